Background: an optimization exercise with open tools, aiming at small area and a short achievable clock period. Do not read the settings as production practice.
RTL that was checked went through simulation tests only; none was proved equivalent to the original.
The runs stand in the order in which they began. Some may have run side by side, so a run need not build on the results above it, and the first need not be the original design.
The series may have gaps, and a smaller design here may also do less where the tests do not look.
No functional check of the RTL was part of runs 1 to 4, 6 to 9, 12, 15 to 23, 28, 32 and 43.
In runs 36 and 38 to 45 the design's own scripts or RTL, not TritonCTS, make the clock network.
The clock port is modelled as an ideal driver, which makes a skipped or thinned clock tree look cheaper than it is; a real chip needs a root buffer or a tree.

### design/flow/run.sh
#!/bin/bash
# synth_recipe.tcl (not shown) runs the flow's synth.tcl, then flattens the netlist and writes it again
# the make line also repeats each setting of config.mk as NAME=value (left out here)
make -C /OpenROAD-flow-scripts/flow DESIGN_CONFIG=/design/flow/config.mk WORK_HOME=/design/flow/orfs CLKGATE_MAP_FILE= SYNTH_SCRIPT=/design/flow/synth_recipe.tcl finish
### design/flow/config.mk
export PLATFORM = sky130hd
export DESIGN_NAME = int8_mac_tree
export DESIGN_NICKNAME = int8_mac_tree
export VERILOG_FILES = /design/flow/design.v
export SDC_FILE = /design/flow/constraint.sdc
export NUM_CORES = 4
export LEC_CHECK = 0
export CAP_MARGIN = 20
export CORE_MARGIN = 2
export CORE_UTILIZATION = 40
export SLEW_MARGIN = 20
### design/flow/constraint.sdc
create_clock -name core_clock -period 12.0 [get_ports {clk}]
set_input_delay 2.4000 -clock core_clock [delete_from_list [all_inputs] [get_ports {clk}]]
set_output_delay 2.4000 -clock core_clock [all_outputs]
set_load 0.01 [all_outputs]
### design/flow/design.v
module multiplier_8bit (
    input signed [7:0] A,
    input signed [7:0] B,
    output signed [15:0] P
);
    assign P = A * B;
endmodule
module adder_16bit (
    input signed [15:0] A,
    input signed [15:0] B,
    output signed [16:0] S
);
    assign S = A + B;
endmodule
module adder_17bit (
    input signed [16:0] A,
    input signed [16:0] B,
    output signed [17:0] S
);
    assign S = A + B;
endmodule
module adder_18bit (
    input signed [17:0] A,
    input signed [17:0] B,
    output signed [18:0] S
);
    assign S = A + B;
endmodule
module int8_mac_tree (
    input clk,  
    input reset,  
    input signed [7:0] in0,
    input signed [7:0] in1,
    input signed [7:0] in2,
    input signed [7:0] in3,
    input signed [7:0] in4,
    input signed [7:0] in5,
    input signed [7:0] in6,
    input signed [7:0] in7,
    input signed [7:0] in8,
    input signed [7:0] in9,
    input signed [7:0] in10,
    input signed [7:0] in11,
    input signed [7:0] in12,
    input signed [7:0] in13,
    input signed [7:0] in14,
    input signed [7:0] in15,
    output reg signed [31:0] out,
    output signed [15:0] prod0, prod1, prod2, prod3, prod4, prod5, prod6, prod7,
    output signed [17:0] sum_level2_0, sum_level2_1
);  
    wire signed [16:0] sum_level1_out [0:3];
    wire signed [18:0] out_temp;
    reg signed [7:0] in0_reg, in1_reg, in2_reg, in3_reg, in4_reg, in5_reg, in6_reg, in7_reg, 
                     in8_reg, in9_reg, in10_reg, in11_reg, in12_reg, in13_reg, in14_reg, in15_reg;
    always @(posedge clk or posedge reset) begin
        if (reset) begin
            in0_reg <= 8'h0; in1_reg <= 8'h0; in2_reg <= 8'h0; in3_reg <= 8'h0;
            in4_reg <= 8'h0; in5_reg <= 8'h0; in6_reg <= 8'h0; in7_reg <= 8'h0;
            in8_reg <= 8'h0; in9_reg <= 8'h0; in10_reg <= 8'h0; in11_reg <= 8'h0;
            in12_reg <= 8'h0; in13_reg <= 8'h0; in14_reg <= 8'h0; in15_reg <= 8'h0;
        end else begin
            in0_reg <= in0; in1_reg <= in1; in2_reg <= in2; in3_reg <= in3;
            in4_reg <= in4; in5_reg <= in5; in6_reg <= in6; in7_reg <= in7;
            in8_reg <= in8; in9_reg <= in9; in10_reg <= in10; in11_reg <= in11;
            in12_reg <= in12; in13_reg <= in13; in14_reg <= in14; in15_reg <= in15;
        end
    end
    multiplier_8bit mul0 (.A(in0_reg), .B(in1_reg), .P(prod0));
    multiplier_8bit mul1 (.A(in2_reg), .B(in3_reg), .P(prod1));
    multiplier_8bit mul2 (.A(in4_reg), .B(in5_reg), .P(prod2));
    multiplier_8bit mul3 (.A(in6_reg), .B(in7_reg), .P(prod3));
    multiplier_8bit mul4 (.A(in8_reg), .B(in9_reg), .P(prod4));
    multiplier_8bit mul5 (.A(in10_reg), .B(in11_reg), .P(prod5));
    multiplier_8bit mul6 (.A(in12_reg), .B(in13_reg), .P(prod6));
    multiplier_8bit mul7 (.A(in14_reg), .B(in15_reg), .P(prod7));
    adder_16bit add_l1_0 (.A(prod0), .B(prod1), .S(sum_level1_out[0]));
    adder_16bit add_l1_1 (.A(prod2), .B(prod3), .S(sum_level1_out[1]));
    adder_16bit add_l1_2 (.A(prod4), .B(prod5), .S(sum_level1_out[2]));
    adder_16bit add_l1_3 (.A(prod6), .B(prod7), .S(sum_level1_out[3]));
    adder_17bit add_l2_0 (.A(sum_level1_out[0]), .B(sum_level1_out[1]), .S(sum_level2_0));
    adder_17bit add_l2_1 (.A(sum_level1_out[2]), .B(sum_level1_out[3]), .S(sum_level2_1));
    adder_18bit add_final (.A(sum_level2_0), .B(sum_level2_1), .S(out_temp));
    always @(posedge clk or posedge reset) begin
        if (reset)
            out <= 32'h0;
        else
            out <= out_temp;
    end
endmodule
==> results of run 1 <==
-- cell type report --
type | count | area [µm²] | share of cell area
Clock buffer | 19 | 433 | 0.0134
Clock inverter | 13 | 160 | 0.00495
Inverter | 764 | 2870 | 0.0889
Multi-Input combinational cell | 1926 | 20800 | 0.644
Sequential cell | 147 | 3680 | 0.114
Tap cell | 882 | 1100 | 0.0341
Timing Repair Buffer | 327 | 3270 | 0.101
-- logic make-up after synthesis --
kind of cell | synth area share
AND/OR/NAND/NOR | 0.131
buffers and inverters | 0.108
adder cells (fa/ha/maj) | 0.499
XOR/XNOR | 0.0606
multiplexers | 0.000729
flip-flops | 0.134
AO/OA/AOI/OAI | 0.0662
-- synthesized netlist by cell type (14+ instances only) --
| library cell | n | area share |
|---|---|---|
| dfrtp_1 | 147 | 0.13 |
| xnor2_1 | 139 | 0.044 |
| nor2_1 | 72 | 0.0098 |
| nor3_1 | 16 | 0.0029 |
| fa_1 | 507 | 0.37 |
| a21oi_1 | 75 | 0.014 |
| nand2_1 | 174 | 0.024 |
| and2_1 | 323 | 0.074 |
| ha_1 | 284 | 0.13 |
| xor2_1 | 51 | 0.016 |
| a21o_1 | 47 | 0.013 |
| o21ai_0 | 39 | 0.0071 |
| nand2b_1 | 44 | 0.010 |
| o21bai_1 | 14 | 0.0038 |
| inv_1 | 764 | 0.10 |
-- worst paths after layout --
kind / startpoint / endpoint / slack [ns] / cells after the start
min: in4_reg[0] / out[0] / 1.14 / 3
max in group asynchronous: reset / in1_reg[2] / 8.58 / 3
min reg2reg: in4_reg[0] / out[0] / 1.14 / 3
max reg2reg: in15_reg[2] / out[18] / 3.23 / 31
min in group asynchronous: reset / in15_reg[6] / 2.30 / 2
max: in15_reg[2] / sum_level2_1[15] / 1.23 / 27
-- per-layer routing --
layer / up-vias / GRT usage
li1: 9215 / -
met1: 9743 / 0.293
met2: 388 / 0.338
met3: 79 / 0.0386
met4: 0 / 0.0755
met5: - / 0
-- through the flow --
stage,setup WS [ns],utilization
after global routing,0.821,0.474
final,1.23,0.474
after detailed placement,1.75,0.465
after global placement,1.72,0.465
after floorplan,3.03,-
after CTS,1.16,0.474
-- worst reg2reg max path, delay by kind of cell (launching register included) --
family / cells / cell delay (ns)
buffers and inverters: 6 / 0.43
flip-flops: 1 / 0.50
adder cells (fa/ha/maj): 9 / 3.92
AO/OA/AOI/OAI: 9 / 2.25
AND/OR/NAND/NOR: 5 / 0.85
XOR/XNOR: 2 / 0.62
==> flow_summary.json, run 1 <==
{
  "n_antenna_cell": 0,
  "cts.path.max_buffers": 2,
  "routed.top_layer": "met4",
  "finalInstanceArea_mm2": 0.0323,
  "arrival_ns": 8.37,
  "wl_per_cell_um": 17.4,
  "rsz0062_at_grt": "false",
  "num-fill-cells": 6503,
  "hold_violations": 0,
  "dp_hpwl_mm": 63.0,
  "place.gp.congestion": 0.864,
  "firstDrtPassIters": 4,
  "fmax_mhz": 92.9,
  "std_cell_rows": 96,
  "cts_resized": 0,
  "holdWs_ns": 1.14,
  "largest-register": "out",
  "mostFrequentLayoutCells": "763 x inv_1, 507 x fa_1, 325 x clkdlybuf4s50_1",
  "overflow": 0,
  "avgViaCountPerCell": 4.76,
  "grt_pass1_vias": 20686,
  "hold_class": "flop to flop",
  "synth_area_mm2": 0.0275,
  "ant_nets": 0,
  "crit_buf_inv": 6,
  "largest_register_ffs": 19,
  "drc": 0,
  "clk_pin_slew_ns": 0.08,
  "final_common_cell": "inv_1",
  "critPathLaunchType": "flop",
  "final_max_slew_viol_count": 0,
  "synth_seq_cells": 147,
  "worstPathMaxFanout": 8,
  "antenna_found_initial": 0,
  "crit_type": "flop to output pin",
  "fin_worst_skew_ns": 0.0196,
  "clkSinkCount": 147,
  "postSynthCellCount": 2851,
  "placed_area_mm2": 0.0317,
  "worstMarginPinSlew_ns": 0.941,
  "cts_htree_levels": 4,
  "nets": 4104,
  "ys_warn_count": 1,
  "die_w_um": 266,
  "critPathSlowestCell": "clkdlybuf4s50_1",
  "seq_area_frac_synth": 0.134,
  "clk_latency_ns": 0.51,
  "synth_ff_type": "dfrtp_1",
  "cts_buffers": 17,
  "grt_usage": 0.213,
  "area_delta_synth_final_pct": 17.7,
  "grt_max_degree": 58,
  "ctsHoldBuffers": 0,
  "synth.distinct_cells": 57,
  "avgSynthCellArea_um2": 9.63,
  "drive_gt1_frac": 0.0200,
  "drt-total-wl_mm": 70.9,
  "dieHeight_um": 266,
  "fin_cells": 4078,
  "die_area_mm2": 0.0708,
  "cpMostUsedCell": "fa_1",
  "grt_pass1_wl_mm": 114,
  "async_reset_ff_frac": 1.00,
  "worstPathRequired_ns": 9.60,
  "met3WireLength_mm": 3.53,
  "finalCritPeriodShare": 0.897,
  "cp-end-kind": "output pin",
  "max-cap-violations": 0,
  "tns_ns": 0,
  "synth_edf_count": 0,
  "slew_headroom": 0.368,
  "syn_nets": 3772,
  "setup_viol": 0,
  "cts_root_buf": "clkbuf_16",
  "io_buffers": 325,
  "cts_tree": "done",
  "placedCellCount": 4046,
  "drt-met1-wl_mm": 32.7,
  "cpPeakStageDelay_ns": 0.71,
  "coreArea_mm2": 0.0682,
  "io_pins": 326,
  "post_cts_buffers": 0,
  "outcome": "no timing/DRC/antenna violations",
  "finalCriticalPeriod_ns": 10.77,
  "cpLargestDelayFamily": "adder cells",
  "wl_met2_mm": 32.5,
  "vias": 19425,
  "drt-initial-drc-count": 839,
  "start_util": 0.403
}
Power of run 1 is not shown: default switching activity piles up to over one toggle a cycle in this logic, so the estimate is an artifact.
==> inputs of run 2 (changes only) <==
==> design/flow/design.v (replaced) <==
module multiplier_8bit (
    input signed [7:0] A,
    input signed [7:0] B,
    output signed [15:0] P
);
    assign P = A * B;
endmodule
module adder_16bit (
    input signed [15:0] A,
    input signed [15:0] B,
    output signed [16:0] S
);
    assign S = A + B;
endmodule
module adder_17bit (
    input signed [16:0] A,
    input signed [16:0] B,
    output signed [17:0] S
);
    assign S = A + B;
endmodule
module adder_18bit (
    input signed [17:0] A,
    input signed [17:0] B,
    output signed [18:0] S
);
    assign S = A + B;
endmodule
module int8_mac_tree (
    input clk,  
    input reset,  
    input signed [7:0] in0,
    input signed [7:0] in1,
    input signed [7:0] in2,
    input signed [7:0] in3,
    input signed [7:0] in4,
    input signed [7:0] in5,
    input signed [7:0] in6,
    input signed [7:0] in7,
    input signed [7:0] in8,
    input signed [7:0] in9,
    input signed [7:0] in10,
    input signed [7:0] in11,
    input signed [7:0] in12,
    input signed [7:0] in13,
    input signed [7:0] in14,
    input signed [7:0] in15,
    output signed [31:0] out,
    output reg signed [15:0] prod0, prod1, prod2, prod3, prod4, prod5, prod6, prod7,
    output signed [17:0] sum_level2_0, sum_level2_1
);
    wire signed [15:0] p0, p1, p2, p3, p4, p5, p6, p7;
    multiplier_8bit mul0 (.A(in0),  .B(in1),  .P(p0));
    multiplier_8bit mul1 (.A(in2),  .B(in3),  .P(p1));
    multiplier_8bit mul2 (.A(in4),  .B(in5),  .P(p2));
    multiplier_8bit mul3 (.A(in6),  .B(in7),  .P(p3));
    multiplier_8bit mul4 (.A(in8),  .B(in9),  .P(p4));
    multiplier_8bit mul5 (.A(in10), .B(in11), .P(p5));
    multiplier_8bit mul6 (.A(in12), .B(in13), .P(p6));
    multiplier_8bit mul7 (.A(in14), .B(in15), .P(p7));
    always @(posedge clk or posedge reset) begin
        if (reset) begin
            prod0 <= 16'h0; prod1 <= 16'h0; prod2 <= 16'h0; prod3 <= 16'h0;
            prod4 <= 16'h0; prod5 <= 16'h0; prod6 <= 16'h0; prod7 <= 16'h0;
        end else begin
            prod0 <= p0; prod1 <= p1; prod2 <= p2; prod3 <= p3;
            prod4 <= p4; prod5 <= p5; prod6 <= p6; prod7 <= p7;
        end
    end
    assign sum_level2_0 = prod0 + prod1 + prod2 + prod3;
    assign sum_level2_1 = prod4 + prod5 + prod6 + prod7;
    reg signed [18:0] out_r;
    always @(posedge clk or posedge reset) begin
        if (reset)
            out_r <= 19'h0;
        else
            out_r <= sum_level2_0 + sum_level2_1;
    end
    assign out = out_r;
endmodule
==> run 2 against run 1 <==
Still clean on timing, DRC and antenna; flip-flop and latch count did not move; sequential share of layout area about the same; register-to-register slack gained 3.5 ns; first-iteration DRC count grew 22%; worst hold slack got worse by 0.34 ns; core utilization up 0.43 points; fmax grew 42%; die area fell by 0.20%; critical path type unchanged; critical endpoint is now sum_level2_0[17].
==> flow_summary.json, run 2 <==
{
  "cpPeakStageDelay_ns": 0.71,
  "grt_pass1_vias": 22010,
  "finalCriticalPeriod_ns": 7.57,
  "synth_top_family_by_area": "adder cells",
  "die_area_mm2": 0.0706,
  "register_area_mm2": 0.00368,
  "synth_ff_type": "dfrtp_1",
  "critPathLaunchType": "flop",
  "synth_top_area_frac": 0.370,
  "cts.path.max_buffers": 2,
  "arrival_ns": 5.17,
  "largest-register": "out_r",
  "cp.depth": 13,
  "ctsHoldBuffers": 0,
  "worstMarginPinSlew_ns": 0.973,
  "cpMostUsedCell": "fa_1",
  "io_pins": 326,
  "largest_register_ffs": 19,
  "synth_edf_count": 0,
  "synth-xor-area-share": 0.0508,
  "yosys.area_share.simple": 0.147,
  "use_met3": 0.0429,
  "synthAdderAreaFrac": 0.500,
  "mostFrequentLayoutCells": "746 x inv_1, 507 x fa_1, 325 x clkdlybuf4s50_1",
  "final_max_slew_viol_count": 0,
  "setup_viol": 0,
  "vias": 19845,
  "hold_violations": 0,
  "finalCritPeriodShare": 0.631,
  "cts_root_buf": "clkbuf_16",
  "seq_area_frac_synth": 0.134,
  "fin_worst_skew_ns": 0.0134,
  "synth_area_mm2": 0.0274,
  "worstPathMaxFanout": 4,
  "cp-end-kind": "output pin",
  "grt_use_met1": 0.285,
  "clk_latency_ns": 0.47,
  "std_cell_rows": 95,
  "avgSynthCellArea_um2": 9.58,
  "place.gp.congestion": 0.936,
  "crit_buf_inv": 1,
  "postSynthCellCount": 2861,
  "firstDrtPassIters": 5,
  "yosysMostFrequentCell": "inv_1",
  "overflow": 0,
  "drt-total-wl_mm": 73.2,
  "cpLargestDelayFamily": "adder cells",
  "start_util": 0.406,
  "final_common_cell": "inv_1",
  "num-fill-cells": 6374,
  "grt-busiest-layer": "met2",
  "multi_input_area_mm2": 0.0208,
  "synthTopCellsByCount": "747 x inv_1, 507 x fa_1, 307 x and2_1, 284 x ha_1, 197 x nand2_1",
  "drt-initial-drc-count": 1025,
  "grt_pass1_wl_mm": 120,
  "post_cts_buffers": 0,
  "synth.largest_area_cell": "fa_1",
  "grt_max_degree": 77,
  "slew_headroom": 0.352,
  "hold_class": "flop to flop",
  "max-cap-violations": 0,
  "async_reset_ff_frac": 1.00,
  "cts_resized": 0,
  "outcome": "no timing/DRC/antenna violations",
  "drive_gt1_frac": 0.0181,
  "nets": 4114,
  "synthMuxAreaShare": 0.00110,
  "cts_tree": "done",
  "dp_hpwl_mm": 65.0,
  "fmax_mhz": 132,
  "path_cells": "fa_1 > fa_1 > ha_1 > fa_1 > a21oi_2 > o211ai_2 > a221oi_1 > o21bai_1 > a211oi_1 > o21bai_1 > a21oi_1 > xnor2_1 > clkdlybuf4s50_1",
  "tns_ns": 0,
  "grt_usage": 0.219,
  "die_w_um": 266,
  "syn_nets": 3782,
  "synth_seq_cells": 147,
  "synth.distinct_cells": 66,
  "clkSinkCount": 147,
  "use_met2": 0.370,
  "yosys-top-cells-area": "fa_1 37%, dfrtp_1 13%, ha_1 13%",
  "worstRegToRegCells": 21,
  "critPathSlowestCell": "clkdlybuf4s50_1",
  "area_delta_synth_final_pct": 17.8,
  "coreArea_mm2": 0.0675,
  "wl_per_cell_um": 17.9,
  "n_antenna_cell": 0,
  "cts_buffers": 17,
  "synth_compound_area_frac": 0.0611,
  "rsz0062_at_grt": "false",
  "cts_htree_levels": 4,
  "antenna_found_initial": 0,
  "ant_nets": 0,
  "holdPathStages": 2,
  "crit_type": "flop to output pin",
  "dieHeight_um": 266,
  "avgViaCountPerCell": 4.87,
  "drc": 0,
  "io_buffers": 325,
  "clk_pin_slew_ns": 0.07,
  "worstPathRequired_ns": 9.60,
  "ys_warn_count": 1
}
## run 2: cell types whose count changed after synthesis, sizes merged, moves of 16 or more
| cell | previous run | this run |
|---|---|---|
| nand2 | 174 | 197 |
| a21oi | 82 | 66 |
| xor2 | 51 | 20 |
| a21boi | 1 | 21 |
| a21o | 47 | 16 |
| nor2b | 7 | 23 |
| inv | 764 | 747 |
| o21ai | 48 | 67 |
| nand2b | 44 | 62 |
## run 2: routing by layer
layer | wire length [µm] | vias up
met5 | 0 | -
met4 | 2050 | 0
met3 | 4200 | 93
met2 | 35300 | 439
met1 | 31600 | 10045
li1 | - | 9268
## run 2: final cells by class
class / count / area share
Clock buffer: 19 / 0.0140
Inverter: 747 / 0.0870
Timing Repair Buffer: 327 / 0.101
Tap cell: 873 / 0.0338
Clock inverter: 12 / 0.00484
Multi-Input combinational cell: 1953 / 0.645
Sequential cell: 147 / 0.114
## run 2: kinds of logic (layout without fill, tap and decap cells)
group / after synthesis / count (layout)
simple gates: 752 / 752
xor+xnor: 152 / 152
buf+inv: 761 / 1105
flops: 147 / 147
mux: 3 / 3
compound gates: 255 / 255
fa+ha+maj: 791 / 791
## run 2: final timing paths
| kind | slack (ns) | end | startpoint |
|---|---|---|---|
| min reg2reg | 0.81 | out_r[0] | prod7[0] |
| max | 4.43 | sum_level2_0[17] | prod1[1] |
| min in group asynchronous | 2.40 | prod6[0] | reset |
| min | 0.81 | out_r[0] | prod7[0] |
| max in group asynchronous | 8.10 | prod1[14] | reset |
| max reg2reg | 6.75 | out_r[17] | prod5[0] |
## run 2: metrics by stage
| stage | cells | hold slack [ns] | worst slack (ns) | util | cell area, µm² |
|---|---|---|---|---|---|
| after global routing | 4078 | 0.837 | 4.19 | 0.478 | 32300 |
| after global placement | 4047 | 0.767 | 4.84 | 0.469 | 31700 |
| after detailed placement | 4047 | 0.764 | 4.80 | 0.469 | 31700 |
| after CTS | 4078 | 0.803 | 4.36 | 0.478 | 32300 |
| final | 4078 | 0.809 | 4.43 | 0.478 | 32300 |
| after floorplan | 2861 | 0.743 | 5.65 | - | 27400 |
## run 2: worst min-delay path, cell delays in order (launching register included)
cell	delay, ns
dfrtp_1	0.38
ha_1	0.23
ha_1	0.16
Power of run 2 is left out for the same reason.
==> inputs of run 3 (changes only) <==
--- a/design/flow/design.v
+++ b/design/flow/design.v
@@ -5,3 +5,305 @@
 );
-    assign P = A * B;
+    wire pp1;
+    assign pp1 = A[0] & B[0];
+    wire pp2;
+    assign pp2 = A[0] & B[1];
+    wire pp3;
+    assign pp3 = A[0] & B[2];
+    wire pp4;
+    assign pp4 = A[0] & B[3];
+    wire pp5;
+    assign pp5 = A[0] & B[4];
+    wire pp6;
+    assign pp6 = A[0] & B[5];
+    wire pp7;
+    assign pp7 = A[0] & B[6];
+    wire pp8;
+    assign pp8 = ~(A[0] & B[7]);
+    wire pp9;
+    assign pp9 = A[1] & B[0];
+    wire pp10;
+    assign pp10 = A[1] & B[1];
+    wire pp11;
+    assign pp11 = A[1] & B[2];
+    wire pp12;
+    assign pp12 = A[1] & B[3];
+    wire pp13;
+    assign pp13 = A[1] & B[4];
+    wire pp14;
+    assign pp14 = A[1] & B[5];
+    wire pp15;
+    assign pp15 = A[1] & B[6];
+    wire pp16;
+    assign pp16 = ~(A[1] & B[7]);
+    wire pp17;
+    assign pp17 = A[2] & B[0];
+    wire pp18;
+    assign pp18 = A[2] & B[1];
+    wire pp19;
+    assign pp19 = A[2] & B[2];
+    wire pp20;
+    assign pp20 = A[2] & B[3];
+    wire pp21;
+    assign pp21 = A[2] & B[4];
+    wire pp22;
+    assign pp22 = A[2] & B[5];
+    wire pp23;
+    assign pp23 = A[2] & B[6];
+    wire pp24;
+    assign pp24 = ~(A[2] & B[7]);
+    wire pp25;
+    assign pp25 = A[3] & B[0];
+    wire pp26;
+    assign pp26 = A[3] & B[1];
+    wire pp27;
+    assign pp27 = A[3] & B[2];
+    wire pp28;
+    assign pp28 = A[3] & B[3];
+    wire pp29;
+    assign pp29 = A[3] & B[4];
+    wire pp30;
+    assign pp30 = A[3] & B[5];
+    wire pp31;
+    assign pp31 = A[3] & B[6];
+    wire pp32;
+    assign pp32 = ~(A[3] & B[7]);
+    wire pp33;
+    assign pp33 = A[4] & B[0];
+    wire pp34;
+    assign pp34 = A[4] & B[1];
+    wire pp35;
+    assign pp35 = A[4] & B[2];
+    wire pp36;
+    assign pp36 = A[4] & B[3];
+    wire pp37;
+    assign pp37 = A[4] & B[4];
+    wire pp38;
+    assign pp38 = A[4] & B[5];
+    wire pp39;
+    assign pp39 = A[4] & B[6];
+    wire pp40;
+    assign pp40 = ~(A[4] & B[7]);
+    wire pp41;
+    assign pp41 = A[5] & B[0];
+    wire pp42;
+    assign pp42 = A[5] & B[1];
+    wire pp43;
+    assign pp43 = A[5] & B[2];
+    wire pp44;
+    assign pp44 = A[5] & B[3];
+    wire pp45;
+    assign pp45 = A[5] & B[4];
+    wire pp46;
+    assign pp46 = A[5] & B[5];
+    wire pp47;
+    assign pp47 = A[5] & B[6];
+    wire pp48;
+    assign pp48 = ~(A[5] & B[7]);
+    wire pp49;
+    assign pp49 = A[6] & B[0];
+    wire pp50;
+    assign pp50 = A[6] & B[1];
+    wire pp51;
+    assign pp51 = A[6] & B[2];
+    wire pp52;
+    assign pp52 = A[6] & B[3];
+    wire pp53;
+    assign pp53 = A[6] & B[4];
+    wire pp54;
+    assign pp54 = A[6] & B[5];
+    wire pp55;
+    assign pp55 = A[6] & B[6];
+    wire pp56;
+    assign pp56 = ~(A[6] & B[7]);
+    wire pp57;
+    assign pp57 = ~(A[7] & B[0]);
+    wire pp58;
+    assign pp58 = ~(A[7] & B[1]);
+    wire pp59;
+    assign pp59 = ~(A[7] & B[2]);
+    wire pp60;
+    assign pp60 = ~(A[7] & B[3]);
+    wire pp61;
+    assign pp61 = ~(A[7] & B[4]);
+    wire pp62;
+    assign pp62 = ~(A[7] & B[5]);
+    wire pp63;
+    assign pp63 = ~(A[7] & B[6]);
+    wire pp64;
+    assign pp64 = A[7] & B[7];
+    wire s65;
+    wire c66;
+    assign s65 = pp7 ^ pp14;
+    assign c66 = pp7 & pp14;
+    wire s67;
+    wire c68;
+    assign s67 = pp8 ^ pp15 ^ pp22;
+    assign c68 = (pp8 & pp15) | (pp8 & pp22) | (pp15 & pp22);
+    wire s69;
+    wire c70;
+    assign s69 = pp29 ^ pp36;
+    assign c70 = pp29 & pp36;
+    wire s71;
+    wire c72;
+    assign s71 = pp16 ^ pp23 ^ pp30;
+    assign c72 = (pp16 & pp23) | (pp16 & pp30) | (pp23 & pp30);
+    wire s73;
+    wire c74;
+    assign s73 = pp37 ^ pp44 ^ pp51;
+    assign c74 = (pp37 & pp44) | (pp37 & pp51) | (pp44 & pp51);
+    wire s75;
+    wire c76;
+    assign s75 = pp24 ^ pp31 ^ pp38;
+    assign c76 = (pp24 & pp31) | (pp24 & pp38) | (pp31 & pp38);
+    wire s77;
+    wire c78;
+    assign s77 = pp5 ^ pp12;
+    assign c78 = pp5 & pp12;
+    wire s79;
+    wire c80;
+    assign s79 = pp6 ^ pp13 ^ pp20;
+    assign c80 = (pp6 & pp13) | (pp6 & pp20) | (pp13 & pp20);
+    wire s81;
+    wire c82;
+    assign s81 = pp27 ^ pp34;
+    assign c82 = pp27 & pp34;
+    wire s83;
+    wire c84;
+    assign s83 = pp21 ^ pp28 ^ pp35;
+    assign c84 = (pp21 & pp28) | (pp21 & pp35) | (pp28 & pp35);
+    wire s85;
+    wire c86;
+    assign s85 = pp42 ^ pp49 ^ s65;
+    assign c86 = (pp42 & pp49) | (pp42 & s65) | (pp49 & s65);
+    wire s87;
+    wire c88;
+    assign s87 = pp43 ^ pp50 ^ pp57;
+    assign c88 = (pp43 & pp50) | (pp43 & pp57) | (pp50 & pp57);
+    wire s89;
+    wire c90;
+    assign s89 = c66 ^ s67 ^ s69;
+    assign c90 = (c66 & s67) | (c66 & s69) | (s67 & s69);
+    wire s91;
+    wire c92;
+    assign s91 = pp58 ^ 1'b1 ^ c68;
+    assign c92 = (pp58 & 1'b1) | (pp58 & c68) | (1'b1 & c68);
+    wire s93;
+    wire c94;
+    assign s93 = c70 ^ s71 ^ s73;
+    assign c94 = (c70 & s71) | (c70 & s73) | (s71 & s73);
+    wire s95;
+    wire c96;
+    assign s95 = pp45 ^ pp52 ^ pp59;
+    assign c96 = (pp45 & pp52) | (pp45 & pp59) | (pp52 & pp59);
+    wire s97;
+    wire c98;
+    assign s97 = c72 ^ c74 ^ s75;
+    assign c98 = (c72 & c74) | (c72 & s75) | (c74 & s75);
+    wire s99;
+    wire c100;
+    assign s99 = pp32 ^ pp39 ^ pp46;
+    assign c100 = (pp32 & pp39) | (pp32 & pp46) | (pp39 & pp46);
+    wire s101;
+    wire c102;
+    assign s101 = pp53 ^ pp60 ^ c76;
+    assign c102 = (pp53 & pp60) | (pp53 & c76) | (pp60 & c76);
+    wire s103;
+    wire c104;
+    assign s103 = pp40 ^ pp47 ^ pp54;
+    assign c104 = (pp40 & pp47) | (pp40 & pp54) | (pp47 & pp54);
+    wire s105;
+    wire c106;
+    assign s105 = pp4 ^ pp11;
+    assign c106 = pp4 & pp11;
+    wire s107;
+    wire c108;
+    assign s107 = pp19 ^ pp26 ^ pp33;
+    assign c108 = (pp19 & pp26) | (pp19 & pp33) | (pp26 & pp33);
+    wire s109;
+    wire c110;
+    assign s109 = pp41 ^ c78 ^ s79;
+    assign c110 = (pp41 & c78) | (pp41 & s79) | (c78 & s79);
+    wire s111;
+    wire c112;
+    assign s111 = c80 ^ c82 ^ s83;
+    assign c112 = (c80 & c82) | (c80 & s83) | (c82 & s83);
+    wire s113;
+    wire c114;
+    assign s113 = c84 ^ c86 ^ s87;
+    assign c114 = (c84 & c86) | (c84 & s87) | (c86 & s87);
+    wire s115;
+    wire c116;
+    assign s115 = c88 ^ c90 ^ s91;
+    assign c116 = (c88 & c90) | (c88 & s91) | (c90 & s91);
+    wire s117;
+    wire c118;
+    assign s117 = c92 ^ c94 ^ s95;
+    assign c118 = (c92 & c94) | (c92 & s95) | (c94 & s95);
+    wire s119;
+    wire c120;
+    assign s119 = c96 ^ c98 ^ s99;
+    assign c120 = (c96 & c98) | (c96 & s99) | (c98 & s99);
+    wire s121;
+    wire c122;
+    assign s121 = pp61 ^ c100 ^ c102;
+    assign c122 = (pp61 & c100) | (pp61 & c102) | (c100 & c102);
+    wire s123;
+    wire c124;
+    assign s123 = pp48 ^ pp55 ^ pp62;
+    assign c124 = (pp48 & pp55) | (pp48 & pp62) | (pp55 & pp62);
+    wire s125;
+    wire c126;
+    assign s125 = pp3 ^ pp10;
+    assign c126 = pp3 & pp10;
+    wire s127;
+    wire c128;
+    assign s127 = pp18 ^ pp25 ^ s105;
+    assign c128 = (pp18 & pp25) | (pp18 & s105) | (pp25 & s105);
+    wire s129;
+    wire c130;
+    assign s129 = s77 ^ c106 ^ s107;
+    assign c130 = (s77 & c106) | (s77 & s107) | (c106 & s107);
+    wire s131;
+    wire c132;
+    assign s131 = s81 ^ c108 ^ s109;
+    assign c132 = (s81 & c108) | (s81 & s109) | (c108 & s109);
+    wire s133;
+    wire c134;
+    assign s133 = s85 ^ c110 ^ s111;
+    assign c134 = (s85 & c110) | (s85 & s111) | (c110 & s111);
+    wire s135;
+    wire c136;
+    assign s135 = s89 ^ c112 ^ s113;
+    assign c136 = (s89 & c112) | (s89 & s113) | (c112 & s113);
+    wire s137;
+    wire c138;
+    assign s137 = s93 ^ c114 ^ s115;
+    assign c138 = (s93 & c114) | (s93 & s115) | (c114 & s115);
+    wire s139;
+    wire c140;
+    assign s139 = s97 ^ c116 ^ s117;
+    assign c140 = (s97 & c116) | (s97 & s117) | (c116 & s117);
+    wire s141;
+    wire c142;
+    assign s141 = s101 ^ c118 ^ s119;
+    assign c142 = (s101 & c118) | (s101 & s119) | (c118 & s119);
+    wire s143;
+    wire c144;
+    assign s143 = s103 ^ c120 ^ s121;
+    assign c144 = (s103 & c120) | (s103 & s121) | (c120 & s121);
+    wire s145;
+    wire c146;
+    assign s145 = c104 ^ c122 ^ s123;
+    assign c146 = (c104 & c122) | (c104 & s123) | (c122 & s123);
+    wire s147;
+    wire c148;
+    assign s147 = pp56 ^ pp63 ^ c124;
+    assign c148 = (pp56 & pp63) | (pp56 & c124) | (pp63 & c124);
+    wire [14:0] va149;
+    wire [14:0] vb150;
+    wire [14:0] vs151;
+    assign va149 = {1'b1, pp64, c146, c144, c142, c140, c138, c136, c134, c132, c130, c128, c126, pp17, pp2};
+    assign vb150 = {1'b0, c148, s147, s145, s143, s141, s139, s137, s135, s133, s131, s129, s127, s125, pp9};
+    assign vs151 = va149 + vb150;
+    assign P = {vs151[14], vs151[13], vs151[12], vs151[11], vs151[10], vs151[9], vs151[8], vs151[7], vs151[6], vs151[5], vs151[4], vs151[3], vs151[2], vs151[1], vs151[0], pp1};
 endmodule
@@ -10,5 +312,141 @@
     input signed [15:0] B,
-    output signed [16:0] S
+    input signed [15:0] C,
+    input signed [15:0] D,
+    output signed [17:0] S
 );
-    assign S = A + B;
+    wire s1;
+    wire c2;
+    assign s1 = A[0] ^ B[0];
+    assign c2 = A[0] & B[0];
+    wire s3;
+    wire c4;
+    assign s3 = A[1] ^ B[1] ^ C[1];
+    assign c4 = (A[1] & B[1]) | (A[1] & C[1]) | (B[1] & C[1]);
+    wire s5;
+    wire c6;
+    assign s5 = A[2] ^ B[2] ^ C[2];
+    assign c6 = (A[2] & B[2]) | (A[2] & C[2]) | (B[2] & C[2]);
+    wire s7;
+    wire c8;
+    assign s7 = A[3] ^ B[3] ^ C[3];
+    assign c8 = (A[3] & B[3]) | (A[3] & C[3]) | (B[3] & C[3]);
+    wire s9;
+    wire c10;
+    assign s9 = A[4] ^ B[4] ^ C[4];
+    assign c10 = (A[4] & B[4]) | (A[4] & C[4]) | (B[4] & C[4]);
+    wire s11;
+    wire c12;
+    assign s11 = A[5] ^ B[5] ^ C[5];
+    assign c12 = (A[5] & B[5]) | (A[5] & C[5]) | (B[5] & C[5]);
+    wire s13;
+    wire c14;
+    assign s13 = A[6] ^ B[6] ^ C[6];
+    assign c14 = (A[6] & B[6]) | (A[6] & C[6]) | (B[6] & C[6]);
+    wire s15;
+    wire c16;
+    assign s15 = A[7] ^ B[7] ^ C[7];
+    assign c16 = (A[7] & B[7]) | (A[7] & C[7]) | (B[7] & C[7]);
+    wire s17;
+    wire c18;
+    assign s17 = A[8] ^ B[8] ^ C[8];
+    assign c18 = (A[8] & B[8]) | (A[8] & C[8]) | (B[8] & C[8]);
+    wire s19;
+    wire c20;
+    assign s19 = A[9] ^ B[9] ^ C[9];
+    assign c20 = (A[9] & B[9]) | (A[9] & C[9]) | (B[9] & C[9]);
+    wire s21;
+    wire c22;
+    assign s21 = A[10] ^ B[10] ^ C[10];
+    assign c22 = (A[10] & B[10]) | (A[10] & C[10]) | (B[10] & C[10]);
+    wire s23;
+    wire c24;
+    assign s23 = A[11] ^ B[11] ^ C[11];
+    assign c24 = (A[11] & B[11]) | (A[11] & C[11]) | (B[11] & C[11]);
+    wire s25;
+    wire c26;
+    assign s25 = A[12] ^ B[12] ^ C[12];
+    assign c26 = (A[12] & B[12]) | (A[12] & C[12]) | (B[12] & C[12]);
+    wire s27;
+    wire c28;
+    assign s27 = A[13] ^ B[13] ^ C[13];
+    assign c28 = (A[13] & B[13]) | (A[13] & C[13]) | (B[13] & C[13]);
+    wire s29;
+    wire c30;
+    assign s29 = A[14] ^ B[14] ^ C[14];
+    assign c30 = (A[14] & B[14]) | (A[14] & C[14]) | (B[14] & C[14]);
+    wire s31;
+    wire c32;
+    assign s31 = ~A[15] ^ ~B[15] ^ ~C[15];
+    assign c32 = (~A[15] & ~B[15]) | (~A[15] & ~C[15]) | (~B[15] & ~C[15]);
+    wire s33;
+    wire c34;
+    assign s33 = C[0] ^ D[0];
+    assign c34 = C[0] & D[0];
+    wire s35;
+    wire c36;
+    assign s35 = D[1] ^ c2 ^ s3;
+    assign c36 = (D[1] & c2) | (D[1] & s3) | (c2 & s3);
+    wire s37;
+    wire c38;
+    assign s37 = D[2] ^ c4 ^ s5;
+    assign c38 = (D[2] & c4) | (D[2] & s5) | (c4 & s5);
+    wire s39;
+    wire c40;
+    assign s39 = D[3] ^ c6 ^ s7;
+    assign c40 = (D[3] & c6) | (D[3] & s7) | (c6 & s7);
+    wire s41;
+    wire c42;
+    assign s41 = D[4] ^ c8 ^ s9;
+    assign c42 = (D[4] & c8) | (D[4] & s9) | (c8 & s9);
+    wire s43;
+    wire c44;
+    assign s43 = D[5] ^ c10 ^ s11;
+    assign c44 = (D[5] & c10) | (D[5] & s11) | (c10 & s11);
+    wire s45;
+    wire c46;
+    assign s45 = D[6] ^ c12 ^ s13;
+    assign c46 = (D[6] & c12) | (D[6] & s13) | (c12 & s13);
+    wire s47;
+    wire c48;
+    assign s47 = D[7] ^ c14 ^ s15;
+    assign c48 = (D[7] & c14) | (D[7] & s15) | (c14 & s15);
+    wire s49;
+    wire c50;
+    assign s49 = D[8] ^ c16 ^ s17;
+    assign c50 = (D[8] & c16) | (D[8] & s17) | (c16 & s17);
+    wire s51;
+    wire c52;
+    assign s51 = D[9] ^ c18 ^ s19;
+    assign c52 = (D[9] & c18) | (D[9] & s19) | (c18 & s19);
+    wire s53;
+    wire c54;
+    assign s53 = D[10] ^ c20 ^ s21;
+    assign c54 = (D[10] & c20) | (D[10] & s21) | (c20 & s21);
+    wire s55;
+    wire c56;
+    assign s55 = D[11] ^ c22 ^ s23;
+    assign c56 = (D[11] & c22) | (D[11] & s23) | (c22 & s23);
+    wire s57;
+    wire c58;
+    assign s57 = D[12] ^ c24 ^ s25;
+    assign c58 = (D[12] & c24) | (D[12] & s25) | (c24 & s25);
+    wire s59;
+    wire c60;
+    assign s59 = D[13] ^ c26 ^ s27;
+    assign c60 = (D[13] & c26) | (D[13] & s27) | (c26 & s27);
+    wire s61;
+    wire c62;
+    assign s61 = D[14] ^ c28 ^ s29;
+    assign c62 = (D[14] & c28) | (D[14] & s29) | (c28 & s29);
+    wire s63;
+    wire c64;
+    assign s63 = ~D[15] ^ c30 ^ s31;
+    assign c64 = (~D[15] & c30) | (~D[15] & s31) | (c30 & s31);
+    wire [17:0] va65;
+    wire [17:0] vb66;
+    wire [17:0] vs67;
+    assign va65 = {1'b1, c32, c62, c60, c58, c56, c54, c52, c50, c48, c46, c44, c42, c40, c38, c36, c34, s1};
+    assign vb66 = {1'b0, c64, s63, s61, s59, s57, s55, s53, s51, s49, s47, s45, s43, s41, s39, s37, s35, s33};
+    assign vs67 = va65 + vb66;
+    assign S = {vs67[17], vs67[16], vs67[15], vs67[14], vs67[13], vs67[12], vs67[11], vs67[10], vs67[9], vs67[8], vs67[7], vs67[6], vs67[5], vs67[4], vs67[3], vs67[2], vs67[1], vs67[0]};
 endmodule
@@ -69,5 +507,7 @@
     end
-    assign sum_level2_0 = prod0 + prod1 + prod2 + prod3;
-    assign sum_level2_1 = prod4 + prod5 + prod6 + prod7;
+    adder_16bit sum0 (.A(prod0), .B(prod1), .C(prod2), .D(prod3), .S(sum_level2_0));
+    adder_16bit sum1 (.A(prod4), .B(prod5), .C(prod6), .D(prod7), .S(sum_level2_1));
     reg signed [18:0] out_r;
+    wire signed [18:0] out_sum;
+    adder_18bit add_final (.A(sum_level2_0), .B(sum_level2_1), .S(out_sum));
     always @(posedge clk or posedge reset) begin
@@ -76,3 +516,3 @@
         else
-            out_r <= sum_level2_0 + sum_level2_1;
+            out_r <= out_sum;
     end
==> run 3 against run 2 <==
Area after synthesis down 17%; via count down 12%; sequential share of layout area up 2.0 points; design area down 15%; core utilization up 1.0 points; worst hold slack better by 0.11 ns; first-iteration DRC count down 18%; die area down 17%; wire length down 15%; register-to-register slack worse by 0.19 ns.
==> flow_summary.json, run 3 <==
{
  "outcome": "no timing/DRC/antenna violations",
  "antenna_found_initial": 3,
  "cts_resized": 0,
  "io_pins": 326,
  "n_antenna_cell": 0,
  "use_met2": 0.344,
  "avgSynthCellArea_um2": 9.21,
  "io_buffers": 325,
  "fin_worst_skew_ns": 0.0148,
  "setup_viol": 0,
  "overflow": 0,
  "cts_tree": "done",
  "cts_htree_levels": 4,
  "placedCellCount": 3542,
  "finalCritPeriodShare": 0.621,
  "clkSinkCount": 147,
  "synth_top_area_frac": 0.308,
  "synth_area_mm2": 0.0228,
  "rsz0062_at_grt": "false",
  "synth_seq_cells": 147,
  "worstPathMaxFanout": 5,
  "synth.largest_area_cell": "fa_1",
  "vias": 17446,
  "async_reset_ff_frac": 1.00,
  "synth_edf_count": 0,
  "hold_violations": 0,
  "tns_ns": 0,
  "area_delta_synth_final_pct": 20.8,
  "die_w_um": 243,
  "fmax_mhz": 134,
  "cts_buffers": 17,
  "slew_headroom": 0.354,
  "largest_register_ffs": 19,
  "ant_nets": 0,
  "ctsHoldBuffers": 0,
  "critPathLaunchType": "flop",
  "clk_pin_slew_ns": 0.07,
  "std_cell_rows": 87,
  "grt_max_degree": 84,
  "crit_type": "flop to output pin",
  "grt-busiest-layer": "met2",
  "grt_pass1_vias": 18341,
  "start_util": 0.404,
  "final_max_slew_viol_count": 0,
  "drt-total-wl_mm": 62.2,
  "num-fill-cells": 5440,
  "clk_latency_ns": 0.48,
  "grt_pass1_wl_mm": 100,
  "dp_hpwl_mm": 53.8,
  "finalCriticalPeriod_ns": 7.45,
  "cp-end-kind": "output pin",
  "yosys-top-cells-area": "fa_1 31%, dfrtp_1 16%, ha_1 12%",
  "synth_ff_type": "dfrtp_1",
  "avgViaCountPerCell": 4.88,
  "drt-initial-drc-count": 842,
  "arrival_ns": 5.05,
  "ys_warn_count": 1,
  "dieHeight_um": 243,
  "final_common_cell": "inv_1",
  "die_area_mm2": 0.0589,
  "use_met3": 0.0439,
  "synth.distinct_cells": 64,
  "syn_nets": 3180,
  "place.gp.congestion": 0.894,
  "synthTopCellsByCount": "607 x inv_1, 351 x fa_1, 337 x and2_1, 224 x ha_1, 206 x nand2_1",
  "grt_usage": 0.219,
  "coreArea_mm2": 0.0564,
  "wl_per_cell_um": 17.4,
  "largest-register": "out_r",
  "holdWs_ns": 0.914,
  "worstPathRequired_ns": 9.60,
  "worstMarginPinSlew_ns": 0.970,
  "fin_cells": 3574,
  "seq_area_frac_synth": 0.161,
  "hold_class": "flop to flop",
  "finish.utilization": 0.488,
  "post_cts_buffers": 0,
  "drive_gt1_frac": 0.0238,
  "postSynthCellCount": 2475,
  "max-cap-violations": 0,
  "firstDrtPassIters": 8,
  "mostFrequentLayoutCells": "606 x inv_1, 351 x fa_1, 337 x and2_1",
  "drc": 0,
  "cts.path.max_buffers": 2,
  "grt_use_met1": 0.304,
  "nets": 3510,
  "yosysMostFrequentCell": "inv_1",
  "cts_root_buf": "clkbuf_16"
}
-- run 3: cell count changes after synthesis, sizes merged, moves of 29 or more --
cell    previous run  this run
o21ai             67        25
nand2b            62         3
and2             308       337
ha               284       224
inv              747       607
a21o              16        46
fa               507       351
-- run 3: final timing paths --
check / slack, ns / from / depth (start not counted) / endpoint
worst max-delay path: 4.55 / prod4[1] / 15 / sum_level2_1[16]
worst min-delay path: 0.91 / prod3[0] / 3 / out_r[0]
worst max register to register: 6.56 / prod0[1] / 18 / out_r[18]
worst min register to register: 0.91 / prod3[0] / 3 / out_r[0]
max in group asynchronous: 8.02 / reset / 3 / prod7[0]
min in group asynchronous: 2.47 / reset / 2 / prod5[14]
-- run 3: stage by stage --
stage / cell area [µm²] / setup slack (ns)
after floorplan: 22800 / 5.65
after global placement: 26900 / 5.00
after detailed placement: 26900 / 4.99
after CTS: 27500 / 4.46
after global routing: 27500 / 4.26
final: 27500 / 4.55
-- run 3: logic make-up (layout without fill, tap and decap cells) --
kind of cell | after synthesis | after routing | synth area share
simple gates | 707 | 707 | 0.163
buf+inv | 622 | 965 | 0.105
fa+ha+maj | 575 | 575 | 0.431
compound gates | 291 | 291 | 0.0884
flops | 147 | 147 | 0.161
xor+xnor | 130 | 130 | 0.0499
mux | 3 | 3 | 0.00137
-- run 3: final cells by class --
class	count	area, µm²	area share
clock buffer	21	480	0.0174
clock inverter	11	150	0.00545
inverter	607	2280	0.0829
multi-input combinational	1706	16700	0.608
sequential	147	3680	0.134
tap	756	946	0.0344
timing repair buffer	326	3260	0.118
-- run 3: routing by layer --
metal | vias up | wire length [µm]
li1 | 8217 | -
met1 | 8692 | 28600
met2 | 451 | 28200
met3 | 86 | 3450
met4 | 0 | 1980
met5 | - | 0
-- run 3: worst max-delay path, stage by stage (launching register included) --
cell and delay (ns):
dfrtp_1 0.34, inv_1 0.06, fa_1 0.55, inv_1 0.07, fa_1 0.51, fa_1 0.42, a21oi_1 0.23, o2111ai_1 0.28
a31o_2 0.30, a21o_1 0.17, a21o_1 0.17, a21o_1 0.20, a21o_1 0.18, a21oi_1 0.18, xnor2_1 0.28, clkdlybuf4s50_1 0.64
Power of run 3 is left out for the same reason.
==> inputs of run 4 (changes only) <==
--- a/design/flow/design.v
+++ b/design/flow/design.v
@@ -301,9 +301,203 @@
     assign c148 = (pp56 & pp63) | (pp56 & c124) | (pp63 & c124);
-    wire [14:0] va149;
-    wire [14:0] vb150;
-    wire [14:0] vs151;
-    assign va149 = {1'b1, pp64, c146, c144, c142, c140, c138, c136, c134, c132, c130, c128, c126, pp17, pp2};
-    assign vb150 = {1'b0, c148, s147, s145, s143, s141, s139, s137, s135, s133, s131, s129, s127, s125, pp9};
-    assign vs151 = va149 + vb150;
-    assign P = {vs151[14], vs151[13], vs151[12], vs151[11], vs151[10], vs151[9], vs151[8], vs151[7], vs151[6], vs151[5], vs151[4], vs151[3], vs151[2], vs151[1], vs151[0], pp1};
+    wire g149;
+    wire p150;
+    assign g149 = pp2 & pp9;
+    assign p150 = pp2 ^ pp9;
+    wire g151;
+    wire p152;
+    assign g151 = pp17 & s125;
+    assign p152 = pp17 ^ s125;
+    wire g153;
+    wire p154;
+    assign g153 = c126 & s127;
+    assign p154 = c126 ^ s127;
+    wire g155;
+    wire p156;
+    assign g155 = c128 & s129;
+    assign p156 = c128 ^ s129;
+    wire g157;
+    wire p158;
+    assign g157 = c130 & s131;
+    assign p158 = c130 ^ s131;
+    wire g159;
+    wire p160;
+    assign g159 = c132 & s133;
+    assign p160 = c132 ^ s133;
+    wire g161;
+    wire p162;
+    assign g161 = c134 & s135;
+    assign p162 = c134 ^ s135;
+    wire g163;
+    wire p164;
+    assign g163 = c136 & s137;
+    assign p164 = c136 ^ s137;
+    wire g165;
+    wire p166;
+    assign g165 = c138 & s139;
+    assign p166 = c138 ^ s139;
+    wire g167;
+    wire p168;
+    assign g167 = c140 & s141;
+    assign p168 = c140 ^ s141;
+    wire g169;
+    wire p170;
+    assign g169 = c142 & s143;
+    assign p170 = c142 ^ s143;
+    wire g171;
+    wire p172;
+    assign g171 = c144 & s145;
+    assign p172 = c144 ^ s145;
+    wire g173;
+    wire p174;
+    assign g173 = c146 & s147;
+    assign p174 = c146 ^ s147;
+    wire g175;
+    wire p176;
+    assign g175 = pp64 & c148;
+    assign p176 = pp64 ^ c148;
+    wire g177;
+    wire p178;
+    assign g177 = 1'b1 & 1'b0;
+    assign p178 = 1'b1 ^ 1'b0;
+    wire G179;
+    assign G179 = g151 | (p152 & g149);
+    wire P180;
+    assign P180 = p152 & p150;
+    wire G181;
+    assign G181 = g155 | (p156 & g153);
+    wire P182;
+    assign P182 = p156 & p154;
+    wire G183;
+    assign G183 = g159 | (p160 & g157);
+    wire P184;
+    assign P184 = p160 & p158;
+    wire G185;
+    assign G185 = g163 | (p164 & g161);
+    wire P186;
+    assign P186 = p164 & p162;
+    wire G187;
+    assign G187 = g167 | (p168 & g165);
+    wire P188;
+    assign P188 = p168 & p166;
+    wire G189;
+    assign G189 = g171 | (p172 & g169);
+    wire P190;
+    assign P190 = p172 & p170;
+    wire G191;
+    assign G191 = g175 | (p176 & g173);
+    wire P192;
+    assign P192 = p176 & p174;
+    wire G193;
+    assign G193 = g153 | (p154 & G179);
+    wire P194;
+    assign P194 = p154 & P180;
+    wire G195;
+    assign G195 = G181 | (P182 & G179);
+    wire P196;
+    assign P196 = P182 & P180;
+    wire G197;
+    assign G197 = g161 | (p162 & G183);
+    wire P198;
+    assign P198 = p162 & P184;
+    wire G199;
+    assign G199 = G185 | (P186 & G183);
+    wire P200;
+    assign P200 = P186 & P184;
+    wire G201;
+    assign G201 = g169 | (p170 & G187);
+    wire P202;
+    assign P202 = p170 & P188;
+    wire G203;
+    assign G203 = G189 | (P190 & G187);
+    wire P204;
+    assign P204 = P190 & P188;
+    wire G205;
+    assign G205 = g177 | (p178 & G191);
+    wire P206;
+    assign P206 = p178 & P192;
+    wire G207;
+    assign G207 = g157 | (p158 & G195);
+    wire P208;
+    assign P208 = p158 & P196;
+    wire G209;
+    assign G209 = G183 | (P184 & G195);
+    wire P210;
+    assign P210 = P184 & P196;
+    wire G211;
+    assign G211 = G197 | (P198 & G195);
+    wire P212;
+    assign P212 = P198 & P196;
+    wire G213;
+    assign G213 = G199 | (P200 & G195);
+    wire P214;
+    assign P214 = P200 & P196;
+    wire G215;
+    assign G215 = g173 | (p174 & G203);
+    wire P216;
+    assign P216 = p174 & P204;
+    wire G217;
+    assign G217 = G191 | (P192 & G203);
+    wire P218;
+    assign P218 = P192 & P204;
+    wire G219;
+    assign G219 = G205 | (P206 & G203);
+    wire P220;
+    assign P220 = P206 & P204;
+    wire G221;
+    assign G221 = g165 | (p166 & G213);
+    wire P222;
+    assign P222 = p166 & P214;
+    wire G223;
+    assign G223 = G187 | (P188 & G213);
+    wire P224;
+    assign P224 = P188 & P214;
+    wire G225;
+    assign G225 = G201 | (P202 & G213);
+    wire P226;
+    assign P226 = P202 & P214;
+    wire G227;
+    assign G227 = G203 | (P204 & G213);
+    wire P228;
+    assign P228 = P204 & P214;
+    wire G229;
+    assign G229 = G215 | (P216 & G213);
+    wire P230;
+    assign P230 = P216 & P214;
+    wire G231;
+    assign G231 = G217 | (P218 & G213);
+    wire P232;
+    assign P232 = P218 & P214;
+    wire G233;
+    assign G233 = G219 | (P220 & G213);
+    wire P234;
+    assign P234 = P220 & P214;
+    wire sum235;
+    assign sum235 = p152 ^ g149;
+    wire sum236;
+    assign sum236 = p154 ^ G179;
+    wire sum237;
+    assign sum237 = p156 ^ G193;
+    wire sum238;
+    assign sum238 = p158 ^ G195;
+    wire sum239;
+    assign sum239 = p160 ^ G207;
+    wire sum240;
+    assign sum240 = p162 ^ G209;
+    wire sum241;
+    assign sum241 = p164 ^ G211;
+    wire sum242;
+    assign sum242 = p166 ^ G213;
+    wire sum243;
+    assign sum243 = p168 ^ G221;
+    wire sum244;
+    assign sum244 = p170 ^ G223;
+    wire sum245;
+    assign sum245 = p172 ^ G225;
+    wire sum246;
+    assign sum246 = p174 ^ G227;
+    wire sum247;
+    assign sum247 = p176 ^ G229;
+    wire sum248;
+    assign sum248 = p178 ^ G231;
+    assign P = {sum248, sum247, sum246, sum245, sum244, sum243, sum242, sum241, sum240, sum239, sum238, sum237, sum236, sum235, p150, pp1};
 endmodule
==> design/flow/flow/run.sh (new file) <==
#!/bin/bash
# Standard layout, with the port buffers made from a plain buffer cell
# instead of the delay buffer buffer_ports picks on its own.
set -euo pipefail
export BUFFER_PORTS_ARGS="-buffer_cell sky130_fd_sc_hd__buf_2"
bash standard.sh > standard.log 2>&1
==> design/flow/standard.sh (new file) <==
#!/bin/bash
# synth_recipe.tcl (not shown) runs the flow's synth.tcl, then flattens the netlist and writes it again
# the make line also repeats each setting of config.mk as NAME=value (left out here)
make -C /OpenROAD-flow-scripts/flow DESIGN_CONFIG=/design/flow/config.mk WORK_HOME=/design/flow/orfs CLKGATE_MAP_FILE= SYNTH_SCRIPT=/design/flow/synth_recipe.tcl "${@:-finish}"
removed: design/flow/run.sh
==> run 4 against run 3 <==
Fmax up 7.1%; worst hold slack better by 0.024 ns; highest routed layer unchanged; sequential share of layout area up 1.6 points; die area is 5.1% lower; final cell count fell by 8.6%; register-to-register slack improved by 0.09 ns; wire length shrank 4.5%; non-clock buffer count unchanged; design area down 11%; core utilization fell by 2.9 points; still clean; clock skew barely moved.
==> flow_summary.json, run 4 <==
{
  "n_antenna_cell": 0,
  "synth_area_mm2": 0.0216,
  "nets": 3278,
  "ys_warn_count": 1,
  "placedCellCount": 3234,
  "yosys-top-cells-area": "fa_1 35%, dfrtp_1 17%, ha_1 13%",
  "worstPathMaxFanout": 5,
  "critPathLaunchType": "flop",
  "synthTopCellsByCount": "467 x inv_1, 375 x fa_1, 314 x and2_1, 238 x nand2_1, 216 x ha_1",
  "finalCriticalPeriod_ns": 6.96,
  "cts_htree_levels": 4,
  "clkSinkCount": 147,
  "clk_latency_ns": 0.49,
  "post_cts_buffers": 0,
  "ctsHoldBuffers": 0,
  "synth.largest_area_cell": "fa_1",
  "setup_viol": 0,
  "synth_top_area_frac": 0.347,
  "cts_buffers": 17,
  "overflow": 0,
  "worstRegToRegCells": 20,
  "cts_root_buf": "clkbuf_16",
  "largest_register_ffs": 19,
  "finish.utilization": 0.460,
  "finalCritPeriodShare": 0.580,
  "syn_nets": 2946,
  "io_pins": 326,
  "place.gp.congestion": 0.903,
  "r2r_slack_ns": 6.65,
  "seq_area_frac_synth": 0.170,
  "firstDrtPassIters": 4,
  "wl_per_cell_um": 18.2,
  "outcome": "no timing/DRC/antenna violations",
  "area_delta_synth_final_pct": 14.0,
  "fin_cells": 3266,
  "worstPathRequired_ns": 9.60,
  "final_max_slew_viol_count": 0,
  "clk_pin_slew_ns": 0.07,
  "arrival_ns": 4.56,
  "synth_seq_cells": 147,
  "holdPathEnd": "out_r[0]",
  "setup_ws_ns": 5.04,
  "slew_headroom": 0.375,
  "mostFrequentLayoutCells": "466 x inv_1, 375 x fa_1, 325 x buf_2",
  "crit_type": "flop to output pin",
  "reg2reg_to": "out_r[17]",
  "std_cell_rows": 85,
  "drt-initial-drc-count": 643,
  "async_reset_ff_frac": 1.00,
  "grt_pass1_vias": 17347,
  "worstMarginPinSlew_ns": 0.937,
  "hold_class": "flop to flop",
  "synth.distinct_cells": 44,
  "drt-total-wl_mm": 59.4,
  "drc": 0,
  "cp-end-kind": "output pin",
  "cts_tree": "done",
  "coreArea_mm2": 0.0536,
  "ant_nets": 0,
  "dp_hpwl_mm": 52.1,
  "grt_max_degree": 78,
  "postSynthCellCount": 2225,
  "largest-register": "out_r",
  "worstHoldStart": "prod6[0]",
  "grt_usage": 0.225,
  "start_util": 0.403,
  "cts_resized": 0,
  "hold_violations": 0,
  "rsz0062_at_grt": "false",
  "avgSynthCellArea_um2": 9.71,
  "vias": 15891,
  "antenna_found_initial": 2,
  "tns_ns": 0,
  "io_buffers": 325,
  "die_area_mm2": 0.0559,
  "yosysMostFrequentCell": "inv_1",
  "max-cap-violations": 0,
  "cts.path.max_buffers": 2,
  "holdPathStages": 3,
  "final_common_cell": "inv_1",
  "fmax_mhz": 144,
  "dieHeight_um": 236,
  "pre_cts_ws_ns": 5.52,
  "fin_worst_skew_ns": 0.0145,
  "avgViaCountPerCell": 4.87,
  "die_w_um": 236,
  "rr_startpoint": "prod5[4]",
  "drive_gt1_frac": 0.149,
  "synth_edf_count": 0,
  "synth_ff_type": "dfrtp_1",
  "grt_pass1_wl_mm": 95.6
}
[run 4: worst max-delay path: stages (launching register included)]
cell	delay [ns]
dfrtp_1	0.35
inv_1	0.06
fa_1	0.49
fa_1	0.51
inv_1	0.04
ha_1	0.35
a21oi_2	0.20
a21oi_2	0.10
o2111a_2	0.31
or3_1	0.37
a21oi_1	0.22
o21bai_1	0.08
a21o_1	0.20
a21o_1	0.17
a21oi_1	0.40
buf_2	0.22
[run 4: worst max-delay path by stage]
stage | startpoint | end
finish | prod4[2] | sum_level2_1[17]
global route | prod5[5] | sum_level2_1[17]
CTS | prod4[2] | sum_level2_1[17]
detailed placement | prod4[2] | sum_level2_1[17]
global placement | prod4[2] | sum_level2_1[17]
floorplan | reset | out_r[0]
[run 4: routing by layer]
layer / routed length [µm] / global-route usage
met2: 29200 / 0.382
met1: 24200 / 0.274
met5: 0 / 0
met3: 4050 / 0.0589
met4: 1970 / 0.0819
[run 4: cell type report]
| class | count | area [µm²] |
|---|---|---|
| Fill cell | 5247 | 29000 |
| Sequential cell | 147 | 3680 |
| Inverter | 467 | 1760 |
| Clock inverter | 15 | 183 |
| Multi-Input combinational cell | 1598 | 16100 |
| Tap cell | 696 | 871 |
| Timing Repair Buffer | 326 | 1630 |
| Clock buffer | 17 | 425 |
[run 4: cells by family (layout without fill, tap and decap cells)]
| family | Yosys count | in the layout | share of synthesized area |
|---|---|---|---|
| buffers and inverters | 480 | 825 | 0.0856 |
| AND/OR/NAND/NOR | 688 | 688 | 0.164 |
| AO/OA/AOI/OAI | 207 | 207 | 0.0619 |
| adder cells (fa/ha/maj) | 591 | 591 | 0.472 |
| flip-flops | 147 | 147 | 0.170 |
| XOR/XNOR | 112 | 112 | 0.0461 |
[run 4: through the flow]
stage / hold WS [ns] / cell area (µm²)
finish: 0.938 / 24600
global route: 0.971 / 24600
CTS: 0.964 / 24600
detailed placement: 0.951 / 24000
floorplan: 0.839 / 21600
global placement: 0.959 / 24000
Power of run 4 is left out for the same reason.
==> run 5: too many edits to list; what changed since run 4 <==
design/flow/design.v: 714 -> 652 lines; modules unchanged: 2
  multiplier_8bit: edited, 503 -> 461 lines, shown in part
  adder_16bit: edited, 143 -> 111 lines, not shown
  fa_cell: new, 10 lines
  ha_cell: new, 9 lines
  removed: adder_17bit
==> module multiplier_8bit, changes in run 5, first 47 of 655 lines <==
@@ -135,369 +135,327 @@
     wire c66;
-    assign s65 = pp7 ^ pp14;
-    assign c66 = pp7 & pp14;
-    wire s67;
-    wire c68;
-    assign s67 = pp8 ^ pp15 ^ pp22;
-    assign c68 = (pp8 & pp15) | (pp8 & pp22) | (pp15 & pp22);
-    wire s69;
-    wire c70;
-    assign s69 = pp29 ^ pp36;
-    assign c70 = pp29 & pp36;
+    ha_cell u67 (.a(pp7), .b(pp14), .s(s65), .co(c66));
+    wire s68;
+    wire c69;
+    fa_cell u70 (.a(pp8), .b(pp15), .c(pp22), .s(s68), .co(c69));
     wire s71;
     wire c72;
-    assign s71 = pp16 ^ pp23 ^ pp30;
-    assign c72 = (pp16 & pp23) | (pp16 & pp30) | (pp23 & pp30);
-    wire s73;
-    wire c74;
-    assign s73 = pp37 ^ pp44 ^ pp51;
-    assign c74 = (pp37 & pp44) | (pp37 & pp51) | (pp44 & pp51);
-    wire s75;
-    wire c76;
-    assign s75 = pp24 ^ pp31 ^ pp38;
-    assign c76 = (pp24 & pp31) | (pp24 & pp38) | (pp31 & pp38);
+    ha_cell u73 (.a(pp29), .b(pp36), .s(s71), .co(c72));
+    wire s74;
+    wire c75;
+    fa_cell u76 (.a(pp16), .b(pp23), .c(pp30), .s(s74), .co(c75));
     wire s77;
     wire c78;
-    assign s77 = pp5 ^ pp12;
-    assign c78 = pp5 & pp12;
-    wire s79;
-    wire c80;
-    assign s79 = pp6 ^ pp13 ^ pp20;
-    assign c80 = (pp6 & pp13) | (pp6 & pp20) | (pp13 & pp20);
-    wire s81;
-    wire c82;
-    assign s81 = pp27 ^ pp34;
-    assign c82 = pp27 & pp34;
+    fa_cell u79 (.a(pp37), .b(pp44), .c(pp51), .s(s77), .co(c78));
+    wire s80;
+    wire c81;
==> module fa_cell as of run 5 <==
module fa_cell (
    input a,
    input b,
    input c,
    output s,
    output co
);
    assign s = a ^ b ^ c;
    assign co = (a & b) | (a & c) | (b & c);
endmodule
==> module ha_cell as of run 5 <==
module ha_cell (
    input a,
    input b,
    output s,
    output co
);
    assign s = a ^ b;
    assign co = a & b;
endmodule
--- a/design/flow/config.mk
+++ b/design/flow/config.mk
@@ -11 +11,3 @@
 export SLEW_MARGIN = 20
+export SYNTH_HIERARCHICAL = 1
+export SYNTH_MINIMUM_KEEP_SIZE = 0
==> run 5 against run 4 <==
First-iteration DRC count rose by 17%; critical path depth fell by 5; clock skew fell by 0.0066 ns; clock-buffer cell count rose by 3.
==> flow_summary.json, run 5 <==
{
  "io_buffers": 325,
  "syn_nets": 2795,
  "finalCritPeriodShare": 0.533,
  "rsz0062_at_grt": "false",
  "avgSynthCellArea_um2": 10.8,
  "start_util": 0.405,
  "synth.distinct_cells": 56,
  "cts_htree_levels": 4,
  "synth_seq_cells": 147,
  "ys_warn_count": 7,
  "drt-initial-drc-count": 752,
  "slew_headroom": 0.402,
  "die_w_um": 240,
  "seq_area_frac_synth": 0.165,
  "crit_buf_inv": 2,
  "cts.path.max_buffers": 2,
  "final_max_slew_viol_count": 0,
  "cpPeakStageDelay_ns": 0.53,
  "synth_edf_count": 0,
  "drc": 0,
  "yosysMostFrequentCell": "and2_1",
  "async_reset_ff_frac": 1.00,
  "coreArea_mm2": 0.0552,
  "synth_top_area_frac": 0.343,
  "hold_violations": 0,
  "hold_class": "flop to flop",
  "outcome": "no timing/DRC/antenna violations",
  "grt_pass1_vias": 16640,
  "drive_gt1_frac": 0.193,
  "grt_pass1_wl_mm": 96.0,
  "dieHeight_um": 240,
  "synth.largest_area_cell": "fa_1",
  "grt_max_degree": 85,
  "arrival_ns": 3.99,
  "largest-register": "out_r",
  "ant_nets": 0,
  "drt-total-wl_mm": 61.0,
  "final_common_cell": "and2_1",
  "critPathLaunchType": "flop",
  "cpMostUsedCell": "fa_1",
  "path_cells": "fa_1 > fa_1 > inv_1 > fa_1 > nand2b_1 > a21o_1 > a21oi_2 > a31oi_1 > xnor2_1 > buf_2",
  "tns_ns": 0,
  "overflow": 0,
  "fin_worst_skew_ns": 0.00786,
  "largest_register_ffs": 19,
  "cts_resized": 0,
  "synth_ff_type": "dfrtp_1",
  "critPathSlowestCell": "fa_1",
  "synthTopCellsByCount": "402 x and2_1, 383 x fa_1, 208 x ha_1, 156 x nand2_1, 147 x dfrtp_1",
  "firstDrtPassIters": 5,
  "die_area_mm2": 0.0578,
  "cp-end-kind": "output pin",
  "cts_tree": "done",
  "yosys-top-cells-area": "fa_1 34%, dfrtp_1 16%, ha_1 12%",
  "clk_pin_slew_ns": 0.06,
  "synth_area_mm2": 0.0223,
  "worstPathMaxFanout": 4,
  "crit_type": "flop to output pin",
  "std_cell_rows": 86,
  "mostFrequentLayoutCells": "402 x and2_1, 383 x fa_1, 325 x buf_2",
  "dp_hpwl_mm": 52.4,
  "wl_per_cell_um": 20.2,
  "cpLargestDelayFamily": "adder cells",
  "nets": 2985,
  "worstPathRequired_ns": 9.60,
  "place.gp.congestion": 0.882,
  "finish.utilization": 0.442,
  "clk_latency_ns": 0.49,
  "vias": 15408,
  "antenna_found_initial": 4,
  "area_delta_synth_final_pct": 9.33,
  "n_antenna_cell": 0,
  "post_cts_buffers": 0,
  "postSynthCellCount": 2074,
  "io_pins": 326,
  "finalCriticalPeriod_ns": 6.39,
  "ctsHoldBuffers": 0,
  "grt_usage": 0.222,
  "worstMarginPinSlew_ns": 0.898,
  "clkSinkCount": 147,
  "avgViaCountPerCell": 5.10,
  "cts_root_buf": "clkbuf_16",
  "max-cap-violations": 0,
  "fmax_mhz": 156,
  "cts_buffers": 17,
  "setup_viol": 0,
  "num-fill-cells": 5285
}
-- run 5: Yosys stat by module (local to each module, per instance) --
module / area, µm² / flip-flops and latches / times used
int8_mac_tree: 3780 / 147 / 1
ha_cell: 12.5 / 0 / 52
adder_16bit: 945 / 0 / 2
adder_18bit: 873 / 0 / 1
fa_cell: 20.0 / 0 / 348
multiplier_8bit: 1020 / 0 / 8
-- run 5: worst paths after layout --
check	start	endpoint	slack [ns]	depth (start not counted)
hold / removal	prod7[0]	out_r[0]	0.87	3
hold reg to reg	prod7[0]	out_r[0]	0.87	3
min in group asynchronous	reset	prod2[14]	2.06	2
setup reg to reg	prod4[1]	out_r[18]	7.14	14
max in group asynchronous	reset	prod0[10]	8.46	3
setup / recovery	prod2[1]	sum_level2_0[16]	5.61	10
-- run 5: logic make-up (layout without fill, tap and decap cells) --
family,count (synthesis),after routing,synth area share
other,8,8,0.00134
buffers and inverters,251,452,0.0667
AOI/OAI and AO/OA,293,293,0.0952
adders and majority gates,591,591,0.460
xor gates and xnor gates,98,98,0.0384
DFF,147,147,0.165
and+or+nand+nor,686,686,0.174
-- run 5: cell type report --
class	instances	area, µm²	area share
multi-input combinational	1676	17200	0.703
sequential	147	3680	0.151
timing repair buffer	326	1630	0.0669
tap	748	936	0.0383
clock buffer	20	457	0.0187
inverter	96	365	0.0150
clock inverter	10	181	0.00743
-- run 5: worst reg2reg max path, delay by kind of cell (launching register included) --
family                   cells  cell delay, ns
adder cells (fa/ha/maj)      4            1.78
flip-flops                   1            0.48
XOR/XNOR                     1            0.51
AND/OR/NAND/NOR              2            0.23
AO/OA/AOI/OAI                7            1.77
-- run 5: stage by stage --
stage / std cells / hold slack (ns) / setup WS (ns) / instance area, µm²
after floorplan: 2074 / 0.839 / 5.65 / 22300
after global placement: 2993 / 0.852 / 5.87 / 23800
after detailed placement: 2993 / 0.848 / 5.84 / 23800
after CTS: 3023 / 0.884 / 5.54 / 24400
after global routing: 3023 / 0.919 / 5.43 / 24400
final: 3023 / 0.874 / 5.61 / 24400
-- run 5: per-layer routing --
metal | global-route usage | vias to the layer above | wire length [µm]
li1 | - | 7082 | -
met1 | 0.312 | 7880 | 28000
met2 | 0.339 | 379 | 27700
met3 | 0.0619 | 67 | 4020
met4 | 0.0527 | 0 | 1310
met5 | 0 | - | 0
Power of run 5 is left out for the same reason.
## Run 6: large edit since run 5, in outline
design/flow/design.v: 652 -> 888 lines; modules unchanged: 4
  multiplier_8bit: edited, 461 -> 457 lines, shown in part
  adder_16bit: edited, 111 -> 351 lines, not shown
==> module multiplier_8bit as of run 6, first 78 of 457 lines <==
module multiplier_8bit (
    input signed [7:0] A,
    input signed [7:0] B,
    output signed [15:0] P
);
    wire pp1;
    assign pp1 = A[0] & B[0];
    wire pp2;
    assign pp2 = A[0] & B[1];
    wire pp3;
    assign pp3 = A[0] & B[2];
    wire pp4;
    assign pp4 = A[0] & B[3];
    wire pp5;
    assign pp5 = A[0] & B[4];
    wire pp6;
    assign pp6 = A[0] & B[5];
    wire pp7;
    assign pp7 = A[0] & B[6];
    wire pp8;
    assign pp8 = ~(A[0] & B[7]);
    wire pp9;
    assign pp9 = A[1] & B[0];
    wire pp10;
    assign pp10 = A[1] & B[1];
    wire pp11;
    assign pp11 = A[1] & B[2];
    wire pp12;
    assign pp12 = A[1] & B[3];
    wire pp13;
    assign pp13 = A[1] & B[4];
    wire pp14;
    assign pp14 = A[1] & B[5];
    wire pp15;
    assign pp15 = A[1] & B[6];
    wire pp16;
    assign pp16 = ~(A[1] & B[7]);
    wire pp17;
    assign pp17 = A[2] & B[0];
    wire pp18;
    assign pp18 = A[2] & B[1];
    wire pp19;
    assign pp19 = A[2] & B[2];
    wire pp20;
    assign pp20 = A[2] & B[3];
    wire pp21;
    assign pp21 = A[2] & B[4];
    wire pp22;
    assign pp22 = A[2] & B[5];
    wire pp23;
    assign pp23 = A[2] & B[6];
    wire pp24;
    assign pp24 = ~(A[2] & B[7]);
    wire pp25;
    assign pp25 = A[3] & B[0];
    wire pp26;
    assign pp26 = A[3] & B[1];
    wire pp27;
    assign pp27 = A[3] & B[2];
    wire pp28;
    assign pp28 = A[3] & B[3];
    wire pp29;
    assign pp29 = A[3] & B[4];
    wire pp30;
    assign pp30 = A[3] & B[5];
    wire pp31;
    assign pp31 = A[3] & B[6];
    wire pp32;
    assign pp32 = ~(A[3] & B[7]);
    wire pp33;
    assign pp33 = A[4] & B[0];
    wire pp34;
    assign pp34 = A[4] & B[1];
    wire pp35;
    assign pp35 = A[4] & B[2];
    wire pp36;
    assign pp36 = A[4] & B[3];
    wire pp37;
--- a/design/flow/config.mk
+++ b/design/flow/config.mk
@@ -9,3 +9,3 @@
 export CORE_MARGIN = 2
-export CORE_UTILIZATION = 40
+export CORE_UTILIZATION = 65
 export SLEW_MARGIN = 20
==> run 6 against run 5 <==
Die area is 37% lower; via count is 1.7% higher; non-clock buffer count stayed put; critical path type unchanged.
==> flow_summary.json, run 6 <==
{
  "synth.largest_area_cell": "fa_1",
  "std_cell_rows": 68,
  "syn_nets": 2883,
  "fin_worst_skew_ns": 0.0152,
  "largest-register": "out_r",
  "nets": 3043,
  "synth_ff_type": "dfrtp_1",
  "drt-total-wl_mm": 55.5,
  "io_buffers": 325,
  "firstDrtPassIters": 7,
  "cts_htree_levels": 4,
  "synth_seq_cells": 147,
  "ys_warn_count": 7,
  "avgSynthCellArea_um2": 10.9,
  "grt-busiest-layer": "met2",
  "cpPeakStageDelay_ns": 0.56,
  "mostFrequentLayoutCells": "402 x and2_1, 399 x fa_1, 325 x buf_2",
  "dp_hpwl_mm": 48.0,
  "antenna_found_initial": 1,
  "seq_area_frac_synth": 0.161,
  "n_antenna_cell": 0,
  "final_common_cell": "and2_1",
  "overflow": 0,
  "grt_use_met1": 0.470,
  "grt_pass1_wl_mm": 89.2,
  "setup_viol": 0,
  "drive_gt1_frac": 0.171,
  "hold_violations": 0,
  "fmax_mhz": 149,
  "die_w_um": 191,
  "synth_area_mm2": 0.0228,
  "place.gp.congestion": 0.988,
  "synth_edf_count": 0,
  "async_reset_ff_frac": 1.00,
  "yosysMostFrequentCell": "and2_1",
  "clkSinkCount": 147,
  "cts_tree": "done",
  "cts.path.max_buffers": 2,
  "worstPathRequired_ns": 9.60,
  "crit_type": "flop to output pin",
  "grt_pass1_vias": 16435,
  "post_cts_buffers": 0,
  "finalCritPeriodShare": 0.559,
  "start_util": 0.660,
  "cts_resized": 0,
  "wl_per_cell_um": 20.4,
  "dieHeight_um": 191,
  "avgViaCountPerCell": 5.76,
  "cts_buffers": 17,
  "coreArea_mm2": 0.0345,
  "drc": 0,
  "postSynthCellCount": 2094,
  "slew_headroom": 0.400,
  "synth.distinct_cells": 43,
  "critPathSlowestCell": "fa_1",
  "synthTopCellsByCount": "402 x and2_1, 399 x fa_1, 260 x ha_1, 177 x buf_4, 158 x nand2_1",
  "yosys-top-cells-area": "fa_1 35%, dfrtp_1 16%, ha_1 14%",
  "r2r_slack_ns": 7.26,
  "holdWs_ns": 0.786,
  "drt-initial-drc-count": 996,
  "ctsHoldBuffers": 0,
  "largest_register_ffs": 19,
  "vias": 15671,
  "use_met2": 0.480,
  "final_max_slew_viol_count": 0,
  "ant_nets": 0,
  "synth_top_area_frac": 0.350,
  "worstPathMaxFanout": 4,
  "finalCriticalPeriod_ns": 6.70,
  "clk_pin_slew_ns": 0.07,
  "use_met3": 0.0587,
  "max-cap-violations": 0,
  "grt_usage": 0.322,
  "arrival_ns": 4.30,
  "worstMarginPinSlew_ns": 0.900,
  "cts_root_buf": "clkbuf_16",
  "clk_latency_ns": 0.44,
  "tns_ns": 0,
  "cp-end-kind": "output pin",
  "hold_class": "flop to flop",
  "io_pins": 326,
  "die_area_mm2": 0.0366,
  "cpMostUsedCell": "fa_1",
  "num-fill-cells": 2718,
  "path_cells": "fa_1 > fa_1 > fa_1 > nand3_1 > a21oi_1 > or2_4 > a311o_1 > a221oi_2 > o21bai_1 > fa_1 > buf_2",
  "area_delta_synth_final_pct": 6.07,
  "grt_max_degree": 79,
  "outcome": "no timing/DRC/antenna violations",
  "rsz0062_at_grt": "false",
  "critPathLaunchType": "flop"
}
-- run 6: changes by cell type in the layout (fill, tap and decap cells not counted), moves of 14 or more --
cell      delta
a21o_1      -30
nand2b_1    +16
ha_1        +52
xor2_1      -18
nand3_1     +22
fa_1        +16
o21ai_2     -14
-- run 6: final cells by class --
| type | count | area (µm²) | share of cell area |
|---|---|---|---|
| Inverter | 96 | 365 | 0.0151 |
| Clock buffer | 21 | 440 | 0.0182 |
| Sequential cell | 147 | 3680 | 0.152 |
| Tap cell | 455 | 569 | 0.0235 |
| Timing Repair Buffer | 326 | 1630 | 0.0675 |
| Multi-Input combinational cell | 1666 | 17400 | 0.719 |
| Clock inverter | 11 | 105 | 0.00434 |
-- run 6: worst paths after layout --
kind	cells past startpoint	from	end
hold reg to reg	3	prod3[0]	out_r[0]
hold / removal	3	prod3[0]	out_r[0]
setup / recovery	11	prod0[1]	sum_level2_0[16]
max in group asynchronous	3	reset	out_r[14]
min in group asynchronous	2	reset	prod4[14]
setup reg to reg	15	prod4[5]	out_r[18]
-- run 6: logic make-up after synthesis --
family / synth area share
DFF: 0.161
adders and majority gates: 0.493
AOI/OAI and AO/OA: 0.0656
buffers and inverters: 0.0758
xor gates and xnor gates: 0.0315
and+or+nand+nor: 0.173
-- run 6: metal layers --
layer,vias up,routed length (µm),share of wire
li1,7038,-,-
met1,7930,24200,0.44
met2,574,24800,0.45
met3,127,3950,0.071
met4,2,2510,0.045
met5,-,13,0.00023
-- run 6: metrics by stage --
| stage | worst slack [ns] | cell area [µm²] | cells | util |
|---|---|---|---|---|
| after global placement | 5.64 | 23600 | 2690 | 0.685 |
| final | 5.30 | 24200 | 2722 | 0.700 |
| after floorplan | 5.65 | 22800 | 2094 | - |
| after CTS | 5.27 | 24200 | 2722 | 0.700 |
| after detailed placement | 5.51 | 23600 | 2690 | 0.685 |
| after global routing | 5.10 | 24200 | 2722 | 0.700 |
-- run 6: Yosys stat by module, one instance, submodules excluded --
module | cell area, µm² | times used | cells | flip-flops and latches
adder_18bit | 873 | 1 | 113 | 0
adder_16bit | 758 | 2 | 94 | 0
fa_cell | 20.0 | 340 | 1 | 0
multiplier_8bit | 1060 | 8 | 148 | 0
ha_cell | 12.5 | 108 | 1 | 0
int8_mac_tree | 3780 | 1 | 161 | 147
-- run 6: critical path, delay by kind of cell (launching register included) --
kind | cells | cell delay, ns
AOI/OAI and AO/OA | 4 | 0.93
adders and majority gates | 4 | 1.94
buffers and inverters | 1 | 0.18
DFF | 1 | 0.42
and+or+nand+nor | 2 | 0.39
Power of run 6 is left out for the same reason.
==> inputs of run 7 (changes only) <==
--- a/design/flow/config.mk
+++ b/design/flow/config.mk
@@ -9,3 +9,3 @@
 export CORE_MARGIN = 2
-export CORE_UTILIZATION = 65
+export CORE_UTILIZATION = 40
 export SLEW_MARGIN = 20
==> run 7 against run 6 <==
Design area rose by 2.1%; via count shrank 2.2%; final cell count is 11% higher; worst hold slack improved by 0.041 ns.
==> flow_summary.json, run 7 <==
{
  "std_cell_rows": 87,
  "avgViaCountPerCell": 5.07,
  "synth_ff_type": "dfrtp_1",
  "grt_pass1_wl_mm": 96.8,
  "cts_tree": "done",
  "clkSinkCount": 147,
  "async_reset_ff_frac": 1.00,
  "final_common_cell": "and2_1",
  "finalInstanceArea_mm2": 0.0247,
  "path_cells": "fa_1 > fa_1 > fa_1 > nand3_1 > a21oi_1 > or2_4 > a311o_1 > a221oi_2 > o21bai_1 > fa_1 > buf_2",
  "dp_hpwl_mm": 52.9,
  "cpLargestDelayFamily": "adder cells",
  "synth.largest_area_cell": "fa_1",
  "setup_viol": 0,
  "largest-register": "out_r",
  "critPathSlowestCell": "fa_1",
  "placed_area_mm2": 0.0240,
  "finalCriticalPeriod_ns": 6.87,
  "grt_max_degree": 79,
  "crit_type": "flop to output pin",
  "synth_area_mm2": 0.0228,
  "yosys-top-cells-area": "fa_1 35%, dfrtp_1 16%, ha_1 14%",
  "worstMarginPinSlew_ns": 0.815,
  "avgSynthCellArea_um2": 10.9,
  "area_delta_synth_final_pct": 8.35,
  "grt_usage": 0.216,
  "cts_buffers": 17,
  "mostFrequentLayoutCells": "402 x and2_1, 399 x fa_1, 325 x buf_2",
  "wl_per_cell_um": 20.2,
  "dieHeight_um": 243,
  "ys_warn_count": 7,
  "setup_ws_ns": 5.13,
  "postSynthCellCount": 2094,
  "place.gp.congestion": 0.906,
  "rsz0062_at_grt": "false",
  "coreArea_mm2": 0.0564,
  "synth_seq_cells": 147,
  "cpMostUsedCell": "fa_1",
  "holdWs_ns": 0.827,
  "overflow": 0,
  "hold_violations": 0,
  "start_util": 0.404,
  "max-cap-violations": 0,
  "drive_gt1_frac": 0.172,
  "die_w_um": 243,
  "n_antenna_cell": 0,
  "synth.distinct_cells": 43,
  "clk_latency_ns": 0.49,
  "synth_top_area_frac": 0.350,
  "fmax_mhz": 146,
  "firstDrtPassIters": 5,
  "fin_worst_skew_ns": 0.0142,
  "final_max_slew_viol_count": 0,
  "synthTopCellsByCount": "402 x and2_1, 399 x fa_1, 260 x ha_1, 177 x buf_4, 158 x nand2_1",
  "drc": 0,
  "syn_nets": 2883,
  "worstPathRequired_ns": 9.60,
  "slew_headroom": 0.456,
  "worstPathMaxFanout": 4,
  "io_buffers": 325,
  "cts.path.max_buffers": 2,
  "antenna_found_initial": 2,
  "crit_buf_inv": 1,
  "pre_cts_ws_ns": 5.50,
  "finalCritPeriodShare": 0.572,
  "outcome": "no timing/DRC/antenna violations",
  "tns_ns": 0,
  "ctsHoldBuffers": 0,
  "die_area_mm2": 0.0589,
  "vias": 15333,
  "drt-total-wl_mm": 61.0,
  "cts_resized": 0,
  "nets": 3044,
  "largest_register_ffs": 19,
  "post_cts_buffers": 0,
  "seq_area_frac_synth": 0.161,
  "synth_edf_count": 0,
  "drt-initial-drc-count": 707,
  "clk_pin_slew_ns": 0.06,
  "cpPeakStageDelay_ns": 0.57,
  "hold_class": "flop to flop",
  "ant_nets": 0,
  "cts_root_buf": "clkbuf_16",
  "critPathLaunchType": "flop",
  "io_pins": 326,
  "arrival_ns": 4.47,
  "yosysMostFrequentCell": "and2_1",
  "cts_htree_levels": 4,
  "cp-end-kind": "output pin",
  "grt_pass1_vias": 16838
}
## run 7: cell counts after synthesis
No cell type changed its count.
## run 7: through the flow
step                cells  utilization
finish               3024        0.438
global route         3024        0.438
CTS                  3023        0.438
detailed placement   2991        0.426
global placement     2991        0.426
floorplan            2094            -
## run 7: layer usage
metal | routed length, µm | track usage | vias to the layer above
met5 | 13 | 0 | -
li1 | - | - | 7035
met1 | 27800 | 0.298 | 7840
met2 | 27800 | 0.332 | 374
met4 | 1530 | 0.0623 | 2
met3 | 3900 | 0.0608 | 82
## run 7: logic make-up after synthesis
logic type	Yosys count	share of synthesized area
xor gates and xnor gates	82	0.0315
DFF	147	0.161
adders and majority gates	659	0.493
AOI/OAI and AO/OA	215	0.0656
and+or+nand+nor	710	0.173
buffers and inverters	281	0.0758
## run 7: layout make-up
class,count,area (µm²)
Clock buffer,20,457
Clock inverter,12,204
Fill cell,5462,31700
Inverter,96,365
Multi-Input combinational cell,1666,17400
Sequential cell,147,3680
Tap cell,756,946
Timing Repair Buffer,327,1660
## run 7: worst reg2reg max path: cells and delay by family, from the launching register on
| family | cells | cell delay (ns) |
|---|---|---|
| compound gates | 5 | 1.53 |
| fa+ha+maj | 5 | 2.45 |
| xor+xnor | 1 | 0.28 |
| simple gates | 4 | 0.59 |
| flops | 1 | 0.42 |
## run 7: per-module statistics from Yosys, one instance, submodules excluded
module	copies in the design	flip-flops and latches	cells inside	area, µm²
adder_16bit	2	0	94	758
adder_18bit	1	0	113	873
fa_cell	340	0	1	20.0
ha_cell	108	0	1	12.5
int8_mac_tree	1	147	161	3780
multiplier_8bit	8	0	148	1060
## run 7: final timing paths
kind                               endpoint  slack, ns     start  depth (start not counted)
setup / recovery           sum_level2_0[16]       5.13  prod0[1]                         11
hold / removal                     out_r[0]       0.83  prod3[0]                          3
setup reg to reg                  out_r[17]       6.61  prod0[1]                         15
hold reg to reg                    out_r[0]       0.83  prod3[0]                          3
max in group asynchronous          out_r[2]       8.76     reset                          4
min in group asynchronous         out_r[16]       2.04     reset                          2
Power of run 7 is left out for the same reason.
==> run 8: too many edits to list; what changed since run 7 <==
design/flow/design.v: 888 -> 857 lines; modules unchanged: 4
  multiplier_8bit: edited, 457 -> 443 lines, shown in part
  adder_16bit: edited, 351 -> 334 lines, not shown
==> module multiplier_8bit as of run 8, first 78 of 443 lines <==
module multiplier_8bit (
    input signed [7:0] A,
    input signed [7:0] B,
    output signed [15:0] P
);
    wire pp1;
    assign pp1 = A[0] & B[0];
    wire pp2;
    assign pp2 = A[0] & B[1];
    wire pp3;
    assign pp3 = A[0] & B[2];
    wire pp4;
    assign pp4 = A[0] & B[3];
    wire pp5;
    assign pp5 = A[0] & B[4];
    wire pp6;
    assign pp6 = A[0] & B[5];
    wire pp7;
    assign pp7 = A[0] & B[6];
    wire pp8;
    assign pp8 = ~(A[0] & B[7]);
    wire pp9;
    assign pp9 = A[1] & B[0];
    wire pp10;
    assign pp10 = A[1] & B[1];
    wire pp11;
    assign pp11 = A[1] & B[2];
    wire pp12;
    assign pp12 = A[1] & B[3];
    wire pp13;
    assign pp13 = A[1] & B[4];
    wire pp14;
    assign pp14 = A[1] & B[5];
    wire pp15;
    assign pp15 = A[1] & B[6];
    wire pp16;
    assign pp16 = ~(A[1] & B[7]);
    wire pp17;
    assign pp17 = A[2] & B[0];
    wire pp18;
    assign pp18 = A[2] & B[1];
    wire pp19;
    assign pp19 = A[2] & B[2];
    wire pp20;
    assign pp20 = A[2] & B[3];
    wire pp21;
    assign pp21 = A[2] & B[4];
    wire pp22;
    assign pp22 = A[2] & B[5];
    wire pp23;
    assign pp23 = A[2] & B[6];
    wire pp24;
    assign pp24 = ~(A[2] & B[7]);
    wire pp25;
    assign pp25 = A[3] & B[0];
    wire pp26;
    assign pp26 = A[3] & B[1];
    wire pp27;
    assign pp27 = A[3] & B[2];
    wire pp28;
    assign pp28 = A[3] & B[3];
    wire pp29;
    assign pp29 = A[3] & B[4];
    wire pp30;
    assign pp30 = A[3] & B[5];
    wire pp31;
    assign pp31 = A[3] & B[6];
    wire pp32;
    assign pp32 = ~(A[3] & B[7]);
    wire pp33;
    assign pp33 = A[4] & B[0];
    wire pp34;
    assign pp34 = A[4] & B[1];
    wire pp35;
    assign pp35 = A[4] & B[2];
    wire pp36;
    assign pp36 = A[4] & B[3];
    wire pp37;
--- a/design/flow/config.mk
+++ b/design/flow/config.mk
@@ -9,3 +9,3 @@
 export CORE_MARGIN = 2
-export CORE_UTILIZATION = 40
+export CORE_UTILIZATION = 65
 export SLEW_MARGIN = 20
==> run 8 against run 7 <==
Final cell count fell by 9.6%; fmax rose by 3.4%; worst setup slack improved by 0.23 ns; area after synthesis fell by 0.94%; die area fell by 38%; largest cell class unchanged.
==> flow_summary.json, run 8 <==
{
  "path_cells": "fa_1 > fa_1 > ha_1 > ha_1 > o211ai_1 > nand2_1 > a31o_2 > a21o_1 > a21o_2 > ha_1 > nor2_1 > xnor2_1 > buf_2",
  "cp.depth": 13,
  "n_antenna_cell": 0,
  "final_max_slew_viol_count": 0,
  "holdPathStages": 3,
  "io_buffers": 325,
  "syn_nets": 2909,
  "pre_cts_ws_ns": 5.53,
  "arrival_ns": 4.24,
  "die_area_mm2": 0.0363,
  "ys_warn_count": 7,
  "avgViaCountPerCell": 5.83,
  "cts_htree_levels": 4,
  "area_delta_synth_final_pct": 6.39,
  "coreArea_mm2": 0.0344,
  "place.gp.congestion": 0.942,
  "antenna_found_initial": 0,
  "die_w_um": 190,
  "worstRegToRegCells": 19,
  "tns_ns": 0,
  "worstPathMaxFanout": 2,
  "post_cts_buffers": 0,
  "grt_usage": 0.325,
  "postSynthCellCount": 2100,
  "setup_ws_ns": 5.36,
  "synth_ff_type": "dfrtp_1",
  "cts_buffers": 17,
  "worstPathRequired_ns": 9.60,
  "overflow": 0,
  "synth_area_mm2": 0.0226,
  "finalInstanceArea_mm2": 0.0240,
  "dp_hpwl_mm": 48.0,
  "seq_area_frac_synth": 0.163,
  "wl_per_cell_um": 20.4,
  "yosysMostFrequentCell": "and2_1",
  "cts_tree": "done",
  "use_met3": 0.0534,
  "synth.distinct_cells": 46,
  "cpMostUsedCell": "ha_1",
  "clkSinkCount": 147,
  "grt_max_degree": 79,
  "start_util": 0.657,
  "grt-busiest-layer": "met2",
  "clk_pin_slew_ns": 0.06,
  "num-fill-cells": 2687,
  "cts.path.max_buffers": 2,
  "firstDrtPassIters": 5,
  "max-cap-violations": 0,
  "nets": 3077,
  "ctsHoldBuffers": 0,
  "slew_headroom": 0.338,
  "rsz0062_at_grt": "false",
  "synth_top_area_frac": 0.302,
  "drt-initial-drc-count": 901,
  "avgSynthCellArea_um2": 10.8,
  "cp-end-kind": "output pin",
  "cts_resized": 0,
  "clk_latency_ns": 0.43,
  "outcome": "no timing/DRC/antenna violations",
  "grt_pass1_wl_mm": 90.0,
  "fmax_mhz": 151,
  "grt_pass1_vias": 16797,
  "critPathSlowestCell": "fa_1",
  "synth_edf_count": 0,
  "largest_register_ffs": 19,
  "drc": 0,
  "setup_viol": 0,
  "synth.largest_area_cell": "fa_1",
  "finalCritPeriodShare": 0.553,
  "synth_seq_cells": 147,
  "drt-total-wl_mm": 55.9,
  "cpLargestDelayFamily": "adder cells",
  "ant_nets": 0,
  "synthTopCellsByCount": "400 x and2_1, 341 x fa_1, 338 x ha_1, 177 x buf_4, 162 x nand2_1",
  "io_pins": 326,
  "grt_use_met1": 0.467,
  "largest-register": "out_r",
  "crit_buf_inv": 1,
  "dieHeight_um": 190,
  "critPathLaunchType": "flop",
  "crit_type": "flop to output pin",
  "async_reset_ff_frac": 1.00,
  "hold_violations": 0,
  "vias": 15937,
  "mostFrequentLayoutCells": "400 x and2_1, 341 x fa_1, 338 x ha_1",
  "finalCriticalPeriod_ns": 6.64,
  "cts_root_buf": "clkbuf_16",
  "yosys-top-cells-area": "fa_1 30%, ha_1 19%, dfrtp_1 16%",
  "placed_area_mm2": 0.0235,
  "final_common_cell": "and2_1",
  "use_met2": 0.503,
  "fin_worst_skew_ns": 0.0186,
  "cpPeakStageDelay_ns": 0.59,
  "std_cell_rows": 68,
  "drive_gt1_frac": 0.187,
  "finish.utilization": 0.699,
  "hold_class": "flop to flop",
  "worstMarginPinSlew_ns": 0.993
}
run 8: cell types whose count changed after synthesis, sizes merged, moves of 22 or more:
cell    previous run  this run
ha               260       338
fa               399       341
inv               96        48
nor2              44        86
nand2b            30         4
xnor2             46        72
a21oi             81        57
xor2              36        14
run 8: cell families (layout without fill, tap and decap cells):
kind of cell	Yosys count	count (layout)	share of synthesized area
and+or+nand+nor	756	756	0.183
adders and majority gates	679	679	0.489
xor gates and xnor gates	86	86	0.0333
DFF	147	147	0.163
AOI/OAI and AO/OA	199	199	0.0609
buffers and inverters	225	405	0.0668
muxes	8	8	0.00399
run 8: Yosys stat by module, one instance, submodules excluded:
module,flip-flops and latches,cells,times used,cell area [µm²]
adder_18bit,0,113,1,873
int8_mac_tree,147,161,1,3780
multiplier_8bit,0,133,8,850
fa_cell,0,1,340,20.0
adder_16bit,0,84,2,578
ha_cell,0,1,254,12.5
run 8: final cells by class:
| cell class | instances | area, µm² | share of cell area |
|---|---|---|---|
| multi-input cells | 1728 | 17400 | 0.724 |
| flip-flops and latches | 147 | 3680 | 0.153 |
| repair buffers | 326 | 1630 | 0.0680 |
| well taps | 455 | 569 | 0.0237 |
| clock buffers | 19 | 443 | 0.0184 |
| inverters | 48 | 185 | 0.00770 |
| clock inverters | 12 | 121 | 0.00505 |
run 8: worst reg2reg max path, cell delays in order (launching register included):
cell      delay, ns
dfrtp_1        0.48
fa_1           0.59
fa_1           0.42
ha_1           0.29
ha_1           0.20
o211ai_1       0.29
nand2_1        0.12
a31o_2         0.28
a21o_1         0.21
a21o_2         0.21
ha_1           0.18
nor2_1         0.12
xnor2_1        0.20
ha_1           0.36
a21oi_1        0.26
o21bai_1       0.09
a21oi_1        0.13
o21ai_1        0.13
a221oi_2       0.29
xnor2_1        0.15
run 8: metrics by stage:
stage,hold WS (ns),std cells
6_report,0.770,2735
5_1_grt,0.836,2735
4_1_cts,0.773,2735
3_5_place_dp,0.766,2704
3_3_place_gp,0.756,2704
2_1_floorplan,0.865,2100
run 8: routing by layer:
metal,vias to the layer above,wire length [µm]
met3,113,4350
met1,7993,24500
met5,-,0
met2,626,24800
met4,0,2190
li1,7205,-
run 8: final timing paths:
kind	slack (ns)	to	from
min reg2reg	0.77	out_r[0]	prod5[0]
max in group asynchronous	8.45	prod5[14]	reset
max reg2reg	6.92	out_r[16]	prod4[1]
max	5.36	sum_level2_1[9]	prod4[1]
min	0.77	out_r[0]	prod5[0]
min in group asynchronous	2.07	prod2[15]	reset
Power of run 8 is left out for the same reason.
==> inputs of run 9 (changes only) <==
--- a/design/flow/design.v
+++ b/design/flow/design.v
@@ -354,90 +354,114 @@
     wire G268;
-    assign G268 = G256 | (P257 & G254);
+    assign G268 = c217 | (s216 & G254);
     wire P269;
-    assign P269 = P257 & P255;
+    assign P269 = s216 & P255;
     wire G270;
-    assign G270 = G260 | (P261 & G258);
+    assign G270 = G256 | (P257 & G254);
     wire P271;
-    assign P271 = P261 & P259;
+    assign P271 = P257 & P255;
     wire G272;
-    assign G272 = G264 | (P265 & G262);
+    assign G272 = c229 | (s228 & G258);
     wire P273;
-    assign P273 = P265 & P263;
+    assign P273 = s228 & P259;
     wire G274;
-    assign G274 = G270 | (P271 & G268);
+    assign G274 = G260 | (P261 & G258);
     wire P275;
-    assign P275 = P271 & P269;
+    assign P275 = P261 & P259;
     wire G276;
-    assign G276 = G272 | (P273 & G274);
+    assign G276 = c241 | (s240 & G262);
     wire P277;
-    assign P277 = P273 & P275;
+    assign P277 = s240 & P263;
     wire G278;
-    assign G278 = G258 | (P259 & G268);
+    assign G278 = G264 | (P265 & G262);
     wire P279;
-    assign P279 = P259 & P269;
+    assign P279 = P265 & P263;
     wire G280;
-    assign G280 = G262 | (P263 & G274);
+    assign G280 = g252 | (p253 & G266);
     wire P281;
-    assign P281 = P263 & P275;
+    assign P281 = p253 & P267;
     wire G282;
-    assign G282 = G266 | (P267 & G276);
+    assign G282 = c223 | (s222 & G270);
     wire P283;
-    assign P283 = P267 & P277;
+    assign P283 = s222 & P271;
     wire G284;
-    assign G284 = c217 | (s216 & G254);
+    assign G284 = G258 | (P259 & G270);
     wire P285;
-    assign P285 = s216 & P255;
+    assign P285 = P259 & P271;
     wire G286;
-    assign G286 = c223 | (s222 & G268);
+    assign G286 = G272 | (P273 & G270);
     wire P287;
-    assign P287 = s222 & P269;
+    assign P287 = P273 & P271;
     wire G288;
-    assign G288 = c229 | (s228 & G278);
+    assign G288 = G274 | (P275 & G270);
     wire P289;
-    assign P289 = s228 & P279;
+    assign P289 = P275 & P271;
     wire G290;
-    assign G290 = c235 | (s234 & G274);
+    assign G290 = c247 | (s246 & G278);
     wire P291;
-    assign P291 = s234 & P275;
+    assign P291 = s246 & P279;
     wire G292;
-    assign G292 = c241 | (s240 & G280);
+    assign G292 = G266 | (P267 & G278);
     wire P293;
-    assign P293 = s240 & P281;
+    assign P293 = P267 & P279;
     wire G294;
-    assign G294 = c247 | (s246 & G276);
+    assign G294 = G280 | (P281 & G278);
     wire P295;
-    assign P295 = s246 & P277;
+    assign P295 = P281 & P279;
     wire G296;
-    assign G296 = g252 | (p253 & G282);
+    assign G296 = c235 | (s234 & G288);
     wire P297;
-    assign P297 = p253 & P283;
-    wire sum298;
-    assign sum298 = s213 ^ c211;
-    wire sum299;
-    assign sum299 = s216 ^ G254;
-    wire sum300;
-    assign sum300 = s219 ^ G284;
-    wire sum301;
-    assign sum301 = s222 ^ G268;
-    wire sum302;
-    assign sum302 = s225 ^ G286;
-    wire sum303;
-    assign sum303 = s228 ^ G278;
-    wire sum304;
-    assign sum304 = s231 ^ G288;
-    wire sum305;
-    assign sum305 = s234 ^ G274;
-    wire sum306;
-    assign sum306 = s237 ^ G290;
-    wire sum307;
-    assign sum307 = s240 ^ G280;
-    wire sum308;
-    assign sum308 = s243 ^ G292;
-    wire sum309;
-    assign sum309 = s246 ^ G276;
+    assign P297 = s234 & P289;
+    wire G298;
+    assign G298 = G262 | (P263 & G288);
+    wire P299;
+    assign P299 = P263 & P289;
+    wire G300;
+    assign G300 = G276 | (P277 & G288);
+    wire P301;
+    assign P301 = P277 & P289;
+    wire G302;
+    assign G302 = G278 | (P279 & G288);
+    wire P303;
+    assign P303 = P279 & P289;
+    wire G304;
+    assign G304 = G290 | (P291 & G288);
+    wire P305;
+    assign P305 = P291 & P289;
+    wire G306;
+    assign G306 = G292 | (P293 & G288);
+    wire P307;
+    assign P307 = P293 & P289;
+    wire G308;
+    assign G308 = G294 | (P295 & G288);
+    wire P309;
+    assign P309 = P295 & P289;
     wire sum310;
-    assign sum310 = s249 ^ G294;
+    assign sum310 = s213 ^ c211;
     wire sum311;
-    assign sum311 = p253 ^ G282;
-    assign P = {sum311, sum310, sum309, sum308, sum307, sum306, sum305, sum304, sum303, sum302, sum301, sum300, sum299, sum298, s210, pp1};
+    assign sum311 = s216 ^ G254;
+    wire sum312;
+    assign sum312 = s219 ^ G268;
+    wire sum313;
+    assign sum313 = s222 ^ G270;
+    wire sum314;
+    assign sum314 = s225 ^ G282;
+    wire sum315;
+    assign sum315 = s228 ^ G284;
+    wire sum316;
+    assign sum316 = s231 ^ G286;
+    wire sum317;
+    assign sum317 = s234 ^ G288;
+    wire sum318;
+    assign sum318 = s237 ^ G296;
+    wire sum319;
+    assign sum319 = s240 ^ G298;
+    wire sum320;
+    assign sum320 = s243 ^ G300;
+    wire sum321;
+    assign sum321 = s246 ^ G302;
+    wire sum322;
+    assign sum322 = s249 ^ G304;
+    wire sum323;
+    assign sum323 = p253 ^ G306;
+    assign P = {sum323, sum322, sum321, sum320, sum319, sum318, sum317, sum316, sum315, sum314, sum313, sum312, sum311, sum310, s210, pp1};
 endmodule
==> run 9 against run 8 <==
Still clean on timing, DRC and antenna; via count rose by 2.4%; core utilization rose by 0.52 points; global-route usage rose by 0.21 points; first-iteration DRC count rose by 2.1%; sequential share of layout area fell by 0.26 points; final cell count rose by 2.4%; fmax rose by 1.1%.
==> flow_summary.json, run 9 <==
{
  "syn_nets": 2949,
  "antenna_found_initial": 1,
  "setup_viol": 0,
  "grt_pass1_wl_mm": 91.8,
  "r2r_slack_ns": 6.95,
  "io_pins": 326,
  "worstPathMaxFanout": 2,
  "grt_max_degree": 80,
  "critPathLaunchType": "flop",
  "drc": 0,
  "start_util": 0.662,
  "worstPathRequired_ns": 9.60,
  "avgSynthCellArea_um2": 10.6,
  "postSynthCellCount": 2164,
  "cts_htree_levels": 4,
  "yosys-top-cells-area": "fa_1 30%, ha_1 17%, dfrtp_1 16%",
  "ctsHoldBuffers": 0,
  "finalCriticalPeriod_ns": 6.57,
  "area_delta_synth_final_pct": 6.45,
  "tns_ns": 0,
  "die_area_mm2": 0.0369,
  "placed_area_mm2": 0.0239,
  "rsz0062_at_grt": "false",
  "coreArea_mm2": 0.0347,
  "drt-initial-drc-count": 920,
  "ant_nets": 0,
  "num-fill-cells": 2728,
  "yosysMostFrequentCell": "and2_1",
  "place.gp.congestion": 0.970,
  "drt-total-wl_mm": 57.1,
  "mostFrequentLayoutCells": "408 x and2_1, 341 x fa_1, 325 x buf_2",
  "clk_pin_slew_ns": 0.06,
  "post_cts_buffers": 0,
  "grt_usage": 0.327,
  "fmax_mhz": 152,
  "ys_warn_count": 7,
  "final_max_slew_viol_count": 0,
  "avgViaCountPerCell": 5.83,
  "hold_violations": 0,
  "fin_worst_skew_ns": 0.0101,
  "std_cell_rows": 68,
  "hold_class": "flop to flop",
  "wl_per_cell_um": 20.4,
  "synth_top_area_frac": 0.297,
  "rr_startpoint": "prod4[1]",
  "synthTopCellsByCount": "408 x and2_1, 341 x fa_1, 314 x ha_1, 177 x buf_4, 162 x nand2_1",
  "critPathSlowestCell": "fa_1",
  "async_reset_ff_frac": 1.00,
  "cts_resized": 0,
  "seq_area_frac_synth": 0.160,
  "firstDrtPassIters": 6,
  "holdWs_ns": 0.821,
  "synth_edf_count": 0,
  "grt_pass1_vias": 17135,
  "drive_gt1_frac": 0.186,
  "worstRegToRegCells": 19,
  "register_area_mm2": 0.00368,
  "arrival_ns": 4.17,
  "crit_type": "flop to output pin",
  "dieHeight_um": 192,
  "worstMarginPinSlew_ns": 0.861,
  "synth_seq_cells": 147,
  "overflow": 0,
  "cpPeakStageDelay_ns": 0.55,
  "path_cells": "fa_1 > fa_1 > ha_1 > ha_1 > o211ai_1 > nand2_1 > a31o_2 > a21o_1 > a21o_2 > ha_1 > nor2_1 > xnor2_1 > buf_2",
  "cp-end-kind": "output pin",
  "clk_latency_ns": 0.42,
  "synth.largest_area_cell": "fa_1",
  "largest-register": "out_r",
  "finalCritPeriodShare": 0.547,
  "final_common_cell": "and2_1",
  "synth_ff_type": "dfrtp_1",
  "slew_headroom": 0.426,
  "outcome": "no timing/DRC/antenna violations",
  "cts_root_buf": "clkbuf_16",
  "io_buffers": 325,
  "largest_register_ffs": 19,
  "synth.distinct_cells": 46,
  "max-cap-violations": 0,
  "cts_buffers": 17,
  "clkSinkCount": 147,
  "multi_input_area_mm2": 0.0177,
  "die_w_um": 192,
  "dp_hpwl_mm": 49.4,
  "synth_area_mm2": 0.0230,
  "reg2reg_to": "out_r[16]",
  "cpMostUsedCell": "ha_1",
  "cp-endpoint": "sum_level2_1[9]",
  "timing.critical_path.from": "prod4[1]",
  "finalInstanceArea_mm2": 0.0245,
  "cts.path.max_buffers": 2,
  "cts_tree": "done",
  "vias": 16324,
  "nets": 3117
}
[run 9: cell count changes after synthesis, sizes merged, moves of 16 or more]
| cell | delta |
|---|---|
| o2111ai | +16 |
| xor2 | +16 |
| nor2b | +16 |
| a21oi | +16 |
| inv | +16 |
| ha | -24 |
[run 9: cells by family (layout without fill, tap and decap cells)]
logic type	Yosys count	count (layout)	share of synthesized area
adders and majority gates	655	655	0.468
buffers and inverters	241	421	0.0683
xor gates and xnor gates	102	102	0.0389
DFF	147	147	0.160
AOI/OAI and AO/OA	255	255	0.0848
and+or+nand+nor	764	764	0.180
other	0	1	0
[run 9: how the worst min path moves through the flow]
stage	startpoint	to	slack (ns)	depth (start not counted)
finish	prod3[0]	out_r[0]	0.82	3
CTS	prod3[0]	out_r[0]	0.82	3
global route	prod3[0]	out_r[0]	0.86	3
global placement	prod3[0]	out_r[0]	0.80	3
floorplan	prod7[0]	out_r[0]	0.87	4
detailed placement	prod3[0]	out_r[0]	0.80	3
[run 9: final cells by class]
type / count / area share
repair buffers: 326 / 0.0668
clock inverters: 13 / 0.00655
inverters: 64 / 0.0100
well taps: 455 / 0.0233
diodes: 1 / 0.000102
flip-flops and latches: 147 / 0.150
multi-input cells: 1776 / 0.725
clock buffers: 18 / 0.0180
[run 9: critical path, delay by kind of cell (launching register included)]
kind / cells / cell delay, ns
buffers and inverters: 1 / 0.23
and+or+nand+nor: 2 / 0.25
adders and majority gates: 5 / 1.61
xor gates and xnor gates: 1 / 0.28
DFF: 1 / 0.40
AOI/OAI and AO/OA: 4 / 0.97
[run 9: metal layers]
metal | vias up | GRT usage | wire length (µm)
li1 | 7412 | - | -
met1 | 8233 | 0.460 | 24400
met2 | 575 | 0.514 | 26100
met3 | 104 | 0.0590 | 4370
met4 | 0 | 0.110 | 2120
met5 | - | 0 | 0
[run 9: Yosys stat by module, one instance, submodules excluded]
module	cell area, µm²	cells inside	flops+latches	times used
adder_16bit	578	84	0	2
int8_mac_tree	3780	161	147	1
fa_cell	20.0	1	0	340
adder_18bit	873	113	0	1
ha_cell	12.5	1	0	254
multiplier_8bit	897	141	0	8
[run 9: stage by stage]
stage | setup slack [ns] | util | std cells
finish | 5.43 | 0.704 | 2800
global route | 5.24 | 0.704 | 2799
floorplan | 5.65 | - | 2164
detailed placement | 5.89 | 0.687 | 2768
global placement | 5.95 | 0.687 | 2768
CTS | 5.43 | 0.704 | 2799
Power of run 9 is left out for the same reason.
==> inputs of run 10 (changes only) <==
==> design/flow/design.v: back to that of run 5 <==
==> design/flow/flow/run.sh (replaced) <==
#!/bin/bash
# Standard layout, with the port buffers made from a plain buffer cell
# instead of the delay buffer buffer_ports picks on its own, and timing
# repair aiming at a setup slack of 6.5 ns.
set -euo pipefail
export BUFFER_PORTS_ARGS="-buffer_cell sky130_fd_sc_hd__buf_2"
bash standard.sh SETUP_SLACK_MARGIN=6.5 finish > standard.log 2>&1
==> run 10 against run 9 <==
Clock-buffer cell count rose by 1; synthesized cell count fell by 4.2%; first-iteration DRC count rose by 18%; flip-flop and latch count did not move; design area rose by 11%; critical endpoint is now sum_level2_0[16].
==> flow_summary.json, run 10 <==
{
  "worstPathMaxFanout": 4,
  "overflow": 0,
  "yosys-top-cells-area": "fa_1 34%, dfrtp_1 16%, ha_1 12%",
  "worstMarginPinSlew_ns": 0.840,
  "wl_per_cell_um": 21.9,
  "largest-register": "out_r",
  "ctsHoldBuffers": 0,
  "arrival_ns": 3.46,
  "placedCellCount": 2694,
  "final_max_slew_viol_count": 0,
  "synth_seq_cells": 147,
  "antenna_found_initial": 1,
  "setup_ws_ns": 6.14,
  "area_delta_synth_final_pct": 21.8,
  "synthTopCellsByCount": "402 x and2_1, 383 x fa_1, 208 x ha_1, 156 x nand2_1, 147 x dfrtp_1",
  "finalCriticalPeriod_ns": 5.86,
  "pre_cts_ws_ns": 5.91,
  "ys_warn_count": 7,
  "largest_register_ffs": 19,
  "place.gp.congestion": 0.942,
  "syn_nets": 2795,
  "vias": 16617,
  "crit_type": "flop to output pin",
  "clkSinkCount": 147,
  "rsz0062_at_grt": "true",
  "dp_hpwl_mm": 48.6,
  "firstDrtPassIters": 7,
  "mostFrequentLayoutCells": "331 x and2_1, 315 x fa_1, 213 x buf_2",
  "clk_latency_ns": 0.44,
  "nets": 3084,
  "grt_pass1_vias": 17219,
  "std_cell_rows": 67,
  "cts_htree_levels": 4,
  "drive_gt1_frac": 0.353,
  "cts_root_buf": "clkbuf_16",
  "cts_tree": "done",
  "cts.path.max_buffers": 2,
  "synth.largest_area_cell": "fa_1",
  "dieHeight_um": 189,
  "grt_max_degree": 85,
  "fmax_mhz": 171,
  "cts_buffers": 17,
  "n_antenna_cell": 0,
  "holdWs_ns": 0.825,
  "tns_ns": 0,
  "postSynthCellCount": 2074,
  "avgSynthCellArea_um2": 10.8,
  "drt-initial-drc-count": 1086,
  "yosysMostFrequentCell": "and2_1",
  "finalCritPeriodShare": 0.489,
  "worstPathRequired_ns": 9.60,
  "slew_headroom": 0.440,
  "max-cap-violations": 0,
  "io_pins": 326,
  "critPathLaunchType": "flop",
  "start_util": 0.663,
  "synth_area_mm2": 0.0223,
  "clk_pin_slew_ns": 0.07,
  "grt_usage": 0.340,
  "outcome": "no timing/DRC/antenna violations",
  "drc": 0,
  "hold_violations": 0,
  "avgViaCountPerCell": 5.88,
  "cp-end-kind": "output pin",
  "fin_cells": 2824,
  "synth_ff_type": "dfrtp_1",
  "hold_class": "flop to flop",
  "grt_pass1_wl_mm": 93.7,
  "synth_edf_count": 0,
  "seq_area_frac_synth": 0.165,
  "io_buffers": 325,
  "synth_top_area_frac": 0.343,
  "die_area_mm2": 0.0359,
  "synth.distinct_cells": 56,
  "drt-total-wl_mm": 61.8,
  "fin_worst_skew_ns": 0.0129,
  "async_reset_ff_frac": 1.00,
  "coreArea_mm2": 0.0337,
  "die_w_um": 189,
  "ant_nets": 0,
  "setup_viol": 0,
  "final_common_cell": "and2_1"
}
==> run 10: worst paths after layout <==
path / depth (start not counted) / end / slack, ns / start
hold reg to reg: 3 / out_r[0] / 0.83 / prod3[0]
min in group asynchronous: 3 / out_r[17] / 2.24 / reset
setup reg to reg: 16 / out_r[17] / 7.42 / prod2[1]
setup / recovery: 10 / sum_level2_0[16] / 6.14 / prod2[1]
max in group asynchronous: 4 / prod2[4] / 8.51 / reset
hold / removal: 3 / out_r[0] / 0.83 / prod3[0]
==> run 10: modules after synthesis, one instance, submodules excluded <==
module / area [µm²] / cells inside / flip-flops and latches / copies in the design
int8_mac_tree: 3780 / 161 / 147 / 1
adder_18bit: 873 / 113 / 0 / 1
ha_cell: 12.5 / 1 / 0 / 52
multiplier_8bit: 1020 / 144 / 0 / 8
adder_16bit: 945 / 124 / 0 / 2
fa_cell: 20.0 / 1 / 0 / 348
==> run 10: repair_timing <==
item	CTS	global route
buffers inserted	58	40
gates resized for setup	141	371
pin swaps	114	113
endpoints found under the hold margin	0	0
setup endpoints to repair	69	81
==> run 10: kinds of logic after synthesis <==
kind of cell | Yosys count | synth area share
and+or+nand+nor | 686 | 0.174
adders and majority gates | 591 | 0.460
AOI/OAI and AO/OA | 293 | 0.0952
buffers and inverters | 251 | 0.0667
DFF | 147 | 0.165
xor gates and xnor gates | 98 | 0.0384
other | 8 | 0.00134
==> run 10: worst max-delay path, stage by stage, from the launching register on <==
cell and delay [ns]:
dfrtp_1 0.43, fa_1 0.50, fa_1 0.56, inv_2 0.05, fa_2 0.35, nand2b_4 0.17
a21o_1 0.20, a21oi_4 0.26, a31oi_4 0.14, xnor2_2 0.19, buf_4 0.18
==> run 10: routing by layer <==
layer	global-route usage	vias up	wire length [µm]
li1	-	7268	-
met1	0.475	8545	25400
met2	0.535	656	29600
met3	0.0656	146	4350
met4	0.124	2	2430
met5	0	-	13
==> run 10: area by class of cell <==
class                      count  area, µm²
clock buffer                  19        453
clock inverter                13        205
fill                        2056       6500
inverter                      96        364
multi-input combinational   1676      18900
sequential                   147       3700
tap                          448        561
timing repair buffer         425       3030
==> run 10: stage by stage <==
stage,util,area [µm²]
2_1_floorplan,-,23000
3_5_place_dp,0.712,24000
4_1_cts,0.764,25800
6_report,0.807,27200
3_3_place_gp,0.712,24000
5_1_grt,0.807,27200
Power of run 10 is left out for the same reason.
==> inputs of run 11 (changes only) <==
==> design/flow/flow/run.sh (replaced) <==
#!/bin/bash
# Standard layout, with the port buffers made from a plain buffer cell
# instead of the delay buffer buffer_ports picks on its own, and timing
# repair aiming at a setup slack of 6.0 ns.
set -euo pipefail
export BUFFER_PORTS_ARGS="-buffer_cell sky130_fd_sc_hd__buf_2"
bash standard.sh SETUP_SLACK_MARGIN=6.0 finish > standard.log 2>&1
==> run 11 against run 10 <==
Worst hold slack worse by 0.0077 ns; non-clock buffer count is 84 lower; fmax down 1.3%; flip-flop and latch count unchanged; sequential share of layout area up 1.6 points; die area stayed put; worst setup slack lost 0.079 ns; clock-buffer cell count up 1; still clean on timing, DRC and antenna; via count is 4.5% lower; area after synthesis did not move; clock skew up 0.0056 ns.
==> flow_summary.json, run 11 <==
{
  "outcome": "no timing/DRC/antenna violations",
  "yosysMostFrequentCell": "and2_1",
  "final_max_slew_viol_count": 0,
  "setup_ws_ns": 6.06,
  "io_buffers": 325,
  "crit_buf_inv": 1,
  "ys_warn_count": 7,
  "largest_register_ffs": 19,
  "path_cells": "fa_1 > fa_1 > ha_1 > a211oi_2 > o21ai_2 > a31o_2 > xor2_1 > buf_2",
  "finalInstanceArea_mm2": 0.0243,
  "nets": 3000,
  "cp-end-kind": "output pin",
  "fin_worst_skew_ns": 0.0185,
  "synth_seq_cells": 147,
  "ctsHoldBuffers": 0,
  "pre_cts_ws_ns": 5.85,
  "ant_nets": 0,
  "tns_ns": 0,
  "place.gp.congestion": 0.971,
  "avgSynthCellArea_um2": 10.8,
  "synth_area_mm2": 0.0223,
  "vias": 15865,
  "synthTopCellsByCount": "402 x and2_1, 383 x fa_1, 208 x ha_1, 156 x nand2_1, 147 x dfrtp_1",
  "io_pins": 326,
  "seq_area_frac_synth": 0.165,
  "clk_pin_slew_ns": 0.07,
  "drive_gt1_frac": 0.211,
  "cts_root_buf": "clkbuf_16",
  "coreArea_mm2": 0.0337,
  "antenna_found_initial": 1,
  "yosys-top-cells-area": "fa_1 34%, dfrtp_1 16%, ha_1 12%",
  "finalCriticalPeriod_ns": 5.94,
  "worstPathMaxFanout": 5,
  "drc": 0,
  "placed_area_mm2": 0.0234,
  "cts_tree": "done",
  "synth_edf_count": 0,
  "cts_buffers": 17,
  "cpLargestDelayFamily": "adder cells",
  "finalCritPeriodShare": 0.495,
  "syn_nets": 2795,
  "arrival_ns": 3.54,
  "avgViaCountPerCell": 5.79,
  "n_antenna_cell": 0,
  "async_reset_ff_frac": 1.00,
  "max-cap-violations": 0,
  "synth.distinct_cells": 56,
  "rsz0062_at_grt": "true",
  "crit_type": "flop to output pin",
  "slew_headroom": 0.513,
  "synth_top_area_frac": 0.343,
  "postSynthCellCount": 2074,
  "largest-register": "out_r",
  "drt-initial-drc-count": 984,
  "grt_pass1_wl_mm": 90.2,
  "grt_usage": 0.328,
  "overflow": 0,
  "critPathSlowestCell": "fa_1",
  "dp_hpwl_mm": 48.0,
  "cts.path.max_buffers": 2,
  "hold_class": "flop to flop",
  "cts_htree_levels": 4,
  "die_w_um": 189,
  "hold_violations": 0,
  "setup_viol": 0,
  "worstPathRequired_ns": 9.60,
  "area_delta_synth_final_pct": 8.82,
  "grt_max_degree": 61,
  "cpPeakStageDelay_ns": 0.59,
  "fmax_mhz": 168,
  "synth_ff_type": "dfrtp_1",
  "start_util": 0.663,
  "std_cell_rows": 67,
  "final_common_cell": "and2_1",
  "worstMarginPinSlew_ns": 0.731,
  "grt_pass1_vias": 16707,
  "critPathLaunchType": "flop",
  "die_area_mm2": 0.0359,
  "mostFrequentLayoutCells": "402 x and2_1, 381 x fa_1, 321 x buf_2",
  "dieHeight_um": 189,
  "clkSinkCount": 147,
  "wl_per_cell_um": 20.6,
  "drt-total-wl_mm": 56.5,
  "firstDrtPassIters": 5,
  "synth.largest_area_cell": "fa_1",
  "clk_latency_ns": 0.44,
  "cpMostUsedCell": "fa_1"
}
## run 11: cell counts after synthesis
Identical to the previous run, type by type.
## run 11: area by class of cell
cell class | instances | area (µm²)
Clock buffer | 20 | 457
Clock inverter | 12 | 144
Fill cell | 2547 | 9390
Inverter | 96 | 364
Multi-Input combinational cell | 1676 | 17300
Sequential cell | 147 | 3690
Tap cell | 448 | 561
Timing Repair Buffer | 341 | 1770
## run 11: logic make-up (layout without fill, tap and decap cells)
kind of cell / count (synthesis) / in the layout / share of synthesized area
simple gates: 686 / 686 / 0.174
fa+ha+maj: 591 / 591 / 0.460
compound gates: 293 / 293 / 0.0952
buf+inv: 251 / 469 / 0.0667
flops: 147 / 147 / 0.165
xor+xnor: 98 / 98 / 0.0384
other cells: 8 / 8 / 0.00134
## run 11: worst paths after layout
check | from | endpoint | slack, ns | cells after the start
worst max-delay path | prod0[1] | sum_level2_0[7] | 6.06 | 8
worst min-delay path | prod5[0] | out_r[0] | 0.82 | 3
worst max register to register | prod0[1] | out_r[18] | 7.39 | 14
worst min register to register | prod5[0] | out_r[0] | 0.82 | 3
max in group asynchronous | reset | prod0[1] | 9.01 | 3
min in group asynchronous | reset | prod1[6] | 1.92 | 2
## run 11: metal layers
| metal | routed length, µm | global-route usage | up-vias |
|---|---|---|---|
| met1 | 23900 | 0.469 | 8012 |
| met5 | 0 | 0 | - |
| met4 | 2440 | 0.133 | 0 |
| li1 | - | - | 7112 |
| met3 | 4320 | 0.0513 | 122 |
| met2 | 25800 | 0.508 | 619 |
## run 11: repair_timing
action,4_1_cts,5_1_grt
pin swaps,2,18
endpoints found under the hold margin,0,0
setup endpoints to repair,10,17
resized for setup,8,31
setup buffers,3,10
## run 11: through the flow
step,hold WS [ns],utilization,instances
6_report,0.817,0.721,2740
3_3_place_gp,0.797,0.695,2694
3_5_place_dp,0.788,0.695,2694
4_1_cts,0.809,0.714,2729
5_1_grt,0.855,0.721,2740
2_1_floorplan,0.839,-,2074
## run 11: modules after synthesis, one instance, submodules excluded
module           cells inside  cell area (µm²)
int8_mac_tree             161             3780
multiplier_8bit           144             1020
adder_16bit               124              945
adder_18bit               113              873
fa_cell                     1             20.0
ha_cell                     1             12.5
## run 11: worst min-delay path: stages, from the launching register on
cell     delay [ns]
dfrtp_1        0.35
ha_1           0.13
ha_1           0.18
ha_1           0.13
Power of run 11 is left out for the same reason.
==> run 12: too many edits to list; what changed since run 11 <==
design/flow/design.v: 652 -> 1083 lines; modules unchanged: 3
  multiplier_8bit: edited, 461 -> 447 lines, shown in part
  adder_16bit: edited, 111 -> 334 lines, not shown
  hac_cell: new, 9 lines
  adder_18bit: edited, 7 -> 220 lines, not shown
==> module multiplier_8bit as of run 12, first 78 of 447 lines <==
module multiplier_8bit (
    input signed [7:0] A,
    input signed [7:0] B,
    output signed [15:0] P
);
    wire pp1;
    assign pp1 = A[0] & B[0];
    wire pp2;
    assign pp2 = A[0] & B[1];
    wire pp3;
    assign pp3 = A[0] & B[2];
    wire pp4;
    assign pp4 = A[0] & B[3];
    wire pp5;
    assign pp5 = A[0] & B[4];
    wire pp6;
    assign pp6 = A[0] & B[5];
    wire pp7;
    assign pp7 = A[0] & B[6];
    wire pp8;
    assign pp8 = ~(A[0] & B[7]);
    wire pp9;
    assign pp9 = A[1] & B[0];
    wire pp10;
    assign pp10 = A[1] & B[1];
    wire pp11;
    assign pp11 = A[1] & B[2];
    wire pp12;
    assign pp12 = A[1] & B[3];
    wire pp13;
    assign pp13 = A[1] & B[4];
    wire pp14;
    assign pp14 = A[1] & B[5];
    wire pp15;
    assign pp15 = A[1] & B[6];
    wire pp16;
    assign pp16 = ~(A[1] & B[7]);
    wire pp17;
    assign pp17 = A[2] & B[0];
    wire pp18;
    assign pp18 = A[2] & B[1];
    wire pp19;
    assign pp19 = A[2] & B[2];
    wire pp20;
    assign pp20 = A[2] & B[3];
    wire pp21;
    assign pp21 = A[2] & B[4];
    wire pp22;
    assign pp22 = A[2] & B[5];
    wire pp23;
    assign pp23 = A[2] & B[6];
    wire pp24;
    assign pp24 = ~(A[2] & B[7]);
    wire pp25;
    assign pp25 = A[3] & B[0];
    wire pp26;
    assign pp26 = A[3] & B[1];
    wire pp27;
    assign pp27 = A[3] & B[2];
    wire pp28;
    assign pp28 = A[3] & B[3];
    wire pp29;
    assign pp29 = A[3] & B[4];
    wire pp30;
    assign pp30 = A[3] & B[5];
    wire pp31;
    assign pp31 = A[3] & B[6];
    wire pp32;
    assign pp32 = ~(A[3] & B[7]);
    wire pp33;
    assign pp33 = A[4] & B[0];
    wire pp34;
    assign pp34 = A[4] & B[1];
    wire pp35;
    assign pp35 = A[4] & B[2];
    wire pp36;
    assign pp36 = A[4] & B[3];
    wire pp37;
==> module hac_cell as of run 12 <==
module hac_cell (
    input a,
    input b,
    output s,
    output co
);
    assign s = ~(a ^ b);
    assign co = a | b;
endmodule
==> run 12 against run 11 <==
Still clean on timing, DRC and antenna; first-iteration DRC count down 32%; clock-buffer cell count down 3; synthesized cell count down 3.4%.
==> flow_summary.json, run 12 <==
{
  "timing.critical_path.from": "prod4[1]",
  "fin_worst_skew_ns": 0.0100,
  "coreArea_mm2": 0.0327,
  "slew_headroom": 0.381,
  "clk_latency_ns": 0.44,
  "outcome": "no timing/DRC/antenna violations",
  "hold_violations": 0,
  "worstPathMaxFanout": 2,
  "wl_per_cell_um": 20.2,
  "vias": 14986,
  "cts_root_buf": "clkbuf_16",
  "placed_area_mm2": 0.0224,
  "synth-xor-area-share": 0.0352,
  "cp.depth": 13,
  "tns_ns": 0,
  "avgViaCountPerCell": 5.67,
  "synthMuxAreaShare": 0,
  "synth_edf_count": 0,
  "synth_compound_area_frac": 0.0617,
  "max-cap-violations": 0,
  "yosysMostFrequentCell": "and2_1",
  "final_common_cell": "and2_1",
  "rr_startpoint": "prod0[1]",
  "path_cells": "fa_1 > fa_1 > ha_1 > ha_2 > o211ai_1 > nand2_1 > a31o_2 > a21o_1 > a21o_2 > ha_4 > nor2_4 > xnor2_2 > buf_2",
  "worstRegToRegCells": 25,
  "crit_buf_inv": 1,
  "wl_met2_mm": 24.9,
  "async_reset_ff_frac": 1.00,
  "largest-register": "out_r",
  "r2r_slack_ns": 6.74,
  "drt-initial-drc-count": 674,
  "critPathSlowestCell": "fa_1",
  "drive_gt1_frac": 0.235,
  "grt_max_degree": 79,
  "grt_pass1_vias": 15845,
  "synth.distinct_cells": 39,
  "yosys-top-cells-area": "fa_1 32%, dfrtp_1 17%, ha_1 15%",
  "postSynthCellCount": 2003,
  "ys_warn_count": 7,
  "io_buffers": 325,
  "largest_register_ffs": 19,
  "finalCriticalPeriod_ns": 6.36,
  "synthTopCellsByCount": "400 x and2_1, 348 x fa_1, 268 x ha_1, 196 x buf_4, 160 x nand2_1",
  "met3WireLength_mm": 3.88,
  "worstHoldStart": "prod4[0]",
  "holdPathStages": 3,
  "final_max_slew_viol_count": 0,
  "worstPathRequired_ns": 9.60,
  "critPathLaunchType": "flop",
  "start_util": 0.663,
  "cts_htree_levels": 4,
  "seq_area_frac_synth": 0.170,
  "place.gp.congestion": 0.963,
  "synth_top_family_by_area": "adder cells",
  "dp_hpwl_mm": 45.2,
  "setup_ws_ns": 5.64,
  "pre_cts_ws_ns": 5.87,
  "grt_pass1_wl_mm": 86.3,
  "io_pins": 326,
  "overflow": 0,
  "cp-endpoint": "sum_level2_1[9]",
  "drt-total-wl_mm": 53.4,
  "ant_nets": 0,
  "antenna_found_initial": 3,
  "die_w_um": 187,
  "cpLargestDelayFamily": "adder cells",
  "cpPeakStageDelay_ns": 0.56,
  "avgSynthCellArea_um2": 10.8,
  "yosys.area_share.simple": 0.183,
  "cts_tree": "done",
  "synth_ff_type": "dfrtp_1",
  "routed.top_layer": "met4",
  "synth.largest_area_cell": "fa_1",
  "std_cell_rows": 66,
  "reg2reg_to": "out_r[17]",
  "rsz0062_at_grt": "true",
  "cts_buffers": 17,
  "firstDrtPassIters": 5,
  "ctsHoldBuffers": 0,
  "fmax_mhz": 157,
  "synth_seq_cells": 147,
  "arrival_ns": 3.96,
  "crit_type": "flop to output pin",
  "dieHeight_um": 187,
  "hold_class": "flop to flop",
  "cts.path.max_buffers": 2,
  "die_area_mm2": 0.0348,
  "synth_top_area_frac": 0.322,
  "grt_usage": 0.322,
  "worstMarginPinSlew_ns": 0.929,
  "area_delta_synth_final_pct": 8.75,
  "drt-met1-wl_mm": 23.1,
  "n_antenna_cell": 0,
  "finalCritPeriodShare": 0.530,
  "drc": 0,
  "mostFrequentLayoutCells": "400 x and2_1, 348 x fa_1, 313 x buf_2",
  "clk_pin_slew_ns": 0.07,
  "finalInstanceArea_mm2": 0.0236,
  "cpMostUsedCell": "fa_1",
  "finish.utilization": 0.721,
  "nets": 2935,
  "setup_viol": 0,
  "clkSinkCount": 147,
  "synthAdderAreaFrac": 0.476,
  "synth_area_mm2": 0.0217,
  "syn_nets": 2749,
  "cp-end-kind": "output pin"
}
-- run 12: changes by cell type in the layout (fill, tap and decap cells not counted), moves of 39 or more --
| cell | delta |
|---|---|
| nor2_1 | +47 |
| xor2_1 | -39 |
| ha_1 | +59 |
| inv_1 | -66 |
| a21oi_1 | -45 |
-- run 12: area by class of cell --
class                           count  area, µm²
Multi-Input combinational cell   1632      16700
Inverter                           28        109
Clock inverter                     15        123
Clock buffer                       17        425
Fill cell                        2519       9140
Tap cell                          442        553
Sequential cell                   147       3680
Timing Repair Buffer              363       1970
-- run 12: worst min-delay path by stage --
stage | slack (ns) | endpoint
after floorplan | 0.95 | out_r[0]
after global placement | 0.81 | out_r[0]
after detailed placement | 0.83 | out_r[0]
after CTS | 0.84 | out_r[0]
after global routing | 0.88 | out_r[0]
final | 0.83 | out_r[0]
-- run 12: per-module statistics from Yosys (local to each module, per instance) --
module,times used,cells inside,cell area (µm²)
adder_16bit,2,84,578
adder_18bit,1,85,594
fa_cell,348,1,20.0
ha_cell,217,1,12.5
int8_mac_tree,1,161,3780
multiplier_8bit,8,128,807
-- run 12: tightest hold or removal path, delay by kind of cell, from the launching register on --
| family | cells | cell delay, ns |
|---|---|---|
| adders and majority gates | 3 | 0.44 |
| DFF | 1 | 0.36 |
-- run 12: layer usage --
| layer | global-route usage | vias up |
|---|---|---|
| met3 | 0.0743 | 77 |
| met2 | 0.499 | 488 |
| met1 | 0.455 | 7686 |
| li1 | - | 6735 |
| met4 | 0.0980 | 0 |
| met5 | 0 | - |
-- run 12: what timing repair did --
action | CTS | global route
setup endpoints to repair | 20 | 24
setup buffers | 21 | 15
resized for setup | 51 | 26
pin swaps | 41 | 25
-- run 12: logic make-up after synthesis --
group                      count (synthesis)
xor gates and xnor gates                  87
AOI/OAI and AO/OA                        180
and+or+nand+nor                          741
adders and majority gates                616
DFF                                      147
other                                      8
buffers and inverters                    224
-- run 12: through the flow --
step	hold WS (ns)	std cells
floorplan	0.953	2003
global placement	0.814	2576
detailed placement	0.826	2576
CTS	0.839	2629
global route	0.879	2644
finish	0.832	2644
Power of run 12 is left out for the same reason.
==> inputs of run 13 (changes only) <==
==> design/flow/design.v: back to that of run 5 <==
--- a/design/flow/config.mk
+++ b/design/flow/config.mk
@@ -9,3 +9,3 @@
 export CORE_MARGIN = 2
-export CORE_UTILIZATION = 65
+export CORE_UTILIZATION = 75
 export SLEW_MARGIN = 20
==> run 13 against run 12 <==
Register-to-register slack better by 0.60 ns; clock skew up 0.0026 ns; area after synthesis up 3.1%; via count up 11%; critical path depth down 2; flip-flop and latch count unchanged; first-iteration DRC count up 91%; worst setup slack better by 0.37 ns; core utilization up 10 points; global-route usage up 6.2 points; critical path type unchanged; largest cell class unchanged.
==> flow_summary.json, run 13 <==
{
  "clk_latency_ns": 0.44,
  "cts_buffers": 17,
  "critPathLaunchType": "flop",
  "nets": 3004,
  "arrival_ns": 3.59,
  "drt-initial-drc-count": 1290,
  "critPathSlowestCell": "fa_1",
  "rsz0062_at_grt": "true",
  "coreArea_mm2": 0.0295,
  "hold_violations": 0,
  "tns_ns": 0,
  "final_common_cell": "and2_1",
  "avgSynthCellArea_um2": 10.8,
  "antenna_found_initial": 2,
  "io_pins": 326,
  "die_area_mm2": 0.0312,
  "cp-end-kind": "output pin",
  "firstDrtPassIters": 5,
  "die_w_um": 177,
  "r2r_slack_ns": 7.34,
  "grt_usage": 0.384,
  "grt_max_degree": 88,
  "multi_input_area_mm2": 0.0174,
  "outcome": "no timing/DRC/antenna violations",
  "worstPathRequired_ns": 9.60,
  "syn_nets": 2795,
  "n_antenna_cell": 0,
  "grt_pass1_vias": 17283,
  "worstMarginPinSlew_ns": 0.803,
  "finalCritPeriodShare": 0.499,
  "largest_register_ffs": 19,
  "synth_edf_count": 0,
  "yosys-top-cells-area": "fa_1 34%, dfrtp_1 16%, ha_1 12%",
  "drt-total-wl_mm": 58.0,
  "overflow": 0,
  "postSynthCellCount": 2074,
  "synth.distinct_cells": 56,
  "yosysMostFrequentCell": "and2_1",
  "path_cells": "fa_1 > fa_1 > inv_1 > fa_2 > nand2b_4 > a21o_1 > a21oi_4 > buf_4 > a31oi_4 > xnor2_2 > buf_2",
  "wl_per_cell_um": 21.6,
  "io_buffers": 325,
  "num-fill-cells": 1730,
  "cts_htree_levels": 4,
  "mostFrequentLayoutCells": "402 x and2_1, 380 x fa_1, 320 x buf_2",
  "dp_hpwl_mm": 47.6,
  "synth_ff_type": "dfrtp_1",
  "synth_area_mm2": 0.0223,
  "cts_root_buf": "clkbuf_16",
  "cts.path.max_buffers": 2,
  "place.gp.congestion": 0.982,
  "dieHeight_um": 177,
  "hold_class": "flop to flop",
  "crit_type": "flop to output pin",
  "drive_gt1_frac": 0.214,
  "seq_area_frac_synth": 0.165,
  "finish.utilization": 0.824,
  "synthTopCellsByCount": "402 x and2_1, 383 x fa_1, 208 x ha_1, 156 x nand2_1, 147 x dfrtp_1",
  "largest-register": "out_r",
  "drc": 0,
  "finalCriticalPeriod_ns": 5.99,
  "register_area_mm2": 0.00368,
  "cpPeakStageDelay_ns": 0.56,
  "max-cap-violations": 0,
  "placedCellCount": 2636,
  "cpMostUsedCell": "fa_1",
  "setup_viol": 0,
  "fin_cells": 2686,
  "synth_seq_cells": 147,
  "slew_headroom": 0.465,
  "ys_warn_count": 7,
  "start_util": 0.758,
  "clkSinkCount": 147,
  "async_reset_ff_frac": 1.00,
  "vias": 16586,
  "final_max_slew_viol_count": 0,
  "cts_tree": "done",
  "area_delta_synth_final_pct": 8.81,
  "worstPathMaxFanout": 3,
  "clk_pin_slew_ns": 0.07,
  "ant_nets": 0,
  "grt_pass1_wl_mm": 91.4,
  "synth.largest_area_cell": "fa_1",
  "avgViaCountPerCell": 6.17,
  "fmax_mhz": 167,
  "std_cell_rows": 63,
  "fin_worst_skew_ns": 0.0127,
  "synth_top_area_frac": 0.343
}
-- run 13: changes by cell type after synthesis, moves of 13 or more --
cell,change
a21oi_2,-24
inv_1,+66
nor2_1,-54
a31oi_1,+17
buf_4,-55
nand4_1,+13
a21o_1,+33
a21oi_1,+47
xor2_1,+37
xnor2_1,-26
ha_1,-60
nor3_1,-19
fa_1,+35
-- run 13: what timing repair did --
item | in CTS | in global routing
buffers inserted | 4 | 14
endpoints found under the setup margin | 11 | 19
pin swaps | 6 | 19
hold buffers | 0 | 0
gates resized for setup | 11 | 34
-- run 13: cells by family (layout without fill, tap and decap cells) --
logic type	after synthesis	count (layout)	synth area share
other cells	8	8	0.00134
xor+xnor	98	98	0.0384
buf+inv	251	473	0.0667
fa+ha+maj	591	591	0.460
compound gates	293	293	0.0952
flops	147	147	0.165
simple gates	686	686	0.174
-- run 13: final timing paths --
path / from / endpoint / cells after the start
worst max-delay path: prod2[1] / sum_level2_0[16] / 11
worst min-delay path: prod5[0] / out_r[0] / 3
worst max register to register: prod2[1] / out_r[17] / 17
worst min register to register: prod5[0] / out_r[0] / 3
max in group asynchronous: reset / prod4[2] / 4
min in group asynchronous: reset / prod1[15] / 3
-- run 13: per-module statistics from Yosys, one instance, submodules excluded --
module           copies in the design  cells inside  flip-flops and latches  cell area, µm²
ha_cell                            52             1                       0            12.5
int8_mac_tree                       1           161                     147            3780
multiplier_8bit                     8           144                       0            1020
adder_18bit                         1           113                       0             873
adder_16bit                         2           124                       0             945
fa_cell                           348             1                       0            20.0
-- run 13: per-layer routing --
layer	GRT usage	part of all wire	vias up	routed length, µm
met4	0.157	0.048	2	2770
met3	0.0848	0.087	199	5040
met5	0	0.00022	-	13
met1	0.524	0.39	8476	22500
met2	0.604	0.48	793	27700
li1	-	-	7116	-
-- run 13: layout make-up --
cell class | instances | area share
Clock buffer | 21 | 0.0189
Clock inverter | 11 | 0.00618
Inverter | 96 | 0.0150
Multi-Input combinational cell | 1676 | 0.714
Sequential cell | 147 | 0.152
Tap cell | 390 | 0.0201
Timing Repair Buffer | 345 | 0.0739
-- run 13: stage by stage --
step                setup WS [ns]  cell area [µm²]  hold WS [ns]
global placement             5.93            23300         0.807
finish                       6.01            24300         0.864
detailed placement           5.83            23300         0.852
global route                 5.89            24300         0.904
floorplan                    6.04            22400         0.839
CTS                          5.95            24000         0.862
-- run 13: critical path: cells and delay by family, from the launching register on --
kind | cells | cell delay [ns]
adders and majority gates | 3 | 1.42
AOI/OAI and AO/OA | 3 | 0.48
DFF | 1 | 0.47
buffers and inverters | 3 | 0.40
xor gates and xnor gates | 1 | 0.21
and+or+nand+nor | 1 | 0.17
Power of run 13 is left out for the same reason.
==> inputs of run 14 (changes only) <==
--- a/design/flow/flow/run.sh
+++ b/design/flow/flow/run.sh
@@ -5,3 +5,3 @@
 set -euo pipefail
-export BUFFER_PORTS_ARGS="-buffer_cell sky130_fd_sc_hd__buf_2"
+export BUFFER_PORTS_ARGS="-buffer_cell sky130_fd_sc_hd__buf_1"
 bash standard.sh SETUP_SLACK_MARGIN=6.0 finish > standard.log 2>&1
--- a/design/flow/config.mk
+++ b/design/flow/config.mk
@@ -9,3 +9,3 @@
 export CORE_MARGIN = 2
-export CORE_UTILIZATION = 75
+export CORE_UTILIZATION = 65
 export SLEW_MARGIN = 20
==> run 14 against run 13 <==
Fmax increased by 0.91%; first-iteration DRC count fell by 35%; critical endpoint is now sum_level2_0[13]; wire length down 4.7%; sequential share of layout area is 0.31 points higher; via count is 4.4% lower; worst hold slack worse by 0.012 ns; critical path depth fell by 2; non-clock buffer count decreased by 10; design area down 2.0%; flip-flop and latch count unchanged; clock skew increased by 0.0021 ns; register-to-register slack better by 0.09 ns.
==> flow_summary.json, run 14 <==
{
  "cpMostUsedCell": "fa_1",
  "critPathSlowestCell": "fa_1",
  "yosys.area_share.simple": 0.174,
  "synth_area_mm2": 0.0223,
  "grt_max_degree": 148,
  "path_cells": "fa_1 > fa_1 > ha_1 > and2_1 > nor2b_4 > a21oi_1 > o211ai_2 > xnor2_1 > buf_1",
  "use_met3": 0.0447,
  "cts_buffers": 17,
  "worstPathRequired_ns": 9.60,
  "finalCriticalPeriod_ns": 5.94,
  "cts_htree_levels": 4,
  "antenna_found_initial": 1,
  "hold_violations": 0,
  "finalCritPeriodShare": 0.495,
  "cpPeakStageDelay_ns": 0.54,
  "synthAdderAreaFrac": 0.460,
  "overflow": 0,
  "mostFrequentLayoutCells": "402 x and2_1, 381 x fa_1, 303 x buf_1",
  "synth_seq_cells": 147,
  "wl_per_cell_um": 20.2,
  "setup_viol": 0,
  "drc": 0,
  "worstMarginPinSlew_ns": 0.831,
  "dp_hpwl_mm": 47.2,
  "io_buffers": 325,
  "clk_latency_ns": 0.44,
  "synthTopCellsByCount": "402 x and2_1, 383 x fa_1, 208 x ha_1, 156 x nand2_1, 147 x dfrtp_1",
  "synth-xor-area-share": 0.0384,
  "outcome": "no timing/DRC/antenna violations",
  "nets": 2994,
  "cts_tree": "done",
  "area_delta_synth_final_pct": 6.67,
  "clk_pin_slew_ns": 0.07,
  "synth_top_family_by_area": "adder cells",
  "ys_warn_count": 7,
  "clkSinkCount": 147,
  "synth.largest_area_cell": "fa_1",
  "ctsHoldBuffers": 0,
  "drt-initial-drc-count": 837,
  "cts.path.max_buffers": 2,
  "coreArea_mm2": 0.0337,
  "num-fill-cells": 2610,
  "place.gp.congestion": 0.970,
  "yosys-top-cells-area": "fa_1 34%, dfrtp_1 16%, ha_1 12%",
  "vias": 15849,
  "use_met2": 0.488,
  "syn_nets": 2795,
  "arrival_ns": 3.54,
  "cpLargestDelayFamily": "adder cells",
  "fin_worst_skew_ns": 0.0148,
  "grt-busiest-layer": "met2",
  "std_cell_rows": 67,
  "async_reset_ff_frac": 1.00,
  "largest_register_ffs": 19,
  "postSynthCellCount": 2074,
  "drive_gt1_frac": 0.0761,
  "synth_ff_type": "dfrtp_1",
  "dieHeight_um": 189,
  "synth_compound_area_frac": 0.0952,
  "crit_buf_inv": 1,
  "final_common_cell": "and2_1",
  "yosysMostFrequentCell": "and2_1",
  "synth_top_area_frac": 0.343,
  "grt_pass1_vias": 16654,
  "hold_class": "flop to flop",
  "grt_pass1_wl_mm": 89.4,
  "synth.distinct_cells": 56,
  "tns_ns": 0,
  "synthMuxAreaShare": 0,
  "rsz0062_at_grt": "true",
  "avgViaCountPerCell": 5.79,
  "drt-total-wl_mm": 55.3,
  "avgSynthCellArea_um2": 10.8,
  "fmax_mhz": 168,
  "die_w_um": 189,
  "io_pins": 326,
  "grt_use_met1": 0.472,
  "final_max_slew_viol_count": 0,
  "cp-end-kind": "output pin",
  "ant_nets": 0,
  "crit_type": "flop to output pin",
  "seq_area_frac_synth": 0.165,
  "slew_headroom": 0.446,
  "grt_usage": 0.324,
  "start_util": 0.663,
  "worstPathMaxFanout": 7,
  "largest-register": "out_r",
  "cts_root_buf": "clkbuf_16",
  "firstDrtPassIters": 5,
  "synth_edf_count": 0,
  "max-cap-violations": 0,
  "critPathLaunchType": "flop",
  "die_area_mm2": 0.0359
}
==> run 14: cell counts after synthesis <==
Identical to the previous run, type by type.
==> run 14: per-module statistics from Yosys, one instance, submodules excluded <==
| module | flops+latches | cells |
|---|---|---|
| fa_cell | 0 | 1 |
| ha_cell | 0 | 1 |
| adder_18bit | 0 | 113 |
| int8_mac_tree | 147 | 161 |
| multiplier_8bit | 0 | 144 |
| adder_16bit | 0 | 124 |
==> run 14: timing repair <==
| item | in CTS | in global routing |
|---|---|---|
| endpoints found under the hold margin | 0 | 0 |
| setup endpoints to repair | 11 | 28 |
| setup buffers | 4 | 5 |
| pin swaps | 4 | 9 |
| gates resized for setup | 17 | 46 |
==> run 14: logic make-up after synthesis <==
group | count (synthesis)
buffers and inverters | 251
other | 8
and+or+nand+nor | 686
AOI/OAI and AO/OA | 293
adders and majority gates | 591
DFF | 147
xor gates and xnor gates | 98
==> run 14: worst min-delay path, delay by kind of cell, from the launching register on <==
kind                     cells  cell delay [ns]
adder cells (fa/ha/maj)      3             0.47
flip-flops                   1             0.35
==> run 14: path summary, 6_finish.rpt <==
kind	startpoint	endpoint	slack, ns	depth (start not counted)
max	prod1[8]	sum_level2_0[13]	6.06	9
min	prod5[0]	out_r[0]	0.85	3
max reg2reg	prod1[1]	out_r[17]	7.43	17
min reg2reg	prod5[0]	out_r[0]	0.85	3
max in group asynchronous	reset	prod4[5]	9.19	3
min in group asynchronous	reset	prod1[15]	2.16	3
==> run 14: layout make-up <==
type                       instances  area [µm²]  share of cell area
multi-input combinational       1676       17300               0.727
sequential                       147        3690               0.155
timing repair buffer             335        1350              0.0565
tap                              448         561              0.0235
clock buffer                      20         447              0.0187
inverter                          96         364              0.0153
clock inverter                    12        98.8             0.00415
antenna                            1        2.50            0.000105
==> run 14: layer usage <==
metal  up-vias  wire length, µm
met1      8048            23900
met4         0             2650
met3       139             3540
met5         -                0
met2       557            25200
li1       7105                -
==> run 14: per-stage QoR <==
stage / instances / hold slack (ns) / setup slack (ns) / cell area [µm²] / utilization
final: 2735 / 0.851 / 6.06 / 23800 / 0.707
after global routing: 2734 / 0.904 / 5.98 / 23800 / 0.707
after CTS: 2729 / 0.844 / 5.93 / 23600 / 0.702
after detailed placement: 2693 / 0.815 / 5.71 / 23000 / 0.683
after global placement: 2693 / 0.810 / 5.78 / 23000 / 0.683
after floorplan: 2074 / 0.839 / 6.04 / 22400 / -
Power of run 14 is left out for the same reason.
==> run 15: too many edits to list; what changed since run 14 <==
design/flow/design.v: 652 -> 812 lines; modules unchanged: 4
  multiplier_8bit: edited, 461 -> 399 lines, shown in part
  hac_cell: new, 9 lines
  adder_18bit: edited, 7 -> 220 lines, not shown
==> module multiplier_8bit, changes in run 15, first 44 of 420 lines <==
@@ -144,6 +144,6 @@
     wire c75;
-    fa_cell u76 (.a(pp16), .b(pp23), .c(pp30), .s(s74), .co(c75));
+    fa_cell u76 (.a(1'b1), .b(pp16), .c(pp23), .s(s74), .co(c75));
     wire s77;
     wire c78;
-    fa_cell u79 (.a(pp37), .b(pp44), .c(pp51), .s(s77), .co(c78));
+    fa_cell u79 (.a(pp30), .b(pp37), .c(pp44), .s(s77), .co(c78));
     wire s80;
@@ -171,9 +171,9 @@
     wire c102;
-    fa_cell u103 (.a(c66), .b(s68), .c(s71), .s(s101), .co(c102));
+    fa_cell u103 (.a(c66), .b(s71), .c(s68), .s(s101), .co(c102));
     wire s104;
     wire c105;
-    fa_cell u106 (.a(pp58), .b(1'b1), .c(c69), .s(s104), .co(c105));
+    fa_cell u106 (.a(pp51), .b(pp58), .c(c72), .s(s104), .co(c105));
     wire s107;
     wire c108;
-    fa_cell u109 (.a(c72), .b(s74), .c(s77), .s(s107), .co(c108));
+    fa_cell u109 (.a(c69), .b(s74), .c(s77), .s(s107), .co(c108));
     wire s110;
@@ -201,21 +201,21 @@
     wire c132;
-    fa_cell u133 (.a(pp41), .b(c84), .c(s86), .s(s131), .co(c132));
+    fa_cell u133 (.a(pp41), .b(c84), .c(s89), .s(s131), .co(c132));
     wire s134;
     wire c135;
-    fa_cell u136 (.a(c87), .b(c90), .c(s92), .s(s134), .co(c135));
+    fa_cell u136 (.a(c90), .b(c87), .c(s92), .s(s134), .co(c135));
     wire s137;
     wire c138;
-    fa_cell u139 (.a(c93), .b(c96), .c(s98), .s(s137), .co(c138));
+    fa_cell u139 (.a(c93), .b(s98), .c(c96), .s(s137), .co(c138));
     wire s140;
     wire c141;
-    fa_cell u142 (.a(c99), .b(c102), .c(s104), .s(s140), .co(c141));
+    fa_cell u142 (.a(c99), .b(s104), .c(c102), .s(s140), .co(c141));
     wire s143;
     wire c144;
-    fa_cell u145 (.a(c105), .b(c108), .c(s110), .s(s143), .co(c144));
+    fa_cell u145 (.a(s110), .b(c105), .c(c108), .s(s143), .co(c144));
     wire s146;
     wire c147;
==> module hac_cell as of run 15 <==
module hac_cell (
    input a,
    input b,
    output s,
    output co
);
    assign s = ~(a ^ b);
    assign co = a | b;
endmodule
==> run 15 against run 14 <==
Still clean; worst hold slack got worse by 0.033 ns; via count fell by 4.3%; synthesized cell count fell by 4.3%; register-to-register slack got worse by 0.08 ns; first-iteration DRC count fell by 0.60%; clock skew fell by 0.0039 ns; final cell count fell by 3.1%; area after synthesis fell by 3.8%; critical path type unchanged.
==> flow_summary.json, run 15 <==
{
  "outcome": "no timing/DRC/antenna violations",
  "final_common_cell": "and2_1",
  "seq_area_frac_synth": 0.171,
  "crit_type": "flop to output pin",
  "slew_headroom": 0.424,
  "setup_viol": 0,
  "drt-initial-drc-count": 832,
  "crit_buf_inv": 2,
  "firstDrtPassIters": 5,
  "nets": 2940,
  "die_w_um": 186,
  "wl_per_cell_um": 20.0,
  "cpMostUsedCell": "fa_1",
  "yosysMostFrequentCell": "and2_1",
  "worstPathMaxFanout": 4,
  "dieHeight_um": 186,
  "ys_warn_count": 7,
  "syn_nets": 2731,
  "start_util": 0.660,
  "antenna_found_initial": 1,
  "synth_area_mm2": 0.0215,
  "fmax_mhz": 166,
  "grt_max_degree": 65,
  "grt_pass1_wl_mm": 82.7,
  "synth.largest_area_cell": "fa_1",
  "area_delta_synth_final_pct": 8.20,
  "synth.distinct_cells": 44,
  "finalCritPeriodShare": 0.501,
  "io_pins": 326,
  "rsz0062_at_grt": "true",
  "dp_hpwl_mm": 45.1,
  "async_reset_ff_frac": 1.00,
  "finalCriticalPeriod_ns": 6.01,
  "hold_class": "flop to flop",
  "path_cells": "fa_1 > fa_1 > ha_4 > o211ai_1 > o21ai_2 > buf_4 > nand3_2 > o311ai_4 > xnor2_1 > buf_2",
  "critPathSlowestCell": "fa_1",
  "cts_tree": "done",
  "worstMarginPinSlew_ns": 0.864,
  "synthTopCellsByCount": "400 x and2_1, 374 x fa_1, 242 x ha_1, 184 x nand2_1, 160 x buf_4",
  "final_max_slew_viol_count": 0,
  "drt-total-wl_mm": 52.9,
  "drive_gt1_frac": 0.0807,
  "tns_ns": 0,
  "grt_usage": 0.319,
  "cts_root_buf": "clkbuf_16",
  "cts.path.max_buffers": 2,
  "clk_pin_slew_ns": 0.06,
  "max-cap-violations": 0,
  "coreArea_mm2": 0.0325,
  "worstPathRequired_ns": 9.60,
  "cts_buffers": 17,
  "std_cell_rows": 66,
  "arrival_ns": 3.61,
  "synth_ff_type": "dfrtp_1",
  "vias": 15171,
  "avgSynthCellArea_um2": 10.8,
  "largest_register_ffs": 19,
  "avgViaCountPerCell": 5.73,
  "place.gp.congestion": 0.938,
  "hold_violations": 0,
  "num-fill-cells": 2515,
  "clk_latency_ns": 0.43,
  "synth_seq_cells": 147,
  "fin_worst_skew_ns": 0.0109,
  "postSynthCellCount": 1985,
  "synth_edf_count": 0,
  "cts_htree_levels": 4,
  "cp-end-kind": "output pin",
  "cpPeakStageDelay_ns": 0.57,
  "largest-register": "out_r",
  "grt_pass1_vias": 15550,
  "overflow": 0,
  "mostFrequentLayoutCells": "400 x and2_1, 371 x fa_1, 297 x buf_1",
  "ant_nets": 0,
  "io_buffers": 325,
  "clkSinkCount": 147,
  "synth_top_area_frac": 0.349,
  "yosys-top-cells-area": "fa_1 35%, dfrtp_1 17%, ha_1 14%",
  "drc": 0,
  "die_area_mm2": 0.0345,
  "cpLargestDelayFamily": "adder cells",
  "critPathLaunchType": "flop"
}
run 15: changes by cell type after synthesis, moves of 21 or more:
| cell | before | now |
|---|---|---|
| a21o_1 | 50 | 14 |
| inv_1 | 94 | 46 |
| nand2_1 | 156 | 184 |
| ha_1 | 208 | 242 |
| xor2_1 | 54 | 13 |
| nor3_1 | 0 | 21 |
run 15: what timing repair did:
action,4_1_cts,5_1_grt
setup endpoints to repair,19,25
endpoints found under the hold margin,0,0
pin swaps,17,19
resized for setup,47,61
hold buffers,0,0
buffers inserted,14,13
run 15: per-stage QoR:
step / instance area [µm²] / util / cells / hold WS (ns) / setup WS, ns
finish: 23200 / 0.714 / 2649 / 0.818 / 5.99
global route: 23200 / 0.714 / 2648 / 0.862 / 5.90
global placement: 22100 / 0.678 / 2590 / 0.796 / 5.82
floorplan: 21500 / - / 1985 / 0.927 / 6.24
CTS: 22900 / 0.704 / 2635 / 0.811 / 5.94
detailed placement: 22100 / 0.678 / 2590 / 0.807 / 5.75
run 15: worst paths after layout:
kind / from / cells past startpoint / slack [ns] / to
min in group asynchronous: reset / 2 / 2.05 / prod1[15]
hold reg to reg: prod5[0] / 3 / 0.82 / out_r[0]
setup reg to reg: prod4[4] / 18 / 7.35 / out_r[15]
max in group asynchronous: reset / 3 / 8.62 / prod4[2]
setup / recovery: prod4[4] / 10 / 5.99 / sum_level2_1[13]
hold / removal: prod5[0] / 3 / 0.82 / out_r[0]
run 15: kinds of logic after synthesis:
group | synth area share
buf+inv | 0.0647
fa+ha+maj | 0.490
simple gates | 0.180
xor+xnor | 0.0273
compound gates | 0.0616
mux | 0.00373
other cells | 0.00140
flops | 0.171
run 15: worst min-delay path, delay by kind of cell, from the launching register on:
kind | cells | cell delay (ns)
adder cells (fa/ha/maj) | 3 | 0.43
flip-flops | 1 | 0.36
run 15: layer usage:
metal  wire length [µm]  up-vias  track usage  part of all wire
met5                 13        -            0           0.00025
met4               1790        2        0.103             0.034
met3               4050       97       0.0597             0.077
met2              24300      577        0.489              0.46
met1              22800     7717        0.464              0.43
li1                   -     6778            -                 -
run 15: final cells by class:
| class | count | area (µm²) | area share |
|---|---|---|---|
| Tap cell | 442 | 553 | 0.0238 |
| Antenna cell | 1 | 2.50 | 0.000108 |
| Clock inverter | 11 | 130 | 0.00560 |
| Timing Repair Buffer | 354 | 1480 | 0.0639 |
| Clock buffer | 20 | 447 | 0.0192 |
| Inverter | 46 | 176 | 0.00759 |
| Multi-Input combinational cell | 1628 | 16800 | 0.721 |
| Sequential cell | 147 | 3690 | 0.159 |
run 15: modules after synthesis (local to each module, per instance):
module	flops+latches	cells	area [µm²]
adder_18bit	0	85	597
ha_cell	0	1	12.5
int8_mac_tree	147	161	3780
multiplier_8bit	0	119	737
fa_cell	0	1	20.0
adder_16bit	0	128	885
Power of run 15 is left out for the same reason.
==> inputs of run 16 (changes only) <==
--- a/design/flow/design.v
+++ b/design/flow/design.v
@@ -502,9 +502,232 @@
     fa_cell u96 (.a(~D[15]), .b(c44), .c(s46), .s(s94), .co(c95));
-    wire [17:0] va97;
-    wire [17:0] vb98;
-    wire [17:0] vs99;
-    assign va97 = {1'b1, c47, c92, c89, c86, c83, c80, c77, c74, c71, c68, c65, c62, c59, c56, c53, c50, s1};
-    assign vb98 = {1'b0, c95, s94, s91, s88, s85, s82, s79, s76, s73, s70, s67, s64, s61, s58, s55, s52, s49};
-    assign vs99 = va97 + vb98;
-    assign S = {vs99[17], vs99[16], vs99[15], vs99[14], vs99[13], vs99[12], vs99[11], vs99[10], vs99[9], vs99[8], vs99[7], vs99[6], vs99[5], vs99[4], vs99[3], vs99[2], vs99[1], vs99[0]};
+    wire s97;
+    wire c98;
+    ha_cell u99 (.a(s1), .b(s49), .s(s97), .co(c98));
+    wire s100;
+    wire c101;
+    ha_cell u102 (.a(c50), .b(s52), .s(s100), .co(c101));
+    wire s103;
+    wire c104;
+    ha_cell u105 (.a(c53), .b(s55), .s(s103), .co(c104));
+    wire s106;
+    wire c107;
+    ha_cell u108 (.a(c56), .b(s58), .s(s106), .co(c107));
+    wire s109;
+    wire c110;
+    ha_cell u111 (.a(c59), .b(s61), .s(s109), .co(c110));
+    wire s112;
+    wire c113;
+    ha_cell u114 (.a(c62), .b(s64), .s(s112), .co(c113));
+    wire s115;
+    wire c116;
+    ha_cell u117 (.a(c65), .b(s67), .s(s115), .co(c116));
+    wire s118;
+    wire c119;
+    ha_cell u120 (.a(c68), .b(s70), .s(s118), .co(c119));
+    wire s121;
+    wire c122;
+    ha_cell u123 (.a(c71), .b(s73), .s(s121), .co(c122));
+    wire s124;
+    wire c125;
+    ha_cell u126 (.a(c74), .b(s76), .s(s124), .co(c125));
+    wire s127;
+    wire c128;
+    ha_cell u129 (.a(c77), .b(s79), .s(s127), .co(c128));
+    wire s130;
+    wire c131;
+    ha_cell u132 (.a(c80), .b(s82), .s(s130), .co(c131));
+    wire s133;
+    wire c134;
+    ha_cell u135 (.a(c83), .b(s85), .s(s133), .co(c134));
+    wire s136;
+    wire c137;
+    ha_cell u138 (.a(c86), .b(s88), .s(s136), .co(c137));
+    wire s139;
+    wire c140;
+    ha_cell u141 (.a(c89), .b(s91), .s(s139), .co(c140));
+    wire s142;
+    wire c143;
+    ha_cell u144 (.a(c92), .b(s94), .s(s142), .co(c143));
+    wire s145;
+    wire c146;
+    ha_cell u147 (.a(c47), .b(c95), .s(s145), .co(c146));
+    wire g148;
+    wire p149;
+    assign g148 = 1'b1 & 1'b0;
+    assign p149 = 1'b1 ^ 1'b0;
+    wire G150;
+    assign G150 = c101 | (s100 & c98);
+    wire P151;
+    assign P151 = s100 & s97;
+    wire G152;
+    assign G152 = c107 | (s106 & c104);
+    wire P153;
+    assign P153 = s106 & s103;
+    wire G154;
+    assign G154 = c113 | (s112 & c110);
+    wire P155;
+    assign P155 = s112 & s109;
+    wire G156;
+    assign G156 = c119 | (s118 & c116);
+    wire P157;
+    assign P157 = s118 & s115;
+    wire G158;
+    assign G158 = c125 | (s124 & c122);
+    wire P159;
+    assign P159 = s124 & s121;
+    wire G160;
+    assign G160 = c131 | (s130 & c128);
+    wire P161;
+    assign P161 = s130 & s127;
+    wire G162;
+    assign G162 = c137 | (s136 & c134);
+    wire P163;
+    assign P163 = s136 & s133;
+    wire G164;
+    assign G164 = c143 | (s142 & c140);
+    wire P165;
+    assign P165 = s142 & s139;
+    wire G166;
+    assign G166 = g148 | (p149 & c146);
+    wire P167;
+    assign P167 = p149 & s145;
+    wire G168;
+    assign G168 = c104 | (s103 & G150);
+    wire P169;
+    assign P169 = s103 & P151;
+    wire G170;
+    assign G170 = G152 | (P153 & G150);
+    wire P171;
+    assign P171 = P153 & P151;
+    wire G172;
+    assign G172 = c116 | (s115 & G154);
+    wire P173;
+    assign P173 = s115 & P155;
+    wire G174;
+    assign G174 = G156 | (P157 & G154);
+    wire P175;
+    assign P175 = P157 & P155;
+    wire G176;
+    assign G176 = c128 | (s127 & G158);
+    wire P177;
+    assign P177 = s127 & P159;
+    wire G178;
+    assign G178 = G160 | (P161 & G158);
+    wire P179;
+    assign P179 = P161 & P159;
+    wire G180;
+    assign G180 = c140 | (s139 & G162);
+    wire P181;
+    assign P181 = s139 & P163;
+    wire G182;
+    assign G182 = G164 | (P165 & G162);
+    wire P183;
+    assign P183 = P165 & P163;
+    wire G184;
+    assign G184 = c110 | (s109 & G170);
+    wire P185;
+    assign P185 = s109 & P171;
+    wire G186;
+    assign G186 = G154 | (P155 & G170);
+    wire P187;
+    assign P187 = P155 & P171;
+    wire G188;
+    assign G188 = G172 | (P173 & G170);
+    wire P189;
+    assign P189 = P173 & P171;
+    wire G190;
+    assign G190 = G174 | (P175 & G170);
+    wire P191;
+    assign P191 = P175 & P171;
+    wire G192;
+    assign G192 = c134 | (s133 & G178);
+    wire P193;
+    assign P193 = s133 & P179;
+    wire G194;
+    assign G194 = G162 | (P163 & G178);
+    wire P195;
+    assign P195 = P163 & P179;
+    wire G196;
+    assign G196 = G180 | (P181 & G178);
+    wire P197;
+    assign P197 = P181 & P179;
+    wire G198;
+    assign G198 = G182 | (P183 & G178);
+    wire P199;
+    assign P199 = P183 & P179;
+    wire G200;
+    assign G200 = c122 | (s121 & G190);
+    wire P201;
+    assign P201 = s121 & P191;
+    wire G202;
+    assign G202 = G158 | (P159 & G190);
+    wire P203;
+    assign P203 = P159 & P191;
+    wire G204;
+    assign G204 = G176 | (P177 & G190);
+    wire P205;
+    assign P205 = P177 & P191;
+    wire G206;
+    assign G206 = G178 | (P179 & G190);
+    wire P207;
+    assign P207 = P179 & P191;
+    wire G208;
+    assign G208 = G192 | (P193 & G190);
+    wire P209;
+    assign P209 = P193 & P191;
+    wire G210;
+    assign G210 = G194 | (P195 & G190);
+    wire P211;
+    assign P211 = P195 & P191;
+    wire G212;
+    assign G212 = G196 | (P197 & G190);
+    wire P213;
+    assign P213 = P197 & P191;
+    wire G214;
+    assign G214 = G198 | (P199 & G190);
+    wire P215;
+    assign P215 = P199 & P191;
+    wire G216;
+    assign G216 = c146 | (s145 & G214);
+    wire P217;
+    assign P217 = s145 & P215;
+    wire G218;
+    assign G218 = G166 | (P167 & G214);
+    wire P219;
+    assign P219 = P167 & P215;
+    wire sum220;
+    assign sum220 = s100 ^ c98;
+    wire sum221;
+    assign sum221 = s103 ^ G150;
+    wire sum222;
+    assign sum222 = s106 ^ G168;
+    wire sum223;
+    assign sum223 = s109 ^ G170;
+    wire sum224;
+    assign sum224 = s112 ^ G184;
+    wire sum225;
+    assign sum225 = s115 ^ G186;
+    wire sum226;
+    assign sum226 = s118 ^ G188;
+    wire sum227;
+    assign sum227 = s121 ^ G190;
+    wire sum228;
+    assign sum228 = s124 ^ G200;
+    wire sum229;
+    assign sum229 = s127 ^ G202;
+    wire sum230;
+    assign sum230 = s130 ^ G204;
+    wire sum231;
+    assign sum231 = s133 ^ G206;
+    wire sum232;
+    assign sum232 = s136 ^ G208;
+    wire sum233;
+    assign sum233 = s139 ^ G210;
+    wire sum234;
+    assign sum234 = s142 ^ G212;
+    wire sum235;
+    assign sum235 = s145 ^ G214;
+    wire sum236;
+    assign sum236 = p149 ^ G216;
+    assign S = {sum236, sum235, sum234, sum233, sum232, sum231, sum230, sum229, sum228, sum227, sum226, sum225, sum224, sum223, sum222, sum221, sum220, s97};
 endmodule
==> run 16 against run 15 <==
Register-to-register slack got worse by 0.63 ns; worst hold slack got worse by 0.011 ns; flip-flop and latch count did not move; highest routed layer is now met4.
==> flow_summary.json, run 16 <==
{
  "place.gp.congestion": 0.968,
  "nets": 2881,
  "cpMostUsedCell": "fa_1",
  "fin_worst_skew_ns": 0.0116,
  "largest_register_ffs": 19,
  "clk_latency_ns": 0.43,
  "cts_tree": "done",
  "path_cells": "fa_1 > fa_1 > ha_1 > ha_2 > o211ai_1 > nand2_1 > a31o_2 > a21o_1 > a21o_2 > ha_4 > nor2_4 > xnor2_4 > buf_6",
  "ys_warn_count": 7,
  "synth_edf_count": 0,
  "reg2reg_to": "out_r[15]",
  "tns_ns": 0,
  "async_reset_ff_frac": 1.00,
  "dp_hpwl_mm": 43.6,
  "slew_headroom": 0.378,
  "crit_type": "flop to output pin",
  "worstPathMaxFanout": 2,
  "final_max_slew_viol_count": 0,
  "synth.largest_area_cell": "fa_1",
  "dieHeight_um": 185,
  "drive_gt1_frac": 0.0832,
  "die_w_um": 185,
  "cpLargestDelayFamily": "adder cells",
  "rr_startpoint": "prod1[1]",
  "clkSinkCount": 147,
  "cpPeakStageDelay_ns": 0.54,
  "finalInstanceArea_mm2": 0.0230,
  "io_buffers": 325,
  "worstHoldStart": "prod3[0]",
  "hold_violations": 0,
  "num-fill-cells": 2507,
  "setup_viol": 0,
  "cts.path.max_buffers": 2,
  "seq_area_frac_synth": 0.173,
  "overflow": 0,
  "start_util": 0.658,
  "drc": 0,
  "vias": 14467,
  "final_common_cell": "and2_1",
  "cts_root_buf": "clkbuf_16",
  "area_delta_synth_final_pct": 8.27,
  "hold_class": "flop to flop",
  "synth_area_mm2": 0.0213,
  "holdPathStages": 3,
  "critPathSlowestCell": "fa_1",
  "mostFrequentLayoutCells": "400 x and2_1, 372 x fa_1, 297 x buf_1",
  "worstPathRequired_ns": 9.60,
  "synth_ff_type": "dfrtp_1",
  "critPathLaunchType": "flop",
  "postSynthCellCount": 1931,
  "firstDrtPassIters": 5,
  "io_pins": 326,
  "worstRegToRegCells": 23,
  "cts_htree_levels": 4,
  "finalCriticalPeriod_ns": 6.38,
  "rsz0062_at_grt": "true",
  "synth.distinct_cells": 38,
  "syn_nets": 2685,
  "ctsHoldBuffers": 0,
  "die_area_mm2": 0.0342,
  "cp-end-kind": "output pin",
  "holdPathEnd": "out_r[0]",
  "clk_pin_slew_ns": 0.06,
  "register_area_mm2": 0.00368,
  "r2r_slack_ns": 6.72,
  "yosysMostFrequentCell": "and2_1",
  "multi_input_area_mm2": 0.0163,
  "synth_seq_cells": 147,
  "cts_buffers": 17,
  "std_cell_rows": 66,
  "fmax_mhz": 157,
  "grt_pass1_vias": 15085,
  "max-cap-violations": 0,
  "antenna_found_initial": 0,
  "cp.depth": 13,
  "avgSynthCellArea_um2": 11.0,
  "grt_usage": 0.313,
  "yosys-top-cells-area": "fa_1 35%, dfrtp_1 17%, ha_1 15%",
  "n_antenna_cell": 0,
  "grt_max_degree": 76,
  "outcome": "no timing/DRC/antenna violations",
  "crit_buf_inv": 1,
  "coreArea_mm2": 0.0324,
  "avgViaCountPerCell": 5.60,
  "ant_nets": 0,
  "synthTopCellsByCount": "400 x and2_1, 372 x fa_1, 252 x ha_1, 196 x buf_4, 168 x nand2_1",
  "wl_per_cell_um": 20.0,
  "holdWs_ns": 0.808,
  "grt_pass1_wl_mm": 80.1,
  "synth_top_area_frac": 0.350,
  "arrival_ns": 3.98,
  "finalCritPeriodShare": 0.532,
  "drt-total-wl_mm": 51.5,
  "placed_area_mm2": 0.0216,
  "largest-register": "out_r",
  "drt-initial-drc-count": 781,
  "worstMarginPinSlew_ns": 0.933
}
==> run 16: cell types whose count changed after synthesis, moves of 4 or more <==
cell	delta
a21o_1	+4
a21oi_1	-29
buf_4	+36
clkbuf_1	-4
ha_1	+10
inv_1	-10
nand2_1	-16
nand2b_1	-6
nor2_1	+4
o211ai_1	-8
o21a_1	-6
o21ai_0	-10
xor2_1	-4
==> run 16: worst max path at each step <==
stage | startpoint | slack [ns] | end
CTS | prod5[1] | 5.62 | sum_level2_1[9]
global placement | in2[0] | 5.86 | prod1[14]
detailed placement | in8[0] | 5.76 | prod4[14]
finish | prod1[1] | 5.62 | sum_level2_0[9]
global route | prod2[1] | 5.48 | sum_level2_0[9]
floorplan | in0[0] | 6.27 | prod0[14]
==> run 16: worst min-delay path, cell delays in order, from the launching register on <==
cell	delay, ns
dfrtp_1	0.36
ha_1	0.13
ha_1	0.15
ha_1	0.14
==> run 16: kinds of logic after synthesis <==
logic type / synth area share
compound gates: 0.0467
xor+xnor: 0.0259
fa+ha+maj: 0.498
buf+inv: 0.0755
flops: 0.173
mux: 0.00376
other cells: 0.00141
simple gates: 0.176
==> run 16: cell type report <==
cell class,instances,area share
Clock buffer,20,0.0202
Timing Repair Buffer,373,0.0754
Inverter,36,0.00603
Tap cell,442,0.0240
Clock inverter,12,0.00619
Multi-Input combinational cell,1552,0.709
Sequential cell,147,0.160
==> run 16: Yosys stat by module, one instance, submodules excluded <==
| module | times used | cell area, µm² |
|---|---|---|
| fa_cell | 372 | 20.0 |
| adder_18bit | 1 | 593 |
| ha_cell | 193 | 12.5 |
| int8_mac_tree | 1 | 3780 |
| multiplier_8bit | 8 | 737 |
| adder_16bit | 2 | 578 |
==> run 16: what timing repair did <==
| item | in CTS | in global routing |
|---|---|---|
| endpoints found under the setup margin | 22 | 28 |
| pin swaps | 35 | 27 |
| setup buffers | 32 | 14 |
| gates resized for setup | 61 | 62 |
| hold endpoints to repair | 0 | 0 |
==> run 16: per-stage QoR <==
| stage | cells | utilization | setup WS, ns |
|---|---|---|---|
| final | 2582 | 0.712 | 5.62 |
| after global routing | 2582 | 0.712 | 5.48 |
| after CTS | 2568 | 0.700 | 5.62 |
| after detailed placement | 2504 | 0.667 | 5.76 |
| after global placement | 2504 | 0.667 | 5.86 |
| after floorplan | 1931 | - | 6.27 |
==> run 16: metal layers <==
layer	GRT usage	vias to the layer above	share of wire
li1	-	6496	-
met1	0.441	7408	0.42
met2	0.495	485	0.47
met3	0.0751	78	0.076
met4	0.0765	0	0.025
met5	0	-	0
Power of run 16 is left out for the same reason.
==> inputs of run 17 (changes only) <==
==> design/flow/design.v: back to that of run 15 <==
==> design/flow/flow/run.sh (replaced) <==
#!/bin/bash
# Standard layout, with the port buffers made from a plain buffer cell
# instead of the delay buffer buffer_ports picks on its own, and timing
# repair aiming at a setup slack of 6.2 ns.
set -euo pipefail
export BUFFER_PORTS_ARGS="-buffer_cell sky130_fd_sc_hd__buf_1"
bash standard.sh SETUP_SLACK_MARGIN=6.2 finish > standard.log 2>&1
==> run 17 against run 16 <==
Critical path type unchanged; largest cell class unchanged; non-clock buffer count is 14 higher; critical path depth is 4 lower; core utilization is 2.1 points higher; fmax is 6.6% higher; still clean on timing, DRC and antenna.
==> flow_summary.json, run 17 <==
{
  "yosys-top-cells-area": "fa_1 35%, dfrtp_1 17%, ha_1 14%",
  "synthTopCellsByCount": "400 x and2_1, 374 x fa_1, 242 x ha_1, 184 x nand2_1, 160 x buf_4",
  "drc": 0,
  "crit_type": "flop to output pin",
  "setup_viol": 0,
  "synth_top_area_frac": 0.349,
  "die_w_um": 186,
  "cts_root_buf": "clkbuf_16",
  "clk_pin_slew_ns": 0.06,
  "synth_edf_count": 0,
  "worstMarginPinSlew_ns": 0.876,
  "arrival_ns": 3.58,
  "worstPathRequired_ns": 9.60,
  "synth.distinct_cells": 44,
  "drt-met1-wl_mm": 22.9,
  "rsz0062_at_grt": "true",
  "worstPathMaxFanout": 3,
  "drive_gt1_frac": 0.148,
  "critPathLaunchType": "flop",
  "firstDrtPassIters": 5,
  "dp_hpwl_mm": 45.1,
  "postSynthCellCount": 1985,
  "register_area_mm2": 0.00369,
  "cp-end-kind": "output pin",
  "wl_met2_mm": 25.0,
  "grt_pass1_wl_mm": 83.4,
  "hold_class": "flop to flop",
  "met3WireLength_mm": 4.10,
  "pre_cts_ws_ns": 5.75,
  "finalInstanceArea_mm2": 0.0239,
  "io_buffers": 325,
  "vias": 15313,
  "clkSinkCount": 147,
  "final_max_slew_viol_count": 0,
  "largest-register": "out_r",
  "multi_input_area_mm2": 0.0170,
  "die_area_mm2": 0.0345,
  "hold_violations": 0,
  "final_common_cell": "and2_1",
  "path_cells": "fa_1 > fa_1 > ha_4 > a211oi_2 > o21ai_2 > o21a_1 > or3_4 > o311a_4 > buf_2",
  "ys_warn_count": 7,
  "place.gp.congestion": 0.938,
  "setup_ws_ns": 6.02,
  "cpMostUsedCell": "fa_1",
  "dieHeight_um": 186,
  "max-cap-violations": 0,
  "crit_buf_inv": 1,
  "n_antenna_cell": 0,
  "drt-total-wl_mm": 53.8,
  "area_delta_synth_final_pct": 11.0,
  "cts_tree": "done",
  "cpLargestDelayFamily": "adder cells",
  "synth_ff_type": "dfrtp_1",
  "routed.top_layer": "met5",
  "fin_worst_skew_ns": 0.0105,
  "placed_area_mm2": 0.0221,
  "ctsHoldBuffers": 0,
  "nets": 2973,
  "avgViaCountPerCell": 5.71,
  "wl_per_cell_um": 20.1,
  "outcome": "no timing/DRC/antenna violations",
  "grt_usage": 0.322,
  "cts.path.max_buffers": 2,
  "fmax_mhz": 167,
  "seq_area_frac_synth": 0.171,
  "ant_nets": 0,
  "overflow": 0,
  "finish.utilization": 0.733,
  "grt_max_degree": 65,
  "finalCriticalPeriod_ns": 5.98,
  "cpPeakStageDelay_ns": 0.56,
  "avgSynthCellArea_um2": 10.8,
  "synth_area_mm2": 0.0215,
  "largest_register_ffs": 19,
  "synth.largest_area_cell": "fa_1",
  "grt_pass1_vias": 15707,
  "mostFrequentLayoutCells": "399 x and2_1, 361 x fa_1, 227 x buf_1",
  "start_util": 0.660,
  "cts_htree_levels": 4,
  "cts_buffers": 17,
  "critPathSlowestCell": "fa_1",
  "antenna_found_initial": 1,
  "syn_nets": 2731,
  "num-fill-cells": 2446,
  "slew_headroom": 0.416,
  "drt-initial-drc-count": 887,
  "clk_latency_ns": 0.44,
  "coreArea_mm2": 0.0325,
  "tns_ns": 0,
  "async_reset_ff_frac": 1.00,
  "yosysMostFrequentCell": "and2_1",
  "finalCritPeriodShare": 0.499,
  "std_cell_rows": 66,
  "synth_seq_cells": 147,
  "io_pins": 326
}
==> run 17: cell types whose count changed in the layout (fill, tap and decap cells not counted), sizes merged, moves of 8 or more <==
cell and delta:
clkbuf +56, buf -42, a21oi +32, nand2 +16, o21ai +12, ha -10, o211ai +8
==> run 17: worst paths after layout <==
kind | startpoint | end | slack [ns] | depth (start not counted)
worst max-delay path | prod6[1] | sum_level2_1[15] | 6.02 | 9
worst min-delay path | prod5[0] | out_r[0] | 0.82 | 3
worst max register to register | prod0[1] | out_r[15] | 7.23 | 22
worst min register to register | prod5[0] | out_r[0] | 0.82 | 3
max in group asynchronous | reset | prod4[5] | 8.62 | 3
min in group asynchronous | reset | prod1[13] | 2.05 | 2
==> run 17: modules after synthesis (local to each module, per instance) <==
| module | cell area [µm²] | cells | flops+latches |
|---|---|---|---|
| multiplier_8bit | 737 | 119 | 0 |
| ha_cell | 12.5 | 1 | 0 |
| adder_16bit | 885 | 128 | 0 |
| int8_mac_tree | 3780 | 161 | 147 |
| adder_18bit | 597 | 85 | 0 |
| fa_cell | 20.0 | 1 | 0 |
==> run 17: stage by stage <==
step | hold slack, ns | instances
global placement | 0.796 | 2590
global route | 0.862 | 2681
finish | 0.822 | 2681
floorplan | 0.927 | 1985
detailed placement | 0.807 | 2590
CTS | 0.811 | 2648
==> run 17: logic make-up (layout without fill, tap and decap cells) <==
group / count (synthesis) / count (layout) / share of synthesized area
flops: 147 / 147 / 0.171
mux: 8 / 8 / 0.00373
other cells: 8 / 8 / 0.00140
compound gates: 212 / 212 / 0.0616
buf+inv: 210 / 464 / 0.0647
xor+xnor: 67 / 67 / 0.0273
simple gates: 717 / 717 / 0.180
fa+ha+maj: 616 / 616 / 0.490
==> run 17: worst min-delay path: stages, from the launching register on <==
cell,delay (ns)
dfrtp_1,0.35
ha_1,0.13
ha_1,0.18
ha_1,0.13
==> run 17: per-layer routing <==
metal  vias to the layer above  GRT usage
met5                         -          0
met4                         2     0.0989
met3                        96     0.0608
met2                       596      0.499
met1                      7776      0.464
li1                       6843          -
==> run 17: timing repair <==
action	4_1_cts	5_1_grt
buffers inserted	27	33
gates resized for setup	102	163
pin swaps	33	59
endpoints found under the setup margin	25	40
==> run 17: layout make-up <==
cell class                      count  share of cell area
Clock inverter                     11             0.00546
Timing Repair Buffer              387              0.0779
Tap cell                          442              0.0232
Multi-Input combinational cell   1628               0.712
Sequential cell                   147               0.155
Clock buffer                       20              0.0187
Inverter                           46             0.00740
Power of run 17 is left out for the same reason.
==> inputs of run 18 (changes only) <==
==> design/flow/flow/run.sh (replaced) <==
#!/bin/bash
# Standard layout, with the port buffers made from a plain buffer cell
# instead of the delay buffer buffer_ports picks on its own, and timing
# repair aiming at a setup slack of 6.0 ns.
set -euo pipefail
export BUFFER_PORTS_ARGS="-buffer_cell sky130_fd_sc_hd__buf_1"
bash standard.sh SETUP_SLACK_MARGIN=6.0 finish > standard.log 2>&1
--- a/design/flow/config.mk
+++ b/design/flow/config.mk
@@ -10,2 +10,3 @@
 export CORE_UTILIZATION = 65
+export CTS_BUF_LIST = sky130_fd_sc_hd__clkbuf_8
 export SLEW_MARGIN = 20
==> run 18 against run 17 <==
Die area unchanged; wire length fell by 1.3%; critical path depth unchanged; design area decreased by 2.7%; final cell count down 0.86%; via count shrank 0.69%; non-clock buffer count is 23 lower.
==> flow_summary.json, run 18 <==
{
  "clkSinkCount": 147,
  "arrival_ns": 3.65,
  "coreArea_mm2": 0.0325,
  "met3WireLength_mm": 4.04,
  "dieHeight_um": 186,
  "ys_warn_count": 7,
  "setup_viol": 0,
  "hold_class": "flop to flop",
  "cts_root_buf": "clkbuf_8",
  "largest-register": "out_r",
  "cpLargestDelayFamily": "adder cells",
  "largest_register_ffs": 19,
  "cpPeakStageDelay_ns": 0.60,
  "clk_pin_slew_ns": 0.09,
  "drive_gt1_frac": 0.0866,
  "syn_nets": 2731,
  "drt-total-wl_mm": 53.1,
  "fmax_mhz": 165,
  "antenna_found_initial": 0,
  "yosysMostFrequentCell": "and2_1",
  "place.gp.congestion": 0.938,
  "async_reset_ff_frac": 1.00,
  "synth_top_area_frac": 0.349,
  "fin_worst_skew_ns": 0.0129,
  "cts_htree_levels": 4,
  "finalCriticalPeriod_ns": 6.05,
  "outcome": "no timing/DRC/antenna violations",
  "final_max_slew_viol_count": 0,
  "cts_buffers": 17,
  "synth.largest_area_cell": "fa_1",
  "rsz0062_at_grt": "true",
  "overflow": 0,
  "grt_pass1_wl_mm": 83.0,
  "synthTopCellsByCount": "400 x and2_1, 374 x fa_1, 242 x ha_1, 184 x nand2_1, 160 x buf_4",
  "synth_area_mm2": 0.0215,
  "grt_usage": 0.321,
  "nets": 2950,
  "synth_edf_count": 0,
  "wl_per_cell_um": 20.0,
  "firstDrtPassIters": 5,
  "die_w_um": 186,
  "seq_area_frac_synth": 0.171,
  "wl_met2_mm": 24.5,
  "vias": 15207,
  "crit_type": "flop to output pin",
  "die_area_mm2": 0.0345,
  "critPathLaunchType": "flop",
  "tns_ns": 0,
  "dp_hpwl_mm": 45.1,
  "avgViaCountPerCell": 5.72,
  "pre_cts_ws_ns": 5.75,
  "hold_violations": 0,
  "yosys-top-cells-area": "fa_1 35%, dfrtp_1 17%, ha_1 14%",
  "cts.path.max_buffers": 2,
  "io_buffers": 325,
  "finalCritPeriodShare": 0.504,
  "grt_max_degree": 65,
  "drt-initial-drc-count": 829,
  "worstPathRequired_ns": 9.60,
  "crit_buf_inv": 1,
  "grt_pass1_vias": 15630,
  "synth_ff_type": "dfrtp_1",
  "std_cell_rows": 66,
  "drc": 0,
  "final_common_cell": "and2_1",
  "num-fill-cells": 2544,
  "avgSynthCellArea_um2": 10.8,
  "critPathSlowestCell": "fa_2",
  "n_antenna_cell": 0,
  "synth.distinct_cells": 44,
  "mostFrequentLayoutCells": "400 x and2_1, 371 x fa_1, 304 x buf_1",
  "area_delta_synth_final_pct": 8.02,
  "worstPathMaxFanout": 3,
  "io_pins": 326,
  "slew_headroom": 0.425,
  "finish.utilization": 0.713,
  "cp-end-kind": "output pin",
  "cts_tree": "done",
  "start_util": 0.660,
  "worstMarginPinSlew_ns": 0.863,
  "ant_nets": 0,
  "max-cap-violations": 0,
  "path_cells": "fa_1 > fa_2 > ha_4 > a211oi_4 > o21ai_2 > o21a_1 > or3_4 > o311a_4 > buf_6",
  "postSynthCellCount": 1985,
  "setup_ws_ns": 5.95,
  "drt-met1-wl_mm": 22.8,
  "synth_seq_cells": 147,
  "routed.top_layer": "met4",
  "clk_latency_ns": 0.46
}
run 18: logic make-up after synthesis:
group | share of synthesized area
XOR/XNOR | 0.0273
flip-flops | 0.171
adder cells (fa/ha/maj) | 0.490
AO/OA/AOI/OAI | 0.0616
multiplexers | 0.00373
AND/OR/NAND/NOR | 0.180
buffers and inverters | 0.0647
other | 0.00140
run 18: final cells by class:
type / instances / area (µm²) / share of cell area
Multi-Input combinational cell: 1628 / 16800 / 0.725
Sequential cell: 147 / 3700 / 0.159
Timing Repair Buffer: 364 / 1570 / 0.0678
Tap cell: 442 / 553 / 0.0238
Clock buffer: 18 / 248 / 0.0107
Inverter: 46 / 176 / 0.00760
Clock inverter: 13 / 138 / 0.00593
run 18: Yosys stat by module (local to each module, per instance):
module           cell area, µm²  flops+latches  times used
int8_mac_tree              3780            147           1
adder_16bit                 885              0           2
multiplier_8bit             737              0           8
adder_18bit                 597              0           1
fa_cell                    20.0              0         372
ha_cell                    12.5              0         159
run 18: stage by stage:
stage	cell area, µm²	std cells	hold WS, ns
floorplan	21500	1985	0.927
global placement	22100	2590	0.796
detailed placement	22100	2590	0.807
CTS	22800	2640	0.824
global route	23200	2658	0.881
finish	23200	2658	0.825
run 18: timing repair:
action / CTS / global route
hold buffers: 0 / 0
endpoints found under the hold margin: 0 / 0
setup buffers: 19 / 18
endpoints found under the setup margin: 20 / 25
pin swaps: 21 / 24
gates resized for setup: 63 / 63
run 18: final timing paths:
| kind | startpoint | to | slack (ns) | cells after the start |
|---|---|---|---|---|
| min in group asynchronous | reset | prod1[8] | 2.02 | 2 |
| worst min-delay path | prod5[0] | out_r[0] | 0.82 | 3 |
| worst max-delay path | prod0[1] | sum_level2_0[15] | 5.95 | 9 |
| worst max register to register | prod0[1] | out_r[15] | 7.17 | 22 |
| worst min register to register | prod5[0] | out_r[0] | 0.82 | 3 |
| max in group asynchronous | reset | prod5[8] | 8.66 | 3 |
run 18: routing by layer:
| metal | GRT usage | vias to the layer above |
|---|---|---|
| met5 | 0 | - |
| met4 | 0.0986 | 0 |
| met3 | 0.0628 | 90 |
| met2 | 0.495 | 580 |
| met1 | 0.464 | 7745 |
| li1 | - | 6792 |
run 18: tightest hold or removal path, cell delays in order (launching register included):
cell,delay [ns]
dfrtp_1,0.36
ha_1,0.13
ha_1,0.17
ha_1,0.13
Power of run 18 is left out for the same reason.
==> run 19: too many edits to list; what changed since run 18 <==
design/flow/design.v: 812 -> 1043 lines; modules unchanged: 4
  multiplier_8bit: edited, 399 -> 399 lines, not shown
  adder_16bit: edited, 111 -> 334 lines, shown in part
  ao_cell: new, 8 lines
  adder_18bit: edited, 220 -> 220 lines, not shown
==> module adder_16bit, changes in run 19, first 44 of 240 lines <==
@@ -103,9 +103,232 @@
     fa_cell u96 (.a(~D[15]), .b(c44), .c(s46), .s(s94), .co(c95));
-    wire [17:0] va97;
-    wire [17:0] vb98;
-    wire [17:0] vs99;
-    assign va97 = {1'b1, c47, c92, c89, c86, c83, c80, c77, c74, c71, c68, c65, c62, c59, c56, c53, c50, s1};
-    assign vb98 = {1'b0, c95, s94, s91, s88, s85, s82, s79, s76, s73, s70, s67, s64, s61, s58, s55, s52, s49};
-    assign vs99 = va97 + vb98;
-    assign S = {vs99[17], vs99[16], vs99[15], vs99[14], vs99[13], vs99[12], vs99[11], vs99[10], vs99[9], vs99[8], vs99[7], vs99[6], vs99[5], vs99[4], vs99[3], vs99[2], vs99[1], vs99[0]};
+    wire s97;
+    wire c98;
+    ha_cell u99 (.a(s1), .b(s49), .s(s97), .co(c98));
+    wire s100;
+    wire c101;
+    ha_cell u102 (.a(c50), .b(s52), .s(s100), .co(c101));
+    wire s103;
+    wire c104;
+    ha_cell u105 (.a(c53), .b(s55), .s(s103), .co(c104));
+    wire s106;
+    wire c107;
+    ha_cell u108 (.a(c56), .b(s58), .s(s106), .co(c107));
+    wire s109;
+    wire c110;
+    ha_cell u111 (.a(c59), .b(s61), .s(s109), .co(c110));
+    wire s112;
+    wire c113;
+    ha_cell u114 (.a(c62), .b(s64), .s(s112), .co(c113));
+    wire s115;
+    wire c116;
+    ha_cell u117 (.a(c65), .b(s67), .s(s115), .co(c116));
+    wire s118;
+    wire c119;
+    ha_cell u120 (.a(c68), .b(s70), .s(s118), .co(c119));
+    wire s121;
+    wire c122;
+    ha_cell u123 (.a(c71), .b(s73), .s(s121), .co(c122));
+    wire s124;
+    wire c125;
+    ha_cell u126 (.a(c74), .b(s76), .s(s124), .co(c125));
+    wire s127;
+    wire c128;
+    ha_cell u129 (.a(c77), .b(s79), .s(s127), .co(c128));
+    wire s130;
+    wire c131;
==> module ao_cell as of run 19 <==
module ao_cell (
    input g,
    input p,
    input c,
    output y
);
    assign y = g | (p & c);
endmodule
--- a/design/flow/config.mk
+++ b/design/flow/config.mk
@@ -10,3 +10,2 @@
 export CORE_UTILIZATION = 65
-export CTS_BUF_LIST = sky130_fd_sc_hd__clkbuf_8
 export SLEW_MARGIN = 20
==> run 19 against run 18 <==
Core utilization fell by 1.1 points; critical path depth rose by 1; non-clock buffer count fell by 24; area after synthesis barely moved; fmax rose by 2.0%; final cell count fell by 5.3%; critical endpoint is now sum_level2_0[17]; largest cell class unchanged.
==> flow_summary.json, run 19 <==
{
  "mostFrequentLayoutCells": "465 x and2_1, 372 x fa_1, 314 x buf_1",
  "worstMarginPinSlew_ns": 0.915,
  "die_w_um": 186,
  "grt_pass1_vias": 14551,
  "avgViaCountPerCell": 5.58,
  "slew_headroom": 0.390,
  "nets": 2764,
  "worstPathMaxFanout": 6,
  "drive_gt1_frac": 0.0540,
  "yosys-top-cells-area": "fa_1 35%, dfrtp_1 17%, and2_1 14%",
  "finalCriticalPeriod_ns": 5.93,
  "cp-end-kind": "output pin",
  "critPathLaunchType": "flop",
  "std_cell_rows": 66,
  "cpLargestDelayFamily": "adder cells",
  "cts.path.max_buffers": 2,
  "synthTopCellsByCount": "465 x and2_1, 372 x fa_1, 215 x a21o_1, 201 x ha_1, 196 x buf_4",
  "crit_buf_inv": 2,
  "fin_worst_skew_ns": 0.0131,
  "fmax_mhz": 169,
  "async_reset_ff_frac": 1.00,
  "ys_warn_count": 7,
  "critPathSlowestCell": "fa_1",
  "postSynthCellCount": 1896,
  "firstDrtPassIters": 5,
  "synth_ff_type": "dfrtp_1",
  "hold_class": "flop to flop",
  "ant_nets": 0,
  "antenna_found_initial": 0,
  "cts_htree_levels": 4,
  "synth.largest_area_cell": "fa_1",
  "grt_pass1_wl_mm": 78.9,
  "wl_per_cell_um": 19.8,
  "io_pins": 326,
  "final_common_cell": "and2_1",
  "coreArea_mm2": 0.0325,
  "num-fill-cells": 2463,
  "area_delta_synth_final_pct": 6.22,
  "finalCritPeriodShare": 0.494,
  "synth_seq_cells": 147,
  "start_util": 0.661,
  "clk_pin_slew_ns": 0.07,
  "synth_top_area_frac": 0.346,
  "cts_buffers": 17,
  "hold_violations": 0,
  "cts_root_buf": "clkbuf_16",
  "avgSynthCellArea_um2": 11.3,
  "seq_area_frac_synth": 0.171,
  "drt-initial-drc-count": 696,
  "cpMostUsedCell": "a21o_4",
  "synth_area_mm2": 0.0215,
  "grt_max_degree": 70,
  "overflow": 0,
  "cts_tree": "done",
  "drt-total-wl_mm": 49.9,
  "synth_edf_count": 0,
  "final_max_slew_viol_count": 0,
  "clkSinkCount": 147,
  "drc": 0,
  "worstPathRequired_ns": 9.60,
  "tns_ns": 0,
  "place.gp.congestion": 0.937,
  "dp_hpwl_mm": 42.6,
  "die_area_mm2": 0.0345,
  "setup_viol": 0,
  "crit_type": "flop to output pin",
  "n_antenna_cell": 0,
  "vias": 14051,
  "synth.distinct_cells": 17,
  "syn_nets": 2599,
  "rsz0062_at_grt": "true",
  "yosysMostFrequentCell": "and2_1",
  "arrival_ns": 3.53,
  "cpPeakStageDelay_ns": 0.57,
  "dieHeight_um": 186,
  "io_buffers": 325,
  "largest-register": "out_r",
  "outcome": "no timing/DRC/antenna violations",
  "max-cap-violations": 0,
  "largest_register_ffs": 19,
  "holdWs_ns": 0.838,
  "path_cells": "fa_1 > fa_1 > ha_1 > a21o_1 > a21o_4 > a21o_4 > a21o_4 > a21o_1 > inv_2 > clkbuf_2",
  "clk_latency_ns": 0.44,
  "grt_usage": 0.305
}
-- run 19: worst reg2reg max path: stages, from the launching register on --
cell	delay [ns]
dfrtp_1	0.42
fa_1	0.57
fa_1	0.41
ha_1	0.32
a21o_1	0.21
a21o_4	0.26
a21o_1	0.17
xor2_1	0.40
ha_1	0.35
and2_1	0.18
and2_1	0.15
a21o_1	0.24
a21o_1	0.24
a21o_1	0.18
xor2_1	0.32
-- run 19: cell type report --
| type | instances | area [µm²] | share of cell area |
|---|---|---|---|
| Clock buffer | 17 | 425 | 0.0186 |
| Inverter | 21 | 82.6 | 0.00362 |
| Multi-Input combinational cell | 1534 | 16500 | 0.725 |
| Tap cell | 442 | 553 | 0.0242 |
| Clock inverter | 15 | 185 | 0.00811 |
| Sequential cell | 147 | 3690 | 0.162 |
| Timing Repair Buffer | 340 | 1350 | 0.0590 |
-- run 19: metal layers --
layer  global-route usage  vias to the layer above  wire (µm)
met5                    0                        -          0
met4               0.0917                        0       1400
met3               0.0671                       78       3610
met2                0.470                      464      23000
met1                0.438                     7216      21900
li1                     -                     6293          -
-- run 19: modules after synthesis (local to each module, per instance) --
module	cells inside	cell area, µm²	copies in the design
adder_16bit	57	408	2
adder_18bit	49	382	1
ao_cell	1	7.51	215
fa_cell	1	20.0	372
ha_cell	1	12.5	193
int8_mac_tree	161	3780	1
multiplier_8bit	99	631	8
-- run 19: final timing paths --
path	start	endpoint	slack, ns	cells past startpoint
worst min register to register	prod3[0]	out_r[0]	0.84	3
max in group asynchronous	reset	prod4[3]	8.86	3
worst max register to register	prod0[1]	out_r[18]	7.46	14
worst max-delay path	prod0[1]	sum_level2_0[17]	6.07	10
worst min-delay path	prod3[0]	out_r[0]	0.84	3
min in group asynchronous	reset	out_r[16]	1.90	2
-- run 19: what timing repair did --
| action | in CTS | in global routing |
|---|---|---|
| hold buffers | 0 | 0 |
| buffers inserted | 2 | 11 |
| gates cloned | 0 | 2 |
| pin swaps | 3 | 7 |
| endpoints found under the setup margin | 18 | 18 |
| gates resized for setup | 18 | 39 |
-- run 19: metrics by stage --
step / utilization / cell area, µm² / cells / worst slack, ns
2_1_floorplan: - / 21500 / 1896 / 6.30
3_3_place_gp: 0.671 / 21800 / 2469 / 5.98
3_5_place_dp: 0.671 / 21800 / 2469 / 5.92
4_1_cts: 0.692 / 22500 / 2503 / 6.01
5_1_grt: 0.702 / 22800 / 2516 / 5.98
6_report: 0.702 / 22800 / 2516 / 6.07
-- run 19: logic make-up after synthesis --
kind of cell,share of synthesized area
compound gates,0.0751
buf+inv,0.0721
simple gates,0.167
fa+ha+maj,0.463
xor+xnor,0.0497
flops,0.171
other cells,0.00140
Power of run 19 is left out for the same reason.
==> inputs of run 20 (changes only) <==
--- a/design/flow/design.v
+++ b/design/flow/design.v
@@ -502,232 +502,9 @@
     fa_cell u96 (.a(~D[15]), .b(c44), .c(s46), .s(s94), .co(c95));
-    wire s97;
-    wire c98;
-    ha_cell u99 (.a(s1), .b(s49), .s(s97), .co(c98));
-    wire s100;
-    wire c101;
-    ha_cell u102 (.a(c50), .b(s52), .s(s100), .co(c101));
-    wire s103;
-    wire c104;
-    ha_cell u105 (.a(c53), .b(s55), .s(s103), .co(c104));
-    wire s106;
-    wire c107;
-    ha_cell u108 (.a(c56), .b(s58), .s(s106), .co(c107));
-    wire s109;
-    wire c110;
-    ha_cell u111 (.a(c59), .b(s61), .s(s109), .co(c110));
-    wire s112;
-    wire c113;
-    ha_cell u114 (.a(c62), .b(s64), .s(s112), .co(c113));
-    wire s115;
-    wire c116;
-    ha_cell u117 (.a(c65), .b(s67), .s(s115), .co(c116));
-    wire s118;
-    wire c119;
-    ha_cell u120 (.a(c68), .b(s70), .s(s118), .co(c119));
-    wire s121;
-    wire c122;
-    ha_cell u123 (.a(c71), .b(s73), .s(s121), .co(c122));
-    wire s124;
-    wire c125;
-    ha_cell u126 (.a(c74), .b(s76), .s(s124), .co(c125));
-    wire s127;
-    wire c128;
-    ha_cell u129 (.a(c77), .b(s79), .s(s127), .co(c128));
-    wire s130;
-    wire c131;
-    ha_cell u132 (.a(c80), .b(s82), .s(s130), .co(c131));
-    wire s133;
-    wire c134;
-    ha_cell u135 (.a(c83), .b(s85), .s(s133), .co(c134));
-    wire s136;
-    wire c137;
-    ha_cell u138 (.a(c86), .b(s88), .s(s136), .co(c137));
-    wire s139;
-    wire c140;
-    ha_cell u141 (.a(c89), .b(s91), .s(s139), .co(c140));
-    wire s142;
-    wire c143;
-    ha_cell u144 (.a(c92), .b(s94), .s(s142), .co(c143));
-    wire s145;
-    wire c146;
-    ha_cell u147 (.a(c47), .b(c95), .s(s145), .co(c146));
-    wire g148;
-    wire p149;
-    assign g148 = 1'b1 & 1'b0;
-    assign p149 = 1'b1 ^ 1'b0;
-    wire G150;
-    ao_cell u151 (.g(c101), .p(s100), .c(c98), .y(G150));
-    wire P152;
-    assign P152 = s100 & s97;
-    wire G153;
-    ao_cell u154 (.g(c107), .p(s106), .c(c104), .y(G153));
-    wire P155;
-    assign P155 = s106 & s103;
-    wire G156;
-    ao_cell u157 (.g(c113), .p(s112), .c(c110), .y(G156));
-    wire P158;
-    assign P158 = s112 & s109;
-    wire G159;
-    ao_cell u160 (.g(c119), .p(s118), .c(c116), .y(G159));
-    wire P161;
-    assign P161 = s118 & s115;
-    wire G162;
-    ao_cell u163 (.g(c125), .p(s124), .c(c122), .y(G162));
-    wire P164;
-    assign P164 = s124 & s121;
-    wire G165;
-    ao_cell u166 (.g(c131), .p(s130), .c(c128), .y(G165));
-    wire P167;
-    assign P167 = s130 & s127;
-    wire G168;
-    ao_cell u169 (.g(c137), .p(s136), .c(c134), .y(G168));
-    wire P170;
-    assign P170 = s136 & s133;
-    wire G171;
-    ao_cell u172 (.g(c143), .p(s142), .c(c140), .y(G171));
-    wire P173;
-    assign P173 = s142 & s139;
-    wire G174;
-    ao_cell u175 (.g(g148), .p(p149), .c(c146), .y(G174));
-    wire P176;
-    assign P176 = p149 & s145;
-    wire G177;
-    ao_cell u178 (.g(c104), .p(s103), .c(G150), .y(G177));
-    wire P179;
-    assign P179 = s103 & P152;
-    wire G180;
-    ao_cell u181 (.g(G153), .p(P155), .c(G150), .y(G180));
-    wire P182;
-    assign P182 = P155 & P152;
-    wire G183;
-    ao_cell u184 (.g(c116), .p(s115), .c(G156), .y(G183));
-    wire P185;
-    assign P185 = s115 & P158;
-    wire G186;
-    ao_cell u187 (.g(G159), .p(P161), .c(G156), .y(G186));
-    wire P188;
-    assign P188 = P161 & P158;
-    wire G189;
-    ao_cell u190 (.g(c128), .p(s127), .c(G162), .y(G189));
-    wire P191;
-    assign P191 = s127 & P164;
-    wire G192;
-    ao_cell u193 (.g(G165), .p(P167), .c(G162), .y(G192));
-    wire P194;
-    assign P194 = P167 & P164;
-    wire G195;
-    ao_cell u196 (.g(c140), .p(s139), .c(G168), .y(G195));
-    wire P197;
-    assign P197 = s139 & P170;
-    wire G198;
-    ao_cell u199 (.g(G171), .p(P173), .c(G168), .y(G198));
-    wire P200;
-    assign P200 = P173 & P170;
-    wire G201;
-    ao_cell u202 (.g(c110), .p(s109), .c(G180), .y(G201));
-    wire P203;
-    assign P203 = s109 & P182;
-    wire G204;
-    ao_cell u205 (.g(G156), .p(P158), .c(G180), .y(G204));
-    wire P206;
-    assign P206 = P158 & P182;
-    wire G207;
-    ao_cell u208 (.g(G183), .p(P185), .c(G180), .y(G207));
-    wire P209;
-    assign P209 = P185 & P182;
-    wire G210;
-    ao_cell u211 (.g(G186), .p(P188), .c(G180), .y(G210));
-    wire P212;
-    assign P212 = P188 & P182;
-    wire G213;
-    ao_cell u214 (.g(c134), .p(s133), .c(G192), .y(G213));
-    wire P215;
-    assign P215 = s133 & P194;
-    wire G216;
-    ao_cell u217 (.g(G168), .p(P170), .c(G192), .y(G216));
-    wire P218;
-    assign P218 = P170 & P194;
-    wire G219;
-    ao_cell u220 (.g(G195), .p(P197), .c(G192), .y(G219));
-    wire P221;
-    assign P221 = P197 & P194;
-    wire G222;
-    ao_cell u223 (.g(G198), .p(P200), .c(G192), .y(G222));
-    wire P224;
-    assign P224 = P200 & P194;
-    wire G225;
-    ao_cell u226 (.g(c122), .p(s121), .c(G210), .y(G225));
-    wire P227;
-    assign P227 = s121 & P212;
-    wire G228;
-    ao_cell u229 (.g(G162), .p(P164), .c(G210), .y(G228));
-    wire P230;
-    assign P230 = P164 & P212;
-    wire G231;
-    ao_cell u232 (.g(G189), .p(P191), .c(G210), .y(G231));
-    wire P233;
-    assign P233 = P191 & P212;
-    wire G234;
-    ao_cell u235 (.g(G192), .p(P194), .c(G210), .y(G234));
-    wire P236;
-    assign P236 = P194 & P212;
-    wire G237;
-    ao_cell u238 (.g(G213), .p(P215), .c(G210), .y(G237));
-    wire P239;
-    assign P239 = P215 & P212;
-    wire G240;
-    ao_cell u241 (.g(G216), .p(P218), .c(G210), .y(G240));
-    wire P242;
-    assign P242 = P218 & P212;
-    wire G243;
-    ao_cell u244 (.g(G219), .p(P221), .c(G210), .y(G243));
-    wire P245;
-    assign P245 = P221 & P212;
-    wire G246;
-    ao_cell u247 (.g(G222), .p(P224), .c(G210), .y(G246));
-    wire P248;
-    assign P248 = P224 & P212;
-    wire G249;
-    ao_cell u250 (.g(c146), .p(s145), .c(G246), .y(G249));
-    wire P251;
-    assign P251 = s145 & P248;
-    wire G252;
-    ao_cell u253 (.g(G174), .p(P176), .c(G246), .y(G252));
-    wire P254;
-    assign P254 = P176 & P248;
-    wire sum255;
-    assign sum255 = s100 ^ c98;
-    wire sum256;
-    assign sum256 = s103 ^ G150;
-    wire sum257;
-    assign sum257 = s106 ^ G177;
-    wire sum258;
-    assign sum258 = s109 ^ G180;
-    wire sum259;
-    assign sum259 = s112 ^ G201;
-    wire sum260;
-    assign sum260 = s115 ^ G204;
-    wire sum261;
-    assign sum261 = s118 ^ G207;
-    wire sum262;
-    assign sum262 = s121 ^ G210;
-    wire sum263;
-    assign sum263 = s124 ^ G225;
-    wire sum264;
-    assign sum264 = s127 ^ G228;
-    wire sum265;
-    assign sum265 = s130 ^ G231;
-    wire sum266;
-    assign sum266 = s133 ^ G234;
-    wire sum267;
-    assign sum267 = s136 ^ G237;
-    wire sum268;
-    assign sum268 = s139 ^ G240;
-    wire sum269;
-    assign sum269 = s142 ^ G243;
-    wire sum270;
-    assign sum270 = s145 ^ G246;
-    wire sum271;
-    assign sum271 = p149 ^ G249;
-    assign S = {sum271, sum270, sum269, sum268, sum267, sum266, sum265, sum264, sum263, sum262, sum261, sum260, sum259, sum258, sum257, sum256, sum255, s97};
+    wire [17:0] va97;
+    wire [17:0] vb98;
+    wire [17:0] vs99;
+    assign va97 = {1'b1, c47, c92, c89, c86, c83, c80, c77, c74, c71, c68, c65, c62, c59, c56, c53, c50, s1};
+    assign vb98 = {1'b0, c95, s94, s91, s88, s85, s82, s79, s76, s73, s70, s67, s64, s61, s58, s55, s52, s49};
+    assign vs99 = va97 + vb98;
+    assign S = {vs99[17], vs99[16], vs99[15], vs99[14], vs99[13], vs99[12], vs99[11], vs99[10], vs99[9], vs99[8], vs99[7], vs99[6], vs99[5], vs99[4], vs99[3], vs99[2], vs99[1], vs99[0]};
 endmodule
==> run 20 against run 19 <==
Critical path type unchanged; register-to-register slack lost 0.04 ns; clock skew down 0.0013 ns; clock-buffer cell count stayed put; sequential share of layout area shrank 0.20 points; still clean; highest routed layer is now met5; design area increased by 0.98%; wire length up 1.9%; worst hold slack got worse by 0.041 ns; synthesized cell count is 1.8% higher; core utilization up 0.33 points; via count increased by 3.4%.
==> flow_summary.json, run 20 <==
{
  "r2r_slack_ns": 7.42,
  "tns_ns": 0,
  "placed_area_mm2": 0.0222,
  "avgViaCountPerCell": 5.64,
  "register_area_mm2": 0.00368,
  "fmax_mhz": 169,
  "grt_usage": 0.307,
  "cts_buffers": 17,
  "holdPathStages": 3,
  "finalCritPeriodShare": 0.494,
  "synth_area_mm2": 0.0217,
  "crit_type": "flop to output pin",
  "synth_seq_cells": 147,
  "io_buffers": 325,
  "finish.utilization": 0.705,
  "dieHeight_um": 187,
  "place.gp.congestion": 0.953,
  "clkSinkCount": 147,
  "synth_edf_count": 0,
  "syn_nets": 2635,
  "cts_root_buf": "clkbuf_16",
  "worstPathMaxFanout": 6,
  "cp-end-kind": "output pin",
  "area_delta_synth_final_pct": 6.50,
  "seq_area_frac_synth": 0.170,
  "yosysMostFrequentCell": "and2_1",
  "finalCriticalPeriod_ns": 5.93,
  "synth.largest_area_cell": "fa_1",
  "worstMarginPinSlew_ns": 0.892,
  "std_cell_rows": 66,
  "avgSynthCellArea_um2": 11.2,
  "worstRegToRegCells": 16,
  "start_util": 0.662,
  "multi_input_area_mm2": 0.0168,
  "overflow": 0,
  "largest-register": "out_r",
  "worstHoldStart": "prod3[0]",
  "slew_headroom": 0.405,
  "clk_latency_ns": 0.43,
  "largest_register_ffs": 19,
  "die_area_mm2": 0.0348,
  "drive_gt1_frac": 0.0600,
  "ant_nets": 0,
  "dp_hpwl_mm": 43.7,
  "yosys-top-cells-area": "fa_1 35%, dfrtp_1 17%, and2_1 13%",
  "nets": 2826,
  "firstDrtPassIters": 5,
  "n_antenna_cell": 0,
  "clk_pin_slew_ns": 0.07,
  "drt-total-wl_mm": 50.9,
  "arrival_ns": 3.53,
  "worstPathRequired_ns": 9.60,
  "coreArea_mm2": 0.0327,
  "rsz0062_at_grt": "true",
  "synth.distinct_cells": 45,
  "num-fill-cells": 2476,
  "critPathLaunchType": "flop",
  "ys_warn_count": 7,
  "hold_violations": 0,
  "grt_pass1_vias": 15120,
  "outcome": "no timing/DRC/antenna violations",
  "wl_per_cell_um": 19.7,
  "holdPathEnd": "out_r[0]",
  "postSynthCellCount": 1930,
  "reg2reg_to": "out_r[18]",
  "synth_ff_type": "dfrtp_1",
  "fin_worst_skew_ns": 0.0119,
  "mostFrequentLayoutCells": "451 x and2_1, 372 x fa_1, 310 x buf_1",
  "synthTopCellsByCount": "451 x and2_1, 374 x fa_1, 201 x ha_1, 161 x a21o_1, 160 x buf_4",
  "io_pins": 326,
  "die_w_um": 187,
  "rr_startpoint": "prod4[5]",
  "cts_tree": "done",
  "hold_class": "flop to flop",
  "grt_max_degree": 71,
  "antenna_found_initial": 4,
  "async_reset_ff_frac": 1.00,
  "drc": 0,
  "cts_htree_levels": 4,
  "final_common_cell": "and2_1",
  "setup_viol": 0,
  "synth_top_area_frac": 0.346,
  "vias": 14529,
  "finalInstanceArea_mm2": 0.0231,
  "grt_pass1_wl_mm": 82.4,
  "ctsHoldBuffers": 0,
  "max-cap-violations": 0,
  "final_max_slew_viol_count": 0,
  "cts.path.max_buffers": 2,
  "drt-initial-drc-count": 706
}
-- run 20: how the worst max path moves through the flow --
| stage | startpoint | end | slack, ns | cells after the start |
|---|---|---|---|---|
| 6_report | prod4[5] | sum_level2_1[14] | 6.07 | 9 |
| 5_1_grt | prod5[1] | sum_level2_1[14] | 5.96 | 10 |
| 4_1_cts | prod4[1] | sum_level2_1[10] | 6.00 | 10 |
| 3_5_place_dp | in11[7] | prod5[14] | 5.96 | 12 |
| 3_3_place_gp | in11[7] | prod5[13] | 5.99 | 11 |
| 2_1_floorplan | in0[1] | prod0[14] | 6.30 | 12 |
-- run 20: kinds of logic (layout without fill, tap and decap cells) --
kind of cell | count (synthesis) | after routing | share of synthesized area
adders and majority gates | 575 | 575 | 0.462
AOI/OAI and AO/OA | 241 | 241 | 0.0839
other | 8 | 8 | 0.00139
and+or+nand+nor | 644 | 644 | 0.173
DFF | 147 | 147 | 0.170
buffers and inverters | 199 | 403 | 0.0630
xor gates and xnor gates | 116 | 116 | 0.0469
-- run 20: cell type report --
cell class | instances | area share
clock buffers | 17 | 0.0184
clock inverters | 15 | 0.00646
inverters | 33 | 0.00553
flip-flops and latches | 147 | 0.160
well taps | 442 | 0.0240
repair buffers | 338 | 0.0587
multi-input cells | 1584 | 0.727
-- run 20: what timing repair did --
action                                  CTS  global route
cloned                                    0             0
setup buffers                             3             8
gates resized for setup                  23            34
endpoints found under the setup margin   11            19
pin swaps                                 4            15
-- run 20: layer usage --
| metal | vias up | share of wire | GRT usage |
|---|---|---|---|
| li1 | 6532 | - | - |
| met1 | 7400 | 0.43 | 0.441 |
| met2 | 518 | 0.46 | 0.472 |
| met3 | 73 | 0.080 | 0.0797 |
| met4 | 6 | 0.025 | 0.0775 |
| met5 | - | 0.00071 | 0 |
-- run 20: worst max-delay path: stages, from the launching register on --
cell      delay [ns]
dfrtp_2         0.47
fa_1            0.58
fa_1            0.42
ha_2            0.41
o211ai_1        0.17
a21oi_4         0.18
o211ai_2        0.13
and4b_1         0.24
nor4_4          0.31
buf_4           0.19
-- run 20: through the flow --
step / cells / hold slack [ns] / worst slack (ns)
final: 2576 / 0.797 / 6.07
after global routing: 2576 / 0.862 / 5.96
after CTS: 2568 / 0.806 / 6.00
after detailed placement: 2533 / 0.783 / 5.96
after global placement: 2533 / 0.789 / 5.99
after floorplan: 1930 / 0.927 / 6.30
-- run 20: Yosys stat by module (local to each module, per instance) --
module / area (µm²) / flops+latches
ha_cell: 12.5 / 0
ao_cell: 7.51 / 0
int8_mac_tree: 3780 / 147
adder_18bit: 382 / 0
adder_16bit: 945 / 0
fa_cell: 20.0 / 0
multiplier_8bit: 631 / 0
Power of run 20 is left out for the same reason.
==> inputs of run 21 (changes only) <==
==> design/flow/design.v: back to that of run 19 <==
==> design/flow/flow/run.sh (replaced) <==
#!/bin/bash
# Standard layout, with the port buffers made from a plain buffer cell
# instead of the delay buffer buffer_ports picks on its own, and timing
# repair aiming at a setup slack of 6.2 ns.
set -euo pipefail
export BUFFER_PORTS_ARGS="-buffer_cell sky130_fd_sc_hd__buf_1"
bash standard.sh SETUP_SLACK_MARGIN=6.2 finish > standard.log 2>&1
==> run 21 against run 20 <==
Still clean; fmax down 0.10%; design area up 1.2%; global-route usage up 0.29 points; area after synthesis down 0.71%; worst setup slack worse by 0.0060 ns; core utilization up 1.2 points; register-to-register slack worse by 0.31 ns; die area down 0.69%; worst hold slack better by 0.052 ns; final cell count down 0.93%; flip-flop and latch count unchanged; clock skew up 0.00066 ns; highest routed layer is now met4.
==> flow_summary.json, run 21 <==
{
  "tns_ns": 0,
  "finalCriticalPeriod_ns": 5.93,
  "avgViaCountPerCell": 5.55,
  "slew_headroom": 0.388,
  "synth_ff_type": "dfrtp_1",
  "nets": 2800,
  "finalInstanceArea_mm2": 0.0233,
  "setup_ws_ns": 6.07,
  "dp_hpwl_mm": 42.6,
  "synth.largest_area_cell": "fa_1",
  "coreArea_mm2": 0.0325,
  "syn_nets": 2599,
  "grt_usage": 0.310,
  "ant_nets": 0,
  "holdPathEnd": "out_r[0]",
  "outcome": "no timing/DRC/antenna violations",
  "holdPathStages": 3,
  "max-cap-violations": 0,
  "drive_gt1_frac": 0.0853,
  "area_delta_synth_final_pct": 8.49,
  "yosys-top-cells-area": "fa_1 35%, dfrtp_1 17%, and2_1 14%",
  "final_common_cell": "and2_1",
  "grt_pass1_wl_mm": 80.1,
  "synth_top_area_frac": 0.346,
  "worstHoldStart": "prod3[0]",
  "finalCritPeriodShare": 0.495,
  "grt_max_degree": 70,
  "overflow": 0,
  "cts_root_buf": "clkbuf_16",
  "setup_viol": 0,
  "vias": 14173,
  "synth.distinct_cells": 17,
  "drt-total-wl_mm": 50.5,
  "postSynthCellCount": 1896,
  "cts_htree_levels": 4,
  "yosysMostFrequentCell": "and2_1",
  "start_util": 0.661,
  "cts.path.max_buffers": 2,
  "io_pins": 326,
  "seq_area_frac_synth": 0.171,
  "clk_pin_slew_ns": 0.07,
  "cts_tree": "done",
  "synth_area_mm2": 0.0215,
  "die_w_um": 186,
  "std_cell_rows": 66,
  "wl_per_cell_um": 19.8,
  "synthTopCellsByCount": "465 x and2_1, 372 x fa_1, 215 x a21o_1, 201 x ha_1, 196 x buf_4",
  "dieHeight_um": 186,
  "ys_warn_count": 7,
  "firstDrtPassIters": 5,
  "largest_register_ffs": 19,
  "r2r_slack_ns": 7.11,
  "largest-register": "out_r",
  "antenna_found_initial": 0,
  "crit_type": "flop to output pin",
  "clkSinkCount": 147,
  "rr_startpoint": "prod1[2]",
  "fmax_mhz": 168,
  "async_reset_ff_frac": 1.00,
  "ctsHoldBuffers": 0,
  "avgSynthCellArea_um2": 11.3,
  "worstPathRequired_ns": 9.60,
  "rsz0062_at_grt": "true",
  "drc": 0,
  "mostFrequentLayoutCells": "465 x and2_1, 372 x fa_1, 303 x buf_1",
  "reg2reg_to": "out_r[18]",
  "worstMarginPinSlew_ns": 0.917,
  "grt_pass1_vias": 14773,
  "holdWs_ns": 0.849,
  "place.gp.congestion": 0.937,
  "placed_area_mm2": 0.0218,
  "synth_seq_cells": 147,
  "arrival_ns": 3.53,
  "clk_latency_ns": 0.45,
  "cts_buffers": 17,
  "io_buffers": 325,
  "hold_violations": 0,
  "worstPathMaxFanout": 6,
  "drt-initial-drc-count": 671,
  "critPathLaunchType": "flop",
  "synth_edf_count": 0,
  "pre_cts_ws_ns": 5.92,
  "worstRegToRegCells": 18,
  "final_max_slew_viol_count": 0,
  "hold_class": "flop to flop",
  "fin_worst_skew_ns": 0.0125,
  "die_area_mm2": 0.0345,
  "cp-end-kind": "output pin",
  "n_antenna_cell": 0
}
run 21: cell count changes in the layout (fill, tap and decap cells not counted), moves of 11 or more:
cell / delta
nor2_1: -16
a21oi_1: -24
inv_1: -12
nand2_1: -11
a21o_1: +50
and2_1: +14
xnor2_1: -16
dfrtp_1: -13
xor2_2: +20
dfrtp_2: +13
ha_1: -12
ha_4: +15
buf_4: +39
run 21: logic make-up (layout without fill, tap and decap cells):
logic type	Yosys count	after routing	share of synthesized area
adder cells (fa/ha/maj)	573	573	0.463
XOR/XNOR	122	122	0.0497
AND/OR/NAND/NOR	614	614	0.167
flip-flops	147	147	0.171
buffers and inverters	217	429	0.0721
other	8	8	0.00140
AO/OA/AOI/OAI	215	217	0.0751
run 21: timing repair:
action / in CTS / in global routing
pin swaps: 10 / 20
gates resized for setup: 66 / 45
cloned: 2 / 0
buffers inserted: 23 / 26
setup endpoints to repair: 21 / 25
run 21: per-layer routing:
layer / GRT usage / share of wire
met1: 0.444 / 0.43
met2: 0.479 / 0.47
met5: 0 / 0
met4: 0.0838 / 0.024
met3: 0.0743 / 0.076
run 21: cell type report:
cell class / instances / area [µm²]
Sequential cell: 147 / 3700
Clock inverter: 15 / 185
Fill cell: 2422 / 9210
Clock buffer: 17 / 425
Timing Repair Buffer: 376 / 1690
Multi-Input combinational cell: 1534 / 16700
Tap cell: 442 / 553
Inverter: 21 / 82.6
run 21: how the worst max path moves through the flow:
stage / from / endpoint / cells past startpoint
after global routing: prod4[5] / sum_level2_1[16] / 9
after detailed placement: in8[0] / prod4[14] / 12
after CTS: prod4[1] / sum_level2_1[16] / 9
after floorplan: in0[1] / prod0[14] / 12
final: prod1[2] / sum_level2_0[16] / 9
after global placement: in8[0] / prod4[14] / 12
run 21: critical path, cell delays in order (launching register included):
cell     delay [ns]
dfrtp_2        0.45
fa_1           0.54
fa_1           0.42
ha_1           0.33
and2_1         0.18
a21o_4         0.23
a21o_4         0.25
a21o_1         0.20
xor2_2         0.28
buf_2          0.19
run 21: per-module statistics from Yosys (local to each module, per instance):
module,cells inside,flip-flops and latches,area (µm²)
ha_cell,1,0,12.5
adder_18bit,49,0,382
multiplier_8bit,99,0,631
fa_cell,1,0,20.0
int8_mac_tree,161,147,3780
adder_16bit,57,0,408
ao_cell,1,0,7.51
run 21: stage by stage:
step / cells / utilization
2_1_floorplan: 1896 / -
3_3_place_gp: 2469 / 0.671
3_5_place_dp: 2469 / 0.671
4_1_cts: 2526 / 0.704
5_1_grt: 2552 / 0.717
6_report: 2552 / 0.717
Power of run 21 is left out for the same reason.
==> inputs of run 22 (changes only) <==
==> design/flow/flow/run.sh (replaced) <==
#!/bin/bash
# Standard layout, with the port buffers made from a plain buffer cell
# instead of the delay buffer buffer_ports picks on its own, and timing
# repair aiming at a setup slack of 6.4 ns.
set -euo pipefail
export BUFFER_PORTS_ARGS="-buffer_cell sky130_fd_sc_hd__buf_1"
bash standard.sh SETUP_SLACK_MARGIN=6.4 finish > standard.log 2>&1
==> run 22 against run 21 <==
Still clean; wire length is 3.7% higher; die area stayed put; non-clock buffer count is 25 higher; first-iteration DRC count is 7.3% lower.
==> flow_summary.json, run 22 <==
{
  "critPathSlowestCell": "fa_1",
  "dieHeight_um": 186,
  "cp-end-kind": "output pin",
  "multi_input_area_mm2": 0.0170,
  "avgSynthCellArea_um2": 11.3,
  "synthTopCellsByCount": "465 x and2_1, 372 x fa_1, 215 x a21o_1, 201 x ha_1, 196 x buf_4",
  "mostFrequentLayoutCells": "462 x and2_1, 371 x fa_1, 237 x buf_1",
  "num-fill-cells": 2407,
  "largest-register": "out_r",
  "n_antenna_cell": 0,
  "cts_buffers": 17,
  "outcome": "no timing/DRC/antenna violations",
  "std_cell_rows": 66,
  "grt_pass1_wl_mm": 82.1,
  "cpPeakStageDelay_ns": 0.54,
  "final_common_cell": "and2_1",
  "clkSinkCount": 147,
  "syn_nets": 2599,
  "synth_edf_count": 0,
  "slew_headroom": 0.373,
  "coreArea_mm2": 0.0325,
  "rsz0062_at_grt": "true",
  "cts.path.max_buffers": 2,
  "die_area_mm2": 0.0345,
  "drt-initial-drc-count": 622,
  "place.gp.congestion": 0.964,
  "grt_usage": 0.318,
  "synth_seq_cells": 147,
  "register_area_mm2": 0.00370,
  "finish.utilization": 0.737,
  "antenna_found_initial": 1,
  "ant_nets": 0,
  "yosys-top-cells-area": "fa_1 35%, dfrtp_1 17%, and2_1 14%",
  "final_max_slew_viol_count": 0,
  "ys_warn_count": 7,
  "crit_type": "flop to output pin",
  "worstMarginPinSlew_ns": 0.941,
  "clk_pin_slew_ns": 0.07,
  "io_pins": 326,
  "hold_class": "flop to flop",
  "worstPathMaxFanout": 4,
  "start_util": 0.661,
  "fin_cells": 2577,
  "dp_hpwl_mm": 43.7,
  "area_delta_synth_final_pct": 11.5,
  "finalCritPeriodShare": 0.488,
  "path_cells": "fa_1 > fa_1 > ha_4 > a21o_1 > a21o_1 > buf_6 > a21o_4 > a21o_1 > xor2_2 > buf_2",
  "yosysMostFrequentCell": "and2_1",
  "worstPathRequired_ns": 9.60,
  "synth.distinct_cells": 17,
  "fin_worst_skew_ns": 0.00925,
  "clk_latency_ns": 0.44,
  "max-cap-violations": 0,
  "drt-total-wl_mm": 52.4,
  "fmax_mhz": 171,
  "firstDrtPassIters": 5,
  "grt_pass1_vias": 15371,
  "cpMostUsedCell": "a21o_1",
  "overflow": 0,
  "synth_area_mm2": 0.0215,
  "synth.largest_area_cell": "fa_1",
  "ctsHoldBuffers": 0,
  "seq_area_frac_synth": 0.171,
  "cts_htree_levels": 4,
  "drive_gt1_frac": 0.142,
  "async_reset_ff_frac": 1.00,
  "vias": 14313,
  "arrival_ns": 3.46,
  "cts_root_buf": "clkbuf_16",
  "grt_max_degree": 73,
  "crit_buf_inv": 2,
  "placed_area_mm2": 0.0220,
  "setup_viol": 0,
  "synth_ff_type": "dfrtp_1",
  "die_w_um": 186,
  "cpLargestDelayFamily": "adder cells",
  "hold_violations": 0,
  "finalInstanceArea_mm2": 0.0240,
  "wl_per_cell_um": 20.3,
  "drc": 0,
  "largest_register_ffs": 19,
  "cts_tree": "done",
  "placedCellCount": 2469,
  "tns_ns": 0,
  "io_buffers": 325,
  "postSynthCellCount": 1896,
  "avgViaCountPerCell": 5.55,
  "nets": 2825,
  "synth_top_area_frac": 0.346,
  "finalCriticalPeriod_ns": 5.86,
  "critPathLaunchType": "flop"
}
==> run 22: cell type report <==
class                      instances  area share
multi-input combinational       1534       0.711
sequential                       147       0.155
timing repair buffer             401      0.0844
tap                              442      0.0231
clock buffer                      17      0.0177
clock inverter                    15     0.00569
inverter                          21     0.00345
==> run 22: per-stage QoR <==
step	setup WS (ns)	hold WS, ns
after floorplan	6.35	0.953
after global placement	6.00	0.799
after detailed placement	5.93	0.786
after CTS	6.11	0.807
after global routing	6.08	0.876
final	6.14	0.805
==> run 22: timing repair <==
item | in CTS | in global routing
gates cloned | 2 | 0
setup endpoints to repair | 27 | 39
pin swaps | 21 | 38
gates resized for setup | 114 | 103
setup buffers | 46 | 28
==> run 22: worst min-delay path: cells and delay by family (launching register included) <==
kind	cells	cell delay [ns]
flops	1	0.36
fa+ha+maj	3	0.40
==> run 22: Yosys stat by module, one instance, submodules excluded, excerpt <==
module / times used / cell area [µm²]
adder_18bit: 1 / 382
ao_cell: 215 / 7.51
ha_cell: 193 / 12.5
multiplier_8bit: 8 / 631
adder_16bit: 2 / 408
int8_mac_tree: 1 / 3780
==> run 22: logic make-up after synthesis <==
family | count (synthesis) | synth area share
other | 8 | 0.00140
buffers and inverters | 217 | 0.0721
flip-flops | 147 | 0.171
adder cells (fa/ha/maj) | 573 | 0.463
XOR/XNOR | 122 | 0.0497
AO/OA/AOI/OAI | 215 | 0.0751
AND/OR/NAND/NOR | 614 | 0.167
==> run 22: path summary, 6_finish.rpt <==
| path | end | from | depth (start not counted) | slack, ns |
|---|---|---|---|---|
| setup / recovery | sum_level2_1[14] | prod6[1] | 10 | 6.14 |
| hold / removal | out_r[0] | prod3[0] | 3 | 0.81 |
| setup reg to reg | out_r[18] | prod6[1] | 18 | 7.19 |
| hold reg to reg | out_r[0] | prod3[0] | 3 | 0.81 |
| max in group asynchronous | prod4[3] | reset | 3 | 8.93 |
| min in group asynchronous | out_r[17] | reset | 2 | 1.86 |
==> run 22: per-layer routing <==
metal | global-route usage | vias to the layer above | routed length, µm
met5 | 0 | - | 0
met4 | 0.121 | 0 | 1940
met3 | 0.0704 | 105 | 3740
met2 | 0.497 | 488 | 24700
met1 | 0.437 | 7328 | 22000
li1 | - | 6392 | -
Power of run 22 is left out for the same reason.
==> inputs of run 23 (changes only) <==
--- a/design/flow/design.v
+++ b/design/flow/design.v
@@ -273,3 +273,3 @@
     wire c204;
-    ha_cell u205 (.a(c162), .b(s164), .s(s203), .co(c204));
+    fa_cell u205 (.a(c162), .b(s164), .c(c201), .s(s203), .co(c204));
     wire s206;
@@ -306,27 +306,27 @@
     wire g235;
-    assign g235 = c204 | (s203 & c201);
+    assign g235 = c207 | (s206 & c204);
     wire G236;
-    ao_cell u237 (.g(c207), .p(s206), .c(g235), .y(G236));
+    ao_cell u237 (.g(c210), .p(s209), .c(g235), .y(G236));
     wire P238;
-    assign P238 = s206 & s203;
+    assign P238 = s209 & s206;
     wire G239;
-    ao_cell u240 (.g(c213), .p(s212), .c(c210), .y(G239));
+    ao_cell u240 (.g(c216), .p(s215), .c(c213), .y(G239));
     wire P241;
-    assign P241 = s212 & s209;
+    assign P241 = s215 & s212;
     wire G242;
-    ao_cell u243 (.g(c219), .p(s218), .c(c216), .y(G242));
+    ao_cell u243 (.g(c222), .p(s221), .c(c219), .y(G242));
     wire P244;
-    assign P244 = s218 & s215;
+    assign P244 = s221 & s218;
     wire G245;
-    ao_cell u246 (.g(c225), .p(s224), .c(c222), .y(G245));
+    ao_cell u246 (.g(c228), .p(s227), .c(c225), .y(G245));
     wire P247;
-    assign P247 = s224 & s221;
+    assign P247 = s227 & s224;
     wire G248;
-    ao_cell u249 (.g(c231), .p(s230), .c(c228), .y(G248));
+    ao_cell u249 (.g(g233), .p(p234), .c(c231), .y(G248));
     wire P250;
-    assign P250 = s230 & s227;
+    assign P250 = p234 & s230;
     wire G251;
-    ao_cell u252 (.g(c210), .p(s209), .c(G236), .y(G251));
+    ao_cell u252 (.g(c213), .p(s212), .c(G236), .y(G251));
     wire P253;
-    assign P253 = s209 & P238;
+    assign P253 = s212 & P238;
     wire G254;
@@ -336,5 +336,5 @@
     wire G257;
-    ao_cell u258 (.g(c222), .p(s221), .c(G242), .y(G257));
+    ao_cell u258 (.g(c225), .p(s224), .c(G242), .y(G257));
     wire P259;
-    assign P259 = s221 & P244;
+    assign P259 = s224 & P244;
     wire G260;
@@ -344,56 +344,46 @@
     wire G263;
-    ao_cell u264 (.g(g233), .p(p234), .c(G248), .y(G263));
+    ao_cell u264 (.g(c219), .p(s218), .c(G254), .y(G263));
     wire P265;
-    assign P265 = p234 & P250;
+    assign P265 = s218 & P256;
     wire G266;
-    ao_cell u267 (.g(c216), .p(s215), .c(G254), .y(G266));
+    ao_cell u267 (.g(G242), .p(P244), .c(G254), .y(G266));
     wire P268;
-    assign P268 = s215 & P256;
+    assign P268 = P244 & P256;
     wire G269;
-    ao_cell u270 (.g(G242), .p(P244), .c(G254), .y(G269));
+    ao_cell u270 (.g(G257), .p(P259), .c(G254), .y(G269));
     wire P271;
-    assign P271 = P244 & P256;
+    assign P271 = P259 & P256;
     wire G272;
-    ao_cell u273 (.g(G257), .p(P259), .c(G254), .y(G272));
+    ao_cell u273 (.g(G260), .p(P262), .c(G254), .y(G272));
     wire P274;
-    assign P274 = P259 & P256;
+    assign P274 = P262 & P256;
     wire G275;
-    ao_cell u276 (.g(G260), .p(P262), .c(G254), .y(G275));
+    ao_cell u276 (.g(c231), .p(s230), .c(G272), .y(G275));
     wire P277;
-    assign P277 = P262 & P256;
+    assign P277 = s230 & P274;
     wire G278;
-    ao_cell u279 (.g(c228), .p(s227), .c(G275), .y(G278));
+    ao_cell u279 (.g(G248), .p(P250), .c(G272), .y(G278));
     wire P280;
-    assign P280 = s227 & P277;
-    wire G281;
-    ao_cell u282 (.g(G248), .p(P250), .c(G275), .y(G281));
-    wire P283;
-    assign P283 = P250 & P277;
-    wire G284;
-    ao_cell u285 (.g(G263), .p(P265), .c(G275), .y(G284));
-    wire P286;
-    assign P286 = P265 & P277;
+    assign P280 = P250 & P274;
+    wire sum281;
+    assign sum281 = s206 ^ c204;
+    wire sum282;
+    assign sum282 = s209 ^ g235;
+    wire sum283;
+    assign sum283 = s212 ^ G236;
+    wire sum284;
+    assign sum284 = s215 ^ G251;
+    wire sum285;
+    assign sum285 = s218 ^ G254;
+    wire sum286;
+    assign sum286 = s221 ^ G263;
     wire sum287;
-    assign sum287 = s203 ^ c201;
+    assign sum287 = s224 ^ G266;
     wire sum288;
-    assign sum288 = s206 ^ g235;
+    assign sum288 = s227 ^ G269;
     wire sum289;
-    assign sum289 = s209 ^ G236;
+    assign sum289 = s230 ^ G272;
     wire sum290;
-    assign sum290 = s212 ^ G251;
-    wire sum291;
-    assign sum291 = s215 ^ G254;
-    wire sum292;
-    assign sum292 = s218 ^ G266;
-    wire sum293;
-    assign sum293 = s221 ^ G269;
-    wire sum294;
-    assign sum294 = s224 ^ G272;
-    wire sum295;
-    assign sum295 = s227 ^ G275;
-    wire sum296;
-    assign sum296 = s230 ^ G278;
-    wire sum297;
-    assign sum297 = p234 ^ G281;
-    assign P = {sum297, sum296, sum295, sum294, sum293, sum292, sum291, sum290, sum289, sum288, sum287, s200, s197, s194, s191, pp1};
+    assign sum290 = p234 ^ G275;
+    assign P = {sum290, sum289, sum288, sum287, sum286, sum285, sum284, sum283, sum282, sum281, s203, s200, s197, s194, s191, pp1};
 endmodule
==> design/flow/flow/run.sh (replaced) <==
#!/bin/bash
# Standard layout, with the port buffers made from a plain buffer cell
# instead of the delay buffer buffer_ports picks on its own, and timing
# repair aiming at a setup slack of 6.0 ns.
set -euo pipefail
export BUFFER_PORTS_ARGS="-buffer_cell sky130_fd_sc_hd__buf_1"
bash standard.sh SETUP_SLACK_MARGIN=6.0 finish > standard.log 2>&1
==> run 23 against run 22 <==
Still clean on timing, DRC and antenna; first-iteration DRC count grew 16%; core utilization shrank 3.8 points; wire length shrank 5.4%; critical path depth shrank 1; fmax shrank 1.0%; final cell count shrank 3.5%; global-route usage shrank 1.2 points; non-clock buffer count shrank 58; register-to-register slack gained 0.38 ns; design area shrank 5.4%; synthesized cell count shrank 1.7%; die area shrank 0.82%.
==> flow_summary.json, run 23 <==
{
  "outcome": "no timing/DRC/antenna violations",
  "fin_worst_skew_ns": 0.0141,
  "final_max_slew_viol_count": 0,
  "largest_register_ffs": 19,
  "worstMarginPinSlew_ns": 0.953,
  "coreArea_mm2": 0.0325,
  "tns_ns": 0,
  "syn_nets": 2567,
  "nets": 2734,
  "synth.largest_area_cell": "fa_1",
  "cpPeakStageDelay_ns": 0.55,
  "n_antenna_cell": 0,
  "rsz0062_at_grt": "true",
  "fmax_mhz": 169,
  "ys_warn_count": 7,
  "critPathLaunchType": "flop",
  "io_pins": 326,
  "worstPathMaxFanout": 5,
  "place.gp.congestion": 0.941,
  "clk_pin_slew_ns": 0.07,
  "hold_class": "flop to flop",
  "yosys-top-cells-area": "fa_1 36%, dfrtp_1 17%, and2_1 13%",
  "slew_headroom": 0.365,
  "synth_top_area_frac": 0.357,
  "clk_latency_ns": 0.45,
  "seq_area_frac_synth": 0.173,
  "overflow": 0,
  "io_buffers": 325,
  "dp_hpwl_mm": 42.6,
  "finalCritPeriodShare": 0.493,
  "setup_viol": 0,
  "synth_edf_count": 0,
  "cts.path.max_buffers": 2,
  "yosysMostFrequentCell": "and2_1",
  "synthTopCellsByCount": "457 x and2_1, 380 x fa_1, 199 x a21o_1, 196 x buf_4, 193 x ha_1",
  "postSynthCellCount": 1864,
  "path_cells": "fa_1 > fa_1 > ha_4 > a21o_1 > a21o_4 > a21o_4 > a21o_1 > xor2_2 > buf_2",
  "cts_root_buf": "clkbuf_16",
  "grt_pass1_wl_mm": 78.6,
  "grt_pass1_vias": 14557,
  "drt-initial-drc-count": 722,
  "final_common_cell": "and2_1",
  "grt_max_degree": 79,
  "max-cap-violations": 0,
  "holdWs_ns": 0.787,
  "drc": 0,
  "largest-register": "out_r",
  "async_reset_ff_frac": 1.00,
  "arrival_ns": 3.52,
  "die_area_mm2": 0.0343,
  "wl_per_cell_um": 19.9,
  "hold_violations": 0,
  "mostFrequentLayoutCells": "457 x and2_1, 380 x fa_1, 309 x buf_1",
  "area_delta_synth_final_pct": 6.36,
  "crit_type": "flop to output pin",
  "drt-total-wl_mm": 49.6,
  "avgViaCountPerCell": 5.55,
  "worstPathRequired_ns": 9.60,
  "synth_seq_cells": 147,
  "antenna_found_initial": 1,
  "cts_htree_levels": 4,
  "vias": 13802,
  "avgSynthCellArea_um2": 11.4,
  "synth_ff_type": "dfrtp_1",
  "start_util": 0.657,
  "ant_nets": 0,
  "critPathSlowestCell": "fa_1",
  "cp-end-kind": "output pin",
  "drive_gt1_frac": 0.0528,
  "std_cell_rows": 66,
  "firstDrtPassIters": 5,
  "finalCriticalPeriod_ns": 5.92,
  "synth_area_mm2": 0.0213,
  "grt_usage": 0.305,
  "cts_buffers": 17,
  "cts_tree": "done",
  "clkSinkCount": 147,
  "dieHeight_um": 185,
  "die_w_um": 185,
  "synth.distinct_cells": 17
}
==> run 23: area by class of cell <==
class                   instances  area [µm²]
flip-flops and latches        147        3690
multi-input cells            1501       16300
well taps                     442         553
clock inverters                14         215
repair buffers                343        1400
inverters                      21        82.6
fillers                      2505        9780
clock buffers                  18         429
==> run 23: worst paths after layout <==
path / from / endpoint / slack, ns / cells after the start
max in group asynchronous: reset / prod1[3] / 8.56 / 5
setup reg to reg: prod4[2] / out_r[18] / 7.57 / 15
hold reg to reg: prod7[0] / out_r[0] / 0.79 / 3
hold / removal: prod7[0] / out_r[0] / 0.79 / 3
setup / recovery: prod0[1] / sum_level2_0[16] / 6.08 / 9
min in group asynchronous: reset / prod2[15] / 2.24 / 3
==> run 23: logic make-up after synthesis <==
logic type,after synthesis,synth area share
AOI/OAI and AO/OA,199,0.0701
xor gates and xnor gates,114,0.0468
adders and majority gates,573,0.470
buffers and inverters,217,0.0727
DFF,147,0.173
other,8,0.00141
and+or+nand+nor,606,0.166
==> run 23: per-module statistics from Yosys, one instance, submodules excluded <==
module	times used	cell area [µm²]
int8_mac_tree	1	3780
ha_cell	185	12.5
fa_cell	380	20.0
multiplier_8bit	8	616
adder_16bit	2	408
ao_cell	199	7.51
adder_18bit	1	382
==> run 23: stage by stage <==
step                      setup slack, ns  instances   util  instance area [µm²]
final                                6.08       2486  0.699                22700
after global routing                 5.97       2486  0.699                22700
after CTS                            6.00       2470  0.689                22400
after detailed placement             5.88       2437  0.667                21600
after global placement               5.94       2437  0.667                21600
after floorplan                      6.21       1864      -                21300
==> run 23: what timing repair did <==
action	in CTS	in global routing
cloned	0	1
pin swaps	2	4
resized for setup	25	28
buffers inserted	1	14
setup endpoints to repair	18	18
hold buffers	0	0
==> run 23: metal layers <==
| layer | vias to the layer above | global-route usage | part of all wire |
|---|---|---|---|
| li1 | 6172 | - | - |
| met1 | 7098 | 0.441 | 0.44 |
| met2 | 466 | 0.472 | 0.46 |
| met3 | 66 | 0.0663 | 0.072 |
| met4 | 0 | 0.0838 | 0.028 |
| met5 | - | 0 | 0 |
==> run 23: critical path, delay by kind of cell (launching register included) <==
kind	cells	cell delay [ns]
buf+inv	1	0.19
compound gates	4	0.91
flops	1	0.43
fa+ha+maj	3	1.27
xor+xnor	1	0.27
Power of run 23 is left out for the same reason.
==> inputs of run 24 (changes only) <==
--- a/design/flow/design.v
+++ b/design/flow/design.v
@@ -328,62 +328,58 @@
     wire G251;
-    ao_cell u252 (.g(c213), .p(s212), .c(G236), .y(G251));
+    ao_cell u252 (.g(G239), .p(P241), .c(G236), .y(G251));
     wire P253;
-    assign P253 = s212 & P238;
+    assign P253 = P241 & P238;
     wire G254;
-    ao_cell u255 (.g(G239), .p(P241), .c(G236), .y(G254));
+    ao_cell u255 (.g(G245), .p(P247), .c(G242), .y(G254));
     wire P256;
-    assign P256 = P241 & P238;
+    assign P256 = P247 & P244;
     wire G257;
-    ao_cell u258 (.g(c225), .p(s224), .c(G242), .y(G257));
+    ao_cell u258 (.g(G254), .p(P256), .c(G251), .y(G257));
     wire P259;
-    assign P259 = s224 & P244;
+    assign P259 = P256 & P253;
     wire G260;
-    ao_cell u261 (.g(G245), .p(P247), .c(G242), .y(G260));
+    ao_cell u261 (.g(G242), .p(P244), .c(G251), .y(G260));
     wire P262;
-    assign P262 = P247 & P244;
+    assign P262 = P244 & P253;
     wire G263;
-    ao_cell u264 (.g(c219), .p(s218), .c(G254), .y(G263));
+    ao_cell u264 (.g(G248), .p(P250), .c(G257), .y(G263));
     wire P265;
-    assign P265 = s218 & P256;
+    assign P265 = P250 & P259;
     wire G266;
-    ao_cell u267 (.g(G242), .p(P244), .c(G254), .y(G266));
+    ao_cell u267 (.g(c213), .p(s212), .c(G236), .y(G266));
     wire P268;
-    assign P268 = P244 & P256;
+    assign P268 = s212 & P238;
     wire G269;
-    ao_cell u270 (.g(G257), .p(P259), .c(G254), .y(G269));
+    ao_cell u270 (.g(c219), .p(s218), .c(G251), .y(G269));
     wire P271;
-    assign P271 = P259 & P256;
+    assign P271 = s218 & P253;
     wire G272;
-    ao_cell u273 (.g(G260), .p(P262), .c(G254), .y(G272));
+    ao_cell u273 (.g(c225), .p(s224), .c(G260), .y(G272));
     wire P274;
-    assign P274 = P262 & P256;
+    assign P274 = s224 & P262;
     wire G275;
-    ao_cell u276 (.g(c231), .p(s230), .c(G272), .y(G275));
+    ao_cell u276 (.g(c231), .p(s230), .c(G257), .y(G275));
     wire P277;
-    assign P277 = s230 & P274;
-    wire G278;
-    ao_cell u279 (.g(G248), .p(P250), .c(G272), .y(G278));
-    wire P280;
-    assign P280 = P250 & P274;
+    assign P277 = s230 & P259;
+    wire sum278;
+    assign sum278 = s206 ^ c204;
+    wire sum279;
+    assign sum279 = s209 ^ g235;
+    wire sum280;
+    assign sum280 = s212 ^ G236;
     wire sum281;
-    assign sum281 = s206 ^ c204;
+    assign sum281 = s215 ^ G266;
     wire sum282;
-    assign sum282 = s209 ^ g235;
+    assign sum282 = s218 ^ G251;
     wire sum283;
-    assign sum283 = s212 ^ G236;
+    assign sum283 = s221 ^ G269;
     wire sum284;
-    assign sum284 = s215 ^ G251;
+    assign sum284 = s224 ^ G260;
     wire sum285;
-    assign sum285 = s218 ^ G254;
+    assign sum285 = s227 ^ G272;
     wire sum286;
-    assign sum286 = s221 ^ G263;
+    assign sum286 = s230 ^ G257;
     wire sum287;
-    assign sum287 = s224 ^ G266;
-    wire sum288;
-    assign sum288 = s227 ^ G269;
-    wire sum289;
-    assign sum289 = s230 ^ G272;
-    wire sum290;
-    assign sum290 = p234 ^ G275;
-    assign P = {sum290, sum289, sum288, sum287, sum286, sum285, sum284, sum283, sum282, sum281, s203, s200, s197, s194, s191, pp1};
+    assign sum287 = p234 ^ G275;
+    assign P = {sum287, sum286, sum285, sum284, sum283, sum282, sum281, sum280, sum279, sum278, s203, s200, s197, s194, s191, pp1};
 endmodule
==> run 24 against run 23 <==
Final cell count is 1.1% lower; sequential share of layout area is 0.23 points higher; highest routed layer is now met5; via count is 1.9% lower; first-iteration DRC count is 16% lower; synthesized cell count is 0.86% lower; critical path depth stayed put; still clean on timing, DRC and antenna; worst hold slack better by 0.013 ns; worst setup slack better by 0.017 ns; non-clock buffer count is 11 lower; flip-flop and latch count stayed put; fmax is 0.28% higher; register-to-register slack hardly changed.
==> flow_summary.json, run 24 <==
{
  "outcome": "no timing/DRC/antenna violations",
  "avgSynthCellArea_um2": 11.5,
  "dieHeight_um": 185,
  "drt-total-wl_mm": 49.7,
  "grt_max_degree": 70,
  "worstMarginPinSlew_ns": 0.918,
  "std_cell_rows": 66,
  "synth.largest_area_cell": "fa_1",
  "synth_edf_count": 0,
  "area_delta_synth_final_pct": 5.36,
  "start_util": 0.655,
  "seq_area_frac_synth": 0.173,
  "hold_violations": 0,
  "largest-register": "out_r",
  "crit_type": "flop to output pin",
  "syn_nets": 2551,
  "worstPathRequired_ns": 9.60,
  "cpMostUsedCell": "fa_1",
  "async_reset_ff_frac": 1.00,
  "cts.path.max_buffers": 2,
  "multi_input_area_mm2": 0.0161,
  "synth_seq_cells": 147,
  "ant_nets": 0,
  "setup_viol": 0,
  "critPathSlowestCell": "fa_1",
  "ys_warn_count": 7,
  "worstHoldStart": "prod3[0]",
  "rsz0062_at_grt": "false",
  "register_area_mm2": 0.00369,
  "max-cap-violations": 0,
  "clk_latency_ns": 0.43,
  "clkSinkCount": 147,
  "nets": 2707,
  "synth.distinct_cells": 17,
  "fmax_mhz": 169,
  "crit_buf_inv": 1,
  "largest_register_ffs": 19,
  "die_area_mm2": 0.0341,
  "hold_class": "flop to flop",
  "wl_per_cell_um": 20.2,
  "cts_root_buf": "clkbuf_16",
  "holdWs_ns": 0.800,
  "place.gp.congestion": 0.927,
  "synthTopCellsByCount": "457 x and2_1, 380 x fa_1, 196 x buf_4, 193 x ha_1, 191 x a21o_1",
  "synth_ff_type": "dfrtp_1",
  "timing.critical_path.from": "prod4[4]",
  "avgViaCountPerCell": 5.51,
  "cts_tree": "done",
  "finalCritPeriodShare": 0.492,
  "grt_pass1_vias": 14627,
  "final_max_slew_viol_count": 0,
  "vias": 13543,
  "drt-initial-drc-count": 609,
  "arrival_ns": 3.50,
  "n_antenna_cell": 0,
  "num-fill-cells": 2616,
  "overflow": 0,
  "fin_worst_skew_ns": 0.0117,
  "clk_pin_slew_ns": 0.07,
  "cpPeakStageDelay_ns": 0.57,
  "final_common_cell": "and2_1",
  "io_buffers": 325,
  "synth_top_area_frac": 0.359,
  "coreArea_mm2": 0.0324,
  "dp_hpwl_mm": 42.7,
  "cpLargestDelayFamily": "adder cells",
  "io_pins": 326,
  "cts_htree_levels": 4,
  "drc": 0,
  "cp-end-kind": "output pin",
  "firstDrtPassIters": 5,
  "postSynthCellCount": 1848,
  "ctsHoldBuffers": 0,
  "drive_gt1_frac": 0.0412,
  "grt_pass1_wl_mm": 78.8,
  "grt_usage": 0.309,
  "path_cells": "fa_1 > fa_1 > ha_1 > and3_1 > and2_1 > a21o_4 > a21o_1 > xor2_1 > buf_1",
  "critPathLaunchType": "flop",
  "cts_buffers": 17,
  "synth_area_mm2": 0.0212,
  "finalCriticalPeriod_ns": 5.90,
  "rr_startpoint": "prod0[1]",
  "slew_headroom": 0.388,
  "worstPathMaxFanout": 9,
  "yosysMostFrequentCell": "and2_1",
  "yosys-top-cells-area": "fa_1 36%, dfrtp_1 17%, and2_1 13%",
  "tns_ns": 0,
  "die_w_um": 185,
  "mostFrequentLayoutCells": "457 x and2_1, 380 x fa_1, 312 x buf_1",
  "antenna_found_initial": 2
}
[run 24: cell types whose count changed after synthesis]
| cell | before | now |
|---|---|---|
| and3_1 | 18 | 10 |
| a21o_1 | 199 | 191 |
[run 24: cells by family (layout without fill, tap and decap cells)]
family | Yosys count | count (layout) | share of synthesized area
buffers and inverters | 217 | 385 | 0.0731
other | 8 | 8 | 0.00142
AO/OA/AOI/OAI | 191 | 192 | 0.0676
XOR/XNOR | 114 | 114 | 0.0471
adder cells (fa/ha/maj) | 573 | 573 | 0.473
flip-flops | 147 | 147 | 0.173
AND/OR/NAND/NOR | 598 | 598 | 0.165
[run 24: per-layer routing]
metal / wire, µm / vias up / global-route usage
met5: 12 / - / 0
met4: 1380 / 2 / 0.0857
met3: 3430 / 69 / 0.0668
met2: 23100 / 399 / 0.488
met1: 21700 / 7000 / 0.438
li1: - / 6073 / -
[run 24: worst paths after layout]
check | to | slack [ns] | cells past startpoint
max | sum_level2_1[9] | 6.10 | 9
min | out_r[0] | 0.80 | 3
max reg2reg | out_r[18] | 7.58 | 15
min reg2reg | out_r[0] | 0.80 | 3
max in group asynchronous | prod4[3] | 8.78 | 3
min in group asynchronous | prod2[14] | 1.94 | 2
[run 24: modules after synthesis, one instance, submodules excluded]
module	flip-flops and latches	cells	cell area, µm²
fa_cell	0	1	20.0
adder_16bit	0	57	408
ao_cell	0	1	7.51
ha_cell	0	1	12.5
adder_18bit	0	49	382
int8_mac_tree	147	161	3780
multiplier_8bit	0	96	609
[run 24: cell type report]
type	count	area share
Tap cell	442	0.0247
Clock buffer	21	0.0215
Multi-Input combinational cell	1485	0.721
Sequential cell	147	0.165
Clock inverter	11	0.00622
Timing Repair Buffer	332	0.0579
Inverter	21	0.00370
[run 24: timing repair]
action | 4_1_cts | 5_1_grt
cloned | 0 | 1
pin swaps | 0 | 5
gates resized for setup | 17 | 21
setup buffers | 0 | 5
endpoints found under the setup margin | 18 | 18
[run 24: stage by stage]
step                worst slack, ns  utilization  cell area [µm²]  cells
floorplan                      6.09            -            21200   1848
global placement               5.85        0.665            21500   2421
detailed placement             5.80        0.665            21500   2421
CTS                            5.97        0.686            22200   2453
global route                   5.99        0.690            22300   2459
finish                         6.10        0.690            22300   2459
[run 24: worst min-delay path, stage by stage (launching register included)]
cell,delay [ns]
dfrtp_1,0.36
ha_1,0.13
ha_1,0.14
ha_1,0.13
Power of run 24 is left out for the same reason.
==> inputs of run 25 (changes only) <==
==> design/flow/flow/run.sh (replaced) <==
#!/bin/bash
# Standard layout, with the port buffers made from a plain buffer cell
# instead of the delay buffer buffer_ports picks on its own, and timing
# repair aiming at a setup slack of 6.1 ns.
set -euo pipefail
export BUFFER_PORTS_ARGS="-buffer_cell sky130_fd_sc_hd__buf_1"
bash standard.sh SETUP_SLACK_MARGIN=6.1 finish > standard.log 2>&1
==> run 25 against run 24 <==
Non-clock buffer count is 10 higher; first-iteration DRC count is 7.7% lower; register-to-register slack worse by 0.13 ns; global-route usage is 0.42 points lower; still clean on timing, DRC and antenna; fmax is 0.44% higher; largest cell class unchanged; design area is 1.4% higher; critical path type unchanged; critical path depth stayed put; worst setup slack better by 0.026 ns; core utilization is 0.94 points higher; synthesized cell count stayed put; worst hold slack worse by 0.019 ns; via count is 1.0% higher.
==> flow_summary.json, run 25 <==
{
  "synth_area_mm2": 0.0212,
  "seq_area_frac_synth": 0.173,
  "hold_class": "flop to flop",
  "final_common_cell": "and2_1",
  "largest_register_ffs": 19,
  "critPathLaunchType": "flop",
  "vias": 13678,
  "syn_nets": 2551,
  "ant_nets": 0,
  "yosysMostFrequentCell": "and2_1",
  "slew_headroom": 0.354,
  "finalCriticalPeriod_ns": 5.88,
  "area_delta_synth_final_pct": 6.80,
  "tns_ns": 0,
  "antenna_found_initial": 2,
  "finish.utilization": 0.700,
  "synthMuxAreaShare": 0,
  "rsz0062_at_grt": "true",
  "avgSynthCellArea_um2": 11.5,
  "synth_edf_count": 0,
  "synthTopCellsByCount": "457 x and2_1, 380 x fa_1, 196 x buf_4, 193 x ha_1, 191 x a21o_1",
  "worstMarginPinSlew_ns": 0.969,
  "worstRegToRegCells": 15,
  "overflow": 0,
  "grt_pass1_vias": 14285,
  "hold_violations": 0,
  "grt_usage": 0.305,
  "firstDrtPassIters": 5,
  "yosys-top-cells-area": "fa_1 36%, dfrtp_1 17%, and2_1 13%",
  "synth_seq_cells": 147,
  "max-cap-violations": 0,
  "outcome": "no timing/DRC/antenna violations",
  "mostFrequentLayoutCells": "457 x and2_1, 372 x fa_1, 305 x buf_1",
  "largest-register": "out_r",
  "drt-initial-drc-count": 562,
  "postSynthCellCount": 1848,
  "rr_startpoint": "prod4[1]",
  "finalCritPeriodShare": 0.490,
  "grt_max_degree": 76,
  "synth.largest_area_cell": "fa_1",
  "setup_viol": 0,
  "cts_root_buf": "clkbuf_16",
  "cts_tree": "done",
  "cts_htree_levels": 4,
  "fmax_mhz": 170,
  "drc": 0,
  "cts.path.max_buffers": 2,
  "clk_latency_ns": 0.43,
  "grt_pass1_wl_mm": 77.8,
  "nets": 2718,
  "clkSinkCount": 147,
  "r2r_slack_ns": 7.45,
  "avgViaCountPerCell": 5.54,
  "reg2reg_to": "out_r[18]",
  "synth_top_area_frac": 0.359,
  "drt-total-wl_mm": 49.6,
  "worstPathRequired_ns": 9.60,
  "std_cell_rows": 66,
  "synth.distinct_cells": 17,
  "synth_top_family_by_area": "adder cells",
  "fin_worst_skew_ns": 0.0126,
  "worstPathMaxFanout": 5,
  "drive_gt1_frac": 0.0661,
  "synth-xor-area-share": 0.0471,
  "cp-end-kind": "output pin",
  "yosys.area_share.simple": 0.165,
  "place.gp.congestion": 0.938,
  "wl_per_cell_um": 20.1,
  "ctsHoldBuffers": 0,
  "synthAdderAreaFrac": 0.473,
  "start_util": 0.655,
  "ys_warn_count": 7,
  "n_antenna_cell": 0,
  "synth_ff_type": "dfrtp_1",
  "cp-endpoint": "sum_level2_1[15]",
  "die_area_mm2": 0.0341,
  "dieHeight_um": 185,
  "io_pins": 326,
  "cts_buffers": 17,
  "die_w_um": 185,
  "io_buffers": 325,
  "dp_hpwl_mm": 42.2,
  "synth_compound_area_frac": 0.0676,
  "final_max_slew_viol_count": 0,
  "async_reset_ff_frac": 1.00,
  "crit_type": "flop to output pin",
  "timing.critical_path.from": "prod4[1]",
  "coreArea_mm2": 0.0324,
  "clk_pin_slew_ns": 0.06,
  "arrival_ns": 3.48
}
[run 25: stage by stage]
stage	setup slack (ns)	area, µm²	hold slack, ns	instances
finish	6.12	22700	0.782	2468
global route	6.03	22700	0.841	2468
CTS	6.10	22300	0.786	2458
detailed placement	5.79	21500	0.767	2421
global placement	5.89	21500	0.772	2421
floorplan	6.10	21200	0.953	1848
[run 25: cell families (layout without fill, tap and decap cells)]
| family | after synthesis | after routing |
|---|---|---|
| xor gates and xnor gates | 114 | 114 |
| and+or+nand+nor | 598 | 598 |
| buffers and inverters | 217 | 393 |
| AOI/OAI and AO/OA | 191 | 193 |
| adders and majority gates | 573 | 573 |
| other | 8 | 8 |
| DFF | 147 | 147 |
[run 25: repair_timing]
action,CTS,global route
endpoints found under the hold margin,0,0
pin swaps,5,8
gates cloned,1,1
gates resized for setup,29,47
setup endpoints to repair,19,24
buffers inserted,6,9
[run 25: final cells by class]
type	count	area (µm²)
inverter	21	82.6
clock inverter	11	178
timing repair buffer	342	1380
fill	2484	9720
sequential	147	3700
tap	442	553
multi-input combinational	1486	16300
clock buffer	19	433
[run 25: worst max-delay path, cell delays in order (launching register included)]
cell     delay (ns)
dfrtp_2        0.45
fa_1           0.52
fa_1           0.61
ha_4           0.22
a21o_1         0.19
a21o_1         0.22
a21o_4         0.26
a21o_1         0.19
xor2_2         0.20
buf_2          0.21
[run 25: per-layer routing]
metal / global-route usage / routed length (µm) / share of wire
met1: 0.432 / 21400 / 0.43
met2: 0.475 / 23200 / 0.47
met3: 0.0769 / 3750 / 0.075
met4: 0.0784 / 1230 / 0.025
met5: 0 / 13 / 0.00026
[run 25: how the worst min path moves through the flow]
stage | startpoint | to | cells after the start
final | prod3[0] | out_r[0] | 3
after detailed placement | prod3[0] | out_r[0] | 3
after floorplan | prod7[0] | out_r[0] | 5
after global routing | prod3[0] | out_r[0] | 3
after global placement | prod3[0] | out_r[0] | 3
after CTS | prod3[0] | out_r[0] | 3
[run 25: modules after synthesis, one instance, submodules excluded]
module           copies in the design  cell area (µm²)  flip-flops and latches  cells inside
int8_mac_tree                       1             3780                     147           161
adder_18bit                         1              382                       0            49
adder_16bit                         2              408                       0            57
fa_cell                           380             20.0                       0             1
ha_cell                           185             12.5                       0             1
ao_cell                           191             7.51                       0             1
multiplier_8bit                     8              609                       0            96
Power of run 25 is left out for the same reason.
==> inputs of run 26 (changes only) <==
==> design/flow/flow/run.sh (replaced) <==
#!/bin/bash
# Standard layout, with the port buffers made from a plain buffer cell
# instead of the delay buffer buffer_ports picks on its own, and timing
# repair aiming at a setup slack of 5.9 ns.
set -euo pipefail
export BUFFER_PORTS_ARGS="-buffer_cell sky130_fd_sc_hd__buf_1"
bash standard.sh SETUP_SLACK_MARGIN=5.9 finish > standard.log 2>&1
==> run 26 against run 25 <==
Sequential share of layout area grew 0.25 points; largest cell class unchanged; critical path type unchanged; first-iteration DRC count grew 22%; worst hold slack gained 0.018 ns; clock skew shrank 0.0011 ns; critical path depth is the same; wire length shrank 0.22%; non-clock buffer count shrank 15.
==> flow_summary.json, run 26 <==
{
  "grt_pass1_wl_mm": 78.7,
  "area_delta_synth_final_pct": 4.68,
  "r2r_slack_ns": 7.51,
  "place.gp.congestion": 0.927,
  "postSynthCellCount": 1848,
  "worstPathRequired_ns": 9.60,
  "overflow": 0,
  "critPathLaunchType": "flop",
  "yosys-top-cells-area": "fa_1 36%, dfrtp_1 17%, and2_1 13%",
  "grt_usage": 0.309,
  "synthTopCellsByCount": "457 x and2_1, 380 x fa_1, 196 x buf_4, 193 x ha_1, 191 x a21o_1",
  "io_buffers": 325,
  "clkSinkCount": 147,
  "firstDrtPassIters": 5,
  "grt_max_degree": 70,
  "hold_class": "flop to flop",
  "cpPeakStageDelay_ns": 0.57,
  "critPathSlowestCell": "fa_1",
  "cts_tree": "done",
  "antenna_found_initial": 2,
  "coreArea_mm2": 0.0324,
  "cts_root_buf": "clkbuf_16",
  "drc": 0,
  "synth_area_mm2": 0.0212,
  "die_area_mm2": 0.0341,
  "num-fill-cells": 2635,
  "largest-register": "out_r",
  "mostFrequentLayoutCells": "457 x and2_1, 380 x fa_1, 316 x buf_1",
  "path_cells": "fa_1 > fa_1 > ha_1 > a21o_1 > a21o_4 > a21o_4 > a21o_1 > xor2_1 > buf_1",
  "use_met2": 0.487,
  "die_w_um": 185,
  "worstPathMaxFanout": 9,
  "worstRegToRegCells": 15,
  "clk_pin_slew_ns": 0.07,
  "worstHoldStart": "prod3[0]",
  "grt-busiest-layer": "met2",
  "finalCriticalPeriod_ns": 5.98,
  "max-cap-violations": 0,
  "synth.distinct_cells": 17,
  "nets": 2701,
  "setup_viol": 0,
  "cts_htree_levels": 4,
  "n_antenna_cell": 0,
  "use_met3": 0.0668,
  "grt_pass1_vias": 14601,
  "dp_hpwl_mm": 42.7,
  "wl_per_cell_um": 20.2,
  "cp-end-kind": "output pin",
  "fmax_mhz": 167,
  "crit_type": "flop to output pin",
  "hold_violations": 0,
  "drive_gt1_frac": 0.0293,
  "clk_latency_ns": 0.43,
  "synth_edf_count": 0,
  "tns_ns": 0,
  "holdPathStages": 3,
  "drt-initial-drc-count": 685,
  "yosysMostFrequentCell": "and2_1",
  "holdPathEnd": "out_r[0]",
  "drt-total-wl_mm": 49.5,
  "io_pins": 326,
  "arrival_ns": 3.58,
  "cts.path.max_buffers": 2,
  "final_max_slew_viol_count": 0,
  "seq_area_frac_synth": 0.173,
  "outcome": "no timing/DRC/antenna violations",
  "avgSynthCellArea_um2": 11.5,
  "std_cell_rows": 66,
  "largest_register_ffs": 19,
  "dieHeight_um": 185,
  "grt_use_met1": 0.437,
  "finalCritPeriodShare": 0.498,
  "vias": 13510,
  "ys_warn_count": 7,
  "synth_top_area_frac": 0.359,
  "ant_nets": 0,
  "rr_startpoint": "prod0[1]",
  "fin_worst_skew_ns": 0.0115,
  "synth.largest_area_cell": "fa_1",
  "worstMarginPinSlew_ns": 0.923,
  "rsz0062_at_grt": "false",
  "final_common_cell": "and2_1",
  "async_reset_ff_frac": 1.00,
  "start_util": 0.655,
  "avgViaCountPerCell": 5.51,
  "slew_headroom": 0.385,
  "syn_nets": 2551,
  "synth_ff_type": "dfrtp_1",
  "cts_buffers": 17,
  "synth_seq_cells": 147,
  "reg2reg_to": "out_r[18]"
}
==> run 26: cell counts after synthesis <==
Identical to the previous run, type by type.
==> run 26: timing repair <==
action,in CTS,in global routing
pin swaps,0,1
buffers inserted,0,0
resized for setup,5,13
hold buffers,0,0
endpoints found under the hold margin,0,0
endpoints found under the setup margin,5,18
==> run 26: worst max-delay path by stage <==
stage               slack [ns]  depth (start not counted)          endpoint     start
floorplan                 6.09                         14         prod0[13]    in0[0]
global placement          5.85                         14         prod4[13]    in9[2]
detailed placement        5.80                         14         prod4[13]    in9[2]
CTS                       5.91                          9   sum_level2_0[9]  prod0[1]
global route              5.90                         10  sum_level2_0[17]  prod0[1]
finish                    6.02                          9   sum_level2_1[9]  prod4[1]
==> run 26: routing by layer <==
metal / up-vias / wire, µm
met3: 71 / 3390
li1: 6060 / -
met2: 412 / 23100
met5: - / 12
met4: 2 / 1400
met1: 6965 / 21600
==> run 26: area by class of cell <==
class                   instances  area, µm²  area share
well taps                     442        553      0.0249
clock inverters                11        139     0.00626
clock buffers                  21        480      0.0216
inverters                      21       82.6     0.00372
flip-flops and latches        147       3680       0.166
multi-input cells            1484      16000       0.721
repair buffers                327       1250      0.0562
==> run 26: cell families after synthesis <==
family / after synthesis / synth area share
compound gates: 191 / 0.0676
simple gates: 598 / 0.165
other cells: 8 / 0.00142
fa+ha+maj: 573 / 0.473
buf+inv: 217 / 0.0731
xor+xnor: 114 / 0.0471
flops: 147 / 0.173
==> run 26: metrics by stage <==
stage                     setup WS [ns]  area [µm²]  hold WS, ns  utilization  instances
after floorplan                    6.09       21200        0.953            -       1848
after CTS                          5.91       22200        0.803        0.685       2453
after global routing               5.90       22200        0.854        0.686       2453
after detailed placement           5.80       21500        0.785        0.665       2421
final                              6.02       22200        0.800        0.686       2453
after global placement             5.85       21500        0.767        0.665       2421
==> run 26: worst max-delay path: cells and delay by family (launching register included) <==
kind / cells / cell delay [ns]
AOI/OAI and AO/OA: 4 / 0.90
xor gates and xnor gates: 1 / 0.20
adders and majority gates: 3 / 1.31
buffers and inverters: 1 / 0.28
DFF: 1 / 0.46
==> run 26: Yosys stat by module (local to each module, per instance) <==
module | times used | cell area [µm²] | cells
fa_cell | 380 | 20.0 | 1
ha_cell | 185 | 12.5 | 1
adder_16bit | 2 | 408 | 57
int8_mac_tree | 1 | 3780 | 161
adder_18bit | 1 | 382 | 49
ao_cell | 191 | 7.51 | 1
multiplier_8bit | 8 | 609 | 96
Power of run 26 is left out for the same reason.
==> inputs of run 27 (changes only) <==
==> design/flow/flow/run.sh (replaced) <==
#!/bin/bash
# Standard layout, with the port buffers made from a plain buffer cell
# instead of the delay buffer buffer_ports picks on its own, and timing
# repair aiming at a setup slack of 6.0 ns.
set -euo pipefail
export BUFFER_PORTS_ARGS="-buffer_cell sky130_fd_sc_hd__buf_1"
bash standard.sh SETUP_SLACK_MARGIN=6.0 finish > standard.log 2>&1
--- a/design/flow/config.mk
+++ b/design/flow/config.mk
@@ -9,3 +9,3 @@
 export CORE_MARGIN = 2
-export CORE_UTILIZATION = 65
+export CORE_UTILIZATION = 72
 export SLEW_MARGIN = 20
==> run 27 against run 26 <==
Synthesized cell count stayed put; wire length is 1.0% lower; critical path depth stayed put; final cell count is 2.3% lower; clock-buffer cell count is 4 lower; clock skew is 0.0016 ns higher; critical path type unchanged; area after synthesis stayed put; flip-flop and latch count stayed put; worst setup slack better by 0.071 ns.
==> flow_summary.json, run 27 <==
{
  "worstPathMaxFanout": 9,
  "arrival_ns": 3.51,
  "synth_seq_cells": 147,
  "synthMuxAreaShare": 0,
  "nets": 2702,
  "worstRegToRegCells": 15,
  "drt-total-wl_mm": 49.0,
  "placed_area_mm2": 0.0215,
  "synth_top_area_frac": 0.359,
  "std_cell_rows": 62,
  "synth_top_family_by_area": "adder cells",
  "place.gp.congestion": 0.962,
  "largest-register": "out_r",
  "overflow": 0,
  "worstPathRequired_ns": 9.60,
  "cpPeakStageDelay_ns": 0.57,
  "synth-xor-area-share": 0.0471,
  "final_common_cell": "and2_1",
  "synth.distinct_cells": 17,
  "avgSynthCellArea_um2": 11.5,
  "rr_startpoint": "prod0[1]",
  "drive_gt1_frac": 0.0373,
  "ys_warn_count": 7,
  "finalCritPeriodShare": 0.493,
  "cp-end-kind": "output pin",
  "start_util": 0.735,
  "clk_pin_slew_ns": 0.08,
  "io_pins": 326,
  "yosysMostFrequentCell": "and2_1",
  "clkSinkCount": 147,
  "async_reset_ff_frac": 1.00,
  "setup_viol": 0,
  "vias": 13730,
  "synth_compound_area_frac": 0.0676,
  "setup_ws_ns": 6.09,
  "outcome": "no timing/DRC/antenna violations",
  "synthAdderAreaFrac": 0.473,
  "reg2reg_to": "out_r[18]",
  "grt_usage": 0.337,
  "mostFrequentLayoutCells": "457 x and2_1, 380 x fa_1, 308 x buf_1",
  "max-cap-violations": 0,
  "wl_per_cell_um": 20.5,
  "critPathLaunchType": "flop",
  "cts_buffers": 17,
  "synth_ff_type": "dfrtp_1",
  "finalInstanceArea_mm2": 0.0222,
  "hold_violations": 0,
  "grt_pass1_vias": 14777,
  "dp_hpwl_mm": 41.9,
  "cts_tree": "done",
  "drt-initial-drc-count": 717,
  "synthTopCellsByCount": "457 x and2_1, 380 x fa_1, 196 x buf_4, 193 x ha_1, 191 x a21o_1",
  "cts.path.max_buffers": 2,
  "coreArea_mm2": 0.0289,
  "ctsHoldBuffers": 0,
  "seq_area_frac_synth": 0.173,
  "yosys-top-cells-area": "fa_1 36%, dfrtp_1 17%, and2_1 13%",
  "holdWs_ns": 0.819,
  "crit_type": "flop to output pin",
  "largest_register_ffs": 19,
  "rsz0062_at_grt": "false",
  "area_delta_synth_final_pct": 4.49,
  "fin_worst_skew_ns": 0.0131,
  "syn_nets": 2551,
  "finalCriticalPeriod_ns": 5.91,
  "tns_ns": 0,
  "ant_nets": 0,
  "antenna_found_initial": 0,
  "r2r_slack_ns": 7.59,
  "synth_area_mm2": 0.0212,
  "synth_edf_count": 0,
  "die_area_mm2": 0.0308,
  "slew_headroom": 0.331,
  "io_buffers": 325,
  "holdPathStages": 3,
  "dieHeight_um": 176,
  "die_w_um": 176,
  "avgViaCountPerCell": 5.73,
  "grt_max_degree": 78,
  "fmax_mhz": 169,
  "n_antenna_cell": 0,
  "num-fill-cells": 2035,
  "path_cells": "fa_1 > fa_1 > ha_1 > a21o_1 > a21o_4 > a21o_4 > a21o_1 > xor2_1 > buf_1",
  "cts_root_buf": "clkbuf_16",
  "postSynthCellCount": 1848,
  "hold_class": "flop to flop",
  "grt_pass1_wl_mm": 79.0,
  "worstHoldStart": "prod3[0]",
  "yosys.area_share.simple": 0.165,
  "pre_cts_ws_ns": 5.82,
  "synth.largest_area_cell": "fa_1",
  "firstDrtPassIters": 5,
  "drc": 0,
  "final_max_slew_viol_count": 0,
  "worstMarginPinSlew_ns": 1.00,
  "clk_latency_ns": 0.43,
  "cts_htree_levels": 4,
  "holdPathEnd": "out_r[0]",
  "critPathSlowestCell": "fa_1"
}
run 27: cell counts after synthesis:
No cell type changed its count.
run 27: routing by layer:
metal	wire length, µm	global-route usage
met1	20200	0.473
met5	0	0
met4	1460	0.0975
met3	3790	0.0740
met2	23600	0.538
run 27: layout make-up:
cell class / instances / area [µm²] / share of cell area
Tap cell: 384 / 480 / 0.0217
Timing Repair Buffer: 328 / 1270 / 0.0573
Sequential cell: 147 / 3680 / 0.166
Multi-Input combinational cell: 1484 / 16000 / 0.724
Clock buffer: 17 / 425 / 0.0192
Clock inverter: 15 / 179 / 0.00807
Inverter: 21 / 82.6 / 0.00373
run 27: kinds of logic after synthesis:
logic type	after synthesis
DFF	147
AOI/OAI and AO/OA	191
buffers and inverters	217
and+or+nand+nor	598
adders and majority gates	573
xor gates and xnor gates	114
other	8
run 27: worst max-delay path: cells and delay by family (launching register included):
family,cells,cell delay [ns]
buffers and inverters,1,0.27
xor gates and xnor gates,1,0.19
adders and majority gates,3,1.30
DFF,1,0.43
AOI/OAI and AO/OA,4,0.88
run 27: modules after synthesis (local to each module, per instance):
module | cell area [µm²] | copies in the design
int8_mac_tree | 3780 | 1
adder_16bit | 408 | 2
ha_cell | 12.5 | 185
adder_18bit | 382 | 1
fa_cell | 20.0 | 380
multiplier_8bit | 609 | 8
ao_cell | 7.51 | 191
run 27: how the worst max path moves through the flow:
stage | from | end | slack, ns | depth (start not counted)
floorplan | in0[0] | prod0[13] | 6.09 | 14
global placement | in9[2] | prod4[13] | 5.87 | 14
detailed placement | in2[0] | prod1[13] | 5.82 | 14
CTS | prod0[1] | sum_level2_0[17] | 6.00 | 10
global route | prod0[1] | sum_level2_0[12] | 6.00 | 9
finish | prod0[1] | sum_level2_0[12] | 6.09 | 9
run 27: per-stage QoR:
| stage | utilization | instances |
|---|---|---|
| CTS | 0.765 | 2395 |
| finish | 0.768 | 2396 |
| global route | 0.768 | 2396 |
| global placement | 0.743 | 2363 |
| detailed placement | 0.743 | 2363 |
| floorplan | - | 1848 |
run 27: repair_timing:
action / in CTS / in global routing
endpoints found under the setup margin: 17 / 19
gates resized for setup: 15 / 19
pin swaps: 0 / 1
cloned: 0 / 0
buffers inserted: 0 / 1
Power of run 27 is left out for the same reason.
==> inputs of run 28 (changes only) <==
--- a/design/flow/design.v
+++ b/design/flow/design.v
@@ -580,140 +580,116 @@
     wire G177;
-    ao_cell u178 (.g(c104), .p(s103), .c(G150), .y(G177));
+    ao_cell u178 (.g(G153), .p(P155), .c(G150), .y(G177));
     wire P179;
-    assign P179 = s103 & P152;
+    assign P179 = P155 & P152;
     wire G180;
-    ao_cell u181 (.g(G153), .p(P155), .c(G150), .y(G180));
+    ao_cell u181 (.g(G159), .p(P161), .c(G156), .y(G180));
     wire P182;
-    assign P182 = P155 & P152;
+    assign P182 = P161 & P158;
     wire G183;
-    ao_cell u184 (.g(c116), .p(s115), .c(G156), .y(G183));
+    ao_cell u184 (.g(G165), .p(P167), .c(G162), .y(G183));
     wire P185;
-    assign P185 = s115 & P158;
+    assign P185 = P167 & P164;
     wire G186;
-    ao_cell u187 (.g(G159), .p(P161), .c(G156), .y(G186));
+    ao_cell u187 (.g(G171), .p(P173), .c(G168), .y(G186));
     wire P188;
-    assign P188 = P161 & P158;
+    assign P188 = P173 & P170;
     wire G189;
-    ao_cell u190 (.g(c128), .p(s127), .c(G162), .y(G189));
+    ao_cell u190 (.g(G180), .p(P182), .c(G177), .y(G189));
     wire P191;
-    assign P191 = s127 & P164;
+    assign P191 = P182 & P179;
     wire G192;
-    ao_cell u193 (.g(G165), .p(P167), .c(G162), .y(G192));
+    ao_cell u193 (.g(G186), .p(P188), .c(G183), .y(G192));
     wire P194;
-    assign P194 = P167 & P164;
+    assign P194 = P188 & P185;
     wire G195;
-    ao_cell u196 (.g(c140), .p(s139), .c(G168), .y(G195));
+    ao_cell u196 (.g(G192), .p(P194), .c(G189), .y(G195));
     wire P197;
-    assign P197 = s139 & P170;
+    assign P197 = P194 & P191;
     wire G198;
-    ao_cell u199 (.g(G171), .p(P173), .c(G168), .y(G198));
+    ao_cell u199 (.g(G183), .p(P185), .c(G189), .y(G198));
     wire P200;
-    assign P200 = P173 & P170;
+    assign P200 = P185 & P191;
     wire G201;
-    ao_cell u202 (.g(c110), .p(s109), .c(G180), .y(G201));
+    ao_cell u202 (.g(G156), .p(P158), .c(G177), .y(G201));
     wire P203;
-    assign P203 = s109 & P182;
+    assign P203 = P158 & P179;
     wire G204;
-    ao_cell u205 (.g(G156), .p(P158), .c(G180), .y(G204));
+    ao_cell u205 (.g(G162), .p(P164), .c(G189), .y(G204));
     wire P206;
-    assign P206 = P158 & P182;
+    assign P206 = P164 & P191;
     wire G207;
-    ao_cell u208 (.g(G183), .p(P185), .c(G180), .y(G207));
+    ao_cell u208 (.g(G168), .p(P170), .c(G198), .y(G207));
     wire P209;
-    assign P209 = P185 & P182;
+    assign P209 = P170 & P200;
     wire G210;
-    ao_cell u211 (.g(G186), .p(P188), .c(G180), .y(G210));
+    ao_cell u211 (.g(G174), .p(P176), .c(G195), .y(G210));
     wire P212;
-    assign P212 = P188 & P182;
+    assign P212 = P176 & P197;
     wire G213;
-    ao_cell u214 (.g(c134), .p(s133), .c(G192), .y(G213));
+    ao_cell u214 (.g(c104), .p(s103), .c(G150), .y(G213));
     wire P215;
-    assign P215 = s133 & P194;
+    assign P215 = s103 & P152;
     wire G216;
-    ao_cell u217 (.g(G168), .p(P170), .c(G192), .y(G216));
+    ao_cell u217 (.g(c110), .p(s109), .c(G177), .y(G216));
     wire P218;
-    assign P218 = P170 & P194;
+    assign P218 = s109 & P179;
     wire G219;
-    ao_cell u220 (.g(G195), .p(P197), .c(G192), .y(G219));
+    ao_cell u220 (.g(c116), .p(s115), .c(G201), .y(G219));
     wire P221;
-    assign P221 = P197 & P194;
+    assign P221 = s115 & P203;
     wire G222;
-    ao_cell u223 (.g(G198), .p(P200), .c(G192), .y(G222));
+    ao_cell u223 (.g(c122), .p(s121), .c(G189), .y(G222));
     wire P224;
-    assign P224 = P200 & P194;
+    assign P224 = s121 & P191;
     wire G225;
-    ao_cell u226 (.g(c122), .p(s121), .c(G210), .y(G225));
+    ao_cell u226 (.g(c128), .p(s127), .c(G204), .y(G225));
     wire P227;
-    assign P227 = s121 & P212;
+    assign P227 = s127 & P206;
     wire G228;
-    ao_cell u229 (.g(G162), .p(P164), .c(G210), .y(G228));
+    ao_cell u229 (.g(c134), .p(s133), .c(G198), .y(G228));
     wire P230;
-    assign P230 = P164 & P212;
+    assign P230 = s133 & P200;
     wire G231;
-    ao_cell u232 (.g(G189), .p(P191), .c(G210), .y(G231));
+    ao_cell u232 (.g(c140), .p(s139), .c(G207), .y(G231));
     wire P233;
-    assign P233 = P191 & P212;
+    assign P233 = s139 & P209;
     wire G234;
-    ao_cell u235 (.g(G192), .p(P194), .c(G210), .y(G234));
+    ao_cell u235 (.g(c146), .p(s145), .c(G195), .y(G234));
     wire P236;
-    assign P236 = P194 & P212;
-    wire G237;
-    ao_cell u238 (.g(G213), .p(P215), .c(G210), .y(G237));
-    wire P239;
-    assign P239 = P215 & P212;
-    wire G240;
-    ao_cell u241 (.g(G216), .p(P218), .c(G210), .y(G240));
-    wire P242;
-    assign P242 = P218 & P212;
-    wire G243;
-    ao_cell u244 (.g(G219), .p(P221), .c(G210), .y(G243));
-    wire P245;
-    assign P245 = P221 & P212;
-    wire G246;
-    ao_cell u247 (.g(G222), .p(P224), .c(G210), .y(G246));
-    wire P248;
-    assign P248 = P224 & P212;
-    wire G249;
-    ao_cell u250 (.g(c146), .p(s145), .c(G246), .y(G249));
-    wire P251;
-    assign P251 = s145 & P248;
-    wire G252;
-    ao_cell u253 (.g(G174), .p(P176), .c(G246), .y(G252));
-    wire P254;
-    assign P254 = P176 & P248;
-    wire sum255;
-    assign sum255 = s100 ^ c98;
-    wire sum256;
-    assign sum256 = s103 ^ G150;
-    wire sum257;
-    assign sum257 = s106 ^ G177;
-    wire sum258;
-    assign sum258 = s109 ^ G180;
-    wire sum259;
-    assign sum259 = s112 ^ G201;
-    wire sum260;
-    assign sum260 = s115 ^ G204;
-    wire sum261;
-    assign sum261 = s118 ^ G207;
-    wire sum262;
-    assign sum262 = s121 ^ G210;
-    wire sum263;
-    assign sum263 = s124 ^ G225;
-    wire sum264;
-    assign sum264 = s127 ^ G228;
-    wire sum265;
-    assign sum265 = s130 ^ G231;
-    wire sum266;
-    assign sum266 = s133 ^ G234;
-    wire sum267;
-    assign sum267 = s136 ^ G237;
-    wire sum268;
-    assign sum268 = s139 ^ G240;
-    wire sum269;
-    assign sum269 = s142 ^ G243;
-    wire sum270;
-    assign sum270 = s145 ^ G246;
-    wire sum271;
-    assign sum271 = p149 ^ G249;
-    assign S = {sum271, sum270, sum269, sum268, sum267, sum266, sum265, sum264, sum263, sum262, sum261, sum260, sum259, sum258, sum257, sum256, sum255, s97};
+    assign P236 = s145 & P197;
+    wire sum237;
+    assign sum237 = s100 ^ c98;
+    wire sum238;
+    assign sum238 = s103 ^ G150;
+    wire sum239;
+    assign sum239 = s106 ^ G213;
+    wire sum240;
+    assign sum240 = s109 ^ G177;
+    wire sum241;
+    assign sum241 = s112 ^ G216;
+    wire sum242;
+    assign sum242 = s115 ^ G201;
+    wire sum243;
+    assign sum243 = s118 ^ G219;
+    wire sum244;
+    assign sum244 = s121 ^ G189;
+    wire sum245;
+    assign sum245 = s124 ^ G222;
+    wire sum246;
+    assign sum246 = s127 ^ G204;
+    wire sum247;
+    assign sum247 = s130 ^ G225;
+    wire sum248;
+    assign sum248 = s133 ^ G198;
+    wire sum249;
+    assign sum249 = s136 ^ G228;
+    wire sum250;
+    assign sum250 = s139 ^ G207;
+    wire sum251;
+    assign sum251 = s142 ^ G231;
+    wire sum252;
+    assign sum252 = s145 ^ G195;
+    wire sum253;
+    assign sum253 = p149 ^ G234;
+    assign S = {sum253, sum252, sum251, sum250, sum249, sum248, sum247, sum246, sum245, sum244, sum243, sum242, sum241, sum240, sum239, sum238, sum237, s97};
 endmodule
--- a/design/flow/config.mk
+++ b/design/flow/config.mk
@@ -9,3 +9,3 @@
 export CORE_MARGIN = 2
-export CORE_UTILIZATION = 72
+export CORE_UTILIZATION = 65
 export SLEW_MARGIN = 20
==> run 28 against run 27 <==
Still clean; non-clock buffer count up 30; flip-flop and latch count unchanged; first-iteration DRC count down 22%; global-route usage down 2.5 points; fmax down 2.4%; via count down 1.4%; wire length up 1.6%; clock-buffer cell count up 2; core utilization down 6.2 points; critical endpoint is now sum_level2_0[15]; highest routed layer unchanged.
==> flow_summary.json, run 28 <==
{
  "grt_pass1_vias": 14593,
  "synth_ff_type": "dfrtp_1",
  "overflow": 0,
  "finish.utilization": 0.706,
  "antenna_found_initial": 1,
  "place.gp.congestion": 0.951,
  "synth_top_area_frac": 0.362,
  "holdPathEnd": "out_r[0]",
  "worstRegToRegCells": 19,
  "avgSynthCellArea_um2": 11.5,
  "syn_nets": 2525,
  "hold_violations": 0,
  "die_area_mm2": 0.0338,
  "largest-register": "out_r",
  "synth_area_mm2": 0.0210,
  "clkSinkCount": 147,
  "synthTopCellsByCount": "457 x and2_1, 380 x fa_1, 196 x buf_4, 193 x ha_1, 179 x a21o_1",
  "rsz0062_at_grt": "true",
  "cpMostUsedCell": "a21o_1",
  "cts_htree_levels": 4,
  "reg2reg_to": "out_r[18]",
  "synth_seq_cells": 147,
  "use_met2": 0.491,
  "cpLargestDelayFamily": "adder cells",
  "area_delta_synth_final_pct": 6.45,
  "path_cells": "fa_1 > fa_1 > ha_4 > a21o_1 > a21o_1 > a21o_1 > a21o_1 > a21o_1 > a21o_1 > xor2_2 > buf_6",
  "register_area_mm2": 0.00369,
  "dieHeight_um": 184,
  "num-fill-cells": 2418,
  "fin_worst_skew_ns": 0.00954,
  "avgViaCountPerCell": 5.59,
  "worstPathMaxFanout": 4,
  "cp-end-kind": "output pin",
  "ant_nets": 0,
  "crit_type": "flop to output pin",
  "rr_startpoint": "prod2[1]",
  "fmax_mhz": 165,
  "outcome": "no timing/DRC/antenna violations",
  "grt_pass1_wl_mm": 79.1,
  "final_max_slew_viol_count": 0,
  "io_buffers": 325,
  "drive_gt1_frac": 0.0585,
  "holdWs_ns": 0.832,
  "r2r_slack_ns": 6.95,
  "placed_area_mm2": 0.0213,
  "worstPathRequired_ns": 9.60,
  "max-cap-violations": 0,
  "use_met3": 0.0725,
  "cts_root_buf": "clkbuf_16",
  "final_common_cell": "and2_1",
  "async_reset_ff_frac": 1.00,
  "std_cell_rows": 65,
  "drt-initial-drc-count": 560,
  "cts.path.max_buffers": 2,
  "grt-busiest-layer": "met2",
  "ys_warn_count": 7,
  "drc": 0,
  "postSynthCellCount": 1822,
  "largest_register_ffs": 19,
  "clk_pin_slew_ns": 0.07,
  "coreArea_mm2": 0.0317,
  "finalCriticalPeriod_ns": 6.05,
  "critPathLaunchType": "flop",
  "finalCritPeriodShare": 0.504,
  "start_util": 0.663,
  "setup_viol": 0,
  "dp_hpwl_mm": 42.5,
  "synth_edf_count": 0,
  "die_w_um": 184,
  "yosysMostFrequentCell": "and2_1",
  "io_pins": 326,
  "drt-total-wl_mm": 49.8,
  "clk_latency_ns": 0.43,
  "grt_use_met1": 0.438,
  "synth.distinct_cells": 13,
  "synth.largest_area_cell": "fa_1",
  "cts_tree": "done",
  "slew_headroom": 0.385,
  "arrival_ns": 3.65,
  "cpPeakStageDelay_ns": 0.56,
  "nets": 2706,
  "vias": 13531,
  "tns_ns": 0,
  "worstMarginPinSlew_ns": 0.923,
  "hold_class": "flop to flop",
  "yosys-top-cells-area": "fa_1 36%, dfrtp_1 17%, and2_1 14%",
  "holdPathStages": 3,
  "finalInstanceArea_mm2": 0.0224,
  "wl_per_cell_um": 20.6,
  "grt_usage": 0.313,
  "mostFrequentLayoutCells": "457 x and2_1, 380 x fa_1, 310 x buf_1",
  "multi_input_area_mm2": 0.0160,
  "worstHoldStart": "prod3[0]",
  "firstDrtPassIters": 4,
  "cts_buffers": 17,
  "seq_area_frac_synth": 0.175,
  "crit_buf_inv": 1,
  "grt_max_degree": 78,
  "critPathSlowestCell": "fa_1"
}
run 28: modules after synthesis, one instance, submodules excluded:
module,flip-flops and latches,cells inside,area (µm²),times used
ha_cell,0,1,12.5,185
ao_cell,0,1,7.51,179
adder_16bit,0,50,369,2
int8_mac_tree,147,161,3780,1
multiplier_8bit,0,96,609,8
adder_18bit,0,49,382,1
fa_cell,0,1,20.0,380
run 28: logic make-up (layout without fill, tap and decap cells):
| group | after synthesis | count (layout) | share of synthesized area |
|---|---|---|---|
| other | 8 | 9 | 0.00143 |
| adder cells (fa/ha/maj) | 573 | 573 | 0.476 |
| AO/OA/AOI/OAI | 179 | 179 | 0.0639 |
| flip-flops | 147 | 147 | 0.175 |
| XOR/XNOR | 114 | 114 | 0.0475 |
| buffers and inverters | 215 | 409 | 0.0733 |
| AND/OR/NAND/NOR | 586 | 586 | 0.163 |
run 28: worst min-delay path: stages (launching register included):
cell	delay, ns
dfrtp_1	0.35
ha_1	0.14
ha_1	0.16
ha_1	0.15
run 28: repair_timing:
action,in CTS,in global routing
gates resized for setup,25,30
pin swaps,11,13
hold buffers,0,0
setup buffers,17,14
hold endpoints to repair,0,0
endpoints found under the setup margin,12,19
run 28: worst max-delay path by stage:
stage	start	to	cells past startpoint
after floorplan	in0[0]	prod0[13]	14
after global placement	in8[0]	prod4[13]	14
after detailed placement	in8[0]	prod4[13]	14
after CTS	prod5[1]	sum_level2_1[15]	11
after global routing	prod2[1]	sum_level2_0[15]	11
final	prod2[1]	sum_level2_0[15]	11
run 28: metrics by stage:
step | std cells | worst slack (ns)
2_1_floorplan | 1822 | 6.09
3_3_place_gp | 2355 | 5.85
3_5_place_dp | 2355 | 5.80
4_1_cts | 2404 | 5.88
5_1_grt | 2418 | 5.81
6_report | 2419 | 5.95
run 28: cell type report:
class                   instances  share of cell area
diodes                          1            0.000112
repair buffers                358              0.0677
clock buffers                  19              0.0193
clock inverters                13             0.00765
multi-input cells            1460               0.715
flip-flops and latches        147               0.165
well taps                     402              0.0225
inverters                      19             0.00335
run 28: routing by layer:
layer / vias up / wire [µm]
met2: 447 / 23200
met5: - / 0
li1: 6028 / -
met1: 6975 / 21200
met3: 81 / 3770
met4: 0 / 1580
Power of run 28 is left out for the same reason.
--- run 29: outline of the changes from run 28 ---
design/flow/design.v: 1005 -> 1050 lines; modules unchanged: 6
  multiplier_8bit: edited, 385 -> 392 lines, shown in part
  adder_16bit: edited, 310 -> 334 lines, not shown
  xn_cell: new, 7 lines
  or_cell: new, 7 lines
==> module multiplier_8bit, changes in run 29, first 64 of 668 lines <==
@@ -6,380 +6,387 @@
     wire pp1;
-    assign pp1 = A[0] & B[0];
+    assign pp1 = ~(A[0] & B[0]);
     wire pp2;
-    assign pp2 = A[0] & B[1];
+    assign pp2 = ~(A[0] & B[1]);
     wire pp3;
-    assign pp3 = A[0] & B[2];
+    assign pp3 = ~(A[0] & B[2]);
     wire pp4;
-    assign pp4 = A[0] & B[3];
+    assign pp4 = ~(A[0] & B[3]);
     wire pp5;
-    assign pp5 = A[0] & B[4];
+    assign pp5 = ~(A[0] & B[4]);
     wire pp6;
-    assign pp6 = A[0] & B[5];
+    assign pp6 = ~(A[0] & B[5]);
     wire pp7;
-    assign pp7 = A[0] & B[6];
+    assign pp7 = ~(A[0] & B[6]);
     wire pp8;
-    assign pp8 = ~(A[0] & B[7]);
+    assign pp8 = A[0] & B[7];
     wire pp9;
-    assign pp9 = A[1] & B[0];
+    assign pp9 = ~(A[1] & B[0]);
     wire pp10;
-    assign pp10 = A[1] & B[1];
+    assign pp10 = ~(A[1] & B[1]);
     wire pp11;
-    assign pp11 = A[1] & B[2];
+    assign pp11 = ~(A[1] & B[2]);
     wire pp12;
-    assign pp12 = A[1] & B[3];
+    assign pp12 = ~(A[1] & B[3]);
     wire pp13;
-    assign pp13 = A[1] & B[4];
+    assign pp13 = ~(A[1] & B[4]);
     wire pp14;
-    assign pp14 = A[1] & B[5];
+    assign pp14 = ~(A[1] & B[5]);
     wire pp15;
-    assign pp15 = A[1] & B[6];
+    assign pp15 = ~(A[1] & B[6]);
     wire pp16;
-    assign pp16 = ~(A[1] & B[7]);
+    assign pp16 = A[1] & B[7];
     wire pp17;
-    assign pp17 = A[2] & B[0];
+    assign pp17 = ~(A[2] & B[0]);
     wire pp18;
-    assign pp18 = A[2] & B[1];
+    assign pp18 = ~(A[2] & B[1]);
     wire pp19;
-    assign pp19 = A[2] & B[2];
+    assign pp19 = ~(A[2] & B[2]);
     wire pp20;
-    assign pp20 = A[2] & B[3];
+    assign pp20 = ~(A[2] & B[3]);
     wire pp21;
-    assign pp21 = A[2] & B[4];
+    assign pp21 = ~(A[2] & B[4]);
==> module xn_cell as of run 29 <==
module xn_cell (
    input a,
    input b,
    output y
);
    assign y = ~(a ^ b);
endmodule
==> module or_cell as of run 29 <==
module or_cell (
    input a,
    input b,
    output y
);
    assign y = a | b;
endmodule
==> run 29 against run 28 <==
Still clean; clock-buffer cell count is 1 lower; die area down 2.1%; global-route usage up 0.098 points; worst hold slack better by 0.0013 ns.
==> flow_summary.json, run 29 <==
{
  "synth_area_mm2": 0.0206,
  "start_util": 0.656,
  "num-fill-cells": 2484,
  "drt-initial-drc-count": 854,
  "die_area_mm2": 0.0331,
  "clk_pin_slew_ns": 0.07,
  "r2r_slack_ns": 7.43,
  "largest-register": "out_r",
  "holdPathStages": 3,
  "cts_htree_levels": 4,
  "fin_worst_skew_ns": 0.0208,
  "vias": 14115,
  "avgViaCountPerCell": 5.64,
  "yosys-top-cells-area": "fa_1 36%, dfrtp_1 18%, ha_1 9.3%",
  "dp_hpwl_mm": 41.9,
  "dieHeight_um": 182,
  "cts_tree": "done",
  "synth.distinct_cells": 20,
  "tns_ns": 0,
  "synth_top_area_frac": 0.362,
  "nets": 2743,
  "postSynthCellCount": 1912,
  "overflow": 0,
  "grt_usage": 0.314,
  "die_w_um": 182,
  "max-cap-violations": 0,
  "crit_type": "flop to output pin",
  "drive_gt1_frac": 0.0471,
  "finish.utilization": 0.699,
  "slew_headroom": 0.397,
  "synth_edf_count": 0,
  "async_reset_ff_frac": 1.00,
  "finalCriticalPeriod_ns": 5.94,
  "fmax_mhz": 168,
  "outcome": "no timing/DRC/antenna violations",
  "place.gp.congestion": 0.956,
  "syn_nets": 2567,
  "worstHoldStart": "prod3[0]",
  "wl_per_cell_um": 19.7,
  "drc": 0,
  "synth_seq_cells": 147,
  "coreArea_mm2": 0.0314,
  "mostFrequentLayoutCells": "376 x nand2_1, 372 x fa_1, 311 x buf_1",
  "firstDrtPassIters": 5,
  "clk_latency_ns": 0.45,
  "grt_pass1_vias": 14882,
  "grt_pass1_wl_mm": 78.6,
  "hold_violations": 0,
  "setup_viol": 0,
  "holdPathEnd": "out_r[0]",
  "avgSynthCellArea_um2": 10.8,
  "area_delta_synth_final_pct": 6.52,
  "std_cell_rows": 65,
  "cts.path.max_buffers": 2,
  "cts_buffers": 17,
  "worstMarginPinSlew_ns": 0.903,
  "clkSinkCount": 147,
  "arrival_ns": 3.54,
  "worstPathRequired_ns": 9.60,
  "ant_nets": 0,
  "antenna_found_initial": 2,
  "drt-total-wl_mm": 49.4,
  "io_buffers": 325,
  "final_max_slew_viol_count": 0,
  "worstPathMaxFanout": 6,
  "synth_ff_type": "dfrtp_1",
  "rsz0062_at_grt": "false",
  "synthTopCellsByCount": "376 x nand2_1, 372 x fa_1, 193 x and2_1, 191 x a21o_1, 153 x ha_1",
  "synth.largest_area_cell": "fa_1",
  "critPathLaunchType": "flop",
  "final_common_cell": "nand2_1",
  "largest_register_ffs": 19,
  "cp-end-kind": "output pin",
  "n_antenna_cell": 0,
  "worstRegToRegCells": 15,
  "io_pins": 326,
  "grt_max_degree": 60,
  "reg2reg_to": "out_r[18]",
  "ys_warn_count": 7,
  "seq_area_frac_synth": 0.179,
  "cts_root_buf": "clkbuf_16",
  "yosysMostFrequentCell": "nand2_1",
  "rr_startpoint": "prod6[1]",
  "finalCritPeriodShare": 0.495,
  "hold_class": "flop to flop"
}
==> run 29: kinds of logic (layout without fill, tap and decap cells) <==
family,Yosys count,count (layout),share of synthesized area
AOI/OAI and AO/OA,191,192,0.0696
and+or+nand+nor,646,646,0.152
DFF,147,147,0.179
xor gates and xnor gates,162,162,0.0718
adders and majority gates,525,525,0.455
buffers and inverters,241,429,0.0729
==> run 29: routing by layer <==
| layer | global-route usage | up-vias | part of all wire |
|---|---|---|---|
| met1 | 0.444 | 7223 | 0.43 |
| met3 | 0.0700 | 68 | 0.078 |
| met4 | 0.0887 | 0 | 0.026 |
| li1 | - | 6267 | - |
| met2 | 0.494 | 557 | 0.47 |
| met5 | 0 | - | 0 |
==> run 29: cell type report <==
type                            count  area, µm²  share of cell area
Multi-Input combinational cell   1525      15600               0.712
Clock buffer                       18        429              0.0196
Tap cell                          402        503              0.0229
Inverter                           61        233              0.0106
Sequential cell                   147       3680               0.168
Clock inverter                     14        158             0.00719
Timing Repair Buffer              336       1320              0.0602
==> run 29: worst max-delay path, stage by stage (launching register included) <==
cell,delay (ns)
dfrtp_2,0.48
fa_1,0.48
fa_1,0.54
ha_4,0.21
a21o_1,0.19
a21o_4,0.25
a21o_4,0.26
a21o_1,0.22
xor2_2,0.27
buf_2,0.19
==> run 29: Yosys stat by module, one instance, submodules excluded <==
module / cells inside / flip-flops and latches / copies in the design
adder_16bit: 57 / 0 / 2
fa_cell: 1 / 0 / 372
xn_cell: 1 / 0 / 48
adder_18bit: 49 / 0 / 1
ao_cell: 1 / 0 / 191
int8_mac_tree: 161 / 147 / 1
or_cell: 1 / 0 / 48
multiplier_8bit: 99 / 0 / 8
ha_cell: 1 / 0 / 137
==> run 29: worst max path at each step <==
stage              from                to  slack (ns)
5_1_grt        prod4[1]  sum_level2_1[16]        6.00
6_report       prod2[1]  sum_level2_0[16]        6.06
3_3_place_gp     in7[1]         prod3[13]        5.80
3_5_place_dp     in3[1]         prod1[13]        5.77
4_1_cts        prod4[1]  sum_level2_1[10]        6.00
2_1_floorplan    in0[2]         prod0[13]        6.12
==> run 29: stage by stage <==
step	worst slack (ns)	area, µm²	instances	hold slack [ns]
6_report	6.06	21900	2503	0.834
4_1_cts	6.00	21700	2493	0.827
2_1_floorplan	6.12	20600	1912	0.953
5_1_grt	6.00	21900	2503	0.866
3_5_place_dp	5.77	21100	2461	0.811
3_3_place_gp	5.80	21100	2461	0.787
==> run 29: what timing repair did <==
item,CTS,global route
gates resized for setup,19,27
setup buffers,0,9
hold buffers,0,0
pin swaps,2,5
gates cloned,0,1
setup endpoints to repair,19,19
Power of run 29 is left out for the same reason.
==> inputs of run 30 (changes only) <==
--- a/design/flow/config.mk
+++ b/design/flow/config.mk
@@ -9,3 +9,5 @@
 export CORE_MARGIN = 2
-export CORE_UTILIZATION = 65
+export CORE_UTILIZATION = 72
+export CTS_CLUSTER_DIAMETER = 100
+export CTS_CLUSTER_SIZE = 30
 export SLEW_MARGIN = 20
==> run 30 against run 29 <==
Final cell count shrank 1.2%; fmax grew 0.19%; sequential share of layout area grew 0.12 points; worst setup slack gained 0.012 ns; global-route usage grew 4.4 points; register-to-register slack gained 0.05 ns; wire length grew 2.8%; still clean; highest routed layer unchanged.
==> flow_summary.json, run 30 <==
{
  "outcome": "no timing/DRC/antenna violations",
  "drt-total-wl_mm": 50.8,
  "grt_max_degree": 78,
  "clk_pin_slew_ns": 0.07,
  "synth_ff_type": "dfrtp_1",
  "postSynthCellCount": 1912,
  "synth.largest_area_cell": "fa_1",
  "final_max_slew_viol_count": 0,
  "arrival_ns": 3.53,
  "drc": 0,
  "synth_top_area_frac": 0.362,
  "die_area_mm2": 0.0300,
  "place.gp.congestion": 0.994,
  "worstMarginPinSlew_ns": 0.962,
  "tns_ns": 0,
  "avgViaCountPerCell": 5.79,
  "seq_area_frac_synth": 0.179,
  "cts.path.max_buffers": 2,
  "holdPathEnd": "out_r[0]",
  "final_common_cell": "nand2_1",
  "vias": 14328,
  "fin_cells": 2474,
  "yosys.area_share.simple": 0.152,
  "ant_nets": 0,
  "nets": 2738,
  "dieHeight_um": 173,
  "synth_top_family_by_area": "adder cells",
  "cts_buffers": 17,
  "synth_compound_area_frac": 0.0696,
  "setup_viol": 0,
  "cts_htree_levels": 4,
  "drt-initial-drc-count": 1040,
  "coreArea_mm2": 0.0279,
  "worstHoldStart": "prod3[0]",
  "syn_nets": 2567,
  "async_reset_ff_frac": 1.00,
  "synth-xor-area-share": 0.0718,
  "critPathLaunchType": "flop",
  "dp_hpwl_mm": 42.6,
  "placed_area_mm2": 0.0210,
  "cts_root_buf": "clkbuf_16",
  "fin_worst_skew_ns": 0.00841,
  "fmax_mhz": 169,
  "synth_seq_cells": 147,
  "largest_register_ffs": 19,
  "hold_violations": 0,
  "largest-register": "out_r",
  "synthMuxAreaShare": 0,
  "ctsHoldBuffers": 0,
  "die_w_um": 173,
  "synth_edf_count": 0,
  "yosys-top-cells-area": "fa_1 36%, dfrtp_1 18%, ha_1 9.3%",
  "yosysMostFrequentCell": "nand2_1",
  "ys_warn_count": 7,
  "area_delta_synth_final_pct": 5.80,
  "std_cell_rows": 61,
  "r2r_slack_ns": 7.48,
  "max-cap-violations": 0,
  "synth.distinct_cells": 20,
  "io_pins": 326,
  "drive_gt1_frac": 0.0401,
  "antenna_found_initial": 1,
  "clkSinkCount": 147,
  "overflow": 0,
  "placedCellCount": 2437,
  "crit_type": "flop to output pin",
  "n_antenna_cell": 0,
  "rr_startpoint": "prod4[2]",
  "cts_tree": "done",
  "grt_usage": 0.358,
  "synthAdderAreaFrac": 0.455,
  "finalCritPeriodShare": 0.494,
  "hold_class": "flop to flop",
  "worstPathRequired_ns": 9.60,
  "worstRegToRegCells": 16,
  "grt_pass1_vias": 15204,
  "clk_latency_ns": 0.43,
  "avgSynthCellArea_um2": 10.8,
  "finalInstanceArea_mm2": 0.0218,
  "rsz0062_at_grt": "true",
  "reg2reg_to": "out_r[15]",
  "slew_headroom": 0.359,
  "start_util": 0.737,
  "finalCriticalPeriod_ns": 5.93,
  "io_buffers": 325,
  "synth_area_mm2": 0.0206,
  "cp-end-kind": "output pin",
  "synthTopCellsByCount": "376 x nand2_1, 372 x fa_1, 193 x and2_1, 191 x a21o_1, 153 x ha_1",
  "mostFrequentLayoutCells": "376 x nand2_1, 372 x fa_1, 310 x buf_1",
  "firstDrtPassIters": 5,
  "grt_pass1_wl_mm": 82.1,
  "holdPathStages": 3,
  "wl_per_cell_um": 20.5,
  "worstPathMaxFanout": 9
}
## run 30: what timing repair did
item                                   4_1_cts  5_1_grt
pin swaps                                    0        1
endpoints found under the hold margin        0        0
gates resized for setup                     15       20
setup endpoints to repair                   14       20
setup buffers                                0        4
## run 30: cells by family after synthesis
logic type               Yosys count
AO/OA/AOI/OAI                    191
AND/OR/NAND/NOR                  646
XOR/XNOR                         162
adder cells (fa/ha/maj)          525
flip-flops                       147
buffers and inverters            241
## run 30: final cells by class
class	count	area [µm²]
sequential	147	3680
timing repair buffer	332	1320
inverter	61	233
clock inverter	12	143
tap	378	473
clock buffer	20	447
fill	1873	6150
multi-input combinational	1524	15500
## run 30: critical path: stages, from the launching register on
cell	delay (ns)
dfrtp_1	0.44
fa_1	0.58
fa_1	0.43
ha_1	0.34
and2_1	0.16
a21o_1	0.23
a21o_4	0.27
a21o_1	0.19
xor2_2	0.25
buf_1	0.20
## run 30: worst max path at each step
| stage | start | slack [ns] | endpoint | cells past startpoint |
|---|---|---|---|---|
| CTS | prod4[3] | 6.00 | sum_level2_1[13] | 9 |
| detailed placement | in5[2] | 5.73 | prod2[13] | 14 |
| floorplan | in0[2] | 6.12 | prod0[13] | 14 |
| finish | prod4[2] | 6.07 | sum_level2_1[13] | 9 |
| global placement | in3[1] | 5.82 | prod1[13] | 15 |
| global route | prod1[3] | 5.95 | sum_level2_0[14] | 9 |
## run 30: routing by layer
metal / global-route usage / share of wire / wire length (µm) / vias to the layer above
li1: - / - / - / 6265
met1: 0.494 / 0.41 / 20600 / 7303
met2: 0.561 / 0.47 / 24000 / 639
met3: 0.0833 / 0.083 / 4210 / 121
met4: 0.132 / 0.040 / 2030 / 0
met5: 0 / 0 / 0 / -
## run 30: stage by stage
step	worst slack, ns	hold WS, ns	util
2_1_floorplan	6.12	0.953	-
3_3_place_gp	5.82	0.763	0.753
3_5_place_dp	5.73	0.773	0.753
4_1_cts	6.00	0.784	0.775
5_1_grt	5.95	0.838	0.780
6_report	6.07	0.781	0.780
## run 30: Yosys stat by module (local to each module, per instance)
module           area, µm²  cells  flip-flops and latches  times used
multiplier_8bit        537     99                       0           8
xn_cell               8.76      1                       0          48
ha_cell               12.5      1                       0         137
adder_18bit            382     49                       0           1
int8_mac_tree         3780    161                     147           1
fa_cell               20.0      1                       0         372
adder_16bit            408     57                       0           2
ao_cell               7.51      1                       0         191
or_cell               6.26      1                       0          48
Power of run 30 is left out for the same reason.
==> inputs of run 31 (changes only) <==
--- a/design/flow/config.mk
+++ b/design/flow/config.mk
@@ -11,3 +11,3 @@
 export CTS_CLUSTER_DIAMETER = 100
-export CTS_CLUSTER_SIZE = 30
+export CTS_CLUSTER_SIZE = 50
 export SLEW_MARGIN = 20
==> run 31 against run 30 <==
Critical path depth did not move; clock-buffer cell count stayed put; clock skew did not move; core utilization unchanged; synthesized cell count did not move; final cell count is the same; sequential share of layout area did not move; via count stayed put; first-iteration DRC count stayed put; register-to-register slack about the same; worst hold slack is the same; design area is the same; highest routed layer unchanged.
==> flow_summary.json, run 31 <==
{
  "yosysMostFrequentCell": "nand2_1",
  "fin_worst_skew_ns": 0.00841,
  "cts_tree": "done",
  "ant_nets": 0,
  "postSynthCellCount": 1912,
  "wl_per_cell_um": 20.5,
  "crit_type": "flop to output pin",
  "max-cap-violations": 0,
  "hold_class": "flop to flop",
  "synth_seq_cells": 147,
  "dp_hpwl_mm": 42.6,
  "io_pins": 326,
  "ctsHoldBuffers": 0,
  "synth_ff_type": "dfrtp_1",
  "nets": 2738,
  "async_reset_ff_frac": 1.00,
  "ys_warn_count": 7,
  "rsz0062_at_grt": "true",
  "synth_edf_count": 0,
  "cp-end-kind": "output pin",
  "largest-register": "out_r",
  "grt_usage": 0.358,
  "coreArea_mm2": 0.0279,
  "area_delta_synth_final_pct": 5.80,
  "drc": 0,
  "place.gp.congestion": 0.994,
  "grt_pass1_vias": 15204,
  "synth.largest_area_cell": "fa_1",
  "synth_area_mm2": 0.0206,
  "clkSinkCount": 147,
  "path_cells": "fa_1 > fa_1 > ha_1 > and2_1 > a21o_1 > a21o_4 > a21o_1 > xor2_2 > buf_1",
  "grt_max_degree": 78,
  "mostFrequentLayoutCells": "376 x nand2_1, 372 x fa_1, 310 x buf_1",
  "n_antenna_cell": 0,
  "dieHeight_um": 173,
  "worstMarginPinSlew_ns": 0.962,
  "synth.distinct_cells": 20,
  "cts_root_buf": "clkbuf_16",
  "largest_register_ffs": 19,
  "avgSynthCellArea_um2": 10.8,
  "finalInstanceArea_mm2": 0.0218,
  "synthTopCellsByCount": "376 x nand2_1, 372 x fa_1, 193 x and2_1, 191 x a21o_1, 153 x ha_1",
  "clk_latency_ns": 0.43,
  "setup_viol": 0,
  "slew_headroom": 0.359,
  "finalCriticalPeriod_ns": 5.93,
  "vias": 14328,
  "antenna_found_initial": 1,
  "worstPathMaxFanout": 9,
  "die_w_um": 173,
  "final_common_cell": "nand2_1",
  "start_util": 0.737,
  "critPathLaunchType": "flop",
  "arrival_ns": 3.53,
  "synth_top_area_frac": 0.362,
  "final_max_slew_viol_count": 0,
  "std_cell_rows": 61,
  "clk_pin_slew_ns": 0.07,
  "syn_nets": 2567,
  "drt-initial-drc-count": 1040,
  "cts_buffers": 17,
  "placed_area_mm2": 0.0210,
  "overflow": 0,
  "hold_violations": 0,
  "cts_htree_levels": 4,
  "outcome": "no timing/DRC/antenna violations",
  "critPathSlowestCell": "fa_1",
  "drive_gt1_frac": 0.0401,
  "io_buffers": 325,
  "die_area_mm2": 0.0300,
  "seq_area_frac_synth": 0.179,
  "firstDrtPassIters": 5,
  "avgViaCountPerCell": 5.79,
  "tns_ns": 0,
  "fmax_mhz": 169,
  "worstPathRequired_ns": 9.60,
  "yosys-top-cells-area": "fa_1 36%, dfrtp_1 18%, ha_1 9.3%",
  "grt_pass1_wl_mm": 82.1,
  "cts.path.max_buffers": 2,
  "cpPeakStageDelay_ns": 0.58,
  "drt-total-wl_mm": 50.8,
  "finalCritPeriodShare": 0.494
}
## run 31: cell counts after synthesis
Identical to the previous run, type by type.
## run 31: layout make-up
class | instances | area, µm²
clock buffers | 20 | 447
clock inverters | 12 | 143
fillers | 1873 | 6150
inverters | 61 | 233
multi-input cells | 1524 | 15500
flip-flops and latches | 147 | 3680
well taps | 378 | 473
repair buffers | 332 | 1320
## run 31: kinds of logic (layout without fill, tap and decap cells)
logic type	Yosys count	in the layout	share of synthesized area
and+or+nand+nor	646	646	0.152
adders and majority gates	525	525	0.455
buffers and inverters	241	425	0.0729
AOI/OAI and AO/OA	191	191	0.0696
xor gates and xnor gates	162	162	0.0718
DFF	147	147	0.179
## run 31: layer usage
layer | routed length [µm] | track usage
met5 | 0 | 0
met4 | 2030 | 0.132
met3 | 4210 | 0.0833
met2 | 24000 | 0.561
met1 | 20600 | 0.494
## run 31: worst paths after layout
kind                          start               end  slack (ns)  cells past startpoint
setup / recovery           prod4[2]  sum_level2_1[13]        6.07                      9
hold / removal             prod3[0]          out_r[0]        0.78                      3
setup reg to reg           prod4[2]         out_r[15]        7.48                     16
hold reg to reg            prod3[0]          out_r[0]        0.78                      3
max in group asynchronous     reset          prod0[1]        8.56                      5
min in group asynchronous     reset         prod4[15]        2.26                      3
## run 31: stage by stage
step	worst slack, ns	cells	util	hold WS (ns)
CTS	6.00	2469	0.775	0.784
floorplan	6.12	1912	-	0.953
global route	5.95	2474	0.780	0.838
detailed placement	5.73	2437	0.753	0.773
finish	6.07	2474	0.780	0.781
global placement	5.82	2437	0.753	0.763
## run 31: what timing repair did
action / 4_1_cts / 5_1_grt
gates resized for setup: 15 / 20
pin swaps: 0 / 1
buffers inserted: 0 / 4
endpoints found under the hold margin: 0 / 0
endpoints found under the setup margin: 14 / 20
## run 31: Yosys stat by module, one instance, submodules excluded
module / cell area [µm²] / cells / flip-flops and latches
xn_cell: 8.76 / 1 / 0
adder_16bit: 408 / 57 / 0
ha_cell: 12.5 / 1 / 0
fa_cell: 20.0 / 1 / 0
or_cell: 6.26 / 1 / 0
int8_mac_tree: 3780 / 161 / 147
ao_cell: 7.51 / 1 / 0
multiplier_8bit: 537 / 99 / 0
adder_18bit: 382 / 49 / 0
## run 31: worst max-delay path, delay by kind of cell, from the launching register on
| family | cells | cell delay [ns] |
|---|---|---|
| flops | 1 | 0.44 |
| xor+xnor | 1 | 0.25 |
| simple gates | 1 | 0.16 |
| fa+ha+maj | 3 | 1.35 |
| buf+inv | 1 | 0.20 |
| compound gates | 3 | 0.69 |
Power of run 31 is left out for the same reason.
==> run 32: too many edits to list; what changed since run 31 <==
design/flow/design.v: 1050 -> 1014 lines; modules unchanged: 8
  multiplier_8bit: edited, 392 -> 392 lines, shown in part
  adder_18bit: edited, 220 -> 184 lines, not shown
==> module multiplier_8bit, changes in run 32, first 57 of 242 lines <==
@@ -267,126 +267,126 @@
     wire c198;
-    assign s197 = ~(pp2 ^ pp9);
-    assign c198 = pp2 | pp9;
-    wire s199;
-    wire c200;
-    fa_cell u201 (.a(c198), .b(pp17), .c(s160), .s(s199), .co(c200));
-    wire s202;
-    wire c203;
-    fa_cell u204 (.a(c161), .b(c200), .c(s164), .s(s202), .co(c203));
-    wire s205;
-    wire c206;
-    fa_cell u207 (.a(c165), .b(s167), .c(c203), .s(s205), .co(c206));
-    wire s208;
-    wire c209;
-    fa_cell u210 (.a(c168), .b(s170), .c(c206), .s(s208), .co(c209));
-    wire s211;
-    wire c212;
-    ha_cell u213 (.a(c171), .b(s173), .s(s211), .co(c212));
-    wire s214;
-    wire c215;
-    ha_cell u216 (.a(c174), .b(s176), .s(s214), .co(c215));
-    wire s217;
-    wire c218;
-    ha_cell u219 (.a(c177), .b(s179), .s(s217), .co(c218));
-    wire s220;
-    wire c221;
-    ha_cell u222 (.a(c180), .b(s182), .s(s220), .co(c221));
-    wire s223;
-    wire c224;
-    ha_cell u225 (.a(c183), .b(s185), .s(s223), .co(c224));
-    wire s226;
-    wire c227;
-    ha_cell u228 (.a(c186), .b(s188), .s(s226), .co(c227));
-    wire s229;
-    wire c230;
-    ha_cell u231 (.a(c189), .b(s191), .s(s229), .co(c230));
-    wire s232;
-    wire c233;
-    ha_cell u234 (.a(c192), .b(s194), .s(s232), .co(c233));
-    wire s235;
-    wire c236;
-    ha_cell u237 (.a(pp64), .b(c195), .s(s235), .co(c236));
-    wire g238;
-    wire p239;
-    assign g238 = 1'b0 & 1'b1;
-    assign p239 = 1'b0 ^ 1'b1;
+    xn_cell u199 (.a(pp2), .b(pp9), .y(s197));
+    or_cell u200 (.a(pp2), .b(pp9), .y(c198));
+    wire s201;
+    wire c202;
+    fa_cell u203 (.a(c198), .b(pp17), .c(s160), .s(s201), .co(c202));
+    wire s204;
+    wire c205;
+    fa_cell u206 (.a(c161), .b(c202), .c(s164), .s(s204), .co(c205));
+    wire s207;
+    wire c208;
--- a/design/flow/config.mk
+++ b/design/flow/config.mk
@@ -10,4 +10,2 @@
 export CORE_UTILIZATION = 72
-export CTS_CLUSTER_DIAMETER = 100
-export CTS_CLUSTER_SIZE = 50
 export SLEW_MARGIN = 20
==> run 32 against run 31 <==
Core utilization is 0.072 points higher; wire length is 0.42% lower; area after synthesis is 0.30% lower; critical path depth stayed put; critical path type unchanged.
==> flow_summary.json, run 32 <==
{
  "outcome": "no timing/DRC/antenna violations",
  "cts_tree": "done",
  "worstMarginPinSlew_ns": 0.985,
  "wl_per_cell_um": 20.5,
  "die_area_mm2": 0.0299,
  "drt-initial-drc-count": 989,
  "rsz0062_at_grt": "false",
  "antenna_found_initial": 2,
  "worstPathMaxFanout": 5,
  "fmax_mhz": 168,
  "dieHeight_um": 173,
  "vias": 14405,
  "grt_pass1_wl_mm": 80.1,
  "die_w_um": 173,
  "clk_latency_ns": 0.44,
  "overflow": 0,
  "critPathSlowestCell": "fa_1",
  "tns_ns": 0,
  "clkSinkCount": 147,
  "drc": 0,
  "final_common_cell": "nand2_1",
  "ys_warn_count": 7,
  "cp-end-kind": "output pin",
  "hold_class": "flop to flop",
  "async_reset_ff_frac": 1.00,
  "cts.path.max_buffers": 2,
  "largest-register": "out_r",
  "slew_headroom": 0.343,
  "synth_top_area_frac": 0.366,
  "path_cells": "fa_1 > fa_1 > ha_1 > and2_1 > a21o_1 > a21o_4 > a21o_1 > xor2_2 > buf_1",
  "finalCriticalPeriod_ns": 5.95,
  "setup_viol": 0,
  "final_max_slew_viol_count": 0,
  "finalCritPeriodShare": 0.496,
  "postSynthCellCount": 1914,
  "synth.largest_area_cell": "fa_1",
  "hold_violations": 0,
  "cts_root_buf": "clkbuf_16",
  "start_util": 0.735,
  "synth_area_mm2": 0.0205,
  "critPathLaunchType": "flop",
  "crit_type": "flop to output pin",
  "cts_htree_levels": 4,
  "arrival_ns": 3.55,
  "firstDrtPassIters": 5,
  "synth_edf_count": 0,
  "coreArea_mm2": 0.0279,
  "clk_pin_slew_ns": 0.06,
  "area_delta_synth_final_pct": 6.22,
  "largest_register_ffs": 19,
  "yosysMostFrequentCell": "nand2_1",
  "seq_area_frac_synth": 0.179,
  "grt_max_degree": 79,
  "drive_gt1_frac": 0.0501,
  "fin_worst_skew_ns": 0.00983,
  "cts_buffers": 17,
  "dp_hpwl_mm": 42.0,
  "syn_nets": 2562,
  "std_cell_rows": 61,
  "avgViaCountPerCell": 5.82,
  "io_buffers": 325,
  "drt-total-wl_mm": 50.6,
  "ant_nets": 0,
  "ctsHoldBuffers": 0,
  "yosys-top-cells-area": "fa_1 37%, dfrtp_1 18%, ha_1 8.7%",
  "synth_ff_type": "dfrtp_1",
  "avgSynthCellArea_um2": 10.7,
  "place.gp.congestion": 0.980,
  "mostFrequentLayoutCells": "392 x nand2_1, 375 x fa_1, 312 x buf_1",
  "max-cap-violations": 0,
  "io_pins": 326,
  "nets": 2731,
  "synth.distinct_cells": 19,
  "grt_pass1_vias": 15215,
  "worstPathRequired_ns": 9.60,
  "grt_usage": 0.348,
  "synthTopCellsByCount": "392 x nand2_1, 375 x fa_1, 183 x a21o_1, 176 x and2_1, 148 x buf_4",
  "cpPeakStageDelay_ns": 0.57,
  "synth_seq_cells": 147
}
-- run 32: cell count changes in the layout (fill, tap and decap cells not counted), sizes merged, moves of 4 or more --
cell / previous run / this run
and2: 194 / 176
nand2: 376 / 392
ha: 153 / 143
or2: 56 / 65
xnor2: 112 / 120
a21o: 191 / 185
buf: 327 / 331
inv: 66 / 70
xor2: 50 / 46
-- run 32: cell type report --
| class | count | area (µm²) |
|---|---|---|
| tap | 378 | 473 |
| inverter | 61 | 233 |
| multi-input combinational | 1520 | 15500 |
| sequential | 147 | 3690 |
| clock inverter | 15 | 135 |
| fill | 1939 | 6130 |
| timing repair buffer | 336 | 1320 |
| clock buffer | 17 | 425 |
| antenna | 1 | 2.50 |
-- run 32: cell families (layout without fill, tap and decap cells) --
kind of cell	after synthesis	in the layout	share of synthesized area
simple gates	651	651	0.152
fa+ha+maj	518	518	0.453
buf+inv	249	429	0.0750
compound gates	183	185	0.0669
xor+xnor	166	166	0.0738
flops	147	147	0.179
other cells	0	1	0
-- run 32: path summary, 6_finish.rpt --
kind	from	end	slack, ns	depth (start not counted)
max in group asynchronous	reset	prod4[1]	8.13	4
max	prod4[3]	sum_level2_1[16]	6.05	9
min reg2reg	prod7[0]	out_r[0]	0.79	3
min in group asynchronous	reset	prod3[3]	2.27	3
min	prod7[0]	out_r[0]	0.79	3
max reg2reg	prod1[1]	out_r[18]	6.78	15
-- run 32: through the flow --
| step | hold slack, ns | utilization | setup WS (ns) | cells | cell area, µm² |
|---|---|---|---|---|---|
| floorplan | 0.953 | - | 6.03 | 1914 | 20500 |
| global placement | 0.746 | 0.749 | 5.87 | 2431 | 20900 |
| detailed placement | 0.777 | 0.749 | 5.76 | 2431 | 20900 |
| CTS | 0.791 | 0.772 | 6.00 | 2464 | 21600 |
| global route | 0.846 | 0.780 | 5.98 | 2475 | 21800 |
| finish | 0.787 | 0.780 | 6.05 | 2475 | 21800 |
-- run 32: per-module statistics from Yosys (local to each module, per instance) --
module,cells,times used
ha_cell,1,134
adder_18bit,43,1
or_cell,1,56
int8_mac_tree,161,1
fa_cell,1,375
xn_cell,1,56
adder_16bit,57,2
ao_cell,1,183
multiplier_8bit,99,8
-- run 32: repair_timing --
action,4_1_cts,5_1_grt
gates resized for setup,18,32
buffers inserted,1,8
pin swaps,2,7
endpoints found under the setup margin,17,21
cloned,0,2
-- run 32: routing by layer --
| metal | up-vias | global-route usage | wire length [µm] |
|---|---|---|---|
| met4 | 2 | 0.142 | 2240 |
| met5 | - | 0 | 14 |
| met3 | 140 | 0.0800 | 4240 |
| li1 | 6224 | - | - |
| met1 | 7359 | 0.478 | 20200 |
| met2 | 680 | 0.544 | 24000 |
-- run 32: critical path: cells and delay by family, from the launching register on --
family                   cells  cell delay (ns)
AO/OA/AOI/OAI                3             0.74
XOR/XNOR                     1             0.24
adder cells (fa/ha/maj)      3             1.32
buffers and inverters        1             0.18
AND/OR/NAND/NOR              1             0.18
flip-flops                   1             0.46
Power of run 32 is left out for the same reason.
==> inputs of run 33 (changes only) <==
==> design/flow/design.v: back to that of run 29 <==
==> design/flow/flow/run.sh (replaced) <==
#!/bin/bash
# Standard layout with three changes:
# - the port buffers are made from a plain buffer cell instead of the delay
#   buffer buffer_ports picks on its own;
# - timing repair aims at a setup slack of 6.0 ns;
# - after CTS, flow/mycts.tcl rebuilds the clock tree with two levels of
#   clkbuf_16 (the clock port drives four of them), see that file.
set -euo pipefail
export BUFFER_PORTS_ARGS="-buffer_cell sky130_fd_sc_hd__buf_1"
export POST_CTS_TCL="$PWD/flow/mycts.tcl"
bash standard.sh SETUP_SLACK_MARGIN=6.0 finish > standard.log 2>&1
==> design/flow/flow/mycts.tcl (new file) <==
# Replace the clock tree that CTS built with a two-level tree: the clock port
# drives four clkbuf_16 buffers directly, each of them drives the leaf clkbuf_16
# buffers of its group, and each leaf buffer feeds the flip-flops of one cluster.
# Runs as the POST CTS step hook, inside ORFS cts.tcl.
set nleaf 8
if { [info exists ::env(MYCTS_LEAVES)] } { set nleaf $::env(MYCTS_LEAVES) }
set block [ord::get_db_block]
set db [ord::get_db]
set clknet [$block findNet clk]
set bufmaster [$db findMaster sky130_fd_sc_hd__clkbuf_16]

# Walk the clock tree from the port: buffers to remove and the sinks they feed.
set sinks {}
set oldbufs {}
set oldnets {}
proc walk { net } {
  global sinks oldbufs oldnets
  foreach it [$net getITerms] {
    if { [$it isOutputSignal] } { continue }
    set inst [$it getInst]
    set m [[$inst getMaster] getName]
    if { [string match "sky130_fd_sc_hd__clkbuf_*" $m] || [string match "sky130_fd_sc_hd__buf_*" $m] } {
      lappend oldbufs $inst
      foreach ot [$inst getITerms] {
        if { [$ot isOutputSignal] && [$ot getNet] != "NULL" } {
          lappend oldnets [$ot getNet]
          walk [$ot getNet]
        }
      }
    } else {
      lappend sinks $it
    }
  }
}
walk $clknet
puts "mycts: [llength $oldbufs] clock buffers, [llength $sinks] sinks"
# Loads that drive nothing are CTS's dummy loads: removed with the tree.
set ffs {}
set dummies {}
foreach it $sinks {
  set inst [$it getInst]
  set m [[$inst getMaster] getName]
  if { [string match "sky130_fd_sc_hd__df*" $m] } {
    lappend ffs $it
    continue
  }
  foreach ot [$inst getITerms] {
    if { [$ot isOutputSignal] && [$ot getNet] != "NULL" } { error "mycts: unexpected clock sink $m" }
  }
  lappend dummies $inst
}
puts "mycts: [llength $ffs] flip-flops, [llength $dummies] dummy loads"
set sinks $ffs

# Sink locations (centre of the flip-flop).
set pts {}
foreach it $sinks {
  set bb [[$it getInst] getBBox]
  lappend pts [list [expr {([$bb xMin] + [$bb xMax]) / 2.0}] [expr {([$bb yMin] + [$bb yMax]) / 2.0}]]
}
proc kmeans { pts nk } {
  set n [llength $pts]
  set cx 0; set cy 0
  foreach p $pts { set cx [expr {$cx + [lindex $p 0]}]; set cy [expr {$cy + [lindex $p 1]}] }
  set cx [expr {$cx / $n}]; set cy [expr {$cy / $n}]
  set cent {}
  for {set k 0} {$k < $nk} {incr k} {
    set a [expr {2 * 3.14159265 * ($k + 0.5) / $nk}]
    lappend cent [list [expr {$cx + 30000 * cos($a)}] [expr {$cy + 30000 * sin($a)}]]
  }
  for {set iter 0} {$iter < 50} {incr iter} {
    set asg {}
    foreach p $pts {
      set best 0; set bd 1e30
      for {set k 0} {$k < $nk} {incr k} {
        set c [lindex $cent $k]
        set d [expr {abs([lindex $p 0] - [lindex $c 0]) + abs([lindex $p 1] - [lindex $c 1])}]
        if { $d < $bd } { set bd $d; set best $k }
      }
      lappend asg $best
    }
    set newc {}
    for {set k 0} {$k < $nk} {incr k} {
      set sx 0; set sy 0; set cnt 0
      foreach p $pts a $asg {
        if { $a == $k } { set sx [expr {$sx + [lindex $p 0]}]; set sy [expr {$sy + [lindex $p 1]}]; incr cnt }
      }
      if { $cnt > 0 } { lappend newc [list [expr {$sx / $cnt}] [expr {$sy / $cnt}]] } else { lappend newc [lindex $cent $k] }
    }
    set cent $newc
  }
  return [list $cent $asg]
}
lassign [kmeans $pts $nleaf] cent asg
set ntop 4
lassign [kmeans $cent $ntop] tcent tasg

# Remove the old tree.
foreach it $sinks { $it disconnect }
foreach inst $dummies { odb::dbInst_destroy $inst }
foreach inst $oldbufs { odb::dbInst_destroy $inst }
foreach net $oldnets { odb::dbNet_destroy $net }

# Build the new one: the port drives the top buffers, each top buffer drives
# the leaf buffers of its group, each leaf buffer drives its flip-flops.
proc mkbuf { name c innet } {
  global block bufmaster
  set inst [odb::dbInst_create $block $bufmaster $name]
  set net [odb::dbNet_create $block "net_$name"]
  $net setSigType CLOCK
  $inst setLocation [expr {int([lindex $c 0])}] [expr {int([lindex $c 1])}]
  $inst setPlacementStatus PLACED
  [$inst findITerm A] connect $innet
  [$inst findITerm X] connect $net
  return $net
}
set topnets {}
for {set t 0} {$t < $ntop} {incr t} {
  lappend topnets [mkbuf "clktop_$t" [lindex $tcent $t] $clknet]
}
for {set k 0} {$k < $nleaf} {incr k} {
  set net [mkbuf "clkleaf_$k" [lindex $cent $k] [lindex $topnets [lindex $tasg $k]]]
  set cnt 0
  foreach it $sinks a $asg {
    if { $a == $k } { $it connect $net; incr cnt }
  }
  puts "mycts: leaf $k (top [lindex $tasg $k]) drives $cnt sinks"
}
detailed_placement
estimate_parasitics -placement

# Timing repair with the new tree, as cts.tcl does after CTS.
repair_timing_helper
detailed_placement
check_placement -verbose
==> run 33 against run 32 <==
The flow now stops in 4_1_cts; area after synthesis increased by 0.30%; synthesized cell count decreased by 0.10%.
==> flow_summary.json, run 33 <==
{
  "firstError": "Error: cts.tcl, 90 divide by zero",
  "syn_nets": 2567,
  "async_reset_ff_frac": 1.00,
  "yosys-top-cells-area": "fa_1 36%, dfrtp_1 18%, ha_1 9.3%",
  "start_util": 0.737,
  "synthTopCellsByCount": "376 x nand2_1, 372 x fa_1, 193 x and2_1, 191 x a21o_1, 153 x ha_1",
  "postSynthCellCount": 1912,
  "synth-xor-area-share": 0.0718,
  "dp_hpwl_mm": 42.6,
  "synthAdderAreaFrac": 0.455,
  "seq_area_frac_synth": 0.179,
  "yosys.area_share.simple": 0.152,
  "std_cell_rows": 61,
  "yosysMostFrequentCell": "nand2_1",
  "stop_stage": "4_1_cts",
  "io_pins": 326,
  "synthMuxAreaShare": 0,
  "synth.distinct_cells": 20,
  "synth_seq_cells": 147,
  "placed_area_mm2": 0.0210,
  "ys_warn_count": 7,
  "synth.largest_area_cell": "fa_1",
  "outcome": "aborted with a tool error",
  "avgSynthCellArea_um2": 10.8,
  "io_buffers": 325,
  "dieHeight_um": 173,
  "synth_edf_count": 0,
  "place.gp.congestion": 0.994,
  "synth_top_family_by_area": "adder cells",
  "synth_top_area_frac": 0.362,
  "synth_ff_type": "dfrtp_1",
  "synth_area_mm2": 0.0206,
  "clkSinkCount": 147,
  "die_w_um": 173,
  "synth_compound_area_frac": 0.0696
}
-- run 33: how the worst max path moves through the flow --
stage / endpoint / slack [ns]
3_5_place_dp: prod2[13] / 5.73
3_3_place_gp: prod1[13] / 5.82
2_1_floorplan: prod0[13] / 6.12
-- run 33: kinds of logic after synthesis --
logic type / Yosys count
AOI/OAI and AO/OA: 191
and+or+nand+nor: 646
DFF: 147
adders and majority gates: 525
buffers and inverters: 241
xor gates and xnor gates: 162
-- run 33: stage by stage --
step | setup slack [ns] | hold slack [ns] | instances
3_3_place_gp | 5.82 | 0.763 | 2437
2_1_floorplan | 6.12 | 0.953 | 1912
3_5_place_dp | 5.73 | 0.773 | 2437
-- run 33: per-module statistics from Yosys (local to each module, per instance) --
module | area (µm²) | flops+latches | cells
multiplier_8bit | 537 | 0 | 99
xn_cell | 8.76 | 0 | 1
fa_cell | 20.0 | 0 | 1
or_cell | 6.26 | 0 | 1
ao_cell | 7.51 | 0 | 1
adder_16bit | 408 | 0 | 57
ha_cell | 12.5 | 0 | 1
int8_mac_tree | 3780 | 147 | 161
adder_18bit | 382 | 0 | 49
==> inputs of run 34 (changes only) <==
==> design/flow/flow/run.sh (replaced) <==
#!/bin/bash
# Standard layout, with the port buffers made from a plain buffer cell
# instead of the delay buffer buffer_ports picks on its own, and timing
# repair aiming at a setup slack of 6.0 ns.
set -euo pipefail
export BUFFER_PORTS_ARGS="-buffer_cell sky130_fd_sc_hd__buf_1"
bash standard.sh SETUP_SLACK_MARGIN=6.0 finish > standard.log 2>&1
removed: design/flow/flow/mycts.tcl
==> run 34 against run 33 <==
Area after synthesis is the same; now clean on timing, DRC and antenna; synthesized cell count did not move.
==> flow_summary.json, run 34 <==
{
  "worstMarginPinSlew_ns": 0.962,
  "syn_nets": 2567,
  "grt_max_degree": 78,
  "slew_headroom": 0.359,
  "nets": 2738,
  "io_pins": 326,
  "path_cells": "fa_1 > fa_1 > ha_1 > and2_1 > a21o_1 > a21o_4 > a21o_1 > xor2_2 > buf_1",
  "finalInstanceArea_mm2": 0.0218,
  "std_cell_rows": 61,
  "worstPathRequired_ns": 9.60,
  "timing.critical_path.from": "prod4[2]",
  "async_reset_ff_frac": 1.00,
  "dieHeight_um": 173,
  "die_w_um": 173,
  "finalCriticalPeriod_ns": 5.93,
  "grt_usage": 0.358,
  "cts.path.max_buffers": 2,
  "max-cap-violations": 0,
  "cpPeakStageDelay_ns": 0.58,
  "avgSynthCellArea_um2": 10.8,
  "cts_htree_levels": 4,
  "n_antenna_cell": 0,
  "cts_root_buf": "clkbuf_16",
  "mostFrequentLayoutCells": "376 x nand2_1, 372 x fa_1, 310 x buf_1",
  "synth_edf_count": 0,
  "final_max_slew_viol_count": 0,
  "cts_tree": "done",
  "synth.largest_area_cell": "fa_1",
  "rsz0062_at_grt": "true",
  "fmax_mhz": 169,
  "die_area_mm2": 0.0300,
  "coreArea_mm2": 0.0279,
  "drt-initial-drc-count": 1040,
  "critPathSlowestCell": "fa_1",
  "yosysMostFrequentCell": "nand2_1",
  "synth_seq_cells": 147,
  "final_common_cell": "nand2_1",
  "finalCritPeriodShare": 0.494,
  "fin_worst_skew_ns": 0.00841,
  "setup_ws_ns": 6.07,
  "cts_buffers": 17,
  "area_delta_synth_final_pct": 5.80,
  "place.gp.congestion": 0.994,
  "placed_area_mm2": 0.0210,
  "synth_top_area_frac": 0.362,
  "setup_viol": 0,
  "wl_per_cell_um": 20.5,
  "yosys-top-cells-area": "fa_1 36%, dfrtp_1 18%, ha_1 9.3%",
  "hold_class": "flop to flop",
  "synthTopCellsByCount": "376 x nand2_1, 372 x fa_1, 193 x and2_1, 191 x a21o_1, 153 x ha_1",
  "start_util": 0.737,
  "drt-total-wl_mm": 50.8,
  "largest-register": "out_r",
  "vias": 14328,
  "worstHoldStart": "prod3[0]",
  "clk_latency_ns": 0.43,
  "clkSinkCount": 147,
  "seq_area_frac_synth": 0.179,
  "pre_cts_ws_ns": 5.73,
  "dp_hpwl_mm": 42.6,
  "synth_ff_type": "dfrtp_1",
  "critPathLaunchType": "flop",
  "worstRegToRegCells": 16,
  "grt_pass1_vias": 15204,
  "num-fill-cells": 1873,
  "antenna_found_initial": 1,
  "ctsHoldBuffers": 0,
  "drc": 0,
  "holdPathStages": 3,
  "ys_warn_count": 7,
  "arrival_ns": 3.53,
  "synth_area_mm2": 0.0206,
  "drive_gt1_frac": 0.0401,
  "cp-end-kind": "output pin",
  "finish.utilization": 0.780,
  "postSynthCellCount": 1912,
  "grt_pass1_wl_mm": 82.1,
  "avgViaCountPerCell": 5.79,
  "hold_violations": 0,
  "tns_ns": 0,
  "largest_register_ffs": 19,
  "outcome": "no timing/DRC/antenna violations",
  "rr_startpoint": "prod4[2]",
  "overflow": 0,
  "io_buffers": 325,
  "clk_pin_slew_ns": 0.07,
  "ant_nets": 0,
  "synth.distinct_cells": 20,
  "crit_type": "flop to output pin",
  "firstDrtPassIters": 5,
  "worstPathMaxFanout": 9
}
## run 34: cell counts after synthesis
Identical to the previous run, type by type.
## run 34: area by class of cell
cell class | instances | area (µm²) | area share
sequential | 147 | 3680 | 0.169
timing repair buffer | 332 | 1320 | 0.0607
multi-input combinational | 1524 | 15500 | 0.711
clock inverter | 12 | 143 | 0.00655
clock buffer | 20 | 447 | 0.0205
inverter | 61 | 233 | 0.0107
tap | 378 | 473 | 0.0217
## run 34: worst paths after layout
| check | endpoint | slack [ns] |
|---|---|---|
| hold reg to reg | out_r[0] | 0.78 |
| max in group asynchronous | prod0[1] | 8.56 |
| setup reg to reg | out_r[15] | 7.48 |
| min in group asynchronous | prod4[15] | 2.26 |
| hold / removal | out_r[0] | 0.78 |
| setup / recovery | sum_level2_1[13] | 6.07 |
## run 34: per-stage QoR
step                hold slack [ns]  instances
finish                        0.781       2474
global route                  0.838       2474
CTS                           0.784       2469
detailed placement            0.773       2437
global placement              0.763       2437
floorplan                     0.953       1912
## run 34: modules after synthesis, one instance, submodules excluded
module           cells  times used
or_cell              1          48
adder_18bit         49           1
xn_cell              1          48
adder_16bit         57           2
multiplier_8bit     99           8
int8_mac_tree      161           1
ao_cell              1         191
fa_cell              1         372
ha_cell              1         137
## run 34: kinds of logic after synthesis
| group | after synthesis | synth area share |
|---|---|---|
| buffers and inverters | 241 | 0.0729 |
| adder cells (fa/ha/maj) | 525 | 0.455 |
| AO/OA/AOI/OAI | 191 | 0.0696 |
| AND/OR/NAND/NOR | 646 | 0.152 |
| XOR/XNOR | 162 | 0.0718 |
| flip-flops | 147 | 0.179 |
## run 34: critical path: cells and delay by family (launching register included)
kind,cells,cell delay (ns)
xor gates and xnor gates,1,0.25
AOI/OAI and AO/OA,3,0.69
buffers and inverters,1,0.20
and+or+nand+nor,1,0.16
adders and majority gates,3,1.35
DFF,1,0.44
## run 34: timing repair
action | CTS | global route
setup buffers | 0 | 4
pin swaps | 0 | 1
resized for setup | 15 | 20
endpoints found under the setup margin | 14 | 20
## run 34: layer usage
layer	vias up	GRT usage	wire, µm
met5	-	0	0
met4	0	0.132	2030
met3	121	0.0833	4210
met2	639	0.561	24000
met1	7303	0.494	20600
li1	6265	-	-
Power of run 34 is left out for the same reason.
==> inputs of run 35 (changes only) <==
==> design/flow/flow/run.sh (replaced) <==
#!/bin/bash
# Standard layout with three changes:
# - the port buffers are made from a plain buffer cell instead of the delay
#   buffer buffer_ports picks on its own;
# - timing repair aims at a setup slack of 6.0 ns;
# - after CTS, flow/mycts.tcl rebuilds the clock tree with two levels of
#   clkbuf_16 (the clock port drives four of them), see that file.
set -euo pipefail
export BUFFER_PORTS_ARGS="-buffer_cell sky130_fd_sc_hd__buf_1"
export POST_CTS_TCL="$PWD/flow/mycts.tcl"
bash standard.sh SETUP_SLACK_MARGIN=6.0 finish > standard.log 2>&1
==> design/flow/flow/mycts.tcl (new file) <==
# Replace the clock tree that CTS built with a two-level tree: the clock port
# drives four clkbuf_16 buffers directly, each of them drives the leaf clkbuf_16
# buffers of its group, and each leaf buffer feeds the flip-flops of one cluster.
# Runs as the POST CTS step hook, inside ORFS cts.tcl.
set nleaf 8
if { [info exists ::env(MYCTS_LEAVES)] } { set nleaf $::env(MYCTS_LEAVES) }
set block [ord::get_db_block]
set db [ord::get_db]
set clknet [[$block findBTerm clk] getNet]
puts "mycts: clock port net [$clknet getName] with [llength [$clknet getITerms]] loads"
set bufmaster [$db findMaster sky130_fd_sc_hd__clkbuf_16]

# Walk the clock tree from the port: buffers to remove and the sinks they feed.
set sinks {}
set oldbufs {}
set oldnets {}
proc walk { net } {
  global sinks oldbufs oldnets
  foreach it [$net getITerms] {
    if { [$it isOutputSignal] } { continue }
    set inst [$it getInst]
    set m [[$inst getMaster] getName]
    if { [string match "sky130_fd_sc_hd__clkbuf_*" $m] || [string match "sky130_fd_sc_hd__buf_*" $m] } {
      lappend oldbufs $inst
      foreach ot [$inst getITerms] {
        if { [$ot isOutputSignal] && [$ot getNet] != "NULL" } {
          lappend oldnets [$ot getNet]
          walk [$ot getNet]
        }
      }
    } else {
      lappend sinks $it
    }
  }
}
walk $clknet
puts "mycts: [llength $oldbufs] clock buffers, [llength $sinks] sinks"
# Loads that drive nothing are CTS's dummy loads: removed with the tree.
set ffs {}
set dummies {}
foreach it $sinks {
  set inst [$it getInst]
  set m [[$inst getMaster] getName]
  if { [string match "sky130_fd_sc_hd__df*" $m] } {
    lappend ffs $it
    continue
  }
  foreach ot [$inst getITerms] {
    if { [$ot isOutputSignal] && [$ot getNet] != "NULL" } { error "mycts: unexpected clock sink $m" }
  }
  lappend dummies $inst
}
puts "mycts: [llength $ffs] flip-flops, [llength $dummies] dummy loads"
set sinks $ffs

# Sink locations (centre of the flip-flop).
set pts {}
foreach it $sinks {
  set bb [[$it getInst] getBBox]
  lappend pts [list [expr {([$bb xMin] + [$bb xMax]) / 2.0}] [expr {([$bb yMin] + [$bb yMax]) / 2.0}]]
}
proc kmeans { pts nk } {
  set n [llength $pts]
  set cx 0; set cy 0
  foreach p $pts { set cx [expr {$cx + [lindex $p 0]}]; set cy [expr {$cy + [lindex $p 1]}] }
  set cx [expr {$cx / $n}]; set cy [expr {$cy / $n}]
  set cent {}
  for {set k 0} {$k < $nk} {incr k} {
    set a [expr {2 * 3.14159265 * ($k + 0.5) / $nk}]
    lappend cent [list [expr {$cx + 30000 * cos($a)}] [expr {$cy + 30000 * sin($a)}]]
  }
  for {set iter 0} {$iter < 50} {incr iter} {
    set asg {}
    foreach p $pts {
      set best 0; set bd 1e30
      for {set k 0} {$k < $nk} {incr k} {
        set c [lindex $cent $k]
        set d [expr {abs([lindex $p 0] - [lindex $c 0]) + abs([lindex $p 1] - [lindex $c 1])}]
        if { $d < $bd } { set bd $d; set best $k }
      }
      lappend asg $best
    }
    set newc {}
    for {set k 0} {$k < $nk} {incr k} {
      set sx 0; set sy 0; set cnt 0
      foreach p $pts a $asg {
        if { $a == $k } { set sx [expr {$sx + [lindex $p 0]}]; set sy [expr {$sy + [lindex $p 1]}]; incr cnt }
      }
      if { $cnt > 0 } { lappend newc [list [expr {$sx / $cnt}] [expr {$sy / $cnt}]] } else { lappend newc [lindex $cent $k] }
    }
    set cent $newc
  }
  return [list $cent $asg]
}
lassign [kmeans $pts $nleaf] cent asg
set ntop 4
lassign [kmeans $cent $ntop] tcent tasg

# Remove the old tree.
foreach it $sinks { $it disconnect }
foreach inst $dummies { odb::dbInst_destroy $inst }
foreach inst $oldbufs { odb::dbInst_destroy $inst }
foreach net $oldnets { odb::dbNet_destroy $net }

# Build the new one: the port drives the top buffers, each top buffer drives
# the leaf buffers of its group, each leaf buffer drives its flip-flops.
proc mkbuf { name c innet } {
  global block bufmaster
  set inst [odb::dbInst_create $block $bufmaster $name]
  set net [odb::dbNet_create $block "net_$name"]
  $net setSigType CLOCK
  $inst setLocation [expr {int([lindex $c 0])}] [expr {int([lindex $c 1])}]
  $inst setPlacementStatus PLACED
  [$inst findITerm A] connect $innet
  [$inst findITerm X] connect $net
  return $net
}
set topnets {}
for {set t 0} {$t < $ntop} {incr t} {
  lappend topnets [mkbuf "clktop_$t" [lindex $tcent $t] $clknet]
}
for {set k 0} {$k < $nleaf} {incr k} {
  set net [mkbuf "clkleaf_$k" [lindex $cent $k] [lindex $topnets [lindex $tasg $k]]]
  set cnt 0
  foreach it $sinks a $asg {
    if { $a == $k } { $it connect $net; incr cnt }
  }
  puts "mycts: leaf $k (top [lindex $tasg $k]) drives $cnt sinks"
}
detailed_placement
estimate_parasitics -placement

# Timing repair with the new tree, as cts.tcl does after CTS.
repair_timing_helper
detailed_placement
check_placement -verbose
==> run 35 against run 34 <==
The run now fails in 4_1_cts; synthesized cell count is the same; area after synthesis is the same.
==> flow_summary.json, run 35 <==
{
  "outcome": "aborted with a tool error",
  "stop_stage": "4_1_cts",
  "firstError": "Error: cts.tcl, 90 divide by zero",
  "std_cell_rows": 61,
  "io_pins": 326,
  "die_w_um": 173,
  "postSynthCellCount": 1912,
  "synth.largest_area_cell": "fa_1",
  "pre_cts_ws_ns": 5.73,
  "seq_area_frac_synth": 0.179,
  "start_util": 0.737,
  "io_buffers": 325,
  "placed_area_mm2": 0.0210,
  "dp_hpwl_mm": 42.6,
  "syn_nets": 2567,
  "synth_top_area_frac": 0.362,
  "clkSinkCount": 147,
  "avgSynthCellArea_um2": 10.8,
  "yosys-top-cells-area": "fa_1 36%, dfrtp_1 18%, ha_1 9.3%",
  "ys_warn_count": 7,
  "async_reset_ff_frac": 1.00,
  "yosysMostFrequentCell": "nand2_1",
  "synth_area_mm2": 0.0206,
  "dieHeight_um": 173,
  "place.gp.congestion": 0.994,
  "synth_seq_cells": 147,
  "synth_ff_type": "dfrtp_1",
  "synth.distinct_cells": 20,
  "synth_edf_count": 0,
  "synthTopCellsByCount": "376 x nand2_1, 372 x fa_1, 193 x and2_1, 191 x a21o_1, 153 x ha_1"
}
==> run 35: cell counts after synthesis <==
No cell type changed its count.
==> run 35: worst max-delay path by stage <==
stage	slack, ns	cells after the start	to	startpoint
after global placement	5.82	15	prod1[13]	in3[1]
after floorplan	6.12	14	prod0[13]	in0[2]
after detailed placement	5.73	14	prod2[13]	in5[2]
==> run 35: Yosys stat by module (local to each module, per instance) <==
| module | cell area [µm²] | cells inside |
|---|---|---|
| ha_cell | 12.5 | 1 |
| fa_cell | 20.0 | 1 |
| adder_18bit | 382 | 49 |
| xn_cell | 8.76 | 1 |
| int8_mac_tree | 3780 | 161 |
| multiplier_8bit | 537 | 99 |
| ao_cell | 7.51 | 1 |
| or_cell | 6.26 | 1 |
| adder_16bit | 408 | 57 |
==> run 35: cell families after synthesis <==
kind of cell,Yosys count,share of synthesized area
and+or+nand+nor,646,0.152
buffers and inverters,241,0.0729
xor gates and xnor gates,162,0.0718
adders and majority gates,525,0.455
DFF,147,0.179
AOI/OAI and AO/OA,191,0.0696
==> run 35: per-stage QoR <==
step	instances	utilization	hold WS, ns
floorplan	1912	-	0.953
global placement	2437	0.753	0.763
detailed placement	2437	0.753	0.773
==> inputs of run 36 (changes only) <==
--- a/design/flow/flow/mycts.tcl
+++ b/design/flow/flow/mycts.tcl
@@ -4,2 +4,4 @@
 # Runs as the POST CTS step hook, inside ORFS cts.tcl.
+# ORFS sources this file inside a procedure; run it at global level.
+uplevel #0 {
 set nleaf 8
@@ -136 +138,3 @@
 check_placement -verbose
+
+}
==> run 36 against run 35 <==
Now clean on timing, DRC and antenna; synthesized cell count did not move; area after synthesis did not move.
==> flow_summary.json, run 36 <==
{
  "num-fill-cells": 1902,
  "critPathSlowestCell": "fa_1",
  "mostFrequentLayoutCells": "376 x nand2_1, 372 x fa_1, 273 x buf_1",
  "postSynthCellCount": 1912,
  "wl_per_cell_um": 20.6,
  "placed_area_mm2": 0.0210,
  "tns_ns": 0,
  "slew_headroom": 0.338,
  "drive_gt1_frac": 0.0430,
  "hold_class": "flop to flop",
  "outcome": "no timing/DRC/antenna violations",
  "arrival_ns": 6.12,
  "final_max_slew_viol_count": 0,
  "crit_type": "primary input to flop",
  "avgViaCountPerCell": 5.82,
  "clkSinkCount": 147,
  "setup_viol": 0,
  "std_cell_rows": 61,
  "max-cap-violations": 0,
  "area_delta_synth_final_pct": 4.05,
  "drt-initial-drc-count": 943,
  "grt_pass1_wl_mm": 82.2,
  "vias": 14263,
  "place.gp.congestion": 0.994,
  "synth_edf_count": 0,
  "synth_top_area_frac": 0.362,
  "avgSynthCellArea_um2": 10.8,
  "drc": 0,
  "largest_register_ffs": 19,
  "register_area_mm2": 0.00368,
  "die_area_mm2": 0.0300,
  "worstMarginPinSlew_ns": 0.994,
  "coreArea_mm2": 0.0279,
  "synthTopCellsByCount": "376 x nand2_1, 372 x fa_1, 193 x and2_1, 191 x a21o_1, 153 x ha_1",
  "grt_usage": 0.355,
  "cpPeakStageDelay_ns": 0.59,
  "antenna_found_initial": 2,
  "seq_area_frac_synth": 0.179,
  "hold_violations": 0,
  "rsz0062_at_grt": "true",
  "nets": 2728,
  "critPathLaunchType": "primary input",
  "n_antenna_cell": 0,
  "finish.utilization": 0.767,
  "io_buffers": 325,
  "worstPathMaxFanout": 8,
  "io_pins": 326,
  "dieHeight_um": 173,
  "dp_hpwl_mm": 42.6,
  "clk_latency_ns": 0.29,
  "final_common_cell": "nand2_1",
  "grt_pass1_vias": 15178,
  "largest-register": "out_r",
  "firstDrtPassIters": 5,
  "finalCritPeriodShare": 0.494,
  "synth_area_mm2": 0.0206,
  "multi_input_area_mm2": 0.0154,
  "yosys-top-cells-area": "fa_1 36%, dfrtp_1 18%, ha_1 9.3%",
  "synth_seq_cells": 147,
  "path_cells": "buf_1 > nand2_1 > fa_1 > fa_1 > fa_1 > fa_1 > ha_1 > or2_4 > a21o_1 > a21o_1 > a21o_1 > a21o_1 > xnor2_1",
  "async_reset_ff_frac": 1.00,
  "grt_max_degree": 78,
  "clk_pin_slew_ns": 0.08,
  "synth.distinct_cells": 20,
  "synth_ff_type": "dfrtp_1",
  "synth.largest_area_cell": "fa_1",
  "drt-total-wl_mm": 50.5,
  "syn_nets": 2567,
  "ant_nets": 0,
  "finalInstanceArea_mm2": 0.0214,
  "finalCriticalPeriod_ns": 5.93,
  "overflow": 0,
  "worstPathRequired_ns": 12.19,
  "die_w_um": 173,
  "fin_worst_skew_ns": 0.0326,
  "fmax_mhz": 169,
  "start_util": 0.737,
  "holdWs_ns": 0.791,
  "ys_warn_count": 7,
  "cp-end-kind": "flop",
  "yosysMostFrequentCell": "nand2_1"
}
run 36: cell counts after synthesis:
Identical to the previous run, type by type.
run 36: modules after synthesis (local to each module, per instance):
module / cells inside / copies in the design / cell area, µm²
int8_mac_tree: 161 / 1 / 3780
multiplier_8bit: 99 / 8 / 537
adder_16bit: 57 / 2 / 408
adder_18bit: 49 / 1 / 382
fa_cell: 1 / 372 / 20.0
ha_cell: 1 / 137 / 12.5
xn_cell: 1 / 48 / 8.76
ao_cell: 1 / 191 / 7.51
or_cell: 1 / 48 / 6.26
run 36: path summary, 6_finish.rpt:
| path | from | end | slack, ns | cells after the start |
|---|---|---|---|---|
| max in group asynchronous | reset | prod0[8] | 8.07 | 4 |
| max | in12[2] | prod6[13] | 6.07 | 13 |
| min in group asynchronous | reset | prod4[14] | 2.40 | 3 |
| max reg2reg | prod4[3] | out_r[18] | 7.46 | 15 |
| min reg2reg | prod3[0] | out_r[0] | 0.79 | 3 |
| min | prod3[0] | out_r[0] | 0.79 | 3 |
run 36: metal layers:
| layer | part of all wire | vias to the layer above | wire length, µm | GRT usage |
|---|---|---|---|---|
| li1 | - | 6220 | - | - |
| met1 | 0.40 | 7284 | 20300 | 0.493 |
| met2 | 0.47 | 649 | 23800 | 0.558 |
| met3 | 0.086 | 110 | 4350 | 0.0820 |
| met4 | 0.041 | 0 | 2090 | 0.126 |
| met5 | 0 | - | 0 | 0 |
run 36: final cells by class:
cell class / instances / share of cell area
inverter: 61 / 0.0109
tap: 378 / 0.0221
sequential: 147 / 0.172
timing repair buffer: 327 / 0.0608
multi-input combinational: 1524 / 0.721
buffer: 12 / 0.0140
run 36: cell families after synthesis:
family                   share of synthesized area
AND/OR/NAND/NOR                              0.152
adder cells (fa/ha/maj)                      0.455
buffers and inverters                       0.0729
AO/OA/AOI/OAI                               0.0696
XOR/XNOR                                    0.0718
flip-flops                                   0.179
run 36: stage by stage:
step	cells	setup WS (ns)
3_3_place_gp	2437	5.82
3_5_place_dp	2437	5.73
2_1_floorplan	1912	6.12
6_report	2449	6.07
5_1_grt	2449	5.94
run 36: critical path, delay by kind of cell:
kind	cells	cell delay, ns
compound gates	4	0.76
xor+xnor	1	0.16
fa+ha+maj	5	2.04
buf+inv	1	0.32
simple gates	2	0.43
Power of run 36 is left out for the same reason.
==> inputs of run 37 (changes only) <==
==> design/flow/flow/run.sh (replaced) <==
#!/bin/bash
# Standard layout, with the port buffers made from a plain buffer cell
# instead of the delay buffer buffer_ports picks on its own, and timing
# repair aiming at a setup slack of 6.0 ns.
set -euo pipefail
export BUFFER_PORTS_ARGS="-buffer_cell sky130_fd_sc_hd__buf_1"
bash standard.sh SETUP_SLACK_MARGIN=6.0 finish > standard.log 2>&1
--- a/design/flow/config.mk
+++ b/design/flow/config.mk
@@ -9,3 +9,3 @@
 export CORE_MARGIN = 2
-export CORE_UTILIZATION = 72
+export CORE_UTILIZATION = 80
 export SLEW_MARGIN = 20
removed: design/flow/flow/mycts.tcl
==> run 37 against run 36 <==
Critical path type unchanged; clock skew fell by 0.016 ns; worst hold slack improved by 0.039 ns; synthesized cell count unchanged; still clean; flip-flop and latch count is the same; fmax fell by 2.0%.
==> flow_summary.json, run 37 <==
{
  "outcome": "no timing/DRC/antenna violations",
  "syn_nets": 2567,
  "overflow": 0,
  "seq_area_frac_synth": 0.179,
  "std_cell_rows": 58,
  "cp-end-kind": "flop",
  "multi_input_area_mm2": 0.0156,
  "async_reset_ff_frac": 1.00,
  "drt-met1-wl_mm": 19.5,
  "synth_edf_count": 0,
  "grt_pass1_vias": 15636,
  "placedCellCount": 2389,
  "final_common_cell": "nand2_1",
  "ctsHoldBuffers": 0,
  "ant_nets": 0,
  "io_buffers": 325,
  "final_max_slew_viol_count": 0,
  "synthTopCellsByCount": "376 x nand2_1, 372 x fa_1, 193 x and2_1, 191 x a21o_1, 153 x ha_1",
  "cts.path.max_buffers": 2,
  "critPathLaunchType": "primary input",
  "fin_cells": 2430,
  "yosys-top-cells-area": "fa_1 36%, dfrtp_1 18%, ha_1 9.3%",
  "drc": 0,
  "hold_violations": 0,
  "synth_compound_area_frac": 0.0696,
  "vias": 15256,
  "synth_ff_type": "dfrtp_1",
  "synth_top_area_frac": 0.362,
  "synth.distinct_cells": 20,
  "arrival_ns": 6.36,
  "critPathSlowestCell": "fa_1",
  "dieHeight_um": 164,
  "path_cells": "buf_1 > nand2_1 > xnor2_1 > fa_1 > fa_1 > fa_1 > fa_1 > ha_1 > or2_4 > a21o_1 > a21o_1 > a21o_1 > xnor2_1",
  "yosys.area_share.simple": 0.152,
  "place.gp.congestion": 0.957,
  "worstMarginPinSlew_ns": 0.940,
  "n_antenna_cell": 0,
  "crit_type": "primary input to flop",
  "nets": 2742,
  "synthAdderAreaFrac": 0.455,
  "register_area_mm2": 0.00369,
  "synth_seq_cells": 147,
  "cpMostUsedCell": "fa_1",
  "grt_max_degree": 77,
  "mostFrequentLayoutCells": "376 x nand2_1, 372 x fa_1, 309 x buf_1",
  "clk_pin_slew_ns": 0.07,
  "io_pins": 326,
  "avgSynthCellArea_um2": 10.8,
  "rsz0062_at_grt": "false",
  "cts_root_buf": "clkbuf_16",
  "die_w_um": 164,
  "fmax_mhz": 165,
  "postSynthCellCount": 1912,
  "setup_viol": 0,
  "clk_latency_ns": 0.45,
  "largest_register_ffs": 19,
  "yosysMostFrequentCell": "nand2_1",
  "firstDrtPassIters": 6,
  "finalCritPeriodShare": 0.504,
  "drive_gt1_frac": 0.0505,
  "ys_warn_count": 7,
  "largest-register": "out_r",
  "routed.top_layer": "met4",
  "slew_headroom": 0.373,
  "drt-total-wl_mm": 56.7,
  "cts_htree_levels": 4,
  "max-cap-violations": 0,
  "start_util": 0.815,
  "synth_top_family_by_area": "adder cells",
  "hold_class": "flop to flop",
  "grt_usage": 0.415,
  "clkSinkCount": 147,
  "cts_tree": "done",
  "worstPathMaxFanout": 8,
  "cts_buffers": 17,
  "wl_met2_mm": 26.4,
  "finalCriticalPeriod_ns": 6.05,
  "antenna_found_initial": 1,
  "synthMuxAreaShare": 0,
  "worstPathRequired_ns": 12.31,
  "tns_ns": 0,
  "synth-xor-area-share": 0.0718,
  "drt-initial-drc-count": 1679,
  "cpPeakStageDelay_ns": 0.48,
  "met3WireLength_mm": 6.93,
  "die_area_mm2": 0.0270,
  "fin_worst_skew_ns": 0.0162,
  "coreArea_mm2": 0.0253,
  "area_delta_synth_final_pct": 6.25,
  "num-fill-cells": 1281,
  "synth.largest_area_cell": "fa_1",
  "wl_per_cell_um": 23.3,
  "dp_hpwl_mm": 43.7,
  "grt_pass1_wl_mm": 83.5,
  "synth_area_mm2": 0.0206,
  "avgViaCountPerCell": 6.28
}
[run 37: cell counts after synthesis]
No cell type changed its count.
[run 37: repair_timing]
action                     in CTS  in global routing
pin swaps                       2                  4
setup endpoints to repair      18                 20
resized for setup              21                 27
buffers inserted                1                  8
cloned                          0                  0
[run 37: final cells by class]
type / count / area share
clock inverters: 15 / 0.00841
well taps: 330 / 0.0189
multi-input cells: 1524 / 0.713
clock buffers: 17 / 0.0194
inverters: 61 / 0.0106
repair buffers: 336 / 0.0607
flip-flops and latches: 147 / 0.169
[run 37: final timing paths]
check	endpoint	slack [ns]	depth (start not counted)	from
worst max-delay path	prod5[12]	5.95	13	in11[2]
worst max register to register	out_r[18]	7.39	15	prod4[5]
worst min-delay path	out_r[0]	0.83	3	prod5[0]
max in group asynchronous	prod2[1]	8.43	4	reset
worst min register to register	out_r[0]	0.83	3	prod5[0]
min in group asynchronous	prod1[15]	2.14	3	reset
[run 37: cells by family (layout without fill, tap and decap cells)]
group | count (synthesis) | after routing
xor+xnor | 162 | 162
fa+ha+maj | 525 | 525
flops | 147 | 147
buf+inv | 241 | 429
simple gates | 646 | 646
compound gates | 191 | 191
[run 37: layer usage]
layer,track usage,vias to the layer above
met5,0,-
met4,0.197,0
met3,0.118,279
met2,0.660,1097
met1,0.534,7604
li1,-,6276
[run 37: Yosys stat by module, one instance, submodules excluded]
module / flops+latches / times used
ao_cell: 0 / 191
int8_mac_tree: 147 / 1
ha_cell: 0 / 137
adder_16bit: 0 / 2
or_cell: 0 / 48
fa_cell: 0 / 372
multiplier_8bit: 0 / 8
xn_cell: 0 / 48
adder_18bit: 0 / 1
[run 37: through the flow]
| step | hold slack (ns) | setup WS [ns] | utilization | instance area (µm²) |
|---|---|---|---|---|
| 3_5_place_dp | 0.796 | 5.74 | 0.830 | 21000 |
| 5_1_grt | 0.856 | 5.85 | 0.866 | 21900 |
| 4_1_cts | 0.812 | 6.00 | 0.857 | 21600 |
| 3_3_place_gp | 0.754 | 5.88 | 0.830 | 21000 |
| 2_1_floorplan | 0.953 | 6.12 | - | 20600 |
| 6_report | 0.829 | 5.95 | 0.866 | 21900 |
[run 37: worst max-delay path, delay by kind of cell]
kind / cells / cell delay, ns
simple gates: 2 / 0.46
compound gates: 3 / 0.62
fa+ha+maj: 5 / 1.93
buf+inv: 1 / 0.34
xor+xnor: 2 / 0.61
Power of run 37 is left out for the same reason.
==> inputs of run 38 (changes only) <==
==> design/flow/flow/run.sh (replaced) <==
#!/bin/bash
# Standard layout with three changes:
# - the port buffers are made from a plain buffer cell instead of the delay
#   buffer buffer_ports picks on its own;
# - timing repair aims at a setup slack of 6.2 ns;
# - after CTS, flow/mycts.tcl rebuilds the clock tree with two levels of
#   clkbuf_16 (the clock port drives four of them), see that file.
set -euo pipefail
export BUFFER_PORTS_ARGS="-buffer_cell sky130_fd_sc_hd__buf_1"
export POST_CTS_TCL="$PWD/flow/mycts.tcl"
bash standard.sh SETUP_SLACK_MARGIN=6.2 finish > standard.log 2>&1
==> design/flow/flow/mycts.tcl: back to that of run 36 <==
--- a/design/flow/config.mk
+++ b/design/flow/config.mk
@@ -9,3 +9,3 @@
 export CORE_MARGIN = 2
-export CORE_UTILIZATION = 80
+export CORE_UTILIZATION = 72
 export SLEW_MARGIN = 20
==> run 38 against run 37 <==
Die area increased by 11%; clock skew increased by 0.020 ns; core utilization decreased by 6.5 points; critical path depth shrank 3; worst setup slack gained 0.28 ns; synthesized cell count unchanged; sequential share of layout area shrank 0.39 points; via count down 4.0%; area after synthesis did not move; global-route usage shrank 5.5 points; first-iteration DRC count fell by 37%; highest routed layer is now met5.
==> flow_summary.json, run 38 <==
{
  "synthTopCellsByCount": "376 x nand2_1, 372 x fa_1, 193 x and2_1, 191 x a21o_1, 153 x ha_1",
  "rsz0062_at_grt": "true",
  "synth_seq_cells": 147,
  "setup_viol": 0,
  "max-cap-violations": 0,
  "synth_top_family_by_area": "adder cells",
  "synth_ff_type": "dfrtp_1",
  "worstHoldStart": "prod3[0]",
  "clk_latency_ns": 0.30,
  "rr_startpoint": "prod4[3]",
  "synth_edf_count": 0,
  "outcome": "no timing/DRC/antenna violations",
  "holdWs_ns": 0.861,
  "n_antenna_cell": 0,
  "dieHeight_um": 173,
  "r2r_slack_ns": 7.04,
  "dp_hpwl_mm": 42.3,
  "synth_top_area_frac": 0.362,
  "wl_per_cell_um": 21.1,
  "firstDrtPassIters": 5,
  "fmax_mhz": 173,
  "drt-initial-drc-count": 1056,
  "tns_ns": 0,
  "synth_compound_area_frac": 0.0696,
  "clkSinkCount": 147,
  "die_w_um": 173,
  "final_common_cell": "nand2_1",
  "holdPathEnd": "out_r[0]",
  "clk_pin_slew_ns": 0.10,
  "mostFrequentLayoutCells": "366 x nand2_1, 346 x fa_1, 202 x buf_1",
  "area_delta_synth_final_pct": 8.74,
  "grt_max_degree": 57,
  "worstRegToRegCells": 16,
  "finalCritPeriodShare": 0.481,
  "std_cell_rows": 61,
  "drc": 0,
  "hold_violations": 0,
  "seq_area_frac_synth": 0.179,
  "largest-register": "out_r",
  "yosys-top-cells-area": "fa_1 36%, dfrtp_1 18%, ha_1 9.3%",
  "crit_type": "flop to output pin",
  "hold_class": "flop to flop",
  "coreArea_mm2": 0.0279,
  "place.gp.congestion": 0.949,
  "grt_pass1_wl_mm": 83.1,
  "ant_nets": 0,
  "cp-end-kind": "output pin",
  "io_pins": 326,
  "finalCriticalPeriod_ns": 5.77,
  "die_area_mm2": 0.0300,
  "critPathLaunchType": "flop",
  "io_buffers": 325,
  "grt_pass1_vias": 15902,
  "fin_worst_skew_ns": 0.0357,
  "largest_register_ffs": 19,
  "worstMarginPinSlew_ns": 0.722,
  "ys_warn_count": 7,
  "final_max_slew_viol_count": 0,
  "worstPathRequired_ns": 9.60,
  "drive_gt1_frac": 0.134,
  "synth-xor-area-share": 0.0718,
  "grt_usage": 0.360,
  "avgSynthCellArea_um2": 10.8,
  "arrival_ns": 3.37,
  "vias": 14641,
  "antenna_found_initial": 4,
  "synth.distinct_cells": 20,
  "num-fill-cells": 1757,
  "synthAdderAreaFrac": 0.455,
  "worstPathMaxFanout": 5,
  "synthMuxAreaShare": 0,
  "overflow": 0,
  "drt-total-wl_mm": 52.3,
  "yosys.area_share.simple": 0.152,
  "avgViaCountPerCell": 5.90,
  "postSynthCellCount": 1912,
  "slew_headroom": 0.518,
  "async_reset_ff_frac": 1.00,
  "reg2reg_to": "out_r[18]",
  "start_util": 0.737,
  "nets": 2762,
  "synth_area_mm2": 0.0206,
  "yosysMostFrequentCell": "nand2_1",
  "holdPathStages": 3,
  "synth.largest_area_cell": "fa_1",
  "syn_nets": 2567
}
## run 38: cell counts after synthesis
Identical to the previous run, type by type.
## run 38: cell type report
cell class                 instances  area, µm²  area share
inverter                          61        233      0.0104
multi-input combinational       1526      15900       0.712
tap                              378        473      0.0211
sequential                       147       3690       0.165
timing repair buffer             359       1750      0.0782
buffer                            12        300      0.0134
## run 38: critical path, stage by stage (launching register included)
cell and delay [ns]:
dfrtp_2 0.45, fa_2 0.61, fa_1 0.48, ha_4 0.25, a21o_1 0.18, a21o_1 0.22, a21o_4 0.26, a21o_4 0.23
a21o_1 0.20, inv_2 0.09, buf_6 0.10
## run 38: routing by layer
| layer | vias up | wire, µm | global-route usage |
|---|---|---|---|
| met3 | 144 | 4590 | 0.0829 |
| met2 | 696 | 25700 | 0.595 |
| met1 | 7515 | 19700 | 0.468 |
| li1 | 6282 | - | - |
| met5 | - | 24 | 0 |
| met4 | 4 | 2330 | 0.136 |
## run 38: how the worst max path moves through the flow
stage	from	to	slack, ns	cells after the start
floorplan	in0[2]	prod0[13]	6.18	14
finish	prod0[1]	sum_level2_0[17]	6.23	10
global placement	in2[0]	prod1[13]	5.81	15
detailed placement	in14[1]	prod7[13]	5.66	15
global route	in4[1]	prod2[13]	6.10	15
## run 38: modules after synthesis, one instance, submodules excluded
| module | area, µm² | flops+latches |
|---|---|---|
| int8_mac_tree | 3780 | 147 |
| multiplier_8bit | 537 | 0 |
| adder_16bit | 408 | 0 |
| adder_18bit | 382 | 0 |
| fa_cell | 20.0 | 0 |
| ha_cell | 12.5 | 0 |
| xn_cell | 8.76 | 0 |
| ao_cell | 7.51 | 0 |
| or_cell | 6.26 | 0 |
## run 38: logic make-up (layout without fill, tap and decap cells)
group | count (synthesis) | in the layout
AO/OA/AOI/OAI | 191 | 193
XOR/XNOR | 162 | 162
adder cells (fa/ha/maj) | 525 | 525
buffers and inverters | 241 | 432
flip-flops | 147 | 147
AND/OR/NAND/NOR | 646 | 646
## run 38: stage by stage
| stage | std cells | setup slack [ns] | utilization | instance area, µm² |
|---|---|---|---|---|
| floorplan | 1912 | 6.18 | - | 20700 |
| global placement | 2437 | 5.81 | 0.755 | 21100 |
| detailed placement | 2437 | 5.66 | 0.755 | 21100 |
| global route | 2483 | 6.10 | 0.801 | 22400 |
| finish | 2483 | 6.23 | 0.801 | 22400 |
Power of run 38 is left out for the same reason.
==> inputs of run 39 (changes only) <==
--- a/design/flow/flow/run.sh
+++ b/design/flow/flow/run.sh
@@ -4,3 +4,3 @@
 #   buffer buffer_ports picks on its own;
-# - timing repair aims at a setup slack of 6.2 ns;
+# - timing repair aims at a setup slack of 6.0 ns;
 # - after CTS, flow/mycts.tcl rebuilds the clock tree with two levels of
@@ -10,2 +10,2 @@
 export POST_CTS_TCL="$PWD/flow/mycts.tcl"
-bash standard.sh SETUP_SLACK_MARGIN=6.2 finish > standard.log 2>&1
+bash standard.sh SETUP_SLACK_MARGIN=6.0 finish > standard.log 2>&1
--- a/design/flow/flow/mycts.tcl
+++ b/design/flow/flow/mycts.tcl
@@ -3,2 +3,5 @@
 # buffers of its group, and each leaf buffer feeds the flip-flops of one cluster.
+# The clusters come from k-means on the flip-flop locations, then a capacitated
+# reassignment so that every leaf drives about the same number of flip-flops
+# (and every top buffer the same number of leaves), which keeps the skew small.
 # Runs as the POST CTS step hook, inside ORFS cts.tcl.
@@ -94,2 +97,33 @@
   }
+  # Balance: capacitated greedy assignment by distance, then new centres.
+  set cap [expr {int(ceil(double($n) / $nk))}]
+  for {set iter 0} {$iter < 10} {incr iter} {
+    set pairs {}
+    set i 0
+    foreach p $pts {
+      for {set k 0} {$k < $nk} {incr k} {
+        set c [lindex $cent $k]
+        lappend pairs [list [expr {abs([lindex $p 0] - [lindex $c 0]) + abs([lindex $p 1] - [lindex $c 1])}] $i $k]
+      }
+      incr i
+    }
+    set pairs [lsort -real -index 0 $pairs]
+    set asg [lrepeat $n -1]
+    set cnt [lrepeat $nk 0]
+    foreach pr $pairs {
+      lassign $pr d i k
+      if { [lindex $asg $i] >= 0 || [lindex $cnt $k] >= $cap } { continue }
+      lset asg $i $k
+      lset cnt $k [expr {[lindex $cnt $k] + 1}]
+    }
+    set newc {}
+    for {set k 0} {$k < $nk} {incr k} {
+      set sx 0; set sy 0; set c 0
+      foreach p $pts a $asg {
+        if { $a == $k } { set sx [expr {$sx + [lindex $p 0]}]; set sy [expr {$sy + [lindex $p 1]}]; incr c }
+      }
+      if { $c > 0 } { lappend newc [list [expr {$sx / $c}] [expr {$sy / $c}]] } else { lappend newc [lindex $cent $k] }
+    }
+    set cent $newc
+  }
   return [list $cent $asg]
==> run 39 against run 38 <==
Still clean on timing, DRC and antenna; worst setup slack lost 0.15 ns; clock skew down 0.014 ns; die area stayed put; synthesized cell count did not move; design area down 4.1%; register-to-register slack gained 0.44 ns; worst hold slack worse by 0.069 ns; global-route usage shrank 0.24 points; critical path depth up 5; first-iteration DRC count decreased by 5.4%; critical path type is now primary input to flop.
==> flow_summary.json, run 39 <==
{
  "area_delta_synth_final_pct": 4.24,
  "dieHeight_um": 173,
  "finalCriticalPeriod_ns": 5.92,
  "postSynthCellCount": 1912,
  "async_reset_ff_frac": 1.00,
  "num-fill-cells": 1906,
  "setup_viol": 0,
  "avgSynthCellArea_um2": 10.8,
  "die_w_um": 173,
  "dp_hpwl_mm": 42.6,
  "final_max_slew_viol_count": 0,
  "drt-initial-drc-count": 999,
  "ys_warn_count": 7,
  "rsz0062_at_grt": "true",
  "r2r_slack_ns": 7.48,
  "fin_worst_skew_ns": 0.0220,
  "ant_nets": 0,
  "largest-register": "out_r",
  "synth_area_mm2": 0.0206,
  "drt-total-wl_mm": 50.9,
  "place.gp.congestion": 0.994,
  "worstPathMaxFanout": 8,
  "yosysMostFrequentCell": "nand2_1",
  "overflow": 0,
  "largest_register_ffs": 19,
  "clk_latency_ns": 0.29,
  "clk_pin_slew_ns": 0.08,
  "antenna_found_initial": 2,
  "synth_ff_type": "dfrtp_1",
  "hold_violations": 0,
  "vias": 14302,
  "synth.distinct_cells": 20,
  "synthTopCellsByCount": "376 x nand2_1, 372 x fa_1, 193 x and2_1, 191 x a21o_1, 153 x ha_1",
  "finalCritPeriodShare": 0.493,
  "arrival_ns": 6.09,
  "worstHoldStart": "prod3[0]",
  "tns_ns": 0,
  "drc": 0,
  "yosys-top-cells-area": "fa_1 36%, dfrtp_1 18%, ha_1 9.3%",
  "critPathLaunchType": "primary input",
  "outcome": "no timing/DRC/antenna violations",
  "rr_startpoint": "prod4[3]",
  "avgViaCountPerCell": 5.84,
  "synth.largest_area_cell": "fa_1",
  "mostFrequentLayoutCells": "376 x nand2_1, 372 x fa_1, 264 x buf_1",
  "worstRegToRegCells": 15,
  "firstDrtPassIters": 5,
  "holdPathStages": 3,
  "max-cap-violations": 0,
  "seq_area_frac_synth": 0.179,
  "pre_cts_ws_ns": 5.73,
  "grt_pass1_wl_mm": 82.6,
  "grt_max_degree": 78,
  "io_buffers": 325,
  "hold_class": "flop to flop",
  "wl_per_cell_um": 20.8,
  "synth_edf_count": 0,
  "holdPathEnd": "out_r[0]",
  "fmax_mhz": 169,
  "cp-end-kind": "flop",
  "final_common_cell": "nand2_1",
  "reg2reg_to": "out_r[18]",
  "drive_gt1_frac": 0.0473,
  "grt_pass1_vias": 15242,
  "crit_type": "primary input to flop",
  "grt_usage": 0.357,
  "synth_seq_cells": 147,
  "std_cell_rows": 61,
  "start_util": 0.737,
  "worstMarginPinSlew_ns": 0.949,
  "setup_ws_ns": 6.08,
  "slew_headroom": 0.367,
  "coreArea_mm2": 0.0279,
  "io_pins": 326,
  "nets": 2729,
  "worstPathRequired_ns": 12.16,
  "synth_top_area_frac": 0.362,
  "clkSinkCount": 147,
  "syn_nets": 2567,
  "die_area_mm2": 0.0300
}
## run 39: cell counts after synthesis
Identical to the previous run, type by type.
## run 39: layout make-up
cell class / count / area [µm²] / area share
diodes: 1 / 2.50 / 0.000117
plain buffers: 12 / 300 / 0.0140
inverters: 61 / 233 / 0.0108
multi-input cells: 1524 / 15400 / 0.719
flip-flops and latches: 147 / 3680 / 0.171
well taps: 378 / 473 / 0.0220
repair buffers: 328 / 1340 / 0.0625
## run 39: critical path, cell delays in order
cell and delay (ns):
buf_1 0.26, and2_1 0.18, ha_1 0.15, inv_1 0.06, fa_1 0.45, fa_1 0.43
fa_1 0.40, fa_1 0.38, ha_1 0.21, or2_4 0.26, a21o_1 0.20, a21o_1 0.22
a21o_1 0.19, a21o_1 0.16, xnor2_1 0.12
## run 39: per-layer routing
layer / global-route usage / wire length (µm)
met5: 0 / 0
met4: 0.135 / 2230
met3: 0.0785 / 4390
met1: 0.497 / 20400
met2: 0.559 / 23900
## run 39: cells by family (layout without fill, tap and decap cells)
logic type / after synthesis / after routing / share of synthesized area
compound gates: 191 / 191 / 0.0696
simple gates: 646 / 646 / 0.152
flops: 147 / 147 / 0.179
other cells: 0 / 1 / 0
fa+ha+maj: 525 / 525 / 0.455
buf+inv: 241 / 401 / 0.0729
xor+xnor: 162 / 162 / 0.0718
## run 39: how the worst max path moves through the flow
| stage | end | slack [ns] | cells after the start | startpoint |
|---|---|---|---|---|
| global route | prod2[13] | 5.98 | 13 | in4[2] |
| finish | prod1[13] | 6.08 | 15 | in3[0] |
| floorplan | prod0[13] | 6.12 | 14 | in0[2] |
| detailed placement | prod2[13] | 5.73 | 14 | in5[2] |
| global placement | prod1[13] | 5.82 | 15 | in3[1] |
## run 39: metrics by stage
stage           util  instance area [µm²]  hold slack [ns]  cells
6_report       0.768                21500            0.792   2451
5_1_grt        0.768                21500            0.856   2450
3_5_place_dp   0.753                21000            0.773   2437
3_3_place_gp   0.753                21000            0.763   2437
2_1_floorplan      -                20600            0.953   1912
## run 39: modules after synthesis, one instance, submodules excluded
| module | copies in the design | area [µm²] |
|---|---|---|
| adder_18bit | 1 | 382 |
| fa_cell | 372 | 20.0 |
| xn_cell | 48 | 8.76 |
| int8_mac_tree | 1 | 3780 |
| or_cell | 48 | 6.26 |
| adder_16bit | 2 | 408 |
| ao_cell | 191 | 7.51 |
| multiplier_8bit | 8 | 537 |
| ha_cell | 137 | 12.5 |
Power of run 39 is left out for the same reason.
==> inputs of run 40 (changes only) <==
--- a/design/flow/flow/run.sh
+++ b/design/flow/flow/run.sh
@@ -4,3 +4,3 @@
 #   buffer buffer_ports picks on its own;
-# - timing repair aims at a setup slack of 6.0 ns;
+# - timing repair aims at a setup slack of 6.2 ns;
 # - after CTS, flow/mycts.tcl rebuilds the clock tree with two levels of
@@ -10,2 +10,2 @@
 export POST_CTS_TCL="$PWD/flow/mycts.tcl"
-bash standard.sh SETUP_SLACK_MARGIN=6.0 finish > standard.log 2>&1
+bash standard.sh SETUP_SLACK_MARGIN=6.2 finish > standard.log 2>&1
==> run 40 against run 39 <==
Still clean on timing, DRC and antenna; clock skew is 0.0025 ns higher; worst setup slack gained 0.16 ns; wire length up 3.2%; critical path depth decreased by 5; flip-flop and latch count stayed put; final cell count increased by 1.4%; critical path type is now flop to output pin; critical endpoint is now sum_level2_0[17].
==> flow_summary.json, run 40 <==
{
  "io_buffers": 325,
  "die_w_um": 173,
  "avgSynthCellArea_um2": 10.8,
  "fmax_mhz": 174,
  "mostFrequentLayoutCells": "368 x nand2_1, 343 x fa_1, 201 x buf_1",
  "ys_warn_count": 7,
  "synth_ff_type": "dfrtp_1",
  "seq_area_frac_synth": 0.179,
  "cpMostUsedCell": "a21o_1",
  "path_cells": "fa_2 > fa_1 > ha_4 > a21o_1 > a21o_1 > a21o_4 > a21o_1 > a21o_1 > inv_2 > buf_6",
  "vias": 14713,
  "worstPathMaxFanout": 5,
  "nets": 2764,
  "clk_latency_ns": 0.29,
  "worstPathRequired_ns": 9.60,
  "slew_headroom": 0.513,
  "cp-end-kind": "output pin",
  "finalCriticalPeriod_ns": 5.76,
  "firstDrtPassIters": 5,
  "synth_top_family_by_area": "adder cells",
  "fin_worst_skew_ns": 0.0245,
  "yosys.area_share.simple": 0.152,
  "coreArea_mm2": 0.0279,
  "setup_viol": 0,
  "synth.largest_area_cell": "fa_1",
  "drive_gt1_frac": 0.136,
  "finalCritPeriodShare": 0.480,
  "antenna_found_initial": 3,
  "std_cell_rows": 61,
  "largest-register": "out_r",
  "synth_seq_cells": 147,
  "grt_pass1_vias": 15951,
  "largest_register_ffs": 19,
  "tns_ns": 0,
  "dieHeight_um": 173,
  "hold_violations": 0,
  "place.gp.congestion": 0.949,
  "cpPeakStageDelay_ns": 0.57,
  "drc": 0,
  "grt_pass1_wl_mm": 83.4,
  "io_pins": 326,
  "max-cap-violations": 0,
  "synth_compound_area_frac": 0.0696,
  "die_area_mm2": 0.0300,
  "arrival_ns": 3.36,
  "grt_max_degree": 57,
  "final_max_slew_viol_count": 0,
  "yosys-top-cells-area": "fa_1 36%, dfrtp_1 18%, ha_1 9.3%",
  "synth_area_mm2": 0.0206,
  "yosysMostFrequentCell": "nand2_1",
  "ant_nets": 0,
  "synthAdderAreaFrac": 0.455,
  "synthTopCellsByCount": "376 x nand2_1, 372 x fa_1, 193 x and2_1, 191 x a21o_1, 153 x ha_1",
  "drt-initial-drc-count": 971,
  "wl_per_cell_um": 21.1,
  "syn_nets": 2567,
  "outcome": "no timing/DRC/antenna violations",
  "grt_usage": 0.360,
  "critPathLaunchType": "flop",
  "synth_edf_count": 0,
  "avgViaCountPerCell": 5.92,
  "synth_top_area_frac": 0.362,
  "overflow": 0,
  "worstMarginPinSlew_ns": 0.730,
  "dp_hpwl_mm": 42.3,
  "critPathSlowestCell": "fa_2",
  "async_reset_ff_frac": 1.00,
  "synthMuxAreaShare": 0,
  "crit_type": "flop to output pin",
  "clk_pin_slew_ns": 0.10,
  "n_antenna_cell": 0,
  "synth-xor-area-share": 0.0718,
  "rsz0062_at_grt": "true",
  "final_common_cell": "nand2_1",
  "num-fill-cells": 1759,
  "register_area_mm2": 0.00369,
  "postSynthCellCount": 1912,
  "synth.distinct_cells": 20,
  "start_util": 0.737,
  "clkSinkCount": 147,
  "hold_class": "flop to flop",
  "area_delta_synth_final_pct": 8.79,
  "drt-total-wl_mm": 52.5,
  "multi_input_area_mm2": 0.0159
}
## run 40: changes by cell type in the layout (fill, tap and decap cells not counted), moves of 12 or more
cell | previous run | this run
ha_4 | 0 | 13
xor2_2 | 3 | 15
buf_4 | 3 | 52
fa_1 | 372 | 343
buf_1 | 264 | 201
clkbuf_4 | 0 | 23
buf_2 | 9 | 55
fa_2 | 0 | 29
ha_1 | 153 | 137
xor2_1 | 47 | 34
clkbuf_2 | 51 | 26
## run 40: cell families (layout without fill, tap and decap cells)
| group | count (synthesis) | count (layout) |
|---|---|---|
| buffers and inverters | 241 | 434 |
| xor gates and xnor gates | 162 | 162 |
| DFF | 147 | 147 |
| and+or+nand+nor | 646 | 646 |
| adders and majority gates | 525 | 525 |
| AOI/OAI and AO/OA | 191 | 193 |
## run 40: layout make-up
type,count,share of cell area
buffer,12,0.0134
inverter,61,0.0104
multi-input combinational,1526,0.711
sequential,147,0.165
tap,378,0.0211
timing repair buffer,361,0.0793
## run 40: layer usage
layer  share of wire  track usage  vias to the layer above
li1                -            -                     6285
met1            0.38        0.469                     7579
met2            0.49        0.594                      695
met3           0.088       0.0871                      150
met4           0.044        0.135                        4
met5         0.00051            0                        -
## run 40: final timing paths
| check | slack (ns) | from | to | cells past startpoint |
|---|---|---|---|---|
| worst max-delay path | 6.24 | prod2[1] | sum_level2_0[17] | 10 |
| worst min-delay path | 0.86 | prod3[0] | out_r[0] | 3 |
| worst max register to register | 7.03 | prod4[3] | out_r[18] | 16 |
| worst min register to register | 0.86 | prod3[0] | out_r[0] | 3 |
| max in group asynchronous | 8.87 | reset | prod0[1] | 3 |
| min in group asynchronous | 2.05 | reset | prod4[15] | 2 |
## run 40: per-stage QoR
| step | worst slack (ns) | instances | utilization | hold slack [ns] | cell area (µm²) |
|---|---|---|---|---|---|
| 2_1_floorplan | 6.18 | 1912 | - | 0.953 | 20700 |
| 3_3_place_gp | 5.81 | 2437 | 0.755 | 0.786 | 21100 |
| 3_5_place_dp | 5.66 | 2437 | 0.755 | 0.810 | 21100 |
| 5_1_grt | 6.15 | 2485 | 0.802 | 0.878 | 22400 |
| 6_report | 6.24 | 2485 | 0.802 | 0.859 | 22400 |
## run 40: per-module statistics from Yosys, one instance, submodules excluded
module,area [µm²],copies in the design,flip-flops and latches
int8_mac_tree,3780,1,147
multiplier_8bit,537,8,0
adder_16bit,408,2,0
adder_18bit,382,1,0
fa_cell,20.0,372,0
ha_cell,12.5,137,0
xn_cell,8.76,48,0
ao_cell,7.51,191,0
or_cell,6.26,48,0
## run 40: worst max-delay path, delay by kind of cell, from the launching register on
family | cells | cell delay, ns
buffers and inverters | 2 | 0.19
flip-flops | 1 | 0.48
adder cells (fa/ha/maj) | 3 | 1.30
AO/OA/AOI/OAI | 5 | 1.10
Power of run 40 is left out for the same reason.
==> inputs of run 41 (changes only) <==
==> design/flow/flow/run.sh (replaced) <==
#!/bin/bash
# Standard layout with three changes:
# - the port buffers are made from a plain buffer cell instead of the delay
#   buffer buffer_ports picks on its own;
# - timing repair aims at a setup slack of 6.1 ns;
# - after CTS, flow/mycts.tcl rebuilds the clock tree with two levels of
#   clkbuf_16 (the clock port drives four of them), see that file;
# - the input port buffers are made buf_2 before repair_design (flow/inbuf.tcl).
set -euo pipefail
export BUFFER_PORTS_ARGS="-buffer_cell sky130_fd_sc_hd__buf_1"
export POST_CTS_TCL="$PWD/flow/mycts.tcl"
export PRE_RESIZE_TCL="$PWD/flow/inbuf.tcl"
bash standard.sh SETUP_SLACK_MARGIN=6.1 finish > standard.log 2>&1
==> design/flow/flow/inbuf.tcl (new file) <==
uplevel #0 {
  set n 0
  foreach inst [get_cells input*] {
    replace_cell $inst sky130_fd_sc_hd__buf_2
    incr n
  }
  puts "inbuf: $n input buffers made buf_2"
}
==> run 41 against run 40 <==
Still clean; die area unchanged; largest cell class unchanged; core utilization decreased by 2.4 points; wire length fell by 2.9%; fmax shrank 0.49%; flip-flop and latch count stayed put; register-to-register slack better by 0.45 ns; sequential share of layout area rose by 0.47 points; area after synthesis did not move; clock skew shrank 0.0067 ns; synthesized cell count did not move; global-route usage is 0.43 points lower; via count fell by 1.6%.
==> flow_summary.json, run 41 <==
{
  "grt_usage": 0.356,
  "synth.distinct_cells": 20,
  "num-fill-cells": 1836,
  "wl_per_cell_um": 20.7,
  "grt_max_degree": 78,
  "grt_pass1_vias": 15311,
  "synthTopCellsByCount": "376 x nand2_1, 372 x fa_1, 193 x and2_1, 191 x a21o_1, 153 x ha_1",
  "synth_ff_type": "dfrtp_1",
  "critPathLaunchType": "primary input",
  "clkSinkCount": 147,
  "synth.largest_area_cell": "fa_1",
  "std_cell_rows": 61,
  "placedCellCount": 2437,
  "fin_cells": 2460,
  "largest-register": "out_r",
  "drt-initial-drc-count": 984,
  "overflow": 0,
  "fin_worst_skew_ns": 0.0178,
  "hold_violations": 0,
  "clk_latency_ns": 0.29,
  "grt_pass1_wl_mm": 82.5,
  "dieHeight_um": 173,
  "drive_gt1_frac": 0.0980,
  "arrival_ns": 5.95,
  "pre_cts_ws_ns": 5.91,
  "worstPathRequired_ns": 12.16,
  "clk_pin_slew_ns": 0.08,
  "seq_area_frac_synth": 0.179,
  "place.gp.congestion": 0.994,
  "yosys-top-cells-area": "fa_1 36%, dfrtp_1 18%, ha_1 9.3%",
  "area_delta_synth_final_pct": 5.57,
  "io_pins": 326,
  "synth_seq_cells": 147,
  "ys_warn_count": 7,
  "io_buffers": 325,
  "drt-total-wl_mm": 51.0,
  "final_common_cell": "nand2_1",
  "finalCriticalPeriod_ns": 5.79,
  "ant_nets": 0,
  "mostFrequentLayoutCells": "376 x nand2_1, 366 x fa_1, 192 x and2_1",
  "avgViaCountPerCell": 5.89,
  "die_area_mm2": 0.0300,
  "placed_area_mm2": 0.0212,
  "max-cap-violations": 0,
  "avgSynthCellArea_um2": 10.8,
  "final_max_slew_viol_count": 0,
  "finalCritPeriodShare": 0.482,
  "outcome": "no timing/DRC/antenna violations",
  "tns_ns": 0,
  "firstDrtPassIters": 7,
  "async_reset_ff_frac": 1.00,
  "antenna_found_initial": 3,
  "setup_viol": 0,
  "drc": 0,
  "die_w_um": 173,
  "setup_ws_ns": 6.21,
  "largest_register_ffs": 19,
  "crit_type": "primary input to flop",
  "synth_edf_count": 0,
  "holdPathStages": 3,
  "dp_hpwl_mm": 42.8,
  "synth_top_area_frac": 0.362,
  "fmax_mhz": 173,
  "worstMarginPinSlew_ns": 0.935,
  "start_util": 0.737,
  "multi_input_area_mm2": 0.0155,
  "cp-end-kind": "flop",
  "vias": 14479,
  "syn_nets": 2567,
  "postSynthCellCount": 1912,
  "rsz0062_at_grt": "false",
  "n_antenna_cell": 0,
  "register_area_mm2": 0.00368,
  "worstPathMaxFanout": 8,
  "hold_class": "flop to flop",
  "finalInstanceArea_mm2": 0.0217,
  "slew_headroom": 0.377,
  "coreArea_mm2": 0.0279,
  "worstRegToRegCells": 16,
  "nets": 2739,
  "synth_area_mm2": 0.0206,
  "yosysMostFrequentCell": "nand2_1"
}
[run 41: cell counts after synthesis]
Identical to the previous run, type by type.
[run 41: worst max-delay path, stage by stage]
cell,delay [ns]
buf_2,0.16
and2_1,0.16
ha_1,0.14
inv_1,0.05
fa_1,0.45
fa_1,0.43
fa_1,0.41
fa_2,0.37
ha_1,0.21
or2_4,0.26
a21o_1,0.19
a21o_1,0.23
a21o_1,0.19
a21o_1,0.17
xnor2_1,0.13
[run 41: area by class of cell]
class	instances	share of cell area
Inverter	61	0.0107
Timing Repair Buffer	338	0.0716
Sequential cell	147	0.169
Multi-Input combinational cell	1524	0.713
Buffer	12	0.0138
Tap cell	378	0.0218
[run 41: logic make-up after synthesis]
logic type,Yosys count,synth area share
buffers and inverters,241,0.0729
adder cells (fa/ha/maj),525,0.455
flip-flops,147,0.179
XOR/XNOR,162,0.0718
AO/OA/AOI/OAI,191,0.0696
AND/OR/NAND/NOR,646,0.152
[run 41: path summary, 6_finish.rpt]
path                                from   endpoint  slack, ns
worst max-delay path              in1[1]  prod0[13]       6.21
worst min-delay path            prod3[0]   out_r[0]       0.79
worst max register to register  prod5[5]  out_r[18]       7.48
worst min register to register  prod3[0]   out_r[0]       0.79
max in group asynchronous          reset   out_r[0]       8.45
min in group asynchronous          reset  prod4[15]       2.37
[run 41: metal layers]
| metal | vias to the layer above | part of all wire | track usage |
|---|---|---|---|
| met5 | - | 0.00035 | 0 |
| met4 | 4 | 0.057 | 0.164 |
| met3 | 181 | 0.088 | 0.0708 |
| met2 | 726 | 0.46 | 0.550 |
| met1 | 7316 | 0.40 | 0.494 |
| li1 | 6252 | - | - |
[run 41: through the flow]
step / util / hold WS [ns]
floorplan: - / 0.953
global placement: 0.753 / 0.763
detailed placement: 0.759 / 0.772
global route: 0.778 / 0.853
finish: 0.778 / 0.788
[run 41: Yosys stat by module (local to each module, per instance), excerpt]
module / copies in the design / cells
multiplier_8bit: 8 / 99
int8_mac_tree: 1 / 161
xn_cell: 48 / 1
adder_18bit: 1 / 49
fa_cell: 372 / 1
ha_cell: 137 / 1
or_cell: 48 / 1
ao_cell: 191 / 1
Power of run 41 is left out for the same reason.
==> inputs of run 42 (changes only) <==
==> design/flow/flow/run.sh (replaced) <==
#!/bin/bash
# Standard layout with three changes:
# - the port buffers are made from a plain buffer cell instead of the delay
#   buffer buffer_ports picks on its own;
# - timing repair aims at a setup slack of 6.1 ns;
# - after CTS, flow/mycts.tcl rebuilds the clock tree with two levels of
#   clkbuf_16 (the clock port drives four of them), see that file.
set -euo pipefail
export BUFFER_PORTS_ARGS="-buffer_cell sky130_fd_sc_hd__buf_1"
export POST_CTS_TCL="$PWD/flow/mycts.tcl"
bash standard.sh SETUP_SLACK_MARGIN=6.1 finish > standard.log 2>&1
removed: design/flow/flow/inbuf.tcl
==> run 42 against run 41 <==
Wire length up 0.84%; area after synthesis did not move; worst setup slack worse by 0.018 ns; core utilization decreased by 0.26 points; worst hold slack improved by 0.0018 ns; critical endpoint is now prod1[13].
==> flow_summary.json, run 42 <==
{
  "worstMarginPinSlew_ns": 0.966,
  "syn_nets": 2567,
  "ant_nets": 0,
  "ys_warn_count": 7,
  "placed_area_mm2": 0.0210,
  "mostFrequentLayoutCells": "376 x nand2_1, 370 x fa_1, 232 x buf_1",
  "largest-register": "out_r",
  "dp_hpwl_mm": 42.6,
  "grt_pass1_vias": 15345,
  "vias": 14352,
  "antenna_found_initial": 2,
  "synth_ff_type": "dfrtp_1",
  "finish.utilization": 0.775,
  "path_cells": "buf_1 > nand2_1 > fa_1 > fa_1 > fa_1 > fa_1 > ha_1 > or2_4 > a21o_1 > a21o_1 > a21o_1 > a21o_1 > xnor2_1",
  "postSynthCellCount": 1912,
  "critPathLaunchType": "primary input",
  "wl_per_cell_um": 20.9,
  "arrival_ns": 5.97,
  "clk_latency_ns": 0.30,
  "finalCriticalPeriod_ns": 5.80,
  "outcome": "no timing/DRC/antenna violations",
  "critPathSlowestCell": "fa_1",
  "avgSynthCellArea_um2": 10.8,
  "slew_headroom": 0.356,
  "synth.largest_area_cell": "fa_1",
  "n_antenna_cell": 0,
  "overflow": 0,
  "tns_ns": 0,
  "nets": 2739,
  "setup_viol": 0,
  "area_delta_synth_final_pct": 5.21,
  "synthTopCellsByCount": "376 x nand2_1, 372 x fa_1, 193 x and2_1, 191 x a21o_1, 153 x ha_1",
  "cp-end-kind": "flop",
  "coreArea_mm2": 0.0279,
  "seq_area_frac_synth": 0.179,
  "grt_pass1_wl_mm": 83.6,
  "final_common_cell": "nand2_1",
  "drt-initial-drc-count": 1007,
  "clk_pin_slew_ns": 0.08,
  "hold_class": "flop to flop",
  "io_buffers": 325,
  "finalInstanceArea_mm2": 0.0217,
  "firstDrtPassIters": 6,
  "cpPeakStageDelay_ns": 0.53,
  "synth.distinct_cells": 20,
  "die_area_mm2": 0.0300,
  "avgViaCountPerCell": 5.83,
  "io_pins": 326,
  "drc": 0,
  "place.gp.congestion": 0.994,
  "die_w_um": 173,
  "fmax_mhz": 172,
  "rsz0062_at_grt": "true",
  "worstPathRequired_ns": 12.17,
  "grt_usage": 0.362,
  "yosys-top-cells-area": "fa_1 36%, dfrtp_1 18%, ha_1 9.3%",
  "drive_gt1_frac": 0.0720,
  "async_reset_ff_frac": 1.00,
  "drt-total-wl_mm": 51.4,
  "synth_edf_count": 0,
  "worstPathMaxFanout": 8,
  "grt_max_degree": 78,
  "dieHeight_um": 173,
  "crit_type": "primary input to flop",
  "final_max_slew_viol_count": 0,
  "yosysMostFrequentCell": "nand2_1",
  "start_util": 0.737,
  "finalCritPeriodShare": 0.484,
  "hold_violations": 0,
  "std_cell_rows": 61,
  "clkSinkCount": 147,
  "fin_worst_skew_ns": 0.0247,
  "synth_seq_cells": 147,
  "max-cap-violations": 0,
  "largest_register_ffs": 19,
  "synth_area_mm2": 0.0206,
  "synth_top_area_frac": 0.362
}
## run 42: cell counts after synthesis
Identical to the previous run, type by type.
## run 42: kinds of logic (layout without fill, tap and decap cells)
logic type,after synthesis,in the layout,synth area share
flip-flops,147,147,0.179
AO/OA/AOI/OAI,191,192,0.0696
XOR/XNOR,162,162,0.0718
adder cells (fa/ha/maj),525,525,0.455
buffers and inverters,241,410,0.0729
AND/OR/NAND/NOR,646,646,0.152
## run 42: final cells by class
cell class | instances | area [µm²]
buffer | 12 | 300
sequential | 147 | 3680
tap | 378 | 473
multi-input combinational | 1525 | 15500
fill | 1860 | 6270
timing repair buffer | 337 | 1470
inverter | 61 | 233
## run 42: modules after synthesis, one instance, submodules excluded
module | cells | copies in the design | flops+latches | cell area [µm²]
ha_cell | 1 | 137 | 0 | 12.5
multiplier_8bit | 99 | 8 | 0 | 537
or_cell | 1 | 48 | 0 | 6.26
adder_16bit | 57 | 2 | 0 | 408
xn_cell | 1 | 48 | 0 | 8.76
ao_cell | 1 | 191 | 0 | 7.51
int8_mac_tree | 161 | 1 | 147 | 3780
adder_18bit | 49 | 1 | 0 | 382
fa_cell | 1 | 372 | 0 | 20.0
## run 42: path summary, 6_finish.rpt
kind / start / cells past startpoint / slack, ns / endpoint
setup / recovery: in2[3] / 13 / 6.20 / prod1[13]
hold reg to reg: prod3[0] / 3 / 0.79 / out_r[0]
hold / removal: prod3[0] / 3 / 0.79 / out_r[0]
min in group asynchronous: reset / 3 / 2.39 / prod4[15]
setup reg to reg: prod5[1] / 16 / 7.47 / out_r[15]
max in group asynchronous: reset / 5 / 8.41 / out_r[8]
## run 42: metrics by stage
stage	std cells	worst slack (ns)	hold slack [ns]
2_1_floorplan	1912	6.12	0.953
3_5_place_dp	2437	5.73	0.773
5_1_grt	2460	6.05	0.856
3_3_place_gp	2437	5.82	0.763
6_report	2460	6.20	0.790
## run 42: routing by layer
layer / up-vias / GRT usage / wire [µm]
li1: 6249 / - / -
met2: 692 / 0.573 / 24300
met1: 7292 / 0.501 / 20300
met5: - / 0 / 0
met3: 119 / 0.0805 / 4710
met4: 0 / 0.126 / 2050
## run 42: worst max-delay path: cells and delay by family
kind                     cells  cell delay [ns]
AO/OA/AOI/OAI                4             0.77
buffers and inverters        1             0.28
AND/OR/NAND/NOR              2             0.39
XOR/XNOR                     1             0.12
adder cells (fa/ha/maj)      5             2.00
Power of run 42 is left out for the same reason.
==> inputs of run 43 (changes only) <==
==> design/flow/design.v: back to that of run 32 <==
==> run 43 against run 42 <==
Synthesized cell count increased by 0.10%; critical path depth fell by 4; design area hardly changed; via count barely moved; flip-flop and latch count unchanged; register-to-register slack got worse by 0.68 ns; fmax is essentially flat; area after synthesis decreased by 0.30%; final cell count decreased by 0.28%; worst setup slack worse by 0.0029 ns; clock skew decreased by 0.012 ns; core utilization about the same; critical path type is now flop to output pin; critical endpoint is now sum_level2_1[11].
==> flow_summary.json, run 43 <==
{
  "coreArea_mm2": 0.0279,
  "dp_hpwl_mm": 41.8,
  "final_max_slew_viol_count": 0,
  "synthTopCellsByCount": "392 x nand2_1, 375 x fa_1, 183 x a21o_1, 176 x and2_1, 148 x buf_4",
  "arrival_ns": 3.41,
  "ant_nets": 0,
  "firstDrtPassIters": 7,
  "grt_pass1_wl_mm": 81.1,
  "die_w_um": 173,
  "syn_nets": 2562,
  "overflow": 0,
  "synth_top_area_frac": 0.366,
  "start_util": 0.735,
  "final_common_cell": "nand2_1",
  "rsz0062_at_grt": "false",
  "max-cap-violations": 0,
  "synth_ff_type": "dfrtp_1",
  "fin_worst_skew_ns": 0.0126,
  "critPathSlowestCell": "fa_1",
  "synth_edf_count": 0,
  "drive_gt1_frac": 0.0902,
  "ys_warn_count": 7,
  "wl_per_cell_um": 20.6,
  "clk_latency_ns": 0.29,
  "antenna_found_initial": 2,
  "nets": 2724,
  "synth_area_mm2": 0.0205,
  "grt_pass1_vias": 15324,
  "yosys-top-cells-area": "fa_1 37%, dfrtp_1 18%, ha_1 8.7%",
  "crit_buf_inv": 1,
  "cp-end-kind": "output pin",
  "io_buffers": 325,
  "num-fill-cells": 1897,
  "place.gp.congestion": 0.934,
  "slew_headroom": 0.414,
  "finalCritPeriodShare": 0.484,
  "hold_violations": 0,
  "cpLargestDelayFamily": "adder cells",
  "critPathLaunchType": "flop",
  "drt-initial-drc-count": 1045,
  "mostFrequentLayoutCells": "392 x nand2_1, 351 x fa_1, 226 x buf_1",
  "clk_pin_slew_ns": 0.08,
  "grt_max_degree": 81,
  "std_cell_rows": 61,
  "yosysMostFrequentCell": "nand2_1",
  "io_pins": 326,
  "die_area_mm2": 0.0299,
  "async_reset_ff_frac": 1.00,
  "vias": 14365,
  "finalCriticalPeriod_ns": 5.81,
  "seq_area_frac_synth": 0.179,
  "register_area_mm2": 0.00368,
  "worstPathRequired_ns": 9.60,
  "synth_seq_cells": 147,
  "multi_input_area_mm2": 0.0155,
  "synth.largest_area_cell": "fa_1",
  "path_cells": "fa_1 > fa_1 > ha_4 > a21o_1 > a21o_1 > a21o_4 > a21o_1 > xor2_4 > buf_2",
  "grt_usage": 0.352,
  "synth.distinct_cells": 19,
  "worstPathMaxFanout": 5,
  "cpPeakStageDelay_ns": 0.58,
  "clkSinkCount": 147,
  "worstMarginPinSlew_ns": 0.879,
  "drt-total-wl_mm": 50.5,
  "dieHeight_um": 173,
  "area_delta_synth_final_pct": 5.50,
  "crit_type": "flop to output pin",
  "tns_ns": 0,
  "cpMostUsedCell": "a21o_1",
  "avgViaCountPerCell": 5.86,
  "largest_register_ffs": 19,
  "fmax_mhz": 172,
  "avgSynthCellArea_um2": 10.7,
  "drc": 0,
  "postSynthCellCount": 1914,
  "largest-register": "out_r",
  "hold_class": "flop to flop",
  "setup_viol": 0,
  "outcome": "no timing/DRC/antenna violations"
}
## run 43: through the flow
| stage | cells | hold slack (ns) | worst slack, ns | util | cell area (µm²) |
|---|---|---|---|---|---|
| global placement | 2431 | 0.758 | 5.87 | 0.751 | 21000 |
| global route | 2453 | 0.831 | 6.09 | 0.775 | 21700 |
| detailed placement | 2431 | 0.761 | 5.79 | 0.751 | 21000 |
| finish | 2453 | 0.786 | 6.19 | 0.775 | 21700 |
| floorplan | 1914 | 0.953 | 6.14 | - | 20600 |
## run 43: worst paths after layout
check,endpoint,slack (ns),startpoint,depth (start not counted)
worst max-delay path,sum_level2_1[11],6.19,prod4[1],9
worst min-delay path,out_r[0],0.79,prod7[0],3
worst max register to register,out_r[18],6.79,prod0[1],15
worst min register to register,out_r[0],0.79,prod7[0],3
max in group asynchronous,prod4[1],8.28,reset,4
min in group asynchronous,out_r[5],2.31,reset,3
## run 43: logic make-up (layout without fill, tap and decap cells)
logic type,Yosys count,after routing,share of synthesized area
DFF,147,147,0.179
AOI/OAI and AO/OA,183,184,0.0669
adders and majority gates,518,518,0.453
other,0,1,0
buffers and inverters,249,408,0.0750
and+or+nand+nor,651,651,0.152
xor gates and xnor gates,166,166,0.0738
## run 43: final cells by class
type                    count  area share
inverters                  61      0.0107
plain buffers              12      0.0139
flip-flops and latches    147       0.170
diodes                      1    0.000116
multi-input cells        1519       0.717
repair buffers            335      0.0661
well taps                 378      0.0218
## run 43: per-module statistics from Yosys, one instance, submodules excluded
module | cell area [µm²] | cells
adder_16bit | 408 | 57
or_cell | 6.26 | 1
int8_mac_tree | 3780 | 161
ao_cell | 7.51 | 1
ha_cell | 12.5 | 1
xn_cell | 8.76 | 1
fa_cell | 20.0 | 1
multiplier_8bit | 524 | 99
adder_18bit | 337 | 43
## run 43: routing by layer
| metal | GRT usage | share of wire |
|---|---|---|
| met1 | 0.474 | 0.39 |
| met2 | 0.566 | 0.48 |
| met3 | 0.0686 | 0.084 |
| met4 | 0.151 | 0.050 |
| met5 | 0 | 0 |
## run 43: worst register-to-register path, cell delays in order, from the launching register on
cell and delay (ns):
dfrtp_1 0.44, fa_1 0.56, fa_1 0.42, ha_1 0.32, xor2_1 0.19, fa_1 0.45
fa_1 0.39, fa_1 0.37, ha_1 0.20, or2_4 0.26, a21o_1 0.20, a21o_1 0.24
a21o_1 0.24, a21o_1 0.22, a21o_1 0.18, xor2_1 0.39
Power of run 43 is left out for the same reason.
==> inputs of run 44 (changes only) <==
==> design/flow/design.v: back to that of run 29 <==
--- a/design/flow/config.mk
+++ b/design/flow/config.mk
@@ -10,2 +10,3 @@
 export CORE_UTILIZATION = 72
+export PLACE_DENSITY = 0.75
 export SLEW_MARGIN = 20
==> run 44 against run 43 <==
Still clean on timing, DRC and antenna; area after synthesis is 0.30% higher; via count about the same; wire length increased by 1.7%; critical endpoint is now prod1[13].
==> flow_summary.json, run 44 <==
{
  "clk_pin_slew_ns": 0.08,
  "seq_area_frac_synth": 0.179,
  "start_util": 0.737,
  "finalCriticalPeriod_ns": 5.80,
  "dp_hpwl_mm": 42.6,
  "rr_startpoint": "prod5[1]",
  "synth_ff_type": "dfrtp_1",
  "avgViaCountPerCell": 5.83,
  "placed_area_mm2": 0.0210,
  "worstMarginPinSlew_ns": 0.966,
  "drc": 0,
  "final_common_cell": "nand2_1",
  "area_delta_synth_final_pct": 5.21,
  "synthTopCellsByCount": "376 x nand2_1, 372 x fa_1, 193 x and2_1, 191 x a21o_1, 153 x ha_1",
  "max-cap-violations": 0,
  "die_area_mm2": 0.0300,
  "num-fill-cells": 1860,
  "antenna_found_initial": 2,
  "ys_warn_count": 7,
  "worstPathMaxFanout": 8,
  "yosysMostFrequentCell": "nand2_1",
  "overflow": 0,
  "mostFrequentLayoutCells": "376 x nand2_1, 370 x fa_1, 232 x buf_1",
  "grt_pass1_wl_mm": 83.6,
  "nets": 2739,
  "multi_input_area_mm2": 0.0155,
  "holdPathStages": 3,
  "synth_area_mm2": 0.0206,
  "hold_violations": 0,
  "outcome": "no timing/DRC/antenna violations",
  "synth_edf_count": 0,
  "io_buffers": 325,
  "register_area_mm2": 0.00368,
  "avgSynthCellArea_um2": 10.8,
  "postSynthCellCount": 1912,
  "synth.largest_area_cell": "fa_1",
  "r2r_slack_ns": 7.47,
  "reg2reg_to": "out_r[15]",
  "std_cell_rows": 61,
  "largest_register_ffs": 19,
  "synth.distinct_cells": 20,
  "place.gp.congestion": 0.994,
  "drive_gt1_frac": 0.0720,
  "drt-initial-drc-count": 1007,
  "die_w_um": 173,
  "vias": 14352,
  "largest-register": "out_r",
  "drt-total-wl_mm": 51.4,
  "finalCritPeriodShare": 0.484,
  "clk_latency_ns": 0.30,
  "firstDrtPassIters": 6,
  "n_antenna_cell": 0,
  "io_pins": 326,
  "arrival_ns": 5.97,
  "syn_nets": 2567,
  "ant_nets": 0,
  "hold_class": "flop to flop",
  "synth_top_area_frac": 0.362,
  "crit_type": "primary input to flop",
  "grt_max_degree": 78,
  "fin_worst_skew_ns": 0.0247,
  "dieHeight_um": 173,
  "clkSinkCount": 147,
  "synth_seq_cells": 147,
  "worstHoldStart": "prod3[0]",
  "slew_headroom": 0.356,
  "async_reset_ff_frac": 1.00,
  "grt_usage": 0.362,
  "fmax_mhz": 172,
  "coreArea_mm2": 0.0279,
  "cp-end-kind": "flop",
  "grt_pass1_vias": 15345,
  "yosys-top-cells-area": "fa_1 36%, dfrtp_1 18%, ha_1 9.3%",
  "finalInstanceArea_mm2": 0.0217,
  "worstRegToRegCells": 16,
  "critPathLaunchType": "primary input",
  "tns_ns": 0,
  "setup_viol": 0,
  "wl_per_cell_um": 20.9,
  "final_max_slew_viol_count": 0,
  "holdPathEnd": "out_r[0]",
  "worstPathRequired_ns": 12.17,
  "rsz0062_at_grt": "true"
}
## run 44: cell types whose count changed after synthesis, sizes merged
cell	before	now
a21o	183	191
and2	176	194
and4	2	4
buf	188	180
fa	375	372
ha	143	153
nand2	392	376
or2	65	56
xnor2	120	112
xor2	46	50
## run 44: metal layers
metal  wire length [µm]  vias to the layer above  track usage
met5                  0                        -            0
li1                   -                     6249            -
met3               4710                      119       0.0805
met2              24300                      692        0.573
met1              20300                     7292        0.501
met4               2050                        0        0.126
## run 44: modules after synthesis (local to each module, per instance), a selection
module	cells	area, µm²	flip-flops and latches
adder_16bit	57	408	0
or_cell	1	6.26	0
ha_cell	1	12.5	0
int8_mac_tree	161	3780	147
adder_18bit	49	382	0
fa_cell	1	20.0	0
multiplier_8bit	99	537	0
xn_cell	1	8.76	0
## run 44: cells by family (layout without fill, tap and decap cells)
logic type	after synthesis	in the layout	synth area share
buffers and inverters	241	410	0.0729
AND/OR/NAND/NOR	646	646	0.152
flip-flops	147	147	0.179
AO/OA/AOI/OAI	191	192	0.0696
adder cells (fa/ha/maj)	525	525	0.455
XOR/XNOR	162	162	0.0718
## run 44: layout make-up
class	instances	share of cell area
plain buffers	12	0.0139
multi-input cells	1525	0.716
flip-flops and latches	147	0.170
well taps	378	0.0218
inverters	61	0.0107
repair buffers	337	0.0679
## run 44: stage by stage
step                setup WS (ns)  hold WS, ns  utilization  std cells
floorplan                    6.12        0.953            -       1912
global placement             5.82        0.763        0.753       2437
detailed placement           5.73        0.773        0.753       2437
global route                 6.05        0.856        0.775       2460
finish                       6.20        0.790        0.775       2460
## run 44: worst max-delay path by stage
stage | from | endpoint | slack [ns] | cells after the start
3_3_place_gp | in3[1] | prod1[13] | 5.82 | 15
2_1_floorplan | in0[2] | prod0[13] | 6.12 | 14
6_report | in2[3] | prod1[13] | 6.20 | 13
5_1_grt | in4[4] | prod2[13] | 6.05 | 13
3_5_place_dp | in5[2] | prod2[13] | 5.73 | 14
## run 44: worst max-delay path, cell delays in order
cell and delay (ns):
buf_1 0.28, nand2_1 0.13, fa_1 0.53, fa_1 0.45
fa_1 0.43, fa_1 0.38, ha_1 0.21, or2_4 0.26
a21o_1 0.20, a21o_1 0.22, a21o_1 0.19, a21o_1 0.16
xnor2_1 0.12
Power of run 44 is left out for the same reason.
==> inputs of run 45 (changes only) <==
--- a/design/flow/config.mk
+++ b/design/flow/config.mk
@@ -10,3 +10,3 @@
 export CORE_UTILIZATION = 72
-export PLACE_DENSITY = 0.75
+export PLACE_DENSITY = 0.9
 export SLEW_MARGIN = 20
==> run 45 against run 44 <==
Still clean; final cell count grew 0.24%; critical path depth shrank 3; global-route usage grew 0.35 points; critical endpoint is now sum_level2_1[17]; highest routed layer unchanged.
==> flow_summary.json, run 45 <==
{
  "clk_latency_ns": 0.30,
  "ys_warn_count": 7,
  "setup_viol": 0,
  "synth_seq_cells": 147,
  "final_common_cell": "nand2_1",
  "dieHeight_um": 173,
  "async_reset_ff_frac": 1.00,
  "synth_area_mm2": 0.0206,
  "synth-xor-area-share": 0.0718,
  "drt-total-wl_mm": 52.0,
  "outcome": "no timing/DRC/antenna violations",
  "crit_type": "flop to output pin",
  "n_antenna_cell": 0,
  "synth.distinct_cells": 20,
  "synth_compound_area_frac": 0.0696,
  "fin_worst_skew_ns": 0.0364,
  "io_buffers": 325,
  "vias": 14574,
  "dp_hpwl_mm": 42.8,
  "synthMuxAreaShare": 0,
  "setup_ws_ns": 6.15,
  "pre_cts_ws_ns": 5.76,
  "fmax_mhz": 171,
  "ant_nets": 0,
  "avgSynthCellArea_um2": 10.8,
  "grt_max_degree": 78,
  "num-fill-cells": 1890,
  "grt_pass1_vias": 15726,
  "syn_nets": 2567,
  "tns_ns": 0,
  "finish.utilization": 0.779,
  "hold_violations": 0,
  "hold_class": "flop to flop",
  "grt_usage": 0.365,
  "overflow": 0,
  "final_max_slew_viol_count": 0,
  "firstDrtPassIters": 5,
  "holdWs_ns": 0.844,
  "nets": 2745,
  "start_util": 0.737,
  "mostFrequentLayoutCells": "375 x nand2_1, 367 x fa_1, 231 x buf_1",
  "area_delta_synth_final_pct": 5.69,
  "postSynthCellCount": 1912,
  "synthTopCellsByCount": "376 x nand2_1, 372 x fa_1, 193 x and2_1, 191 x a21o_1, 153 x ha_1",
  "cp-end-kind": "output pin",
  "yosys-top-cells-area": "fa_1 36%, dfrtp_1 18%, ha_1 9.3%",
  "die_w_um": 173,
  "arrival_ns": 3.45,
  "synth.largest_area_cell": "fa_1",
  "path_cells": "fa_1 > fa_1 > ha_4 > a21o_1 > a21o_1 > a21o_4 > a21o_1 > a21o_1 > inv_1 > buf_4",
  "die_area_mm2": 0.0300,
  "wl_per_cell_um": 21.1,
  "critPathLaunchType": "flop",
  "synth_top_area_frac": 0.362,
  "cpPeakStageDelay_ns": 0.57,
  "place.gp.congestion": 0.954,
  "synth_ff_type": "dfrtp_1",
  "drc": 0,
  "clk_pin_slew_ns": 0.12,
  "slew_headroom": 0.363,
  "rsz0062_at_grt": "true",
  "clkSinkCount": 147,
  "io_pins": 326,
  "synth_edf_count": 0,
  "max-cap-violations": 0,
  "critPathSlowestCell": "fa_1",
  "seq_area_frac_synth": 0.179,
  "drt-initial-drc-count": 982,
  "worstMarginPinSlew_ns": 0.955,
  "avgViaCountPerCell": 5.91,
  "largest-register": "out_r",
  "finalCriticalPeriod_ns": 5.85,
  "worstPathRequired_ns": 9.60,
  "synthAdderAreaFrac": 0.455,
  "synth_top_family_by_area": "adder cells",
  "grt_pass1_wl_mm": 84.6,
  "finalCritPeriodShare": 0.487,
  "std_cell_rows": 61,
  "worstPathMaxFanout": 9,
  "largest_register_ffs": 19,
  "cpMostUsedCell": "a21o_1",
  "coreArea_mm2": 0.0279,
  "yosysMostFrequentCell": "nand2_1",
  "antenna_found_initial": 0,
  "yosys.area_share.simple": 0.152,
  "drive_gt1_frac": 0.0819
}
-- run 45: cell counts after synthesis --
No cell type changed its count.
-- run 45: kinds of logic after synthesis --
group                    count (synthesis)
AND/OR/NAND/NOR                        646
buffers and inverters                  241
adder cells (fa/ha/maj)                525
AO/OA/AOI/OAI                          191
XOR/XNOR                               162
flip-flops                             147
-- run 45: cell type report --
| type | count | area (µm²) | share of cell area |
|---|---|---|---|
| multi-input combinational | 1524 | 15600 | 0.715 |
| sequential | 147 | 3690 | 0.169 |
| timing repair buffer | 344 | 1510 | 0.0695 |
| tap | 378 | 473 | 0.0217 |
| buffer | 12 | 300 | 0.0138 |
| inverter | 61 | 233 | 0.0107 |
-- run 45: per-stage QoR --
stage	area, µm²	std cells
6_report	21800	2466
5_1_grt	21800	2466
3_5_place_dp	21000	2437
3_3_place_gp	21000	2437
2_1_floorplan	20600	1912
-- run 45: worst paths after layout --
path                                from          endpoint  slack (ns)  depth (start not counted)
worst max-delay path            prod4[1]  sum_level2_1[17]        6.15                         10
worst min-delay path            prod3[0]          out_r[0]        0.84                          3
worst max register to register  prod4[1]         out_r[15]        7.39                         16
worst min register to register  prod3[0]          out_r[0]        0.84                          3
max in group asynchronous          reset          prod0[5]        8.02                          4
min in group asynchronous          reset         prod4[15]        2.40                          3
-- run 45: metal layers --
| metal | wire [µm] | GRT usage | vias to the layer above | part of all wire |
|---|---|---|---|---|
| met5 | 0 | 0 | - | 0 |
| met3 | 4120 | 0.0717 | 171 | 0.079 |
| met4 | 2980 | 0.167 | 0 | 0.057 |
| met2 | 24800 | 0.585 | 686 | 0.48 |
| li1 | - | - | 6272 | - |
| met1 | 20100 | 0.489 | 7445 | 0.39 |
-- run 45: Yosys stat by module, one instance, submodules excluded --
module | times used | cells inside | flip-flops and latches
int8_mac_tree | 1 | 161 | 147
multiplier_8bit | 8 | 99 | 0
adder_16bit | 2 | 57 | 0
adder_18bit | 1 | 49 | 0
fa_cell | 372 | 1 | 0
ha_cell | 137 | 1 | 0
xn_cell | 48 | 1 | 0
ao_cell | 191 | 1 | 0
or_cell | 48 | 1 | 0
-- run 45: worst max-delay path, delay by kind of cell, from the launching register on --
kind | cells | cell delay, ns
adder cells (fa/ha/maj) | 3 | 1.31
AO/OA/AOI/OAI | 5 | 1.08
flip-flops | 1 | 0.50
buffers and inverters | 2 | 0.26
Power of run 45 is left out for the same reason.

-- what the ideal ports hide --
No port has a modelled driver above. Below, the same layouts with a new extraction and two added sets of constraints.
Step 1 assumes that a clkbuf_16 drives the clock port and a buf_2 every other input.
Step 2 moves the port delays by t, midway between the first and last clock arrival at a register: inputs arrive t later, outputs are due t later. That takes back most of the time a late clock gives input paths.
Three values: ideal, step 1, step 2; two values: the first two.
| run | shift t [ns] | setup slack, ns | hold WS [ns] | latest minus earliest clock arrival (ns) | worst slew at a driven data input, ns |
|---|---|---|---|---|---|
| run 1 | 0.564 | 1.234 / 1.168 / 1.732 | 1.144 / 1.144 / 1.144 | 0.020 / 0.019 | 0.06 |
| run 2 | 0.518 | 4.433 / 4.380 / 4.759 | 0.809 / 0.809 / 0.809 | 0.013 / 0.013 | 0.05 |
| run 3 | 0.526 | 4.547 / 4.496 / 4.917 | 0.914 / 0.914 / 0.914 | 0.017 / 0.017 | 0.04 |
| run 4 | 0.535 | 5.039 / 4.985 / 5.520 | 0.938 / 0.938 / 0.938 | 0.015 / 0.014 | 0.04 |
| run 5 | 0.538 | 5.607 / 5.551 / 5.816 | 0.874 / 0.874 / 0.874 | 0.009 / 0.009 | 0.05 |
| run 6 | 0.483 | 5.297 / 5.246 / 5.501 | 0.786 / 0.786 / 0.786 | 0.017 / 0.016 | 0.04 |
| run 7 | 0.537 | 5.133 / 5.076 / 5.473 | 0.827 / 0.827 / 0.827 | 0.016 / 0.016 | 0.03 |
| run 8 | 0.472 | 5.360 / 5.310 / 5.462 | 0.770 / 0.770 / 0.770 | 0.020 / 0.020 | 0.04 |
| run 9 | 0.468 | 5.431 / 5.382 / 5.848 | 0.821 / 0.821 / 0.821 | 0.010 / 0.010 | 0.05 |
| run 10 | 0.479 | 6.135 / 6.085 / 5.882 | 0.825 / 0.825 / 0.825 | 0.013 / 0.013 | 0.09 |
| run 11 | 0.485 | 6.056 / 6.006 / 5.811 | 0.817 / 0.817 / 0.817 | 0.019 / 0.018 | 0.04 |
| run 12 | 0.486 | 5.636 / 5.590 / 5.963 | 0.832 / 0.832 / 0.832 | 0.010 / 0.010 | 0.03 |
| run 13 | 0.481 | 6.008 / 5.955 / 5.731 | 0.864 / 0.864 / 0.864 | 0.013 / 0.013 | 0.04 |
| run 14 | 0.482 | 6.062 / 6.015 / 5.700 | 0.851 / 0.851 / 0.851 | 0.014 / 0.015 | 0.04 |
| run 15 | 0.479 | 5.986 / 5.936 / 5.703 | 0.818 / 0.818 / 0.818 | 0.012 / 0.012 | 0.04 |
| run 16 | 0.476 | 5.618 / 5.570 / 5.713 | 0.808 / 0.808 / 0.808 | 0.013 / 0.014 | 0.04 |
| run 17 | 0.481 | 6.015 / 5.964 / 5.873 | 0.822 / 0.822 / 0.822 | 0.010 / 0.010 | 0.04 |
| run 18 | 0.502 | 5.947 / 5.902 / 5.693 | 0.825 / 0.825 / 0.825 | 0.014 / 0.015 | 0.04 |
| run 19 | 0.489 | 6.067 / 6.016 / 5.875 | 0.838 / 0.838 / 0.838 | 0.015 / 0.015 | 0.04 |
| run 20 | 0.478 | 6.071 / 6.022 / 5.833 | 0.797 / 0.797 / 0.797 | 0.014 / 0.014 | 0.04 |
| run 21 | 0.493 | 6.065 / 6.015 / 5.867 | 0.849 / 0.849 / 0.849 | 0.014 / 0.014 | 0.04 |
| run 22 | 0.484 | 6.140 / 6.093 / 6.049 | 0.805 / 0.805 / 0.805 | 0.010 / 0.010 | 0.05 |
| run 23 | 0.491 | 6.080 / 6.030 / 5.830 | 0.787 / 0.787 / 0.787 | 0.014 / 0.014 | 0.04 |
| run 24 | 0.473 | 6.096 / 6.049 / 5.723 | 0.800 / 0.800 / 0.800 | 0.012 / 0.012 | 0.04 |
| run 25 | 0.478 | 6.122 / 6.069 / 5.779 | 0.782 / 0.782 / 0.782 | 0.016 / 0.016 | 0.04 |
| run 26 | 0.472 | 6.019 / 5.971 / 5.753 | 0.800 / 0.800 / 0.800 | 0.012 / 0.012 | 0.04 |
| run 27 | 0.474 | 6.089 / 6.039 / 5.758 | 0.819 / 0.819 / 0.819 | 0.015 / 0.015 | 0.05 |
| run 28 | 0.475 | 5.946 / 5.896 / 5.762 | 0.832 / 0.832 / 0.832 | 0.009 / 0.009 | 0.04 |
| run 29 | 0.486 | 6.060 / 6.008 / 5.739 | 0.834 / 0.834 / 0.834 | 0.021 / 0.021 | 0.05 |
| run 30 | 0.480 | 6.071 / 6.017 / 5.739 | 0.781 / 0.781 / 0.781 | 0.012 / 0.012 | 0.04 |
| run 31 | 0.480 | 6.071 / 6.017 / 5.739 | 0.781 / 0.781 / 0.781 | 0.012 / 0.012 | 0.04 |
| run 32 | 0.481 | 6.045 / 5.997 / 5.719 | 0.787 / 0.787 / 0.787 | 0.012 / 0.012 | 0.08 |
| run 34 | 0.480 | 6.071 / 6.017 / 5.739 | 0.781 / 0.781 / 0.781 | 0.012 / 0.012 | 0.04 |
| run 36 | 0.374 | 6.069 / 6.016 / 5.768 | 0.791 / 0.791 / 0.791 | 0.033 / 0.033 | 0.04 |
| run 37 | 0.490 | 5.950 / 5.962 / 5.472 | 0.829 / 0.829 / 0.829 | 0.017 / 0.016 | 0.05 |
| run 38 | 0.376 | 6.229 / 6.133 / 5.967 | 0.861 / 0.861 / 0.861 | 0.036 / 0.037 | 0.07 |
| run 39 | 0.386 | 6.080 / 6.033 / 5.773 | 0.792 / 0.792 / 0.792 | 0.022 / 0.022 | 0.04 |
| run 40 | 0.374 | 6.242 / 6.147 / 5.963 | 0.859 / 0.859 / 0.859 | 0.025 / 0.025 | 0.07 |
| run 41 | 0.383 | 6.214 / 6.138 / 5.893 | 0.788 / 0.788 / 0.788 | 0.018 / 0.018 | 0.05 |
| run 42 | 0.383 | 6.196 / 6.114 / 5.886 | 0.790 / 0.790 / 0.790 | 0.025 / 0.025 | 0.04 |
| run 43 | 0.376 | 6.193 / 6.098 / 5.885 | 0.786 / 0.786 / 0.786 | 0.013 / 0.013 | 0.08 |
| run 44 | 0.383 | 6.196 / 6.114 / 5.886 | 0.790 / 0.790 / 0.790 | 0.025 / 0.025 | 0.04 |
| run 45 | 0.385 | 6.154 / 6.056 / 5.886 | 0.844 / 0.844 / 0.844 | 0.038 / 0.038 | 0.04 |
After both steps setup and hold are still met in every run listed. For run 37, which loses most, drivers alone change the setup slack by +0.012 ns; drivers and shift together by -0.478 ns.
